Background: an optimization exercise with open tools, aiming at small area and a short achievable clock period. Do not read the settings as production practice.
Where RTL was checked, it was by simulation tests only, not by an equivalence proof against the original.
The runs stand in the order in which they began. Some may have run side by side, so a run need not build on the results above it, and the first need not be the original design.
Some runs may be left out. An edit can pass the tests and still lose a function that they never use.
The RTL of runs 1 to 4, 7 to 12, 16, 21 and 24 to 29 was laid out without a check of its function.
No activity file was given, so power comes from the tool's default toggle rates.

**design/flow/config.mk**
```make
export PLATFORM = sky130hd
export DESIGN_NAME = MAC
export DESIGN_NICKNAME = MAC
export VERILOG_FILES = /design/flow/design.v
export SDC_FILE = /design/flow/constraint.sdc
export NUM_CORES = 4
export LEC_CHECK = 0
export CAP_MARGIN = 20
export CORE_MARGIN = 2
export CORE_UTILIZATION = 40
export SLEW_MARGIN = 20
```
**design/flow/run.sh**
```bash
#!/bin/bash
# synth_recipe.tcl (not shown) runs the flow's synth.tcl, then flattens the netlist and writes it again
# the make line also repeats each setting of config.mk as NAME=value (left out here)
make -C /OpenROAD-flow-scripts/flow DESIGN_CONFIG=/design/flow/config.mk WORK_HOME=/design/flow/orfs CLKGATE_MAP_FILE= SYNTH_SCRIPT=/design/flow/synth_recipe.tcl finish
```
**design/flow/constraint.sdc**
```tcl
create_clock -name core_clock -period 8.4 [get_ports {clk}]
set_input_delay 1.6800 -clock core_clock [delete_from_list [all_inputs] [get_ports {clk}]]
set_output_delay 1.6800 -clock core_clock [all_outputs]
set_load 0.01 [all_outputs]
```
**design/flow/design.v**
```verilog
module MAC(
	clk,
	rst_n,
	in_valid,
	in_mode,
	in_act,
	in_wgt,
	out_act_idx,
	out_wgt_idx,
	out_idx,
    out_valid,
	out_data,
	out_finish
);
input clk, rst_n, in_valid, in_mode;
input [0:7][3:0] in_act;
input [0:8][3:0] in_wgt;
output logic [3:0] out_act_idx, out_wgt_idx, out_idx;
output logic out_valid, out_finish;
output logic [0:7][11:0] out_data;
logic cs, ns;
logic mode;
logic [3:0] cnt_reg, cnt, cnt_nxt;
logic [0:7][0:7][3:0] in;  
logic [0:9][0:9][3:0] act;  
logic [0:8][3:0] wgt;
logic [0:7][0:8][3:0] a;
logic [0:8][3:0] w;
logic [0:7][11:0] d;
logic [0:7][11:0] data;
logic [2:0] out_cnt;  
logic out_valid_nxt;
always @(*) begin
	case (cs)
	0: ns = (in_valid)? 1 : cs;
	1: ns = (out_finish)? 0 : cs;
	endcase
end
always @(posedge clk or negedge rst_n) begin
	if (~rst_n) begin
		cs <= 0;
	end else begin
		cs <= ns;
	end
end
always @(posedge clk or negedge rst_n) begin
	if (~rst_n) begin
		mode <= 0;
	end else if (in_valid) begin  
		mode <= in_mode;
	end	else begin  
		mode <= mode;
	end
end
assign out_act_idx = cnt;
assign out_wgt_idx = cnt + 1;
always @(*) begin
	if (in_valid) begin
		cnt_nxt = 0;
	end else if (cnt == 15) begin 
		cnt_nxt = 0;
	end else begin
		cnt_nxt = cnt + 1;
	end
end
always @(posedge clk or negedge rst_n) begin
	if (!rst_n) begin
		cnt <= 0;
		cnt_reg <= 0;
	end
	else begin
		cnt <= cnt_nxt;
		cnt_reg <= cnt;
	end
end
genvar i;
genvar j;
generate
	for (i = 0; i < 8; i = i + 1) begin  
		for (j = 0; j < 8; j = j + 1) begin  
			always @(posedge clk or negedge rst_n) begin
				if (~rst_n) begin
					in[i][j] <= 0;
				end else if (i == out_act_idx) begin  
					in[i][j] <= in_act[j];
				end else begin
					in[i][j] <= in[i][j];  
				end
			end
		end
	end
endgenerate
generate
	for(i = 0;i<10; i = i+1)begin
		assign act[0][i] = 0;
		assign act[9][i] = 0;
		assign act[i][0] = 0;
		assign act[i][9] = 0;
	end
	for (i = 1; i < 9; i = i + 1) begin
		for (j = 1; j < 9; j = j + 1) begin
			assign act[i][j] = in[i-1][j-1]; 
		end
	end
endgenerate
generate
	for (i = 0; i < 9; i = i + 1) begin  
		always @(posedge clk or negedge rst_n) begin  
			if (~rst_n) begin
				wgt[i] <= 0;
			end else begin
				wgt[i] <= in_wgt[i];
			end
		end
	end
endgenerate
always @(*) begin
	if (mode) begin  
		case (cnt - 2)  
		0:begin  
			for (integer n = 0; n < 8; n = n + 1) begin
				a[n][0] = act[0][n];
				a[n][1] = act[0][n + 1];
				a[n][2] = act[0][n + 2];
				a[n][3] = act[1][n];
				a[n][4] = act[1][n + 1];
				a[n][5] = act[1][n + 2];
				a[n][6] = act[2][n];
				a[n][7] = act[2][n + 1];
				a[n][8] = act[2][n + 2];
			end
		end
		1:begin  
			for (integer n = 0; n < 8; n = n + 1) begin
				a[n][0] = act[1][n];
				a[n][1] = act[1][n + 1];
				a[n][2] = act[1][n + 2];
				a[n][3] = act[2][n];
				a[n][4] = act[2][n + 1];
				a[n][5] = act[2][n + 2];
				a[n][6] = act[3][n];
				a[n][7] = act[3][n + 1];
				a[n][8] = act[3][n + 2];
			end
		end
		2:begin  
			for (integer n = 0; n < 8; n = n + 1) begin
				a[n][0] = act[2][n];
				a[n][1] = act[2][n + 1];
				a[n][2] = act[2][n + 2];
				a[n][3] = act[3][n];
				a[n][4] = act[3][n + 1];
				a[n][5] = act[3][n + 2];
				a[n][6] = act[4][n];
				a[n][7] = act[4][n + 1];
				a[n][8] = act[4][n + 2];
			end
		end
		3:begin  
			for (integer n = 0; n < 8; n = n + 1) begin
				a[n][0] = act[3][n];
				a[n][1] = act[3][n + 1];
				a[n][2] = act[3][n + 2];
				a[n][3] = act[4][n];
				a[n][4] = act[4][n + 1];
				a[n][5] = act[4][n + 2];
				a[n][6] = act[5][n];
				a[n][7] = act[5][n + 1];
				a[n][8] = act[5][n + 2];
			end
		end
		4:begin  
			for (integer n = 0; n < 8; n = n + 1) begin
				a[n][0] = act[4][n];
				a[n][1] = act[4][n + 1];
				a[n][2] = act[4][n + 2];
				a[n][3] = act[5][n];
				a[n][4] = act[5][n + 1];
				a[n][5] = act[5][n + 2];
				a[n][6] = act[6][n];
				a[n][7] = act[6][n + 1];
				a[n][8] = act[6][n + 2];
			end
		end
		5:begin  
			for (integer n = 0; n < 8; n = n + 1) begin
				a[n][0] = act[5][n];
				a[n][1] = act[5][n + 1];
				a[n][2] = act[5][n + 2];
				a[n][3] = act[6][n];
				a[n][4] = act[6][n + 1];
				a[n][5] = act[6][n + 2];
				a[n][6] = act[7][n];
				a[n][7] = act[7][n + 1];
				a[n][8] = act[7][n + 2];
			end
		end
		6:begin  
			for (integer n = 0; n < 8; n = n + 1) begin
				a[n][0] = act[6][n];
				a[n][1] = act[6][n + 1];
				a[n][2] = act[6][n + 2];
				a[n][3] = act[7][n];
				a[n][4] = act[7][n + 1];
				a[n][5] = act[7][n + 2];
				a[n][6] = act[8][n];
				a[n][7] = act[8][n + 1];
				a[n][8] = act[8][n + 2];
			end
		end
		7:begin  
			for (integer n = 0; n < 8; n = n + 1) begin
				a[n][0] = act[7][n];
				a[n][1] = act[7][n + 1];
				a[n][2] = act[7][n + 2];
				a[n][3] = act[8][n];
				a[n][4] = act[8][n + 1];
				a[n][5] = act[8][n + 2];
				a[n][6] = act[9][n];
				a[n][7] = act[9][n + 1];
				a[n][8] = act[9][n + 2];
			end
		end
		default:begin  
			for (integer n = 0; n < 8; n = n + 1) begin
				for (integer m = 0; m < 9; m = m + 1) begin
					a[n][m] = 0;
				end
			end
		end
		endcase
	end else begin  
		for (integer n = 0; n < 8; n = n + 1) begin
			for (integer m = 0; m < 9; m = m + 1) begin
				a[n][m] = act [n + 1][m + 1];
			end
		end
	end
end
generate
	for (i = 0; i < 9; i = i + 1) begin
		always @(*) begin
			w[i] = wgt[i];  
			if (~mode) begin  
				if (i == 8) begin
					w[i] = 0;
				end
			end
		end
	end
endgenerate
genvar n;
generate
	for (n = 0; n < 8; n = n + 1) begin  
		always @(*) begin
			data[n] =  a[n][0]*w[0] + a[n][1]*w[1] + a[n][2]*w[2] + a[n][3]*w[3] + a[n][4]*w[4] + a[n][5]*w[5] + a[n][6]*w[6] + a[n][7]*w[7] + a[n][8]*w[8];
		end
	end
endgenerate
generate
	for (i = 0; i < 8; i = i + 1) begin
		always @(posedge clk or negedge rst_n) begin
			if (~rst_n) begin  
				out_data[i] <= 0;
			end else begin  
				out_data[i] <= data[i];
			end
		end
	end
endgenerate
assign out_cnt = (mode)? (cnt - 2) : (cnt - 8);  
always @(*) begin
	out_valid_nxt = 0;
	if (in_valid) begin
		out_valid_nxt = 0;
	end else if (mode && cs) begin  
		out_valid_nxt = ((cnt >= 2) && (cnt <= 9));
	end else if (~mode && cs) begin  
		out_valid_nxt = ((cnt >= 8) && (cnt <= 15));
	end
end
always @(posedge clk or negedge rst_n) begin
	if (~rst_n) begin  
		out_valid <= 0;
	end else begin 
		out_valid <= out_valid_nxt;
	end 
end
always @(posedge clk or negedge rst_n) begin
	if (~rst_n) begin
		out_idx[2:0] <= 0;
	end else begin
		out_idx[2:0] <= out_cnt;  
	end
end
always @(posedge clk or negedge rst_n) begin
	if (~rst_n) begin
		out_idx[3] <= 0;
	end else begin
		out_idx[3] <= ~mode;  
	end
end
always @(posedge clk or negedge rst_n) begin
	if (~rst_n) begin
		out_finish <= 0;
	end else begin
		out_finish <= out_valid && (out_cnt == 7);  
	end
end
endmodule
```
==> summary.md, run 1 <==
| Metric | Value |
|---|---|
| Gate count of the mapped netlist | around 6400 |
| R2R cell count | 25 |
| Sequential-to-total area share from yosys stat | 16.1% |
| Post-DRT Antenna Nets | 0 |
| Max-Cap Viols | 0 |
| Vias in the first global route | 53200 |
| CP endpoint kind | flop |
| Reg2reg end | out_data[46] |
| Die Wd | 398 um |
| Vias per std cell | 5.87 |
| Overall Global Routing Usage | a little over a third |
| Largest registers | in x256, out_data x96, wgt x36 |
| Core Util, Final | between 40% and 50% |
| Netlist cell types | 71 |
| Reg clk slew, reported paths | 0.06 ns |
| Worst Max-Slew Pin Slew | ~1.2 ns |
| Setup CP Type | flop to flop |
| Hold Path Origin | cs |
| Overflow after GRT | 0 |
| Largest register FFs | 256 |
| Status | complete, no violations |
| Final GP Congestion | just over 1 |
| Pin count of the biggest net entering global routing | between 100 and 150 |
| Final hold vios | 0 |
| #FFs+latches synth | 400 |
| Row count | 144 |
| Post-route clock period utilization | a little over nine tenths |
| Clock sinks | 400 |
| Period minus WS final | approximately 8.2 ns |
| Post-synth top flop | dfrtp_1 |
| Async SR Flop Fraction | 100% |
| Cell Area, Synth | 0.0620 sq mm |
| Total of warnings raised by yosys | 1 |
| Syn Area/Cell | a little under 10 sq um |
| Commonest non-fill, non-tap cell in the layout | inv_1 |
| Drt pass-1 iters | 9 |
| RSZ-0062 raised after global routing | yes |
| Layout Cells excl Fill | approximately 8800 |
| Worst Hold Depth | 1 |
| DR DRC count | 0 |
| Drt total wl | 278000 um |
| Worst Clk Skew | around 0.087 ns |
| CTS tree | done |
| Most frequent cells in the layout | 1279 x inv_1, 993 x fa_1, 590 x ha_1, 393 x dfrtp_1, 351 x buf_4 |
| Relative slew slack | 19.3% |
| Layout area overhead | 14.9% |
| HPWL reported at the end of detailed placement | about 230000 um |
| Fin Hold WS | between 0.4 and 0.5 ns |
| Crit Reg-Reg Startpoint | cnt[1] |
| TritonCTS Buffers | 54 |
| First-pass GRT wire length | a little under 400000 um |
| # IOs | between 150 and 200 |
| Path category of the worst min-delay check | flop to flop |
| Via count | 51600 |
| Drt wl/cell | between 30 and 40 um |
| Setup TNS | 0 ns |
| Final nets | 8349 |
| Initial antenna violation count | 33 |
| Worst-path fanout max | 23 |
| Layout cells sized above 1 | roughly 16% |
| Post-synth EDFFs | 0 |
| Final setup viols | 0 |
| Initial Util | 40.3% |
| Slowest cell on the critical path | a2111oi_0 |
| Initial drt markers | between 5000 and 6000 |
| Max Freq | between 0.1 and 0.15 GHz |
| CTS Hold Bufs | 0 |
| Max stage delay on crit path | approximately 0.55 ns |
| Die Ht | slightly below 400 um |
| Cell mode on critical path | fa_1 |
| Die ar. | ~0.16 sq mm |
| Port Buffers | between 150 and 200 |
| CTS Root Cell | clkbuf_16 |
| Hold EP | cs |
| Largest Register | in |
| Core box area | approximately 0.15 sq mm |
| Fillers | between 10000 and 15000 |
| H-tree Lvls | 2 |
| Max Slew Vio Count | 0 |
| Clk Latency, worst-skew pair | 0.75 ns |
| CP required | 8.95 ns |
| Crit path DAT | between 8 and 9 ns |
| CTS max path bufs | 3 |
| CP startpoint kind | flop |
| Flop2flop setup slack | between 0.15 and 0.2 ns |
| Dpl cells | 8649 |
worst max path at each step:
stage | depth (start not counted) | slack (ns) | end | startpoint
5_1_grt | 28 | -0.05 | out_data[81] | cnt[1]
3_5_place_dp | 29 | -0.33 | out_data[59] | cnt[1]
3_3_place_gp | 29 | -0.24 | out_data[59] | cnt[1]
6_report | 25 | 0.16 | out_data[46] | cnt[1]
2_1_floorplan | 34 | 0.25 | out_data[59] | cnt[1]
4_1_cts | 29 | 0.003 | out_data[59] | cnt[1]
cell families (layout without fill, tap and decap cells):
logic type | Yosys count | count (layout) | share of synthesized area [%]
and+or+nand+nor | 1781 | 1784 | 16.2
buffers and inverters | 1682 | 1998 | 10.8
adders and majority gates | 1593 | 1593 | 44.2
AOI/OAI and AO/OA | 648 | 649 | 7.27
DFF | 400 | 400 | 16.1
muxes | 256 | 256 | 4.65
xor gates and xnor gates | 48 | 48 | 0.678
other | 0 | 13 | 0
routing by layer:
layer  track usage, %  wire (um)  part of all wire (%)  vias up
met5                0         35                 0.013        -
met3             7.64      25600                   9.2      835
met4             23.3      22700                   8.2        6
met1             43.3     104000                    38    26500
li1                 -          -                     -    21300
met2             54.7     125000                    45     2927
synthesized netlist by cell type (101+ instances only):
master / count / area (sq um)
nor3b_1: 256 / 1920
mux2_2: 256 / 2880
nand3_1: 240 / 1200
and3_1: 310 / 1940
nor2_1: 279 / 1050
nand2_1: 283 / 1060
clkbuf_1: 226 / 848
o21ai_0: 279 / 1400
or2_2: 115 / 719
ha_1: 594 / 7430
buf_2: 101 / 505
dfrtp_1: 400 / 10000
inv_1: 1279 / 4800
fa_1: 999 / 20000
a22oi_1: 116 / 871
layout make-up:
type / instances / area, sq um / area share [%]
antenna: 13 / 32.5 / 0.0457
tap: 2044 / 2560 / 3.59
timing repair buffer: 618 / 6160 / 8.64
multi-input combinational: 4330 / 45700 / 64.2
clock buffer: 70 / 1510 / 2.12
clock inverter: 30 / 452 / 0.634
sequential: 400 / 10000 / 14.1
inverter: 1280 / 4800 / 6.74
what timing repair did:
item,in CTS,in global routing
pin swaps,1,28
buffers inserted,0,16
gates cloned,0,7
gates resized for setup,8,102
setup endpoints to repair,19,43
per-stage QoR:
step / area [sq um] / worst slack [ns]
3_5_place_dp: 68700 / -0.329
6_report: 71300 / 0.165
3_3_place_gp: 68700 / -0.242
2_1_floorplan: 62000 / 0.253
5_1_grt: 71200 / -0.0550
4_1_cts: 70700 / 0.00328
critical path: cells and delay by family (launching register included):
kind / cells / cell delay (ns)
fa+ha+maj: 9 / 4.24
compound gates: 4 / 1.38
buf+inv: 6 / 0.95
simple gates: 5 / 0.91
flops: 1 / 0.38
xor+xnor: 1 / 0.15
Power of run 1 is left out: the tool's default activity adds up to more than one toggle a clock period on the data nets, which glitch-free logic cannot reach.
## Run 2: large edit since run 1, in outline
design/flow/design.v: 310 -> 3497 lines; modules unchanged: 0
  MAC: edited, 310 -> 3497 lines, shown in part
==> module MAC, changes in run 2, first 87 of 3763 lines <==
@@ -10,3 +10,3 @@
 	out_idx,
-    out_valid,
+	out_valid,
 	out_data,
@@ -20,290 +20,3477 @@
 output logic [0:7][11:0] out_data;
-logic cs, ns;
-logic mode;
-logic [3:0] cnt_reg, cnt, cnt_nxt;
-logic [0:7][0:7][3:0] in;  
-logic [0:9][0:9][3:0] act;  
-logic [0:8][3:0] wgt;
-logic [0:7][0:8][3:0] a;
-logic [0:8][3:0] w;
-logic [0:7][11:0] d;
-logic [0:7][11:0] data;
-logic [2:0] out_cnt;  
-logic out_valid_nxt;
-always @(*) begin
-	case (cs)
-	0: ns = (in_valid)? 1 : cs;
-	1: ns = (out_finish)? 0 : cs;
-	endcase
-end
-always @(posedge clk or negedge rst_n) begin
-	if (~rst_n) begin
-		cs <= 0;
-	end else begin
-		cs <= ns;
-	end
-end
-always @(posedge clk or negedge rst_n) begin
-	if (~rst_n) begin
-		mode <= 0;
-	end else if (in_valid) begin  
-		mode <= in_mode;
-	end	else begin  
-		mode <= mode;
-	end
-end
+logic cs, mode;
+logic [3:0] cnt;
+logic [2:0] out_cnt;
 assign out_act_idx = cnt;
-assign out_wgt_idx = cnt + 1;
-always @(*) begin
-	if (in_valid) begin
-		cnt_nxt = 0;
-	end else if (cnt == 15) begin 
-		cnt_nxt = 0;
-	end else begin
-		cnt_nxt = cnt + 1;
-	end
-end
+assign out_wgt_idx = cnt + 4'd1;
+assign out_cnt = mode ? (cnt[2:0] - 3'd2) : cnt[2:0];
 always @(posedge clk or negedge rst_n) begin
 	if (!rst_n) begin
-		cnt <= 0;
-		cnt_reg <= 0;
-	end
-	else begin
-		cnt <= cnt_nxt;
-		cnt_reg <= cnt;
-	end
-end
-genvar i;
-genvar j;
-generate
-	for (i = 0; i < 8; i = i + 1) begin  
-		for (j = 0; j < 8; j = j + 1) begin  
-			always @(posedge clk or negedge rst_n) begin
-				if (~rst_n) begin
-					in[i][j] <= 0;
-				end else if (i == out_act_idx) begin  
-					in[i][j] <= in_act[j];
-				end else begin
-					in[i][j] <= in[i][j];  
-				end
-			end
-		end
-	end
-endgenerate
-generate
-	for(i = 0;i<10; i = i+1)begin
-		assign act[0][i] = 0;
==> summary.md, run 2 <==
| Metric | Value |
|---|---|
| Initial drt markers | 3056 (-46%) |
| Largest Register | S |
| Die ar. | 0.122 sq mm (-23%) |
| Status | complete, no violations |
| Initial Util | 40.4% (+0.18 points) |
| Worst Max-Slew Pin Slew | 1.21 ns (+0.00400 ns) |
| Most frequent cells in the layout | 1057 x inv_1, 962 x fa_1, 397 x nor2b_1, 376 x nand2_1, 315 x and2_1 |
| Port Buffers | 179 (-1.1%) |
| Largest register FFs | 256 (unchanged) |
| Max-Cap Viols | 0 (unchanged) |
| Flop2flop setup slack | 0.67 ns (+0.51 ns) |
| Cell Area, Synth | 0.0478 sq mm (-23%) |
| Worst Hold Depth | 0 (-1) |
| Final nets | 5987 (-28%) |
| CP Launch Point | mode |
| Sequential-to-total area share from yosys stat | 22.1% (+6.0 points) |
| CP endpoint kind | flop |
| Netlist cell types | 56 (-21%) |
| Post-Synth Simple-Gate Area | 15.1% (-1.1 points) |
| Hold Path Origin | S[32] |
| Post-CTS sizing | 0 (-8) |
| RSZ-0062 raised after global routing | no |
| Metal2 WL | 76700 um (-39%) |
| Async SR Flop Fraction | 2.01% (-98 points) |
| CP required | 9.01 ns (+0.06 ns) |
| Fraction of the mapped netlist area in compound gates | 3.84% (-3.4 points) |
| Crit path DAT | 8.33 ns (-0.45 ns) |
| Clk Latency, worst-skew pair | 0.70 ns (-0.05 ns) |
| Path category of the worst min-delay check | flop to flop |
| Layout cells sized above 1 | 5.07% (-11 points) |
| Post-CTS Setup Bufs | 0 (unchanged) |
| Hold EP | S[0] |
| R2R cell count | 19 (-24%) |
| Most frequent cell after synthesis | inv_1 |
| Total of warnings raised by yosys | 1 (unchanged) |
| Dpl cells | 6233 (-28%) |
| Post-DRT Antenna Nets | 0 (unchanged) |
| Setup TNS | 0 ns (unchanged) |
| CTS tree | done |
| Cell mode on critical path | fa_1 |
| Setup CP Type | flop to flop |
| Top cell type by total area after synthesis | fa_1 |
| Layout Cells excl Fill | 6330 (-28%) |
| Adder-cell area share of the yosys netlist | 45.6% (+1.4 points) |
| Reg2reg end | out_data[58] |
| Largest registers | S x256, out_data x94, wreg x36 |
| #FFs+latches synth | 398 (-0.50%) |
| Reg clk slew, reported paths | 0.07 ns (about the same) |
| Vias per std cell | 5.21 (-11%) |
| Gate count of the mapped netlist | 4575 (-29%) |
| Max stage delay on crit path | 0.77 ns (+0.22 ns) |
| CP cell instances | inv_1 > buf_4 > a21boi_0 > nor2b_1 > fa_1 > inv_1 > fa_1 > fa_1 > fa_1 > fa_1 > inv_1 > fa_1 > fa_1 > ha_1 > and3_1 > a2111oi_4 > o21ai_0 > a21oi_1 > xnor2_1 |
| Leak | around 25 nW |
| Relative slew slack | 18.3% (-0.99 points) |
| Drt total wl | 162000 um (-42%) |
| Post-Route M1 WL | 61700 um (-41%) |
| Highest routed layer | met5 |
| Pin count of the biggest net entering global routing | 176 (+52%) |
| Overall Global Routing Usage | 27.2% (-7.7 points) |
| Slowest cell on the critical path | a21boi_0 |
| Core box area | 0.118 sq mm (-23%) |
| HPWL reported at the end of detailed placement | 130000 um (-42%) |
| Met3 wire len | 14700 um (-43%) |
| Drt wl/cell | 25.6 um (-19%) |
| First-pass GRT wire length | 239000 um (-39%) |
| Final setup viols | 0 (unchanged) |
| CP startpoint kind | flop |
| DR DRC count | 0 (unchanged) |
| Fillers | 11300 (-24%) |
| Vias in the first global route | 35600 (-33%) |
| Crit Reg-Reg Startpoint | mode |
| H-tree Lvls | 2 (unchanged) |
| Final hold vios | 0 (unchanged) |
| Period minus WS final | 7.73 ns (-0.508 ns) |
| Max Freq | 0.129 GHz (+6.6%) |
| Largest family of logic cells by synthesized area | adder cells |
| Pwr Density | between 300 and 400 mW/mm^2 |
| Largest cells by area after synthesis | fa_1 40%, edfxtp_1 16%, inv_1 8.3% |
| Post-synth top flop | edfxtp_1 |
| # IOs | 182 (unchanged) |
| TritonCTS Buffers | 51 (-5.6%) |
| Die Wd | 350 um (-12%) |
| Syn Area/Cell | 10.4 sq um (+8.0%) |
| VDD IR max | 0.794 mV |
| Drt pass-1 iters | 5 (-4) |
| Area share of the largest cell type after synthesis | 40.3% (+8.0 points) |
| Die Ht | 350 um (-12%) |
| Row count | 126 (-13%) |
| Post-route clock period utilization | 92.0% (-6.1 points) |
| Overflow after GRT | 0 (unchanged) |
| Mux contribution to synthesized area | 2.36% (-2.3 points) |
| Via count | 33000 (-36%) |
| CTS Hold Bufs | 0 (unchanged) |
| Post-synth EDFFs | 256 (+256) |
| Fin Hold WS | 0.434 ns (-0.0304 ns) |
| Post-synth top cells | 1057 x inv_1, 962 x fa_1, 397 x nor2b_1 |
| Worst-path fanout max | 40 (+74%) |
| CTS Root Cell | clkbuf_16 |
| Worst Clk Skew | 0.0419 ns (-0.0446 ns) |
| Final GP Congestion | 0.950 (-8.5%) |
| Synth Area in XOR/XNOR | 1.32% (+0.64 points) |
| Layout area overhead | 12.0% |
| CTS max path bufs | 3 (unchanged) |
| Initial antenna violation count | 7 (-79%) |
| Max Slew Vio Count | 0 (unchanged) |
| Clock sinks | 398 (-0.50%) |
| Commonest non-fill, non-tap cell in the layout | inv_1 |
## run 2: cell types whose count changed in the layout (fill, tap and decap cells not counted), sizes merged, moves of 253 or more
cell / change
edfxtp: +256
and3: -253
nor2b: +357
ha: -391
dfrtp: -392
buf: -337
nor3b: -254
## run 2: worst max-delay path: cells and delay by family (launching register included)
kind,cells,cell delay [ns]
adder cells (fa/ha/maj),8,3.96
buffers and inverters,4,0.92
flip-flops,1,0.69
AND/OR/NAND/NOR,2,0.39
XOR/XNOR,1,0.14
AO/OA/AOI/OAI,4,1.50
## run 2: stage by stage
step                cell area [sq um]  setup WS [ns]  utilization (%)  total power [mW]
floorplan                       47800           1.69                -              12.7
global placement                51700          0.863             43.8              15.9
detailed placement              51700          0.770             43.8              16.0
CTS                             53500          0.727             45.3              18.4
global route                    53500          0.399             45.3              20.2
finish                          53500          0.673             45.3              18.1
## run 2: cell families (layout without fill, tap and decap cells)
logic type / count (synthesis) / in the layout
AOI/OAI and AO/OA: 290 / 290
xor gates and xnor gates: 72 / 72
adders and majority gates: 1165 / 1165
buffers and inverters: 1213 / 1429
DFF: 398 / 398
muxes: 109 / 109
other: 1 / 4
and+or+nand+nor: 1327 / 1327
## run 2: worst max path at each step
stage,to,slack [ns],cells after the start
after floorplan,S[0],1.69,2
after global placement,out_data[46],0.86,19
after detailed placement,out_data[58],0.77,19
after CTS,out_data[58],0.73,19
after global routing,out_data[58],0.40,19
final,out_data[58],0.67,19
## run 2: per-layer routing
metal / track usage, % / up-vias
met4: 12.5 / 6
met2: 44.6 / 1612
met3: 5.63 / 422
li1: - / 14000
met5: 0 / -
met1: 34.7 / 16900
## run 2: where the power goes
group	total, mW	internal, mW	leakage (nW)	switching (mW)
Sequential	2.77	2.58	4.18	0.197
Clock	2.37	1.32	0.846	1.04
Combinational	13.0	5.78	20.0	7.19
## run 2: area by class of cell
| type | count | area [sq um] | area share, % |
|---|---|---|---|
| multi-input cells | 2965 | 32700 | 61.0 |
| flip-flops and latches | 398 | 10600 | 19.8 |
| inverters | 1057 | 3970 | 7.41 |
| repair buffers | 277 | 2600 | 4.86 |
| well taps | 1536 | 1920 | 3.59 |
| clock buffers | 54 | 1290 | 2.41 |
| clock inverters | 41 | 484 | 0.905 |
| diodes | 2 | 5.00 | 0.00935 |
--- run 3: outline of the changes from run 2 ---
design/flow/design.v: 3497 -> 3443 lines; modules unchanged: 0
  MAC: edited, 3497 -> 3443 lines, shown in part
==> module MAC as of run 3, first 69 of 3443 lines <==
module MAC(
	clk,
	rst_n,
	in_valid,
	in_mode,
	in_act,
	in_wgt,
	out_act_idx,
	out_wgt_idx,
	out_idx,
	out_valid,
	out_data,
	out_finish
);
input clk, rst_n, in_valid, in_mode;
input [0:7][3:0] in_act;
input [0:8][3:0] in_wgt;
output logic [3:0] out_act_idx, out_wgt_idx, out_idx;
output logic out_valid, out_finish;
output logic [0:7][11:0] out_data;
logic cs, mode;
logic [3:0] cnt;
logic [2:0] out_cnt;
assign out_act_idx = cnt;
assign out_wgt_idx = cnt + 4'd1;
assign out_cnt = mode ? (cnt[2:0] - 3'd2) : cnt[2:0];
always @(posedge clk or negedge rst_n) begin
	if (!rst_n) begin
		cs <= 1'b0;
		mode <= 1'b0;
		cnt <= 4'd0;
		out_valid <= 1'b0;
		out_finish <= 1'b0;
	end else begin
		if (in_valid) cs <= 1'b1;
		else if (out_finish) cs <= 1'b0;
		if (in_valid) mode <= in_mode;
		cnt <= in_valid ? 4'd0 : cnt + 4'd1;
		out_valid <= !in_valid && cs && (mode ? (cnt >= 4'd2 && cnt <= 4'd9) : cnt[3]);
		out_finish <= out_valid && (out_cnt == 3'd7);
	end
end
always @(posedge clk) begin
	out_idx <= {~mode, out_cnt};
end
logic [0:8][3:0] wr;
always @(posedge clk) begin
	for (integer x = 0; x < 9; x = x + 1) begin
		wr[x] <= in_wgt[x];
	end
end
logic csel, ld_zero;
logic [0:7][3:0] act_z;
assign csel = mode | in_valid;
assign ld_zero = in_valid | cnt[3];
assign act_z = ld_zero ? 32'd0 : in_act;
logic [0:8][3:0] a0;    
wire ld0 = csel | (cnt == 4'd0);
always @(posedge clk) begin
	if (ld0) a0[0] <= csel ? act_z[1] : in_act[0];
	if (ld0) a0[1] <= csel ? a0[4] : in_act[1];
	if (ld0) a0[2] <= csel ? a0[5] : in_act[2];
	if (cnt == 4'd0) a0[3] <= in_act[3];
	if (ld0) a0[4] <= csel ? a0[7] : in_act[4];
	if (ld0) a0[5] <= csel ? a0[0] : in_act[5];
	if (cnt == 4'd0) a0[6] <= in_act[6];
	if (ld0) a0[7] <= csel ? act_z[0] : in_act[7];
end
wire [3:0] ws8_0 = mode ? wr[8] : wr[0];
==> summary.md, run 3 <==
| Metric | Value |
|---|---|
| R2R cell count | 17 (-2) |
| Drt pass-1 iters | 5 (unchanged) |
| GR Util met1 | 34.6% (-0.077 points) |
| Layout area overhead | 11.0% |
| Status | complete, no violations |
| Post-DRT Antenna Nets | 0 (unchanged) |
| Initial drt markers | 2987 (-2.3%) |
| TritonCTS Buffers | 58 (+14%) |
| Slowest cell on the critical path | dfxtp_1 |
| Cell mode on critical path | fa_1 |
| First-pass GRT wire length | 221000 um (-7.6%) |
| CTS Hold Bufs | 0 (unchanged) |
| Clk Latency, worst-skew pair | 0.70 ns (about the same) |
| Async SR Flop Fraction | 1.75% (-0.26 points) |
| RSZ-0062 raised after global routing | no |
| Reg2reg end | rx0[7] |
| Most frequent cells in the layout | 1025 x inv_1, 990 x fa_1, 799 x and2_1, 466 x nand2_1, 256 x edfxtp_1 |
| Syn Area/Cell | 10.6 sq um (+1.5%) |
| Crit path to | rx0[7] |
| Final nets | 5659 (-5.5%) |
| Pwr Total | 17.7 mW (-2.3%) |
| Post-synth top cells | 1025 x inv_1, 990 x fa_1, 799 x and2_1 |
| Overall Global Routing Usage | 25.2% (-2.0 points) |
| Die Ht | 347 um (-0.76%) |
| Clock sinks | 458 (+15%) |
| Relative slew slack | 13.3% (-5.0 points) |
| #FFs+latches synth | 458 (+15%) |
| Max Slew Vio Count | 0 (unchanged) |
| Layout Cells excl Fill | 6113 (-3.4%) |
| Netlist cell types | 42 (-25%) |
| Core box area | 0.117 sq mm (-1.5%) |
| Design Area, Final | 0.0523 sq mm (-2.3%) |
| CTS Root Cell | clkbuf_16 |
| Period minus WS final | 5.90 ns (-1.83 ns) |
| HPWL reported at the end of detailed placement | 111000 um (-14%) |
| Gate count of the mapped netlist | 4437 (-3.0%) |
| Pin count of the biggest net entering global routing | 99 (-44%) |
| Row count | 125 (-0.79%) |
| VDD IR max | 0.399 mV (-50%) |
| Dpl cells | 5997 (-3.8%) |
| Post-synth EDFFs | 256 (unchanged) |
| CTS max path bufs | 3 (unchanged) |
| Vias per std cell | 5.09 (-2.3%) |
| Max stage delay on crit path | 0.77 ns (about the same) |
| Drt total wl | 148000 um (-8.9%) |
| Setup CP Type | flop to flop |
| Post-CTS Setup Bufs | 0 (unchanged) |
| CP endpoint kind | flop |
| Initial antenna violation count | 5 (-2) |
| Max Freq | 0.170 GHz (+31%) |
| Most frequent cell after synthesis | inv_1 |
| CP Launch Point | wr[35] |
| Total of warnings raised by yosys | 1 (unchanged) |
| Max-Cap Viols | 0 (unchanged) |
| Crit path DAT | 6.47 ns (-1.86 ns) |
| Fin Hold WS | 0.473 ns (+0.0387 ns) |
| Cell Area, Synth | 0.0471 sq mm (-1.5%) |
| Sequential-to-total area share from yosys stat | 25.0% (+2.9 points) |
| DR DRC count | 0 (unchanged) |
| Final hold vios | 0 (unchanged) |
| GR met2 Demand/Resource | 39.3% (-5.3 points) |
| H-tree Lvls | 2 (unchanged) |
| Final setup viols | 0 (unchanged) |
| CP startpoint kind | flop |
| Port Buffers | 173 (-3.4%) |
| Layout cells sized above 1 | 3.40% (-1.7 points) |
| Final GP Congestion | 0.913 (-3.9%) |
| CP cell instances | buf_4 > mux2_2 > nand2_1 > fa_1 > inv_1 > fa_1 > fa_1 > inv_1 > fa_1 > inv_1 > fa_1 > fa_1 > fa_1 > inv_1 > fa_1 > inv_1 > fa_1 |
| Top cell type by total area after synthesis | fa_1 |
| Overflow after GRT | 0 (unchanged) |
| GR peak layer | met2 |
| Die ar. | 0.120 sq mm (-1.5%) |
| Setup TNS | 0 ns (unchanged) |
| Post-CTS sizing | 0 (unchanged) |
| Crit Reg-Reg Startpoint | wr[35] |
| Fillers | 11000 (-2.4%) |
| Leak | 25.4 nW (+1.4%) |
| Worst-path fanout max | 17 (-57%) |
| CP required | 8.97 ns (-0.04 ns) |
| Die Wd | 347 um (-0.76%) |
| # IOs | 182 (unchanged) |
| Vias in the first global route | 33500 (-5.8%) |
| Via count | 31100 (-5.7%) |
| Drt wl/cell | 24.2 um (-5.7%) |
| Worst Max-Slew Pin Slew | 1.30 ns (+0.0862 ns) |
| Largest cells by area after synthesis | fa_1 42%, edfxtp_1 16%, and2_1 11% |
| Cell Area, Placed | 0.0502 sq mm (-3.1%) |
| Area share of the largest cell type after synthesis | 42.1% (+1.8 points) |
| Worst Clk Skew | 0.0365 ns (-0.00539 ns) |
| Initial Util | 40.4% (about the same) |
| Reg clk slew, reported paths | 0.06 ns (about the same) |
| M3 GR Usage | 5.29% (-0.35 points) |
| Post-route clock period utilization | 70.2% (-22 points) |
| Flop2flop setup slack | 2.50 ns (+1.83 ns) |
| Commonest non-fill, non-tap cell in the layout | inv_1 |
| Path category of the worst min-delay check | flop to flop |
| CTS tree | done |
| Pwr Density | 339 mW/mm^2 (about the same) |
| Post-synth top flop | edfxtp_1 |
[run 3: cell count changes after synthesis, moves of 60 or more]
cell and delta:
nor2b_1 -371, and2_1 +484, nand2b_1 -91, a21o_1 +135, ha_1 -139, mux2i_1 -80, nand2_1 +90, o21ai_0 -102
dfxtp_1 +60
[run 3: layout make-up]
| cell class | instances | area [sq um] | area share, % |
|---|---|---|---|
| clock buffer | 69 | 1580 | 3.02 |
| multi-input combinational | 2777 | 30600 | 58.5 |
| antenna | 6 | 15.0 | 0.0287 |
| timing repair buffer | 212 | 2040 | 3.90 |
| sequential | 458 | 11800 | 22.5 |
| clock inverter | 41 | 520 | 0.996 |
| inverter | 1026 | 3850 | 7.37 |
| tap | 1524 | 1910 | 3.65 |
[run 3: metrics by stage]
step | util, % | setup slack (ns)
2_1_floorplan | - | 3.00
3_3_place_gp | 43.0 | 2.65
3_5_place_dp | 43.0 | 2.55
4_1_cts | 44.8 | 2.56
5_1_grt | 44.9 | 2.35
6_report | 44.9 | 2.50
[run 3: how the worst min path moves through the flow]
stage               startpoint  endpoint  slack (ns)  depth (start not counted)
CTS                         cs        cs        0.47                          1
finish                      cs        cs        0.47                          1
floorplan                   cs        cs        0.44                          1
detailed placement          cs        cs        0.46                          1
global route                cs        cs        0.50                          1
global placement            cs        cs        0.46                          1
[run 3: layer usage]
metal / share of wire (%) / up-vias / wire length, um
li1: - / 13100 / -
met1: 41 / 16200 / 60800
met2: 45 / 1490 / 67100
met3: 9.3 / 279 / 13800
met4: 4.1 / 0 / 6110
met5: 0 / - / 0
[run 3: logic make-up (layout without fill, tap and decap cells)]
logic type / count (synthesis) / in the layout / share of synthesized area, %
multiplexers: 4 / 4 / 0.0957
adder cells (fa/ha/maj): 1054 / 1054 / 43.8
AO/OA/AOI/OAI: 228 / 228 / 3.47
flip-flops: 458 / 458 / 25.0
buffers and inverters: 1209 / 1348 / 10.1
AND/OR/NAND/NOR: 1422 / 1422 / 16.4
other: 1 / 14 / 0.00797
XOR/XNOR: 61 / 61 / 1.13
[run 3: worst max-delay path: cells and delay by family, from the launching register on]
family,cells,cell delay (ns)
adder cells (fa/ha/maj),9,3.80
buffers and inverters,6,0.81
flip-flops,1,0.77
multiplexers,1,0.29
AND/OR/NAND/NOR,1,0.08
[run 3: where the power goes]
| group | internal [mW] | total, mW | switching, mW |
|---|---|---|---|
| Clock | 1.63 | 2.79 | 1.16 |
| Sequential | 3.20 | 3.68 | 0.480 |
| Combinational | 5.06 | 11.2 | 6.17 |
==> run 4, diff against run 3 <==
==> design/flow/flow/run.sh (new file) <==
#!/bin/bash
# Standard flow with Yosys's early ABC pass skipped.
export SYNTH_ARGS="-noabc"
bash standard.sh > standard_run.log 2>&1
==> design/flow/standard.sh (new file) <==
#!/bin/bash
# synth_recipe.tcl (not shown) runs the flow's synth.tcl, then flattens the netlist and writes it again
# the make line also repeats each setting of config.mk as NAME=value (left out here)
make -C /OpenROAD-flow-scripts/flow DESIGN_CONFIG=/design/flow/config.mk WORK_HOME=/design/flow/orfs CLKGATE_MAP_FILE= SYNTH_SCRIPT=/design/flow/synth_recipe.tcl "${@:-finish}"
removed: design/flow/run.sh
==> summary.md, run 4 <==
| Metric | Value |
|---|---|
| Status | complete, no violations |
| M3 GR Usage | 5.42% (+0.13 points) |
| GR met2 Demand/Resource | 40.3% (+1.0 points) |
| Netlist cell types | 47 (+12%) |
| CP Launch Point | wr[20] |
| NetSw | 6.87 mW (-12%) |
| Period minus WS final | 5.94 ns (+0.0449 ns) |
| Synth Area in XOR/XNOR | 1.13% (-0.0021 points) |
| Max Slew Vio Count | 0 (unchanged) |
| Setup TNS | 0 ns (unchanged) |
| HPWL reported at the end of detailed placement | 107000 um (-3.8%) |
| Most frequent cells in the layout | 1064 x and2_1, 990 x fa_1, 256 x edfxtp_1, 185 x nand2_1 |
| Net Sw Frac | 41.3% (-2.8 points) |
| Post-synth EDFFs | 256 (unchanged) |
| Register area | 0.0118 sq mm (+0.15%) |
| Flop pwr share | 22.2% (+1.4 points) |
| Area share of the largest cell type after synthesis | 45.0% (+2.9 points) |
| Total of warnings raised by yosys | 1 (unchanged) |
| DR DRC count | 0 (unchanged) |
| Hold Path Origin | cs |
| Multi-input gate area | 0.0315 sq mm (+2.9%) |
| Adder-cell area share of the yosys netlist | 46.8% (+3.0 points) |
| Port Buffers | 173 (unchanged) |
| VDD IR max | 0.412 mV (+3.3%) |
| Reg clk slew, reported paths | 0.07 ns (about the same) |
| Initial antenna violation count | 13 (+8) |
| Top cell type by total area after synthesis | fa_1 |
| Post-synth top flop | edfxtp_1 |
| Layout area overhead | 11.0% (about the same) |
| CTS Root Cell | clkbuf_16 |
| CTS tree | done |
| TritonCTS Buffers | 57 (-1.7%) |
| Cell Area, Synth | 0.0441 sq mm (-6.4%) |
| Overall Global Routing Usage | 25.9% (+0.73 points) |
| Leak | 22.4 nW (-12%) |
| Mux contribution to synthesized area | 0.0908% (-0.0048 points) |
| Row count | 121 (-3.2%) |
| CP endpoint kind | flop |
| Drt wl/cell | 28.3 um (+17%) |
| Fillers | 9935 (-9.6%) |
| # IOs | 182 (unchanged) |
| Syn Area/Cell | 12.8 sq um (+21%) |
| Combinational share of power | 62.6% (-0.9 points) |
| Vias per std cell | 5.44 (+6.9%) |
| Commonest non-fill, non-tap cell in the layout | and2_1 |
| Worst Max-Slew Pin Slew | 1.29 ns (-0.0126 ns) |
| Pwr Density | 340 mW/mm^2 (+0.32%) |
| Relative slew slack | 14.1% (+0.84 points) |
| Die Ht | 336 um (-3.2%) |
| Via count | 27200 (-13%) |
| Setup CP Type | flop to flop |
| CP startpoint kind | flop |
| Max Freq | 0.168 GHz (-0.75%) |
| Max-Cap Viols | 0 (unchanged) |
| Cell Area, Placed | 0.0470 sq mm (-6.2%) |
| Core box area | 0.109 sq mm (-6.4%) |
| Post-DRT Antenna Nets | 0 (unchanged) |
| Fraction of the mapped netlist area in compound gates | 3.94% (+0.47 points) |
| GR Util met1 | 35.7% (+1.1 points) |
| Post-CTS Setup Bufs | 0 (unchanged) |
| Post-Synth Simple-Gate Area | 19.3% (+2.9 points) |
| Clock power share | 15.2% (-0.6 points) |
| Worst Clk Skew | 0.0486 ns (+0.0121 ns) |
| RSZ-0062 raised after global routing | no |
| Largest cells by area after synthesis | fa_1 45%, edfxtp_1 17%, and2_1 15% |
| Int Power | 9.76 mW (-1.3%) |
| Post-synth top cells | 1064 x and2_1, 990 x fa_1, 256 x edfxtp_1 |
| Crit path DAT | 6.51 ns (+0.04 ns) |
| Sequential-to-total area share from yosys stat | 26.7% (+1.7 points) |
| Final setup viols | 0 (unchanged) |
| Post-route clock period utilization | 70.8% (+0.53 points) |
| CTS max path bufs | 3 (unchanged) |
| Clk Latency, worst-skew pair | 0.69 ns (about the same) |
| Overflow after GRT | 0 (unchanged) |
| Post-CTS sizing | 0 (unchanged) |
| Die Wd | 336 um (-3.2%) |
| Drt pass-1 iters | 5 (unchanged) |
| Most frequent cell after synthesis | and2_1 |
| Async SR Flop Fraction | 1.75% (unchanged) |
| Design Area, Final | 0.0489 sq mm (-6.4%) |
| Gate count of the mapped netlist | 3445 (-22%) |
| Pin count of the biggest net entering global routing | 96 (-3.0%) |
| GR peak layer | met2 |
| Initial drt markers | 2827 (-5.4%) |
| Initial Util | 40.4% (about the same) |
| Layout cells sized above 1 | 4.55% (+1.1 points) |
| Path category of the worst min-delay check | flop to flop |
| Crit Reg-Reg Startpoint | wr[20] |
| Largest family of logic cells by synthesized area | adder cells |
| First-pass GRT wire length | 209000 um (-5.2%) |
| Drt total wl | 141000 um (-4.2%) |
| Final GP Congestion | 0.907 (-0.65%) |
| Die ar. | 0.113 sq mm (-6.3%) |
| H-tree Lvls | 2 (unchanged) |
| Worst-path fanout max | 18 (+1) |
| Final nets | 4659 (-18%) |
| Clock sinks | 458 (unchanged) |
| #FFs+latches synth | 458 (unchanged) |
| Dpl ws | 2.50 ns (-0.0526 ns) |
| Vias in the first global route | 30200 (-9.8%) |
| Fin Hold WS | 0.481 ns (+0.00876 ns) |
| CTS Hold Bufs | 0 (unchanged) |
| Final hold vios | 0 (unchanged) |
| CP required | 8.97 ns (about the same) |
| Setup ws final | 2.46 ns (-0.0448 ns) |
==> run 4: per-layer routing <==
metal  part of all wire (%)  routed length, um
met5                  0.066                 93
met4                    4.2               5990
met3                    9.1              12800
met2                     46              65100
met1                     41              57500
==> run 4: path summary, 6_finish.rpt <==
kind	to	slack [ns]	cells after the start
worst max-delay path	rx0[7]	2.46	12
worst min-delay path	cs	0.48	1
worst max register to register	rx0[7]	2.46	12
worst min register to register	cs	0.48	1
max in group asynchronous	mode	6.81	1
min in group asynchronous	mode	1.29	1
==> run 4: power groups by stage <==
stage	registers [mW]	clock network (mW)	logic (mW)
6_report	3.69	2.53	10.4
2_1_floorplan	3.44	0	7.28
4_1_cts	3.68	2.58	10.8
3_3_place_gp	3.72	0	10.5
3_5_place_dp	3.72	0	10.7
5_1_grt	3.73	2.65	12.1
==> run 4: cells by family (layout without fill, tap and decap cells) <==
| group | count (synthesis) | in the layout |
|---|---|---|
| flip-flops | 458 | 458 |
| multiplexers | 4 | 4 |
| buffers and inverters | 189 | 317 |
| XOR/XNOR | 57 | 57 |
| other | 1 | 14 |
| AND/OR/NAND/NOR | 1436 | 1436 |
| AO/OA/AOI/OAI | 244 | 244 |
| adder cells (fa/ha/maj) | 1056 | 1056 |
==> run 4: final cells by class <==
class                      instances  share of cell area, %
timing repair buffer             203                   4.07
clock buffer                      72                   3.18
sequential                       458                   24.1
multi-input combinational       2805                   64.3
inverter                           6                 0.0460
tap                             1414                   3.62
clock inverter                    36                  0.662
antenna                            6                 0.0307
==> run 4: worst max-delay path: stages (launching register included) <==
cell     delay (ns)
dfxtp_1        0.69
buf_4          0.38
nor2b_1        0.41
and2_1         0.22
fa_1           0.42
fa_1           0.57
fa_1           0.44
fa_1           0.48
fa_1           0.42
fa_1           0.46
fa_1           0.45
fa_1           0.42
fa_1           0.45
==> run 4: metrics by stage <==
stage / cells / util [%] / total power [mW]
2_1_floorplan: 3452 / - / 10.7
3_3_place_gp: 4885 / 43.1 / 14.2
3_5_place_dp: 4886 / 43.2 / 14.4
4_1_cts: 4994 / 44.9 / 17.0
5_1_grt: 4994 / 44.9 / 18.5
6_report: 5000 / 44.9 / 16.6
==> run 5, diff against run 4 <==
--- a/design/flow/design.v
+++ b/design/flow/design.v
@@ -314,4 +314,4 @@
 wire fc0_11 = (fs0_7 & fs0_8) | (fs0_7 & fc0_3) | (fs0_8 & fc0_3);
-wire fs0_12 = fs0_9 ^ fs0_10 ^ fs0_11;
-wire fc0_12 = (fs0_9 & fs0_10) | (fs0_9 & fs0_11) | (fs0_10 & fs0_11);
+wire fs0_12 = fs0_9 ^ fs0_10;
+wire fc0_12 = fs0_9 & fs0_10;
 wire fs0_13 = q0_0_02 ^ q0_0_11 ^ q0_0_20;
@@ -344,6 +344,6 @@
 wire fc0_26 = (fs0_21 & fs0_22) | (fs0_21 & fs0_23) | (fs0_22 & fs0_23);
-wire fs0_27 = fs0_24 ^ fc0_11 ^ fs0_25;
-wire fc0_27 = (fs0_24 & fc0_11) | (fs0_24 & fs0_25) | (fc0_11 & fs0_25);
-wire fs0_28 = fs0_26 ^ fc0_12 ^ fs0_27;
-wire fc0_28 = (fs0_26 & fc0_12) | (fs0_26 & fs0_27) | (fc0_12 & fs0_27);
+wire fs0_27 = fs0_24 ^ fc0_12 ^ fc0_11;
+wire fc0_27 = (fs0_24 & fc0_12) | (fs0_24 & fc0_11) | (fc0_12 & fc0_11);
+wire fs0_28 = fs0_25 ^ fs0_26 ^ fs0_27;
+wire fc0_28 = (fs0_25 & fs0_26) | (fs0_25 & fs0_27) | (fs0_26 & fs0_27);
 wire fs0_29 = q0_0_03 ^ q0_0_12 ^ q0_0_21;
@@ -514,4 +514,4 @@
 wire fc0_111 = (fc0_103 & fc0_104) | (fc0_103 & fs0_110) | (fc0_104 & fs0_110);
-wire fs0_112 = fc0_105 ^ fs0_111 ^ fc0_106;
-wire fc0_112 = (fc0_105 & fs0_111) | (fc0_105 & fc0_106) | (fs0_111 & fc0_106);
+wire fs0_112 = fc0_105 ^ fs0_111;
+wire fc0_112 = fc0_105 & fs0_111;
 wire fs0_113 = fc0_107 ^ fc0_108 ^ fc0_109;
@@ -524,3 +524,4 @@
 	ry0[0] <= fs0_3;
-	rx0[1] <= fs0_12;
+	rx0[1] <= fs0_11;
+	ry0[1] <= fs0_12;
 	rx0[2] <= fs0_28;
@@ -531,3 +532,4 @@
 	rx0[6] <= fs0_106;
-	rx0[7] <= fs0_112;
+	rx0[7] <= fc0_106;
+	ry0[7] <= fs0_112;
 	rx0[8] <= fc0_112;
@@ -538,3 +540,3 @@
 wire [10:0] tx0 = {1'b0 , rx0[9] , rx0[8] , rx0[7] , rx0[6] , rx0[5] , rx0[4] , rx0[3] , rx0[2] , rx0[1] , rx0[0]};
-wire [10:0] ty0 = {1'b0 , ry0[9] , ry0[8] , 1'b0 , 1'b0 , 1'b0 , 1'b0 , ry0[3] , 1'b0 , 1'b0 , ry0[0]};
+wire [10:0] ty0 = {1'b0 , ry0[9] , ry0[8] , ry0[7] , 1'b0 , 1'b0 , 1'b0 , ry0[3] , 1'b0 , ry0[1] , ry0[0]};
 assign out_data[0] = {1'b0, tx0 + ty0};
@@ -3216,4 +3218,4 @@
 wire fc7_11 = (fs7_7 & fs7_8) | (fs7_7 & fc7_3) | (fs7_8 & fc7_3);
-wire fs7_12 = fs7_9 ^ fs7_10 ^ fs7_11;
-wire fc7_12 = (fs7_9 & fs7_10) | (fs7_9 & fs7_11) | (fs7_10 & fs7_11);
+wire fs7_12 = fs7_9 ^ fs7_10;
+wire fc7_12 = fs7_9 & fs7_10;
 wire fs7_13 = q7_0_02 ^ q7_0_11 ^ q7_0_20;
@@ -3246,6 +3248,6 @@
 wire fc7_26 = (fs7_21 & fs7_22) | (fs7_21 & fs7_23) | (fs7_22 & fs7_23);
-wire fs7_27 = fs7_24 ^ fc7_11 ^ fs7_25;
-wire fc7_27 = (fs7_24 & fc7_11) | (fs7_24 & fs7_25) | (fc7_11 & fs7_25);
-wire fs7_28 = fs7_26 ^ fc7_12 ^ fs7_27;
-wire fc7_28 = (fs7_26 & fc7_12) | (fs7_26 & fs7_27) | (fc7_12 & fs7_27);
+wire fs7_27 = fs7_24 ^ fc7_12 ^ fc7_11;
+wire fc7_27 = (fs7_24 & fc7_12) | (fs7_24 & fc7_11) | (fc7_12 & fc7_11);
+wire fs7_28 = fs7_25 ^ fs7_26 ^ fs7_27;
+wire fc7_28 = (fs7_25 & fs7_26) | (fs7_25 & fs7_27) | (fs7_26 & fs7_27);
 wire fs7_29 = q7_0_03 ^ q7_0_12 ^ q7_0_21;
@@ -3416,4 +3418,4 @@
 wire fc7_111 = (fc7_103 & fc7_104) | (fc7_103 & fs7_110) | (fc7_104 & fs7_110);
-wire fs7_112 = fc7_105 ^ fs7_111 ^ fc7_106;
-wire fc7_112 = (fc7_105 & fs7_111) | (fc7_105 & fc7_106) | (fs7_111 & fc7_106);
+wire fs7_112 = fc7_105 ^ fs7_111;
+wire fc7_112 = fc7_105 & fs7_111;
 wire fs7_113 = fc7_107 ^ fc7_108 ^ fc7_109;
@@ -3426,3 +3428,4 @@
 	ry7[0] <= fs7_3;
-	rx7[1] <= fs7_12;
+	rx7[1] <= fs7_11;
+	ry7[1] <= fs7_12;
 	rx7[2] <= fs7_28;
@@ -3433,3 +3436,4 @@
 	rx7[6] <= fs7_106;
-	rx7[7] <= fs7_112;
+	rx7[7] <= fc7_106;
+	ry7[7] <= fs7_112;
 	rx7[8] <= fc7_112;
@@ -3440,3 +3444,3 @@
 wire [10:0] tx7 = {1'b0 , rx7[9] , rx7[8] , rx7[7] , rx7[6] , rx7[5] , rx7[4] , rx7[3] , rx7[2] , rx7[1] , rx7[0]};
-wire [10:0] ty7 = {1'b0 , ry7[9] , ry7[8] , 1'b0 , 1'b0 , 1'b0 , 1'b0 , ry7[3] , 1'b0 , 1'b0 , ry7[0]};
+wire [10:0] ty7 = {1'b0 , ry7[9] , ry7[8] , ry7[7] , 1'b0 , 1'b0 , 1'b0 , ry7[3] , 1'b0 , ry7[1] , ry7[0]};
 assign out_data[7] = {1'b0, tx7 + ty7};
==> design/flow/flow/run.sh (replaced) <==
#!/bin/bash
# Layout flow: the standard flow, except that synthesis skips Yosys's early
# "abc -fast" pass (SYNTH_ARGS=-noabc), so the full adders the RTL spells out
# map to full-adder cells without inverters between them. The registers keep
# the standard synthesis's instance names and cell types: the standard
# synthesis is run first for reference, and if the two differ in anything but
# the names, its netlist is used unchanged. Each step logs to a file here.
set -u
RES=$PWD/orfs/results/$FLOW_PLATFORM/MAC/base

bash standard.sh synth > 1_synth_standard.log 2>&1 || exit 1
cp "$RES/1_2_yosys.v" standard_netlist.v

bash standard.sh clean_synth > 1_clean.log 2>&1
if SYNTH_ARGS=-noabc bash standard.sh "$RES/1_2_yosys.v" > 1_synth_noabc.log 2>&1 &&
   python3 flow/match_regs.py standard_netlist.v "$RES/1_2_yosys.v" > 1_match_regs.log 2>&1; then
  echo "using the netlist synthesized without the early ABC pass" >> 1_match_regs.log
else
  echo "falling back to the standard netlist" >> 1_match_regs.log
  bash standard.sh clean_synth >> 1_clean.log 2>&1
  bash standard.sh synth > 1_synth_standard2.log 2>&1 || exit 1
fi

bash standard.sh > 2_layout.log 2>&1
==> design/flow/flow/match_regs.py (new file) <==
#!/usr/bin/env python3
"""Give the registers of a netlist the instance names of a reference netlist.

usage: match_regs.py REF.v NET.v

Both netlists come from the same RTL; register instance names have the form
<register bit>$<Yosys flip-flop type>, and the type part can differ between two
syntheses (an enable or reset absorbed with the other polarity). Each register
of NET.v is renamed to the reference register with the same register bit. NET.v
is rewritten only if both hold the same register bits in the same cell types;
otherwise the script exits with status 1 and leaves NET.v alone.
"""
import re
import sys

INST = re.compile(r'^(\s*)(sky130_fd_sc_hd__\w+)(\s+)(\S+)(\s*\()')
SEQ = re.compile(r'sky130_fd_sc_hd__(df|edf|sdf|dl)')


def regs(lines):
    found = {}
    for k, line in enumerate(lines):
        m = INST.match(line)
        if not m or not SEQ.match(m.group(2)):
            continue
        name = m.group(4)
        plain = name[1:] if name.startswith('\\') else name
        cut = plain.rfind('$_')
        base = plain[:cut] if cut >= 0 else plain
        if base in found:
            raise SystemExit(f"two registers share the bit name {base}")
        found[base] = (m.group(2), name, k)
    return found


def main():
    ref_lines = open(sys.argv[1]).read().split('\n')
    net_lines = open(sys.argv[2]).read().split('\n')
    ref, net = regs(ref_lines), regs(net_lines)
    if set(ref) != set(net):
        print("register bits differ:", sorted(set(ref) ^ set(net))[:20])
        return 1
    bad = [b for b in ref if ref[b][0] != net[b][0]]
    if bad:
        print("cell types differ:", [(b, ref[b][0], net[b][0]) for b in bad[:20]])
        return 1
    renamed = 0
    for b, (cell, name, k) in net.items():
        new = ref[b][1]
        if new != name:
            m = INST.match(net_lines[k])
            net_lines[k] = m.group(1) + cell + m.group(3) + new + \
                (' ' if new.startswith('\\') and not m.group(5).startswith(' ') else '') + \
                m.group(5) + net_lines[k][m.end():]
            renamed += 1
    open(sys.argv[2], 'w').write('\n'.join(net_lines))
    print(f"{len(net)} registers, {renamed} renamed")
    return 0


if __name__ == '__main__':
    sys.exit(main())
--- a/design/flow/config.mk
+++ b/design/flow/config.mk
@@ -10,2 +10,3 @@
 export CORE_UTILIZATION = 40
+export SETUP_SLACK_MARGIN = 2.5
 export SLEW_MARGIN = 20
==> summary.md, run 5 <==
| Metric | Value |
|---|---|
| Pin count of the biggest net entering global routing | 78 (-19%) |
| Worst Clk Skew | 0.0338 ns (-0.0148 ns) |
| Drt wl/cell | 28.3 um (+0.13%) |
| Flop2flop setup slack | 2.69 ns (+0.23 ns) |
| Row count | 121 (unchanged) |
| Crit Reg-Reg Startpoint | wr[25] |
| Cell mode on critical path | fa_1 |
| Port Buffers | 173 (unchanged) |
| Overall Global Routing Usage | 26.2% (+0.28 points) |
| Leak | 22.5 nW (+0.43%) |
| Fraction of the mapped netlist area in compound gates | 4.01% (+0.063 points) |
| Net Sw Frac | 40.9% (-0.44 points) |
| Clk Latency, worst-skew pair | 0.68 ns (about the same) |
| Pwr Density | 339 mW/mm^2 (-0.31%) |
| Clock power share | 15.8% (+0.6 points) |
| Commonest non-fill, non-tap cell in the layout | and2_1 |
| Most frequent cells in the layout | 1065 x and2_1, 988 x fa_1, 256 x edfxtp_1, 177 x dfxtp_1, 176 x nand2_1 |
| First-pass GRT wire length | 212000 um (+1.1%) |
| Final GP Congestion | 0.904 (-0.34%) |
| Async SR Flop Fraction | 1.73% (-0.015 points) |
| Overflow after GRT | 0 (unchanged) |
| Post-CTS Setup Bufs | 0 (unchanged) |
| Syn Area/Cell | 12.8 sq um (+0.27%) |
| Drt total wl | 143000 um (+1.4%) |
| Slowest cell on the critical path | dfxtp_1 |
| Max stage delay on crit path | 0.81 ns (+0.12 ns) |
| Drt pass-1 iters | 5 (unchanged) |
| Synth Area in XOR/XNOR | 1.17% (+0.036 points) |
| Post-synth EDFFs | 256 (unchanged) |
| Post-route clock period utilization | 68.0% (-2.7 points) |
| Core Util, Final | 45.0% (+0.086 points) |
| Core box area | 0.109 sq mm (+0.28%) |
| Max-Cap Viols | 0 (unchanged) |
| HPWL reported at the end of detailed placement | 106000 um (-1.1%) |
| TritonCTS Buffers | 58 (+1.8%) |
| Final nets | 4664 (+0.11%) |
| Clock sinks | 462 (+0.87%) |
| Setup CP Type | flop to flop |
| Crit path DAT | 6.27 ns (-0.24 ns) |
| Worst-path fanout max | 17 (-1) |
| Adder-cell area share of the yosys netlist | 46.8% (-0.075 points) |
| Gate count of the mapped netlist | 3447 (+0.058%) |
| Final setup viols | 0 (unchanged) |
| Post-Synth Simple-Gate Area | 19.0% (-0.24 points) |
| CTS tree | done |
| Highest routed layer | met5 |
| Fillers | 10100 (+1.7%) |
| CP endpoint kind | flop |
| Total of warnings raised by yosys | 1 (unchanged) |
| Sequential-to-total area share from yosys stat | 26.8% (+0.093 points) |
| Combinational share of power | 61.8% (-0.8 points) |
| Area share of the largest cell type after synthesis | 44.7% (-0.24 points) |
| CP required | 8.95 ns (-0.02 ns) |
| Initial Util | 40.5% (about the same) |
| Via count | 27700 (+1.7%) |
| Top cell type by total area after synthesis | fa_1 |
| Layout cells sized above 1 | 4.52% (-0.029 points) |
| Final hold vios | 0 (unchanged) |
| Worst Max-Slew Pin Slew | 1.17 ns (-0.113 ns) |
| RSZ-0062 raised after global routing | no |
| Dpl cells | 4947 (+1.2%) |
| Hold Path Origin | cs |
| Netlist cell types | 43 (-8.5%) |
| Post-DRT Antenna Nets | 0 (unchanged) |
| CTS Root Cell | clkbuf_16 |
| CTS Hold Bufs | 0 (unchanged) |
| #FFs+latches synth | 462 (+0.87%) |
| Status | complete, no violations |
| CP cell instances | buf_4 > nor2b_1 > and2_1 > fa_1 > fa_1 > fa_1 > fa_1 > fa_1 > fa_1 > fa_1 > fa_1 |
| Post-synth top flop | edfxtp_1 |
| H-tree Lvls | 2 (unchanged) |
| Vias in the first global route | 30300 (+0.086%) |
| Die ar. | 0.113 sq mm (+0.32%) |
| Cell Area, Synth | 0.0442 sq mm (+0.33%) |
| Post-Route M1 WL | 57800 um (+0.55%) |
| # IOs | 182 (unchanged) |
| Path category of the worst min-delay check | flop to flop |
| Layout Cells excl Fill | 5063 (+1.3%) |
| Layout area overhead | 11.2% |
| Setup TNS | 0 ns (unchanged) |
| CP startpoint kind | flop |
| Vias per std cell | 5.46 (+0.48%) |
| Post-CTS sizing | 0 (unchanged) |
| Most frequent cell after synthesis | and2_1 |
| CP Launch Point | wr[25] |
| Crit-path leading delay family | adder cells |
| Worst path buffer plus inverter count | 1 (unchanged) |
| Max Freq | 0.175 GHz (+4.0%) |
| Flop pwr share | 22.4% (+0.2 points) |
| DR DRC count | 0 (unchanged) |
| CTS max path bufs | 3 (unchanged) |
| Period minus WS final | 5.71 ns (-0.229 ns) |
| Die Wd | 336 um (+0.16%) |
| Die Ht | 336 um (+0.16%) |
| Largest cells by area after synthesis | fa_1 45%, edfxtp_1 17%, and2_1 15% |
| Mux contribution to synthesized area | 0.0905% (-0.00030 points) |
| Met3 wire len | 14300 um (+12%) |
| Int Power | 9.85 mW (+0.90%) |
| NetSw | 6.80 mW (-0.90%) |
| Largest family of logic cells by synthesized area | adder cells |
| Relative slew slack | 21.7% (+7.6 points) |
| VDD IR max | 0.298 mV (-28%) |
| Reg clk slew, reported paths | 0.06 ns (about the same) |
| Post-synth top cells | 1066 x and2_1, 988 x fa_1, 256 x edfxtp_1 |
| Initial drt markers | 2798 (-1.0%) |
| Max Slew Vio Count | 0 (unchanged) |
| Initial antenna violation count | 14 (+1) |
| Metal2 WL | 65300 um (+0.29%) |
==> run 5: cells by family (layout without fill, tap and decap cells) <==
group,Yosys count,after routing
AOI/OAI and AO/OA,249,249
xor gates and xnor gates,59,59
adders and majority gates,1060,1060
buffers and inverters,191,318
DFF,462,462
muxes,4,4
other,1,14
and+or+nand+nor,1421,1421
==> run 5: per-layer routing <==
layer | vias up | global-route usage [%]
met5 | - | 0
met4 | 14 | 9.99
met3 | 291 | 5.15
met2 | 1506 | 40.5
met1 | 14700 | 36.7
li1 | 11100 | -
==> run 5: area by class of cell <==
class / instances / area, sq um / share of cell area (%)
Timing Repair Buffer: 201 / 1950 / 3.96
Clock buffer: 75 / 1590 / 3.22
Multi-Input combinational cell: 2801 / 31500 / 64.0
Inverter: 8 / 30.0 / 0.0611
Tap cell: 1476 / 1850 / 3.76
Sequential cell: 462 / 11900 / 24.2
Antenna cell: 6 / 15.0 / 0.0305
Clock inverter: 34 / 385 / 0.784
==> run 5: final timing paths <==
kind / end / depth (start not counted)
setup / recovery: rx7[6] / 11
hold / removal: cs / 1
setup reg to reg: rx7[6] / 11
hold reg to reg: cs / 1
max in group asynchronous: mode / 1
min in group asynchronous: cnt[3] / 1
==> run 5: power groups by stage <==
| stage | Clock [mW] | Sequential [mW] | Combinational, mW |
|---|---|---|---|
| floorplan | 0 | 3.46 | 7.23 |
| global placement | 0 | 3.76 | 10.4 |
| detailed placement | 0 | 3.76 | 10.6 |
| CTS | 2.70 | 3.72 | 10.6 |
| global route | 2.77 | 3.78 | 12.1 |
| finish | 2.64 | 3.73 | 10.3 |
==> run 5: stage by stage <==
stage          hold slack (ns)  total power, mW  cell area [sq um]  setup WS, ns
2_1_floorplan            0.441             10.7              44200          3.50
3_3_place_gp             0.470             14.1              47200          2.82
3_5_place_dp             0.480             14.3              47200          2.74
4_1_cts                  0.491             17.0              49100          2.72
5_1_grt                  0.516             18.6              49200          2.54
6_report                 0.496             16.6              49200          2.69
==> run 6, diff against run 5 <==
--- a/design/flow/config.mk
+++ b/design/flow/config.mk
@@ -10,3 +10,3 @@
 export CORE_UTILIZATION = 40
-export SETUP_SLACK_MARGIN = 2.5
+export SETUP_SLACK_MARGIN = 3.5
 export SLEW_MARGIN = 20
==> summary.md, run 6 <==
| Metric | Value |
|---|---|
| Drt total wl | 149000 um (+4.0%) |
| Overflow after GRT | 0 (unchanged) |
| Largest cells by area after synthesis | fa_1 45%, edfxtp_1 17%, and2_1 15% |
| Vias per std cell | 5.48 (+0.36%) |
| Path category of the worst min-delay check | flop to flop |
| Final hold vios | 0 (unchanged) |
| CP required | 8.96 ns (about the same) |
| Sequential-to-total area share from yosys stat | 26.8% (unchanged) |
| Status | complete, no violations |
| Pwr Density | 338 mW/mm^2 (-0.26%) |
| Worst Clk Skew | 0.0359 ns (+0.00203 ns) |
| Worst-path fanout max | 8 (-9) |
| # IOs | 182 (unchanged) |
| H-tree Lvls | 2 (unchanged) |
| Netlist cell types | 43 (unchanged) |
| Top cell type by total area after synthesis | fa_1 |
| Drt wl/cell | 29.3 um (+3.5%) |
| CP startpoint kind | flop |
| Worst Hold Depth | 1 (unchanged) |
| Area share of the largest cell type after synthesis | 44.7% (unchanged) |
| CTS max path bufs | 3 (unchanged) |
| Setup CP Type | flop to flop |
| RSZ-0062 raised after global routing | yes |
| Max stage delay on crit path | 0.60 ns (-0.21 ns) |
| Reg clk slew, reported paths | 0.06 ns (about the same) |
| Port Buffers | 173 (unchanged) |
| Async SR Flop Fraction | 1.73% (unchanged) |
| Layout Cells excl Fill | 5091 (+0.55%) |
| Die Wd | 336 um (unchanged) |
| Most frequent cell after synthesis | and2_1 |
| Pwr Total | 16.8 mW (+1.0%) |
| Clk Latency, worst-skew pair | 0.68 ns (about the same) |
| CP cell instances | buf_12 > nor2b_4 > and2_4 > fa_1 > fa_2 > fa_1 > fa_1 > fa_2 > fa_2 > fa_2 > fa_1 |
| Relative slew slack | 16.6% (-5.1 points) |
| Leak | 22.7 nW (+0.83%) |
| Dpl cells | 4947 (unchanged) |
| Flop2flop setup slack | 3.54 ns (+0.85 ns) |
| Max Slew Vio Count | 0 (unchanged) |
| Core box area | 0.109 sq mm (unchanged) |
| Layout cells sized above 1 | 6.77% (+2.2 points) |
| TritonCTS Buffers | 58 (unchanged) |
| Gate count of the mapped netlist | 3447 (unchanged) |
| Crit path DAT | 5.42 ns (-0.85 ns) |
| Post-synth top cells | 1066 x and2_1, 988 x fa_1, 256 x edfxtp_1 |
| Vias in the first global route | 30600 (+1.0%) |
| Post-route clock period utilization | 57.9% (-10 points) |
| Initial Util | 40.5% (unchanged) |
| HPWL reported at the end of detailed placement | 106000 um (unchanged) |
| DR DRC count | 0 (unchanged) |
| R2R cell count | 11 (unchanged) |
| Max Freq | 0.206 GHz (+17%) |
| Most frequent cells in the layout | 1061 x and2_1, 955 x fa_1, 256 x edfxtp_1, 176 x nand2_1 |
| Overall Global Routing Usage | 27.1% (+0.90 points) |
| Max-Cap Viols | 0 (unchanged) |
| Core Util, Final | 45.6% (+0.59 points) |
| #FFs+latches synth | 462 (unchanged) |
| CTS Root Cell | clkbuf_16 |
| Period minus WS final | 4.86 ns (-0.851 ns) |
| Post-DRT Antenna Nets | 0 (unchanged) |
| CTS tree | done |
| Drt pass-1 iters | 5 (unchanged) |
| Initial drt markers | 3052 (+9.1%) |
| Final setup viols | 0 (unchanged) |
| CP endpoint kind | flop |
| Total of warnings raised by yosys | 1 (unchanged) |
| Pin count of the biggest net entering global routing | 78 (unchanged) |
| Die Ht | 336 um (unchanged) |
| Initial antenna violation count | 20 (+6) |
| VDD IR max | 0.308 mV (+3.3%) |
| Post-synth EDFFs | 256 (unchanged) |
| Final GP Congestion | 0.904 (unchanged) |
| Commonest non-fill, non-tap cell in the layout | and2_1 |
| Syn Area/Cell | 12.8 sq um (unchanged) |
| Post-synth top flop | edfxtp_1 |
| Layout area overhead | 12.6% |
| Clock sinks | 462 (unchanged) |
| Cell Area, Synth | 0.0442 sq mm (unchanged) |
| Worst Max-Slew Pin Slew | 1.25 ns (+0.0769 ns) |
| Row count | 121 (unchanged) |
| Setup TNS | 0 ns (unchanged) |
| Die ar. | 0.113 sq mm (unchanged) |
| First-pass GRT wire length | 217000 um (+2.6%) |
| Via count | 27900 (+0.91%) |
| Slowest cell on the critical path | dfrtp_4 |
| Final nets | 4687 (+0.49%) |
run 6: cell type report:
cell class / count / area [sq um]
diodes: 11 / 27.5
clock buffers: 75 / 1590
clock inverters: 34 / 385
fillers: 10000 / 59500
inverters: 8 / 30.0
multi-input cells: 2801 / 31700
flip-flops and latches: 462 / 11900
well taps: 1476 / 1850
repair buffers: 224 / 2310
run 6: logic make-up (layout without fill, tap and decap cells):
kind of cell,Yosys count,in the layout,synth area share [%]
and+or+nand+nor,1421,1421,19.0
adders and majority gates,1060,1060,46.8
DFF,462,462,26.8
AOI/OAI and AO/OA,249,249,4.01
buffers and inverters,191,341,2.13
xor gates and xnor gates,59,59,1.17
muxes,4,4,0.0906
other,1,19,0.00848
run 6: critical path: cells and delay by family, from the launching register on:
family	cells	cell delay (ns)
adders and majority gates	8	3.56
buffers and inverters	1	0.21
DFF	1	0.60
and+or+nand+nor	2	0.34
run 6: path summary, 6_finish.rpt:
path / start / endpoint
max: mode / rx7[6]
max in group asynchronous: rst_n / mode
min reg2reg: cs / cs
min in group asynchronous: rst_n / cnt[3]
max reg2reg: mode / rx7[6]
min: cs / cs
run 6: repair_timing:
action / in CTS / in global routing
setup buffers: 19 / 4
hold buffers: 0 / 0
gates resized for setup: 57 / 47
endpoints found under the setup margin: 46 / 22
pin swaps: 0 / 19
run 6: routing by layer:
layer / up-vias / wire, um / global-route usage [%]
met5: - / 74 / 0
met2: 1691 / 66600 / 41.2
met4: 12 / 7890 / 12.1
met3: 359 / 16700 / 6.09
met1: 14600 / 58000 / 37.4
li1: 11200 / - / -
run 6: power by group:
| group | switching (mW) | total (mW) | internal (mW) |
|---|---|---|---|
| clock | 1.13 | 2.65 | 1.52 |
| combinational | 5.26 | 10.5 | 5.20 |
| sequential | 0.496 | 3.71 | 3.21 |
| total | 6.88 | 16.8 | 9.94 |
run 6: through the flow:
step                area (sq um)  setup slack (ns)  hold slack (ns)
floorplan                  44200              3.50            0.441
global placement           47200              2.82            0.470
detailed placement         47200              2.74            0.480
CTS                        49600              3.44            0.491
global route               49800              3.43            0.516
finish                     49800              3.54            0.486
--- run 7: outline of the changes from run 6 ---
design/flow/design.v: 3447 -> 3443 lines; modules unchanged: 0
  MAC: edited, 3447 -> 3443 lines, shown in part
==> module MAC, changes in run 7, first 49 of 2455 lines <==
@@ -48,3 +48,3 @@
 	for (integer x = 0; x < 9; x = x + 1) begin
-		wr[x] <= in_wgt[x];
+		wr[x] <= ~in_wgt[x];
 	end
@@ -56,238 +56,234 @@
 assign act_z = ld_zero ? 32'd0 : in_act;
+wire [0:7][3:0] act_zn = ~act_z;
+wire [0:7][3:0] act_n = ~in_act;
 logic [0:8][3:0] a0;    
+logic [0:8][3:0] a1;    
+logic [0:8][3:0] a2;    
+logic [0:8][3:0] a3;    
+logic [0:8][3:0] a4;    
+logic [0:8][3:0] a5;    
+logic [0:8][3:0] a6;    
+logic [0:8][3:0] a7;    
 wire ld0 = csel | (cnt == 4'd0);
 always @(posedge clk) begin
-	if (ld0) a0[0] <= csel ? act_z[1] : in_act[0];
-	if (ld0) a0[1] <= csel ? a0[4] : in_act[1];
-	if (ld0) a0[2] <= csel ? a0[5] : in_act[2];
-	if (cnt == 4'd0) a0[3] <= in_act[3];
-	if (ld0) a0[4] <= csel ? a0[7] : in_act[4];
-	if (ld0) a0[5] <= csel ? a0[0] : in_act[5];
-	if (cnt == 4'd0) a0[6] <= in_act[6];
-	if (ld0) a0[7] <= csel ? act_z[0] : in_act[7];
+	if (ld0) a0[0] <= csel ? act_zn[1] : act_n[0];
+	if (ld0) a0[1] <= csel ? a0[4] : act_n[1];
+	if (ld0) a0[2] <= csel ? a0[5] : act_n[2];
+	if (cnt == 4'd0) a0[3] <= act_n[3];
+	if (ld0) a0[4] <= csel ? a0[7] : act_n[4];
+	if (ld0) a0[5] <= csel ? a0[0] : act_n[5];
+	if (cnt == 4'd0) a0[6] <= act_n[6];
+	if (ld0) a0[7] <= csel ? act_zn[0] : act_n[7];
 end
 wire [3:0] ws8_0 = mode ? wr[8] : wr[0];
-wire [3:0] wm3 = mode ? 4'd0 : wr[3];
-wire [3:0] wm6 = mode ? 4'd0 : wr[6];
-logic [0:8][3:0] a1;    
+wire [3:0] wm3 = mode ? 4'hf : wr[3];
+wire [3:0] wm6 = mode ? 4'hf : wr[6];
 wire ld1 = csel | (cnt == 4'd1);
 always @(posedge clk) begin
-	if (ld1) a1[0] <= csel ? a1[3] : in_act[0];
-	if (ld1) a1[1] <= csel ? a1[4] : in_act[1];
-	if (ld1) a1[2] <= csel ? a1[5] : in_act[2];
-	if (ld1) a1[3] <= csel ? a1[6] : in_act[3];
-	if (ld1) a1[4] <= csel ? a1[7] : in_act[4];
--- a/design/flow/config.mk
+++ b/design/flow/config.mk
@@ -10,3 +10,3 @@
 export CORE_UTILIZATION = 40
-export SETUP_SLACK_MARGIN = 3.5
+export SETUP_SLACK_MARGIN = 4.5
 export SLEW_MARGIN = 20
==> summary.md, run 7 <==
| Metric | Value |
|---|---|
| Status | complete, no violations |
| Drt pass-1 iters | 8 (+3) |
| Sequential-to-total area share from yosys stat | 27.7% (+0.87 points) |
| Total of warnings raised by yosys | 1 (unchanged) |
| Syn Area/Cell | 11.9 sq um (-7.0%) |
| H-tree Lvls | 2 (unchanged) |
| Initial drt markers | 3483 (+14%) |
| Net Sw Frac | 41.7% (+0.76 points) |
| Post-synth top cells | 1073 x nor2_1, 988 x fa_1, 256 x edfxtp_1 |
| Pwr Density | 326 mW/mm^2 (-3.4%) |
| Drt total wl | 149000 um (-0.24%) |
| Port Buffers | 173 (unchanged) |
| Final setup viols | 0 (unchanged) |
| Max Freq | 0.210 GHz (+2.3%) |
| Core box area | 0.102 sq mm (-6.8%) |
| Int Power | 9.43 mW (-5.2%) |
| Dpl cells | 4846 (-2.0%) |
| Die ar. | 0.105 sq mm (-7.0%) |
| Layout cells sized above 1 | 23.9% (+17 points) |
| CTS Root Cell | clkbuf_16 |
| VDD IR max | 0.224 mV (-27%) |
| Layout area overhead | 20.6% |
| Post-DRT Antenna Nets | 0 (unchanged) |
| #FFs+latches synth | 438 (-5.2%) |
| Crit path DAT | 5.28 ns (-0.14 ns) |
| Largest register FFs | 36 |
| Cell Area, Synth | 0.0411 sq mm (-7.1%) |
| Most frequent cells in the layout | 1001 x nor2_1, 635 x fa_1, 353 x fa_2, 256 x edfxtp_1, 142 x dfxtp_1 |
| Pwr Total | 16.2 mW (-3.9%) |
| Via count | 29100 (+4.4%) |
| Clock sinks | 438 (-5.2%) |
| Multi-input gate area | 0.0308 sq mm (-2.7%) |
| NetSw | 6.73 mW (-2.1%) |
| Cell mode on critical path | fa_2 |
| Path category of the worst min-delay check | flop to flop |
| CTS Hold Bufs | 0 (unchanged) |
| Area share of the largest cell type after synthesis | 48.1% (+3.4 points) |
| DR DRC count | 0 (unchanged) |
| Flop pwr share | 22.1% (about the same) |
| Setup TNS | 0 ns (unchanged) |
| HPWL reported at the end of detailed placement | 102000 um (-3.9%) |
| Initial antenna violation count | 6 (-70%) |
| Final hold vios | 0 (unchanged) |
| # IOs | 182 (unchanged) |
| RSZ-0062 raised after global routing | yes |
| Async SR Flop Fraction | 1.83% (+0.095 points) |
| Leak | 20.6 nW (-9.3%) |
| Fillers | 9085 (-9.4%) |
| Post-route clock period utilization | 56.6% (-1.3 points) |
| Overflow after GRT | 0 (unchanged) |
| Max Slew Vio Count | 0 (unchanged) |
| Largest Register | wr |
| Reg clk slew, reported paths | 0.06 ns (about the same) |
| Die Wd | 325 um (-3.6%) |
| Top cell type by total area after synthesis | fa_1 |
| Overall Global Routing Usage | 28.0% (+0.90 points) |
| CP required | 8.92 ns (-0.04 ns) |
| Die Ht | 325 um (-3.6%) |
| Max stage delay on crit path | 0.56 ns (-0.04 ns) |
| Initial Util | 40.3% (-0.12 points) |
| Drt wl/cell | 29.5 um (+0.50%) |
| First-pass GRT wire length | 213000 um (-1.8%) |
| Commonest non-fill, non-tap cell in the layout | nor2_1 |
| Post-synth top flop | edfxtp_1 |
| Register area | 0.0115 sq mm (-4.0%) |
| CP cell instances | buf_12 > mux2_4 > nor2_4 > fa_1 > fa_2 > fa_2 > fa_2 > fa_2 > fa_1 > fa_2 > fa_1 |
| Period minus WS final | 4.75 ns (-0.110 ns) |
| Relative slew slack | 27.0% (+10 points) |
| Vias per std cell | 5.77 (+5.1%) |
| Pin count of the biggest net entering global routing | 113 (+45%) |
| Design Area, Final | 0.0496 sq mm (-0.51%) |
| Most frequent cell after synthesis | nor2_1 |
| Gate count of the mapped netlist | 3443 (-0.12%) |
| Combinational share of power | 63.4% (+1.2 points) |
| Slowest cell on the critical path | fa_2 |
| Setup ws final | 3.65 ns (+0.110 ns) |
| CTS max path bufs | 3 (unchanged) |
| Worst-path fanout max | 4 (-4) |
| Layout Cells excl Fill | 5054 (-0.73%) |
| Vias in the first global route | 31500 (+3.1%) |
| CTS tree | done |
| Netlist cell types | 53 (+23%) |
| Worst Max-Slew Pin Slew | 1.09 ns (-0.158 ns) |
| Max-Cap Viols | 0 (unchanged) |
| Final GP Congestion | 0.928 (+2.7%) |
| TritonCTS Buffers | 52 (-10%) |
| Cell Area, Placed | 0.0450 sq mm (-4.6%) |
| Final nets | 4775 (+1.9%) |
| Setup CP Type | flop to flop |
| CP startpoint kind | flop |
| Row count | 117 (-3.3%) |
| Clock power share | 14.5% (-1.3 points) |
| Post-synth EDFFs | 256 (unchanged) |
| CP endpoint kind | flop |
| Worst Clk Skew | 0.0295 ns (-0.00636 ns) |
| Clk Latency, worst-skew pair | 0.65 ns (-0.03 ns) |
| Dpl ws | 2.89 ns (+0.146 ns) |
| Largest cells by area after synthesis | fa_1 48%, edfxtp_1 19%, nor2_1 9.8% |
run 7: cell types whose count changed in the layout (fill, tap and decap cells not counted), sizes merged, moves of 24 or more:
cell	previous run	this run
nor2	16	1086
and2	1066	5
clkdlybuf4s50	173	115
a21o	163	92
dfxtp	198	174
buf	51	174
nand2	180	124
dlygate4sd2	0	25
and3	101	3
nor2b	41	7
inv	11	62
o21a	8	93
nor3	1	67
run 7: cells by family (layout without fill, tap and decap cells):
logic type | Yosys count | after routing | share of synthesized area, %
AND/OR/NAND/NOR | 1332 | 1334 | 12.9
multiplexers | 4 | 4 | 0.110
other | 1 | 9 | 0.00912
buffers and inverters | 249 | 482 | 2.61
adder cells (fa/ha/maj) | 1060 | 1060 | 50.3
flip-flops | 438 | 438 | 27.7
AO/OA/AOI/OAI | 301 | 301 | 5.19
XOR/XNOR | 58 | 58 | 1.24
run 7: layout make-up:
class	instances	area share, %
Inverter	59	0.447
Tap cell	1368	3.45
Multi-Input combinational cell	2765	62.2
Clock inverter	31	0.654
Timing Repair Buffer	327	7.25
Sequential cell	438	23.1
Clock buffer	65	2.85
Antenna cell	1	0.00505
run 7: stage by stage:
step	utilization [%]	hold WS (ns)
6_report	48.6	0.490
3_5_place_dp	44.2	0.483
2_1_floorplan	-	0.442
3_3_place_gp	44.2	0.459
5_1_grt	48.6	0.520
4_1_cts	47.4	0.497
run 7: worst max-delay path, delay by kind of cell, from the launching register on:
family / cells / cell delay [ns]
muxes: 1 / 0.36
and+or+nand+nor: 1 / 0.10
DFF: 1 / 0.51
buffers and inverters: 1 / 0.16
adders and majority gates: 8 / 3.49
run 7: layer usage:
| layer | global-route usage [%] | part of all wire, % | vias to the layer above | wire length, um |
|---|---|---|---|---|
| met5 | 0 | 0.046 | - | 69 |
| li1 | - | - | 11400 | - |
| met1 | 36.2 | 36 | 15200 | 53300 |
| met4 | 14.1 | 6.0 | 10 | 8940 |
| met2 | 43.1 | 45 | 2089 | 67600 |
| met3 | 8.22 | 13 | 445 | 19000 |
run 7: final timing paths:
| check | to | cells after the start | startpoint | slack (ns) |
|---|---|---|---|---|
| min reg2reg | cs | 1 | cs | 0.49 |
| max reg2reg | rx0[6] | 11 | mode | 3.65 |
| max | rx0[6] | 11 | mode | 3.65 |
| min | cs | 1 | cs | 0.49 |
| min in group asynchronous | out_finish | 1 | rst_n | 1.32 |
| max in group asynchronous | mode | 1 | rst_n | 6.76 |
run 7: power groups by stage:
stage / Sequential [mW] / Combinational [mW] / Clock (mW)
2_1_floorplan: 3.27 / 6.66 / 0
3_3_place_gp: 3.54 / 9.49 / 0
3_5_place_dp: 3.54 / 9.71 / 0
4_1_cts: 3.53 / 10.1 / 2.37
5_1_grt: 3.61 / 11.8 / 2.44
6_report: 3.58 / 10.3 / 2.34
run 7: what timing repair did:
action	CTS	global route
setup endpoints to repair	310	229
cloned	9	4
resized for setup	370	202
buffers inserted	44	54
pin swaps	70	126
## Run 8: large edit since run 7, in outline
design/flow/design.v: 3443 -> 3407 lines; modules unchanged: 0
  MAC: edited, 3443 -> 3407 lines, shown in part
==> module MAC, changes in run 8, first 31 of 3123 lines <==
@@ -288,252 +288,246 @@
 wire q0_7_33 = (~a0[7][3]) & (~wr[7][3]);
-wire fs0_1 = q0_0_00 ^ q0_1_00 ^ q0_2_00;
-wire fc0_1 = (q0_0_00 & q0_1_00) | (q0_0_00 & q0_2_00) | (q0_1_00 & q0_2_00);
-wire fs0_2 = q0_3_00 ^ q0_4_00 ^ q0_5_00;
-wire fc0_2 = (q0_3_00 & q0_4_00) | (q0_3_00 & q0_5_00) | (q0_4_00 & q0_5_00);
-wire fs0_3 = q0_6_00 ^ q0_7_00 ^ fs0_1;
-wire fc0_3 = (q0_6_00 & q0_7_00) | (q0_6_00 & fs0_1) | (q0_7_00 & fs0_1);
-wire fs0_4 = q0_0_01 ^ q0_0_10 ^ q0_1_01;
-wire fc0_4 = (q0_0_01 & q0_0_10) | (q0_0_01 & q0_1_01) | (q0_0_10 & q0_1_01);
-wire fs0_5 = q0_1_10 ^ q0_2_01 ^ q0_2_10;
-wire fc0_5 = (q0_1_10 & q0_2_01) | (q0_1_10 & q0_2_10) | (q0_2_01 & q0_2_10);
-wire fs0_6 = q0_3_01 ^ q0_3_10 ^ q0_4_01;
-wire fc0_6 = (q0_3_01 & q0_3_10) | (q0_3_01 & q0_4_01) | (q0_3_10 & q0_4_01);
-wire fs0_7 = q0_4_10 ^ q0_5_01 ^ q0_5_10;
-wire fc0_7 = (q0_4_10 & q0_5_01) | (q0_4_10 & q0_5_10) | (q0_5_01 & q0_5_10);
-wire fs0_8 = q0_6_01 ^ q0_6_10 ^ q0_7_01;
-wire fc0_8 = (q0_6_01 & q0_6_10) | (q0_6_01 & q0_7_01) | (q0_6_10 & q0_7_01);
-wire fs0_9 = q0_7_10 ^ fc0_1 ^ fc0_2;
-wire fc0_9 = (q0_7_10 & fc0_1) | (q0_7_10 & fc0_2) | (fc0_1 & fc0_2);
-wire fs0_10 = fs0_4 ^ fs0_5 ^ fs0_6;
-wire fc0_10 = (fs0_4 & fs0_5) | (fs0_4 & fs0_6) | (fs0_5 & fs0_6);
+wire fs0_1 = q0_1_00 ^ q0_2_00 ^ q0_4_00;
+wire fc0_1 = (q0_1_00 & q0_2_00) | (q0_1_00 & q0_4_00) | (q0_2_00 & q0_4_00);
+wire fs0_2 = q0_5_00 ^ q0_7_00 ^ q0_3_00;
+wire fc0_2 = (q0_5_00 & q0_7_00) | (q0_5_00 & q0_3_00) | (q0_7_00 & q0_3_00);
+wire fs0_3 = q0_6_00 ^ q0_0_00 ^ fs0_1;
+wire fc0_3 = (q0_6_00 & q0_0_00) | (q0_6_00 & fs0_1) | (q0_0_00 & fs0_1);
+wire fs0_4 = q0_1_01 ^ q0_1_10 ^ q0_2_01;
+wire fc0_4 = (q0_1_01 & q0_1_10) | (q0_1_01 & q0_2_01) | (q0_1_10 & q0_2_01);
+wire fs0_5 = q0_2_10 ^ q0_4_01 ^ q0_4_10;
==> summary.md, run 8 <==
| Metric | Value |
|---|---|
| Status | complete, no violations |
| Commonest non-fill, non-tap cell in the layout | nor2_1 |
| Layout cells sized above 1 | 15.5% (-8.4 points) |
| Die Wd | 328 um (+1.2%) |
| Cell Area, Placed | 0.0452 sq mm (+0.33%) |
| Fraction of the mapped netlist area in compound gates | 5.02% (-0.17 points) |
| Dpl ws | 3.62 ns (+0.735 ns) |
| DR DRC count | 0 (unchanged) |
| Final nets | 4913 (+2.9%) |
| First-pass GRT wire length | 203000 um (-5.0%) |
| Post-synth top cells | 1104 x nor2_1, 982 x fa_1, 256 x edfxtp_1 |
| Post-route clock period utilization | 54.3% (-2.3 points) |
| Drt pass-1 iters | 6 (-2) |
| CTS Root Cell | clkbuf_16 |
| H-tree Lvls | 2 (unchanged) |
| Port Buffers | 173 (unchanged) |
| Relative slew slack | 32.7% (+5.7 points) |
| Path category of the worst min-delay check | flop to flop |
| Clk Latency, worst-skew pair | 0.65 ns (about the same) |
| Syn Area/Cell | 12.0 sq um (+0.28%) |
| Largest cells by area after synthesis | fa_1 47%, edfxtp_1 18%, dfxtp_1 11% |
| Die Ht | 328 um (+1.2%) |
| Initial drt markers | 4046 (+16%) |
| NetSw | 7.40 mW (+9.8%) |
| Vias per std cell | 5.78 (+0.14%) |
| CP endpoint kind | output pin |
| Setup TNS | 0 ns (unchanged) |
| Setup CP Type | flop to output pin |
| Worst Max-Slew Pin Slew | 1.01 ns (-0.0848 ns) |
| Cell mode on critical path | fa_2 |
| Largest register FFs | 36 (unchanged) |
| Net Sw Frac | 41.7% (+0.089 points) |
| CTS max path bufs | 3 (unchanged) |
| Initial antenna violation count | 8 (+2) |
| Overflow after GRT | 0 (unchanged) |
| TritonCTS Buffers | 55 (+5.8%) |
| Combinational share of power | 64.3% (+0.9 points) |
| Pin count of the biggest net entering global routing | 81 (-28%) |
| Layout area overhead | 19.8% |
| Synth Area in XOR/XNOR | 0.937% (-0.30 points) |
| Flop pwr share | 21.2% (-0.9 points) |
| Largest family of logic cells by synthesized area | adder cells |
| # IOs | 182 (unchanged) |
| Post-synth top flop | edfxtp_1 |
| Overall Global Routing Usage | 25.6% (-2.4 points) |
| Clock power share | 14.5% (about the same) |
| Clock sinks | 486 (+11%) |
| RSZ-0062 raised after global routing | yes |
| Mux contribution to synthesized area | 0.131% (+0.021 points) |
| Max Slew Vio Count | 0 (unchanged) |
| Sequential-to-total area share from yosys stat | 29.3% (+1.6 points) |
| Reg clk slew, reported paths | 0.06 ns (about the same) |
| Row count | 118 (+0.85%) |
| Post-Synth Simple-Gate Area | 12.4% (-0.44 points) |
| Area share of the largest cell type after synthesis | 46.7% (-1.4 points) |
| Pwr Density | 352 mW/mm^2 (+7.8%) |
| Max stage delay on crit path | 0.48 ns (-0.08 ns) |
| Largest Register | wr |
| Final hold vios | 0 (unchanged) |
| Leak | 22.1 nW (+7.1%) |
| Int Power | 10.3 mW (+9.4%) |
| Crit path DAT | 2.88 ns (-2.40 ns) |
| Slowest cell on the critical path | fa_2 |
| Design Area, Final | 0.0504 sq mm (+1.7%) |
| Final setup viols | 0 (unchanged) |
| Post-DRT Antenna Nets | 0 (unchanged) |
| Worst path buffer plus inverter count | 1 (unchanged) |
| Drt total wl | 154000 um (+3.6%) |
| Worst Clk Skew | 0.0277 ns (-0.00179 ns) |
| VDD IR max | 0.565 mV (+150%) |
| Max Freq | 0.219 GHz (+4.2%) |
| Vias in the first global route | 31500 (-0.14%) |
| Cell Area, Synth | 0.0421 sq mm (+2.4%) |
| Max-Cap Viols | 0 (unchanged) |
| CTS tree | done |
| Via count | 30000 (+2.8%) |
| Worst-path fanout max | 2 (-2) |
| CTS Hold Bufs | 0 (unchanged) |
| Gate count of the mapped netlist | 3515 (+2.1%) |
| CP startpoint kind | flop |
| Initial Util | 40.5% (+0.14 points) |
| CP required | 6.72 ns (-2.20 ns) |
| HPWL reported at the end of detailed placement | 98700 um (-2.8%) |
| Adder-cell area share of the yosys netlist | 49.6% (-0.68 points) |
| Top cell type by total area after synthesis | fa_1 |
| Total of warnings raised by yosys | 1 (unchanged) |
| Most frequent cell after synthesis | nor2_1 |
| Setup ws final | 3.84 ns (+0.194 ns) |
| #FFs+latches synth | 486 (+11%) |
| Drt wl/cell | 29.7 um (+0.91%) |
| Most frequent cells in the layout | 1093 x nor2_1, 940 x fa_1, 256 x edfxtp_1, 188 x dfxtp_1, 106 x clkdlybuf4s50_1 |
| Die ar. | 0.108 sq mm (+2.3%) |
| CP cell instances | fa_2 > ha_4 > fa_2 > a21o_1 > a22o_1 > nor3_2 > o21bai_1 > xor2_1 > buf_2 |
| Post-synth EDFFs | 256 (unchanged) |
| Crit-path leading delay family | adder cells |
| Async SR Flop Fraction | 1.65% (-0.18 points) |
| Final GP Congestion | 0.911 (-1.9%) |
| Netlist cell types | 55 (+3.8%) |
| Period minus WS final | 4.56 ns (-0.194 ns) |
| Core box area | 0.104 sq mm (+2.0%) |
==> run 8: logic make-up after synthesis <==
group / Yosys count
AND/OR/NAND/NOR: 1323
adder cells (fa/ha/maj): 1080
flip-flops: 486
AO/OA/AOI/OAI: 320
buffers and inverters: 255
XOR/XNOR: 45
multiplexers: 5
other: 1
==> run 8: final timing paths <==
| kind | from | end | slack, ns | cells after the start |
|---|---|---|---|---|
| max | r0_2[1] | out_data[93] | 3.84 | 9 |
| min | cs | cs | 0.47 | 1 |
| max reg2reg | a3[6] | r3_2[7] | 4.54 | 7 |
| min reg2reg | cs | cs | 0.47 | 1 |
| max in group asynchronous | rst_n | mode | 6.79 | 1 |
| min in group asynchronous | rst_n | out_valid | 1.32 | 1 |
==> run 8: area by class of cell <==
class | count | area, sq um
inverters | 64 | 240
diodes | 2 | 5.00
clock buffers | 80 | 1620
multi-input cells | 2784 | 29900
fillers | 9257 | 53500
well taps | 1380 | 1730
clock inverters | 23 | 290
repair buffers | 370 | 4170
flip-flops and latches | 486 | 12400
==> run 8: power groups by stage <==
stage | Clock, mW | Sequential (mW) | Combinational, mW
after floorplan | 0 | 3.56 | 6.31
after global placement | 0 | 3.79 | 10.0
after detailed placement | 0 | 3.80 | 10.2
after CTS | 2.60 | 3.74 | 10.7
after global routing | 2.69 | 3.81 | 12.8
final | 2.56 | 3.76 | 11.4
==> run 8: per-layer routing <==
metal,track usage (%),vias up,part of all wire [%]
li1,-,11700,-
met1,34.7,15400,35
met2,39.9,2358,43
met3,6.36,504,15
met4,10.1,14,6.8
met5,0,-,0.082
==> run 8: stage by stage <==
stage                     total power [mW]  std cells  utilization, %  hold slack [ns]
final                                 17.7       5189            48.5            0.472
after global routing                  19.3       5188            48.5            0.477
after CTS                             17.1       5085            46.4            0.472
after detailed placement              14.0       4932            43.4            0.458
after global placement                13.8       4931            43.4            0.450
after floorplan                       9.87       3522               -            0.442
==> run 8: what timing repair did <==
item,CTS,global route
buffers inserted,49,72
resized for setup,455,207
pin swaps,87,73
cloned,1,30
endpoints found under the setup margin,227,120
==> run 8: worst reg2reg max path, stage by stage, from the launching register on <==
cell and delay (ns):
edfxtp_1 0.78, nor2_1 0.16, fa_1 0.57, fa_1 0.45
fa_2 0.38, fa_1 0.48, fa_1 0.46, fa_1 0.45
==> run 9, diff against run 8 <==
--- a/design/flow/config.mk
+++ b/design/flow/config.mk
@@ -9,3 +9,3 @@
 export CORE_MARGIN = 2
-export CORE_UTILIZATION = 40
+export CORE_UTILIZATION = 60
 export SETUP_SLACK_MARGIN = 4.5
==> summary.md, run 9 <==
| Metric | Value |
|---|---|
| HPWL reported at the end of detailed placement | 97600 um (-1.1%) |
| Commonest non-fill, non-tap cell in the layout | nor2_1 |
| Overall Global Routing Usage | 43.6% (+18 points) |
| Reg clk slew, reported paths | 0.06 ns (about the same) |
| Crit-path leading delay family | adder cells |
| Layout cells sized above 1 | 18.5% (+3.0 points) |
| Drt total wl | 164000 um (+6.2%) |
| Highest routed layer | met5 |
| Core box area | 0.0698 sq mm (-33%) |
| Period minus WS final | 4.56 ns (+0.000310 ns) |
| Cell Area, Synth | 0.0421 sq mm (unchanged) |
| Gate count of the mapped netlist | 3515 (unchanged) |
| Relative slew slack | 34.1% (+1.4 points) |
| Final setup viols | 0 (unchanged) |
| Clk Latency, worst-skew pair | 0.65 ns (about the same) |
| Die Ht | 269 um (-18%) |
| Post-synth top flop | edfxtp_1 |
| Port Buffers | 173 (unchanged) |
| Drt wl/cell | 34.1 um (+15%) |
| Largest cells by area after synthesis | fa_1 47%, edfxtp_1 18%, dfxtp_1 11% |
| CP endpoint kind | output pin |
| # IOs | 182 (unchanged) |
| DR DRC count | 0 (unchanged) |
| Initial drt markers | 4926 (+22%) |
| Overflow after GRT | 0 (unchanged) |
| Worst Clk Skew | 0.0400 ns (+0.0123 ns) |
| Layout area overhead | 20.6% |
| Post-DRT Antenna Nets | 0 (unchanged) |
| Crit path DAT | 2.88 ns (about the same) |
| CTS Hold Bufs | 0 (unchanged) |
| Via count | 31600 (+5.6%) |
| Drt pass-1 iters | 8 (+2) |
| Final hold vios | 0 (unchanged) |
| Vias per std cell | 6.59 (+14%) |
| VDD IR max | 0.529 mV (-6.2%) |
| Setup TNS | 0 ns (unchanged) |
| Fillers | 4707 (-49%) |
| Multi-input gate area | 0.0302 sq mm (+1.1%) |
| Most frequent cells in the layout | 1068 x nor2_1, 890 x fa_1, 256 x edfxtp_1, 180 x dfxtp_1, 106 x clkdlybuf4s50_1 |
| Initial Util | 60.3% (+20 points) |
| Cell count along the critical path | 9 (unchanged) |
| CTS tree | done |
| R2R cell count | 12 (+5) |
| CP cell instances | fa_2 > ha_4 > fa_2 > a21o_1 > a22o_1 > nor3_1 > o21bai_1 > xor2_1 > buf_2 |
| Final nets | 4953 (+0.81%) |
| Post-synth top cells | 1104 x nor2_1, 982 x fa_1, 256 x edfxtp_1 |
| Slowest cell on the critical path | fa_2 |
| Pwr Density | 352 mW/mm^2 (about the same) |
| Pin count of the biggest net entering global routing | 86 (+6.2%) |
| Area share of the largest cell type after synthesis | 46.7% (unchanged) |
| Row count | 97 (-18%) |
| Register area | 0.0124 sq mm (+0.17%) |
| Crit path to | out_data[93] |
| Met3 wire len | 28200 um (+21%) |
| CTS Root Cell | clkbuf_16 |
| Max Slew Vio Count | 0 (unchanged) |
| Flop2flop setup slack | 4.39 ns (-0.15 ns) |
| CP required | 6.72 ns (about the same) |
| Max-Cap Viols | 0 (unchanged) |
| Pwr Total | 17.9 mW (+0.79%) |
| Vias in the first global route | 32900 (+4.7%) |
| Max Freq | 0.219 GHz (about the same) |
| Netlist cell types | 55 (unchanged) |
| Reg2reg end | r6_1[3] |
| Worst Max-Slew Pin Slew | 0.987 ns (-0.0215 ns) |
| TritonCTS Buffers | 52 (-5.5%) |
| Worst path buffer plus inverter count | 1 (unchanged) |
| H-tree Lvls | 2 (unchanged) |
| Die ar. | 0.0723 sq mm (-33%) |
| First-pass GRT wire length | 219000 um (+7.9%) |
| Setup CP Type | flop to output pin |
| #FFs+latches synth | 486 (unchanged) |
| Clock sinks | 486 (unchanged) |
| Post-Route M1 WL | 52000 um (-4.0%) |
| RSZ-0062 raised after global routing | yes |
| Top cell type by total area after synthesis | fa_1 |
| Post-route clock period utilization | 54.3% (about the same) |
| Largest register FFs | 36 (unchanged) |
| Total of warnings raised by yosys | 1 (unchanged) |
| CP startpoint kind | flop |
| Path category of the worst min-delay check | flop to flop |
| Final GP Congestion | 0.970 (+6.5%) |
| Largest Register | wr |
| Syn Area/Cell | 12.0 sq um (unchanged) |
| Most frequent cell after synthesis | nor2_1 |
| Async SR Flop Fraction | 1.65% (unchanged) |
| Metal2 WL | 69500 um (+5.1%) |
| CTS max path bufs | 3 (unchanged) |
| Crit Reg-Reg Startpoint | mode |
| Leak | 22.3 nW (+1.0%) |
| Cell mode on critical path | fa_2 |
| Die Wd | 269 um (-18%) |
| Status | complete, no violations |
| Max stage delay on crit path | 0.48 ns (about the same) |
| Post-synth EDFFs | 256 (unchanged) |
| Sequential-to-total area share from yosys stat | 29.3% (unchanged) |
| Initial antenna violation count | 15 (+7) |
| Worst-path fanout max | 2 (unchanged) |
| CP Launch Point | r0_2[1] |
==> run 9: repair_timing <==
item,in CTS,in global routing
pin swaps,88,116
gates cloned,15,18
resized for setup,461,270
endpoints found under the setup margin,370,350
buffers inserted,91,81
==> run 9: cell type report <==
| class | instances | share of cell area [%] |
|---|---|---|
| tap | 940 | 2.32 |
| sequential | 486 | 24.5 |
| inverter | 64 | 0.473 |
| timing repair buffer | 409 | 9.59 |
| clock inverter | 35 | 0.717 |
| clock buffer | 63 | 2.75 |
| antenna | 13 | 0.0641 |
| multi-input combinational | 2788 | 59.6 |
==> run 9: routing by layer <==
layer	vias up	global-route usage, %
met5	-	0
met4	12	26.8
met3	777	17.0
met2	3067	63.8
met1	16000	55.2
li1	11800	-
==> run 9: kinds of logic after synthesis <==
group / share of synthesized area (%)
other cells: 0.00891
buf+inv: 2.53
flops: 29.3
simple gates: 12.4
compound gates: 5.02
xor+xnor: 0.937
fa+ha+maj: 49.6
mux: 0.131
==> run 9: worst min-delay path by stage <==
stage               from  to  slack (ns)  depth (start not counted)
floorplan             cs  cs        0.44                          1
global placement      cs  cs        0.45                          1
detailed placement    cs  cs        0.48                          1
CTS                   cs  cs        0.49                          1
global route          cs  cs        0.52                          1
finish                cs  cs        0.50                          1
==> run 9: power by group <==
group          switching (mW)  internal [mW]  total [mW]
clock                    1.05           1.38        2.43
sequential              0.527           3.25        3.78
combinational            6.01           5.64        11.6
total                    7.58           10.3        17.9
==> run 9: worst reg2reg max path: cells and delay by family, from the launching register on <==
| kind | cells | cell delay, ns |
|---|---|---|
| adders and majority gates | 5 | 2.49 |
| buffers and inverters | 5 | 0.77 |
| and+or+nand+nor | 2 | 0.17 |
| DFF | 1 | 0.52 |
==> run 9: metrics by stage <==
| step | cell area (sq um) | setup slack (ns) | hold WS (ns) | utilization, % | cells |
|---|---|---|---|---|---|
| 2_1_floorplan | 42100 | 4.49 | 0.442 | - | 3522 |
| 3_3_place_gp | 44500 | 3.53 | 0.452 | 63.8 | 4482 |
| 3_5_place_dp | 44500 | 3.40 | 0.477 | 63.8 | 4482 |
| 4_1_cts | 48500 | 3.77 | 0.494 | 69.5 | 4686 |
| 5_1_grt | 50700 | 3.77 | 0.518 | 72.7 | 4785 |
| 6_report | 50800 | 3.84 | 0.496 | 72.7 | 4798 |
==> run 10: too many edits to list; what changed since run 9 <==
design/flow/design.v: 3407 -> 3497 lines; modules unchanged: 0
  MAC: edited, 3407 -> 3497 lines, shown in part
==> module MAC as of run 10, first 71 of 3497 lines <==
module MAC(
	clk,
	rst_n,
	in_valid,
	in_mode,
	in_act,
	in_wgt,
	out_act_idx,
	out_wgt_idx,
	out_idx,
	out_valid,
	out_data,
	out_finish
);
input clk, rst_n, in_valid, in_mode;
input [0:7][3:0] in_act;
input [0:8][3:0] in_wgt;
output logic [3:0] out_act_idx, out_wgt_idx, out_idx;
output logic out_valid, out_finish;
output logic [0:7][11:0] out_data;
logic cs, mode;
logic [3:0] cnt;
logic [2:0] out_cnt;
assign out_act_idx = cnt;
assign out_wgt_idx = cnt + 4'd1;
assign out_cnt = mode ? (cnt[2:0] - 3'd2) : cnt[2:0];
always @(posedge clk or negedge rst_n) begin
	if (!rst_n) begin
		cs <= 1'b0;
		mode <= 1'b0;
		cnt <= 4'd0;
		out_valid <= 1'b0;
		out_finish <= 1'b0;
	end else begin
		if (in_valid) cs <= 1'b1;
		else if (out_finish) cs <= 1'b0;
		if (in_valid) mode <= in_mode;
		cnt <= in_valid ? 4'd0 : cnt + 4'd1;
		out_valid <= !in_valid && cs && (mode ? (cnt >= 4'd2 && cnt <= 4'd9) : cnt[3]);
		out_finish <= out_valid && (out_cnt == 3'd7);
	end
end
always @(posedge clk) begin
	out_idx <= {~mode, out_cnt};
end
logic [0:8][3:0] wr;
always @(posedge clk) begin
	for (integer x = 0; x < 9; x = x + 1) begin
		wr[x] <= ~in_wgt[x];
	end
end
logic csel, ld_zero;
logic [0:7][3:0] act_z;
assign csel = mode | in_valid;
assign ld_zero = in_valid | cnt[3];
assign act_z = ld_zero ? 32'd0 : in_act;
wire [0:7][3:0] act_zn = ~act_z;
wire [0:7][3:0] act_n = ~in_act;
logic [0:8][3:0] a0;    
logic [0:8][3:0] a1;    
logic [0:8][3:0] a2;    
logic [0:8][3:0] a3;    
logic [0:8][3:0] a4;    
logic [0:8][3:0] a5;    
logic [0:8][3:0] a6;    
logic [0:8][3:0] a7;    
wire ld0 = csel | (cnt == 4'd0);
always @(posedge clk) begin
	if (ld0) a0[0] <= csel ? act_zn[1] : act_n[0];
	if (ld0) a0[1] <= csel ? a0[4] : act_n[1];
	if (ld0) a0[2] <= csel ? a0[5] : act_n[2];
--- a/design/flow/config.mk
+++ b/design/flow/config.mk
@@ -9,3 +9,3 @@
 export CORE_MARGIN = 2
-export CORE_UTILIZATION = 60
+export CORE_UTILIZATION = 40
 export SETUP_SLACK_MARGIN = 4.5
==> summary.md, run 10 <==
| Metric | Value |
|---|---|
| VDD IR max | 0.267 mV (-50%) |
| Core Util, Final | 52.8% (-20 points) |
| Reg clk slew, reported paths | 0.07 ns (about the same) |
| First-pass GRT wire length | 229000 um (+4.5%) |
| NetSw | 6.84 mW (-9.8%) |
| Overall Global Routing Usage | 30.1% (-13 points) |
| Path category of the worst min-delay check | flop to flop |
| Layout area overhead | 30.4% |
| Async SR Flop Fraction | 1.82% (+0.17 points) |
| Max Slew Vio Count | 0 (unchanged) |
| Final nets | 5007 (+1.1%) |
| R2R cell count | 9 (-3) |
| Dpl ws | 3.49 ns (+0.0948 ns) |
| CP cell instances | buf_12 > nor2_1 > fa_2 > fa_2 > fa_2 > fa_2 > fa_2 > fa_2 > fa_2 |
| Max Freq | 0.236 GHz (+7.8%) |
| Clk Latency, worst-skew pair | 0.67 ns (+0.02 ns) |
| Largest Register | wr |
| Period minus WS final | 4.23 ns (-0.330 ns) |
| CTS max path bufs | 3 (unchanged) |
| Int Power | 9.65 mW (-6.1%) |
| Final GP Congestion | 0.920 (-5.1%) |
| Cell Area, Synth | 0.0414 sq mm (-1.7%) |
| Sequential-to-total area share from yosys stat | 27.6% (-1.7 points) |
| Gate count of the mapped netlist | 3473 (-1.2%) |
| CP startpoint kind | flop |
| Worst Max-Slew Pin Slew | 0.933 ns (-0.0539 ns) |
| Most frequent cell after synthesis | nor2_1 |
| CTS tree | done |
| RSZ-0062 raised after global routing | yes |
| Row count | 117 (+21%) |
| Post-DRT Antenna Nets | 0 (unchanged) |
| Drt pass-1 iters | 13 (+5) |
| Max stage delay on crit path | 0.57 ns (+0.09 ns) |
| Via count | 32400 (+2.3%) |
| Overflow after GRT | 0 (unchanged) |
| Final hold vios | 0 (unchanged) |
| Combinational share of power | 63.4% (-1.8 points) |
| Fillers | 8667 (+84%) |
| Flop pwr share | 21.4% (+0.2 points) |
| Initial antenna violation count | 14 (-1) |
| Syn Area/Cell | 11.9 sq um (-0.53%) |
| Total of warnings raised by yosys | 1 (unchanged) |
| Largest cells by area after synthesis | fa_1 48%, edfxtp_1 19%, nor2_1 9.9% |
| Post-route clock period utilization | 50.4% (-3.9 points) |
| Reg2reg end | r4_1[6] |
| Status | complete, no violations |
| Hold Path Origin | cs |
| Cell mode on critical path | fa_2 |
| Pin count of the biggest net entering global routing | 70 (-19%) |
| Largest register FFs | 36 (unchanged) |
| TritonCTS Buffers | 53 (+1.9%) |
| Setup TNS | 0 ns (unchanged) |
| Slowest cell on the critical path | fa_2 |
| Vias per std cell | 6.13 (-7.0%) |
| Top cell type by total area after synthesis | fa_1 |
| Worst Clk Skew | 0.0338 ns (-0.00614 ns) |
| Initial Util | 40.5% (-20 points) |
| DR DRC count | 0 (unchanged) |
| H-tree Lvls | 2 (unchanged) |
| # IOs | 182 (unchanged) |
| Die ar. | 0.106 sq mm (+47%) |
| CP required | 8.91 ns (+2.19 ns) |
| Flop2flop setup slack | 4.17 ns (-0.22 ns) |
| Layout cells sized above 1 | 32.0% (+14 points) |
| Multi-input gate area | 0.0318 sq mm (+5.2%) |
| CP endpoint kind | flop |
| Final setup viols | 0 (unchanged) |
| Post-synth top cells | 1091 x nor2_1, 984 x fa_1, 256 x edfxtp_1 |
| Setup CP Type | flop to flop |
| Drt wl/cell | 34.0 um (-0.54%) |
| Net Sw Frac | 41.5% (-0.97 points) |
| Max-Cap Viols | 0 (unchanged) |
| Crit Reg-Reg Startpoint | wr[23] |
| Die Wd | 326 um (+21%) |
| Clock power share | 15.2% (+1.6 points) |
| Vias in the first global route | 32800 (-0.48%) |
| Setup ws final | 4.17 ns (+0.330 ns) |
| Post-synth EDFFs | 256 (unchanged) |
| #FFs+latches synth | 440 (-9.5%) |
| Port Buffers | 173 (unchanged) |
| Clock sinks | 440 (-9.5%) |
| Core box area | 0.102 sq mm (+46%) |
| Worst-path fanout max | 10 (+8) |
| Pwr Density | 306 mW/mm^2 (-13%) |
| Pwr Total | 16.5 mW (-7.7%) |
| Initial drt markers | 4798 (-2.6%) |
| CTS Root Cell | clkbuf_16 |
| Hold EP | cs |
| Commonest non-fill, non-tap cell in the layout | nor2_1 |
| Netlist cell types | 47 (-15%) |
| Crit path DAT | 4.74 ns (+1.86 ns) |
| Most frequent cells in the layout | 904 x nor2_1, 580 x fa_1, 404 x fa_2, 256 x edfxtp_1, 144 x buf_4 |
| Post-synth top flop | edfxtp_1 |
| Register area | 0.0116 sq mm (-7.2%) |
| Die Ht | 326 um (+21%) |
| Drt total wl | 179000 um (+9.4%) |
| Fin Hold WS | 0.481 ns (-0.0154 ns) |
| Leak | 22.5 nW (+0.90%) |
| Relative slew slack | 37.7% (+3.6 points) |
| Worst Hold Depth | 1 (unchanged) |
| Area share of the largest cell type after synthesis | 47.6% (+0.91 points) |
| HPWL reported at the end of detailed placement | 99800 um (+2.2%) |
==> run 10: how the worst max path moves through the flow <==
stage               to  startpoint  cells after the start  slack [ns]
2_1_floorplan  r0_1[6]        mode                     12        4.30
6_report       r4_1[6]      wr[23]                      9        4.17
3_3_place_gp    a0[24]    in_valid                      4        3.56
3_5_place_dp   r0_1[6]        mode                      9        3.49
4_1_cts        r7_1[6]      wr[16]                      9        4.22
5_1_grt        r0_1[6]        mode                     10        4.12
==> run 10: final cells by class <==
type	count	area share (%)
clock inverters	36	0.889
flip-flops and latches	440	21.4
clock buffers	63	2.53
repair buffers	513	12.5
diodes	10	0.0464
multi-input cells	2793	59.0
well taps	1368	3.17
inverters	57	0.397
==> run 10: logic make-up (layout without fill, tap and decap cells) <==
family / Yosys count / count (layout) / synth area share [%]
other: 1 / 18 / 0.00907
AOI/OAI and AO/OA: 347 / 347 / 5.66
adders and majority gates: 1077 / 1077 / 50.5
muxes: 4 / 4 / 0.109
xor gates and xnor gates: 52 / 52 / 1.10
DFF: 440 / 440 / 27.6
and+or+nand+nor: 1301 / 1305 / 12.5
buffers and inverters: 251 / 669 / 2.53
==> run 10: power groups by stage <==
stage                     combinational, mW  sequential, mW  clock [mW]
final                                  10.5            3.53        2.51
after global routing                   11.9            3.55        2.61
after CTS                              10.1            3.46        2.52
after detailed placement               9.51            3.48           0
after global placement                 9.21            3.48           0
after floorplan                        6.45            3.25           0
==> run 10: repair_timing <==
action | 4_1_cts | 5_1_grt
endpoints found under the setup margin | 264 | 165
resized for setup | 475 | 539
cloned | 27 | 39
setup buffers | 156 | 75
pin swaps | 58 | 218
hold buffers | 0 | 0
==> run 10: worst max-delay path, delay by kind of cell (launching register included) <==
kind / cells / cell delay [ns]
fa+ha+maj: 7 / 3.25
buf+inv: 1 / 0.16
flops: 1 / 0.38
simple gates: 1 / 0.28
==> run 10: metal layers <==
metal  vias up  track usage (%)  share of wire, %
li1      11900                -                 -
met1     16300             38.6                32
met2      3127             43.7                40
met3       927             11.2                18
met4        34             18.1               9.6
met5         -                0              0.41
==> run 10: per-stage QoR <==
step | cells | cell area (sq um)
2_1_floorplan | 3480 | 42500
3_3_place_gp | 4874 | 45000
3_5_place_dp | 4874 | 45000
4_1_cts | 5156 | 50600
5_1_grt | 5273 | 53900
6_report | 5280 | 53900
==> run 11, diff against run 10 <==
--- a/design/flow/config.mk
+++ b/design/flow/config.mk
@@ -10,3 +10,3 @@
 export CORE_UTILIZATION = 40
-export SETUP_SLACK_MARGIN = 4.5
+export SETUP_SLACK_MARGIN = 4.0
 export SLEW_MARGIN = 20
==> summary.md, run 11 <==
| Metric | Value |
|---|---|
| Pwr Density | 320 mW/mm^2 (+4.5%) |
| #FFs+latches synth | 440 (unchanged) |
| Crit path DAT | 4.88 ns (+0.14 ns) |
| CP required | 8.89 ns (-0.02 ns) |
| CP endpoint kind | flop |
| VDD IR max | 0.211 mV (-21%) |
| Initial antenna violation count | 10 (-4) |
| HPWL reported at the end of detailed placement | 100000 um (+0.42%) |
| Post-synth top cells | 1091 x nor2_1, 984 x fa_1, 256 x edfxtp_1 |
| Overall Global Routing Usage | 27.4% (-2.8 points) |
| Post-DRT Antenna Nets | 0 (unchanged) |
| Die Ht | 326 um (unchanged) |
| TritonCTS Buffers | 51 (-3.8%) |
| Core box area | 0.102 sq mm (unchanged) |
| Layout Cells excl Fill | 5043 (-4.5%) |
| Overflow after GRT | 0 (unchanged) |
| Top cell type by total area after synthesis | fa_1 |
| CTS tree | done |
| First-pass GRT wire length | 211000 um (-7.6%) |
| Row count | 117 (unchanged) |
| Drt wl/cell | 29.6 um (-13%) |
| Vias in the first global route | 31400 (-4.2%) |
| Flop2flop setup slack | 4.02 ns (-0.15 ns) |
| Post-synth top flop | edfxtp_1 |
| DR DRC count | 0 (unchanged) |
| Fin Hold WS | 0.488 ns (+0.00700 ns) |
| H-tree Lvls | 2 (unchanged) |
| CTS Root Cell | clkbuf_16 |
| Most frequent cell after synthesis | nor2_1 |
| Drt total wl | 149000 um (-17%) |
| Clock sinks | 440 (unchanged) |
| Initial drt markers | 3947 (-18%) |
| Setup ws final | 4.02 ns (-0.152 ns) |
| Final nets | 4780 (-4.5%) |
| # IOs | 182 (unchanged) |
| RSZ-0062 raised after global routing | yes |
| Total of warnings raised by yosys | 1 (unchanged) |
| Final setup viols | 0 (unchanged) |
| Dpl cells | 4872 (-0.041%) |
| Most frequent cells in the layout | 1086 x nor2_1, 970 x fa_1, 256 x edfxtp_1, 165 x dfxtp_1, 160 x clkdlybuf4s50_1 |
| Clk Latency, worst-skew pair | 0.66 ns (about the same) |
| Largest cells by area after synthesis | fa_1 48%, edfxtp_1 19%, nor2_1 9.9% |
| Commonest non-fill, non-tap cell in the layout | nor2_1 |
| Final hold vios | 0 (unchanged) |
| Worst Clk Skew | 0.0331 ns (-0.000759 ns) |
| Worst Hold Depth | 1 (unchanged) |
| Async SR Flop Fraction | 1.82% (unchanged) |
| Cell Area, Synth | 0.0414 sq mm (unchanged) |
| R2R cell count | 10 (+1) |
| Die Wd | 326 um (unchanged) |
| Path category of the worst min-delay check | flop to flop |
| Relative slew slack | 29.2% (-8.5 points) |
| Core Util, Final | 46.7% (-6.0 points) |
| Max-Cap Viols | 0 (unchanged) |
| CTS Hold Bufs | 0 (unchanged) |
| Reg clk slew, reported paths | 0.07 ns (about the same) |
| Layout cells sized above 1 | 8.79% (-23 points) |
| Die ar. | 0.106 sq mm (unchanged) |
| Period minus WS final | 4.38 ns (+0.152 ns) |
| CP startpoint kind | flop |
| Status | complete, no violations |
| Max Slew Vio Count | 0 (unchanged) |
| Vias per std cell | 5.85 (-4.6%) |
| Sequential-to-total area share from yosys stat | 27.6% (unchanged) |
| Largest Register | wr |
| Netlist cell types | 47 (unchanged) |
| Initial Util | 40.5% (unchanged) |
| Pin count of the biggest net entering global routing | 83 (+19%) |
| Port Buffers | 173 (unchanged) |
| Post-route clock period utilization | 52.2% (+1.8 points) |
| Dpl ws | 3.27 ns (-0.225 ns) |
| CTS max path bufs | 3 (unchanged) |
| Post-synth EDFFs | 256 (unchanged) |
| Via count | 29500 (-8.9%) |
| Setup CP Type | flop to flop |
| Layout area overhead | 15.5% |
| Worst-path fanout max | 12 (+2) |
| Drt pass-1 iters | 6 (-7) |
| Leak | 21.1 nW (-6.4%) |
| Area share of the largest cell type after synthesis | 47.6% (unchanged) |
| Gate count of the mapped netlist | 3473 (unchanged) |
| Final GP Congestion | 0.948 (+3.0%) |
| Worst Max-Slew Pin Slew | 1.06 ns (+0.127 ns) |
| Syn Area/Cell | 11.9 sq um (unchanged) |
| Largest register FFs | 36 (unchanged) |
| Setup TNS | 0 ns (unchanged) |
| Max Freq | 0.228 GHz (-3.5%) |
==> run 11: cell counts after synthesis <==
No cell type changed its count.
==> run 11: layout make-up <==
class	instances	area [sq um]
Antenna cell	1	2.50
Clock inverter	31	364
Multi-Input combinational cell	2792	29300
Timing Repair Buffer	289	3270
Sequential cell	440	11500
Inverter	57	214
Tap cell	1368	1710
Clock buffer	65	1400
Fill cell	9355	54400
==> run 11: through the flow <==
step	area, sq um	power (mW)
6_report	47700	15.3
5_1_grt	47700	16.8
4_1_cts	46800	15.4
3_5_place_dp	44500	12.9
3_3_place_gp	44500	12.7
2_1_floorplan	41500	9.42
==> run 11: path summary, 6_finish.rpt <==
kind | from | end
setup / recovery | mode | r1_1[5]
hold / removal | cs | cs
setup reg to reg | mode | r1_1[5]
hold reg to reg | cs | cs
max in group asynchronous | rst_n | mode
min in group asynchronous | rst_n | cnt[1]
==> run 11: cell families after synthesis <==
family                   synth area share (%)
AND/OR/NAND/NOR                          12.5
adder cells (fa/ha/maj)                  50.5
flip-flops                               27.6
AO/OA/AOI/OAI                            5.66
buffers and inverters                    2.53
XOR/XNOR                                 1.10
multiplexers                            0.109
other                                 0.00907
==> run 11: critical path, cell delays in order, from the launching register on <==
cell and delay [ns]:
dfrtp_4 0.54, buf_6 0.16, buf_4 0.17, nand2b_4 0.36, nor2_1 0.12, fa_1 0.54
fa_1 0.42, fa_1 0.51, fa_1 0.43, fa_1 0.51, fa_1 0.44
==> run 11: where the power goes <==
part / switching, mW / total, mW / internal [mW]
registers: 0.417 / 3.41 / 3.00
logic: 4.93 / 9.48 / 4.55
clock network: 1.03 / 2.38 / 1.35
==> run 11: repair_timing <==
action,CTS,global route
buffers inserted,20,42
pin swaps,3,7
resized for setup,93,92
cloned,1,11
setup endpoints to repair,95,76
==> run 11: routing by layer <==
layer  global-route usage, %  wire length [um]  vias up
li1                        -                 -    11400
met1                    36.6             53900    15300
met2                    41.4             66000     2285
met3                    8.20             21200      417
met4                    12.0              8210       16
met5                       0               110        -
==> run 12: too many edits to list; what changed since run 11 <==
design/flow/design.v: 3497 -> 3508 lines; modules unchanged: 0
  MAC: edited, 3497 -> 3508 lines, shown in part
==> module MAC, changes in run 12, first 50 of 2201 lines <==
@@ -24,5 +24,8 @@
 assign out_act_idx = cnt;
-assign out_wgt_idx = cnt + 4'd1;
 assign out_cnt = mode ? (cnt[2:0] - 3'd2) : cnt[2:0];
 always @(posedge clk or negedge rst_n) begin
+	if (!rst_n) out_wgt_idx <= 4'd1;
+	else out_wgt_idx <= in_valid ? 4'd1 : cnt + 4'd2;
+end
+always @(posedge clk or negedge rst_n) begin
 	if (!rst_n) begin
@@ -51,2 +54,4 @@
 end
+logic mode_nx;
+assign mode_nx = in_valid ? in_mode : mode;
 logic csel, ld_zero;
@@ -77,5 +82,8 @@
 end
-wire [3:0] ws8_0 = mode ? wr[8] : wr[0];
-wire [3:0] wm3 = mode ? 4'hf : wr[3];
-wire [3:0] wm6 = mode ? 4'hf : wr[6];
+logic [3:0] ws8_0;
+always @(posedge clk) ws8_0 <= mode_nx ? ~in_wgt[8] : ~in_wgt[0];
+logic [3:0] wm3;
+always @(posedge clk) wm3 <= mode_nx ? 4'hf : ~in_wgt[3];
+logic [3:0] wm6;
+always @(posedge clk) wm6 <= mode_nx ? 4'hf : ~in_wgt[6];
 wire ld1 = csel | (cnt == 4'd1);
@@ -91,3 +99,4 @@
 end
-wire [3:0] wc8 = mode ? wr[8] : 4'hf;
+logic [3:0] wc8;
+always @(posedge clk) wc8 <= mode_nx ? ~in_wgt[8] : 4'hf;
 wire ld2 = csel | (cnt == 4'd2);
@@ -158,4 +167,6 @@
 end
-wire [3:0] wm2 = mode ? 4'hf : wr[2];
-wire [3:0] wm5 = mode ? 4'hf : wr[5];
+logic [3:0] wm2;
+always @(posedge clk) wm2 <= mode_nx ? 4'hf : ~in_wgt[2];
+logic [3:0] wm5;
+always @(posedge clk) wm5 <= mode_nx ? 4'hf : ~in_wgt[5];
 wire q0_0_00 = (~a0[0][0]) & (~ws8_0[0]);
@@ -288,90 +299,90 @@
 wire q0_7_33 = (~a0[7][3]) & (~wr[7][3]);
-wire fs0_1 = q0_1_00 ^ q0_2_00 ^ q0_4_00;
-wire fc0_1 = (q0_1_00 & q0_2_00) | (q0_1_00 & q0_4_00) | (q0_2_00 & q0_4_00);
-wire fs0_2 = q0_5_00 ^ q0_7_00 ^ 1'b0;
-wire fc0_2 = (q0_5_00 & q0_7_00) | (q0_5_00 & 1'b0) | (q0_7_00 & 1'b0);
-wire fs0_3 = q0_3_00 ^ q0_6_00 ^ q0_0_00;
-wire fc0_3 = (q0_3_00 & q0_6_00) | (q0_3_00 & q0_0_00) | (q0_6_00 & q0_0_00);
--- a/design/flow/flow/run.sh
+++ b/design/flow/flow/run.sh
@@ -6,3 +6,4 @@
 # synthesis is run first for reference, and if the two differ in anything but
-# the names, its netlist is used unchanged. Each step logs to a file here.
+# the names, its netlist is used unchanged. Ports are buffered with buf_2 rather
+# than the delay cell buffer_ports picks by default. Each step logs to a file here.
 set -u
@@ -23,2 +24,3 @@
 
+export BUFFER_PORTS_ARGS="-buffer_cell sky130_fd_sc_hd__buf_2"
 bash standard.sh > 2_layout.log 2>&1
--- a/design/flow/config.mk
+++ b/design/flow/config.mk
@@ -10,3 +10,3 @@
 export CORE_UTILIZATION = 40
-export SETUP_SLACK_MARGIN = 4.0
+export SETUP_SLACK_MARGIN = 4.5
 export SLEW_MARGIN = 20
==> summary.md, run 12 <==
| Metric | Value |
|---|---|
| Cell Area, Synth | 0.0417 sq mm (+0.90%) |
| CTS Root Cell | clkbuf_16 |
| CP Launch Point | wc8[1] |
| Vias per std cell | 6.16 (+5.3%) |
| Core box area | 0.103 sq mm (+1.3%) |
| Path category of the worst min-delay check | flop to flop |
| Die Ht | 327 um (+0.44%) |
| Layout area overhead | 29.6% |
| Pwr Total | 16.7 mW (+9.3%) |
| Vias in the first global route | 33400 (+6.3%) |
| Worst-path fanout max | 7 (-5) |
| Max-Cap Viols | 0 (unchanged) |
| Largest cells by area after synthesis | fa_1 47%, edfxtp_1 18%, nor2_1 10% |
| Final nets | 5032 (+5.3%) |
| Async SR Flop Fraction | 2.59% (+0.77 points) |
| Crit Reg-Reg Startpoint | wc8[1] |
| Final GP Congestion | 0.987 (+4.2%) |
| Dpl ws | 3.46 ns (+0.196 ns) |
| Core Util, Final | 52.2% (+5.5 points) |
| Worst Clk Skew | 0.0306 ns (-0.00242 ns) |
| Sequential-to-total area share from yosys stat | 28.6% (+0.96 points) |
| Gate count of the mapped netlist | 3497 (+0.69%) |
| Commonest non-fill, non-tap cell in the layout | nor2_1 |
| Drt wl/cell | 35.4 um (+19%) |
| CTS max path bufs | 3 (unchanged) |
| TritonCTS Buffers | 54 (+5.9%) |
| Crit path to | r4_1[6] |
| Max Slew Vio Count | 0 (unchanged) |
| Post-synth EDFFs | 256 (unchanged) |
| Reg2reg end | r4_1[6] |
| Clock sinks | 464 (+5.5%) |
| Setup CP Type | flop to flop |
| Pwr Density | 309 mW/mm^2 (-3.5%) |
| Pin count of the biggest net entering global routing | 83 (unchanged) |
| Most frequent cells in the layout | 859 x nor2_1, 529 x fa_2, 455 x fa_1, 256 x edfxtp_1, 198 x nor2_2 |
| HPWL reported at the end of detailed placement | 103000 um (+3.2%) |
| Drt pass-1 iters | 10 (+4) |
| Top cell type by total area after synthesis | fa_1 |
| Reg clk slew, reported paths | 0.06 ns (about the same) |
| Setup TNS | 0 ns (unchanged) |
| First-pass GRT wire length | 250000 um (+18%) |
| VDD IR max | 0.268 mV (+27%) |
| Row count | 118 (+0.85%) |
| H-tree Lvls | 2 (unchanged) |
| Clk Latency, worst-skew pair | 0.71 ns (+0.05 ns) |
| Relative slew slack | 17.4% (-12 points) |
| CTS Hold Bufs | 0 (unchanged) |
| Worst Max-Slew Pin Slew | 1.24 ns (+0.177 ns) |
| Overall Global Routing Usage | 34.0% (+6.7 points) |
| Post-DRT Antenna Nets | 0 (unchanged) |
| Via count | 32700 (+11%) |
| R2R cell count | 9 (-1) |
| Status | complete, no violations |
| Post-synth top flop | edfxtp_1 |
| Leak | 22.5 nW (+6.8%) |
| Syn Area/Cell | 11.9 sq um (+0.21%) |
| GR peak layer | met2 |
| Initial drt markers | 5287 (+34%) |
| Overflow after GRT | 0 (unchanged) |
| Max Freq | 0.236 GHz (+3.4%) |
| Area share of the largest cell type after synthesis | 47.2% (-0.43 points) |
| GR Util met1 | 40.1% (+3.5 points) |
| Setup ws final | 4.16 ns (+0.143 ns) |
| Post-synth top cells | 1134 x nor2_1, 984 x fa_1, 256 x edfxtp_1 |
| Initial antenna violation count | 17 (+7) |
| Netlist cell types | 46 (-2.1%) |
| # IOs | 182 (unchanged) |
| Period minus WS final | 4.24 ns (-0.143 ns) |
| Post-route clock period utilization | 50.5% (-1.7 points) |
| Crit path DAT | 4.81 ns (-0.07 ns) |
| Layout cells sized above 1 | 39.1% (+30 points) |
| RSZ-0062 raised after global routing | yes |
| Fillers | 8672 (-7.3%) |
| Port Buffers | 173 (unchanged) |
| Final setup viols | 0 (unchanged) |
| DR DRC count | 0 (unchanged) |
| Die ar. | 0.107 sq mm (+0.89%) |
| CP startpoint kind | flop |
| Flop2flop setup slack | 4.16 ns (+0.14 ns) |
| GR met2 Demand/Resource | 46.2% (+4.9 points) |
| CTS tree | done |
| Drt total wl | 188000 um (+26%) |
| Die Wd | 327 um (+0.44%) |
| CP required | 8.97 ns (+0.08 ns) |
| CP endpoint kind | flop |
| Most frequent cell after synthesis | nor2_1 |
| M3 GR Usage | 19.9% (+12 points) |
| #FFs+latches synth | 464 (+5.5%) |
| Initial Util | 40.3% (-0.15 points) |
| Final hold vios | 0 (unchanged) |
| Total of warnings raised by yosys | 1 (unchanged) |
[run 12: logic make-up after synthesis]
logic type / after synthesis / share of synthesized area, %
AND/OR/NAND/NOR: 1341 / 12.5
adder cells (fa/ha/maj): 1078 / 50.0
flip-flops: 464 / 28.6
AO/OA/AOI/OAI: 321 / 5.42
buffers and inverters: 237 / 2.36
XOR/XNOR: 55 / 1.15
other: 1 / 0.00899
[run 12: per-stage QoR]
| stage | cells | area [sq um] | hold WS, ns |
|---|---|---|---|
| floorplan | 3504 | 42900 | 0.441 |
| global placement | 4927 | 44600 | 0.457 |
| detailed placement | 4927 | 44600 | 0.475 |
| CTS | 5229 | 51800 | 0.489 |
| global route | 5312 | 54100 | 0.508 |
| finish | 5318 | 54100 | 0.485 |
[run 12: repair_timing]
item,in CTS,in global routing
resized for setup,656,368
pin swaps,163,221
gates cloned,58,14
endpoints found under the hold margin,0,0
setup buffers,143,64
setup endpoints to repair,129,151
[run 12: worst min path at each step]
stage	cells past startpoint	from	endpoint
2_1_floorplan	1	cs	cs
3_3_place_gp	1	cs	cs
3_5_place_dp	1	cs	cs
4_1_cts	1	cs	cs
5_1_grt	1	cs	cs
6_report	1	cs	cs
[run 12: worst max-delay path, stage by stage (launching register included)]
cell and delay, ns:
dfxtp_4 0.56, buf_12 0.22, nor2_2 0.07, fa_1 0.57, fa_2 0.51, fa_2 0.42
fa_2 0.40, fa_2 0.35, fa_2 0.56, fa_2 0.43
[run 12: cell type report]
class	instances	area (sq um)	area share (%)
repair buffers	502	6130	11.3
well taps	1380	1730	3.19
clock buffers	57	1360	2.52
multi-input cells	2803	31900	59.1
clock inverters	44	609	1.13
flip-flops and latches	464	12100	22.3
diodes	11	27.5	0.0509
inverters	57	214	0.396
[run 12: power by group]
part	switching [mW]	total, mW	internal, mW
Combinational	5.32	10.3	4.96
Sequential	0.571	3.71	3.14
Clock	1.14	2.70	1.56
Total	7.03	16.7	9.66
[run 12: routing by layer]
metal | part of all wire, % | up-vias
li1 | - | 11900
met1 | 32 | 16500
met2 | 39 | 3359
met3 | 19 | 967
met4 | 9.6 | 35
met5 | 0.28 | -
==> run 13, diff against run 12 <==
--- a/design/flow/design.v
+++ b/design/flow/design.v
@@ -48,16 +48,15 @@
 end
-logic [0:8][3:0] wr;
-always @(posedge clk) begin
-	for (integer x = 0; x < 9; x = x + 1) begin
-		wr[x] <= ~in_wgt[x];
+logic mode_nx, pad_top, pad_bot;
+assign mode_nx = in_valid ? in_mode : mode;    
+assign pad_top = mode_nx & (cnt == 4'd1);
+assign pad_bot = mode_nx & (cnt == 4'd8);
+logic [0:7][3:0] wr;
+always @(posedge clk) begin
+	for (integer x = 0; x < 8; x = x + 1) begin
+		if ((x < 3 && pad_top) || (x >= 6 && pad_bot)) wr[x] <= 4'hf;
+		else wr[x] <= ~in_wgt[x];
 	end
 end
-logic mode_nx;
-assign mode_nx = in_valid ? in_mode : mode;
-logic csel, ld_zero;
-logic [0:7][3:0] act_z;
-assign csel = mode | in_valid;
-assign ld_zero = in_valid | cnt[3];
-assign act_z = ld_zero ? 32'd0 : in_act;
-wire [0:7][3:0] act_zn = ~act_z;
+logic csel;
+assign csel = mode;
 wire [0:7][3:0] act_n = ~in_act;
@@ -73,3 +72,3 @@
 always @(posedge clk) begin
-	if (ld0) a0[0] <= csel ? act_zn[1] : act_n[0];
+	if (ld0) a0[0] <= csel ? act_n[1] : act_n[0];
 	if (ld0) a0[1] <= csel ? a0[4] : act_n[1];
@@ -80,6 +79,6 @@
 	if (cnt == 4'd0) a0[6] <= act_n[6];
-	if (ld0) a0[7] <= csel ? act_zn[0] : act_n[7];
+	if (ld0) a0[7] <= csel ? act_n[0] : act_n[7];
 end
 logic [3:0] ws8_0;
-always @(posedge clk) ws8_0 <= mode_nx ? ~in_wgt[8] : ~in_wgt[0];
+always @(posedge clk) ws8_0 <= mode_nx ? (pad_bot ? 4'hf : ~in_wgt[8]) : ~in_wgt[0];
 logic [3:0] wm3;
@@ -96,7 +95,7 @@
 	if (ld1) a1[5] <= csel ? a2[7] : act_n[5];
-	if (ld1) a1[6] <= csel ? act_zn[0] : act_n[6];
-	if (ld1) a1[7] <= csel ? act_zn[1] : act_n[7];
+	if (ld1) a1[6] <= csel ? act_n[0] : act_n[6];
+	if (ld1) a1[7] <= csel ? act_n[1] : act_n[7];
 end
 logic [3:0] wc8;
-always @(posedge clk) wc8 <= mode_nx ? ~in_wgt[8] : 4'hf;
+always @(posedge clk) wc8 <= (mode_nx && !pad_bot) ? ~in_wgt[8] : 4'hf;
 wire ld2 = csel | (cnt == 4'd2);
@@ -109,4 +108,4 @@
 	if (ld2) a2[5] <= csel ? a3[7] : act_n[5];
-	if (ld2) a2[6] <= csel ? act_zn[1] : act_n[6];
-	if (ld2) a2[7] <= csel ? act_zn[2] : act_n[7];
+	if (ld2) a2[6] <= csel ? act_n[1] : act_n[6];
+	if (ld2) a2[7] <= csel ? act_n[2] : act_n[7];
 end
@@ -120,4 +119,4 @@
 	if (ld3) a3[5] <= csel ? a4[7] : act_n[5];
-	if (ld3) a3[6] <= csel ? act_zn[2] : act_n[6];
-	if (ld3) a3[7] <= csel ? act_zn[3] : act_n[7];
+	if (ld3) a3[6] <= csel ? act_n[2] : act_n[6];
+	if (ld3) a3[7] <= csel ? act_n[3] : act_n[7];
 end
@@ -131,4 +130,4 @@
 	if (ld4) a4[5] <= csel ? a5[7] : act_n[5];
-	if (ld4) a4[6] <= csel ? act_zn[3] : act_n[6];
-	if (ld4) a4[7] <= csel ? act_zn[4] : act_n[7];
+	if (ld4) a4[6] <= csel ? act_n[3] : act_n[6];
+	if (ld4) a4[7] <= csel ? act_n[4] : act_n[7];
 end
@@ -142,4 +141,4 @@
 	if (ld5) a5[5] <= csel ? a6[7] : act_n[5];
-	if (ld5) a5[6] <= csel ? act_zn[4] : act_n[6];
-	if (ld5) a5[7] <= csel ? act_zn[5] : act_n[7];
+	if (ld5) a5[6] <= csel ? act_n[4] : act_n[6];
+	if (ld5) a5[7] <= csel ? act_n[5] : act_n[7];
 end
@@ -153,4 +152,4 @@
 	if (ld6) a6[5] <= csel ? a7[7] : act_n[5];
-	if (ld6) a6[6] <= csel ? act_zn[5] : act_n[6];
-	if (ld6) a6[7] <= csel ? act_zn[6] : act_n[7];
+	if (ld6) a6[6] <= csel ? act_n[5] : act_n[6];
+	if (ld6) a6[7] <= csel ? act_n[6] : act_n[7];
 end
@@ -164,4 +163,4 @@
 	if (cnt == 4'd7) a7[5] <= act_n[5];
-	if (ld7) a7[6] <= csel ? act_zn[6] : act_n[6];
-	if (ld7) a7[7] <= csel ? act_zn[7] : act_n[7];
+	if (ld7) a7[6] <= csel ? act_n[6] : act_n[6];
+	if (ld7) a7[7] <= csel ? act_n[7] : act_n[7];
 end
--- a/design/flow/config.mk
+++ b/design/flow/config.mk
@@ -10,3 +10,3 @@
 export CORE_UTILIZATION = 40
-export SETUP_SLACK_MARGIN = 4.5
+export SETUP_SLACK_MARGIN = 4.2
 export SLEW_MARGIN = 20
==> summary.md, run 13 <==
| Metric | Value |
|---|---|
| Status | complete, no violations |
| Worst-path fanout max | 16 (+9) |
| Layout Cells excl Fill | 5299 (-0.36%) |
| Cell mode on critical path | fa_1 |
| # IOs | 182 (unchanged) |
| Slowest cell on the critical path | fa_1 |
| Setup CP Type | flop to flop |
| Die Wd | 327 um (about the same) |
| Layout cells sized above 1 | 21.4% (-18 points) |
| Final setup viols | 0 (unchanged) |
| Largest cells by area after synthesis | fa_1 47%, edfxtp_1 18%, nor2_1 11% |
| CP endpoint kind | flop |
| Pwr Density | 344 mW/mm^2 (+11%) |
| Final GP Congestion | 0.939 (-4.8%) |
| Post-synth top cells | 1192 x nor2_1, 984 x fa_1, 256 x edfxtp_1 |
| DR DRC count | 0 (unchanged) |
| Max-Cap Viols | 0 (unchanged) |
| Die Ht | 327 um (about the same) |
| Post-route clock period utilization | 50.4% (about the same) |
| Leak | 21.8 nW (-2.9%) |
| Max stage delay on crit path | 0.62 ns (+0.05 ns) |
| Cell Area, Synth | 0.0416 sq mm (-0.19%) |
| Dpl ws | 3.66 ns (+0.195 ns) |
| Dpl cells | 4996 (+1.4%) |
| TritonCTS Buffers | 53 (-1.9%) |
| Post-DRT Antenna Nets | 0 (unchanged) |
| Overflow after GRT | 0 (unchanged) |
| Max Slew Vio Count | 0 (unchanged) |
| CTS tree | done |
| Pin count of the biggest net entering global routing | 216 (+160%) |
| #FFs+latches synth | 464 (unchanged) |
| Core box area | 0.103 sq mm (-0.14%) |
| Total of warnings raised by yosys | 1 (unchanged) |
| Via count | 31600 (-3.5%) |
| Drt wl/cell | 32.6 um (-7.8%) |
| First-pass GRT wire length | 224000 um (-10%) |
| Worst Clk Skew | 0.0224 ns (-0.00827 ns) |
| Most frequent cells in the layout | 1115 x nor2_1, 759 x fa_1, 256 x edfxtp_1, 225 x fa_2, 192 x a21oi_1 |
| Netlist cell types | 46 (unchanged) |
| Initial drt markers | 5230 (-1.1%) |
| Drt pass-1 iters | 9 (-1) |
| Initial antenna violation count | 28 (+11) |
| Gate count of the mapped netlist | 3581 (+2.4%) |
| Period minus WS final | 4.24 ns (-0.00190 ns) |
| Post-synth EDFFs | 256 (unchanged) |
| Die ar. | 0.107 sq mm (-0.19%) |
| Most frequent cell after synthesis | nor2_1 |
| Setup ws final | 4.16 ns (+0.00190 ns) |
| RSZ-0062 raised after global routing | yes |
| Port Buffers | 173 (unchanged) |
| CTS max path bufs | 3 (unchanged) |
| CP cell instances | bufbuf_16 > nor2_1 > fa_1 > fa_1 > fa_1 > fa_1 > fa_2 > fa_1 |
| Commonest non-fill, non-tap cell in the layout | nor2_1 |
| Async SR Flop Fraction | 2.59% (unchanged) |
| CP startpoint kind | flop |
| Crit path DAT | 4.75 ns (-0.06 ns) |
| CTS Root Cell | clkbuf_16 |
| Row count | 118 (unchanged) |
| Setup TNS | 0 ns (unchanged) |
| Area share of the largest cell type after synthesis | 47.3% (+0.091 points) |
| Final nets | 5007 (-0.50%) |
| Layout area overhead | 19.4% |
| Relative slew slack | 13.3% (-4.2 points) |
| Top cell type by total area after synthesis | fa_1 |
| CP required | 8.91 ns (-0.06 ns) |
| Clk Latency, worst-skew pair | 0.65 ns (-0.06 ns) |
| Max Freq | 0.236 GHz (about the same) |
| Syn Area/Cell | 11.6 sq um (-2.5%) |
| Worst Max-Slew Pin Slew | 1.30 ns (+0.0592 ns) |
| Initial Util | 40.3% (about the same) |
| Post-synth top flop | edfxtp_1 |
| HPWL reported at the end of detailed placement | 100000 um (-3.1%) |
| Vias in the first global route | 32100 (-4.0%) |
| Core Util, Final | 48.1% (-4.2 points) |
| Overall Global Routing Usage | 29.7% (-4.3 points) |
| H-tree Lvls | 2 (unchanged) |
| VDD IR max | 0.260 mV (-3.1%) |
| Clock sinks | 464 (unchanged) |
| Final hold vios | 0 (unchanged) |
| Reg clk slew, reported paths | 0.06 ns (about the same) |
| Vias per std cell | 5.96 (-3.1%) |
| Drt total wl | 173000 um (-8.2%) |
| Path category of the worst min-delay check | flop to flop |
| Sequential-to-total area share from yosys stat | 28.6% (+0.055 points) |
==> run 13: cell types whose count changed in the layout (fill, tap and decap cells not counted), moves of 48 or more <==
cell     delta
a21o_1     -50
inv_1      +95
buf_16     -48
a21oi_1   +167
o21a_1     -97
fa_2      -304
nor2_2    -123
nand2_1    -65
fa_1      +304
nor2_1    +256
nor2_4     -86
==> run 13: power by group <==
group	total [mW]	switching [mW]	internal, mW
registers	3.68	0.455	3.22
logic	11.1	5.98	5.14
clock network	2.29	1.04	1.25
==> run 13: what timing repair did <==
action                                  CTS  global route
endpoints found under the setup margin   78            64
buffers inserted                         85            59
gates resized for setup                 144           299
hold buffers                              0             0
cloned                                   14            28
pin swaps                                 6            54
==> run 13: metal layers <==
| metal | global-route usage (%) | share of wire (%) | wire [um] | up-vias |
|---|---|---|---|---|
| li1 | - | - | - | 11800 |
| met1 | 38.4 | 33 | 57700 | 15900 |
| met2 | 41.6 | 40 | 68600 | 3055 |
| met3 | 13.5 | 18 | 31800 | 800 |
| met4 | 15.8 | 8.3 | 14300 | 32 |
| met5 | 0.754 | 0.23 | 391 | - |
==> run 13: critical path, delay by kind of cell, from the launching register on <==
kind | cells | cell delay (ns)
and+or+nand+nor | 1 | 0.09
adders and majority gates | 6 | 3.18
DFF | 1 | 0.43
buffers and inverters | 1 | 0.38
==> run 13: layout make-up <==
cell class	count	area, sq um
well taps	1380	1730
flip-flops and latches	464	12000
diodes	18	45.0
repair buffers	401	4480
multi-input cells	2785	29200
clock inverters	32	255
fillers	9165	53600
clock buffers	67	1390
inverters	152	571
==> run 13: metrics by stage <==
| stage | total power, mW | area (sq um) | hold slack (ns) |
|---|---|---|---|
| floorplan | 10.8 | 41700 | 0.441 |
| global placement | 13.9 | 43800 | 0.454 |
| detailed placement | 14.1 | 43800 | 0.462 |
| CTS | 16.8 | 47600 | 0.477 |
| global route | 18.8 | 49700 | 0.512 |
| finish | 17.1 | 49700 | 0.471 |
==> run 13: final timing paths <==
| check | startpoint | end | slack [ns] | cells past startpoint |
|---|---|---|---|---|
| max in group asynchronous | rst_n | out_wgt_idx[0] | 7.21 | 1 |
| worst min register to register | cs | cs | 0.47 | 1 |
| worst min-delay path | cs | cs | 0.47 | 1 |
| worst max register to register | wr[3] | r0_1[5] | 4.16 | 8 |
| min in group asynchronous | rst_n | cnt[2] | 0.91 | 1 |
| worst max-delay path | wr[3] | r0_1[5] | 4.16 | 8 |
==> run 13: kinds of logic (layout without fill, tap and decap cells) <==
kind of cell | after synthesis | count (layout) | synth area share, %
other | 1 | 26 | 0.00900
xor gates and xnor gates | 56 | 56 | 1.18
AOI/OAI and AO/OA | 323 | 323 | 4.54
DFF | 464 | 464 | 28.6
and+or+nand+nor | 1318 | 1318 | 12.2
muxes | 2 | 2 | 0.0481
buffers and inverters | 339 | 652 | 3.29
adders and majority gates | 1078 | 1078 | 50.1
==> run 14, diff against run 13 <==
--- a/design/flow/design.v
+++ b/design/flow/design.v
@@ -552,25 +552,62 @@
 wire fc0_127 = (fc0_123 & fs0_126) | (fc0_123 & fc0_124) | (fs0_126 & fc0_124);
-logic [10:0] r0_0, r0_1;    
+wire lo0_0_s = fs0_4;
+wire lo0_1_s = fs0_13 ^ fs0_14;
+wire lo0_1_c = fs0_13 & fs0_14;
+wire lo0_2_s = fs0_32 ^ lo0_1_c;
+wire lo0_2_c = fs0_32 & lo0_1_c;
+wire lo0_3_s = fc0_32 ^ fs0_58 ^ lo0_2_c;
+wire lo0_3_c = (fc0_32 & fs0_58) | (fc0_32 & lo0_2_c) | (fs0_58 & lo0_2_c);
+logic [3:0] rs0;    
+logic rc0;         
+logic [10:0] rx0, ry0;    
 always @(posedge clk) begin
-	r0_0[0] <= fs0_4;
-	r0_0[1] <= fs0_13;
-	r0_1[1] <= fs0_14;
-	r0_0[2] <= fs0_32;
-	r0_0[3] <= fc0_32;
-	r0_1[3] <= fs0_58;
-	r0_0[4] <= fs0_84;
-	r0_0[5] <= fc0_84;
-	r0_1[5] <= fs0_105;
-	r0_0[6] <= fc0_105;
-	r0_1[6] <= fs0_119;
-	r0_0[7] <= fc0_119;
-	r0_1[7] <= fs0_125;
-	r0_0[8] <= fc0_125;
-	r0_1[8] <= fs0_127;
-	r0_0[9] <= fc0_126;
-	r0_1[9] <= fc0_127;
+	rs0[0] <= lo0_0_s;
+	rs0[1] <= lo0_1_s;
+	rs0[2] <= lo0_2_s;
+	rs0[3] <= lo0_3_s;
+	rc0 <= lo0_3_c;
+	rx0[4] <= fs0_84;
+	rx0[5] <= fc0_84;
+	ry0[5] <= fs0_105;
+	rx0[6] <= fc0_105;
+	ry0[6] <= fs0_119;
+	rx0[7] <= fc0_119;
+	ry0[7] <= fs0_125;
+	rx0[8] <= fc0_125;
+	ry0[8] <= fs0_127;
+	rx0[9] <= fc0_126;
+	ry0[9] <= fc0_127;
 end
-wire [10:0] t0_0 = {1'b0 , r0_0[9] , r0_0[8] , r0_0[7] , r0_0[6] , r0_0[5] , r0_0[4] , r0_0[3] , r0_0[2] , r0_0[1] , r0_0[0]};
-wire [10:0] t0_1 = {1'b0 , r0_1[9] , r0_1[8] , r0_1[7] , r0_1[6] , r0_1[5] , 1'b0 , r0_1[3] , 1'b0 , r0_1[1] , 1'b0};
-assign out_data[0] = {1'b0, t0_0 + t0_1};
+wire hp0_5 = rx0[5] ^ ry0[5];
+wire hg0_5 = rx0[5] & ry0[5];
+wire hp0_6 = rx0[6] ^ ry0[6];
+wire hg0_6 = rx0[6] & ry0[6];
+wire hp0_7 = rx0[7] ^ ry0[7];
+wire hg0_7 = rx0[7] & ry0[7];
+wire hp0_8 = rx0[8] ^ ry0[8];
+wire hg0_8 = rx0[8] & ry0[8];
+wire hp0_9 = rx0[9] ^ ry0[9];
+wire hg0_9 = rx0[9] & ry0[9];
+wire ks0_g1_4 = 1'b0 | (rx0[4] & rc0);
+wire ks0_p1_5 = hp0_5 & rx0[4];
+wire ks0_g1_6 = hg0_6 | (hp0_6 & hg0_5);
+wire ks0_p1_6 = hp0_6 & hp0_5;
+wire ks0_g1_7 = hg0_7 | (hp0_7 & hg0_6);
+wire ks0_p1_7 = hp0_7 & hp0_6;
+wire ks0_g1_8 = hg0_8 | (hp0_8 & hg0_7);
+wire ks0_p1_8 = hp0_8 & hp0_7;
+wire ks0_g1_9 = hg0_9 | (hp0_9 & hg0_8);
+wire ks0_p1_9 = hp0_9 & hp0_8;
+wire ks0_g2_5 = hg0_5 | (ks0_p1_5 & rc0);
+wire ks0_g2_6 = ks0_g1_6 | (ks0_p1_6 & ks0_g1_4);
+wire ks0_g2_7 = ks0_g1_7 | (ks0_p1_7 & hg0_5);
+wire ks0_p2_7 = ks0_p1_7 & ks0_p1_5;
+wire ks0_g2_8 = ks0_g1_8 | (ks0_p1_8 & ks0_g1_6);
+wire ks0_p2_8 = ks0_p1_8 & ks0_p1_6;
+wire ks0_g2_9 = ks0_g1_9 | (ks0_p1_9 & ks0_g1_7);
+wire ks0_p2_9 = ks0_p1_9 & ks0_p1_7;
+wire ks0_g3_7 = ks0_g2_7 | (ks0_p2_7 & rc0);
+wire ks0_g3_8 = ks0_g2_8 | (ks0_p2_8 & ks0_g1_4);
+wire ks0_g3_9 = ks0_g2_9 | (ks0_p2_9 & ks0_g2_5);
+assign out_data[0] = {1'b0, (1'b0 ^ ks0_g3_9), (hp0_9 ^ ks0_g3_8), (hp0_8 ^ ks0_g3_7), (hp0_7 ^ ks0_g2_6), (hp0_6 ^ ks0_g2_5), (hp0_5 ^ ks0_g1_4), (rx0[4] ^ rc0), rs0[3], rs0[2], rs0[1], rs0[0]};
 wire q1_0_00 = (~a1[0][0]) & (~wr[0][0]);
@@ -973,25 +1010,62 @@
 wire fc1_127 = (fc1_123 & fs1_126) | (fc1_123 & fc1_124) | (fs1_126 & fc1_124);
-logic [10:0] r1_0, r1_1;    
+wire lo1_0_s = fs1_4;
+wire lo1_1_s = fs1_13 ^ fs1_14;
+wire lo1_1_c = fs1_13 & fs1_14;
+wire lo1_2_s = fs1_32 ^ lo1_1_c;
+wire lo1_2_c = fs1_32 & lo1_1_c;
+wire lo1_3_s = fc1_32 ^ fs1_58 ^ lo1_2_c;
+wire lo1_3_c = (fc1_32 & fs1_58) | (fc1_32 & lo1_2_c) | (fs1_58 & lo1_2_c);
+logic [3:0] rs1;    
+logic rc1;         
+logic [10:0] rx1, ry1;    
 always @(posedge clk) begin
-	r1_0[0] <= fs1_4;
-	r1_0[1] <= fs1_13;
-	r1_1[1] <= fs1_14;
-	r1_0[2] <= fs1_32;
-	r1_0[3] <= fc1_32;
-	r1_1[3] <= fs1_58;
-	r1_0[4] <= fs1_84;
-	r1_0[5] <= fc1_84;
-	r1_1[5] <= fs1_105;
-	r1_0[6] <= fc1_105;
-	r1_1[6] <= fs1_119;
-	r1_0[7] <= fc1_119;
-	r1_1[7] <= fs1_125;
-	r1_0[8] <= fc1_125;
-	r1_1[8] <= fs1_127;
-	r1_0[9] <= fc1_126;
-	r1_1[9] <= fc1_127;
+	rs1[0] <= lo1_0_s;
+	rs1[1] <= lo1_1_s;
+	rs1[2] <= lo1_2_s;
+	rs1[3] <= lo1_3_s;
+	rc1 <= lo1_3_c;
+	rx1[4] <= fs1_84;
+	rx1[5] <= fc1_84;
+	ry1[5] <= fs1_105;
+	rx1[6] <= fc1_105;
+	ry1[6] <= fs1_119;
+	rx1[7] <= fc1_119;
+	ry1[7] <= fs1_125;
+	rx1[8] <= fc1_125;
+	ry1[8] <= fs1_127;
+	rx1[9] <= fc1_126;
+	ry1[9] <= fc1_127;
 end
-wire [10:0] t1_0 = {1'b0 , r1_0[9] , r1_0[8] , r1_0[7] , r1_0[6] , r1_0[5] , r1_0[4] , r1_0[3] , r1_0[2] , r1_0[1] , r1_0[0]};
-wire [10:0] t1_1 = {1'b0 , r1_1[9] , r1_1[8] , r1_1[7] , r1_1[6] , r1_1[5] , 1'b0 , r1_1[3] , 1'b0 , r1_1[1] , 1'b0};
-assign out_data[1] = {1'b0, t1_0 + t1_1};
+wire hp1_5 = rx1[5] ^ ry1[5];
+wire hg1_5 = rx1[5] & ry1[5];
+wire hp1_6 = rx1[6] ^ ry1[6];
+wire hg1_6 = rx1[6] & ry1[6];
+wire hp1_7 = rx1[7] ^ ry1[7];
+wire hg1_7 = rx1[7] & ry1[7];
+wire hp1_8 = rx1[8] ^ ry1[8];
+wire hg1_8 = rx1[8] & ry1[8];
+wire hp1_9 = rx1[9] ^ ry1[9];
+wire hg1_9 = rx1[9] & ry1[9];
+wire ks1_g1_4 = 1'b0 | (rx1[4] & rc1);
+wire ks1_p1_5 = hp1_5 & rx1[4];
+wire ks1_g1_6 = hg1_6 | (hp1_6 & hg1_5);
+wire ks1_p1_6 = hp1_6 & hp1_5;
+wire ks1_g1_7 = hg1_7 | (hp1_7 & hg1_6);
+wire ks1_p1_7 = hp1_7 & hp1_6;
+wire ks1_g1_8 = hg1_8 | (hp1_8 & hg1_7);
+wire ks1_p1_8 = hp1_8 & hp1_7;
+wire ks1_g1_9 = hg1_9 | (hp1_9 & hg1_8);
+wire ks1_p1_9 = hp1_9 & hp1_8;
+wire ks1_g2_5 = hg1_5 | (ks1_p1_5 & rc1);
+wire ks1_g2_6 = ks1_g1_6 | (ks1_p1_6 & ks1_g1_4);
+wire ks1_g2_7 = ks1_g1_7 | (ks1_p1_7 & hg1_5);
+wire ks1_p2_7 = ks1_p1_7 & ks1_p1_5;
+wire ks1_g2_8 = ks1_g1_8 | (ks1_p1_8 & ks1_g1_6);
+wire ks1_p2_8 = ks1_p1_8 & ks1_p1_6;
+wire ks1_g2_9 = ks1_g1_9 | (ks1_p1_9 & ks1_g1_7);
+wire ks1_p2_9 = ks1_p1_9 & ks1_p1_7;
+wire ks1_g3_7 = ks1_g2_7 | (ks1_p2_7 & rc1);
+wire ks1_g3_8 = ks1_g2_8 | (ks1_p2_8 & ks1_g1_4);
+wire ks1_g3_9 = ks1_g2_9 | (ks1_p2_9 & ks1_g2_5);
+assign out_data[1] = {1'b0, (1'b0 ^ ks1_g3_9), (hp1_9 ^ ks1_g3_8), (hp1_8 ^ ks1_g3_7), (hp1_7 ^ ks1_g2_6), (hp1_6 ^ ks1_g2_5), (hp1_5 ^ ks1_g1_4), (rx1[4] ^ rc1), rs1[3], rs1[2], rs1[1], rs1[0]};
 wire q2_0_00 = (~a2[0][0]) & (~wr[0][0]);
@@ -1394,25 +1468,62 @@
 wire fc2_127 = (fc2_123 & fs2_126) | (fc2_123 & fc2_124) | (fs2_126 & fc2_124);
-logic [10:0] r2_0, r2_1;    
+wire lo2_0_s = fs2_4;
+wire lo2_1_s = fs2_13 ^ fs2_14;
+wire lo2_1_c = fs2_13 & fs2_14;
+wire lo2_2_s = fs2_32 ^ lo2_1_c;
+wire lo2_2_c = fs2_32 & lo2_1_c;
+wire lo2_3_s = fc2_32 ^ fs2_58 ^ lo2_2_c;
+wire lo2_3_c = (fc2_32 & fs2_58) | (fc2_32 & lo2_2_c) | (fs2_58 & lo2_2_c);
+logic [3:0] rs2;    
+logic rc2;         
+logic [10:0] rx2, ry2;    
 always @(posedge clk) begin
-	r2_0[0] <= fs2_4;
-	r2_0[1] <= fs2_13;
-	r2_1[1] <= fs2_14;
-	r2_0[2] <= fs2_32;
-	r2_0[3] <= fc2_32;
-	r2_1[3] <= fs2_58;
-	r2_0[4] <= fs2_84;
-	r2_0[5] <= fc2_84;
-	r2_1[5] <= fs2_105;
-	r2_0[6] <= fc2_105;
-	r2_1[6] <= fs2_119;
-	r2_0[7] <= fc2_119;
-	r2_1[7] <= fs2_125;
-	r2_0[8] <= fc2_125;
-	r2_1[8] <= fs2_127;
-	r2_0[9] <= fc2_126;
-	r2_1[9] <= fc2_127;
+	rs2[0] <= lo2_0_s;
+	rs2[1] <= lo2_1_s;
+	rs2[2] <= lo2_2_s;
+	rs2[3] <= lo2_3_s;
+	rc2 <= lo2_3_c;
+	rx2[4] <= fs2_84;
+	rx2[5] <= fc2_84;
+	ry2[5] <= fs2_105;
+	rx2[6] <= fc2_105;
+	ry2[6] <= fs2_119;
+	rx2[7] <= fc2_119;
+	ry2[7] <= fs2_125;
+	rx2[8] <= fc2_125;
+	ry2[8] <= fs2_127;
+	rx2[9] <= fc2_126;
+	ry2[9] <= fc2_127;
 end
-wire [10:0] t2_0 = {1'b0 , r2_0[9] , r2_0[8] , r2_0[7] , r2_0[6] , r2_0[5] , r2_0[4] , r2_0[3] , r2_0[2] , r2_0[1] , r2_0[0]};
-wire [10:0] t2_1 = {1'b0 , r2_1[9] , r2_1[8] , r2_1[7] , r2_1[6] , r2_1[5] , 1'b0 , r2_1[3] , 1'b0 , r2_1[1] , 1'b0};
-assign out_data[2] = {1'b0, t2_0 + t2_1};
+wire hp2_5 = rx2[5] ^ ry2[5];
+wire hg2_5 = rx2[5] & ry2[5];
+wire hp2_6 = rx2[6] ^ ry2[6];
+wire hg2_6 = rx2[6] & ry2[6];
+wire hp2_7 = rx2[7] ^ ry2[7];
+wire hg2_7 = rx2[7] & ry2[7];
+wire hp2_8 = rx2[8] ^ ry2[8];
+wire hg2_8 = rx2[8] & ry2[8];
+wire hp2_9 = rx2[9] ^ ry2[9];
+wire hg2_9 = rx2[9] & ry2[9];
+wire ks2_g1_4 = 1'b0 | (rx2[4] & rc2);
+wire ks2_p1_5 = hp2_5 & rx2[4];
+wire ks2_g1_6 = hg2_6 | (hp2_6 & hg2_5);
+wire ks2_p1_6 = hp2_6 & hp2_5;
+wire ks2_g1_7 = hg2_7 | (hp2_7 & hg2_6);
+wire ks2_p1_7 = hp2_7 & hp2_6;
+wire ks2_g1_8 = hg2_8 | (hp2_8 & hg2_7);
+wire ks2_p1_8 = hp2_8 & hp2_7;
+wire ks2_g1_9 = hg2_9 | (hp2_9 & hg2_8);
+wire ks2_p1_9 = hp2_9 & hp2_8;
+wire ks2_g2_5 = hg2_5 | (ks2_p1_5 & rc2);
+wire ks2_g2_6 = ks2_g1_6 | (ks2_p1_6 & ks2_g1_4);
+wire ks2_g2_7 = ks2_g1_7 | (ks2_p1_7 & hg2_5);
+wire ks2_p2_7 = ks2_p1_7 & ks2_p1_5;
+wire ks2_g2_8 = ks2_g1_8 | (ks2_p1_8 & ks2_g1_6);
+wire ks2_p2_8 = ks2_p1_8 & ks2_p1_6;
+wire ks2_g2_9 = ks2_g1_9 | (ks2_p1_9 & ks2_g1_7);
+wire ks2_p2_9 = ks2_p1_9 & ks2_p1_7;
+wire ks2_g3_7 = ks2_g2_7 | (ks2_p2_7 & rc2);
+wire ks2_g3_8 = ks2_g2_8 | (ks2_p2_8 & ks2_g1_4);
+wire ks2_g3_9 = ks2_g2_9 | (ks2_p2_9 & ks2_g2_5);
+assign out_data[2] = {1'b0, (1'b0 ^ ks2_g3_9), (hp2_9 ^ ks2_g3_8), (hp2_8 ^ ks2_g3_7), (hp2_7 ^ ks2_g2_6), (hp2_6 ^ ks2_g2_5), (hp2_5 ^ ks2_g1_4), (rx2[4] ^ rc2), rs2[3], rs2[2], rs2[1], rs2[0]};
 wire q3_0_00 = (~a3[0][0]) & (~wr[0][0]);
@@ -1815,25 +1926,62 @@
 wire fc3_127 = (fc3_123 & fs3_126) | (fc3_123 & fc3_124) | (fs3_126 & fc3_124);
-logic [10:0] r3_0, r3_1;    
+wire lo3_0_s = fs3_4;
+wire lo3_1_s = fs3_13 ^ fs3_14;
+wire lo3_1_c = fs3_13 & fs3_14;
+wire lo3_2_s = fs3_32 ^ lo3_1_c;
+wire lo3_2_c = fs3_32 & lo3_1_c;
+wire lo3_3_s = fc3_32 ^ fs3_58 ^ lo3_2_c;
+wire lo3_3_c = (fc3_32 & fs3_58) | (fc3_32 & lo3_2_c) | (fs3_58 & lo3_2_c);
+logic [3:0] rs3;    
+logic rc3;         
+logic [10:0] rx3, ry3;    
 always @(posedge clk) begin
-	r3_0[0] <= fs3_4;
-	r3_0[1] <= fs3_13;
-	r3_1[1] <= fs3_14;
-	r3_0[2] <= fs3_32;
-	r3_0[3] <= fc3_32;
-	r3_1[3] <= fs3_58;
-	r3_0[4] <= fs3_84;
-	r3_0[5] <= fc3_84;
-	r3_1[5] <= fs3_105;
-	r3_0[6] <= fc3_105;
-	r3_1[6] <= fs3_119;
-	r3_0[7] <= fc3_119;
-	r3_1[7] <= fs3_125;
-	r3_0[8] <= fc3_125;
-	r3_1[8] <= fs3_127;
-	r3_0[9] <= fc3_126;
-	r3_1[9] <= fc3_127;
+	rs3[0] <= lo3_0_s;
+	rs3[1] <= lo3_1_s;
+	rs3[2] <= lo3_2_s;
+	rs3[3] <= lo3_3_s;
+	rc3 <= lo3_3_c;
+	rx3[4] <= fs3_84;
+	rx3[5] <= fc3_84;
+	ry3[5] <= fs3_105;
+	rx3[6] <= fc3_105;
+	ry3[6] <= fs3_119;
+	rx3[7] <= fc3_119;
+	ry3[7] <= fs3_125;
+	rx3[8] <= fc3_125;
+	ry3[8] <= fs3_127;
+	rx3[9] <= fc3_126;
+	ry3[9] <= fc3_127;
 end
-wire [10:0] t3_0 = {1'b0 , r3_0[9] , r3_0[8] , r3_0[7] , r3_0[6] , r3_0[5] , r3_0[4] , r3_0[3] , r3_0[2] , r3_0[1] , r3_0[0]};
-wire [10:0] t3_1 = {1'b0 , r3_1[9] , r3_1[8] , r3_1[7] , r3_1[6] , r3_1[5] , 1'b0 , r3_1[3] , 1'b0 , r3_1[1] , 1'b0};
-assign out_data[3] = {1'b0, t3_0 + t3_1};
+wire hp3_5 = rx3[5] ^ ry3[5];
+wire hg3_5 = rx3[5] & ry3[5];
+wire hp3_6 = rx3[6] ^ ry3[6];
+wire hg3_6 = rx3[6] & ry3[6];
+wire hp3_7 = rx3[7] ^ ry3[7];
+wire hg3_7 = rx3[7] & ry3[7];
+wire hp3_8 = rx3[8] ^ ry3[8];
+wire hg3_8 = rx3[8] & ry3[8];
+wire hp3_9 = rx3[9] ^ ry3[9];
+wire hg3_9 = rx3[9] & ry3[9];
+wire ks3_g1_4 = 1'b0 | (rx3[4] & rc3);
+wire ks3_p1_5 = hp3_5 & rx3[4];
+wire ks3_g1_6 = hg3_6 | (hp3_6 & hg3_5);
+wire ks3_p1_6 = hp3_6 & hp3_5;
+wire ks3_g1_7 = hg3_7 | (hp3_7 & hg3_6);
+wire ks3_p1_7 = hp3_7 & hp3_6;
+wire ks3_g1_8 = hg3_8 | (hp3_8 & hg3_7);
+wire ks3_p1_8 = hp3_8 & hp3_7;
+wire ks3_g1_9 = hg3_9 | (hp3_9 & hg3_8);
+wire ks3_p1_9 = hp3_9 & hp3_8;
+wire ks3_g2_5 = hg3_5 | (ks3_p1_5 & rc3);
+wire ks3_g2_6 = ks3_g1_6 | (ks3_p1_6 & ks3_g1_4);
+wire ks3_g2_7 = ks3_g1_7 | (ks3_p1_7 & hg3_5);
+wire ks3_p2_7 = ks3_p1_7 & ks3_p1_5;
+wire ks3_g2_8 = ks3_g1_8 | (ks3_p1_8 & ks3_g1_6);
+wire ks3_p2_8 = ks3_p1_8 & ks3_p1_6;
+wire ks3_g2_9 = ks3_g1_9 | (ks3_p1_9 & ks3_g1_7);
+wire ks3_p2_9 = ks3_p1_9 & ks3_p1_7;
+wire ks3_g3_7 = ks3_g2_7 | (ks3_p2_7 & rc3);
+wire ks3_g3_8 = ks3_g2_8 | (ks3_p2_8 & ks3_g1_4);
+wire ks3_g3_9 = ks3_g2_9 | (ks3_p2_9 & ks3_g2_5);
+assign out_data[3] = {1'b0, (1'b0 ^ ks3_g3_9), (hp3_9 ^ ks3_g3_8), (hp3_8 ^ ks3_g3_7), (hp3_7 ^ ks3_g2_6), (hp3_6 ^ ks3_g2_5), (hp3_5 ^ ks3_g1_4), (rx3[4] ^ rc3), rs3[3], rs3[2], rs3[1], rs3[0]};
 wire q4_0_00 = (~a4[0][0]) & (~wr[0][0]);
@@ -2236,25 +2384,62 @@
 wire fc4_127 = (fc4_123 & fs4_126) | (fc4_123 & fc4_124) | (fs4_126 & fc4_124);
-logic [10:0] r4_0, r4_1;    
+wire lo4_0_s = fs4_4;
+wire lo4_1_s = fs4_13 ^ fs4_14;
+wire lo4_1_c = fs4_13 & fs4_14;
+wire lo4_2_s = fs4_32 ^ lo4_1_c;
+wire lo4_2_c = fs4_32 & lo4_1_c;
+wire lo4_3_s = fc4_32 ^ fs4_58 ^ lo4_2_c;
+wire lo4_3_c = (fc4_32 & fs4_58) | (fc4_32 & lo4_2_c) | (fs4_58 & lo4_2_c);
+logic [3:0] rs4;    
+logic rc4;         
+logic [10:0] rx4, ry4;    
 always @(posedge clk) begin
-	r4_0[0] <= fs4_4;
-	r4_0[1] <= fs4_13;
-	r4_1[1] <= fs4_14;
-	r4_0[2] <= fs4_32;
-	r4_0[3] <= fc4_32;
-	r4_1[3] <= fs4_58;
-	r4_0[4] <= fs4_84;
-	r4_0[5] <= fc4_84;
-	r4_1[5] <= fs4_105;
-	r4_0[6] <= fc4_105;
-	r4_1[6] <= fs4_119;
-	r4_0[7] <= fc4_119;
-	r4_1[7] <= fs4_125;
-	r4_0[8] <= fc4_125;
-	r4_1[8] <= fs4_127;
-	r4_0[9] <= fc4_126;
-	r4_1[9] <= fc4_127;
+	rs4[0] <= lo4_0_s;
+	rs4[1] <= lo4_1_s;
+	rs4[2] <= lo4_2_s;
+	rs4[3] <= lo4_3_s;
+	rc4 <= lo4_3_c;
+	rx4[4] <= fs4_84;
+	rx4[5] <= fc4_84;
+	ry4[5] <= fs4_105;
+	rx4[6] <= fc4_105;
+	ry4[6] <= fs4_119;
+	rx4[7] <= fc4_119;
+	ry4[7] <= fs4_125;
+	rx4[8] <= fc4_125;
+	ry4[8] <= fs4_127;
+	rx4[9] <= fc4_126;
+	ry4[9] <= fc4_127;
 end
-wire [10:0] t4_0 = {1'b0 , r4_0[9] , r4_0[8] , r4_0[7] , r4_0[6] , r4_0[5] , r4_0[4] , r4_0[3] , r4_0[2] , r4_0[1] , r4_0[0]};
-wire [10:0] t4_1 = {1'b0 , r4_1[9] , r4_1[8] , r4_1[7] , r4_1[6] , r4_1[5] , 1'b0 , r4_1[3] , 1'b0 , r4_1[1] , 1'b0};
-assign out_data[4] = {1'b0, t4_0 + t4_1};
+wire hp4_5 = rx4[5] ^ ry4[5];
+wire hg4_5 = rx4[5] & ry4[5];
+wire hp4_6 = rx4[6] ^ ry4[6];
+wire hg4_6 = rx4[6] & ry4[6];
+wire hp4_7 = rx4[7] ^ ry4[7];
+wire hg4_7 = rx4[7] & ry4[7];
+wire hp4_8 = rx4[8] ^ ry4[8];
+wire hg4_8 = rx4[8] & ry4[8];
+wire hp4_9 = rx4[9] ^ ry4[9];
+wire hg4_9 = rx4[9] & ry4[9];
+wire ks4_g1_4 = 1'b0 | (rx4[4] & rc4);
+wire ks4_p1_5 = hp4_5 & rx4[4];
+wire ks4_g1_6 = hg4_6 | (hp4_6 & hg4_5);
+wire ks4_p1_6 = hp4_6 & hp4_5;
+wire ks4_g1_7 = hg4_7 | (hp4_7 & hg4_6);
+wire ks4_p1_7 = hp4_7 & hp4_6;
+wire ks4_g1_8 = hg4_8 | (hp4_8 & hg4_7);
+wire ks4_p1_8 = hp4_8 & hp4_7;
+wire ks4_g1_9 = hg4_9 | (hp4_9 & hg4_8);
+wire ks4_p1_9 = hp4_9 & hp4_8;
+wire ks4_g2_5 = hg4_5 | (ks4_p1_5 & rc4);
+wire ks4_g2_6 = ks4_g1_6 | (ks4_p1_6 & ks4_g1_4);
+wire ks4_g2_7 = ks4_g1_7 | (ks4_p1_7 & hg4_5);
+wire ks4_p2_7 = ks4_p1_7 & ks4_p1_5;
+wire ks4_g2_8 = ks4_g1_8 | (ks4_p1_8 & ks4_g1_6);
+wire ks4_p2_8 = ks4_p1_8 & ks4_p1_6;
+wire ks4_g2_9 = ks4_g1_9 | (ks4_p1_9 & ks4_g1_7);
+wire ks4_p2_9 = ks4_p1_9 & ks4_p1_7;
+wire ks4_g3_7 = ks4_g2_7 | (ks4_p2_7 & rc4);
+wire ks4_g3_8 = ks4_g2_8 | (ks4_p2_8 & ks4_g1_4);
+wire ks4_g3_9 = ks4_g2_9 | (ks4_p2_9 & ks4_g2_5);
+assign out_data[4] = {1'b0, (1'b0 ^ ks4_g3_9), (hp4_9 ^ ks4_g3_8), (hp4_8 ^ ks4_g3_7), (hp4_7 ^ ks4_g2_6), (hp4_6 ^ ks4_g2_5), (hp4_5 ^ ks4_g1_4), (rx4[4] ^ rc4), rs4[3], rs4[2], rs4[1], rs4[0]};
 wire q5_0_00 = (~a5[0][0]) & (~wr[0][0]);
@@ -2657,25 +2842,62 @@
 wire fc5_127 = (fc5_123 & fs5_126) | (fc5_123 & fc5_124) | (fs5_126 & fc5_124);
-logic [10:0] r5_0, r5_1;    
+wire lo5_0_s = fs5_4;
+wire lo5_1_s = fs5_13 ^ fs5_14;
+wire lo5_1_c = fs5_13 & fs5_14;
+wire lo5_2_s = fs5_32 ^ lo5_1_c;
+wire lo5_2_c = fs5_32 & lo5_1_c;
+wire lo5_3_s = fc5_32 ^ fs5_58 ^ lo5_2_c;
+wire lo5_3_c = (fc5_32 & fs5_58) | (fc5_32 & lo5_2_c) | (fs5_58 & lo5_2_c);
+logic [3:0] rs5;    
+logic rc5;         
+logic [10:0] rx5, ry5;    
 always @(posedge clk) begin
-	r5_0[0] <= fs5_4;
-	r5_0[1] <= fs5_13;
-	r5_1[1] <= fs5_14;
-	r5_0[2] <= fs5_32;
-	r5_0[3] <= fc5_32;
-	r5_1[3] <= fs5_58;
-	r5_0[4] <= fs5_84;
-	r5_0[5] <= fc5_84;
-	r5_1[5] <= fs5_105;
-	r5_0[6] <= fc5_105;
-	r5_1[6] <= fs5_119;
-	r5_0[7] <= fc5_119;
-	r5_1[7] <= fs5_125;
-	r5_0[8] <= fc5_125;
-	r5_1[8] <= fs5_127;
-	r5_0[9] <= fc5_126;
-	r5_1[9] <= fc5_127;
+	rs5[0] <= lo5_0_s;
+	rs5[1] <= lo5_1_s;
+	rs5[2] <= lo5_2_s;
+	rs5[3] <= lo5_3_s;
+	rc5 <= lo5_3_c;
+	rx5[4] <= fs5_84;
+	rx5[5] <= fc5_84;
+	ry5[5] <= fs5_105;
+	rx5[6] <= fc5_105;
+	ry5[6] <= fs5_119;
+	rx5[7] <= fc5_119;
+	ry5[7] <= fs5_125;
+	rx5[8] <= fc5_125;
+	ry5[8] <= fs5_127;
+	rx5[9] <= fc5_126;
+	ry5[9] <= fc5_127;
 end
-wire [10:0] t5_0 = {1'b0 , r5_0[9] , r5_0[8] , r5_0[7] , r5_0[6] , r5_0[5] , r5_0[4] , r5_0[3] , r5_0[2] , r5_0[1] , r5_0[0]};
-wire [10:0] t5_1 = {1'b0 , r5_1[9] , r5_1[8] , r5_1[7] , r5_1[6] , r5_1[5] , 1'b0 , r5_1[3] , 1'b0 , r5_1[1] , 1'b0};
-assign out_data[5] = {1'b0, t5_0 + t5_1};
+wire hp5_5 = rx5[5] ^ ry5[5];
+wire hg5_5 = rx5[5] & ry5[5];
+wire hp5_6 = rx5[6] ^ ry5[6];
+wire hg5_6 = rx5[6] & ry5[6];
+wire hp5_7 = rx5[7] ^ ry5[7];
+wire hg5_7 = rx5[7] & ry5[7];
+wire hp5_8 = rx5[8] ^ ry5[8];
+wire hg5_8 = rx5[8] & ry5[8];
+wire hp5_9 = rx5[9] ^ ry5[9];
+wire hg5_9 = rx5[9] & ry5[9];
+wire ks5_g1_4 = 1'b0 | (rx5[4] & rc5);
+wire ks5_p1_5 = hp5_5 & rx5[4];
+wire ks5_g1_6 = hg5_6 | (hp5_6 & hg5_5);
+wire ks5_p1_6 = hp5_6 & hp5_5;
+wire ks5_g1_7 = hg5_7 | (hp5_7 & hg5_6);
+wire ks5_p1_7 = hp5_7 & hp5_6;
+wire ks5_g1_8 = hg5_8 | (hp5_8 & hg5_7);
+wire ks5_p1_8 = hp5_8 & hp5_7;
+wire ks5_g1_9 = hg5_9 | (hp5_9 & hg5_8);
+wire ks5_p1_9 = hp5_9 & hp5_8;
+wire ks5_g2_5 = hg5_5 | (ks5_p1_5 & rc5);
+wire ks5_g2_6 = ks5_g1_6 | (ks5_p1_6 & ks5_g1_4);
+wire ks5_g2_7 = ks5_g1_7 | (ks5_p1_7 & hg5_5);
+wire ks5_p2_7 = ks5_p1_7 & ks5_p1_5;
+wire ks5_g2_8 = ks5_g1_8 | (ks5_p1_8 & ks5_g1_6);
+wire ks5_p2_8 = ks5_p1_8 & ks5_p1_6;
+wire ks5_g2_9 = ks5_g1_9 | (ks5_p1_9 & ks5_g1_7);
+wire ks5_p2_9 = ks5_p1_9 & ks5_p1_7;
+wire ks5_g3_7 = ks5_g2_7 | (ks5_p2_7 & rc5);
+wire ks5_g3_8 = ks5_g2_8 | (ks5_p2_8 & ks5_g1_4);
+wire ks5_g3_9 = ks5_g2_9 | (ks5_p2_9 & ks5_g2_5);
+assign out_data[5] = {1'b0, (1'b0 ^ ks5_g3_9), (hp5_9 ^ ks5_g3_8), (hp5_8 ^ ks5_g3_7), (hp5_7 ^ ks5_g2_6), (hp5_6 ^ ks5_g2_5), (hp5_5 ^ ks5_g1_4), (rx5[4] ^ rc5), rs5[3], rs5[2], rs5[1], rs5[0]};
 wire q6_0_00 = (~a6[0][0]) & (~wr[0][0]);
@@ -3078,25 +3300,62 @@
 wire fc6_127 = (fc6_123 & fs6_126) | (fc6_123 & fc6_124) | (fs6_126 & fc6_124);
-logic [10:0] r6_0, r6_1;    
+wire lo6_0_s = fs6_4;
+wire lo6_1_s = fs6_13 ^ fs6_14;
+wire lo6_1_c = fs6_13 & fs6_14;
+wire lo6_2_s = fs6_32 ^ lo6_1_c;
+wire lo6_2_c = fs6_32 & lo6_1_c;
+wire lo6_3_s = fc6_32 ^ fs6_58 ^ lo6_2_c;
+wire lo6_3_c = (fc6_32 & fs6_58) | (fc6_32 & lo6_2_c) | (fs6_58 & lo6_2_c);
+logic [3:0] rs6;    
+logic rc6;         
+logic [10:0] rx6, ry6;    
 always @(posedge clk) begin
-	r6_0[0] <= fs6_4;
-	r6_0[1] <= fs6_13;
-	r6_1[1] <= fs6_14;
-	r6_0[2] <= fs6_32;
-	r6_0[3] <= fc6_32;
-	r6_1[3] <= fs6_58;
-	r6_0[4] <= fs6_84;
-	r6_0[5] <= fc6_84;
-	r6_1[5] <= fs6_105;
-	r6_0[6] <= fc6_105;
-	r6_1[6] <= fs6_119;
-	r6_0[7] <= fc6_119;
-	r6_1[7] <= fs6_125;
-	r6_0[8] <= fc6_125;
-	r6_1[8] <= fs6_127;
-	r6_0[9] <= fc6_126;
-	r6_1[9] <= fc6_127;
+	rs6[0] <= lo6_0_s;
+	rs6[1] <= lo6_1_s;
+	rs6[2] <= lo6_2_s;
+	rs6[3] <= lo6_3_s;
+	rc6 <= lo6_3_c;
+	rx6[4] <= fs6_84;
+	rx6[5] <= fc6_84;
+	ry6[5] <= fs6_105;
+	rx6[6] <= fc6_105;
+	ry6[6] <= fs6_119;
+	rx6[7] <= fc6_119;
+	ry6[7] <= fs6_125;
+	rx6[8] <= fc6_125;
+	ry6[8] <= fs6_127;
+	rx6[9] <= fc6_126;
+	ry6[9] <= fc6_127;
 end
-wire [10:0] t6_0 = {1'b0 , r6_0[9] , r6_0[8] , r6_0[7] , r6_0[6] , r6_0[5] , r6_0[4] , r6_0[3] , r6_0[2] , r6_0[1] , r6_0[0]};
-wire [10:0] t6_1 = {1'b0 , r6_1[9] , r6_1[8] , r6_1[7] , r6_1[6] , r6_1[5] , 1'b0 , r6_1[3] , 1'b0 , r6_1[1] , 1'b0};
-assign out_data[6] = {1'b0, t6_0 + t6_1};
+wire hp6_5 = rx6[5] ^ ry6[5];
+wire hg6_5 = rx6[5] & ry6[5];
+wire hp6_6 = rx6[6] ^ ry6[6];
+wire hg6_6 = rx6[6] & ry6[6];
+wire hp6_7 = rx6[7] ^ ry6[7];
+wire hg6_7 = rx6[7] & ry6[7];
+wire hp6_8 = rx6[8] ^ ry6[8];
+wire hg6_8 = rx6[8] & ry6[8];
+wire hp6_9 = rx6[9] ^ ry6[9];
+wire hg6_9 = rx6[9] & ry6[9];
+wire ks6_g1_4 = 1'b0 | (rx6[4] & rc6);
+wire ks6_p1_5 = hp6_5 & rx6[4];
+wire ks6_g1_6 = hg6_6 | (hp6_6 & hg6_5);
+wire ks6_p1_6 = hp6_6 & hp6_5;
+wire ks6_g1_7 = hg6_7 | (hp6_7 & hg6_6);
+wire ks6_p1_7 = hp6_7 & hp6_6;
+wire ks6_g1_8 = hg6_8 | (hp6_8 & hg6_7);
+wire ks6_p1_8 = hp6_8 & hp6_7;
+wire ks6_g1_9 = hg6_9 | (hp6_9 & hg6_8);
+wire ks6_p1_9 = hp6_9 & hp6_8;
+wire ks6_g2_5 = hg6_5 | (ks6_p1_5 & rc6);
+wire ks6_g2_6 = ks6_g1_6 | (ks6_p1_6 & ks6_g1_4);
+wire ks6_g2_7 = ks6_g1_7 | (ks6_p1_7 & hg6_5);
+wire ks6_p2_7 = ks6_p1_7 & ks6_p1_5;
+wire ks6_g2_8 = ks6_g1_8 | (ks6_p1_8 & ks6_g1_6);
+wire ks6_p2_8 = ks6_p1_8 & ks6_p1_6;
+wire ks6_g2_9 = ks6_g1_9 | (ks6_p1_9 & ks6_g1_7);
+wire ks6_p2_9 = ks6_p1_9 & ks6_p1_7;
+wire ks6_g3_7 = ks6_g2_7 | (ks6_p2_7 & rc6);
+wire ks6_g3_8 = ks6_g2_8 | (ks6_p2_8 & ks6_g1_4);
+wire ks6_g3_9 = ks6_g2_9 | (ks6_p2_9 & ks6_g2_5);
+assign out_data[6] = {1'b0, (1'b0 ^ ks6_g3_9), (hp6_9 ^ ks6_g3_8), (hp6_8 ^ ks6_g3_7), (hp6_7 ^ ks6_g2_6), (hp6_6 ^ ks6_g2_5), (hp6_5 ^ ks6_g1_4), (rx6[4] ^ rc6), rs6[3], rs6[2], rs6[1], rs6[0]};
 wire q7_0_00 = (~a7[0][0]) & (~wr[0][0]);
@@ -3483,25 +3742,62 @@
 wire fc7_127 = (fc7_123 & fs7_126) | (fc7_123 & fc7_124) | (fs7_126 & fc7_124);
-logic [10:0] r7_0, r7_1;    
+wire lo7_0_s = fs7_4;
+wire lo7_1_s = fs7_13 ^ fs7_14;
+wire lo7_1_c = fs7_13 & fs7_14;
+wire lo7_2_s = fs7_32 ^ lo7_1_c;
+wire lo7_2_c = fs7_32 & lo7_1_c;
+wire lo7_3_s = fc7_32 ^ fs7_58 ^ lo7_2_c;
+wire lo7_3_c = (fc7_32 & fs7_58) | (fc7_32 & lo7_2_c) | (fs7_58 & lo7_2_c);
+logic [3:0] rs7;    
+logic rc7;         
+logic [10:0] rx7, ry7;    
 always @(posedge clk) begin
-	r7_0[0] <= fs7_4;
-	r7_0[1] <= fs7_13;
-	r7_1[1] <= fs7_14;
-	r7_0[2] <= fs7_32;
-	r7_0[3] <= fc7_32;
-	r7_1[3] <= fs7_58;
-	r7_0[4] <= fs7_84;
-	r7_0[5] <= fc7_84;
-	r7_1[5] <= fs7_105;
-	r7_0[6] <= fc7_105;
-	r7_1[6] <= fs7_119;
-	r7_0[7] <= fc7_119;
-	r7_1[7] <= fs7_125;
-	r7_0[8] <= fc7_125;
-	r7_1[8] <= fs7_127;
-	r7_0[9] <= fc7_126;
-	r7_1[9] <= fc7_127;
+	rs7[0] <= lo7_0_s;
+	rs7[1] <= lo7_1_s;
+	rs7[2] <= lo7_2_s;
+	rs7[3] <= lo7_3_s;
+	rc7 <= lo7_3_c;
+	rx7[4] <= fs7_84;
+	rx7[5] <= fc7_84;
+	ry7[5] <= fs7_105;
+	rx7[6] <= fc7_105;
+	ry7[6] <= fs7_119;
+	rx7[7] <= fc7_119;
+	ry7[7] <= fs7_125;
+	rx7[8] <= fc7_125;
+	ry7[8] <= fs7_127;
+	rx7[9] <= fc7_126;
+	ry7[9] <= fc7_127;
 end
-wire [10:0] t7_0 = {1'b0 , r7_0[9] , r7_0[8] , r7_0[7] , r7_0[6] , r7_0[5] , r7_0[4] , r7_0[3] , r7_0[2] , r7_0[1] , r7_0[0]};
-wire [10:0] t7_1 = {1'b0 , r7_1[9] , r7_1[8] , r7_1[7] , r7_1[6] , r7_1[5] , 1'b0 , r7_1[3] , 1'b0 , r7_1[1] , 1'b0};
-assign out_data[7] = {1'b0, t7_0 + t7_1};
+wire hp7_5 = rx7[5] ^ ry7[5];
+wire hg7_5 = rx7[5] & ry7[5];
+wire hp7_6 = rx7[6] ^ ry7[6];
+wire hg7_6 = rx7[6] & ry7[6];
+wire hp7_7 = rx7[7] ^ ry7[7];
+wire hg7_7 = rx7[7] & ry7[7];
+wire hp7_8 = rx7[8] ^ ry7[8];
+wire hg7_8 = rx7[8] & ry7[8];
+wire hp7_9 = rx7[9] ^ ry7[9];
+wire hg7_9 = rx7[9] & ry7[9];
+wire ks7_g1_4 = 1'b0 | (rx7[4] & rc7);
+wire ks7_p1_5 = hp7_5 & rx7[4];
+wire ks7_g1_6 = hg7_6 | (hp7_6 & hg7_5);
+wire ks7_p1_6 = hp7_6 & hp7_5;
+wire ks7_g1_7 = hg7_7 | (hp7_7 & hg7_6);
+wire ks7_p1_7 = hp7_7 & hp7_6;
+wire ks7_g1_8 = hg7_8 | (hp7_8 & hg7_7);
+wire ks7_p1_8 = hp7_8 & hp7_7;
+wire ks7_g1_9 = hg7_9 | (hp7_9 & hg7_8);
+wire ks7_p1_9 = hp7_9 & hp7_8;
+wire ks7_g2_5 = hg7_5 | (ks7_p1_5 & rc7);
+wire ks7_g2_6 = ks7_g1_6 | (ks7_p1_6 & ks7_g1_4);
+wire ks7_g2_7 = ks7_g1_7 | (ks7_p1_7 & hg7_5);
+wire ks7_p2_7 = ks7_p1_7 & ks7_p1_5;
+wire ks7_g2_8 = ks7_g1_8 | (ks7_p1_8 & ks7_g1_6);
+wire ks7_p2_8 = ks7_p1_8 & ks7_p1_6;
+wire ks7_g2_9 = ks7_g1_9 | (ks7_p1_9 & ks7_g1_7);
+wire ks7_p2_9 = ks7_p1_9 & ks7_p1_7;
+wire ks7_g3_7 = ks7_g2_7 | (ks7_p2_7 & rc7);
+wire ks7_g3_8 = ks7_g2_8 | (ks7_p2_8 & ks7_g1_4);
+wire ks7_g3_9 = ks7_g2_9 | (ks7_p2_9 & ks7_g2_5);
+assign out_data[7] = {1'b0, (1'b0 ^ ks7_g3_9), (hp7_9 ^ ks7_g3_8), (hp7_8 ^ ks7_g3_7), (hp7_7 ^ ks7_g2_6), (hp7_6 ^ ks7_g2_5), (hp7_5 ^ ks7_g1_4), (rx7[4] ^ rc7), rs7[3], rs7[2], rs7[1], rs7[0]};
 endmodule
--- a/design/flow/config.mk
+++ b/design/flow/config.mk
@@ -10,3 +10,3 @@
 export CORE_UTILIZATION = 40
-export SETUP_SLACK_MARGIN = 4.2
+export SETUP_SLACK_MARGIN = 4.0
 export SLEW_MARGIN = 20
==> summary.md, run 14 <==
| Metric | Value |
|---|---|
| Layout cells sized above 1 | 10.7% (-11 points) |
| Via count | 29100 (-7.9%) |
| CP cell instances | nor2_1 > fa_1 > fa_1 > fa_1 > fa_1 > fa_1 > fa_1 > fa_1 |
| CTS Root Cell | clkbuf_16 |
| Initial Util | 40.2% (-0.12 points) |
| Slowest cell on the critical path | dfxtp_4 |
| Crit-path leading delay family | adder cells |
| First-pass GRT wire length | 207000 um (-7.5%) |
| Clk Latency, worst-skew pair | 0.65 ns (about the same) |
| Leak | 21.0 nW (-4.0%) |
| Area share of the largest cell type after synthesis | 48.0% (+0.67 points) |
| Relative slew slack | 16.9% (+3.6 points) |
| Overall Global Routing Usage | 26.9% (-2.8 points) |
| Gate count of the mapped netlist | 3560 (-0.59%) |
| Drt pass-1 iters | 6 (-3) |
| Drt total wl | 148000 um (-14%) |
| Crit path DAT | 4.84 ns (+0.09 ns) |
| Commonest non-fill, non-tap cell in the layout | nor2_1 |
| Die Wd | 326 um (-0.29%) |
| Async SR Flop Fraction | 2.63% (+0.045 points) |
| CP startpoint kind | flop |
| RSZ-0062 raised after global routing | yes |
| HPWL reported at the end of detailed placement | 101000 um (+0.31%) |
| DR DRC count | 0 (unchanged) |
| Setup CP Type | flop to flop |
| Max stage delay on crit path | 0.68 ns (+0.06 ns) |
| CP endpoint kind | flop |
| # IOs | 182 (unchanged) |
| Core box area | 0.103 sq mm (-0.29%) |
| TritonCTS Buffers | 54 (+1.9%) |
| Post-synth top flop | edfxtp_1 |
| Status | complete, no violations |
| CTS Hold Bufs | 0 (unchanged) |
| Period minus WS final | 4.34 ns (+0.102 ns) |
| Clock sinks | 456 (-1.7%) |
| Post-route clock period utilization | 51.7% (+1.2 points) |
| Post-synth top cells | 1230 x nor2_1, 992 x fa_1, 256 x edfxtp_1 |
| Netlist cell types | 47 (+2.2%) |
| Max-Cap Viols | 0 (unchanged) |
| Post-DRT Antenna Nets | 0 (unchanged) |
| Die Ht | 326 um (-0.29%) |
| Most frequent cells in the layout | 1228 x nor2_1, 992 x fa_1, 256 x edfxtp_1, 194 x a21oi_1, 173 x buf_2 |
| #FFs+latches synth | 456 (-1.7%) |
| CP required | 8.91 ns (about the same) |
| Layout area overhead | 12.8% |
| Final nets | 4869 (-2.8%) |
| Vias per std cell | 5.66 (-5.1%) |
| Total of warnings raised by yosys | 1 (unchanged) |
| Row count | 118 (unchanged) |
| Cell Area, Synth | 0.0414 sq mm (-0.59%) |
| Overflow after GRT | 0 (unchanged) |
| Worst Clk Skew | 0.0225 ns (+0.0000824 ns) |
| Setup ws final | 4.06 ns (-0.102 ns) |
| Drt wl/cell | 28.7 um (-12%) |
| Setup TNS | 0 ns (unchanged) |
| Worst Max-Slew Pin Slew | 1.24 ns (-0.0545 ns) |
| VDD IR max | 0.339 mV (+30%) |
| Initial drt markers | 4160 (-20%) |
| Vias in the first global route | 31000 (-3.2%) |
| Port Buffers | 173 (unchanged) |
| H-tree Lvls | 2 (unchanged) |
| Pwr Density | 378 mW/mm^2 (+10%) |
| Final hold vios | 0 (unchanged) |
| CTS max path bufs | 3 (unchanged) |
| Initial antenna violation count | 16 (-43%) |
| Path category of the worst min-delay check | flop to flop |
| Pin count of the biggest net entering global routing | 176 (-19%) |
| Sequential-to-total area share from yosys stat | 28.4% (-0.22 points) |
| Post-synth EDFFs | 256 (unchanged) |
| Reg clk slew, reported paths | 0.07 ns (about the same) |
| Die ar. | 0.106 sq mm (-0.58%) |
| Cell mode on critical path | fa_1 |
| Largest cells by area after synthesis | fa_1 48%, edfxtp_1 19%, nor2_1 11% |
| CTS tree | done |
| Worst-path fanout max | 24 (+8) |
| Final setup viols | 0 (unchanged) |
| Syn Area/Cell | 11.6 sq um (about the same) |
| Dpl ws | 3.32 ns (-0.341 ns) |
| Top cell type by total area after synthesis | fa_1 |
| Worst path buffer plus inverter count | 0 (-1) |
| Max Freq | 0.230 GHz (-2.3%) |
| Max Slew Vio Count | 0 (unchanged) |
| Most frequent cell after synthesis | nor2_1 |
| Final GP Congestion | 0.948 (+0.88%) |
[run 14: cell families (layout without fill, tap and decap cells)]
group / after synthesis / in the layout / synth area share (%)
xor+xnor: 34 / 34 / 0.719
compound gates: 287 / 287 / 4.00
other cells: 1 / 16 / 0.00906
flops: 456 / 456 / 28.4
mux: 1 / 1 / 0.0544
simple gates: 1338 / 1338 / 12.5
fa+ha+maj: 1086 / 1086 / 50.8
buf+inv: 357 / 546 / 3.51
[run 14: routing by layer]
layer	wire length (um)	track usage (%)
met1	53000	36.6
met2	63700	39.4
met3	23200	8.96
met4	7870	11.3
met5	98	0.932
[run 14: per-stage QoR]
step	hold slack [ns]	cell area (sq um)	total power [mW]	util, %	std cells
2_1_floorplan	0.441	41400	11.5	-	3567
3_3_place_gp	0.456	43600	14.9	42.3	4973
3_5_place_dp	0.474	43600	15.3	42.3	4973
4_1_cts	0.488	45700	17.9	44.3	5085
5_1_grt	0.512	46700	19.7	45.3	5137
6_report	0.482	46700	17.7	45.3	5144
[run 14: worst paths after layout]
path / cells after the start / startpoint / slack (ns) / to
max in group asynchronous: 1 / rst_n / 7.20 / out_wgt_idx[0]
hold / removal: 1 / cs / 0.48 / cs
hold reg to reg: 1 / cs / 0.48 / cs
setup reg to reg: 8 / wc8[3] / 4.06 / ry4[7]
setup / recovery: 8 / wc8[3] / 4.06 / ry4[7]
min in group asynchronous: 1 / rst_n / 0.91 / mode
[run 14: what timing repair did]
| action | in CTS | in global routing |
|---|---|---|
| buffers inserted | 11 | 47 |
| gates resized for setup | 40 | 51 |
| endpoints found under the setup margin | 93 | 57 |
| gates cloned | 0 | 4 |
[run 14: area by class of cell]
type / instances / area [sq um]
clock buffer: 68 / 1510
sequential: 456 / 11800
clock inverter: 33 / 344
inverter: 168 / 631
fill: 9562 / 56400
antenna: 8 / 20.0
multi-input combinational: 2754 / 28200
timing repair buffer: 277 / 2400
tap: 1380 / 1730
[run 14: power by group]
part	leakage [nW]	switching, mW	internal, mW
registers	4.21	0.499	3.25
clock network	0.897	1.02	1.45
logic	15.8	6.22	5.23
total	21.0	7.74	9.93
==> run 15, diff against run 14 <==
==> design/flow/design.v: back to that of run 13 <==
--- a/design/flow/config.mk
+++ b/design/flow/config.mk
@@ -10,2 +10,3 @@
 export CORE_UTILIZATION = 40
+export CTS_BUF_LIST = sky130_fd_sc_hd__clkbuf_8
 export SETUP_SLACK_MARGIN = 4.0
==> summary.md, run 15 <==
| Metric | Value |
|---|---|
| Pwr Density | 345 mW/mm^2 (-8.8%) |
| Post-route clock period utilization | 51.6% (about the same) |
| CTS max path bufs | 3 (unchanged) |
| Leak | 21.5 nW (+2.5%) |
| Setup ws final | 4.06 ns (+0.00299 ns) |
| Max Freq | 0.231 GHz (about the same) |
| Relative slew slack | 15.1% (-1.8 points) |
| Dpl ws | 3.60 ns (+0.284 ns) |
| CTS Root Cell | clkbuf_8 |
| CP endpoint kind | flop |
| # IOs | 182 (unchanged) |
| First-pass GRT wire length | 212000 um (+2.2%) |
| Most frequent cell after synthesis | nor2_1 |
| Via count | 29600 (+1.7%) |
| Vias in the first global route | 31700 (+2.0%) |
| RSZ-0062 raised after global routing | yes |
| Die ar. | 0.107 sq mm (+0.58%) |
| Final nets | 4944 (+1.5%) |
| Final setup viols | 0 (unchanged) |
| Top cell type by total area after synthesis | fa_1 |
| Max-Cap Viols | 0 (unchanged) |
| Drt pass-1 iters | 8 (+2) |
| Initial Util | 40.3% (+0.12 points) |
| Final GP Congestion | 0.943 (-0.53%) |
| HPWL reported at the end of detailed placement | 99800 um (-0.75%) |
| Layout cells sized above 1 | 12.0% (+1.2 points) |
| Pin count of the biggest net entering global routing | 91 (-48%) |
| CTS Hold Bufs | 0 (unchanged) |
| Largest cells by area after synthesis | fa_1 47%, edfxtp_1 18%, nor2_1 11% |
| Worst Clk Skew | 0.0611 ns (+0.0387 ns) |
| TritonCTS Buffers | 84 (+56%) |
| Drt wl/cell | 28.9 um (+0.61%) |
| Layout area overhead | 13.5% |
| Syn Area/Cell | 11.6 sq um (about the same) |
| Worst-path fanout max | 28 (+17%) |
| Worst Max-Slew Pin Slew | 1.27 ns (+0.0273 ns) |
| CP startpoint kind | flop |
| Crit path DAT | 4.91 ns (+0.07 ns) |
| Status | complete, no violations |
| Most frequent cells in the layout | 1186 x nor2_1, 982 x fa_1, 256 x edfxtp_1, 194 x a21oi_1, 178 x inv_1 |
| Max Slew Vio Count | 0 (unchanged) |
| Reg clk slew, reported paths | 0.06 ns (about the same) |
| Row count | 118 (unchanged) |
| Cell Area, Synth | 0.0416 sq mm (+0.59%) |
| Overall Global Routing Usage | 27.6% (+0.73 points) |
| Final hold vios | 0 (unchanged) |
| DR DRC count | 0 (unchanged) |
| H-tree Lvls | 3 (+1) |
| Met3 wire len | 25900 um (+12%) |
| Post-synth EDFFs | 256 (unchanged) |
| Area share of the largest cell type after synthesis | 47.3% (-0.67 points) |
| Netlist cell types | 46 (-2.1%) |
| Die Ht | 327 um (+0.29%) |
| VDD IR max | 0.246 mV (-28%) |
| Async SR Flop Fraction | 2.59% (-0.045 points) |
| Path category of the worst min-delay check | flop to flop |
| Initial antenna violation count | 17 (+1) |
| Setup TNS | 0 ns (unchanged) |
| Core box area | 0.103 sq mm (+0.29%) |
| Fillers | 9467 (-0.99%) |
| Highest routed layer | met5 |
| Period minus WS final | 4.34 ns (-0.00299 ns) |
| Initial drt markers | 4215 (+1.3%) |
| Post-Route M1 WL | 53500 um (+0.87%) |
| Post-synth top cells | 1192 x nor2_1, 984 x fa_1, 256 x edfxtp_1 |
| Clk Latency, worst-skew pair | 0.74 ns (+0.09 ns) |
| #FFs+latches synth | 464 (+1.8%) |
| Metal2 WL | 63800 um (+0.25%) |
| Setup CP Type | flop to flop |
| CP required | 8.98 ns (+0.07 ns) |
| Post-synth top flop | edfxtp_1 |
| Overflow after GRT | 0 (unchanged) |
| Total of warnings raised by yosys | 1 (unchanged) |
| Drt total wl | 152000 um (+2.7%) |
| Die Wd | 327 um (+0.29%) |
| Gate count of the mapped netlist | 3581 (+0.59%) |
| CTS tree | done |
| Clock sinks | 464 (+1.8%) |
| Post-DRT Antenna Nets | 0 (unchanged) |
| Commonest non-fill, non-tap cell in the layout | nor2_1 |
| Vias per std cell | 5.64 (-0.37%) |
| Port Buffers | 173 (unchanged) |
| Sequential-to-total area share from yosys stat | 28.6% (+0.22 points) |
run 15: worst max-delay path, stage by stage (launching register included):
cell and delay, ns:
dfxtp_1 0.35, buf_12 0.28, nor2_1 0.12, fa_1 0.56, fa_1 0.45, fa_1 0.43
fa_1 0.45, fa_1 0.48, fa_1 0.57, fa_1 0.45
run 15: path summary, 6_finish.rpt:
kind	from	endpoint	slack, ns	cells after the start
max in group asynchronous	rst_n	out_wgt_idx[0]	7.29	1
min in group asynchronous	rst_n	mode	0.83	1
worst max-delay path	wr[21]	r0_1[5]	4.06	9
worst min-delay path	cs	cs	0.48	1
worst max register to register	wr[21]	r0_1[5]	4.06	9
worst min register to register	cs	cs	0.48	1
run 15: timing repair:
item                       4_1_cts  5_1_grt
buffers inserted                39       47
cloned                           0        7
setup endpoints to repair       71       55
resized for setup               36       57
pin swaps                        0        2
run 15: cell type report:
| type | count | area [sq um] | share of cell area [%] |
|---|---|---|---|
| flip-flops and latches | 464 | 12000 | 25.4 |
| clock buffers | 86 | 1180 | 2.51 |
| diodes | 5 | 12.5 | 0.0265 |
| clock inverters | 70 | 493 | 1.04 |
| multi-input cells | 2785 | 28400 | 60.1 |
| well taps | 1380 | 1730 | 3.65 |
| inverters | 152 | 571 | 1.21 |
| repair buffers | 307 | 2850 | 6.03 |
run 15: per-stage QoR:
stage / util, % / cells / hold WS (ns) / power, mW / instance area (sq um)
6_report: 45.7 / 5249 / 0.479 / 16.3 / 47300
5_1_grt: 45.7 / 5245 / 0.490 / 18.2 / 47200
4_1_cts: 44.7 / 5190 / 0.480 / 16.4 / 46200
3_5_place_dp: 42.4 / 4995 / 0.467 / 14.1 / 43800
3_3_place_gp: 42.4 / 4994 / 0.464 / 13.9 / 43800
2_1_floorplan: - / 3588 / 0.441 / 10.8 / 41700
run 15: power breakdown:
| part | internal (mW) | switching, mW | total [mW] |
|---|---|---|---|
| clock network | 1.15 | 1.06 | 2.21 |
| logic | 4.77 | 5.67 | 10.4 |
| registers | 3.23 | 0.431 | 3.66 |
| total | 9.15 | 7.17 | 16.3 |
run 15: cells by family after synthesis:
logic type / synth area share, %
adder cells (fa/ha/maj): 50.1
XOR/XNOR: 1.18
AND/OR/NAND/NOR: 12.2
AO/OA/AOI/OAI: 4.54
multiplexers: 0.0481
other: 0.00900
buffers and inverters: 3.29
flip-flops: 28.6
run 15: per-layer routing:
metal | up-vias | global-route usage, %
met5 | - | 0
li1 | 11700 | -
met2 | 2462 | 40.0
met4 | 22 | 13.1
met3 | 416 | 11.1
met1 | 15000 | 36.2
==> run 16: too many edits to list; what changed since run 15 <==
design/flow/design.v: 3507 -> 3539 lines; modules unchanged: 0
  MAC: edited, 3507 -> 3539 lines, shown in part
==> module MAC, changes in run 16, first 31 of 1800 lines <==
@@ -464,113 +464,117 @@
 wire fc0_83 = (fc0_57 & fs0_80) | (fc0_57 & fs0_81) | (fs0_80 & fs0_81);
-wire fs0_84 = fs0_82 ^ fc0_58 ^ fs0_83;
-wire fc0_84 = (fs0_82 & fc0_58) | (fs0_82 & fs0_83) | (fc0_58 & fs0_83);
-wire fs0_85 = q0_0_23 ^ q0_0_32 ^ q0_1_23;
-wire fc0_85 = (q0_0_23 & q0_0_32) | (q0_0_23 & q0_1_23) | (q0_0_32 & q0_1_23);
-wire fs0_86 = q0_1_32 ^ q0_2_23 ^ q0_2_32;
-wire fc0_86 = (q0_1_32 & q0_2_23) | (q0_1_32 & q0_2_32) | (q0_2_23 & q0_2_32);
-wire fs0_87 = q0_3_23 ^ q0_3_32 ^ q0_4_23;
-wire fc0_87 = (q0_3_23 & q0_3_32) | (q0_3_23 & q0_4_23) | (q0_3_32 & q0_4_23);
-wire fs0_88 = q0_4_32 ^ q0_5_23 ^ q0_5_32;
-wire fc0_88 = (q0_4_32 & q0_5_23) | (q0_4_32 & q0_5_32) | (q0_5_23 & q0_5_32);
-wire fs0_89 = q0_6_23 ^ q0_6_32 ^ q0_7_23;
-wire fc0_89 = (q0_6_23 & q0_6_32) | (q0_6_23 & q0_7_23) | (q0_6_32 & q0_7_23);
-wire fs0_90 = q0_7_32 ^ 1'b0 ^ 1'b0;
-wire fc0_90 = (q0_7_32 & 1'b0) | (q0_7_32 & 1'b0) | (1'b0 & 1'b0);
-wire fs0_91 = fc0_59 ^ fc0_60 ^ fc0_61;
-wire fc0_91 = (fc0_59 & fc0_60) | (fc0_59 & fc0_61) | (fc0_60 & fc0_61);
-wire fs0_92 = fc0_62 ^ fc0_63 ^ fc0_64;
-wire fc0_92 = (fc0_62 & fc0_63) | (fc0_62 & fc0_64) | (fc0_63 & fc0_64);
-wire fs0_93 = fc0_65 ^ fc0_66 ^ fc0_67;
-wire fc0_93 = (fc0_65 & fc0_66) | (fc0_65 & fc0_67) | (fc0_66 & fc0_67);
-wire fs0_94 = fs0_85 ^ fs0_86 ^ fs0_87;
-wire fc0_94 = (fs0_85 & fs0_86) | (fs0_85 & fs0_87) | (fs0_86 & fs0_87);
-wire fs0_95 = fs0_88 ^ fs0_89 ^ fs0_90;
-wire fc0_95 = (fs0_88 & fs0_89) | (fs0_88 & fs0_90) | (fs0_89 & fs0_90);
-wire fs0_96 = fc0_68 ^ fc0_69 ^ fc0_70;
-wire fc0_96 = (fc0_68 & fc0_69) | (fc0_68 & fc0_70) | (fc0_69 & fc0_70);
-wire fs0_97 = fc0_71 ^ fc0_72 ^ fc0_73;
-wire fc0_97 = (fc0_71 & fc0_72) | (fc0_71 & fc0_73) | (fc0_72 & fc0_73);
-wire fs0_98 = fc0_74 ^ fs0_91 ^ fs0_92;
==> summary.md, run 16 <==
| Metric | Value |
|---|---|
| Via count | 28900 (-2.5%) |
| Drt wl/cell | 26.8 um (-7.3%) |
| Layout cells sized above 1 | 13.3% (+1.4 points) |
| Period minus WS final | 4.47 ns (+0.137 ns) |
| R2R cell count | 7 (-2) |
| Clock sinks | 504 (+8.6%) |
| Row count | 119 (+0.85%) |
| Crit Reg-Reg Startpoint | wr[29] |
| Worst Clk Skew | 0.0894 ns (+0.0283 ns) |
| Worst-path fanout max | 3 (-89%) |
| Port Buffers | 173 (unchanged) |
| Initial Util | 40.3% (about the same) |
| Final setup viols | 0 (unchanged) |
| Relative slew slack | 22.9% (+7.8 points) |
| Total of warnings raised by yosys | 1 (unchanged) |
| Overflow after GRT | 0 (unchanged) |
| Initial antenna violation count | 9 (-8) |
| Async SR Flop Fraction | 2.38% (-0.21 points) |
| Reg2reg end | r1_2[5] |
| CTS max path bufs | 3 (unchanged) |
| Leak | 21.4 nW (-0.34%) |
| # IOs | 182 (unchanged) |
| HPWL reported at the end of detailed placement | 100000 um (+0.55%) |
| Clk Latency, worst-skew pair | 0.76 ns (+0.02 ns) |
| Setup CP Type | flop to output pin |
| Crit path DAT | 2.79 ns (-2.12 ns) |
| CTS Root Cell | clkbuf_8 |
| CP required | 6.72 ns (-2.26 ns) |
| CP startpoint kind | flop |
| Drt pass-1 iters | 5 (-3) |
| First-pass GRT wire length | 207000 um (-2.1%) |
| Cell Area, Synth | 0.0424 sq mm (+1.9%) |
| H-tree Lvls | 3 (unchanged) |
| Path category of the worst min-delay check | flop to flop |
| Drt total wl | 140000 um (-7.9%) |
| Post-route clock period utilization | 53.2% (+1.6 points) |
| Pin count of the biggest net entering global routing | 213 (+130%) |
| Worst Hold Depth | 1 (unchanged) |
| Setup TNS | 0 ns (unchanged) |
| Max Freq | 0.224 GHz (-3.1%) |
| Syn Area/Cell | 11.9 sq um (+2.0%) |
| Layout area overhead | 11.9% |
| VDD IR max | 0.455 mV (+85%) |
| RSZ-0062 raised after global routing | yes |
| Register area | 0.0128 sq mm (+6.5%) |
| Most frequent cell after synthesis | nor2_1 |
| Multi-input gate area | 0.0290 sq mm (+2.1%) |
| CTS Hold Bufs | 0 (unchanged) |
| #FFs+latches synth | 504 (+8.6%) |
| Gate count of the mapped netlist | 3577 (-0.11%) |
| Core box area | 0.105 sq mm (+1.9%) |
| Final nets | 4912 (-0.65%) |
| CTS tree | done |
| Hold Path Origin | cs |
| Final GP Congestion | 0.942 (about the same) |
| Overall Global Routing Usage | 26.5% (-1.1 points) |
| Max-Cap Viols | 0 (unchanged) |
| Max Slew Vio Count | 0 (unchanged) |
| Vias in the first global route | 31800 (+0.33%) |
| Post-synth EDFFs | 256 (unchanged) |
| DR DRC count | 0 (unchanged) |
| Die ar. | 0.109 sq mm (+1.8%) |
| Commonest non-fill, non-tap cell in the layout | nor2_1 |
| Final hold vios | 0 (unchanged) |
| Area share of the largest cell type after synthesis | 47.2% (-0.10 points) |
| Netlist cell types | 46 (unchanged) |
| Status | complete, no violations |
| Largest cells by area after synthesis | fa_1 47%, edfxtp_1 18%, dfxtp_1 11% |
| Vias per std cell | 5.54 (-1.8%) |
| Fillers | 9627 (+1.7%) |
| TritonCTS Buffers | 89 (+6.0%) |
| Sequential-to-total area share from yosys stat | 30.0% (+1.4 points) |
| Worst Max-Slew Pin Slew | 1.15 ns (-0.117 ns) |
| Initial drt markers | 3222 (-24%) |
| Die Ht | 330 um (+0.91%) |
| Post-synth top cells | 1195 x nor2_1, 1000 x fa_1, 256 x edfxtp_1 |
| CP endpoint kind | output pin |
| Die Wd | 330 um (+0.91%) |
| Post-DRT Antenna Nets | 0 (unchanged) |
| Top cell type by total area after synthesis | fa_1 |
| Reg clk slew, reported paths | 0.05 ns (about the same) |
| Pwr Density | 391 mW/mm^2 (+13%) |
| Post-synth top flop | edfxtp_1 |
| Hold EP | cs |
| Most frequent cells in the layout | 1191 x nor2_1, 984 x fa_1, 256 x edfxtp_1, 194 x dfxtp_1, 185 x inv_1 |
| Flop2flop setup slack | 4.09 ns (+0.03 ns) |
| Fin Hold WS | 0.468 ns (-0.0117 ns) |
run 16: kinds of logic after synthesis:
kind of cell / count (synthesis) / share of synthesized area, %
multiplexers: 2 / 0.0472
buffers and inverters: 336 / 3.16
adder cells (fa/ha/maj): 1094 / 50.0
XOR/XNOR: 26 / 0.537
AND/OR/NAND/NOR: 1299 / 11.9
flip-flops: 504 / 30.0
other: 1 / 0.00884
AO/OA/AOI/OAI: 315 / 4.41
run 16: worst max path at each step:
| stage | start | end | slack, ns |
|---|---|---|---|
| floorplan | wr[22] | r0_2[6] | 4.54 |
| global placement | wr[29] | r4_2[5] | 4.22 |
| detailed placement | wr[31] | r7_2[6] | 4.17 |
| CTS | r1_2[6] | out_data[81] | 3.85 |
| global route | r0_2[4] | out_data[92] | 3.84 |
| finish | t0_1[2] | out_data[92] | 3.93 |
run 16: report_power, final:
part	internal [mW]	switching (mW)
clock	1.23	1.14
combinational	5.79	6.23
sequential	3.48	0.678
total	10.5	8.05
run 16: final cells by class:
type / count / share of cell area (%)
timing repair buffer: 249 / 3.16
clock buffer: 95 / 2.75
sequential: 504 / 26.9
multi-input combinational: 2744 / 61.2
inverter: 158 / 1.25
clock inverter: 71 / 1.08
antenna: 3 / 0.0158
tap: 1391 / 3.67
run 16: timing repair:
item / in CTS / in global routing
buffers inserted: 29 / 8
resized for setup: 102 / 44
setup endpoints to repair: 26 / 31
cloned: 0 / 0
hold endpoints to repair: 0 / 0
pin swaps: 98 / 35
run 16: stage by stage:
stage	power, mW	instance area, sq um	instances	utilization (%)	worst slack [ns]
2_1_floorplan	11.3	42400	3584	-	4.54
3_3_place_gp	14.7	44700	5009	42.4	4.22
3_5_place_dp	14.9	44700	5009	42.4	4.17
4_1_cts	18.5	47200	5204	44.9	3.85
5_1_grt	20.5	47500	5213	45.1	3.84
6_report	18.5	47500	5215	45.1	3.93
run 16: critical path: stages, from the launching register on:
cell     delay (ns)
dfxtp_2        0.32
fa_2           0.51
buf_4          0.16
fa_2           0.42
a21o_1         0.18
a21oi_2        0.14
xnor2_1        0.15
buf_2          0.16
run 16: routing by layer:
metal,GRT usage [%],part of all wire [%]
met4,11.6,4.9
met2,40.2,45
met1,35.3,38
met3,8.00,13
met5,0,0.047
==> run 17, diff against run 16 <==
==> design/flow/design.v: back to that of run 14 <==
==> summary.md, run 17 <==
| Metric | Value |
|---|---|
| Sequential-to-total area share from yosys stat | 28.4% (-1.6 points) |
| Max-Cap Viols | 0 (unchanged) |
| Reg2reg end | ry6[6] |
| Multi-input gate area | 0.0282 sq mm (-2.7%) |
| Setup CP Type | flop to flop |
| TritonCTS Buffers | 83 (-6.7%) |
| Die Wd | 326 um (-1.2%) |
| Max Slew Vio Count | 0 (unchanged) |
| Overflow after GRT | 0 (unchanged) |
| Setup ws final | 4.05 ns (+0.125 ns) |
| Post-synth top flop | edfxtp_1 |
| Final hold vios | 0 (unchanged) |
| Die ar. | 0.106 sq mm (-2.4%) |
| NetSw | 7.83 mW (-2.7%) |
| Synth Area in XOR/XNOR | 0.719% (+0.18 points) |
| CP required | 8.99 ns (+2.27 ns) |
| R2R cell count | 8 (+1) |
| DR DRC count | 0 (unchanged) |
| Port Buffers | 173 (unchanged) |
| Initial drt markers | 4257 (+32%) |
| Post-synth EDFFs | 256 (unchanged) |
| Gate count of the mapped netlist | 3560 (-0.48%) |
| Fillers | 9589 (-0.39%) |
| Most frequent cells in the layout | 1227 x nor2_1, 992 x fa_1, 256 x edfxtp_1, 194 x a21oi_1, 181 x inv_1 |
| Pwr Density | 376 mW/mm^2 (-3.7%) |
| Worst Hold Depth | 1 (unchanged) |
| Crit path DAT | 4.93 ns (+2.14 ns) |
| Largest cells by area after synthesis | fa_1 48%, edfxtp_1 19%, nor2_1 11% |
| Largest family of logic cells by synthesized area | adder cells |
| Clock sinks | 456 (-9.5%) |
| Commonest non-fill, non-tap cell in the layout | nor2_1 |
| Reg clk slew, reported paths | 0.06 ns (about the same) |
| Cell Area, Synth | 0.0414 sq mm (-2.4%) |
| Post-Synth Simple-Gate Area | 12.5% (+0.63 points) |
| Leak | 21.1 nW (-1.5%) |
| Overall Global Routing Usage | 27.1% (+0.58 points) |
| Drt wl/cell | 28.8 um (+7.6%) |
| Initial Util | 40.2% (-0.12 points) |
| Dpl ws | 3.32 ns (-0.851 ns) |
| Adder-cell area share of the yosys netlist | 50.8% (+0.84 points) |
| Status | complete, no violations |
| CTS max path bufs | 3 (unchanged) |
| Post-route clock period utilization | 51.8% (-1.5 points) |
| Final GP Congestion | 0.948 (+0.61%) |
| H-tree Lvls | 3 (unchanged) |
| Total of warnings raised by yosys | 1 (unchanged) |
| Worst Max-Slew Pin Slew | 1.27 ns (+0.121 ns) |
| Fraction of the mapped netlist area in compound gates | 4.00% (-0.42 points) |
| Layout cells sized above 1 | 11.7% (-1.6 points) |
| First-pass GRT wire length | 208000 um (+0.43%) |
| Async SR Flop Fraction | 2.63% (+0.25 points) |
| Cell Area, Placed | 0.0436 sq mm (-2.4%) |
| Row count | 118 (-0.84%) |
| CP endpoint kind | flop |
| CTS Hold Bufs | 0 (unchanged) |
| Worst-path fanout max | 9 (+6) |
| Core box area | 0.103 sq mm (-2.1%) |
| #FFs+latches synth | 456 (-9.5%) |
| Int Power | 9.76 mW (-6.9%) |
| Clk Latency, worst-skew pair | 0.75 ns (about the same) |
| Relative slew slack | 14.8% (-8.0 points) |
| Worst Clk Skew | 0.0519 ns (-0.0375 ns) |
| Via count | 29500 (+2.2%) |
| Area share of the largest cell type after synthesis | 48.0% (+0.77 points) |
| Syn Area/Cell | 11.6 sq um (-1.9%) |
| Post-synth top cells | 1230 x nor2_1, 992 x fa_1, 256 x edfxtp_1 |
| Drt pass-1 iters | 7 (+2) |
| Netlist cell types | 47 (+2.2%) |
| Die Ht | 326 um (-1.2%) |
| Hold EP | cs |
| Path category of the worst min-delay check | flop to flop |
| Most frequent cell after synthesis | nor2_1 |
| Register area | 0.0118 sq mm (-7.5%) |
| RSZ-0062 raised after global routing | yes |
| Crit Reg-Reg Startpoint | a7[5] |
| Hold Path Origin | cs |
| Post-DRT Antenna Nets | 0 (unchanged) |
| Combinational share of power | 65.5% (+0.7 points) |
| Mux contribution to synthesized area | 0.0544% (+0.0072 points) |
| Max Freq | 0.230 GHz (+2.9%) |
| VDD IR max | 0.357 mV (-22%) |
| Layout area overhead | 12.9% |
| CP startpoint kind | flop |
| Period minus WS final | 4.35 ns (-0.125 ns) |
| Vias per std cell | 5.67 (+2.5%) |
| Net Sw Frac | 44.5% (+1.1 points) |
| Initial antenna violation count | 18 (+9) |
| Drt total wl | 150000 um (+7.3%) |
| Vias in the first global route | 31400 (-1.1%) |
| Flop2flop setup slack | 4.05 ns (-0.04 ns) |
| Final nets | 4908 (-0.081%) |
| # IOs | 182 (unchanged) |
| Pin count of the biggest net entering global routing | 176 (-17%) |
| Flop pwr share | 21.2% (-1.2 points) |
| Setup TNS | 0 ns (unchanged) |
| HPWL reported at the end of detailed placement | 101000 um (+0.20%) |
| Top cell type by total area after synthesis | fa_1 |
| Final setup viols | 0 (unchanged) |
| CTS tree | done |
| Clock power share | 13.3% (+0.5 points) |
| Design Area, Final | 0.0468 sq mm (-1.5%) |
| CTS Root Cell | clkbuf_8 |
## run 17: changes by cell type after synthesis, sizes merged, moves of 10 or more
cell,delta
nor2,+35
a31oi,+10
inv,+11
dfxtp,-48
buf,+13
a21o,-49
a211oi,-10
a21oi,+15
## run 17: layer usage
metal | global-route usage (%) | wire length, um | vias up
met5 | 0 | 361 | -
met3 | 9.88 | 24200 | 476
li1 | - | - | 11500
met2 | 39.5 | 63400 | 2399
met4 | 11.5 | 8270 | 24
met1 | 36.4 | 53800 | 15100
## run 17: worst max path at each step
stage	from	endpoint	slack [ns]	cells past startpoint
5_1_grt	wr[22]	ry3[6]	3.98	9
2_1_floorplan	wr[22]	ry2[6]	4.07	10
4_1_cts	wr[29]	ry4[5]	3.95	8
3_5_place_dp	wr[24]	ry6[5]	3.32	9
6_report	a7[5]	ry6[6]	4.05	8
3_3_place_gp	wr[24]	ry5[5]	3.49	9
## run 17: worst max-delay path, stage by stage (launching register included)
cell      delay (ns)
edfxtp_1        0.71
nor2_1          0.16
fa_1            0.62
fa_1            0.44
fa_1            0.41
fa_1            0.46
fa_1            0.43
fa_1            0.53
fa_1            0.40
## run 17: layout make-up
cell class | instances | area share [%]
diodes | 9 | 0.0482
clock buffers | 88 | 2.59
clock inverters | 61 | 1.15
inverters | 168 | 1.35
multi-input cells | 2754 | 60.4
flip-flops and latches | 456 | 25.3
well taps | 1380 | 3.69
repair buffers | 287 | 5.47
## run 17: cell families after synthesis
| group | Yosys count |
|---|---|
| buffers and inverters | 357 |
| muxes | 1 |
| other | 1 |
| DFF | 456 |
| AOI/OAI and AO/OA | 287 |
| and+or+nand+nor | 1338 |
| adders and majority gates | 1086 |
| xor gates and xnor gates | 34 |
## run 17: power by group through the flow
stage | sequential (mW) | clock [mW] | combinational (mW)
after CTS | 3.79 | 2.37 | 11.6
after detailed placement | 3.85 | 0 | 11.4
after global placement | 3.86 | 0 | 11.0
after global routing | 3.77 | 2.46 | 13.4
final | 3.74 | 2.34 | 11.5
after floorplan | 3.56 | 0 | 7.93
## run 17: timing repair
item                                    in CTS  in global routing
pin swaps                                    0                  0
endpoints found under the setup margin      93                 57
gates cloned                                 0                  3
resized for setup                           40                 55
setup buffers                               14                 55
## run 17: through the flow
step,util [%],instances,hold WS (ns),total power [mW]
floorplan,-,3567,0.441,11.5
global placement,42.3,4973,0.456,14.9
detailed placement,42.3,4973,0.474,15.3
CTS,44.3,5136,0.488,17.7
global route,45.4,5198,0.513,19.6
finish,45.4,5203,0.481,17.6
==> run 18, diff against run 17 <==
--- a/design/flow/config.mk
+++ b/design/flow/config.mk
@@ -11,3 +11,3 @@
 export CTS_BUF_LIST = sky130_fd_sc_hd__clkbuf_8
-export SETUP_SLACK_MARGIN = 4.0
+export SETUP_SLACK_MARGIN = 3.8
 export SLEW_MARGIN = 20
==> summary.md, run 18 <==
| Metric | Value |
|---|---|
| Reg2reg end | ry2[6] |
| Metal2 WL | 60100 um (-5.3%) |
| H-tree Lvls | 3 (unchanged) |
| CP Launch Point | wr[7] |
| Worst Max-Slew Pin Slew | 1.26 ns (-0.0137 ns) |
| Setup CP Type | flop to flop |
| Total of warnings raised by yosys | 1 (unchanged) |
| HPWL reported at the end of detailed placement | 101000 um (unchanged) |
| Int Power | 9.67 mW (-0.99%) |
| Setup TNS | 0 ns (unchanged) |
| Cell Area, Placed | 0.0436 sq mm (unchanged) |
| Register area | 0.0118 sq mm (about the same) |
| Clock sinks | 456 (unchanged) |
| Flop2flop setup slack | 3.86 ns (-0.20 ns) |
| Post-route clock period utilization | 54.1% (+2.3 points) |
| Core box area | 0.103 sq mm (unchanged) |
| Overflow after GRT | 0 (unchanged) |
| Crit Reg-Reg Startpoint | wr[7] |
| Worst Hold Depth | 1 (unchanged) |
| Net Sw Frac | 44.4% (-0.12 points) |
| Layout cells sized above 1 | 10.1% (-1.7 points) |
| Status | complete, no violations |
| Crit path DAT | 5.13 ns (+0.20 ns) |
| CP required | 8.98 ns (about the same) |
| Post-Route M1 WL | 52700 um (-2.2%) |
| Met3 wire len | 19900 um (-18%) |
| Period minus WS final | 4.54 ns (+0.197 ns) |
| Area share of the largest cell type after synthesis | 48.0% (unchanged) |
| CP endpoint kind | flop |
| Final nets | 4840 (-1.4%) |
| Hold EP | cs |
| Fillers | 9714 (+1.3%) |
| Drt wl/cell | 27.2 um (-5.7%) |
| Final setup viols | 0 (unchanged) |
| Clk Latency, worst-skew pair | 0.74 ns (about the same) |
| Initial drt markers | 3718 (-13%) |
| Worst-path fanout max | 28 (+19) |
| Pin count of the biggest net entering global routing | 176 (unchanged) |
| Pwr Total | 17.4 mW (-1.2%) |
| Syn Area/Cell | 11.6 sq um (unchanged) |
| CTS Hold Bufs | 0 (unchanged) |
| Leak | 20.5 nW (-2.9%) |
| Max Freq | 0.220 GHz (-4.3%) |
| First-pass GRT wire length | 208000 um (-0.35%) |
| Post-synth top flop | edfxtp_1 |
| Commonest non-fill, non-tap cell in the layout | nor2_1 |
| Row count | 118 (unchanged) |
| CTS tree | done |
| Pwr Density | 382 mW/mm^2 (+1.5%) |
| Layout area overhead | 9.96% |
| Vias in the first global route | 31300 (-0.25%) |
| CTS Root Cell | clkbuf_8 |
| Combinational share of power | 64.6% (-0.9 points) |
| R2R cell count | 9 (+1) |
| Top cell type by total area after synthesis | fa_1 |
| Design Area, Final | 0.0455 sq mm (-2.6%) |
| Reg clk slew, reported paths | 0.06 ns (about the same) |
| Gate count of the mapped netlist | 3560 (unchanged) |
| Final GP Congestion | 0.948 (unchanged) |
| Drt pass-1 iters | 6 (-1) |
| Dpl ws | 3.32 ns (unchanged) |
| Cell Area, Synth | 0.0414 sq mm (unchanged) |
| CP startpoint kind | flop |
| Overall Global Routing Usage | 26.9% (-0.13 points) |
| Clock power share | 13.4% (about the same) |
| Max-Cap Viols | 0 (unchanged) |
| Post-synth EDFFs | 256 (unchanged) |
| Die Wd | 326 um (unchanged) |
| Worst Clk Skew | 0.0393 ns (-0.0126 ns) |
| Post-DRT Antenna Nets | 0 (unchanged) |
| Most frequent cell after synthesis | nor2_1 |
| Initial antenna violation count | 15 (-3) |
| Port Buffers | 173 (unchanged) |
| Relative slew slack | 15.7% (+0.92 points) |
| DR DRC count | 0 (unchanged) |
| Vias per std cell | 5.56 (-2.0%) |
| Async SR Flop Fraction | 2.63% (unchanged) |
| Flop pwr share | 22.0% (+0.8 points) |
| Sequential-to-total area share from yosys stat | 28.4% (unchanged) |
| Initial Util | 40.2% (unchanged) |
| Most frequent cells in the layout | 1228 x nor2_1, 992 x fa_1, 256 x edfxtp_1, 194 x a21oi_1, 181 x inv_1 |
| Setup ws final | 3.86 ns (-0.197 ns) |
| Hold Path Origin | cs |
| TritonCTS Buffers | 83 (unchanged) |
| Die Ht | 326 um (unchanged) |
| Path category of the worst min-delay check | flop to flop |
| CTS max path bufs | 3 (unchanged) |
| Final hold vios | 0 (unchanged) |
| Highest routed layer | met5 |
| Largest cells by area after synthesis | fa_1 48%, edfxtp_1 19%, nor2_1 11% |
| # IOs | 182 (unchanged) |
| Die ar. | 0.106 sq mm (unchanged) |
| #FFs+latches synth | 456 (unchanged) |
| Post-synth top cells | 1230 x nor2_1, 992 x fa_1, 256 x edfxtp_1 |
| NetSw | 7.72 mW (-1.5%) |
| VDD IR max | 0.357 mV (about the same) |
| Drt total wl | 140000 um (-6.9%) |
| Netlist cell types | 47 (unchanged) |
| Via count | 28500 (-3.3%) |
| Multi-input gate area | 0.0282 sq mm (about the same) |
| Max Slew Vio Count | 0 (unchanged) |
| RSZ-0062 raised after global routing | no |
-- run 18: kinds of logic (layout without fill, tap and decap cells) --
| kind of cell | after synthesis | after routing | synth area share [%] |
|---|---|---|---|
| other cells | 1 | 15 | 0.00906 |
| compound gates | 287 | 287 | 4.00 |
| buf+inv | 357 | 536 | 3.51 |
| flops | 456 | 456 | 28.4 |
| mux | 1 | 1 | 0.0544 |
| simple gates | 1338 | 1338 | 12.5 |
| xor+xnor | 34 | 34 | 0.719 |
| fa+ha+maj | 1086 | 1086 | 50.8 |
-- run 18: worst max path at each step --
stage	end	slack [ns]	cells after the start
after floorplan	ry2[6]	4.07	10
after detailed placement	ry6[5]	3.32	9
after CTS	ry2[6]	3.81	8
after global routing	ry0[7]	3.80	9
final	ry2[6]	3.86	9
after global placement	ry5[5]	3.49	9
-- run 18: per-layer routing --
metal  track usage (%)  up-vias
met5             0.932        -
met2              39.2     2072
met1              36.5    14700
met3              9.40      351
met4              11.6       16
li1                  -    11400
-- run 18: what timing repair did --
action	4_1_cts	5_1_grt
gates resized for setup	16	18
endpoints found under the setup margin	65	38
buffers inserted	0	4
-- run 18: final cells by class --
class	instances	area share, %
Clock inverter	61	1.18
Multi-Input combinational cell	2754	62.0
Antenna cell	7	0.0385
Timing Repair Buffer	219	2.94
Tap cell	1380	3.79
Inverter	168	1.39
Sequential cell	456	26.0
Clock buffer	88	2.66
-- run 18: worst max-delay path, stage by stage (launching register included) --
cell	delay (ns)
dfxtp_2	0.31
buf_4	0.55
nor2_1	0.17
fa_1	0.63
fa_1	0.47
fa_1	0.43
fa_1	0.47
fa_1	0.43
fa_1	0.53
fa_1	0.40
-- run 18: per-stage QoR --
stage | utilization [%] | hold slack, ns | instances
detailed placement | 42.3 | 0.474 | 4973
global route | 44.2 | 0.513 | 5129
global placement | 42.3 | 0.456 | 4973
CTS | 44.0 | 0.488 | 5122
floorplan | - | 0.441 | 3567
finish | 44.2 | 0.481 | 5133
-- run 18: power groups by stage --
stage	clock network (mW)	registers [mW]	logic [mW]
finish	2.33	3.83	11.2
global route	2.46	3.86	13.1
CTS	2.37	3.81	11.5
detailed placement	0	3.85	11.4
global placement	0	3.86	11.0
floorplan	0	3.56	7.93
==> run 19, diff against run 18 <==
--- a/design/flow/config.mk
+++ b/design/flow/config.mk
@@ -11,3 +11,4 @@
 export CTS_BUF_LIST = sky130_fd_sc_hd__clkbuf_8
-export SETUP_SLACK_MARGIN = 3.8
+export PLACE_DENSITY = 0.7
+export SETUP_SLACK_MARGIN = 4.0
 export SLEW_MARGIN = 20
==> summary.md, run 19 <==
| Metric | Value |
|---|---|
| Status | complete, no violations |
| Pwr Total | 17.3 mW (-0.42%) |
| Total of warnings raised by yosys | 1 (unchanged) |
| Initial drt markers | 4393 (+18%) |
| Cell mode on critical path | fa_1 |
| Vias in the first global route | 31300 (+0.013%) |
| NetSw | 7.80 mW (+1.1%) |
| Worst-path fanout max | 28 (unchanged) |
| Post-synth top cells | 1230 x nor2_1, 992 x fa_1, 256 x edfxtp_1 |
| Post-DRT Antenna Nets | 0 (unchanged) |
| Initial Util | 40.2% (unchanged) |
| Setup TNS | 0 ns (unchanged) |
| Post-synth top flop | edfxtp_1 |
| First-pass GRT wire length | 202000 um (-2.5%) |
| Syn Area/Cell | 11.6 sq um (unchanged) |
| Net Sw Frac | 45.1% (+0.68 points) |
| DR DRC count | 0 (unchanged) |
| Via count | 29700 (+4.0%) |
| Netlist cell types | 47 (unchanged) |
| Top cell type by total area after synthesis | fa_1 |
| Leak | 20.9 nW (+2.0%) |
| Overall Global Routing Usage | 26.1% (-0.83 points) |
| Slowest cell on the critical path | dfxtp_4 |
| Port Buffers | 173 (unchanged) |
| Crit path DAT | 5.01 ns (-0.12 ns) |
| H-tree Lvls | 3 (unchanged) |
| CTS Hold Bufs | 0 (unchanged) |
| # IOs | 182 (unchanged) |
| Vias per std cell | 5.72 (+2.9%) |
| Gate count of the mapped netlist | 3560 (unchanged) |
| #FFs+latches synth | 456 (unchanged) |
| Worst Max-Slew Pin Slew | 1.29 ns (+0.0335 ns) |
| Clock sinks | 456 (unchanged) |
| Fillers | 9468 (-2.5%) |
| Core box area | 0.103 sq mm (unchanged) |
| CP required | 8.99 ns (about the same) |
| Async SR Flop Fraction | 2.63% (unchanged) |
| Int Power | 9.51 mW (-1.6%) |
| Clk Latency, worst-skew pair | 0.73 ns (about the same) |
| Final nets | 4886 (+0.95%) |
| Flop pwr share | 21.7% (-0.3 points) |
| Final setup viols | 0 (unchanged) |
| CTS Root Cell | clkbuf_8 |
| Pwr Density | 373 mW/mm^2 (-2.3%) |
| HPWL reported at the end of detailed placement | 97700 um (-2.8%) |
| Clock power share | 11.8% (-1.6 points) |
| Initial antenna violation count | 16 (+1) |
| VDD IR max | 0.323 mV (-9.4%) |
| Most frequent cells in the layout | 1226 x nor2_1, 992 x fa_1, 256 x edfxtp_1, 194 x inv_1, 194 x a21oi_1 |
| Die Ht | 326 um (unchanged) |
| Sequential-to-total area share from yosys stat | 28.4% (unchanged) |
| Layout cells sized above 1 | 11.2% (+1.1 points) |
| Drt wl/cell | 28.2 um (+3.6%) |
| Multi-input gate area | 0.0282 sq mm (unchanged) |
| Max Slew Vio Count | 0 (unchanged) |
| Fin Hold WS | 0.471 ns (-0.0108 ns) |
| Overflow after GRT | 0 (unchanged) |
| Combinational share of power | 66.5% (+1.9 points) |
| Largest cells by area after synthesis | fa_1 48%, edfxtp_1 19%, nor2_1 11% |
| Most frequent cell after synthesis | nor2_1 |
| Max stage delay on crit path | 0.75 ns (+0.12 ns) |
| Drt pass-1 iters | 6 (unchanged) |
| Flop2flop setup slack | 3.98 ns (+0.12 ns) |
| Commonest non-fill, non-tap cell in the layout | nor2_1 |
| Cell Area, Synth | 0.0414 sq mm (unchanged) |
| CP startpoint kind | flop |
| CP cell instances | nor2_1 > fa_1 > fa_1 > fa_1 > fa_1 > fa_1 > fa_1 > fa_1 |
| Die Wd | 326 um (unchanged) |
| Die ar. | 0.106 sq mm (unchanged) |
| RSZ-0062 raised after global routing | yes |
| TritonCTS Buffers | 79 (-4.8%) |
| Final hold vios | 0 (unchanged) |
| Relative slew slack | 13.7% (-2.0 points) |
| Post-route clock period utilization | 52.6% (-1.5 points) |
| Reg clk slew, reported paths | 0.06 ns (about the same) |
| Worst Clk Skew | 0.0407 ns (+0.00142 ns) |
| Post-synth EDFFs | 256 (unchanged) |
| Layout area overhead | 12.1% |
| Path category of the worst min-delay check | flop to flop |
| Drt total wl | 146000 um (+4.6%) |
| Row count | 118 (unchanged) |
| Max Freq | 0.226 GHz (+2.8%) |
| Register area | 0.0118 sq mm (+0.23%) |
| Final GP Congestion | 0.957 (+0.98%) |
| Core Util, Final | 45.0% (+0.85 points) |
| CTS tree | done |
| Period minus WS final | 4.42 ns (-0.124 ns) |
| Pin count of the biggest net entering global routing | 206 (+17%) |
| Area share of the largest cell type after synthesis | 48.0% (unchanged) |
| CTS max path bufs | 3 (unchanged) |
| Max-Cap Viols | 0 (unchanged) |
| CP endpoint kind | flop |
| Setup CP Type | flop to flop |
==> run 19: power groups by stage <==
stage	clock, mW	combinational (mW)	sequential (mW)
floorplan	0	7.93	3.56
global placement	0	11.0	3.89
detailed placement	0	11.4	3.88
CTS	2.05	11.6	3.81
global route	2.15	13.4	3.79
finish	2.04	11.5	3.76
==> run 19: through the flow <==
| step | instances | setup slack [ns] | instance area [sq um] |
|---|---|---|---|
| after floorplan | 3567 | 4.07 | 41400 |
| after global placement | 4962 | 3.68 | 43500 |
| after detailed placement | 4962 | 3.63 | 43500 |
| after CTS | 5124 | 4.00 | 45400 |
| after global routing | 5180 | 3.95 | 46400 |
| final | 5186 | 3.98 | 46400 |
==> run 19: path summary, 6_finish.rpt <==
path	startpoint	endpoint	cells after the start
hold reg to reg	cs	cs	1
min in group asynchronous	rst_n	mode	1
max in group asynchronous	rst_n	out_wgt_idx[0]	1
setup / recovery	wr[9]	ry5[5]	8
setup reg to reg	wr[9]	ry5[5]	8
hold / removal	cs	cs	1
==> run 19: timing repair <==
action	4_1_cts	5_1_grt
setup endpoints to repair	77	55
gates cloned	0	1
resized for setup	37	38
buffers inserted	14	50
==> run 19: area by class of cell <==
type	count	area share [%]
flip-flops and latches	456	25.5
clock inverters	68	0.933
clock buffers	80	2.37
well taps	1380	3.72
diodes	11	0.0593
repair buffers	269	5.14
multi-input cells	2754	60.9
inverters	168	1.36
==> run 19: layer usage <==
metal  GRT usage [%]  vias to the layer above  part of all wire (%)
li1                -                    11500                     -
met1            33.6                    15000                    33
met2            37.9                     2639                    42
met3            11.1                      503                    18
met4            12.8                       16                   6.6
met5           0.133                        -                 0.056
==> run 19: worst max-delay path, delay by kind of cell, from the launching register on <==
kind | cells | cell delay, ns
adder cells (fa/ha/maj) | 7 | 3.41
AND/OR/NAND/NOR | 1 | 0.15
flip-flops | 1 | 0.75
==> run 19: cell families after synthesis <==
kind of cell    after synthesis  synth area share (%)
buf+inv                     357                  3.51
flops                       456                  28.4
compound gates              287                  4.00
mux                           1                0.0544
fa+ha+maj                  1086                  50.8
xor+xnor                     34                 0.719
other cells                   1               0.00906
simple gates               1338                  12.5
==> run 20, diff against run 19 <==
--- a/design/flow/config.mk
+++ b/design/flow/config.mk
@@ -7,2 +7,3 @@
 export LEC_CHECK = 0
+export ABC_AREA = 1
 export CAP_MARGIN = 20
@@ -11,3 +12,2 @@
 export CTS_BUF_LIST = sky130_fd_sc_hd__clkbuf_8
-export PLACE_DENSITY = 0.7
 export SETUP_SLACK_MARGIN = 4.0
==> summary.md, run 20 <==
| Metric | Value |
|---|---|
| Clock power share | 12.8% (+1.0 points) |
| M3 GR Usage | 10.1% (-0.95 points) |
| Net Sw Frac | 45.0% (-0.12 points) |
| Die Wd | 326 um (+0.23%) |
| Worst-path fanout max | 28 (unchanged) |
| Vias in the first global route | 31700 (+1.2%) |
| Flop2flop setup slack | 4.02 ns (+0.04 ns) |
| Leak | 21.6 nW (+3.5%) |
| Status | complete, no violations |
| Post-synth top flop | edfxtp_1 |
| Post-DRT Antenna Nets | 0 (unchanged) |
| # IOs | 182 (unchanged) |
| Worst Clk Skew | 0.0492 ns (+0.00844 ns) |
| RSZ-0062 raised after global routing | yes |
| Sequential-to-total area share from yosys stat | 28.3% (-0.13 points) |
| Clock sinks | 456 (unchanged) |
| Setup TNS | 0 ns (unchanged) |
| #FFs+latches synth | 456 (unchanged) |
| Post-synth EDFFs | 256 (unchanged) |
| CTS tree | done |
| Drt total wl | 151000 um (+3.2%) |
| Dpl cells | 5156 (+3.9%) |
| First-pass GRT wire length | 213000 um (+5.0%) |
| Post-synth top cells | 1162 x nor2_1, 992 x fa_1, 516 x nand2_1 |
| CP required | 8.95 ns (-0.04 ns) |
| Layout cells sized above 1 | 11.4% (+0.19 points) |
| Overflow after GRT | 0 (unchanged) |
| Hold Path Origin | out_finish |
| Largest cells by area after synthesis | fa_1 48%, edfxtp_1 18%, nor2_1 10% |
| Vias per std cell | 5.56 (-2.9%) |
| Pwr Total | 17.8 mW (+2.7%) |
| Area share of the largest cell type after synthesis | 47.7% (-0.22 points) |
| Cell Area, Placed | 0.0437 sq mm (+0.39%) |
| Worst Hold Depth | 1 (unchanged) |
| Setup CP Type | flop to flop |
| Core Util, Final | 45.4% (+0.43 points) |
| Slowest cell on the critical path | fa_1 |
| Final setup viols | 0 (unchanged) |
| Core box area | 0.103 sq mm (+0.29%) |
| CP startpoint kind | flop |
| Path category of the worst min-delay check | flop to flop |
| Pwr Density | 379 mW/mm^2 (+1.5%) |
| Initial antenna violation count | 9 (-7) |
| CP endpoint kind | flop |
| Async SR Flop Fraction | 2.63% (unchanged) |
| Initial Util | 40.2% (+0.072 points) |
| Cell Area, Synth | 0.0416 sq mm (+0.47%) |
| CP cell instances | buf_8 > nor2_1 > fa_1 > fa_1 > fa_1 > fa_1 > fa_1 > fa_1 > fa_1 |
| Syn Area/Cell | 11.1 sq um (-4.7%) |
| TritonCTS Buffers | 82 (+3.8%) |
| Overall Global Routing Usage | 27.6% (+1.5 points) |
| Drt wl/cell | 28.0 um (-0.80%) |
| Die Ht | 326 um (+0.23%) |
| Flop pwr share | 21.0% (-0.7 points) |
| Commonest non-fill, non-tap cell in the layout | nor2_1 |
| Max-Cap Viols | 0 (unchanged) |
| Most frequent cells in the layout | 1161 x nor2_1, 992 x fa_1, 516 x nand2_1, 256 x edfxtp_1, 173 x buf_2 |
| Initial drt markers | 3883 (-12%) |
| HPWL reported at the end of detailed placement | 100000 um (+2.7%) |
| Max Freq | 0.228 GHz (+0.90%) |
| Max Slew Vio Count | 0 (unchanged) |
| Crit Reg-Reg Startpoint | wr[7] |
| Combinational share of power | 66.3% (-0.2 points) |
| Cell mode on critical path | fa_1 |
| Reg2reg end | rx4[8] |
| VDD IR max | 0.270 mV (-16%) |
| Fillers | 9654 (+2.0%) |
| Gate count of the mapped netlist | 3754 (+5.4%) |
| Via count | 30000 (+1.0%) |
| GR met2 Demand/Resource | 40.0% (+2.1 points) |
| NetSw | 8.00 mW (+2.5%) |
| Crit path DAT | 4.93 ns (-0.08 ns) |
| Row count | 118 (unchanged) |
| H-tree Lvls | 3 (unchanged) |
| Final hold vios | 0 (unchanged) |
| Final nets | 5102 (+4.4%) |
| Int Power | 9.79 mW (+3.0%) |
| Top cell type by total area after synthesis | fa_1 |
| Die ar. | 0.107 sq mm (+0.46%) |
| CTS Root Cell | clkbuf_8 |
| Port Buffers | 173 (unchanged) |
| Total of warnings raised by yosys | 1 (unchanged) |
| Design Area, Final | 0.0470 sq mm (+1.2%) |
| CTS max path bufs | 3 (unchanged) |
| R2R cell count | 9 (+1) |
| Pin count of the biggest net entering global routing | 113 (-45%) |
| Post-route clock period utilization | 52.2% (-0.47 points) |
| Period minus WS final | 4.38 ns (-0.0396 ns) |
| Layout Cells excl Fill | 5396 (+4.0%) |
| Clk Latency, worst-skew pair | 0.73 ns (about the same) |
| Netlist cell types | 30 (-36%) |
| Worst path buffer plus inverter count | 1 (+1) |
| Worst Max-Slew Pin Slew | 1.15 ns (-0.143 ns) |
| Layout area overhead | 12.9% |
| DR DRC count | 0 (unchanged) |
| Reg clk slew, reported paths | 0.06 ns (about the same) |
| GR Util met1 | 36.7% (+3.1 points) |
| GR peak layer | met2 |
| Max stage delay on crit path | 0.57 ns (-0.18 ns) |
| Most frequent cell after synthesis | nor2_1 |
| Hold EP | cs |
| Final GP Congestion | 0.938 (-1.9%) |
| Drt pass-1 iters | 6 (unchanged) |
| Relative slew slack | 23.0% (+9.3 points) |
| Crit-path leading delay family | adder cells |
[run 20: cell types whose count changed in the layout (fill, tap and decap cells not counted), moves of 26 or more]
| cell | previous run | this run |
|---|---|---|
| a21oi_1 | 194 | 18 |
| inv_1 | 194 | 168 |
| o21ai_0 | 15 | 94 |
| nand2_1 | 62 | 516 |
| nand3_1 | 2 | 35 |
| nor2_1 | 1226 | 1161 |
[run 20: how the worst max path moves through the flow]
| stage | startpoint | end | slack, ns | depth (start not counted) |
|---|---|---|---|---|
| floorplan | wr[22] | ry2[6] | 4.07 | 10 |
| global placement | wr[15] | ry6[6] | 3.49 | 9 |
| detailed placement | wr[15] | ry6[6] | 3.44 | 9 |
| CTS | wr[29] | ry4[6] | 3.98 | 8 |
| global route | wr[27] | ry4[6] | 3.95 | 9 |
| finish | wr[7] | rx4[8] | 4.02 | 9 |
[run 20: final cells by class]
cell class / count / area [sq um] / share of cell area, %
Antenna cell: 4 / 10.0 / 0.0213
Clock buffer: 87 / 1200 / 2.55
Clock inverter: 65 / 524 / 1.12
Inverter: 152 / 572 / 1.22
Multi-Input combinational cell: 2965 / 28500 / 60.7
Sequential cell: 456 / 11800 / 25.2
Tap cell: 1380 / 1730 / 3.68
Timing Repair Buffer: 287 / 2610 / 5.56
[run 20: through the flow]
step | hold WS (ns) | setup WS (ns)
after floorplan | 0.498 | 4.07
after global placement | 0.449 | 3.49
after detailed placement | 0.485 | 3.44
after CTS | 0.497 | 3.98
after global routing | 0.515 | 3.95
final | 0.494 | 4.02
[run 20: cell families (layout without fill, tap and decap cells)]
kind of cell	count (synthesis)	in the layout	synth area share, %
compound gates	121	121	1.50
flops	456	456	28.3
other cells	1	12	0.00902
buf+inv	340	591	3.35
fa+ha+maj	1086	1086	50.6
simple gates	1724	1724	15.8
xor+xnor	26	26	0.566
[run 20: worst register-to-register path, stage by stage, from the launching register on]
cell and delay, ns:
dfxtp_2 0.33, buf_8 0.34, nor2_1 0.16, fa_1 0.53
fa_1 0.50, fa_1 0.46, fa_1 0.44, fa_1 0.57
fa_1 0.44, fa_1 0.44
[run 20: what timing repair did]
action,4_1_cts,5_1_grt
buffers inserted,17,66
gates cloned,0,1
pin swaps,0,0
endpoints found under the setup margin,87,52
hold buffers,0,0
gates resized for setup,39,49
[run 20: power groups by stage]
stage / logic, mW / clock network [mW] / registers [mW]
after floorplan: 8.35 / 0 / 3.56
after global placement: 11.5 / 0 / 3.87
after detailed placement: 11.8 / 0 / 3.86
after CTS: 11.9 / 2.30 / 3.79
after global routing: 13.9 / 2.39 / 3.76
final: 11.8 / 2.27 / 3.73
[run 20: per-layer routing]
metal	wire length, um	part of all wire, %	vias to the layer above
met1	54800	36	15200
met2	63100	42	2360
met4	9780	6.5	16
li1	-	-	11900
met5	111	0.074	-
met3	23100	15	508
==> run 21, diff against run 20 <==
==> design/flow/design.v: back to that of run 16 <==
--- a/design/flow/config.mk
+++ b/design/flow/config.mk
@@ -7,3 +7,2 @@
 export LEC_CHECK = 0
-export ABC_AREA = 1
 export CAP_MARGIN = 20
@@ -11,3 +10,4 @@
 export CORE_UTILIZATION = 40
-export CTS_BUF_LIST = sky130_fd_sc_hd__clkbuf_8
+export CTS_CLUSTER_DIAMETER = 150
+export CTS_CLUSTER_SIZE = 20
 export SETUP_SLACK_MARGIN = 4.0
==> summary.md, run 21 <==
| Metric | Value |
|---|---|
| Final GP Congestion | 0.942 (+0.38%) |
| NetSw | 7.63 mW (-4.5%) |
| Post-route clock period utilization | 52.3% (+0.19 points) |
| Clock power share | 8.9% (-3.9 points) |
| Post-synth top cells | 1195 x nor2_1, 1000 x fa_1, 256 x edfxtp_1 |
| CP startpoint kind | flop |
| Initial antenna violation count | 8 (-1) |
| Die ar. | 0.109 sq mm (+2.0%) |
| Leak | 20.7 nW (-4.5%) |
| Pwr Density | 374 mW/mm^2 (-1.2%) |
| Worst-path fanout max | 3 (-89%) |
| Area share of the largest cell type after synthesis | 47.2% (-0.55 points) |
| Port Buffers | 173 (unchanged) |
| Async SR Flop Fraction | 2.38% (-0.25 points) |
| Flop pwr share | 24.0% (+3.0 points) |
| Gate count of the mapped netlist | 3577 (-4.7%) |
| Sequential-to-total area share from yosys stat | 30.0% (+1.7 points) |
| Worst Max-Slew Pin Slew | 1.17 ns (+0.0192 ns) |
| Die Ht | 330 um (+0.97%) |
| Hold Path Origin | cs |
| Total of warnings raised by yosys | 1 (unchanged) |
| Path category of the worst min-delay check | flop to flop |
| Via count | 28300 (-5.7%) |
| Crit Reg-Reg Startpoint | wr[9] |
| Post-Route M1 WL | 52600 um (-4.1%) |
| Post-DRT Antenna Nets | 0 (unchanged) |
| DR DRC count | 0 (unchanged) |
| CTS Root Cell | clkbuf_16 |
| Max-Cap Viols | 0 (unchanged) |
| Reg2reg end | r4_2[5] |
| Dpl ws | 4.17 ns (+0.730 ns) |
| #FFs+latches synth | 504 (+11%) |
| Status | complete, no violations |
| Netlist cell types | 46 (+53%) |
| CTS tree | done |
| Highest routed layer | met5 |
| Top cell type by total area after synthesis | fa_1 |
| Syn Area/Cell | 11.9 sq um (+7.0%) |
| Int Power | 9.66 mW (-1.3%) |
| Net Sw Frac | 44.1% (-0.81 points) |
| Drt wl/cell | 27.2 um (-2.9%) |
| Clk Latency, worst-skew pair | 0.67 ns (-0.06 ns) |
| HPWL reported at the end of detailed placement | 100000 um (about the same) |
| Setup TNS | 0 ns (unchanged) |
| Crit path to | out_data[34] |
| Flop2flop setup slack | 4.07 ns (+0.05 ns) |
| Overall Global Routing Usage | 26.0% (-1.6 points) |
| Reg clk slew, reported paths | 0.09 ns (+0.03 ns) |
| Period minus WS final | 4.40 ns (+0.0160 ns) |
| Setup CP Type | flop to output pin |
| Worst Clk Skew | 0.0473 ns (-0.00192 ns) |
| Drt total wl | 138000 um (-8.5%) |
| CTS Hold Bufs | 0 (unchanged) |
| Fillers | 9695 (+0.42%) |
| Multi-input gate area | 0.0289 sq mm (+1.4%) |
| Metal2 WL | 62000 um (-1.7%) |
| Setup ws final | 4.00 ns (-0.0160 ns) |
| First-pass GRT wire length | 205000 um (-3.7%) |
| Initial drt markers | 3234 (-17%) |
| Max Freq | 0.227 GHz (-0.36%) |
| R2R cell count | 7 (-2) |
| Commonest non-fill, non-tap cell in the layout | nor2_1 |
| Post-synth EDFFs | 256 (unchanged) |
| Row count | 119 (+0.85%) |
| Overflow after GRT | 0 (unchanged) |
| Vias per std cell | 5.56 (about the same) |
| Crit path DAT | 2.72 ns (-2.21 ns) |
| Combinational share of power | 67.1% (+0.8 points) |
| H-tree Lvls | 1 (-2) |
| Most frequent cells in the layout | 1191 x nor2_1, 986 x fa_1, 256 x edfxtp_1, 200 x dfxtp_1, 172 x a21oi_1 |
| Layout cells sized above 1 | 10.4% (-0.95 points) |
| # IOs | 182 (unchanged) |
| VDD IR max | 0.440 mV (+63%) |
| Max Slew Vio Count | 0 (unchanged) |
| Largest cells by area after synthesis | fa_1 47%, edfxtp_1 18%, dfxtp_1 11% |
| Final nets | 4836 (-5.2%) |
| CP endpoint kind | output pin |
| Cell Area, Synth | 0.0424 sq mm (+2.0%) |
| Register area | 0.0128 sq mm (+7.9%) |
| Initial Util | 40.3% (+0.048 points) |
| Pin count of the biggest net entering global routing | 213 (+88%) |
| CTS max path bufs | 3 (unchanged) |
| CP required | 6.72 ns (-2.23 ns) |
| Final hold vios | 0 (unchanged) |
| Vias in the first global route | 30900 (-2.5%) |
| Die Wd | 330 um (+0.97%) |
| RSZ-0062 raised after global routing | yes |
| Layout area overhead | 8.94% |
| Most frequent cell after synthesis | nor2_1 |
| Final setup viols | 0 (unchanged) |
| CP Launch Point | r5_2[4] |
| Post-synth top flop | edfxtp_1 |
| Core box area | 0.105 sq mm (+1.9%) |
| Drt pass-1 iters | 6 (unchanged) |
| Met3 wire len | 17100 um (-26%) |
| Clock sinks | 504 (+11%) |
| Relative slew slack | 21.7% (-1.3 points) |
| TritonCTS Buffers | 29 (-65%) |
[run 21: changes by cell type after synthesis, sizes merged, moves of 16 or more]
cell and delta:
nor2 +33, nand2 -461, clkbuf +16, o21ai -78, nand3 -35, a21o +68
a211oi +17, dfxtp +48, a21oi +161, buf -26
[run 21: per-stage QoR]
step / util (%) / hold slack (ns) / cells / power, mW / instance area [sq um]
after global routing: 43.9 / 0.500 / 5080 / 19.2 / 46200
after global placement: 42.4 / 0.452 / 5009 / 14.7 / 44700
after CTS: 43.7 / 0.478 / 5073 / 17.2 / 46000
final: 43.9 / 0.475 / 5084 / 17.3 / 46200
after detailed placement: 42.4 / 0.457 / 5009 / 14.9 / 44700
after floorplan: - / 0.441 / 3584 / 11.3 / 42400
[run 21: cells by family (layout without fill, tap and decap cells)]
group                    count (synthesis)  after routing  share of synthesized area (%)
AND/OR/NAND/NOR                       1299           1299                           11.9
multiplexers                             2              2                         0.0472
XOR/XNOR                                26             26                          0.537
adder cells (fa/ha/maj)               1094           1094                           50.0
other                                    1             12                        0.00884
buffers and inverters                  336            441                           3.16
AO/OA/AOI/OAI                          315            315                           4.41
flip-flops                             504            504                           30.0
[run 21: timing repair]
| action | CTS | global route |
|---|---|---|
| gates resized for setup | 70 | 41 |
| setup buffers | 14 | 7 |
| pin swaps | 38 | 44 |
| setup endpoints to repair | 24 | 27 |
[run 21: power by group through the flow]
stage | Clock [mW] | Combinational [mW] | Sequential, mW
finish | 1.54 | 11.6 | 4.14
global route | 1.64 | 13.4 | 4.20
CTS | 1.56 | 11.6 | 4.12
detailed placement | 0 | 10.7 | 4.17
global placement | 0 | 10.6 | 4.17
floorplan | 0 | 7.45 | 3.85
[run 21: cell type report]
type | instances | area share [%]
clock inverter | 2 | 0.0785
inverter | 158 | 1.28
timing repair buffer | 233 | 2.96
sequential | 504 | 27.6
antenna | 4 | 0.0217
tap | 1391 | 3.77
multi-input combinational | 2744 | 62.5
clock buffer | 48 | 1.72
[run 21: critical path, cell delays in order, from the launching register on]
cell and delay (ns):
dfxtp_2 0.33, fa_1 0.51, ha_4 0.19, fa_2 0.41
a211oi_2 0.19, o21ai_1 0.09, a21o_1 0.18, buf_2 0.14
[run 21: metal layers]
| metal | track usage (%) | up-vias |
|---|---|---|
| met5 | 0 | - |
| met4 | 9.31 | 10 |
| met3 | 7.22 | 333 |
| met2 | 40.2 | 1810 |
| met1 | 35.3 | 14700 |
| li1 | - | 11400 |
[run 21: how the worst min path moves through the flow]
stage	end	slack, ns	depth (start not counted)
floorplan	cs	0.44	1
global placement	cs	0.45	1
detailed placement	cs	0.46	1
CTS	cs	0.48	1
global route	cs	0.50	1
finish	cs	0.48	1
==> run 22, diff against run 21 <==
==> design/flow/design.v: back to that of run 14 <==
==> summary.md, run 22 <==
| Metric | Value |
|---|---|
| Worst path buffer plus inverter count | 0 (-1) |
| CP endpoint kind | flop |
| # IOs | 182 (unchanged) |
| Sequential-to-total area share from yosys stat | 28.4% (-1.6 points) |
| Most frequent cell after synthesis | nor2_1 |
| Max stage delay on crit path | 0.82 ns (+0.31 ns) |
| Post-synth top cells | 1230 x nor2_1, 992 x fa_1, 256 x edfxtp_1 |
| CTS max path bufs | 3 (unchanged) |
| Pwr Density | 366 mW/mm^2 (-2.3%) |
| TritonCTS Buffers | 27 (-6.9%) |
| Clk Latency, worst-skew pair | 0.64 ns (-0.03 ns) |
| Area share of the largest cell type after synthesis | 48.0% (+0.77 points) |
| Cell Area, Synth | 0.0414 sq mm (-2.4%) |
| Max Slew Vio Count | 0 (unchanged) |
| Final nets | 4831 (-0.10%) |
| Final hold vios | 0 (unchanged) |
| Initial antenna violation count | 14 (+6) |
| Core box area | 0.103 sq mm (-2.1%) |
| Initial drt markers | 3899 (+21%) |
| Drt total wl | 146000 um (+5.6%) |
| Post-DRT Antenna Nets | 0 (unchanged) |
| Design Area, Final | 0.0455 sq mm (-1.6%) |
| Cell Area, Placed | 0.0436 sq mm (-2.4%) |
| Dpl cells | 4973 (-0.72%) |
| Worst-path fanout max | 9 (+6) |
| Setup TNS | 0 ns (unchanged) |
| Pwr Total | 16.6 mW (-3.8%) |
| Post-synth top flop | edfxtp_1 |
| CTS Hold Bufs | 0 (unchanged) |
| Via count | 28700 (+1.4%) |
| RSZ-0062 raised after global routing | yes |
| Worst Max-Slew Pin Slew | 1.26 ns (+0.0860 ns) |
| Post-synth EDFFs | 256 (unchanged) |
| Drt pass-1 iters | 8 (+2) |
| Layout cells sized above 1 | 9.04% (-1.4 points) |
| DR DRC count | 0 (unchanged) |
| Largest cells by area after synthesis | fa_1 48%, edfxtp_1 19%, nor2_1 11% |
| Status | complete, no violations |
| Commonest non-fill, non-tap cell in the layout | nor2_1 |
| Period minus WS final | 4.34 ns (-0.0550 ns) |
| Setup CP Type | flop to flop |
| Slowest cell on the critical path | edfxtp_1 |
| Max Freq | 0.230 GHz (+1.3%) |
| #FFs+latches synth | 456 (-9.5%) |
| Final setup viols | 0 (unchanged) |
| Total of warnings raised by yosys | 1 (unchanged) |
| Initial Util | 40.2% (-0.12 points) |
| VDD IR max | 0.340 mV (-23%) |
| Gate count of the mapped netlist | 3560 (-0.48%) |
| Post-route clock period utilization | 51.7% (-0.65 points) |
| Port Buffers | 173 (unchanged) |
| Leak | 20.3 nW (-1.6%) |
| Final GP Congestion | 0.948 (+0.61%) |
| Clock sinks | 456 (-9.5%) |
| Cell mode on critical path | fa_1 |
| Layout area overhead | 9.80% |
| Setup ws final | 4.06 ns (+0.0550 ns) |
| CTS Root Cell | clkbuf_16 |
| CP cell instances | nor2_1 > fa_1 > fa_1 > fa_1 > fa_1 > fa_1 > fa_1 > fa_1 |
| Async SR Flop Fraction | 2.63% (+0.25 points) |
| Overflow after GRT | 0 (unchanged) |
| Layout Cells excl Fill | 5077 (-0.14%) |
| Die ar. | 0.106 sq mm (-2.4%) |
| Reg clk slew, reported paths | 0.10 ns (about the same) |
| Overall Global Routing Usage | 26.7% (+0.65 points) |
| Top cell type by total area after synthesis | fa_1 |
| Fin Hold WS | 0.488 ns (+0.0127 ns) |
| Vias in the first global route | 30900 (-0.14%) |
| Dpl ws | 3.32 ns (-0.851 ns) |
| Relative slew slack | 16.1% (-5.6 points) |
| Vias per std cell | 5.65 (+1.5%) |
| Pin count of the biggest net entering global routing | 176 (-17%) |
| Crit path DAT | 4.86 ns (+2.14 ns) |
| Path category of the worst min-delay check | flop to flop |
| Netlist cell types | 47 (+2.2%) |
| HPWL reported at the end of detailed placement | 101000 um (+0.20%) |
| Die Wd | 326 um (-1.2%) |
| Syn Area/Cell | 11.6 sq um (-1.9%) |
| H-tree Lvls | 1 (unchanged) |
| Drt wl/cell | 28.7 um (+5.8%) |
| First-pass GRT wire length | 206000 um (+0.69%) |
| CP required | 8.92 ns (+2.20 ns) |
| Core Util, Final | 44.1% (+0.22 points) |
| Row count | 118 (-0.84%) |
| Die Ht | 326 um (-1.2%) |
| Worst Clk Skew | 0.0425 ns (-0.00476 ns) |
| Most frequent cells in the layout | 1228 x nor2_1, 992 x fa_1, 256 x edfxtp_1, 194 x a21oi_1, 173 x buf_2 |
| CTS tree | done |
| CP startpoint kind | flop |
| Max-Cap Viols | 0 (unchanged) |
| Crit-path leading delay family | adder cells |
==> run 22: final cells by class <==
type                    count  area (sq um)
fillers                  9698         57600
multi-input cells        2754         28200
flip-flops and latches    456         11800
repair buffers            266          2250
well taps                1380          1730
clock buffers              47           751
inverters                 168           631
clock inverters             2          25.0
diodes                      4          10.0
==> run 22: report_power, final <==
part           switching, mW  leakage, nW  internal (mW)  total [mW]
clock network          0.833        0.368          0.614        1.45
registers              0.508         4.21           3.24        3.75
logic                   6.20         15.8           5.23        11.4
==> run 22: path summary, 6_finish.rpt <==
check / start / end / slack [ns] / depth (start not counted)
max: a6[6] / ry6[6] / 4.06 / 8
min: cs / cs / 0.49 / 1
max reg2reg: a6[6] / ry6[6] / 4.06 / 8
min reg2reg: cs / cs / 0.49 / 1
max in group asynchronous: rst_n / out_wgt_idx[0] / 7.21 / 1
min in group asynchronous: rst_n / cnt[2] / 0.92 / 1
==> run 22: cells by family (layout without fill, tap and decap cells) <==
kind of cell | Yosys count | in the layout | synth area share (%)
fa+ha+maj | 1086 | 1086 | 50.8
compound gates | 287 | 287 | 4.00
buf+inv | 357 | 483 | 3.51
other cells | 1 | 12 | 0.00906
mux | 1 | 1 | 0.0544
xor+xnor | 34 | 34 | 0.719
simple gates | 1338 | 1338 | 12.5
flops | 456 | 456 | 28.4
==> run 22: layer usage <==
layer	global-route usage [%]	up-vias	share of wire (%)
met5	0.932	-	0.059
met2	39.3	2213	43
met4	10.5	14	5.5
met3	9.02	361	15
li1	-	11300	-
met1	36.3	14700	36
==> run 22: repair_timing <==
action	4_1_cts	5_1_grt
gates cloned	0	2
resized for setup	39	49
setup buffers	12	37
endpoints found under the setup margin	95	57
pin swaps	0	0
==> run 23, diff against run 22 <==
--- a/design/flow/config.mk
+++ b/design/flow/config.mk
@@ -12,3 +12,3 @@
 export CTS_CLUSTER_SIZE = 20
-export SETUP_SLACK_MARGIN = 4.0
+export SETUP_SLACK_MARGIN = 4.2
 export SLEW_MARGIN = 20
==> summary.md, run 23 <==
| Metric | Value |
|---|---|
| Port Buffers | 173 (unchanged) |
| Core Util, Final | 47.0% (+2.9 points) |
| CP endpoint kind | flop |
| Gate count of the mapped netlist | 3560 (unchanged) |
| Worst Hold Depth | 1 (unchanged) |
| Relative slew slack | 15.9% (-0.28 points) |
| Worst Clk Skew | 0.0216 ns (-0.0209 ns) |
| Flop2flop setup slack | 4.18 ns (+0.13 ns) |
| R2R cell count | 9 (+1) |
| Clk Latency, worst-skew pair | 0.63 ns (about the same) |
| H-tree Lvls | 1 (unchanged) |
| Reg clk slew, reported paths | 0.09 ns (about the same) |
| Drt pass-1 iters | 7 (-1) |
| RSZ-0062 raised after global routing | yes |
| Period minus WS final | 4.22 ns (-0.125 ns) |
| Vias in the first global route | 31400 (+1.6%) |
| DR DRC count | 0 (unchanged) |
| Cell Area, Synth | 0.0414 sq mm (unchanged) |
| Max Slew Vio Count | 0 (unchanged) |
| Reg2reg end | rs0[3] |
| # IOs | 182 (unchanged) |
| Final GP Congestion | 0.935 (-1.4%) |
| CTS Hold Bufs | 0 (unchanged) |
| Initial antenna violation count | 21 (+7) |
| Pwr Density | 354 mW/mm^2 (-3.2%) |
| Post-DRT Antenna Nets | 0 (unchanged) |
| Most frequent cells in the layout | 1154 x nor2_1, 792 x fa_1, 256 x edfxtp_1, 200 x fa_2, 194 x a21oi_1 |
| Pin count of the biggest net entering global routing | 213 (+21%) |
| Crit path DAT | 4.68 ns (-0.18 ns) |
| CTS max path bufs | 3 (unchanged) |
| Leak | 21.1 nW (+4.0%) |
| VDD IR max | 0.329 mV (-3.3%) |
| Overall Global Routing Usage | 29.4% (+2.8 points) |
| Setup ws final | 4.18 ns (+0.125 ns) |
| Syn Area/Cell | 11.6 sq um (unchanged) |
| Clock sinks | 456 (unchanged) |
| Netlist cell types | 47 (unchanged) |
| Row count | 118 (unchanged) |
| Sequential-to-total area share from yosys stat | 28.4% (unchanged) |
| #FFs+latches synth | 456 (unchanged) |
| Overflow after GRT | 0 (unchanged) |
| Die ar. | 0.106 sq mm (unchanged) |
| Drt wl/cell | 32.3 um (+12%) |
| Area share of the largest cell type after synthesis | 48.0% (unchanged) |
| Drt total wl | 168000 um (+15%) |
| Hold Path Origin | cs |
| Total of warnings raised by yosys | 1 (unchanged) |
| CP startpoint kind | flop |
| Top cell type by total area after synthesis | fa_1 |
| First-pass GRT wire length | 222000 um (+7.6%) |
| Max Freq | 0.237 GHz (+3.0%) |
| TritonCTS Buffers | 26 (-3.7%) |
| Initial Util | 40.2% (unchanged) |
| CP required | 8.86 ns (-0.06 ns) |
| Setup CP Type | flop to flop |
| Worst-path fanout max | 7 (-2) |
| Post-synth top flop | edfxtp_1 |
| Hold EP | cs |
| Status | complete, no violations |
| Largest cells by area after synthesis | fa_1 48%, edfxtp_1 19%, nor2_1 11% |
| Dpl ws | 3.50 ns (+0.180 ns) |
| Multi-input gate area | 0.0289 sq mm (+2.4%) |
| CTS tree | done |
| Vias per std cell | 5.87 (+4.0%) |
| Max-Cap Viols | 0 (unchanged) |
| Commonest non-fill, non-tap cell in the layout | nor2_1 |
| Final hold vios | 0 (unchanged) |
| Initial drt markers | 4823 (+24%) |
| Setup TNS | 0 ns (unchanged) |
| Final nets | 4959 (+2.6%) |
| Worst Max-Slew Pin Slew | 1.26 ns (+0.00416 ns) |
| Final setup viols | 0 (unchanged) |
| CTS Root Cell | clkbuf_16 |
| Path category of the worst min-delay check | flop to flop |
| Post-synth top cells | 1230 x nor2_1, 992 x fa_1, 256 x edfxtp_1 |
| Post-route clock period utilization | 50.2% (-1.5 points) |
| Via count | 30600 (+6.8%) |
| Die Ht | 326 um (unchanged) |
| Crit Reg-Reg Startpoint | wr[12] |
| Most frequent cell after synthesis | nor2_1 |
| Layout area overhead | 16.9% |
| Async SR Flop Fraction | 2.63% (unchanged) |
| Die Wd | 326 um (unchanged) |
| Fillers | 9294 (-4.2%) |
| Layout cells sized above 1 | 19.6% (+11 points) |
| Post-synth EDFFs | 256 (unchanged) |
| Core box area | 0.103 sq mm (unchanged) |
| Register area | 0.0119 sq mm (+0.46%) |
| HPWL reported at the end of detailed placement | 98800 um (-1.7%) |
[run 23: cell counts after synthesis]
No cell type changed its count.
[run 23: timing repair]
item	CTS	global route
resized for setup	185	221
pin swaps	24	46
gates cloned	13	22
endpoints found under the setup margin	96	51
buffers inserted	99	44
[run 23: kinds of logic after synthesis]
family	after synthesis	synth area share, %
simple gates	1338	12.5
fa+ha+maj	1086	50.8
flops	456	28.4
buf+inv	357	3.51
compound gates	287	4.00
xor+xnor	34	0.719
other cells	1	0.00906
mux	1	0.0544
[run 23: layout make-up]
| cell class | instances | area share (%) |
|---|---|---|
| inverter | 168 | 1.30 |
| timing repair buffer | 395 | 9.22 |
| tap | 1380 | 3.57 |
| sequential | 456 | 24.5 |
| clock buffer | 48 | 1.58 |
| antenna | 11 | 0.0569 |
| multi-input combinational | 2754 | 59.8 |
[run 23: critical path: stages (launching register included)]
cell       delay, ns
dfxtp_4         0.49
clkbuf_16       0.26
nor2_1          0.08
fa_1            0.51
fa_1            0.46
fa_1            0.49
fa_1            0.57
fa_1            0.42
ha_1            0.23
fa_1            0.53
[run 23: power by group]
part / internal, mW / switching, mW / total, mW
Sequential: 3.24 / 0.473 / 3.71
Combinational: 5.55 / 6.44 / 12.0
Clock: 0.615 / 0.814 / 1.43
[run 23: metrics by stage]
step / total power, mW / std cells / cell area (sq um) / hold WS [ns]
final: 17.1 / 5212 / 48400 / 0.512
after global routing: 19.1 / 5201 / 48400 / 0.542
after CTS: 17.1 / 5135 / 46800 / 0.514
after detailed placement: 15.3 / 4975 / 43600 / 0.492
after global placement: 15.0 / 4975 / 43600 / 0.471
after floorplan: 11.5 / 3567 / 41500 / 0.441
[run 23: per-layer routing]
layer | vias up | GRT usage, % | part of all wire (%)
met5 | - | 0 | 0.22
met4 | 32 | 16.2 | 8.7
met3 | 699 | 12.3 | 19
met2 | 2814 | 42.0 | 40
met1 | 15400 | 38.0 | 33
li1 | 11600 | - | -
[run 23: worst max-delay path by stage]
stage	from	endpoint	slack [ns]	cells past startpoint
2_1_floorplan	wr[23]	ry4[7]	4.20	10
3_3_place_gp	wr[2]	ry6[6]	3.62	9
3_5_place_dp	wr[2]	ry6[6]	3.50	9
4_1_cts	wr[14]	ry4[6]	4.18	9
5_1_grt	wr[7]	ry1[6]	4.14	10
6_report	wr[12]	rs0[3]	4.18	9
==> run 24, diff against run 23 <==
--- a/design/flow/design.v
+++ b/design/flow/design.v
@@ -52,3 +52,5 @@
 assign pad_bot = mode_nx & (cnt == 4'd8);
-logic [0:7][3:0] wr;
+logic [0:7][3:0] wr, wh;
+logic wh_load;
+assign wh_load = !mode_nx || in_valid || cnt == 4'd1 || cnt == 4'd2 || cnt == 4'd8 || cnt == 4'd9;
 always @(posedge clk) begin
@@ -57,2 +59,6 @@
 		else wr[x] <= ~in_wgt[x];
+		if (wh_load) begin
+			if ((x < 3 && pad_top) || (x >= 6 && pad_bot)) wh[x] <= 4'hf;
+			else wh[x] <= ~in_wgt[x];
+		end
 	end
@@ -1986,130 +1992,130 @@
 assign out_data[3] = {1'b0, (1'b0 ^ ks3_g3_9), (hp3_9 ^ ks3_g3_8), (hp3_8 ^ ks3_g3_7), (hp3_7 ^ ks3_g2_6), (hp3_6 ^ ks3_g2_5), (hp3_5 ^ ks3_g1_4), (rx3[4] ^ rc3), rs3[3], rs3[2], rs3[1], rs3[0]};
-wire q4_0_00 = (~a4[0][0]) & (~wr[0][0]);
-wire q4_0_01 = (~a4[0][0]) & (~wr[0][1]);
-wire q4_0_02 = (~a4[0][0]) & (~wr[0][2]);
-wire q4_0_03 = (~a4[0][0]) & (~wr[0][3]);
-wire q4_0_10 = (~a4[0][1]) & (~wr[0][0]);
-wire q4_0_11 = (~a4[0][1]) & (~wr[0][1]);
-wire q4_0_12 = (~a4[0][1]) & (~wr[0][2]);
-wire q4_0_13 = (~a4[0][1]) & (~wr[0][3]);
-wire q4_0_20 = (~a4[0][2]) & (~wr[0][0]);
-wire q4_0_21 = (~a4[0][2]) & (~wr[0][1]);
-wire q4_0_22 = (~a4[0][2]) & (~wr[0][2]);
-wire q4_0_23 = (~a4[0][2]) & (~wr[0][3]);
-wire q4_0_30 = (~a4[0][3]) & (~wr[0][0]);
-wire q4_0_31 = (~a4[0][3]) & (~wr[0][1]);
-wire q4_0_32 = (~a4[0][3]) & (~wr[0][2]);
-wire q4_0_33 = (~a4[0][3]) & (~wr[0][3]);
-wire q4_1_00 = (~a4[1][0]) & (~wr[1][0]);
-wire q4_1_01 = (~a4[1][0]) & (~wr[1][1]);
-wire q4_1_02 = (~a4[1][0]) & (~wr[1][2]);
-wire q4_1_03 = (~a4[1][0]) & (~wr[1][3]);
-wire q4_1_10 = (~a4[1][1]) & (~wr[1][0]);
-wire q4_1_11 = (~a4[1][1]) & (~wr[1][1]);
-wire q4_1_12 = (~a4[1][1]) & (~wr[1][2]);
-wire q4_1_13 = (~a4[1][1]) & (~wr[1][3]);
-wire q4_1_20 = (~a4[1][2]) & (~wr[1][0]);
-wire q4_1_21 = (~a4[1][2]) & (~wr[1][1]);
-wire q4_1_22 = (~a4[1][2]) & (~wr[1][2]);
-wire q4_1_23 = (~a4[1][2]) & (~wr[1][3]);
-wire q4_1_30 = (~a4[1][3]) & (~wr[1][0]);
-wire q4_1_31 = (~a4[1][3]) & (~wr[1][1]);
-wire q4_1_32 = (~a4[1][3]) & (~wr[1][2]);
-wire q4_1_33 = (~a4[1][3]) & (~wr[1][3]);
-wire q4_2_00 = (~a4[2][0]) & (~wr[2][0]);
-wire q4_2_01 = (~a4[2][0]) & (~wr[2][1]);
-wire q4_2_02 = (~a4[2][0]) & (~wr[2][2]);
-wire q4_2_03 = (~a4[2][0]) & (~wr[2][3]);
-wire q4_2_10 = (~a4[2][1]) & (~wr[2][0]);
-wire q4_2_11 = (~a4[2][1]) & (~wr[2][1]);
-wire q4_2_12 = (~a4[2][1]) & (~wr[2][2]);
-wire q4_2_13 = (~a4[2][1]) & (~wr[2][3]);
-wire q4_2_20 = (~a4[2][2]) & (~wr[2][0]);
-wire q4_2_21 = (~a4[2][2]) & (~wr[2][1]);
-wire q4_2_22 = (~a4[2][2]) & (~wr[2][2]);
-wire q4_2_23 = (~a4[2][2]) & (~wr[2][3]);
-wire q4_2_30 = (~a4[2][3]) & (~wr[2][0]);
-wire q4_2_31 = (~a4[2][3]) & (~wr[2][1]);
-wire q4_2_32 = (~a4[2][3]) & (~wr[2][2]);
-wire q4_2_33 = (~a4[2][3]) & (~wr[2][3]);
-wire q4_3_00 = (~a4[3][0]) & (~wr[3][0]);
-wire q4_3_01 = (~a4[3][0]) & (~wr[3][1]);
-wire q4_3_02 = (~a4[3][0]) & (~wr[3][2]);
-wire q4_3_03 = (~a4[3][0]) & (~wr[3][3]);
-wire q4_3_10 = (~a4[3][1]) & (~wr[3][0]);
-wire q4_3_11 = (~a4[3][1]) & (~wr[3][1]);
-wire q4_3_12 = (~a4[3][1]) & (~wr[3][2]);
-wire q4_3_13 = (~a4[3][1]) & (~wr[3][3]);
-wire q4_3_20 = (~a4[3][2]) & (~wr[3][0]);
-wire q4_3_21 = (~a4[3][2]) & (~wr[3][1]);
-wire q4_3_22 = (~a4[3][2]) & (~wr[3][2]);
-wire q4_3_23 = (~a4[3][2]) & (~wr[3][3]);
-wire q4_3_30 = (~a4[3][3]) & (~wr[3][0]);
-wire q4_3_31 = (~a4[3][3]) & (~wr[3][1]);
-wire q4_3_32 = (~a4[3][3]) & (~wr[3][2]);
-wire q4_3_33 = (~a4[3][3]) & (~wr[3][3]);
-wire q4_4_00 = (~a4[4][0]) & (~wr[4][0]);
-wire q4_4_01 = (~a4[4][0]) & (~wr[4][1]);
-wire q4_4_02 = (~a4[4][0]) & (~wr[4][2]);
-wire q4_4_03 = (~a4[4][0]) & (~wr[4][3]);
-wire q4_4_10 = (~a4[4][1]) & (~wr[4][0]);
-wire q4_4_11 = (~a4[4][1]) & (~wr[4][1]);
-wire q4_4_12 = (~a4[4][1]) & (~wr[4][2]);
-wire q4_4_13 = (~a4[4][1]) & (~wr[4][3]);
-wire q4_4_20 = (~a4[4][2]) & (~wr[4][0]);
-wire q4_4_21 = (~a4[4][2]) & (~wr[4][1]);
-wire q4_4_22 = (~a4[4][2]) & (~wr[4][2]);
-wire q4_4_23 = (~a4[4][2]) & (~wr[4][3]);
-wire q4_4_30 = (~a4[4][3]) & (~wr[4][0]);
-wire q4_4_31 = (~a4[4][3]) & (~wr[4][1]);
-wire q4_4_32 = (~a4[4][3]) & (~wr[4][2]);
-wire q4_4_33 = (~a4[4][3]) & (~wr[4][3]);
-wire q4_5_00 = (~a4[5][0]) & (~wr[5][0]);
-wire q4_5_01 = (~a4[5][0]) & (~wr[5][1]);
-wire q4_5_02 = (~a4[5][0]) & (~wr[5][2]);
-wire q4_5_03 = (~a4[5][0]) & (~wr[5][3]);
-wire q4_5_10 = (~a4[5][1]) & (~wr[5][0]);
-wire q4_5_11 = (~a4[5][1]) & (~wr[5][1]);
-wire q4_5_12 = (~a4[5][1]) & (~wr[5][2]);
-wire q4_5_13 = (~a4[5][1]) & (~wr[5][3]);
-wire q4_5_20 = (~a4[5][2]) & (~wr[5][0]);
-wire q4_5_21 = (~a4[5][2]) & (~wr[5][1]);
-wire q4_5_22 = (~a4[5][2]) & (~wr[5][2]);
-wire q4_5_23 = (~a4[5][2]) & (~wr[5][3]);
-wire q4_5_30 = (~a4[5][3]) & (~wr[5][0]);
-wire q4_5_31 = (~a4[5][3]) & (~wr[5][1]);
-wire q4_5_32 = (~a4[5][3]) & (~wr[5][2]);
-wire q4_5_33 = (~a4[5][3]) & (~wr[5][3]);
-wire q4_6_00 = (~a4[6][0]) & (~wr[6][0]);
-wire q4_6_01 = (~a4[6][0]) & (~wr[6][1]);
-wire q4_6_02 = (~a4[6][0]) & (~wr[6][2]);
-wire q4_6_03 = (~a4[6][0]) & (~wr[6][3]);
-wire q4_6_10 = (~a4[6][1]) & (~wr[6][0]);
-wire q4_6_11 = (~a4[6][1]) & (~wr[6][1]);
-wire q4_6_12 = (~a4[6][1]) & (~wr[6][2]);
-wire q4_6_13 = (~a4[6][1]) & (~wr[6][3]);
-wire q4_6_20 = (~a4[6][2]) & (~wr[6][0]);
-wire q4_6_21 = (~a4[6][2]) & (~wr[6][1]);
-wire q4_6_22 = (~a4[6][2]) & (~wr[6][2]);
-wire q4_6_23 = (~a4[6][2]) & (~wr[6][3]);
-wire q4_6_30 = (~a4[6][3]) & (~wr[6][0]);
-wire q4_6_31 = (~a4[6][3]) & (~wr[6][1]);
-wire q4_6_32 = (~a4[6][3]) & (~wr[6][2]);
-wire q4_6_33 = (~a4[6][3]) & (~wr[6][3]);
-wire q4_7_00 = (~a4[7][0]) & (~wr[7][0]);
-wire q4_7_01 = (~a4[7][0]) & (~wr[7][1]);
-wire q4_7_02 = (~a4[7][0]) & (~wr[7][2]);
-wire q4_7_03 = (~a4[7][0]) & (~wr[7][3]);
-wire q4_7_10 = (~a4[7][1]) & (~wr[7][0]);
-wire q4_7_11 = (~a4[7][1]) & (~wr[7][1]);
-wire q4_7_12 = (~a4[7][1]) & (~wr[7][2]);
-wire q4_7_13 = (~a4[7][1]) & (~wr[7][3]);
-wire q4_7_20 = (~a4[7][2]) & (~wr[7][0]);
-wire q4_7_21 = (~a4[7][2]) & (~wr[7][1]);
-wire q4_7_22 = (~a4[7][2]) & (~wr[7][2]);
-wire q4_7_23 = (~a4[7][2]) & (~wr[7][3]);
-wire q4_7_30 = (~a4[7][3]) & (~wr[7][0]);
-wire q4_7_31 = (~a4[7][3]) & (~wr[7][1]);
-wire q4_7_32 = (~a4[7][3]) & (~wr[7][2]);
-wire q4_7_33 = (~a4[7][3]) & (~wr[7][3]);
+wire q4_0_00 = (~a4[0][0]) & (~wh[0][0]);
+wire q4_0_01 = (~a4[0][0]) & (~wh[0][1]);
+wire q4_0_02 = (~a4[0][0]) & (~wh[0][2]);
+wire q4_0_03 = (~a4[0][0]) & (~wh[0][3]);
+wire q4_0_10 = (~a4[0][1]) & (~wh[0][0]);
+wire q4_0_11 = (~a4[0][1]) & (~wh[0][1]);
+wire q4_0_12 = (~a4[0][1]) & (~wh[0][2]);
+wire q4_0_13 = (~a4[0][1]) & (~wh[0][3]);
+wire q4_0_20 = (~a4[0][2]) & (~wh[0][0]);
+wire q4_0_21 = (~a4[0][2]) & (~wh[0][1]);
+wire q4_0_22 = (~a4[0][2]) & (~wh[0][2]);
+wire q4_0_23 = (~a4[0][2]) & (~wh[0][3]);
+wire q4_0_30 = (~a4[0][3]) & (~wh[0][0]);
+wire q4_0_31 = (~a4[0][3]) & (~wh[0][1]);
+wire q4_0_32 = (~a4[0][3]) & (~wh[0][2]);
+wire q4_0_33 = (~a4[0][3]) & (~wh[0][3]);
+wire q4_1_00 = (~a4[1][0]) & (~wh[1][0]);
+wire q4_1_01 = (~a4[1][0]) & (~wh[1][1]);
+wire q4_1_02 = (~a4[1][0]) & (~wh[1][2]);
+wire q4_1_03 = (~a4[1][0]) & (~wh[1][3]);
+wire q4_1_10 = (~a4[1][1]) & (~wh[1][0]);
+wire q4_1_11 = (~a4[1][1]) & (~wh[1][1]);
+wire q4_1_12 = (~a4[1][1]) & (~wh[1][2]);
+wire q4_1_13 = (~a4[1][1]) & (~wh[1][3]);
+wire q4_1_20 = (~a4[1][2]) & (~wh[1][0]);
+wire q4_1_21 = (~a4[1][2]) & (~wh[1][1]);
+wire q4_1_22 = (~a4[1][2]) & (~wh[1][2]);
+wire q4_1_23 = (~a4[1][2]) & (~wh[1][3]);
+wire q4_1_30 = (~a4[1][3]) & (~wh[1][0]);
+wire q4_1_31 = (~a4[1][3]) & (~wh[1][1]);
+wire q4_1_32 = (~a4[1][3]) & (~wh[1][2]);
+wire q4_1_33 = (~a4[1][3]) & (~wh[1][3]);
+wire q4_2_00 = (~a4[2][0]) & (~wh[2][0]);
+wire q4_2_01 = (~a4[2][0]) & (~wh[2][1]);
+wire q4_2_02 = (~a4[2][0]) & (~wh[2][2]);
+wire q4_2_03 = (~a4[2][0]) & (~wh[2][3]);
+wire q4_2_10 = (~a4[2][1]) & (~wh[2][0]);
+wire q4_2_11 = (~a4[2][1]) & (~wh[2][1]);
+wire q4_2_12 = (~a4[2][1]) & (~wh[2][2]);
+wire q4_2_13 = (~a4[2][1]) & (~wh[2][3]);
+wire q4_2_20 = (~a4[2][2]) & (~wh[2][0]);
+wire q4_2_21 = (~a4[2][2]) & (~wh[2][1]);
+wire q4_2_22 = (~a4[2][2]) & (~wh[2][2]);
+wire q4_2_23 = (~a4[2][2]) & (~wh[2][3]);
+wire q4_2_30 = (~a4[2][3]) & (~wh[2][0]);
+wire q4_2_31 = (~a4[2][3]) & (~wh[2][1]);
+wire q4_2_32 = (~a4[2][3]) & (~wh[2][2]);
+wire q4_2_33 = (~a4[2][3]) & (~wh[2][3]);
+wire q4_3_00 = (~a4[3][0]) & (~wh[3][0]);
+wire q4_3_01 = (~a4[3][0]) & (~wh[3][1]);
+wire q4_3_02 = (~a4[3][0]) & (~wh[3][2]);
+wire q4_3_03 = (~a4[3][0]) & (~wh[3][3]);
+wire q4_3_10 = (~a4[3][1]) & (~wh[3][0]);
+wire q4_3_11 = (~a4[3][1]) & (~wh[3][1]);
+wire q4_3_12 = (~a4[3][1]) & (~wh[3][2]);
+wire q4_3_13 = (~a4[3][1]) & (~wh[3][3]);
+wire q4_3_20 = (~a4[3][2]) & (~wh[3][0]);
+wire q4_3_21 = (~a4[3][2]) & (~wh[3][1]);
+wire q4_3_22 = (~a4[3][2]) & (~wh[3][2]);
+wire q4_3_23 = (~a4[3][2]) & (~wh[3][3]);
+wire q4_3_30 = (~a4[3][3]) & (~wh[3][0]);
+wire q4_3_31 = (~a4[3][3]) & (~wh[3][1]);
+wire q4_3_32 = (~a4[3][3]) & (~wh[3][2]);
+wire q4_3_33 = (~a4[3][3]) & (~wh[3][3]);
+wire q4_4_00 = (~a4[4][0]) & (~wh[4][0]);
+wire q4_4_01 = (~a4[4][0]) & (~wh[4][1]);
+wire q4_4_02 = (~a4[4][0]) & (~wh[4][2]);
+wire q4_4_03 = (~a4[4][0]) & (~wh[4][3]);
+wire q4_4_10 = (~a4[4][1]) & (~wh[4][0]);
+wire q4_4_11 = (~a4[4][1]) & (~wh[4][1]);
+wire q4_4_12 = (~a4[4][1]) & (~wh[4][2]);
+wire q4_4_13 = (~a4[4][1]) & (~wh[4][3]);
+wire q4_4_20 = (~a4[4][2]) & (~wh[4][0]);
+wire q4_4_21 = (~a4[4][2]) & (~wh[4][1]);
+wire q4_4_22 = (~a4[4][2]) & (~wh[4][2]);
+wire q4_4_23 = (~a4[4][2]) & (~wh[4][3]);
+wire q4_4_30 = (~a4[4][3]) & (~wh[4][0]);
+wire q4_4_31 = (~a4[4][3]) & (~wh[4][1]);
+wire q4_4_32 = (~a4[4][3]) & (~wh[4][2]);
+wire q4_4_33 = (~a4[4][3]) & (~wh[4][3]);
+wire q4_5_00 = (~a4[5][0]) & (~wh[5][0]);
+wire q4_5_01 = (~a4[5][0]) & (~wh[5][1]);
+wire q4_5_02 = (~a4[5][0]) & (~wh[5][2]);
+wire q4_5_03 = (~a4[5][0]) & (~wh[5][3]);
+wire q4_5_10 = (~a4[5][1]) & (~wh[5][0]);
+wire q4_5_11 = (~a4[5][1]) & (~wh[5][1]);
+wire q4_5_12 = (~a4[5][1]) & (~wh[5][2]);
+wire q4_5_13 = (~a4[5][1]) & (~wh[5][3]);
+wire q4_5_20 = (~a4[5][2]) & (~wh[5][0]);
+wire q4_5_21 = (~a4[5][2]) & (~wh[5][1]);
+wire q4_5_22 = (~a4[5][2]) & (~wh[5][2]);
+wire q4_5_23 = (~a4[5][2]) & (~wh[5][3]);
+wire q4_5_30 = (~a4[5][3]) & (~wh[5][0]);
+wire q4_5_31 = (~a4[5][3]) & (~wh[5][1]);
+wire q4_5_32 = (~a4[5][3]) & (~wh[5][2]);
+wire q4_5_33 = (~a4[5][3]) & (~wh[5][3]);
+wire q4_6_00 = (~a4[6][0]) & (~wh[6][0]);
+wire q4_6_01 = (~a4[6][0]) & (~wh[6][1]);
+wire q4_6_02 = (~a4[6][0]) & (~wh[6][2]);
+wire q4_6_03 = (~a4[6][0]) & (~wh[6][3]);
+wire q4_6_10 = (~a4[6][1]) & (~wh[6][0]);
+wire q4_6_11 = (~a4[6][1]) & (~wh[6][1]);
+wire q4_6_12 = (~a4[6][1]) & (~wh[6][2]);
+wire q4_6_13 = (~a4[6][1]) & (~wh[6][3]);
+wire q4_6_20 = (~a4[6][2]) & (~wh[6][0]);
+wire q4_6_21 = (~a4[6][2]) & (~wh[6][1]);
+wire q4_6_22 = (~a4[6][2]) & (~wh[6][2]);
+wire q4_6_23 = (~a4[6][2]) & (~wh[6][3]);
+wire q4_6_30 = (~a4[6][3]) & (~wh[6][0]);
+wire q4_6_31 = (~a4[6][3]) & (~wh[6][1]);
+wire q4_6_32 = (~a4[6][3]) & (~wh[6][2]);
+wire q4_6_33 = (~a4[6][3]) & (~wh[6][3]);
+wire q4_7_00 = (~a4[7][0]) & (~wh[7][0]);
+wire q4_7_01 = (~a4[7][0]) & (~wh[7][1]);
+wire q4_7_02 = (~a4[7][0]) & (~wh[7][2]);
+wire q4_7_03 = (~a4[7][0]) & (~wh[7][3]);
+wire q4_7_10 = (~a4[7][1]) & (~wh[7][0]);
+wire q4_7_11 = (~a4[7][1]) & (~wh[7][1]);
+wire q4_7_12 = (~a4[7][1]) & (~wh[7][2]);
+wire q4_7_13 = (~a4[7][1]) & (~wh[7][3]);
+wire q4_7_20 = (~a4[7][2]) & (~wh[7][0]);
+wire q4_7_21 = (~a4[7][2]) & (~wh[7][1]);
+wire q4_7_22 = (~a4[7][2]) & (~wh[7][2]);
+wire q4_7_23 = (~a4[7][2]) & (~wh[7][3]);
+wire q4_7_30 = (~a4[7][3]) & (~wh[7][0]);
+wire q4_7_31 = (~a4[7][3]) & (~wh[7][1]);
+wire q4_7_32 = (~a4[7][3]) & (~wh[7][2]);
+wire q4_7_33 = (~a4[7][3]) & (~wh[7][3]);
 wire q4_8_00 = (~a5[7][0]) & (~wc8[0]);
@@ -2444,130 +2450,130 @@
 assign out_data[4] = {1'b0, (1'b0 ^ ks4_g3_9), (hp4_9 ^ ks4_g3_8), (hp4_8 ^ ks4_g3_7), (hp4_7 ^ ks4_g2_6), (hp4_6 ^ ks4_g2_5), (hp4_5 ^ ks4_g1_4), (rx4[4] ^ rc4), rs4[3], rs4[2], rs4[1], rs4[0]};
-wire q5_0_00 = (~a5[0][0]) & (~wr[0][0]);
-wire q5_0_01 = (~a5[0][0]) & (~wr[0][1]);
-wire q5_0_02 = (~a5[0][0]) & (~wr[0][2]);
-wire q5_0_03 = (~a5[0][0]) & (~wr[0][3]);
-wire q5_0_10 = (~a5[0][1]) & (~wr[0][0]);
-wire q5_0_11 = (~a5[0][1]) & (~wr[0][1]);
-wire q5_0_12 = (~a5[0][1]) & (~wr[0][2]);
-wire q5_0_13 = (~a5[0][1]) & (~wr[0][3]);
-wire q5_0_20 = (~a5[0][2]) & (~wr[0][0]);
-wire q5_0_21 = (~a5[0][2]) & (~wr[0][1]);
-wire q5_0_22 = (~a5[0][2]) & (~wr[0][2]);
-wire q5_0_23 = (~a5[0][2]) & (~wr[0][3]);
-wire q5_0_30 = (~a5[0][3]) & (~wr[0][0]);
-wire q5_0_31 = (~a5[0][3]) & (~wr[0][1]);
-wire q5_0_32 = (~a5[0][3]) & (~wr[0][2]);
-wire q5_0_33 = (~a5[0][3]) & (~wr[0][3]);
-wire q5_1_00 = (~a5[1][0]) & (~wr[1][0]);
-wire q5_1_01 = (~a5[1][0]) & (~wr[1][1]);
-wire q5_1_02 = (~a5[1][0]) & (~wr[1][2]);
-wire q5_1_03 = (~a5[1][0]) & (~wr[1][3]);
-wire q5_1_10 = (~a5[1][1]) & (~wr[1][0]);
-wire q5_1_11 = (~a5[1][1]) & (~wr[1][1]);
-wire q5_1_12 = (~a5[1][1]) & (~wr[1][2]);
-wire q5_1_13 = (~a5[1][1]) & (~wr[1][3]);
-wire q5_1_20 = (~a5[1][2]) & (~wr[1][0]);
-wire q5_1_21 = (~a5[1][2]) & (~wr[1][1]);
-wire q5_1_22 = (~a5[1][2]) & (~wr[1][2]);
-wire q5_1_23 = (~a5[1][2]) & (~wr[1][3]);
-wire q5_1_30 = (~a5[1][3]) & (~wr[1][0]);
-wire q5_1_31 = (~a5[1][3]) & (~wr[1][1]);
-wire q5_1_32 = (~a5[1][3]) & (~wr[1][2]);
-wire q5_1_33 = (~a5[1][3]) & (~wr[1][3]);
-wire q5_2_00 = (~a5[2][0]) & (~wr[2][0]);
-wire q5_2_01 = (~a5[2][0]) & (~wr[2][1]);
-wire q5_2_02 = (~a5[2][0]) & (~wr[2][2]);
-wire q5_2_03 = (~a5[2][0]) & (~wr[2][3]);
-wire q5_2_10 = (~a5[2][1]) & (~wr[2][0]);
-wire q5_2_11 = (~a5[2][1]) & (~wr[2][1]);
-wire q5_2_12 = (~a5[2][1]) & (~wr[2][2]);
-wire q5_2_13 = (~a5[2][1]) & (~wr[2][3]);
-wire q5_2_20 = (~a5[2][2]) & (~wr[2][0]);
-wire q5_2_21 = (~a5[2][2]) & (~wr[2][1]);
-wire q5_2_22 = (~a5[2][2]) & (~wr[2][2]);
-wire q5_2_23 = (~a5[2][2]) & (~wr[2][3]);
-wire q5_2_30 = (~a5[2][3]) & (~wr[2][0]);
-wire q5_2_31 = (~a5[2][3]) & (~wr[2][1]);
-wire q5_2_32 = (~a5[2][3]) & (~wr[2][2]);
-wire q5_2_33 = (~a5[2][3]) & (~wr[2][3]);
-wire q5_3_00 = (~a5[3][0]) & (~wr[3][0]);
-wire q5_3_01 = (~a5[3][0]) & (~wr[3][1]);
-wire q5_3_02 = (~a5[3][0]) & (~wr[3][2]);
-wire q5_3_03 = (~a5[3][0]) & (~wr[3][3]);
-wire q5_3_10 = (~a5[3][1]) & (~wr[3][0]);
-wire q5_3_11 = (~a5[3][1]) & (~wr[3][1]);
-wire q5_3_12 = (~a5[3][1]) & (~wr[3][2]);
-wire q5_3_13 = (~a5[3][1]) & (~wr[3][3]);
-wire q5_3_20 = (~a5[3][2]) & (~wr[3][0]);
-wire q5_3_21 = (~a5[3][2]) & (~wr[3][1]);
-wire q5_3_22 = (~a5[3][2]) & (~wr[3][2]);
-wire q5_3_23 = (~a5[3][2]) & (~wr[3][3]);
-wire q5_3_30 = (~a5[3][3]) & (~wr[3][0]);
-wire q5_3_31 = (~a5[3][3]) & (~wr[3][1]);
-wire q5_3_32 = (~a5[3][3]) & (~wr[3][2]);
-wire q5_3_33 = (~a5[3][3]) & (~wr[3][3]);
-wire q5_4_00 = (~a5[4][0]) & (~wr[4][0]);
-wire q5_4_01 = (~a5[4][0]) & (~wr[4][1]);
-wire q5_4_02 = (~a5[4][0]) & (~wr[4][2]);
-wire q5_4_03 = (~a5[4][0]) & (~wr[4][3]);
-wire q5_4_10 = (~a5[4][1]) & (~wr[4][0]);
-wire q5_4_11 = (~a5[4][1]) & (~wr[4][1]);
-wire q5_4_12 = (~a5[4][1]) & (~wr[4][2]);
-wire q5_4_13 = (~a5[4][1]) & (~wr[4][3]);
-wire q5_4_20 = (~a5[4][2]) & (~wr[4][0]);
-wire q5_4_21 = (~a5[4][2]) & (~wr[4][1]);
-wire q5_4_22 = (~a5[4][2]) & (~wr[4][2]);
-wire q5_4_23 = (~a5[4][2]) & (~wr[4][3]);
-wire q5_4_30 = (~a5[4][3]) & (~wr[4][0]);
-wire q5_4_31 = (~a5[4][3]) & (~wr[4][1]);
-wire q5_4_32 = (~a5[4][3]) & (~wr[4][2]);
-wire q5_4_33 = (~a5[4][3]) & (~wr[4][3]);
-wire q5_5_00 = (~a5[5][0]) & (~wr[5][0]);
-wire q5_5_01 = (~a5[5][0]) & (~wr[5][1]);
-wire q5_5_02 = (~a5[5][0]) & (~wr[5][2]);
-wire q5_5_03 = (~a5[5][0]) & (~wr[5][3]);
-wire q5_5_10 = (~a5[5][1]) & (~wr[5][0]);
-wire q5_5_11 = (~a5[5][1]) & (~wr[5][1]);
-wire q5_5_12 = (~a5[5][1]) & (~wr[5][2]);
-wire q5_5_13 = (~a5[5][1]) & (~wr[5][3]);
-wire q5_5_20 = (~a5[5][2]) & (~wr[5][0]);
-wire q5_5_21 = (~a5[5][2]) & (~wr[5][1]);
-wire q5_5_22 = (~a5[5][2]) & (~wr[5][2]);
-wire q5_5_23 = (~a5[5][2]) & (~wr[5][3]);
-wire q5_5_30 = (~a5[5][3]) & (~wr[5][0]);
-wire q5_5_31 = (~a5[5][3]) & (~wr[5][1]);
-wire q5_5_32 = (~a5[5][3]) & (~wr[5][2]);
-wire q5_5_33 = (~a5[5][3]) & (~wr[5][3]);
-wire q5_6_00 = (~a5[6][0]) & (~wr[6][0]);
-wire q5_6_01 = (~a5[6][0]) & (~wr[6][1]);
-wire q5_6_02 = (~a5[6][0]) & (~wr[6][2]);
-wire q5_6_03 = (~a5[6][0]) & (~wr[6][3]);
-wire q5_6_10 = (~a5[6][1]) & (~wr[6][0]);
-wire q5_6_11 = (~a5[6][1]) & (~wr[6][1]);
-wire q5_6_12 = (~a5[6][1]) & (~wr[6][2]);
-wire q5_6_13 = (~a5[6][1]) & (~wr[6][3]);
-wire q5_6_20 = (~a5[6][2]) & (~wr[6][0]);
-wire q5_6_21 = (~a5[6][2]) & (~wr[6][1]);
-wire q5_6_22 = (~a5[6][2]) & (~wr[6][2]);
-wire q5_6_23 = (~a5[6][2]) & (~wr[6][3]);
-wire q5_6_30 = (~a5[6][3]) & (~wr[6][0]);
-wire q5_6_31 = (~a5[6][3]) & (~wr[6][1]);
-wire q5_6_32 = (~a5[6][3]) & (~wr[6][2]);
-wire q5_6_33 = (~a5[6][3]) & (~wr[6][3]);
-wire q5_7_00 = (~a5[7][0]) & (~wr[7][0]);
-wire q5_7_01 = (~a5[7][0]) & (~wr[7][1]);
-wire q5_7_02 = (~a5[7][0]) & (~wr[7][2]);
-wire q5_7_03 = (~a5[7][0]) & (~wr[7][3]);
-wire q5_7_10 = (~a5[7][1]) & (~wr[7][0]);
-wire q5_7_11 = (~a5[7][1]) & (~wr[7][1]);
-wire q5_7_12 = (~a5[7][1]) & (~wr[7][2]);
-wire q5_7_13 = (~a5[7][1]) & (~wr[7][3]);
-wire q5_7_20 = (~a5[7][2]) & (~wr[7][0]);
-wire q5_7_21 = (~a5[7][2]) & (~wr[7][1]);
-wire q5_7_22 = (~a5[7][2]) & (~wr[7][2]);
-wire q5_7_23 = (~a5[7][2]) & (~wr[7][3]);
-wire q5_7_30 = (~a5[7][3]) & (~wr[7][0]);
-wire q5_7_31 = (~a5[7][3]) & (~wr[7][1]);
-wire q5_7_32 = (~a5[7][3]) & (~wr[7][2]);
-wire q5_7_33 = (~a5[7][3]) & (~wr[7][3]);
+wire q5_0_00 = (~a5[0][0]) & (~wh[0][0]);
+wire q5_0_01 = (~a5[0][0]) & (~wh[0][1]);
+wire q5_0_02 = (~a5[0][0]) & (~wh[0][2]);
+wire q5_0_03 = (~a5[0][0]) & (~wh[0][3]);
+wire q5_0_10 = (~a5[0][1]) & (~wh[0][0]);
+wire q5_0_11 = (~a5[0][1]) & (~wh[0][1]);
+wire q5_0_12 = (~a5[0][1]) & (~wh[0][2]);
+wire q5_0_13 = (~a5[0][1]) & (~wh[0][3]);
+wire q5_0_20 = (~a5[0][2]) & (~wh[0][0]);
+wire q5_0_21 = (~a5[0][2]) & (~wh[0][1]);
+wire q5_0_22 = (~a5[0][2]) & (~wh[0][2]);
+wire q5_0_23 = (~a5[0][2]) & (~wh[0][3]);
+wire q5_0_30 = (~a5[0][3]) & (~wh[0][0]);
+wire q5_0_31 = (~a5[0][3]) & (~wh[0][1]);
+wire q5_0_32 = (~a5[0][3]) & (~wh[0][2]);
+wire q5_0_33 = (~a5[0][3]) & (~wh[0][3]);
+wire q5_1_00 = (~a5[1][0]) & (~wh[1][0]);
+wire q5_1_01 = (~a5[1][0]) & (~wh[1][1]);
+wire q5_1_02 = (~a5[1][0]) & (~wh[1][2]);
+wire q5_1_03 = (~a5[1][0]) & (~wh[1][3]);
+wire q5_1_10 = (~a5[1][1]) & (~wh[1][0]);
+wire q5_1_11 = (~a5[1][1]) & (~wh[1][1]);
+wire q5_1_12 = (~a5[1][1]) & (~wh[1][2]);
+wire q5_1_13 = (~a5[1][1]) & (~wh[1][3]);
+wire q5_1_20 = (~a5[1][2]) & (~wh[1][0]);
+wire q5_1_21 = (~a5[1][2]) & (~wh[1][1]);
+wire q5_1_22 = (~a5[1][2]) & (~wh[1][2]);
+wire q5_1_23 = (~a5[1][2]) & (~wh[1][3]);
+wire q5_1_30 = (~a5[1][3]) & (~wh[1][0]);
+wire q5_1_31 = (~a5[1][3]) & (~wh[1][1]);
+wire q5_1_32 = (~a5[1][3]) & (~wh[1][2]);
+wire q5_1_33 = (~a5[1][3]) & (~wh[1][3]);
+wire q5_2_00 = (~a5[2][0]) & (~wh[2][0]);
+wire q5_2_01 = (~a5[2][0]) & (~wh[2][1]);
+wire q5_2_02 = (~a5[2][0]) & (~wh[2][2]);
+wire q5_2_03 = (~a5[2][0]) & (~wh[2][3]);
+wire q5_2_10 = (~a5[2][1]) & (~wh[2][0]);
+wire q5_2_11 = (~a5[2][1]) & (~wh[2][1]);
+wire q5_2_12 = (~a5[2][1]) & (~wh[2][2]);
+wire q5_2_13 = (~a5[2][1]) & (~wh[2][3]);
+wire q5_2_20 = (~a5[2][2]) & (~wh[2][0]);
+wire q5_2_21 = (~a5[2][2]) & (~wh[2][1]);
+wire q5_2_22 = (~a5[2][2]) & (~wh[2][2]);
+wire q5_2_23 = (~a5[2][2]) & (~wh[2][3]);
+wire q5_2_30 = (~a5[2][3]) & (~wh[2][0]);
+wire q5_2_31 = (~a5[2][3]) & (~wh[2][1]);
+wire q5_2_32 = (~a5[2][3]) & (~wh[2][2]);
+wire q5_2_33 = (~a5[2][3]) & (~wh[2][3]);
+wire q5_3_00 = (~a5[3][0]) & (~wh[3][0]);
+wire q5_3_01 = (~a5[3][0]) & (~wh[3][1]);
+wire q5_3_02 = (~a5[3][0]) & (~wh[3][2]);
+wire q5_3_03 = (~a5[3][0]) & (~wh[3][3]);
+wire q5_3_10 = (~a5[3][1]) & (~wh[3][0]);
+wire q5_3_11 = (~a5[3][1]) & (~wh[3][1]);
+wire q5_3_12 = (~a5[3][1]) & (~wh[3][2]);
+wire q5_3_13 = (~a5[3][1]) & (~wh[3][3]);
+wire q5_3_20 = (~a5[3][2]) & (~wh[3][0]);
+wire q5_3_21 = (~a5[3][2]) & (~wh[3][1]);
+wire q5_3_22 = (~a5[3][2]) & (~wh[3][2]);
+wire q5_3_23 = (~a5[3][2]) & (~wh[3][3]);
+wire q5_3_30 = (~a5[3][3]) & (~wh[3][0]);
+wire q5_3_31 = (~a5[3][3]) & (~wh[3][1]);
+wire q5_3_32 = (~a5[3][3]) & (~wh[3][2]);
+wire q5_3_33 = (~a5[3][3]) & (~wh[3][3]);
+wire q5_4_00 = (~a5[4][0]) & (~wh[4][0]);
+wire q5_4_01 = (~a5[4][0]) & (~wh[4][1]);
+wire q5_4_02 = (~a5[4][0]) & (~wh[4][2]);
+wire q5_4_03 = (~a5[4][0]) & (~wh[4][3]);
+wire q5_4_10 = (~a5[4][1]) & (~wh[4][0]);
+wire q5_4_11 = (~a5[4][1]) & (~wh[4][1]);
+wire q5_4_12 = (~a5[4][1]) & (~wh[4][2]);
+wire q5_4_13 = (~a5[4][1]) & (~wh[4][3]);
+wire q5_4_20 = (~a5[4][2]) & (~wh[4][0]);
+wire q5_4_21 = (~a5[4][2]) & (~wh[4][1]);
+wire q5_4_22 = (~a5[4][2]) & (~wh[4][2]);
+wire q5_4_23 = (~a5[4][2]) & (~wh[4][3]);
+wire q5_4_30 = (~a5[4][3]) & (~wh[4][0]);
+wire q5_4_31 = (~a5[4][3]) & (~wh[4][1]);
+wire q5_4_32 = (~a5[4][3]) & (~wh[4][2]);
+wire q5_4_33 = (~a5[4][3]) & (~wh[4][3]);
+wire q5_5_00 = (~a5[5][0]) & (~wh[5][0]);
+wire q5_5_01 = (~a5[5][0]) & (~wh[5][1]);
+wire q5_5_02 = (~a5[5][0]) & (~wh[5][2]);
+wire q5_5_03 = (~a5[5][0]) & (~wh[5][3]);
+wire q5_5_10 = (~a5[5][1]) & (~wh[5][0]);
+wire q5_5_11 = (~a5[5][1]) & (~wh[5][1]);
+wire q5_5_12 = (~a5[5][1]) & (~wh[5][2]);
+wire q5_5_13 = (~a5[5][1]) & (~wh[5][3]);
+wire q5_5_20 = (~a5[5][2]) & (~wh[5][0]);
+wire q5_5_21 = (~a5[5][2]) & (~wh[5][1]);
+wire q5_5_22 = (~a5[5][2]) & (~wh[5][2]);
+wire q5_5_23 = (~a5[5][2]) & (~wh[5][3]);
+wire q5_5_30 = (~a5[5][3]) & (~wh[5][0]);
+wire q5_5_31 = (~a5[5][3]) & (~wh[5][1]);
+wire q5_5_32 = (~a5[5][3]) & (~wh[5][2]);
+wire q5_5_33 = (~a5[5][3]) & (~wh[5][3]);
+wire q5_6_00 = (~a5[6][0]) & (~wh[6][0]);
+wire q5_6_01 = (~a5[6][0]) & (~wh[6][1]);
+wire q5_6_02 = (~a5[6][0]) & (~wh[6][2]);
+wire q5_6_03 = (~a5[6][0]) & (~wh[6][3]);
+wire q5_6_10 = (~a5[6][1]) & (~wh[6][0]);
+wire q5_6_11 = (~a5[6][1]) & (~wh[6][1]);
+wire q5_6_12 = (~a5[6][1]) & (~wh[6][2]);
+wire q5_6_13 = (~a5[6][1]) & (~wh[6][3]);
+wire q5_6_20 = (~a5[6][2]) & (~wh[6][0]);
+wire q5_6_21 = (~a5[6][2]) & (~wh[6][1]);
+wire q5_6_22 = (~a5[6][2]) & (~wh[6][2]);
+wire q5_6_23 = (~a5[6][2]) & (~wh[6][3]);
+wire q5_6_30 = (~a5[6][3]) & (~wh[6][0]);
+wire q5_6_31 = (~a5[6][3]) & (~wh[6][1]);
+wire q5_6_32 = (~a5[6][3]) & (~wh[6][2]);
+wire q5_6_33 = (~a5[6][3]) & (~wh[6][3]);
+wire q5_7_00 = (~a5[7][0]) & (~wh[7][0]);
+wire q5_7_01 = (~a5[7][0]) & (~wh[7][1]);
+wire q5_7_02 = (~a5[7][0]) & (~wh[7][2]);
+wire q5_7_03 = (~a5[7][0]) & (~wh[7][3]);
+wire q5_7_10 = (~a5[7][1]) & (~wh[7][0]);
+wire q5_7_11 = (~a5[7][1]) & (~wh[7][1]);
+wire q5_7_12 = (~a5[7][1]) & (~wh[7][2]);
+wire q5_7_13 = (~a5[7][1]) & (~wh[7][3]);
+wire q5_7_20 = (~a5[7][2]) & (~wh[7][0]);
+wire q5_7_21 = (~a5[7][2]) & (~wh[7][1]);
+wire q5_7_22 = (~a5[7][2]) & (~wh[7][2]);
+wire q5_7_23 = (~a5[7][2]) & (~wh[7][3]);
+wire q5_7_30 = (~a5[7][3]) & (~wh[7][0]);
+wire q5_7_31 = (~a5[7][3]) & (~wh[7][1]);
+wire q5_7_32 = (~a5[7][3]) & (~wh[7][2]);
+wire q5_7_33 = (~a5[7][3]) & (~wh[7][3]);
 wire q5_8_00 = (~a6[7][0]) & (~wc8[0]);
@@ -2902,130 +2908,130 @@
 assign out_data[5] = {1'b0, (1'b0 ^ ks5_g3_9), (hp5_9 ^ ks5_g3_8), (hp5_8 ^ ks5_g3_7), (hp5_7 ^ ks5_g2_6), (hp5_6 ^ ks5_g2_5), (hp5_5 ^ ks5_g1_4), (rx5[4] ^ rc5), rs5[3], rs5[2], rs5[1], rs5[0]};
-wire q6_0_00 = (~a6[0][0]) & (~wr[0][0]);
-wire q6_0_01 = (~a6[0][0]) & (~wr[0][1]);
-wire q6_0_02 = (~a6[0][0]) & (~wr[0][2]);
-wire q6_0_03 = (~a6[0][0]) & (~wr[0][3]);
-wire q6_0_10 = (~a6[0][1]) & (~wr[0][0]);
-wire q6_0_11 = (~a6[0][1]) & (~wr[0][1]);
-wire q6_0_12 = (~a6[0][1]) & (~wr[0][2]);
-wire q6_0_13 = (~a6[0][1]) & (~wr[0][3]);
-wire q6_0_20 = (~a6[0][2]) & (~wr[0][0]);
-wire q6_0_21 = (~a6[0][2]) & (~wr[0][1]);
-wire q6_0_22 = (~a6[0][2]) & (~wr[0][2]);
-wire q6_0_23 = (~a6[0][2]) & (~wr[0][3]);
-wire q6_0_30 = (~a6[0][3]) & (~wr[0][0]);
-wire q6_0_31 = (~a6[0][3]) & (~wr[0][1]);
-wire q6_0_32 = (~a6[0][3]) & (~wr[0][2]);
-wire q6_0_33 = (~a6[0][3]) & (~wr[0][3]);
-wire q6_1_00 = (~a6[1][0]) & (~wr[1][0]);
-wire q6_1_01 = (~a6[1][0]) & (~wr[1][1]);
-wire q6_1_02 = (~a6[1][0]) & (~wr[1][2]);
-wire q6_1_03 = (~a6[1][0]) & (~wr[1][3]);
-wire q6_1_10 = (~a6[1][1]) & (~wr[1][0]);
-wire q6_1_11 = (~a6[1][1]) & (~wr[1][1]);
-wire q6_1_12 = (~a6[1][1]) & (~wr[1][2]);
-wire q6_1_13 = (~a6[1][1]) & (~wr[1][3]);
-wire q6_1_20 = (~a6[1][2]) & (~wr[1][0]);
-wire q6_1_21 = (~a6[1][2]) & (~wr[1][1]);
-wire q6_1_22 = (~a6[1][2]) & (~wr[1][2]);
-wire q6_1_23 = (~a6[1][2]) & (~wr[1][3]);
-wire q6_1_30 = (~a6[1][3]) & (~wr[1][0]);
-wire q6_1_31 = (~a6[1][3]) & (~wr[1][1]);
-wire q6_1_32 = (~a6[1][3]) & (~wr[1][2]);
-wire q6_1_33 = (~a6[1][3]) & (~wr[1][3]);
-wire q6_2_00 = (~a6[2][0]) & (~wr[2][0]);
-wire q6_2_01 = (~a6[2][0]) & (~wr[2][1]);
-wire q6_2_02 = (~a6[2][0]) & (~wr[2][2]);
-wire q6_2_03 = (~a6[2][0]) & (~wr[2][3]);
-wire q6_2_10 = (~a6[2][1]) & (~wr[2][0]);
-wire q6_2_11 = (~a6[2][1]) & (~wr[2][1]);
-wire q6_2_12 = (~a6[2][1]) & (~wr[2][2]);
-wire q6_2_13 = (~a6[2][1]) & (~wr[2][3]);
-wire q6_2_20 = (~a6[2][2]) & (~wr[2][0]);
-wire q6_2_21 = (~a6[2][2]) & (~wr[2][1]);
-wire q6_2_22 = (~a6[2][2]) & (~wr[2][2]);
-wire q6_2_23 = (~a6[2][2]) & (~wr[2][3]);
-wire q6_2_30 = (~a6[2][3]) & (~wr[2][0]);
-wire q6_2_31 = (~a6[2][3]) & (~wr[2][1]);
-wire q6_2_32 = (~a6[2][3]) & (~wr[2][2]);
-wire q6_2_33 = (~a6[2][3]) & (~wr[2][3]);
-wire q6_3_00 = (~a6[3][0]) & (~wr[3][0]);
-wire q6_3_01 = (~a6[3][0]) & (~wr[3][1]);
-wire q6_3_02 = (~a6[3][0]) & (~wr[3][2]);
-wire q6_3_03 = (~a6[3][0]) & (~wr[3][3]);
-wire q6_3_10 = (~a6[3][1]) & (~wr[3][0]);
-wire q6_3_11 = (~a6[3][1]) & (~wr[3][1]);
-wire q6_3_12 = (~a6[3][1]) & (~wr[3][2]);
-wire q6_3_13 = (~a6[3][1]) & (~wr[3][3]);
-wire q6_3_20 = (~a6[3][2]) & (~wr[3][0]);
-wire q6_3_21 = (~a6[3][2]) & (~wr[3][1]);
-wire q6_3_22 = (~a6[3][2]) & (~wr[3][2]);
-wire q6_3_23 = (~a6[3][2]) & (~wr[3][3]);
-wire q6_3_30 = (~a6[3][3]) & (~wr[3][0]);
-wire q6_3_31 = (~a6[3][3]) & (~wr[3][1]);
-wire q6_3_32 = (~a6[3][3]) & (~wr[3][2]);
-wire q6_3_33 = (~a6[3][3]) & (~wr[3][3]);
-wire q6_4_00 = (~a6[4][0]) & (~wr[4][0]);
-wire q6_4_01 = (~a6[4][0]) & (~wr[4][1]);
-wire q6_4_02 = (~a6[4][0]) & (~wr[4][2]);
-wire q6_4_03 = (~a6[4][0]) & (~wr[4][3]);
-wire q6_4_10 = (~a6[4][1]) & (~wr[4][0]);
-wire q6_4_11 = (~a6[4][1]) & (~wr[4][1]);
-wire q6_4_12 = (~a6[4][1]) & (~wr[4][2]);
-wire q6_4_13 = (~a6[4][1]) & (~wr[4][3]);
-wire q6_4_20 = (~a6[4][2]) & (~wr[4][0]);
-wire q6_4_21 = (~a6[4][2]) & (~wr[4][1]);
-wire q6_4_22 = (~a6[4][2]) & (~wr[4][2]);
-wire q6_4_23 = (~a6[4][2]) & (~wr[4][3]);
-wire q6_4_30 = (~a6[4][3]) & (~wr[4][0]);
-wire q6_4_31 = (~a6[4][3]) & (~wr[4][1]);
-wire q6_4_32 = (~a6[4][3]) & (~wr[4][2]);
-wire q6_4_33 = (~a6[4][3]) & (~wr[4][3]);
-wire q6_5_00 = (~a6[5][0]) & (~wr[5][0]);
-wire q6_5_01 = (~a6[5][0]) & (~wr[5][1]);
-wire q6_5_02 = (~a6[5][0]) & (~wr[5][2]);
-wire q6_5_03 = (~a6[5][0]) & (~wr[5][3]);
-wire q6_5_10 = (~a6[5][1]) & (~wr[5][0]);
-wire q6_5_11 = (~a6[5][1]) & (~wr[5][1]);
-wire q6_5_12 = (~a6[5][1]) & (~wr[5][2]);
-wire q6_5_13 = (~a6[5][1]) & (~wr[5][3]);
-wire q6_5_20 = (~a6[5][2]) & (~wr[5][0]);
-wire q6_5_21 = (~a6[5][2]) & (~wr[5][1]);
-wire q6_5_22 = (~a6[5][2]) & (~wr[5][2]);
-wire q6_5_23 = (~a6[5][2]) & (~wr[5][3]);
-wire q6_5_30 = (~a6[5][3]) & (~wr[5][0]);
-wire q6_5_31 = (~a6[5][3]) & (~wr[5][1]);
-wire q6_5_32 = (~a6[5][3]) & (~wr[5][2]);
-wire q6_5_33 = (~a6[5][3]) & (~wr[5][3]);
-wire q6_6_00 = (~a6[6][0]) & (~wr[6][0]);
-wire q6_6_01 = (~a6[6][0]) & (~wr[6][1]);
-wire q6_6_02 = (~a6[6][0]) & (~wr[6][2]);
-wire q6_6_03 = (~a6[6][0]) & (~wr[6][3]);
-wire q6_6_10 = (~a6[6][1]) & (~wr[6][0]);
-wire q6_6_11 = (~a6[6][1]) & (~wr[6][1]);
-wire q6_6_12 = (~a6[6][1]) & (~wr[6][2]);
-wire q6_6_13 = (~a6[6][1]) & (~wr[6][3]);
-wire q6_6_20 = (~a6[6][2]) & (~wr[6][0]);
-wire q6_6_21 = (~a6[6][2]) & (~wr[6][1]);
-wire q6_6_22 = (~a6[6][2]) & (~wr[6][2]);
-wire q6_6_23 = (~a6[6][2]) & (~wr[6][3]);
-wire q6_6_30 = (~a6[6][3]) & (~wr[6][0]);
-wire q6_6_31 = (~a6[6][3]) & (~wr[6][1]);
-wire q6_6_32 = (~a6[6][3]) & (~wr[6][2]);
-wire q6_6_33 = (~a6[6][3]) & (~wr[6][3]);
-wire q6_7_00 = (~a6[7][0]) & (~wr[7][0]);
-wire q6_7_01 = (~a6[7][0]) & (~wr[7][1]);
-wire q6_7_02 = (~a6[7][0]) & (~wr[7][2]);
-wire q6_7_03 = (~a6[7][0]) & (~wr[7][3]);
-wire q6_7_10 = (~a6[7][1]) & (~wr[7][0]);
-wire q6_7_11 = (~a6[7][1]) & (~wr[7][1]);
-wire q6_7_12 = (~a6[7][1]) & (~wr[7][2]);
-wire q6_7_13 = (~a6[7][1]) & (~wr[7][3]);
-wire q6_7_20 = (~a6[7][2]) & (~wr[7][0]);
-wire q6_7_21 = (~a6[7][2]) & (~wr[7][1]);
-wire q6_7_22 = (~a6[7][2]) & (~wr[7][2]);
-wire q6_7_23 = (~a6[7][2]) & (~wr[7][3]);
-wire q6_7_30 = (~a6[7][3]) & (~wr[7][0]);
-wire q6_7_31 = (~a6[7][3]) & (~wr[7][1]);
-wire q6_7_32 = (~a6[7][3]) & (~wr[7][2]);
-wire q6_7_33 = (~a6[7][3]) & (~wr[7][3]);
+wire q6_0_00 = (~a6[0][0]) & (~wh[0][0]);
+wire q6_0_01 = (~a6[0][0]) & (~wh[0][1]);
+wire q6_0_02 = (~a6[0][0]) & (~wh[0][2]);
+wire q6_0_03 = (~a6[0][0]) & (~wh[0][3]);
+wire q6_0_10 = (~a6[0][1]) & (~wh[0][0]);
+wire q6_0_11 = (~a6[0][1]) & (~wh[0][1]);
+wire q6_0_12 = (~a6[0][1]) & (~wh[0][2]);
+wire q6_0_13 = (~a6[0][1]) & (~wh[0][3]);
+wire q6_0_20 = (~a6[0][2]) & (~wh[0][0]);
+wire q6_0_21 = (~a6[0][2]) & (~wh[0][1]);
+wire q6_0_22 = (~a6[0][2]) & (~wh[0][2]);
+wire q6_0_23 = (~a6[0][2]) & (~wh[0][3]);
+wire q6_0_30 = (~a6[0][3]) & (~wh[0][0]);
+wire q6_0_31 = (~a6[0][3]) & (~wh[0][1]);
+wire q6_0_32 = (~a6[0][3]) & (~wh[0][2]);
+wire q6_0_33 = (~a6[0][3]) & (~wh[0][3]);
+wire q6_1_00 = (~a6[1][0]) & (~wh[1][0]);
+wire q6_1_01 = (~a6[1][0]) & (~wh[1][1]);
+wire q6_1_02 = (~a6[1][0]) & (~wh[1][2]);
+wire q6_1_03 = (~a6[1][0]) & (~wh[1][3]);
+wire q6_1_10 = (~a6[1][1]) & (~wh[1][0]);
+wire q6_1_11 = (~a6[1][1]) & (~wh[1][1]);
+wire q6_1_12 = (~a6[1][1]) & (~wh[1][2]);
+wire q6_1_13 = (~a6[1][1]) & (~wh[1][3]);
+wire q6_1_20 = (~a6[1][2]) & (~wh[1][0]);
+wire q6_1_21 = (~a6[1][2]) & (~wh[1][1]);
+wire q6_1_22 = (~a6[1][2]) & (~wh[1][2]);
+wire q6_1_23 = (~a6[1][2]) & (~wh[1][3]);
+wire q6_1_30 = (~a6[1][3]) & (~wh[1][0]);
+wire q6_1_31 = (~a6[1][3]) & (~wh[1][1]);
+wire q6_1_32 = (~a6[1][3]) & (~wh[1][2]);
+wire q6_1_33 = (~a6[1][3]) & (~wh[1][3]);
+wire q6_2_00 = (~a6[2][0]) & (~wh[2][0]);
+wire q6_2_01 = (~a6[2][0]) & (~wh[2][1]);
+wire q6_2_02 = (~a6[2][0]) & (~wh[2][2]);
+wire q6_2_03 = (~a6[2][0]) & (~wh[2][3]);
+wire q6_2_10 = (~a6[2][1]) & (~wh[2][0]);
+wire q6_2_11 = (~a6[2][1]) & (~wh[2][1]);
+wire q6_2_12 = (~a6[2][1]) & (~wh[2][2]);
+wire q6_2_13 = (~a6[2][1]) & (~wh[2][3]);
+wire q6_2_20 = (~a6[2][2]) & (~wh[2][0]);
+wire q6_2_21 = (~a6[2][2]) & (~wh[2][1]);
+wire q6_2_22 = (~a6[2][2]) & (~wh[2][2]);
+wire q6_2_23 = (~a6[2][2]) & (~wh[2][3]);
+wire q6_2_30 = (~a6[2][3]) & (~wh[2][0]);
+wire q6_2_31 = (~a6[2][3]) & (~wh[2][1]);
+wire q6_2_32 = (~a6[2][3]) & (~wh[2][2]);
+wire q6_2_33 = (~a6[2][3]) & (~wh[2][3]);
+wire q6_3_00 = (~a6[3][0]) & (~wh[3][0]);
+wire q6_3_01 = (~a6[3][0]) & (~wh[3][1]);
+wire q6_3_02 = (~a6[3][0]) & (~wh[3][2]);
+wire q6_3_03 = (~a6[3][0]) & (~wh[3][3]);
+wire q6_3_10 = (~a6[3][1]) & (~wh[3][0]);
+wire q6_3_11 = (~a6[3][1]) & (~wh[3][1]);
+wire q6_3_12 = (~a6[3][1]) & (~wh[3][2]);
+wire q6_3_13 = (~a6[3][1]) & (~wh[3][3]);
+wire q6_3_20 = (~a6[3][2]) & (~wh[3][0]);
+wire q6_3_21 = (~a6[3][2]) & (~wh[3][1]);
+wire q6_3_22 = (~a6[3][2]) & (~wh[3][2]);
+wire q6_3_23 = (~a6[3][2]) & (~wh[3][3]);
+wire q6_3_30 = (~a6[3][3]) & (~wh[3][0]);
+wire q6_3_31 = (~a6[3][3]) & (~wh[3][1]);
+wire q6_3_32 = (~a6[3][3]) & (~wh[3][2]);
+wire q6_3_33 = (~a6[3][3]) & (~wh[3][3]);
+wire q6_4_00 = (~a6[4][0]) & (~wh[4][0]);
+wire q6_4_01 = (~a6[4][0]) & (~wh[4][1]);
+wire q6_4_02 = (~a6[4][0]) & (~wh[4][2]);
+wire q6_4_03 = (~a6[4][0]) & (~wh[4][3]);
+wire q6_4_10 = (~a6[4][1]) & (~wh[4][0]);
+wire q6_4_11 = (~a6[4][1]) & (~wh[4][1]);
+wire q6_4_12 = (~a6[4][1]) & (~wh[4][2]);
+wire q6_4_13 = (~a6[4][1]) & (~wh[4][3]);
+wire q6_4_20 = (~a6[4][2]) & (~wh[4][0]);
+wire q6_4_21 = (~a6[4][2]) & (~wh[4][1]);
+wire q6_4_22 = (~a6[4][2]) & (~wh[4][2]);
+wire q6_4_23 = (~a6[4][2]) & (~wh[4][3]);
+wire q6_4_30 = (~a6[4][3]) & (~wh[4][0]);
+wire q6_4_31 = (~a6[4][3]) & (~wh[4][1]);
+wire q6_4_32 = (~a6[4][3]) & (~wh[4][2]);
+wire q6_4_33 = (~a6[4][3]) & (~wh[4][3]);
+wire q6_5_00 = (~a6[5][0]) & (~wh[5][0]);
+wire q6_5_01 = (~a6[5][0]) & (~wh[5][1]);
+wire q6_5_02 = (~a6[5][0]) & (~wh[5][2]);
+wire q6_5_03 = (~a6[5][0]) & (~wh[5][3]);
+wire q6_5_10 = (~a6[5][1]) & (~wh[5][0]);
+wire q6_5_11 = (~a6[5][1]) & (~wh[5][1]);
+wire q6_5_12 = (~a6[5][1]) & (~wh[5][2]);
+wire q6_5_13 = (~a6[5][1]) & (~wh[5][3]);
+wire q6_5_20 = (~a6[5][2]) & (~wh[5][0]);
+wire q6_5_21 = (~a6[5][2]) & (~wh[5][1]);
+wire q6_5_22 = (~a6[5][2]) & (~wh[5][2]);
+wire q6_5_23 = (~a6[5][2]) & (~wh[5][3]);
+wire q6_5_30 = (~a6[5][3]) & (~wh[5][0]);
+wire q6_5_31 = (~a6[5][3]) & (~wh[5][1]);
+wire q6_5_32 = (~a6[5][3]) & (~wh[5][2]);
+wire q6_5_33 = (~a6[5][3]) & (~wh[5][3]);
+wire q6_6_00 = (~a6[6][0]) & (~wh[6][0]);
+wire q6_6_01 = (~a6[6][0]) & (~wh[6][1]);
+wire q6_6_02 = (~a6[6][0]) & (~wh[6][2]);
+wire q6_6_03 = (~a6[6][0]) & (~wh[6][3]);
+wire q6_6_10 = (~a6[6][1]) & (~wh[6][0]);
+wire q6_6_11 = (~a6[6][1]) & (~wh[6][1]);
+wire q6_6_12 = (~a6[6][1]) & (~wh[6][2]);
+wire q6_6_13 = (~a6[6][1]) & (~wh[6][3]);
+wire q6_6_20 = (~a6[6][2]) & (~wh[6][0]);
+wire q6_6_21 = (~a6[6][2]) & (~wh[6][1]);
+wire q6_6_22 = (~a6[6][2]) & (~wh[6][2]);
+wire q6_6_23 = (~a6[6][2]) & (~wh[6][3]);
+wire q6_6_30 = (~a6[6][3]) & (~wh[6][0]);
+wire q6_6_31 = (~a6[6][3]) & (~wh[6][1]);
+wire q6_6_32 = (~a6[6][3]) & (~wh[6][2]);
+wire q6_6_33 = (~a6[6][3]) & (~wh[6][3]);
+wire q6_7_00 = (~a6[7][0]) & (~wh[7][0]);
+wire q6_7_01 = (~a6[7][0]) & (~wh[7][1]);
+wire q6_7_02 = (~a6[7][0]) & (~wh[7][2]);
+wire q6_7_03 = (~a6[7][0]) & (~wh[7][3]);
+wire q6_7_10 = (~a6[7][1]) & (~wh[7][0]);
+wire q6_7_11 = (~a6[7][1]) & (~wh[7][1]);
+wire q6_7_12 = (~a6[7][1]) & (~wh[7][2]);
+wire q6_7_13 = (~a6[7][1]) & (~wh[7][3]);
+wire q6_7_20 = (~a6[7][2]) & (~wh[7][0]);
+wire q6_7_21 = (~a6[7][2]) & (~wh[7][1]);
+wire q6_7_22 = (~a6[7][2]) & (~wh[7][2]);
+wire q6_7_23 = (~a6[7][2]) & (~wh[7][3]);
+wire q6_7_30 = (~a6[7][3]) & (~wh[7][0]);
+wire q6_7_31 = (~a6[7][3]) & (~wh[7][1]);
+wire q6_7_32 = (~a6[7][3]) & (~wh[7][2]);
+wire q6_7_33 = (~a6[7][3]) & (~wh[7][3]);
 wire q6_8_00 = (~a7[7][0]) & (~wc8[0]);
@@ -3360,34 +3366,34 @@
 assign out_data[6] = {1'b0, (1'b0 ^ ks6_g3_9), (hp6_9 ^ ks6_g3_8), (hp6_8 ^ ks6_g3_7), (hp6_7 ^ ks6_g2_6), (hp6_6 ^ ks6_g2_5), (hp6_5 ^ ks6_g1_4), (rx6[4] ^ rc6), rs6[3], rs6[2], rs6[1], rs6[0]};
-wire q7_0_00 = (~a7[0][0]) & (~wr[0][0]);
-wire q7_0_01 = (~a7[0][0]) & (~wr[0][1]);
-wire q7_0_02 = (~a7[0][0]) & (~wr[0][2]);
-wire q7_0_03 = (~a7[0][0]) & (~wr[0][3]);
-wire q7_0_10 = (~a7[0][1]) & (~wr[0][0]);
-wire q7_0_11 = (~a7[0][1]) & (~wr[0][1]);
-wire q7_0_12 = (~a7[0][1]) & (~wr[0][2]);
-wire q7_0_13 = (~a7[0][1]) & (~wr[0][3]);
-wire q7_0_20 = (~a7[0][2]) & (~wr[0][0]);
-wire q7_0_21 = (~a7[0][2]) & (~wr[0][1]);
-wire q7_0_22 = (~a7[0][2]) & (~wr[0][2]);
-wire q7_0_23 = (~a7[0][2]) & (~wr[0][3]);
-wire q7_0_30 = (~a7[0][3]) & (~wr[0][0]);
-wire q7_0_31 = (~a7[0][3]) & (~wr[0][1]);
-wire q7_0_32 = (~a7[0][3]) & (~wr[0][2]);
-wire q7_0_33 = (~a7[0][3]) & (~wr[0][3]);
-wire q7_1_00 = (~a7[1][0]) & (~wr[1][0]);
-wire q7_1_01 = (~a7[1][0]) & (~wr[1][1]);
-wire q7_1_02 = (~a7[1][0]) & (~wr[1][2]);
-wire q7_1_03 = (~a7[1][0]) & (~wr[1][3]);
-wire q7_1_10 = (~a7[1][1]) & (~wr[1][0]);
-wire q7_1_11 = (~a7[1][1]) & (~wr[1][1]);
-wire q7_1_12 = (~a7[1][1]) & (~wr[1][2]);
-wire q7_1_13 = (~a7[1][1]) & (~wr[1][3]);
-wire q7_1_20 = (~a7[1][2]) & (~wr[1][0]);
-wire q7_1_21 = (~a7[1][2]) & (~wr[1][1]);
-wire q7_1_22 = (~a7[1][2]) & (~wr[1][2]);
-wire q7_1_23 = (~a7[1][2]) & (~wr[1][3]);
-wire q7_1_30 = (~a7[1][3]) & (~wr[1][0]);
-wire q7_1_31 = (~a7[1][3]) & (~wr[1][1]);
-wire q7_1_32 = (~a7[1][3]) & (~wr[1][2]);
-wire q7_1_33 = (~a7[1][3]) & (~wr[1][3]);
+wire q7_0_00 = (~a7[0][0]) & (~wh[0][0]);
+wire q7_0_01 = (~a7[0][0]) & (~wh[0][1]);
+wire q7_0_02 = (~a7[0][0]) & (~wh[0][2]);
+wire q7_0_03 = (~a7[0][0]) & (~wh[0][3]);
+wire q7_0_10 = (~a7[0][1]) & (~wh[0][0]);
+wire q7_0_11 = (~a7[0][1]) & (~wh[0][1]);
+wire q7_0_12 = (~a7[0][1]) & (~wh[0][2]);
+wire q7_0_13 = (~a7[0][1]) & (~wh[0][3]);
+wire q7_0_20 = (~a7[0][2]) & (~wh[0][0]);
+wire q7_0_21 = (~a7[0][2]) & (~wh[0][1]);
+wire q7_0_22 = (~a7[0][2]) & (~wh[0][2]);
+wire q7_0_23 = (~a7[0][2]) & (~wh[0][3]);
+wire q7_0_30 = (~a7[0][3]) & (~wh[0][0]);
+wire q7_0_31 = (~a7[0][3]) & (~wh[0][1]);
+wire q7_0_32 = (~a7[0][3]) & (~wh[0][2]);
+wire q7_0_33 = (~a7[0][3]) & (~wh[0][3]);
+wire q7_1_00 = (~a7[1][0]) & (~wh[1][0]);
+wire q7_1_01 = (~a7[1][0]) & (~wh[1][1]);
+wire q7_1_02 = (~a7[1][0]) & (~wh[1][2]);
+wire q7_1_03 = (~a7[1][0]) & (~wh[1][3]);
+wire q7_1_10 = (~a7[1][1]) & (~wh[1][0]);
+wire q7_1_11 = (~a7[1][1]) & (~wh[1][1]);
+wire q7_1_12 = (~a7[1][1]) & (~wh[1][2]);
+wire q7_1_13 = (~a7[1][1]) & (~wh[1][3]);
+wire q7_1_20 = (~a7[1][2]) & (~wh[1][0]);
+wire q7_1_21 = (~a7[1][2]) & (~wh[1][1]);
+wire q7_1_22 = (~a7[1][2]) & (~wh[1][2]);
+wire q7_1_23 = (~a7[1][2]) & (~wh[1][3]);
+wire q7_1_30 = (~a7[1][3]) & (~wh[1][0]);
+wire q7_1_31 = (~a7[1][3]) & (~wh[1][1]);
+wire q7_1_32 = (~a7[1][3]) & (~wh[1][2]);
+wire q7_1_33 = (~a7[1][3]) & (~wh[1][3]);
 wire q7_2_00 = (~a7[2][0]) & (~wm2[0]);
@@ -3408,34 +3414,34 @@
 wire q7_2_33 = (~a7[2][3]) & (~wm2[3]);
-wire q7_3_00 = (~a7[3][0]) & (~wr[3][0]);
-wire q7_3_01 = (~a7[3][0]) & (~wr[3][1]);
-wire q7_3_02 = (~a7[3][0]) & (~wr[3][2]);
-wire q7_3_03 = (~a7[3][0]) & (~wr[3][3]);
-wire q7_3_10 = (~a7[3][1]) & (~wr[3][0]);
-wire q7_3_11 = (~a7[3][1]) & (~wr[3][1]);
-wire q7_3_12 = (~a7[3][1]) & (~wr[3][2]);
-wire q7_3_13 = (~a7[3][1]) & (~wr[3][3]);
-wire q7_3_20 = (~a7[3][2]) & (~wr[3][0]);
-wire q7_3_21 = (~a7[3][2]) & (~wr[3][1]);
-wire q7_3_22 = (~a7[3][2]) & (~wr[3][2]);
-wire q7_3_23 = (~a7[3][2]) & (~wr[3][3]);
-wire q7_3_30 = (~a7[3][3]) & (~wr[3][0]);
-wire q7_3_31 = (~a7[3][3]) & (~wr[3][1]);
-wire q7_3_32 = (~a7[3][3]) & (~wr[3][2]);
-wire q7_3_33 = (~a7[3][3]) & (~wr[3][3]);
-wire q7_4_00 = (~a7[4][0]) & (~wr[4][0]);
-wire q7_4_01 = (~a7[4][0]) & (~wr[4][1]);
-wire q7_4_02 = (~a7[4][0]) & (~wr[4][2]);
-wire q7_4_03 = (~a7[4][0]) & (~wr[4][3]);
-wire q7_4_10 = (~a7[4][1]) & (~wr[4][0]);
-wire q7_4_11 = (~a7[4][1]) & (~wr[4][1]);
-wire q7_4_12 = (~a7[4][1]) & (~wr[4][2]);
-wire q7_4_13 = (~a7[4][1]) & (~wr[4][3]);
-wire q7_4_20 = (~a7[4][2]) & (~wr[4][0]);
-wire q7_4_21 = (~a7[4][2]) & (~wr[4][1]);
-wire q7_4_22 = (~a7[4][2]) & (~wr[4][2]);
-wire q7_4_23 = (~a7[4][2]) & (~wr[4][3]);
-wire q7_4_30 = (~a7[4][3]) & (~wr[4][0]);
-wire q7_4_31 = (~a7[4][3]) & (~wr[4][1]);
-wire q7_4_32 = (~a7[4][3]) & (~wr[4][2]);
-wire q7_4_33 = (~a7[4][3]) & (~wr[4][3]);
+wire q7_3_00 = (~a7[3][0]) & (~wh[3][0]);
+wire q7_3_01 = (~a7[3][0]) & (~wh[3][1]);
+wire q7_3_02 = (~a7[3][0]) & (~wh[3][2]);
+wire q7_3_03 = (~a7[3][0]) & (~wh[3][3]);
+wire q7_3_10 = (~a7[3][1]) & (~wh[3][0]);
+wire q7_3_11 = (~a7[3][1]) & (~wh[3][1]);
+wire q7_3_12 = (~a7[3][1]) & (~wh[3][2]);
+wire q7_3_13 = (~a7[3][1]) & (~wh[3][3]);
+wire q7_3_20 = (~a7[3][2]) & (~wh[3][0]);
+wire q7_3_21 = (~a7[3][2]) & (~wh[3][1]);
+wire q7_3_22 = (~a7[3][2]) & (~wh[3][2]);
+wire q7_3_23 = (~a7[3][2]) & (~wh[3][3]);
+wire q7_3_30 = (~a7[3][3]) & (~wh[3][0]);
+wire q7_3_31 = (~a7[3][3]) & (~wh[3][1]);
+wire q7_3_32 = (~a7[3][3]) & (~wh[3][2]);
+wire q7_3_33 = (~a7[3][3]) & (~wh[3][3]);
+wire q7_4_00 = (~a7[4][0]) & (~wh[4][0]);
+wire q7_4_01 = (~a7[4][0]) & (~wh[4][1]);
+wire q7_4_02 = (~a7[4][0]) & (~wh[4][2]);
+wire q7_4_03 = (~a7[4][0]) & (~wh[4][3]);
+wire q7_4_10 = (~a7[4][1]) & (~wh[4][0]);
+wire q7_4_11 = (~a7[4][1]) & (~wh[4][1]);
+wire q7_4_12 = (~a7[4][1]) & (~wh[4][2]);
+wire q7_4_13 = (~a7[4][1]) & (~wh[4][3]);
+wire q7_4_20 = (~a7[4][2]) & (~wh[4][0]);
+wire q7_4_21 = (~a7[4][2]) & (~wh[4][1]);
+wire q7_4_22 = (~a7[4][2]) & (~wh[4][2]);
+wire q7_4_23 = (~a7[4][2]) & (~wh[4][3]);
+wire q7_4_30 = (~a7[4][3]) & (~wh[4][0]);
+wire q7_4_31 = (~a7[4][3]) & (~wh[4][1]);
+wire q7_4_32 = (~a7[4][3]) & (~wh[4][2]);
+wire q7_4_33 = (~a7[4][3]) & (~wh[4][3]);
 wire q7_5_00 = (~a7[5][0]) & (~wm5[0]);
@@ -3456,34 +3462,34 @@
 wire q7_5_33 = (~a7[5][3]) & (~wm5[3]);
-wire q7_6_00 = (~a7[6][0]) & (~wr[6][0]);
-wire q7_6_01 = (~a7[6][0]) & (~wr[6][1]);
-wire q7_6_02 = (~a7[6][0]) & (~wr[6][2]);
-wire q7_6_03 = (~a7[6][0]) & (~wr[6][3]);
-wire q7_6_10 = (~a7[6][1]) & (~wr[6][0]);
-wire q7_6_11 = (~a7[6][1]) & (~wr[6][1]);
-wire q7_6_12 = (~a7[6][1]) & (~wr[6][2]);
-wire q7_6_13 = (~a7[6][1]) & (~wr[6][3]);
-wire q7_6_20 = (~a7[6][2]) & (~wr[6][0]);
-wire q7_6_21 = (~a7[6][2]) & (~wr[6][1]);
-wire q7_6_22 = (~a7[6][2]) & (~wr[6][2]);
-wire q7_6_23 = (~a7[6][2]) & (~wr[6][3]);
-wire q7_6_30 = (~a7[6][3]) & (~wr[6][0]);
-wire q7_6_31 = (~a7[6][3]) & (~wr[6][1]);
-wire q7_6_32 = (~a7[6][3]) & (~wr[6][2]);
-wire q7_6_33 = (~a7[6][3]) & (~wr[6][3]);
-wire q7_7_00 = (~a7[7][0]) & (~wr[7][0]);
-wire q7_7_01 = (~a7[7][0]) & (~wr[7][1]);
-wire q7_7_02 = (~a7[7][0]) & (~wr[7][2]);
-wire q7_7_03 = (~a7[7][0]) & (~wr[7][3]);
-wire q7_7_10 = (~a7[7][1]) & (~wr[7][0]);
-wire q7_7_11 = (~a7[7][1]) & (~wr[7][1]);
-wire q7_7_12 = (~a7[7][1]) & (~wr[7][2]);
-wire q7_7_13 = (~a7[7][1]) & (~wr[7][3]);
-wire q7_7_20 = (~a7[7][2]) & (~wr[7][0]);
-wire q7_7_21 = (~a7[7][2]) & (~wr[7][1]);
-wire q7_7_22 = (~a7[7][2]) & (~wr[7][2]);
-wire q7_7_23 = (~a7[7][2]) & (~wr[7][3]);
-wire q7_7_30 = (~a7[7][3]) & (~wr[7][0]);
-wire q7_7_31 = (~a7[7][3]) & (~wr[7][1]);
-wire q7_7_32 = (~a7[7][3]) & (~wr[7][2]);
-wire q7_7_33 = (~a7[7][3]) & (~wr[7][3]);
+wire q7_6_00 = (~a7[6][0]) & (~wh[6][0]);
+wire q7_6_01 = (~a7[6][0]) & (~wh[6][1]);
+wire q7_6_02 = (~a7[6][0]) & (~wh[6][2]);
+wire q7_6_03 = (~a7[6][0]) & (~wh[6][3]);
+wire q7_6_10 = (~a7[6][1]) & (~wh[6][0]);
+wire q7_6_11 = (~a7[6][1]) & (~wh[6][1]);
+wire q7_6_12 = (~a7[6][1]) & (~wh[6][2]);
+wire q7_6_13 = (~a7[6][1]) & (~wh[6][3]);
+wire q7_6_20 = (~a7[6][2]) & (~wh[6][0]);
+wire q7_6_21 = (~a7[6][2]) & (~wh[6][1]);
+wire q7_6_22 = (~a7[6][2]) & (~wh[6][2]);
+wire q7_6_23 = (~a7[6][2]) & (~wh[6][3]);
+wire q7_6_30 = (~a7[6][3]) & (~wh[6][0]);
+wire q7_6_31 = (~a7[6][3]) & (~wh[6][1]);
+wire q7_6_32 = (~a7[6][3]) & (~wh[6][2]);
+wire q7_6_33 = (~a7[6][3]) & (~wh[6][3]);
+wire q7_7_00 = (~a7[7][0]) & (~wh[7][0]);
+wire q7_7_01 = (~a7[7][0]) & (~wh[7][1]);
+wire q7_7_02 = (~a7[7][0]) & (~wh[7][2]);
+wire q7_7_03 = (~a7[7][0]) & (~wh[7][3]);
+wire q7_7_10 = (~a7[7][1]) & (~wh[7][0]);
+wire q7_7_11 = (~a7[7][1]) & (~wh[7][1]);
+wire q7_7_12 = (~a7[7][1]) & (~wh[7][2]);
+wire q7_7_13 = (~a7[7][1]) & (~wh[7][3]);
+wire q7_7_20 = (~a7[7][2]) & (~wh[7][0]);
+wire q7_7_21 = (~a7[7][2]) & (~wh[7][1]);
+wire q7_7_22 = (~a7[7][2]) & (~wh[7][2]);
+wire q7_7_23 = (~a7[7][2]) & (~wh[7][3]);
+wire q7_7_30 = (~a7[7][3]) & (~wh[7][0]);
+wire q7_7_31 = (~a7[7][3]) & (~wh[7][1]);
+wire q7_7_32 = (~a7[7][3]) & (~wh[7][2]);
+wire q7_7_33 = (~a7[7][3]) & (~wh[7][3]);
 wire fs7_1 = q7_0_00 ^ q7_1_00 ^ q7_2_00;
==> summary.md, run 24 <==
| Metric | Value |
|---|---|
| Setup CP Type | flop to flop |
| Netlist cell types | 49 (+4.3%) |
| Adder-cell area share of the yosys netlist | 49.5% (-1.3 points) |
| CP startpoint kind | flop |
| Largest cells by area after synthesis | fa_1 47%, edfxtp_1 20%, nor2_1 11% |
| Die ar. | 0.109 sq mm (+2.6%) |
| R2R cell count | 10 (+1) |
| Design Area, Final | 0.0483 sq mm (-0.13%) |
| Post-synth top flop | edfxtp_1 |
| Initial Util | 40.4% (+0.19 points) |
| Overflow after GRT | 0 (unchanged) |
| Cell Area, Placed | 0.0446 sq mm (+2.3%) |
| Overall Global Routing Usage | 27.6% (-1.9 points) |
| CTS Hold Bufs | 0 (unchanged) |
| Drt pass-1 iters | 6 (-1) |
| Drt wl/cell | 28.5 um (-12%) |
| Sequential-to-total area share from yosys stat | 29.9% (+1.5 points) |
| Post-synth EDFFs | 288 (+13%) |
| Initial drt markers | 3537 (-27%) |
| Final hold vios | 0 (unchanged) |
| Fillers | 9532 (+2.6%) |
| Worst-path fanout max | 7 (unchanged) |
| Setup ws final | 4.23 ns (+0.0487 ns) |
| Pwr Density | 371 mW/mm^2 (+4.8%) |
| Synth Area in XOR/XNOR | 0.722% (+0.0022 points) |
| Commonest non-fill, non-tap cell in the layout | nor2_1 |
| HPWL reported at the end of detailed placement | 109000 um (+10%) |
| Initial antenna violation count | 7 (-67%) |
| Cell Area, Synth | 0.0425 sq mm (+2.6%) |
| Reg clk slew, reported paths | 0.09 ns (about the same) |
| TritonCTS Buffers | 28 (+7.7%) |
| Path category of the worst min-delay check | flop to flop |
| Vias per std cell | 5.64 (-4.0%) |
| CP endpoint kind | flop |
| Max Freq | 0.240 GHz (+1.2%) |
| Largest family of logic cells by synthesized area | adder cells |
| First-pass GRT wire length | 213000 um (-3.9%) |
| RSZ-0062 raised after global routing | yes |
| Die Ht | 330 um (+1.3%) |
| Leak | 21.3 nW (+0.63%) |
| Setup TNS | 0 ns (unchanged) |
| Final setup viols | 0 (unchanged) |
| Layout cells sized above 1 | 18.6% (-0.99 points) |
| # IOs | 182 (unchanged) |
| Final GP Congestion | 0.946 (+1.2%) |
| CTS Root Cell | clkbuf_16 |
| H-tree Lvls | 1 (unchanged) |
| Worst Clk Skew | 0.0191 ns (-0.00252 ns) |
| Dpl ws | 3.63 ns (+0.135 ns) |
| CP required | 8.91 ns (+0.05 ns) |
| Fraction of the mapped netlist area in compound gates | 4.40% (+0.41 points) |
| Pwr Total | 17.9 mW (+4.7%) |
| Worst Hold Depth | 1 (unchanged) |
| Gate count of the mapped netlist | 3585 (+0.70%) |
| Core box area | 0.105 sq mm (+2.1%) |
| Crit path DAT | 4.68 ns (about the same) |
| Async SR Flop Fraction | 2.46% (-0.17 points) |
| Syn Area/Cell | 11.9 sq um (+1.9%) |
| Clock sinks | 488 (+7.0%) |
| Most frequent cell after synthesis | nor2_1 |
| Max-Cap Viols | 0 (unchanged) |
| Port Buffers | 173 (unchanged) |
| Area share of the largest cell type after synthesis | 46.7% (-1.2 points) |
| Die Wd | 330 um (+1.3%) |
| Final nets | 4966 (+0.14%) |
| Clk Latency, worst-skew pair | 0.64 ns (about the same) |
| Mux contribution to synthesized area | 0.0560% (+0.0016 points) |
| CTS tree | done |
| Pin count of the biggest net entering global routing | 82 (-62%) |
| Status | complete, no violations |
| Post-DRT Antenna Nets | 0 (unchanged) |
| Most frequent cells in the layout | 1064 x nor2_1, 880 x fa_1, 288 x edfxtp_1, 185 x a21oi_1, 173 x buf_2 |
| VDD IR max | 0.369 mV (+12%) |
| Layout area overhead | 13.8% |
| Max Slew Vio Count | 0 (unchanged) |
| Period minus WS final | 4.17 ns (-0.0487 ns) |
| Total of warnings raised by yosys | 1 (unchanged) |
| Post-route clock period utilization | 49.6% (-0.58 points) |
| CTS max path bufs | 3 (unchanged) |
| Row count | 119 (+0.85%) |
| Top cell type by total area after synthesis | fa_1 |
| Vias in the first global route | 31300 (-0.25%) |
| Post-Synth Simple-Gate Area | 11.8% (-0.67 points) |
| Drt total wl | 149000 um (-11%) |
| Relative slew slack | 10.8% (-5.1 points) |
| Post-synth top cells | 1199 x nor2_1, 992 x fa_1, 288 x edfxtp_1 |
| Via count | 29500 (-3.8%) |
| DR DRC count | 0 (unchanged) |
| #FFs+latches synth | 488 (+7.0%) |
| Worst Max-Slew Pin Slew | 1.34 ns (+0.0770 ns) |
run 24: cell types whose count changed after synthesis, sizes merged, moves of 7 or more:
cell / previous run / this run
a21o: 19 / 52
a21oi: 194 / 185
buf: 66 / 59
clkbuf: 123 / 141
edfxtp: 256 / 288
inv: 168 / 159
nor2: 1230 / 1199
run 24: through the flow:
| stage | instances | util, % | hold WS, ns |
|---|---|---|---|
| 2_1_floorplan | 3592 | - | 0.442 |
| 3_3_place_gp | 4996 | 42.3 | 0.463 |
| 3_5_place_dp | 4997 | 42.3 | 0.467 |
| 4_1_cts | 5155 | 44.6 | 0.489 |
| 5_1_grt | 5221 | 45.9 | 0.507 |
| 6_report | 5226 | 45.9 | 0.482 |
run 24: final timing paths:
| kind | endpoint | slack (ns) | startpoint |
|---|---|---|---|
| min in group asynchronous | cnt[0] | 0.90 | rst_n |
| max | ry5[6] | 4.23 | wh[5] |
| min reg2reg | cs | 0.48 | cs |
| min | cs | 0.48 | cs |
| max in group asynchronous | out_wgt_idx[0] | 7.22 | rst_n |
| max reg2reg | ry5[6] | 4.23 | wh[5] |
run 24: power breakdown:
group / leakage, nW / switching (mW) / internal, mW
Clock: 0.390 / 0.857 / 0.652
Combinational: 16.3 / 6.64 / 5.83
Sequential: 4.55 / 0.485 / 3.48
Total: 21.3 / 7.98 / 9.96
run 24: area by class of cell:
| cell class | count | area (sq um) | share of cell area, % |
|---|---|---|---|
| clock inverters | 2 | 17.5 | 0.0362 |
| inverters | 159 | 597 | 1.23 |
| multi-input cells | 2745 | 29000 | 59.9 |
| well taps | 1391 | 1740 | 3.60 |
| repair buffers | 386 | 3390 | 7.02 |
| flip-flops and latches | 488 | 12800 | 26.5 |
| diodes | 5 | 12.5 | 0.0259 |
| clock buffers | 50 | 805 | 1.66 |
run 24: timing repair:
action | 4_1_cts | 5_1_grt
resized for setup | 75 | 263
setup buffers | 106 | 64
cloned | 0 | 2
pin swaps | 3 | 52
setup endpoints to repair | 97 | 54
run 24: logic make-up after synthesis:
family,after synthesis
other,1
and+or+nand+nor,1302
AOI/OAI and AO/OA,312
adders and majority gates,1086
buffers and inverters,359
DFF,488
xor gates and xnor gates,35
muxes,2
run 24: routing by layer:
metal	track usage, %	share of wire (%)	vias to the layer above	routed length, um
met1	36.5	36	15300	53500
met2	41.5	45	2090	66300
met5	0	0.031	-	46
met4	12.2	5.4	8	7970
met3	9.14	14	396	21000
li1	-	-	11700	-
run 24: critical path, cell delays in order (launching register included):
cell,delay [ns]
edfxtp_1,0.43
buf_4,0.18
clkbuf_16,0.19
nor2_4,0.12
fa_1,0.46
fa_2,0.52
fa_2,0.37
fa_1,0.44
fa_2,0.37
fa_2,0.55
fa_1,0.40
==> run 25, diff against run 24 <==
--- a/design/flow/config.mk
+++ b/design/flow/config.mk
@@ -12,3 +12,3 @@
 export CTS_CLUSTER_SIZE = 20
-export SETUP_SLACK_MARGIN = 4.2
+export SETUP_SLACK_MARGIN = 4.0
 export SLEW_MARGIN = 20
==> summary.md, run 25 <==
| Metric | Value |
|---|---|
| Status | complete, no violations |
| Largest cells by area after synthesis | fa_1 47%, edfxtp_1 20%, nor2_1 11% |
| DR DRC count | 0 (unchanged) |
| Port Buffers | 173 (unchanged) |
| Flop2flop setup slack | 4.05 ns (-0.19 ns) |
| Layout area overhead | 9.21% |
| Crit path DAT | 4.86 ns (+0.18 ns) |
| RSZ-0062 raised after global routing | yes |
| Path category of the worst min-delay check | flop to flop |
| Via count | 28800 (-2.1%) |
| Clock sinks | 488 (unchanged) |
| CTS Root Cell | clkbuf_16 |
| Final nets | 4866 (-2.0%) |
| Core box area | 0.105 sq mm (unchanged) |
| Final setup viols | 0 (unchanged) |
| TritonCTS Buffers | 28 (unchanged) |
| Post-DRT Antenna Nets | 0 (unchanged) |
| Drt pass-1 iters | 6 (unchanged) |
| Async SR Flop Fraction | 2.46% (unchanged) |
| Max Freq | 0.230 GHz (-4.3%) |
| Top cell type by total area after synthesis | fa_1 |
| Mux contribution to synthesized area | 0.0560% (unchanged) |
| Final hold vios | 0 (unchanged) |
| Initial drt markers | 3699 (+4.6%) |
| Post-Synth Simple-Gate Area | 11.8% (unchanged) |
| Overflow after GRT | 0 (unchanged) |
| Cell mode on critical path | fa_1 |
| Largest family of logic cells by synthesized area | adder cells |
| Max Slew Vio Count | 0 (unchanged) |
| Synth Area in XOR/XNOR | 0.722% (unchanged) |
| VDD IR max | 0.282 mV (-23%) |
| Syn Area/Cell | 11.9 sq um (unchanged) |
| #FFs+latches synth | 488 (unchanged) |
| CP required | 8.91 ns (about the same) |
| H-tree Lvls | 1 (unchanged) |
| CP startpoint kind | flop |
| Slowest cell on the critical path | dfxtp_2 |
| Post-synth top flop | edfxtp_1 |
| R2R cell count | 8 (-2) |
| Fraction of the mapped netlist area in compound gates | 4.40% (unchanged) |
| Total of warnings raised by yosys | 1 (unchanged) |
| Worst Max-Slew Pin Slew | 1.25 ns (-0.0906 ns) |
| Reg clk slew, reported paths | 0.09 ns (about the same) |
| Worst path buffer plus inverter count | 0 (-2) |
| Most frequent cells in the layout | 1191 x nor2_1, 992 x fa_1, 288 x edfxtp_1, 185 x a21oi_1, 173 x buf_2 |
| CTS Hold Bufs | 0 (unchanged) |
| Crit-path leading delay family | adder cells |
| Cell Area, Synth | 0.0425 sq mm (unchanged) |
| Fillers | 9717 (+1.9%) |
| Final GP Congestion | 0.976 (+3.2%) |
| Setup CP Type | flop to flop |
| Relative slew slack | 16.6% (+5.8 points) |
| Leak | 20.8 nW (-2.5%) |
| CTS tree | done |
| # IOs | 182 (unchanged) |
| Cell count along the critical path | 8 (-2) |
| Die ar. | 0.109 sq mm (unchanged) |
| Die Ht | 330 um (unchanged) |
| Max stage delay on crit path | 0.66 ns (+0.11 ns) |
| CP cell instances | nor2_1 > fa_1 > fa_1 > fa_1 > fa_1 > fa_1 > fa_1 > fa_1 |
| Vias in the first global route | 31300 (-0.061%) |
| Area share of the largest cell type after synthesis | 46.7% (unchanged) |
| Gate count of the mapped netlist | 3585 (unchanged) |
| Die Wd | 330 um (unchanged) |
| Commonest non-fill, non-tap cell in the layout | nor2_1 |
| Post-synth top cells | 1199 x nor2_1, 992 x fa_1, 288 x edfxtp_1 |
| Pin count of the biggest net entering global routing | 201 (+150%) |
| Pwr Density | 381 mW/mm^2 (+2.6%) |
| HPWL reported at the end of detailed placement | 109000 um (-0.13%) |
| Layout cells sized above 1 | 10.0% (-8.6 points) |
| Initial Util | 40.4% (unchanged) |
| Adder-cell area share of the yosys netlist | 49.5% (unchanged) |
| Netlist cell types | 49 (unchanged) |
| First-pass GRT wire length | 212000 um (-0.46%) |
| Post-route clock period utilization | 51.8% (+2.2 points) |
| Crit path to | ry3[6] |
| Vias per std cell | 5.62 (-0.20%) |
| Drt total wl | 145000 um (-2.7%) |
| Initial antenna violation count | 10 (+3) |
| Period minus WS final | 4.35 ns (+0.186 ns) |
| Post-synth EDFFs | 288 (unchanged) |
| Sequential-to-total area share from yosys stat | 29.9% (unchanged) |
| Drt wl/cell | 28.2 um (-0.83%) |
| Worst Clk Skew | 0.0493 ns (+0.0302 ns) |
| Reg2reg end | ry3[6] |
| CTS max path bufs | 3 (unchanged) |
| Worst-path fanout max | 12 (+5) |
| Overall Global Routing Usage | 27.4% (-0.17 points) |
| Layout Cells excl Fill | 5126 (-1.9%) |
| Max-Cap Viols | 0 (unchanged) |
| Most frequent cell after synthesis | nor2_1 |
| Clk Latency, worst-skew pair | 0.67 ns (+0.03 ns) |
| Dpl cells | 4996 (-0.020%) |
| Setup TNS | 0 ns (unchanged) |
| CP endpoint kind | flop |
| CP Launch Point | wr[19] |
| Row count | 119 (unchanged) |
| Crit Reg-Reg Startpoint | wr[19] |
run 25: cell counts after synthesis:
Identical to the previous run, type by type.
run 25: area by class of cell:
cell class / count / area, sq um / share of cell area, %
antenna: 5 / 12.5 / 0.0270
clock buffer: 49 / 779 / 1.68
clock inverter: 3 / 32.5 / 0.0701
inverter: 159 / 597 / 1.29
multi-input combinational: 2745 / 28300 / 61.1
sequential: 488 / 12800 / 27.6
tap: 1391 / 1740 / 3.75
timing repair buffer: 286 / 2100 / 4.54
run 25: how the worst min path moves through the flow:
stage / from / to / slack, ns / cells past startpoint
2_1_floorplan: cs / cs / 0.44 / 1
3_3_place_gp: cs / cs / 0.46 / 1
3_5_place_dp: cs / cs / 0.47 / 1
4_1_cts: cs / cs / 0.49 / 1
5_1_grt: cs / cs / 0.52 / 1
6_report: cs / cs / 0.48 / 1
run 25: cell families (layout without fill, tap and decap cells):
group | Yosys count | count (layout)
simple gates | 1302 | 1302
fa+ha+maj | 1086 | 1086
flops | 488 | 488
buf+inv | 359 | 497
compound gates | 312 | 312
xor+xnor | 35 | 35
mux | 2 | 2
other cells | 1 | 13
run 25: worst reg2reg max path, stage by stage (launching register included):
cell	delay [ns]
dfxtp_2	0.66
nor2_1	0.15
fa_1	0.59
fa_1	0.49
fa_1	0.48
fa_1	0.46
fa_1	0.44
fa_1	0.53
fa_1	0.41
run 25: power breakdown:
| part | switching (mW) | internal [mW] |
|---|---|---|
| clock network | 0.877 | 0.637 |
| logic | 6.51 | 5.61 |
| registers | 0.536 | 3.49 |
run 25: metrics by stage:
step / area, sq um / worst slack [ns] / hold WS [ns] / total power, mW / util [%]
finish: 46400 / 4.05 / 0.480 / 17.7 / 44.1
global route: 46400 / 3.97 / 0.516 / 19.9 / 44.1
CTS: 46100 / 3.99 / 0.485 / 18.1 / 43.8
detailed placement: 44600 / 3.60 / 0.465 / 16.4 / 42.3
global placement: 44600 / 3.61 / 0.460 / 16.1 / 42.3
floorplan: 42500 / 4.13 / 0.442 / 12.5 / -
run 25: timing repair:
item	CTS	global route
gates resized for setup	32	13
setup buffers	57	16
endpoints found under the setup margin	81	41
pin swaps	0	0
run 25: routing by layer:
| layer | up-vias | track usage, % | share of wire [%] | wire (um) |
|---|---|---|---|---|
| met4 | 12 | 10.9 | 4.8 | 6980 |
| met2 | 1958 | 41.8 | 45 | 65100 |
| li1 | 11500 | - | - | - |
| met3 | 351 | 9.96 | 14 | 20300 |
| met1 | 15000 | 35.7 | 36 | 52300 |
| met5 | - | 0 | 0.057 | 82 |
==> run 26, diff against run 25 <==
--- a/design/flow/design.v
+++ b/design/flow/design.v
@@ -52,12 +52,11 @@
 assign pad_bot = mode_nx & (cnt == 4'd8);
-logic [0:7][3:0] wr, wh;
-logic wh_load;
-assign wh_load = !mode_nx || in_valid || cnt == 4'd1 || cnt == 4'd2 || cnt == 4'd8 || cnt == 4'd9;
+logic [0:7][3:0] wr, wt;
 always @(posedge clk) begin
 	for (integer x = 0; x < 8; x = x + 1) begin
-		if ((x < 3 && pad_top) || (x >= 6 && pad_bot)) wr[x] <= 4'hf;
-		else wr[x] <= ~in_wgt[x];
-		if (wh_load) begin
-			if ((x < 3 && pad_top) || (x >= 6 && pad_bot)) wh[x] <= 4'hf;
-			else wh[x] <= ~in_wgt[x];
+		if ((x < 3 && pad_top) || (x >= 6 && pad_bot)) begin
+			wr[x] <= 4'hf;
+			wt[x] <= 4'h0;
+		end else begin
+			wr[x] <= ~in_wgt[x];
+			wt[x] <= in_wgt[x];
 		end
@@ -1992,130 +1991,130 @@
 assign out_data[3] = {1'b0, (1'b0 ^ ks3_g3_9), (hp3_9 ^ ks3_g3_8), (hp3_8 ^ ks3_g3_7), (hp3_7 ^ ks3_g2_6), (hp3_6 ^ ks3_g2_5), (hp3_5 ^ ks3_g1_4), (rx3[4] ^ rc3), rs3[3], rs3[2], rs3[1], rs3[0]};
-wire q4_0_00 = (~a4[0][0]) & (~wh[0][0]);
-wire q4_0_01 = (~a4[0][0]) & (~wh[0][1]);
-wire q4_0_02 = (~a4[0][0]) & (~wh[0][2]);
-wire q4_0_03 = (~a4[0][0]) & (~wh[0][3]);
-wire q4_0_10 = (~a4[0][1]) & (~wh[0][0]);
-wire q4_0_11 = (~a4[0][1]) & (~wh[0][1]);
-wire q4_0_12 = (~a4[0][1]) & (~wh[0][2]);
-wire q4_0_13 = (~a4[0][1]) & (~wh[0][3]);
-wire q4_0_20 = (~a4[0][2]) & (~wh[0][0]);
-wire q4_0_21 = (~a4[0][2]) & (~wh[0][1]);
-wire q4_0_22 = (~a4[0][2]) & (~wh[0][2]);
-wire q4_0_23 = (~a4[0][2]) & (~wh[0][3]);
-wire q4_0_30 = (~a4[0][3]) & (~wh[0][0]);
-wire q4_0_31 = (~a4[0][3]) & (~wh[0][1]);
-wire q4_0_32 = (~a4[0][3]) & (~wh[0][2]);
-wire q4_0_33 = (~a4[0][3]) & (~wh[0][3]);
-wire q4_1_00 = (~a4[1][0]) & (~wh[1][0]);
-wire q4_1_01 = (~a4[1][0]) & (~wh[1][1]);
-wire q4_1_02 = (~a4[1][0]) & (~wh[1][2]);
-wire q4_1_03 = (~a4[1][0]) & (~wh[1][3]);
-wire q4_1_10 = (~a4[1][1]) & (~wh[1][0]);
-wire q4_1_11 = (~a4[1][1]) & (~wh[1][1]);
-wire q4_1_12 = (~a4[1][1]) & (~wh[1][2]);
-wire q4_1_13 = (~a4[1][1]) & (~wh[1][3]);
-wire q4_1_20 = (~a4[1][2]) & (~wh[1][0]);
-wire q4_1_21 = (~a4[1][2]) & (~wh[1][1]);
-wire q4_1_22 = (~a4[1][2]) & (~wh[1][2]);
-wire q4_1_23 = (~a4[1][2]) & (~wh[1][3]);
-wire q4_1_30 = (~a4[1][3]) & (~wh[1][0]);
-wire q4_1_31 = (~a4[1][3]) & (~wh[1][1]);
-wire q4_1_32 = (~a4[1][3]) & (~wh[1][2]);
-wire q4_1_33 = (~a4[1][3]) & (~wh[1][3]);
-wire q4_2_00 = (~a4[2][0]) & (~wh[2][0]);
-wire q4_2_01 = (~a4[2][0]) & (~wh[2][1]);
-wire q4_2_02 = (~a4[2][0]) & (~wh[2][2]);
-wire q4_2_03 = (~a4[2][0]) & (~wh[2][3]);
-wire q4_2_10 = (~a4[2][1]) & (~wh[2][0]);
-wire q4_2_11 = (~a4[2][1]) & (~wh[2][1]);
-wire q4_2_12 = (~a4[2][1]) & (~wh[2][2]);
-wire q4_2_13 = (~a4[2][1]) & (~wh[2][3]);
-wire q4_2_20 = (~a4[2][2]) & (~wh[2][0]);
-wire q4_2_21 = (~a4[2][2]) & (~wh[2][1]);
-wire q4_2_22 = (~a4[2][2]) & (~wh[2][2]);
-wire q4_2_23 = (~a4[2][2]) & (~wh[2][3]);
-wire q4_2_30 = (~a4[2][3]) & (~wh[2][0]);
-wire q4_2_31 = (~a4[2][3]) & (~wh[2][1]);
-wire q4_2_32 = (~a4[2][3]) & (~wh[2][2]);
-wire q4_2_33 = (~a4[2][3]) & (~wh[2][3]);
-wire q4_3_00 = (~a4[3][0]) & (~wh[3][0]);
-wire q4_3_01 = (~a4[3][0]) & (~wh[3][1]);
-wire q4_3_02 = (~a4[3][0]) & (~wh[3][2]);
-wire q4_3_03 = (~a4[3][0]) & (~wh[3][3]);
-wire q4_3_10 = (~a4[3][1]) & (~wh[3][0]);
-wire q4_3_11 = (~a4[3][1]) & (~wh[3][1]);
-wire q4_3_12 = (~a4[3][1]) & (~wh[3][2]);
-wire q4_3_13 = (~a4[3][1]) & (~wh[3][3]);
-wire q4_3_20 = (~a4[3][2]) & (~wh[3][0]);
-wire q4_3_21 = (~a4[3][2]) & (~wh[3][1]);
-wire q4_3_22 = (~a4[3][2]) & (~wh[3][2]);
-wire q4_3_23 = (~a4[3][2]) & (~wh[3][3]);
-wire q4_3_30 = (~a4[3][3]) & (~wh[3][0]);
-wire q4_3_31 = (~a4[3][3]) & (~wh[3][1]);
-wire q4_3_32 = (~a4[3][3]) & (~wh[3][2]);
-wire q4_3_33 = (~a4[3][3]) & (~wh[3][3]);
-wire q4_4_00 = (~a4[4][0]) & (~wh[4][0]);
-wire q4_4_01 = (~a4[4][0]) & (~wh[4][1]);
-wire q4_4_02 = (~a4[4][0]) & (~wh[4][2]);
-wire q4_4_03 = (~a4[4][0]) & (~wh[4][3]);
-wire q4_4_10 = (~a4[4][1]) & (~wh[4][0]);
-wire q4_4_11 = (~a4[4][1]) & (~wh[4][1]);
-wire q4_4_12 = (~a4[4][1]) & (~wh[4][2]);
-wire q4_4_13 = (~a4[4][1]) & (~wh[4][3]);
-wire q4_4_20 = (~a4[4][2]) & (~wh[4][0]);
-wire q4_4_21 = (~a4[4][2]) & (~wh[4][1]);
-wire q4_4_22 = (~a4[4][2]) & (~wh[4][2]);
-wire q4_4_23 = (~a4[4][2]) & (~wh[4][3]);
-wire q4_4_30 = (~a4[4][3]) & (~wh[4][0]);
-wire q4_4_31 = (~a4[4][3]) & (~wh[4][1]);
-wire q4_4_32 = (~a4[4][3]) & (~wh[4][2]);
-wire q4_4_33 = (~a4[4][3]) & (~wh[4][3]);
-wire q4_5_00 = (~a4[5][0]) & (~wh[5][0]);
-wire q4_5_01 = (~a4[5][0]) & (~wh[5][1]);
-wire q4_5_02 = (~a4[5][0]) & (~wh[5][2]);
-wire q4_5_03 = (~a4[5][0]) & (~wh[5][3]);
-wire q4_5_10 = (~a4[5][1]) & (~wh[5][0]);
-wire q4_5_11 = (~a4[5][1]) & (~wh[5][1]);
-wire q4_5_12 = (~a4[5][1]) & (~wh[5][2]);
-wire q4_5_13 = (~a4[5][1]) & (~wh[5][3]);
-wire q4_5_20 = (~a4[5][2]) & (~wh[5][0]);
-wire q4_5_21 = (~a4[5][2]) & (~wh[5][1]);
-wire q4_5_22 = (~a4[5][2]) & (~wh[5][2]);
-wire q4_5_23 = (~a4[5][2]) & (~wh[5][3]);
-wire q4_5_30 = (~a4[5][3]) & (~wh[5][0]);
-wire q4_5_31 = (~a4[5][3]) & (~wh[5][1]);
-wire q4_5_32 = (~a4[5][3]) & (~wh[5][2]);
-wire q4_5_33 = (~a4[5][3]) & (~wh[5][3]);
-wire q4_6_00 = (~a4[6][0]) & (~wh[6][0]);
-wire q4_6_01 = (~a4[6][0]) & (~wh[6][1]);
-wire q4_6_02 = (~a4[6][0]) & (~wh[6][2]);
-wire q4_6_03 = (~a4[6][0]) & (~wh[6][3]);
-wire q4_6_10 = (~a4[6][1]) & (~wh[6][0]);
-wire q4_6_11 = (~a4[6][1]) & (~wh[6][1]);
-wire q4_6_12 = (~a4[6][1]) & (~wh[6][2]);
-wire q4_6_13 = (~a4[6][1]) & (~wh[6][3]);
-wire q4_6_20 = (~a4[6][2]) & (~wh[6][0]);
-wire q4_6_21 = (~a4[6][2]) & (~wh[6][1]);
-wire q4_6_22 = (~a4[6][2]) & (~wh[6][2]);
-wire q4_6_23 = (~a4[6][2]) & (~wh[6][3]);
-wire q4_6_30 = (~a4[6][3]) & (~wh[6][0]);
-wire q4_6_31 = (~a4[6][3]) & (~wh[6][1]);
-wire q4_6_32 = (~a4[6][3]) & (~wh[6][2]);
-wire q4_6_33 = (~a4[6][3]) & (~wh[6][3]);
-wire q4_7_00 = (~a4[7][0]) & (~wh[7][0]);
-wire q4_7_01 = (~a4[7][0]) & (~wh[7][1]);
-wire q4_7_02 = (~a4[7][0]) & (~wh[7][2]);
-wire q4_7_03 = (~a4[7][0]) & (~wh[7][3]);
-wire q4_7_10 = (~a4[7][1]) & (~wh[7][0]);
-wire q4_7_11 = (~a4[7][1]) & (~wh[7][1]);
-wire q4_7_12 = (~a4[7][1]) & (~wh[7][2]);
-wire q4_7_13 = (~a4[7][1]) & (~wh[7][3]);
-wire q4_7_20 = (~a4[7][2]) & (~wh[7][0]);
-wire q4_7_21 = (~a4[7][2]) & (~wh[7][1]);
-wire q4_7_22 = (~a4[7][2]) & (~wh[7][2]);
-wire q4_7_23 = (~a4[7][2]) & (~wh[7][3]);
-wire q4_7_30 = (~a4[7][3]) & (~wh[7][0]);
-wire q4_7_31 = (~a4[7][3]) & (~wh[7][1]);
-wire q4_7_32 = (~a4[7][3]) & (~wh[7][2]);
-wire q4_7_33 = (~a4[7][3]) & (~wh[7][3]);
+wire q4_0_00 = (~a4[0][0]) & wt[0][0];
+wire q4_0_01 = (~a4[0][0]) & wt[0][1];
+wire q4_0_02 = (~a4[0][0]) & wt[0][2];
+wire q4_0_03 = (~a4[0][0]) & wt[0][3];
+wire q4_0_10 = (~a4[0][1]) & wt[0][0];
+wire q4_0_11 = (~a4[0][1]) & wt[0][1];
+wire q4_0_12 = (~a4[0][1]) & wt[0][2];
+wire q4_0_13 = (~a4[0][1]) & wt[0][3];
+wire q4_0_20 = (~a4[0][2]) & wt[0][0];
+wire q4_0_21 = (~a4[0][2]) & wt[0][1];
+wire q4_0_22 = (~a4[0][2]) & wt[0][2];
+wire q4_0_23 = (~a4[0][2]) & wt[0][3];
+wire q4_0_30 = (~a4[0][3]) & wt[0][0];
+wire q4_0_31 = (~a4[0][3]) & wt[0][1];
+wire q4_0_32 = (~a4[0][3]) & wt[0][2];
+wire q4_0_33 = (~a4[0][3]) & wt[0][3];
+wire q4_1_00 = (~a4[1][0]) & wt[1][0];
+wire q4_1_01 = (~a4[1][0]) & wt[1][1];
+wire q4_1_02 = (~a4[1][0]) & wt[1][2];
+wire q4_1_03 = (~a4[1][0]) & wt[1][3];
+wire q4_1_10 = (~a4[1][1]) & wt[1][0];
+wire q4_1_11 = (~a4[1][1]) & wt[1][1];
+wire q4_1_12 = (~a4[1][1]) & wt[1][2];
+wire q4_1_13 = (~a4[1][1]) & wt[1][3];
+wire q4_1_20 = (~a4[1][2]) & wt[1][0];
+wire q4_1_21 = (~a4[1][2]) & wt[1][1];
+wire q4_1_22 = (~a4[1][2]) & wt[1][2];
+wire q4_1_23 = (~a4[1][2]) & wt[1][3];
+wire q4_1_30 = (~a4[1][3]) & wt[1][0];
+wire q4_1_31 = (~a4[1][3]) & wt[1][1];
+wire q4_1_32 = (~a4[1][3]) & wt[1][2];
+wire q4_1_33 = (~a4[1][3]) & wt[1][3];
+wire q4_2_00 = (~a4[2][0]) & wt[2][0];
+wire q4_2_01 = (~a4[2][0]) & wt[2][1];
+wire q4_2_02 = (~a4[2][0]) & wt[2][2];
+wire q4_2_03 = (~a4[2][0]) & wt[2][3];
+wire q4_2_10 = (~a4[2][1]) & wt[2][0];
+wire q4_2_11 = (~a4[2][1]) & wt[2][1];
+wire q4_2_12 = (~a4[2][1]) & wt[2][2];
+wire q4_2_13 = (~a4[2][1]) & wt[2][3];
+wire q4_2_20 = (~a4[2][2]) & wt[2][0];
+wire q4_2_21 = (~a4[2][2]) & wt[2][1];
+wire q4_2_22 = (~a4[2][2]) & wt[2][2];
+wire q4_2_23 = (~a4[2][2]) & wt[2][3];
+wire q4_2_30 = (~a4[2][3]) & wt[2][0];
+wire q4_2_31 = (~a4[2][3]) & wt[2][1];
+wire q4_2_32 = (~a4[2][3]) & wt[2][2];
+wire q4_2_33 = (~a4[2][3]) & wt[2][3];
+wire q4_3_00 = (~a4[3][0]) & wt[3][0];
+wire q4_3_01 = (~a4[3][0]) & wt[3][1];
+wire q4_3_02 = (~a4[3][0]) & wt[3][2];
+wire q4_3_03 = (~a4[3][0]) & wt[3][3];
+wire q4_3_10 = (~a4[3][1]) & wt[3][0];
+wire q4_3_11 = (~a4[3][1]) & wt[3][1];
+wire q4_3_12 = (~a4[3][1]) & wt[3][2];
+wire q4_3_13 = (~a4[3][1]) & wt[3][3];
+wire q4_3_20 = (~a4[3][2]) & wt[3][0];
+wire q4_3_21 = (~a4[3][2]) & wt[3][1];
+wire q4_3_22 = (~a4[3][2]) & wt[3][2];
+wire q4_3_23 = (~a4[3][2]) & wt[3][3];
+wire q4_3_30 = (~a4[3][3]) & wt[3][0];
+wire q4_3_31 = (~a4[3][3]) & wt[3][1];
+wire q4_3_32 = (~a4[3][3]) & wt[3][2];
+wire q4_3_33 = (~a4[3][3]) & wt[3][3];
+wire q4_4_00 = (~a4[4][0]) & wt[4][0];
+wire q4_4_01 = (~a4[4][0]) & wt[4][1];
+wire q4_4_02 = (~a4[4][0]) & wt[4][2];
+wire q4_4_03 = (~a4[4][0]) & wt[4][3];
+wire q4_4_10 = (~a4[4][1]) & wt[4][0];
+wire q4_4_11 = (~a4[4][1]) & wt[4][1];
+wire q4_4_12 = (~a4[4][1]) & wt[4][2];
+wire q4_4_13 = (~a4[4][1]) & wt[4][3];
+wire q4_4_20 = (~a4[4][2]) & wt[4][0];
+wire q4_4_21 = (~a4[4][2]) & wt[4][1];
+wire q4_4_22 = (~a4[4][2]) & wt[4][2];
+wire q4_4_23 = (~a4[4][2]) & wt[4][3];
+wire q4_4_30 = (~a4[4][3]) & wt[4][0];
+wire q4_4_31 = (~a4[4][3]) & wt[4][1];
+wire q4_4_32 = (~a4[4][3]) & wt[4][2];
+wire q4_4_33 = (~a4[4][3]) & wt[4][3];
+wire q4_5_00 = (~a4[5][0]) & wt[5][0];
+wire q4_5_01 = (~a4[5][0]) & wt[5][1];
+wire q4_5_02 = (~a4[5][0]) & wt[5][2];
+wire q4_5_03 = (~a4[5][0]) & wt[5][3];
+wire q4_5_10 = (~a4[5][1]) & wt[5][0];
+wire q4_5_11 = (~a4[5][1]) & wt[5][1];
+wire q4_5_12 = (~a4[5][1]) & wt[5][2];
+wire q4_5_13 = (~a4[5][1]) & wt[5][3];
+wire q4_5_20 = (~a4[5][2]) & wt[5][0];
+wire q4_5_21 = (~a4[5][2]) & wt[5][1];
+wire q4_5_22 = (~a4[5][2]) & wt[5][2];
+wire q4_5_23 = (~a4[5][2]) & wt[5][3];
+wire q4_5_30 = (~a4[5][3]) & wt[5][0];
+wire q4_5_31 = (~a4[5][3]) & wt[5][1];
+wire q4_5_32 = (~a4[5][3]) & wt[5][2];
+wire q4_5_33 = (~a4[5][3]) & wt[5][3];
+wire q4_6_00 = (~a4[6][0]) & wt[6][0];
+wire q4_6_01 = (~a4[6][0]) & wt[6][1];
+wire q4_6_02 = (~a4[6][0]) & wt[6][2];
+wire q4_6_03 = (~a4[6][0]) & wt[6][3];
+wire q4_6_10 = (~a4[6][1]) & wt[6][0];
+wire q4_6_11 = (~a4[6][1]) & wt[6][1];
+wire q4_6_12 = (~a4[6][1]) & wt[6][2];
+wire q4_6_13 = (~a4[6][1]) & wt[6][3];
+wire q4_6_20 = (~a4[6][2]) & wt[6][0];
+wire q4_6_21 = (~a4[6][2]) & wt[6][1];
+wire q4_6_22 = (~a4[6][2]) & wt[6][2];
+wire q4_6_23 = (~a4[6][2]) & wt[6][3];
+wire q4_6_30 = (~a4[6][3]) & wt[6][0];
+wire q4_6_31 = (~a4[6][3]) & wt[6][1];
+wire q4_6_32 = (~a4[6][3]) & wt[6][2];
+wire q4_6_33 = (~a4[6][3]) & wt[6][3];
+wire q4_7_00 = (~a4[7][0]) & wt[7][0];
+wire q4_7_01 = (~a4[7][0]) & wt[7][1];
+wire q4_7_02 = (~a4[7][0]) & wt[7][2];
+wire q4_7_03 = (~a4[7][0]) & wt[7][3];
+wire q4_7_10 = (~a4[7][1]) & wt[7][0];
+wire q4_7_11 = (~a4[7][1]) & wt[7][1];
+wire q4_7_12 = (~a4[7][1]) & wt[7][2];
+wire q4_7_13 = (~a4[7][1]) & wt[7][3];
+wire q4_7_20 = (~a4[7][2]) & wt[7][0];
+wire q4_7_21 = (~a4[7][2]) & wt[7][1];
+wire q4_7_22 = (~a4[7][2]) & wt[7][2];
+wire q4_7_23 = (~a4[7][2]) & wt[7][3];
+wire q4_7_30 = (~a4[7][3]) & wt[7][0];
+wire q4_7_31 = (~a4[7][3]) & wt[7][1];
+wire q4_7_32 = (~a4[7][3]) & wt[7][2];
+wire q4_7_33 = (~a4[7][3]) & wt[7][3];
 wire q4_8_00 = (~a5[7][0]) & (~wc8[0]);
@@ -2450,130 +2449,130 @@
 assign out_data[4] = {1'b0, (1'b0 ^ ks4_g3_9), (hp4_9 ^ ks4_g3_8), (hp4_8 ^ ks4_g3_7), (hp4_7 ^ ks4_g2_6), (hp4_6 ^ ks4_g2_5), (hp4_5 ^ ks4_g1_4), (rx4[4] ^ rc4), rs4[3], rs4[2], rs4[1], rs4[0]};
-wire q5_0_00 = (~a5[0][0]) & (~wh[0][0]);
-wire q5_0_01 = (~a5[0][0]) & (~wh[0][1]);
-wire q5_0_02 = (~a5[0][0]) & (~wh[0][2]);
-wire q5_0_03 = (~a5[0][0]) & (~wh[0][3]);
-wire q5_0_10 = (~a5[0][1]) & (~wh[0][0]);
-wire q5_0_11 = (~a5[0][1]) & (~wh[0][1]);
-wire q5_0_12 = (~a5[0][1]) & (~wh[0][2]);
-wire q5_0_13 = (~a5[0][1]) & (~wh[0][3]);
-wire q5_0_20 = (~a5[0][2]) & (~wh[0][0]);
-wire q5_0_21 = (~a5[0][2]) & (~wh[0][1]);
-wire q5_0_22 = (~a5[0][2]) & (~wh[0][2]);
-wire q5_0_23 = (~a5[0][2]) & (~wh[0][3]);
-wire q5_0_30 = (~a5[0][3]) & (~wh[0][0]);
-wire q5_0_31 = (~a5[0][3]) & (~wh[0][1]);
-wire q5_0_32 = (~a5[0][3]) & (~wh[0][2]);
-wire q5_0_33 = (~a5[0][3]) & (~wh[0][3]);
-wire q5_1_00 = (~a5[1][0]) & (~wh[1][0]);
-wire q5_1_01 = (~a5[1][0]) & (~wh[1][1]);
-wire q5_1_02 = (~a5[1][0]) & (~wh[1][2]);
-wire q5_1_03 = (~a5[1][0]) & (~wh[1][3]);
-wire q5_1_10 = (~a5[1][1]) & (~wh[1][0]);
-wire q5_1_11 = (~a5[1][1]) & (~wh[1][1]);
-wire q5_1_12 = (~a5[1][1]) & (~wh[1][2]);
-wire q5_1_13 = (~a5[1][1]) & (~wh[1][3]);
-wire q5_1_20 = (~a5[1][2]) & (~wh[1][0]);
-wire q5_1_21 = (~a5[1][2]) & (~wh[1][1]);
-wire q5_1_22 = (~a5[1][2]) & (~wh[1][2]);
-wire q5_1_23 = (~a5[1][2]) & (~wh[1][3]);
-wire q5_1_30 = (~a5[1][3]) & (~wh[1][0]);
-wire q5_1_31 = (~a5[1][3]) & (~wh[1][1]);
-wire q5_1_32 = (~a5[1][3]) & (~wh[1][2]);
-wire q5_1_33 = (~a5[1][3]) & (~wh[1][3]);
-wire q5_2_00 = (~a5[2][0]) & (~wh[2][0]);
-wire q5_2_01 = (~a5[2][0]) & (~wh[2][1]);
-wire q5_2_02 = (~a5[2][0]) & (~wh[2][2]);
-wire q5_2_03 = (~a5[2][0]) & (~wh[2][3]);
-wire q5_2_10 = (~a5[2][1]) & (~wh[2][0]);
-wire q5_2_11 = (~a5[2][1]) & (~wh[2][1]);
-wire q5_2_12 = (~a5[2][1]) & (~wh[2][2]);
-wire q5_2_13 = (~a5[2][1]) & (~wh[2][3]);
-wire q5_2_20 = (~a5[2][2]) & (~wh[2][0]);
-wire q5_2_21 = (~a5[2][2]) & (~wh[2][1]);
-wire q5_2_22 = (~a5[2][2]) & (~wh[2][2]);
-wire q5_2_23 = (~a5[2][2]) & (~wh[2][3]);
-wire q5_2_30 = (~a5[2][3]) & (~wh[2][0]);
-wire q5_2_31 = (~a5[2][3]) & (~wh[2][1]);
-wire q5_2_32 = (~a5[2][3]) & (~wh[2][2]);
-wire q5_2_33 = (~a5[2][3]) & (~wh[2][3]);
-wire q5_3_00 = (~a5[3][0]) & (~wh[3][0]);
-wire q5_3_01 = (~a5[3][0]) & (~wh[3][1]);
-wire q5_3_02 = (~a5[3][0]) & (~wh[3][2]);
-wire q5_3_03 = (~a5[3][0]) & (~wh[3][3]);
-wire q5_3_10 = (~a5[3][1]) & (~wh[3][0]);
-wire q5_3_11 = (~a5[3][1]) & (~wh[3][1]);
-wire q5_3_12 = (~a5[3][1]) & (~wh[3][2]);
-wire q5_3_13 = (~a5[3][1]) & (~wh[3][3]);
-wire q5_3_20 = (~a5[3][2]) & (~wh[3][0]);
-wire q5_3_21 = (~a5[3][2]) & (~wh[3][1]);
-wire q5_3_22 = (~a5[3][2]) & (~wh[3][2]);
-wire q5_3_23 = (~a5[3][2]) & (~wh[3][3]);
-wire q5_3_30 = (~a5[3][3]) & (~wh[3][0]);
-wire q5_3_31 = (~a5[3][3]) & (~wh[3][1]);
-wire q5_3_32 = (~a5[3][3]) & (~wh[3][2]);
-wire q5_3_33 = (~a5[3][3]) & (~wh[3][3]);
-wire q5_4_00 = (~a5[4][0]) & (~wh[4][0]);
-wire q5_4_01 = (~a5[4][0]) & (~wh[4][1]);
-wire q5_4_02 = (~a5[4][0]) & (~wh[4][2]);
-wire q5_4_03 = (~a5[4][0]) & (~wh[4][3]);
-wire q5_4_10 = (~a5[4][1]) & (~wh[4][0]);
-wire q5_4_11 = (~a5[4][1]) & (~wh[4][1]);
-wire q5_4_12 = (~a5[4][1]) & (~wh[4][2]);
-wire q5_4_13 = (~a5[4][1]) & (~wh[4][3]);
-wire q5_4_20 = (~a5[4][2]) & (~wh[4][0]);
-wire q5_4_21 = (~a5[4][2]) & (~wh[4][1]);
-wire q5_4_22 = (~a5[4][2]) & (~wh[4][2]);
-wire q5_4_23 = (~a5[4][2]) & (~wh[4][3]);
-wire q5_4_30 = (~a5[4][3]) & (~wh[4][0]);
-wire q5_4_31 = (~a5[4][3]) & (~wh[4][1]);
-wire q5_4_32 = (~a5[4][3]) & (~wh[4][2]);
-wire q5_4_33 = (~a5[4][3]) & (~wh[4][3]);
-wire q5_5_00 = (~a5[5][0]) & (~wh[5][0]);
-wire q5_5_01 = (~a5[5][0]) & (~wh[5][1]);
-wire q5_5_02 = (~a5[5][0]) & (~wh[5][2]);
-wire q5_5_03 = (~a5[5][0]) & (~wh[5][3]);
-wire q5_5_10 = (~a5[5][1]) & (~wh[5][0]);
-wire q5_5_11 = (~a5[5][1]) & (~wh[5][1]);
-wire q5_5_12 = (~a5[5][1]) & (~wh[5][2]);
-wire q5_5_13 = (~a5[5][1]) & (~wh[5][3]);
-wire q5_5_20 = (~a5[5][2]) & (~wh[5][0]);
-wire q5_5_21 = (~a5[5][2]) & (~wh[5][1]);
-wire q5_5_22 = (~a5[5][2]) & (~wh[5][2]);
-wire q5_5_23 = (~a5[5][2]) & (~wh[5][3]);
-wire q5_5_30 = (~a5[5][3]) & (~wh[5][0]);
-wire q5_5_31 = (~a5[5][3]) & (~wh[5][1]);
-wire q5_5_32 = (~a5[5][3]) & (~wh[5][2]);
-wire q5_5_33 = (~a5[5][3]) & (~wh[5][3]);
-wire q5_6_00 = (~a5[6][0]) & (~wh[6][0]);
-wire q5_6_01 = (~a5[6][0]) & (~wh[6][1]);
-wire q5_6_02 = (~a5[6][0]) & (~wh[6][2]);
-wire q5_6_03 = (~a5[6][0]) & (~wh[6][3]);
-wire q5_6_10 = (~a5[6][1]) & (~wh[6][0]);
-wire q5_6_11 = (~a5[6][1]) & (~wh[6][1]);
-wire q5_6_12 = (~a5[6][1]) & (~wh[6][2]);
-wire q5_6_13 = (~a5[6][1]) & (~wh[6][3]);
-wire q5_6_20 = (~a5[6][2]) & (~wh[6][0]);
-wire q5_6_21 = (~a5[6][2]) & (~wh[6][1]);
-wire q5_6_22 = (~a5[6][2]) & (~wh[6][2]);
-wire q5_6_23 = (~a5[6][2]) & (~wh[6][3]);
-wire q5_6_30 = (~a5[6][3]) & (~wh[6][0]);
-wire q5_6_31 = (~a5[6][3]) & (~wh[6][1]);
-wire q5_6_32 = (~a5[6][3]) & (~wh[6][2]);
-wire q5_6_33 = (~a5[6][3]) & (~wh[6][3]);
-wire q5_7_00 = (~a5[7][0]) & (~wh[7][0]);
-wire q5_7_01 = (~a5[7][0]) & (~wh[7][1]);
-wire q5_7_02 = (~a5[7][0]) & (~wh[7][2]);
-wire q5_7_03 = (~a5[7][0]) & (~wh[7][3]);
-wire q5_7_10 = (~a5[7][1]) & (~wh[7][0]);
-wire q5_7_11 = (~a5[7][1]) & (~wh[7][1]);
-wire q5_7_12 = (~a5[7][1]) & (~wh[7][2]);
-wire q5_7_13 = (~a5[7][1]) & (~wh[7][3]);
-wire q5_7_20 = (~a5[7][2]) & (~wh[7][0]);
-wire q5_7_21 = (~a5[7][2]) & (~wh[7][1]);
-wire q5_7_22 = (~a5[7][2]) & (~wh[7][2]);
-wire q5_7_23 = (~a5[7][2]) & (~wh[7][3]);
-wire q5_7_30 = (~a5[7][3]) & (~wh[7][0]);
-wire q5_7_31 = (~a5[7][3]) & (~wh[7][1]);
-wire q5_7_32 = (~a5[7][3]) & (~wh[7][2]);
-wire q5_7_33 = (~a5[7][3]) & (~wh[7][3]);
+wire q5_0_00 = (~a5[0][0]) & wt[0][0];
+wire q5_0_01 = (~a5[0][0]) & wt[0][1];
+wire q5_0_02 = (~a5[0][0]) & wt[0][2];
+wire q5_0_03 = (~a5[0][0]) & wt[0][3];
+wire q5_0_10 = (~a5[0][1]) & wt[0][0];
+wire q5_0_11 = (~a5[0][1]) & wt[0][1];
+wire q5_0_12 = (~a5[0][1]) & wt[0][2];
+wire q5_0_13 = (~a5[0][1]) & wt[0][3];
+wire q5_0_20 = (~a5[0][2]) & wt[0][0];
+wire q5_0_21 = (~a5[0][2]) & wt[0][1];
+wire q5_0_22 = (~a5[0][2]) & wt[0][2];
+wire q5_0_23 = (~a5[0][2]) & wt[0][3];
+wire q5_0_30 = (~a5[0][3]) & wt[0][0];
+wire q5_0_31 = (~a5[0][3]) & wt[0][1];
+wire q5_0_32 = (~a5[0][3]) & wt[0][2];
+wire q5_0_33 = (~a5[0][3]) & wt[0][3];
+wire q5_1_00 = (~a5[1][0]) & wt[1][0];
+wire q5_1_01 = (~a5[1][0]) & wt[1][1];
+wire q5_1_02 = (~a5[1][0]) & wt[1][2];
+wire q5_1_03 = (~a5[1][0]) & wt[1][3];
+wire q5_1_10 = (~a5[1][1]) & wt[1][0];
+wire q5_1_11 = (~a5[1][1]) & wt[1][1];
+wire q5_1_12 = (~a5[1][1]) & wt[1][2];
+wire q5_1_13 = (~a5[1][1]) & wt[1][3];
+wire q5_1_20 = (~a5[1][2]) & wt[1][0];
+wire q5_1_21 = (~a5[1][2]) & wt[1][1];
+wire q5_1_22 = (~a5[1][2]) & wt[1][2];
+wire q5_1_23 = (~a5[1][2]) & wt[1][3];
+wire q5_1_30 = (~a5[1][3]) & wt[1][0];
+wire q5_1_31 = (~a5[1][3]) & wt[1][1];
+wire q5_1_32 = (~a5[1][3]) & wt[1][2];
+wire q5_1_33 = (~a5[1][3]) & wt[1][3];
+wire q5_2_00 = (~a5[2][0]) & wt[2][0];
+wire q5_2_01 = (~a5[2][0]) & wt[2][1];
+wire q5_2_02 = (~a5[2][0]) & wt[2][2];
+wire q5_2_03 = (~a5[2][0]) & wt[2][3];
+wire q5_2_10 = (~a5[2][1]) & wt[2][0];
+wire q5_2_11 = (~a5[2][1]) & wt[2][1];
+wire q5_2_12 = (~a5[2][1]) & wt[2][2];
+wire q5_2_13 = (~a5[2][1]) & wt[2][3];
+wire q5_2_20 = (~a5[2][2]) & wt[2][0];
+wire q5_2_21 = (~a5[2][2]) & wt[2][1];
+wire q5_2_22 = (~a5[2][2]) & wt[2][2];
+wire q5_2_23 = (~a5[2][2]) & wt[2][3];
+wire q5_2_30 = (~a5[2][3]) & wt[2][0];
+wire q5_2_31 = (~a5[2][3]) & wt[2][1];
+wire q5_2_32 = (~a5[2][3]) & wt[2][2];
+wire q5_2_33 = (~a5[2][3]) & wt[2][3];
+wire q5_3_00 = (~a5[3][0]) & wt[3][0];
+wire q5_3_01 = (~a5[3][0]) & wt[3][1];
+wire q5_3_02 = (~a5[3][0]) & wt[3][2];
+wire q5_3_03 = (~a5[3][0]) & wt[3][3];
+wire q5_3_10 = (~a5[3][1]) & wt[3][0];
+wire q5_3_11 = (~a5[3][1]) & wt[3][1];
+wire q5_3_12 = (~a5[3][1]) & wt[3][2];
+wire q5_3_13 = (~a5[3][1]) & wt[3][3];
+wire q5_3_20 = (~a5[3][2]) & wt[3][0];
+wire q5_3_21 = (~a5[3][2]) & wt[3][1];
+wire q5_3_22 = (~a5[3][2]) & wt[3][2];
+wire q5_3_23 = (~a5[3][2]) & wt[3][3];
+wire q5_3_30 = (~a5[3][3]) & wt[3][0];
+wire q5_3_31 = (~a5[3][3]) & wt[3][1];
+wire q5_3_32 = (~a5[3][3]) & wt[3][2];
+wire q5_3_33 = (~a5[3][3]) & wt[3][3];
+wire q5_4_00 = (~a5[4][0]) & wt[4][0];
+wire q5_4_01 = (~a5[4][0]) & wt[4][1];
+wire q5_4_02 = (~a5[4][0]) & wt[4][2];
+wire q5_4_03 = (~a5[4][0]) & wt[4][3];
+wire q5_4_10 = (~a5[4][1]) & wt[4][0];
+wire q5_4_11 = (~a5[4][1]) & wt[4][1];
+wire q5_4_12 = (~a5[4][1]) & wt[4][2];
+wire q5_4_13 = (~a5[4][1]) & wt[4][3];
+wire q5_4_20 = (~a5[4][2]) & wt[4][0];
+wire q5_4_21 = (~a5[4][2]) & wt[4][1];
+wire q5_4_22 = (~a5[4][2]) & wt[4][2];
+wire q5_4_23 = (~a5[4][2]) & wt[4][3];
+wire q5_4_30 = (~a5[4][3]) & wt[4][0];
+wire q5_4_31 = (~a5[4][3]) & wt[4][1];
+wire q5_4_32 = (~a5[4][3]) & wt[4][2];
+wire q5_4_33 = (~a5[4][3]) & wt[4][3];
+wire q5_5_00 = (~a5[5][0]) & wt[5][0];
+wire q5_5_01 = (~a5[5][0]) & wt[5][1];
+wire q5_5_02 = (~a5[5][0]) & wt[5][2];
+wire q5_5_03 = (~a5[5][0]) & wt[5][3];
+wire q5_5_10 = (~a5[5][1]) & wt[5][0];
+wire q5_5_11 = (~a5[5][1]) & wt[5][1];
+wire q5_5_12 = (~a5[5][1]) & wt[5][2];
+wire q5_5_13 = (~a5[5][1]) & wt[5][3];
+wire q5_5_20 = (~a5[5][2]) & wt[5][0];
+wire q5_5_21 = (~a5[5][2]) & wt[5][1];
+wire q5_5_22 = (~a5[5][2]) & wt[5][2];
+wire q5_5_23 = (~a5[5][2]) & wt[5][3];
+wire q5_5_30 = (~a5[5][3]) & wt[5][0];
+wire q5_5_31 = (~a5[5][3]) & wt[5][1];
+wire q5_5_32 = (~a5[5][3]) & wt[5][2];
+wire q5_5_33 = (~a5[5][3]) & wt[5][3];
+wire q5_6_00 = (~a5[6][0]) & wt[6][0];
+wire q5_6_01 = (~a5[6][0]) & wt[6][1];
+wire q5_6_02 = (~a5[6][0]) & wt[6][2];
+wire q5_6_03 = (~a5[6][0]) & wt[6][3];
+wire q5_6_10 = (~a5[6][1]) & wt[6][0];
+wire q5_6_11 = (~a5[6][1]) & wt[6][1];
+wire q5_6_12 = (~a5[6][1]) & wt[6][2];
+wire q5_6_13 = (~a5[6][1]) & wt[6][3];
+wire q5_6_20 = (~a5[6][2]) & wt[6][0];
+wire q5_6_21 = (~a5[6][2]) & wt[6][1];
+wire q5_6_22 = (~a5[6][2]) & wt[6][2];
+wire q5_6_23 = (~a5[6][2]) & wt[6][3];
+wire q5_6_30 = (~a5[6][3]) & wt[6][0];
+wire q5_6_31 = (~a5[6][3]) & wt[6][1];
+wire q5_6_32 = (~a5[6][3]) & wt[6][2];
+wire q5_6_33 = (~a5[6][3]) & wt[6][3];
+wire q5_7_00 = (~a5[7][0]) & wt[7][0];
+wire q5_7_01 = (~a5[7][0]) & wt[7][1];
+wire q5_7_02 = (~a5[7][0]) & wt[7][2];
+wire q5_7_03 = (~a5[7][0]) & wt[7][3];
+wire q5_7_10 = (~a5[7][1]) & wt[7][0];
+wire q5_7_11 = (~a5[7][1]) & wt[7][1];
+wire q5_7_12 = (~a5[7][1]) & wt[7][2];
+wire q5_7_13 = (~a5[7][1]) & wt[7][3];
+wire q5_7_20 = (~a5[7][2]) & wt[7][0];
+wire q5_7_21 = (~a5[7][2]) & wt[7][1];
+wire q5_7_22 = (~a5[7][2]) & wt[7][2];
+wire q5_7_23 = (~a5[7][2]) & wt[7][3];
+wire q5_7_30 = (~a5[7][3]) & wt[7][0];
+wire q5_7_31 = (~a5[7][3]) & wt[7][1];
+wire q5_7_32 = (~a5[7][3]) & wt[7][2];
+wire q5_7_33 = (~a5[7][3]) & wt[7][3];
 wire q5_8_00 = (~a6[7][0]) & (~wc8[0]);
@@ -2908,130 +2907,130 @@
 assign out_data[5] = {1'b0, (1'b0 ^ ks5_g3_9), (hp5_9 ^ ks5_g3_8), (hp5_8 ^ ks5_g3_7), (hp5_7 ^ ks5_g2_6), (hp5_6 ^ ks5_g2_5), (hp5_5 ^ ks5_g1_4), (rx5[4] ^ rc5), rs5[3], rs5[2], rs5[1], rs5[0]};
-wire q6_0_00 = (~a6[0][0]) & (~wh[0][0]);
-wire q6_0_01 = (~a6[0][0]) & (~wh[0][1]);
-wire q6_0_02 = (~a6[0][0]) & (~wh[0][2]);
-wire q6_0_03 = (~a6[0][0]) & (~wh[0][3]);
-wire q6_0_10 = (~a6[0][1]) & (~wh[0][0]);
-wire q6_0_11 = (~a6[0][1]) & (~wh[0][1]);
-wire q6_0_12 = (~a6[0][1]) & (~wh[0][2]);
-wire q6_0_13 = (~a6[0][1]) & (~wh[0][3]);
-wire q6_0_20 = (~a6[0][2]) & (~wh[0][0]);
-wire q6_0_21 = (~a6[0][2]) & (~wh[0][1]);
-wire q6_0_22 = (~a6[0][2]) & (~wh[0][2]);
-wire q6_0_23 = (~a6[0][2]) & (~wh[0][3]);
-wire q6_0_30 = (~a6[0][3]) & (~wh[0][0]);
-wire q6_0_31 = (~a6[0][3]) & (~wh[0][1]);
-wire q6_0_32 = (~a6[0][3]) & (~wh[0][2]);
-wire q6_0_33 = (~a6[0][3]) & (~wh[0][3]);
-wire q6_1_00 = (~a6[1][0]) & (~wh[1][0]);
-wire q6_1_01 = (~a6[1][0]) & (~wh[1][1]);
-wire q6_1_02 = (~a6[1][0]) & (~wh[1][2]);
-wire q6_1_03 = (~a6[1][0]) & (~wh[1][3]);
-wire q6_1_10 = (~a6[1][1]) & (~wh[1][0]);
-wire q6_1_11 = (~a6[1][1]) & (~wh[1][1]);
-wire q6_1_12 = (~a6[1][1]) & (~wh[1][2]);
-wire q6_1_13 = (~a6[1][1]) & (~wh[1][3]);
-wire q6_1_20 = (~a6[1][2]) & (~wh[1][0]);
-wire q6_1_21 = (~a6[1][2]) & (~wh[1][1]);
-wire q6_1_22 = (~a6[1][2]) & (~wh[1][2]);
-wire q6_1_23 = (~a6[1][2]) & (~wh[1][3]);
-wire q6_1_30 = (~a6[1][3]) & (~wh[1][0]);
-wire q6_1_31 = (~a6[1][3]) & (~wh[1][1]);
-wire q6_1_32 = (~a6[1][3]) & (~wh[1][2]);
-wire q6_1_33 = (~a6[1][3]) & (~wh[1][3]);
-wire q6_2_00 = (~a6[2][0]) & (~wh[2][0]);
-wire q6_2_01 = (~a6[2][0]) & (~wh[2][1]);
-wire q6_2_02 = (~a6[2][0]) & (~wh[2][2]);
-wire q6_2_03 = (~a6[2][0]) & (~wh[2][3]);
-wire q6_2_10 = (~a6[2][1]) & (~wh[2][0]);
-wire q6_2_11 = (~a6[2][1]) & (~wh[2][1]);
-wire q6_2_12 = (~a6[2][1]) & (~wh[2][2]);
-wire q6_2_13 = (~a6[2][1]) & (~wh[2][3]);
-wire q6_2_20 = (~a6[2][2]) & (~wh[2][0]);
-wire q6_2_21 = (~a6[2][2]) & (~wh[2][1]);
-wire q6_2_22 = (~a6[2][2]) & (~wh[2][2]);
-wire q6_2_23 = (~a6[2][2]) & (~wh[2][3]);
-wire q6_2_30 = (~a6[2][3]) & (~wh[2][0]);
-wire q6_2_31 = (~a6[2][3]) & (~wh[2][1]);
-wire q6_2_32 = (~a6[2][3]) & (~wh[2][2]);
-wire q6_2_33 = (~a6[2][3]) & (~wh[2][3]);
-wire q6_3_00 = (~a6[3][0]) & (~wh[3][0]);
-wire q6_3_01 = (~a6[3][0]) & (~wh[3][1]);
-wire q6_3_02 = (~a6[3][0]) & (~wh[3][2]);
-wire q6_3_03 = (~a6[3][0]) & (~wh[3][3]);
-wire q6_3_10 = (~a6[3][1]) & (~wh[3][0]);
-wire q6_3_11 = (~a6[3][1]) & (~wh[3][1]);
-wire q6_3_12 = (~a6[3][1]) & (~wh[3][2]);
-wire q6_3_13 = (~a6[3][1]) & (~wh[3][3]);
-wire q6_3_20 = (~a6[3][2]) & (~wh[3][0]);
-wire q6_3_21 = (~a6[3][2]) & (~wh[3][1]);
-wire q6_3_22 = (~a6[3][2]) & (~wh[3][2]);
-wire q6_3_23 = (~a6[3][2]) & (~wh[3][3]);
-wire q6_3_30 = (~a6[3][3]) & (~wh[3][0]);
-wire q6_3_31 = (~a6[3][3]) & (~wh[3][1]);
-wire q6_3_32 = (~a6[3][3]) & (~wh[3][2]);
-wire q6_3_33 = (~a6[3][3]) & (~wh[3][3]);
-wire q6_4_00 = (~a6[4][0]) & (~wh[4][0]);
-wire q6_4_01 = (~a6[4][0]) & (~wh[4][1]);
-wire q6_4_02 = (~a6[4][0]) & (~wh[4][2]);
-wire q6_4_03 = (~a6[4][0]) & (~wh[4][3]);
-wire q6_4_10 = (~a6[4][1]) & (~wh[4][0]);
-wire q6_4_11 = (~a6[4][1]) & (~wh[4][1]);
-wire q6_4_12 = (~a6[4][1]) & (~wh[4][2]);
-wire q6_4_13 = (~a6[4][1]) & (~wh[4][3]);
-wire q6_4_20 = (~a6[4][2]) & (~wh[4][0]);
-wire q6_4_21 = (~a6[4][2]) & (~wh[4][1]);
-wire q6_4_22 = (~a6[4][2]) & (~wh[4][2]);
-wire q6_4_23 = (~a6[4][2]) & (~wh[4][3]);
-wire q6_4_30 = (~a6[4][3]) & (~wh[4][0]);
-wire q6_4_31 = (~a6[4][3]) & (~wh[4][1]);
-wire q6_4_32 = (~a6[4][3]) & (~wh[4][2]);
-wire q6_4_33 = (~a6[4][3]) & (~wh[4][3]);
-wire q6_5_00 = (~a6[5][0]) & (~wh[5][0]);
-wire q6_5_01 = (~a6[5][0]) & (~wh[5][1]);
-wire q6_5_02 = (~a6[5][0]) & (~wh[5][2]);
-wire q6_5_03 = (~a6[5][0]) & (~wh[5][3]);
-wire q6_5_10 = (~a6[5][1]) & (~wh[5][0]);
-wire q6_5_11 = (~a6[5][1]) & (~wh[5][1]);
-wire q6_5_12 = (~a6[5][1]) & (~wh[5][2]);
-wire q6_5_13 = (~a6[5][1]) & (~wh[5][3]);
-wire q6_5_20 = (~a6[5][2]) & (~wh[5][0]);
-wire q6_5_21 = (~a6[5][2]) & (~wh[5][1]);
-wire q6_5_22 = (~a6[5][2]) & (~wh[5][2]);
-wire q6_5_23 = (~a6[5][2]) & (~wh[5][3]);
-wire q6_5_30 = (~a6[5][3]) & (~wh[5][0]);
-wire q6_5_31 = (~a6[5][3]) & (~wh[5][1]);
-wire q6_5_32 = (~a6[5][3]) & (~wh[5][2]);
-wire q6_5_33 = (~a6[5][3]) & (~wh[5][3]);
-wire q6_6_00 = (~a6[6][0]) & (~wh[6][0]);
-wire q6_6_01 = (~a6[6][0]) & (~wh[6][1]);
-wire q6_6_02 = (~a6[6][0]) & (~wh[6][2]);
-wire q6_6_03 = (~a6[6][0]) & (~wh[6][3]);
-wire q6_6_10 = (~a6[6][1]) & (~wh[6][0]);
-wire q6_6_11 = (~a6[6][1]) & (~wh[6][1]);
-wire q6_6_12 = (~a6[6][1]) & (~wh[6][2]);
-wire q6_6_13 = (~a6[6][1]) & (~wh[6][3]);
-wire q6_6_20 = (~a6[6][2]) & (~wh[6][0]);
-wire q6_6_21 = (~a6[6][2]) & (~wh[6][1]);
-wire q6_6_22 = (~a6[6][2]) & (~wh[6][2]);
-wire q6_6_23 = (~a6[6][2]) & (~wh[6][3]);
-wire q6_6_30 = (~a6[6][3]) & (~wh[6][0]);
-wire q6_6_31 = (~a6[6][3]) & (~wh[6][1]);
-wire q6_6_32 = (~a6[6][3]) & (~wh[6][2]);
-wire q6_6_33 = (~a6[6][3]) & (~wh[6][3]);
-wire q6_7_00 = (~a6[7][0]) & (~wh[7][0]);
-wire q6_7_01 = (~a6[7][0]) & (~wh[7][1]);
-wire q6_7_02 = (~a6[7][0]) & (~wh[7][2]);
-wire q6_7_03 = (~a6[7][0]) & (~wh[7][3]);
-wire q6_7_10 = (~a6[7][1]) & (~wh[7][0]);
-wire q6_7_11 = (~a6[7][1]) & (~wh[7][1]);
-wire q6_7_12 = (~a6[7][1]) & (~wh[7][2]);
-wire q6_7_13 = (~a6[7][1]) & (~wh[7][3]);
-wire q6_7_20 = (~a6[7][2]) & (~wh[7][0]);
-wire q6_7_21 = (~a6[7][2]) & (~wh[7][1]);
-wire q6_7_22 = (~a6[7][2]) & (~wh[7][2]);
-wire q6_7_23 = (~a6[7][2]) & (~wh[7][3]);
-wire q6_7_30 = (~a6[7][3]) & (~wh[7][0]);
-wire q6_7_31 = (~a6[7][3]) & (~wh[7][1]);
-wire q6_7_32 = (~a6[7][3]) & (~wh[7][2]);
-wire q6_7_33 = (~a6[7][3]) & (~wh[7][3]);
+wire q6_0_00 = (~a6[0][0]) & wt[0][0];
+wire q6_0_01 = (~a6[0][0]) & wt[0][1];
+wire q6_0_02 = (~a6[0][0]) & wt[0][2];
+wire q6_0_03 = (~a6[0][0]) & wt[0][3];
+wire q6_0_10 = (~a6[0][1]) & wt[0][0];
+wire q6_0_11 = (~a6[0][1]) & wt[0][1];
+wire q6_0_12 = (~a6[0][1]) & wt[0][2];
+wire q6_0_13 = (~a6[0][1]) & wt[0][3];
+wire q6_0_20 = (~a6[0][2]) & wt[0][0];
+wire q6_0_21 = (~a6[0][2]) & wt[0][1];
+wire q6_0_22 = (~a6[0][2]) & wt[0][2];
+wire q6_0_23 = (~a6[0][2]) & wt[0][3];
+wire q6_0_30 = (~a6[0][3]) & wt[0][0];
+wire q6_0_31 = (~a6[0][3]) & wt[0][1];
+wire q6_0_32 = (~a6[0][3]) & wt[0][2];
+wire q6_0_33 = (~a6[0][3]) & wt[0][3];
+wire q6_1_00 = (~a6[1][0]) & wt[1][0];
+wire q6_1_01 = (~a6[1][0]) & wt[1][1];
+wire q6_1_02 = (~a6[1][0]) & wt[1][2];
+wire q6_1_03 = (~a6[1][0]) & wt[1][3];
+wire q6_1_10 = (~a6[1][1]) & wt[1][0];
+wire q6_1_11 = (~a6[1][1]) & wt[1][1];
+wire q6_1_12 = (~a6[1][1]) & wt[1][2];
+wire q6_1_13 = (~a6[1][1]) & wt[1][3];
+wire q6_1_20 = (~a6[1][2]) & wt[1][0];
+wire q6_1_21 = (~a6[1][2]) & wt[1][1];
+wire q6_1_22 = (~a6[1][2]) & wt[1][2];
+wire q6_1_23 = (~a6[1][2]) & wt[1][3];
+wire q6_1_30 = (~a6[1][3]) & wt[1][0];
+wire q6_1_31 = (~a6[1][3]) & wt[1][1];
+wire q6_1_32 = (~a6[1][3]) & wt[1][2];
+wire q6_1_33 = (~a6[1][3]) & wt[1][3];
+wire q6_2_00 = (~a6[2][0]) & wt[2][0];
+wire q6_2_01 = (~a6[2][0]) & wt[2][1];
+wire q6_2_02 = (~a6[2][0]) & wt[2][2];
+wire q6_2_03 = (~a6[2][0]) & wt[2][3];
+wire q6_2_10 = (~a6[2][1]) & wt[2][0];
+wire q6_2_11 = (~a6[2][1]) & wt[2][1];
+wire q6_2_12 = (~a6[2][1]) & wt[2][2];
+wire q6_2_13 = (~a6[2][1]) & wt[2][3];
+wire q6_2_20 = (~a6[2][2]) & wt[2][0];
+wire q6_2_21 = (~a6[2][2]) & wt[2][1];
+wire q6_2_22 = (~a6[2][2]) & wt[2][2];
+wire q6_2_23 = (~a6[2][2]) & wt[2][3];
+wire q6_2_30 = (~a6[2][3]) & wt[2][0];
+wire q6_2_31 = (~a6[2][3]) & wt[2][1];
+wire q6_2_32 = (~a6[2][3]) & wt[2][2];
+wire q6_2_33 = (~a6[2][3]) & wt[2][3];
+wire q6_3_00 = (~a6[3][0]) & wt[3][0];
+wire q6_3_01 = (~a6[3][0]) & wt[3][1];
+wire q6_3_02 = (~a6[3][0]) & wt[3][2];
+wire q6_3_03 = (~a6[3][0]) & wt[3][3];
+wire q6_3_10 = (~a6[3][1]) & wt[3][0];
+wire q6_3_11 = (~a6[3][1]) & wt[3][1];
+wire q6_3_12 = (~a6[3][1]) & wt[3][2];
+wire q6_3_13 = (~a6[3][1]) & wt[3][3];
+wire q6_3_20 = (~a6[3][2]) & wt[3][0];
+wire q6_3_21 = (~a6[3][2]) & wt[3][1];
+wire q6_3_22 = (~a6[3][2]) & wt[3][2];
+wire q6_3_23 = (~a6[3][2]) & wt[3][3];
+wire q6_3_30 = (~a6[3][3]) & wt[3][0];
+wire q6_3_31 = (~a6[3][3]) & wt[3][1];
+wire q6_3_32 = (~a6[3][3]) & wt[3][2];
+wire q6_3_33 = (~a6[3][3]) & wt[3][3];
+wire q6_4_00 = (~a6[4][0]) & wt[4][0];
+wire q6_4_01 = (~a6[4][0]) & wt[4][1];
+wire q6_4_02 = (~a6[4][0]) & wt[4][2];
+wire q6_4_03 = (~a6[4][0]) & wt[4][3];
+wire q6_4_10 = (~a6[4][1]) & wt[4][0];
+wire q6_4_11 = (~a6[4][1]) & wt[4][1];
+wire q6_4_12 = (~a6[4][1]) & wt[4][2];
+wire q6_4_13 = (~a6[4][1]) & wt[4][3];
+wire q6_4_20 = (~a6[4][2]) & wt[4][0];
+wire q6_4_21 = (~a6[4][2]) & wt[4][1];
+wire q6_4_22 = (~a6[4][2]) & wt[4][2];
+wire q6_4_23 = (~a6[4][2]) & wt[4][3];
+wire q6_4_30 = (~a6[4][3]) & wt[4][0];
+wire q6_4_31 = (~a6[4][3]) & wt[4][1];
+wire q6_4_32 = (~a6[4][3]) & wt[4][2];
+wire q6_4_33 = (~a6[4][3]) & wt[4][3];
+wire q6_5_00 = (~a6[5][0]) & wt[5][0];
+wire q6_5_01 = (~a6[5][0]) & wt[5][1];
+wire q6_5_02 = (~a6[5][0]) & wt[5][2];
+wire q6_5_03 = (~a6[5][0]) & wt[5][3];
+wire q6_5_10 = (~a6[5][1]) & wt[5][0];
+wire q6_5_11 = (~a6[5][1]) & wt[5][1];
+wire q6_5_12 = (~a6[5][1]) & wt[5][2];
+wire q6_5_13 = (~a6[5][1]) & wt[5][3];
+wire q6_5_20 = (~a6[5][2]) & wt[5][0];
+wire q6_5_21 = (~a6[5][2]) & wt[5][1];
+wire q6_5_22 = (~a6[5][2]) & wt[5][2];
+wire q6_5_23 = (~a6[5][2]) & wt[5][3];
+wire q6_5_30 = (~a6[5][3]) & wt[5][0];
+wire q6_5_31 = (~a6[5][3]) & wt[5][1];
+wire q6_5_32 = (~a6[5][3]) & wt[5][2];
+wire q6_5_33 = (~a6[5][3]) & wt[5][3];
+wire q6_6_00 = (~a6[6][0]) & wt[6][0];
+wire q6_6_01 = (~a6[6][0]) & wt[6][1];
+wire q6_6_02 = (~a6[6][0]) & wt[6][2];
+wire q6_6_03 = (~a6[6][0]) & wt[6][3];
+wire q6_6_10 = (~a6[6][1]) & wt[6][0];
+wire q6_6_11 = (~a6[6][1]) & wt[6][1];
+wire q6_6_12 = (~a6[6][1]) & wt[6][2];
+wire q6_6_13 = (~a6[6][1]) & wt[6][3];
+wire q6_6_20 = (~a6[6][2]) & wt[6][0];
+wire q6_6_21 = (~a6[6][2]) & wt[6][1];
+wire q6_6_22 = (~a6[6][2]) & wt[6][2];
+wire q6_6_23 = (~a6[6][2]) & wt[6][3];
+wire q6_6_30 = (~a6[6][3]) & wt[6][0];
+wire q6_6_31 = (~a6[6][3]) & wt[6][1];
+wire q6_6_32 = (~a6[6][3]) & wt[6][2];
+wire q6_6_33 = (~a6[6][3]) & wt[6][3];
+wire q6_7_00 = (~a6[7][0]) & wt[7][0];
+wire q6_7_01 = (~a6[7][0]) & wt[7][1];
+wire q6_7_02 = (~a6[7][0]) & wt[7][2];
+wire q6_7_03 = (~a6[7][0]) & wt[7][3];
+wire q6_7_10 = (~a6[7][1]) & wt[7][0];
+wire q6_7_11 = (~a6[7][1]) & wt[7][1];
+wire q6_7_12 = (~a6[7][1]) & wt[7][2];
+wire q6_7_13 = (~a6[7][1]) & wt[7][3];
+wire q6_7_20 = (~a6[7][2]) & wt[7][0];
+wire q6_7_21 = (~a6[7][2]) & wt[7][1];
+wire q6_7_22 = (~a6[7][2]) & wt[7][2];
+wire q6_7_23 = (~a6[7][2]) & wt[7][3];
+wire q6_7_30 = (~a6[7][3]) & wt[7][0];
+wire q6_7_31 = (~a6[7][3]) & wt[7][1];
+wire q6_7_32 = (~a6[7][3]) & wt[7][2];
+wire q6_7_33 = (~a6[7][3]) & wt[7][3];
 wire q6_8_00 = (~a7[7][0]) & (~wc8[0]);
@@ -3366,34 +3365,34 @@
 assign out_data[6] = {1'b0, (1'b0 ^ ks6_g3_9), (hp6_9 ^ ks6_g3_8), (hp6_8 ^ ks6_g3_7), (hp6_7 ^ ks6_g2_6), (hp6_6 ^ ks6_g2_5), (hp6_5 ^ ks6_g1_4), (rx6[4] ^ rc6), rs6[3], rs6[2], rs6[1], rs6[0]};
-wire q7_0_00 = (~a7[0][0]) & (~wh[0][0]);
-wire q7_0_01 = (~a7[0][0]) & (~wh[0][1]);
-wire q7_0_02 = (~a7[0][0]) & (~wh[0][2]);
-wire q7_0_03 = (~a7[0][0]) & (~wh[0][3]);
-wire q7_0_10 = (~a7[0][1]) & (~wh[0][0]);
-wire q7_0_11 = (~a7[0][1]) & (~wh[0][1]);
-wire q7_0_12 = (~a7[0][1]) & (~wh[0][2]);
-wire q7_0_13 = (~a7[0][1]) & (~wh[0][3]);
-wire q7_0_20 = (~a7[0][2]) & (~wh[0][0]);
-wire q7_0_21 = (~a7[0][2]) & (~wh[0][1]);
-wire q7_0_22 = (~a7[0][2]) & (~wh[0][2]);
-wire q7_0_23 = (~a7[0][2]) & (~wh[0][3]);
-wire q7_0_30 = (~a7[0][3]) & (~wh[0][0]);
-wire q7_0_31 = (~a7[0][3]) & (~wh[0][1]);
-wire q7_0_32 = (~a7[0][3]) & (~wh[0][2]);
-wire q7_0_33 = (~a7[0][3]) & (~wh[0][3]);
-wire q7_1_00 = (~a7[1][0]) & (~wh[1][0]);
-wire q7_1_01 = (~a7[1][0]) & (~wh[1][1]);
-wire q7_1_02 = (~a7[1][0]) & (~wh[1][2]);
-wire q7_1_03 = (~a7[1][0]) & (~wh[1][3]);
-wire q7_1_10 = (~a7[1][1]) & (~wh[1][0]);
-wire q7_1_11 = (~a7[1][1]) & (~wh[1][1]);
-wire q7_1_12 = (~a7[1][1]) & (~wh[1][2]);
-wire q7_1_13 = (~a7[1][1]) & (~wh[1][3]);
-wire q7_1_20 = (~a7[1][2]) & (~wh[1][0]);
-wire q7_1_21 = (~a7[1][2]) & (~wh[1][1]);
-wire q7_1_22 = (~a7[1][2]) & (~wh[1][2]);
-wire q7_1_23 = (~a7[1][2]) & (~wh[1][3]);
-wire q7_1_30 = (~a7[1][3]) & (~wh[1][0]);
-wire q7_1_31 = (~a7[1][3]) & (~wh[1][1]);
-wire q7_1_32 = (~a7[1][3]) & (~wh[1][2]);
-wire q7_1_33 = (~a7[1][3]) & (~wh[1][3]);
+wire q7_0_00 = (~a7[0][0]) & wt[0][0];
+wire q7_0_01 = (~a7[0][0]) & wt[0][1];
+wire q7_0_02 = (~a7[0][0]) & wt[0][2];
+wire q7_0_03 = (~a7[0][0]) & wt[0][3];
+wire q7_0_10 = (~a7[0][1]) & wt[0][0];
+wire q7_0_11 = (~a7[0][1]) & wt[0][1];
+wire q7_0_12 = (~a7[0][1]) & wt[0][2];
+wire q7_0_13 = (~a7[0][1]) & wt[0][3];
+wire q7_0_20 = (~a7[0][2]) & wt[0][0];
+wire q7_0_21 = (~a7[0][2]) & wt[0][1];
+wire q7_0_22 = (~a7[0][2]) & wt[0][2];
+wire q7_0_23 = (~a7[0][2]) & wt[0][3];
+wire q7_0_30 = (~a7[0][3]) & wt[0][0];
+wire q7_0_31 = (~a7[0][3]) & wt[0][1];
+wire q7_0_32 = (~a7[0][3]) & wt[0][2];
+wire q7_0_33 = (~a7[0][3]) & wt[0][3];
+wire q7_1_00 = (~a7[1][0]) & wt[1][0];
+wire q7_1_01 = (~a7[1][0]) & wt[1][1];
+wire q7_1_02 = (~a7[1][0]) & wt[1][2];
+wire q7_1_03 = (~a7[1][0]) & wt[1][3];
+wire q7_1_10 = (~a7[1][1]) & wt[1][0];
+wire q7_1_11 = (~a7[1][1]) & wt[1][1];
+wire q7_1_12 = (~a7[1][1]) & wt[1][2];
+wire q7_1_13 = (~a7[1][1]) & wt[1][3];
+wire q7_1_20 = (~a7[1][2]) & wt[1][0];
+wire q7_1_21 = (~a7[1][2]) & wt[1][1];
+wire q7_1_22 = (~a7[1][2]) & wt[1][2];
+wire q7_1_23 = (~a7[1][2]) & wt[1][3];
+wire q7_1_30 = (~a7[1][3]) & wt[1][0];
+wire q7_1_31 = (~a7[1][3]) & wt[1][1];
+wire q7_1_32 = (~a7[1][3]) & wt[1][2];
+wire q7_1_33 = (~a7[1][3]) & wt[1][3];
 wire q7_2_00 = (~a7[2][0]) & (~wm2[0]);
@@ -3414,34 +3413,34 @@
 wire q7_2_33 = (~a7[2][3]) & (~wm2[3]);
-wire q7_3_00 = (~a7[3][0]) & (~wh[3][0]);
-wire q7_3_01 = (~a7[3][0]) & (~wh[3][1]);
-wire q7_3_02 = (~a7[3][0]) & (~wh[3][2]);
-wire q7_3_03 = (~a7[3][0]) & (~wh[3][3]);
-wire q7_3_10 = (~a7[3][1]) & (~wh[3][0]);
-wire q7_3_11 = (~a7[3][1]) & (~wh[3][1]);
-wire q7_3_12 = (~a7[3][1]) & (~wh[3][2]);
-wire q7_3_13 = (~a7[3][1]) & (~wh[3][3]);
-wire q7_3_20 = (~a7[3][2]) & (~wh[3][0]);
-wire q7_3_21 = (~a7[3][2]) & (~wh[3][1]);
-wire q7_3_22 = (~a7[3][2]) & (~wh[3][2]);
-wire q7_3_23 = (~a7[3][2]) & (~wh[3][3]);
-wire q7_3_30 = (~a7[3][3]) & (~wh[3][0]);
-wire q7_3_31 = (~a7[3][3]) & (~wh[3][1]);
-wire q7_3_32 = (~a7[3][3]) & (~wh[3][2]);
-wire q7_3_33 = (~a7[3][3]) & (~wh[3][3]);
-wire q7_4_00 = (~a7[4][0]) & (~wh[4][0]);
-wire q7_4_01 = (~a7[4][0]) & (~wh[4][1]);
-wire q7_4_02 = (~a7[4][0]) & (~wh[4][2]);
-wire q7_4_03 = (~a7[4][0]) & (~wh[4][3]);
-wire q7_4_10 = (~a7[4][1]) & (~wh[4][0]);
-wire q7_4_11 = (~a7[4][1]) & (~wh[4][1]);
-wire q7_4_12 = (~a7[4][1]) & (~wh[4][2]);
-wire q7_4_13 = (~a7[4][1]) & (~wh[4][3]);
-wire q7_4_20 = (~a7[4][2]) & (~wh[4][0]);
-wire q7_4_21 = (~a7[4][2]) & (~wh[4][1]);
-wire q7_4_22 = (~a7[4][2]) & (~wh[4][2]);
-wire q7_4_23 = (~a7[4][2]) & (~wh[4][3]);
-wire q7_4_30 = (~a7[4][3]) & (~wh[4][0]);
-wire q7_4_31 = (~a7[4][3]) & (~wh[4][1]);
-wire q7_4_32 = (~a7[4][3]) & (~wh[4][2]);
-wire q7_4_33 = (~a7[4][3]) & (~wh[4][3]);
+wire q7_3_00 = (~a7[3][0]) & wt[3][0];
+wire q7_3_01 = (~a7[3][0]) & wt[3][1];
+wire q7_3_02 = (~a7[3][0]) & wt[3][2];
+wire q7_3_03 = (~a7[3][0]) & wt[3][3];
+wire q7_3_10 = (~a7[3][1]) & wt[3][0];
+wire q7_3_11 = (~a7[3][1]) & wt[3][1];
+wire q7_3_12 = (~a7[3][1]) & wt[3][2];
+wire q7_3_13 = (~a7[3][1]) & wt[3][3];
+wire q7_3_20 = (~a7[3][2]) & wt[3][0];
+wire q7_3_21 = (~a7[3][2]) & wt[3][1];
+wire q7_3_22 = (~a7[3][2]) & wt[3][2];
+wire q7_3_23 = (~a7[3][2]) & wt[3][3];
+wire q7_3_30 = (~a7[3][3]) & wt[3][0];
+wire q7_3_31 = (~a7[3][3]) & wt[3][1];
+wire q7_3_32 = (~a7[3][3]) & wt[3][2];
+wire q7_3_33 = (~a7[3][3]) & wt[3][3];
+wire q7_4_00 = (~a7[4][0]) & wt[4][0];
+wire q7_4_01 = (~a7[4][0]) & wt[4][1];
+wire q7_4_02 = (~a7[4][0]) & wt[4][2];
+wire q7_4_03 = (~a7[4][0]) & wt[4][3];
+wire q7_4_10 = (~a7[4][1]) & wt[4][0];
+wire q7_4_11 = (~a7[4][1]) & wt[4][1];
+wire q7_4_12 = (~a7[4][1]) & wt[4][2];
+wire q7_4_13 = (~a7[4][1]) & wt[4][3];
+wire q7_4_20 = (~a7[4][2]) & wt[4][0];
+wire q7_4_21 = (~a7[4][2]) & wt[4][1];
+wire q7_4_22 = (~a7[4][2]) & wt[4][2];
+wire q7_4_23 = (~a7[4][2]) & wt[4][3];
+wire q7_4_30 = (~a7[4][3]) & wt[4][0];
+wire q7_4_31 = (~a7[4][3]) & wt[4][1];
+wire q7_4_32 = (~a7[4][3]) & wt[4][2];
+wire q7_4_33 = (~a7[4][3]) & wt[4][3];
 wire q7_5_00 = (~a7[5][0]) & (~wm5[0]);
@@ -3462,34 +3461,34 @@
 wire q7_5_33 = (~a7[5][3]) & (~wm5[3]);
-wire q7_6_00 = (~a7[6][0]) & (~wh[6][0]);
-wire q7_6_01 = (~a7[6][0]) & (~wh[6][1]);
-wire q7_6_02 = (~a7[6][0]) & (~wh[6][2]);
-wire q7_6_03 = (~a7[6][0]) & (~wh[6][3]);
-wire q7_6_10 = (~a7[6][1]) & (~wh[6][0]);
-wire q7_6_11 = (~a7[6][1]) & (~wh[6][1]);
-wire q7_6_12 = (~a7[6][1]) & (~wh[6][2]);
-wire q7_6_13 = (~a7[6][1]) & (~wh[6][3]);
-wire q7_6_20 = (~a7[6][2]) & (~wh[6][0]);
-wire q7_6_21 = (~a7[6][2]) & (~wh[6][1]);
-wire q7_6_22 = (~a7[6][2]) & (~wh[6][2]);
-wire q7_6_23 = (~a7[6][2]) & (~wh[6][3]);
-wire q7_6_30 = (~a7[6][3]) & (~wh[6][0]);
-wire q7_6_31 = (~a7[6][3]) & (~wh[6][1]);
-wire q7_6_32 = (~a7[6][3]) & (~wh[6][2]);
-wire q7_6_33 = (~a7[6][3]) & (~wh[6][3]);
-wire q7_7_00 = (~a7[7][0]) & (~wh[7][0]);
-wire q7_7_01 = (~a7[7][0]) & (~wh[7][1]);
-wire q7_7_02 = (~a7[7][0]) & (~wh[7][2]);
-wire q7_7_03 = (~a7[7][0]) & (~wh[7][3]);
-wire q7_7_10 = (~a7[7][1]) & (~wh[7][0]);
-wire q7_7_11 = (~a7[7][1]) & (~wh[7][1]);
-wire q7_7_12 = (~a7[7][1]) & (~wh[7][2]);
-wire q7_7_13 = (~a7[7][1]) & (~wh[7][3]);
-wire q7_7_20 = (~a7[7][2]) & (~wh[7][0]);
-wire q7_7_21 = (~a7[7][2]) & (~wh[7][1]);
-wire q7_7_22 = (~a7[7][2]) & (~wh[7][2]);
-wire q7_7_23 = (~a7[7][2]) & (~wh[7][3]);
-wire q7_7_30 = (~a7[7][3]) & (~wh[7][0]);
-wire q7_7_31 = (~a7[7][3]) & (~wh[7][1]);
-wire q7_7_32 = (~a7[7][3]) & (~wh[7][2]);
-wire q7_7_33 = (~a7[7][3]) & (~wh[7][3]);
+wire q7_6_00 = (~a7[6][0]) & wt[6][0];
+wire q7_6_01 = (~a7[6][0]) & wt[6][1];
+wire q7_6_02 = (~a7[6][0]) & wt[6][2];
+wire q7_6_03 = (~a7[6][0]) & wt[6][3];
+wire q7_6_10 = (~a7[6][1]) & wt[6][0];
+wire q7_6_11 = (~a7[6][1]) & wt[6][1];
+wire q7_6_12 = (~a7[6][1]) & wt[6][2];
+wire q7_6_13 = (~a7[6][1]) & wt[6][3];
+wire q7_6_20 = (~a7[6][2]) & wt[6][0];
+wire q7_6_21 = (~a7[6][2]) & wt[6][1];
+wire q7_6_22 = (~a7[6][2]) & wt[6][2];
+wire q7_6_23 = (~a7[6][2]) & wt[6][3];
+wire q7_6_30 = (~a7[6][3]) & wt[6][0];
+wire q7_6_31 = (~a7[6][3]) & wt[6][1];
+wire q7_6_32 = (~a7[6][3]) & wt[6][2];
+wire q7_6_33 = (~a7[6][3]) & wt[6][3];
+wire q7_7_00 = (~a7[7][0]) & wt[7][0];
+wire q7_7_01 = (~a7[7][0]) & wt[7][1];
+wire q7_7_02 = (~a7[7][0]) & wt[7][2];
+wire q7_7_03 = (~a7[7][0]) & wt[7][3];
+wire q7_7_10 = (~a7[7][1]) & wt[7][0];
+wire q7_7_11 = (~a7[7][1]) & wt[7][1];
+wire q7_7_12 = (~a7[7][1]) & wt[7][2];
+wire q7_7_13 = (~a7[7][1]) & wt[7][3];
+wire q7_7_20 = (~a7[7][2]) & wt[7][0];
+wire q7_7_21 = (~a7[7][2]) & wt[7][1];
+wire q7_7_22 = (~a7[7][2]) & wt[7][2];
+wire q7_7_23 = (~a7[7][2]) & wt[7][3];
+wire q7_7_30 = (~a7[7][3]) & wt[7][0];
+wire q7_7_31 = (~a7[7][3]) & wt[7][1];
+wire q7_7_32 = (~a7[7][3]) & wt[7][2];
+wire q7_7_33 = (~a7[7][3]) & wt[7][3];
 wire fs7_1 = q7_0_00 ^ q7_1_00 ^ q7_2_00;
--- a/design/flow/config.mk
+++ b/design/flow/config.mk
@@ -12,3 +12,3 @@
 export CTS_CLUSTER_SIZE = 20
-export SETUP_SLACK_MARGIN = 4.0
+export SETUP_SLACK_MARGIN = 4.2
 export SLEW_MARGIN = 20
==> summary.md, run 26 <==
| Metric | Value |
|---|---|
| Register area | 0.0126 sq mm (-1.4%) |
| Syn Area/Cell | 12.1 sq um (+1.7%) |
| Cell Area, Synth | 0.0433 sq mm (+1.9%) |
| Drt pass-1 iters | 5 (-1) |
| Post-synth top flop | edfxtp_1 |
| Sequential-to-total area share from yosys stat | 28.6% (-1.3 points) |
| Period minus WS final | 4.15 ns (-0.204 ns) |
| Max Slew Vio Count | 0 (unchanged) |
| Worst-path fanout max | 5 (-7) |
| Drt wl/cell | 28.8 um (+2.1%) |
| Slowest cell on the critical path | edfxtp_1 |
| Commonest non-fill, non-tap cell in the layout | fa_1 |
| Flop2flop setup slack | 4.25 ns (+0.20 ns) |
| Post-synth top cells | 992 x fa_1, 745 x nor2_1, 494 x nor2b_1 |
| Final hold vios | 0 (unchanged) |
| Relative slew slack | 15.8% (-0.74 points) |
| Multi-input gate area | 0.0302 sq mm (+6.7%) |
| Layout cells sized above 1 | 19.4% (+9.4 points) |
| Max stage delay on crit path | 0.58 ns (-0.08 ns) |
| CP cell instances | nor2b_1 > fa_1 > fa_1 > fa_2 > fa_1 > fa_1 > fa_1 > fa_1 |
| Post-route clock period utilization | 49.4% (-2.4 points) |
| Cell count along the critical path | 8 (unchanged) |
| Max Freq | 0.241 GHz (+4.9%) |
| Max-Cap Viols | 0 (unchanged) |
| Leak | 21.5 nW (+3.5%) |
| Reg2reg end | ry5[6] |
| TritonCTS Buffers | 28 (unchanged) |
| CP Launch Point | a5[9] |
| Path category of the worst min-delay check | flop to flop |
| Most frequent cells in the layout | 917 x fa_1, 688 x nor2_1, 378 x nor2b_1, 256 x edfxtp_1, 185 x a21oi_1 |
| Final GP Congestion | 0.960 (-1.6%) |
| HPWL reported at the end of detailed placement | 110000 um (+1.3%) |
| Final setup viols | 0 (unchanged) |
| Clk Latency, worst-skew pair | 0.67 ns (about the same) |
| Initial Util | 40.4% (about the same) |
| H-tree Lvls | 1 (unchanged) |
| Total of warnings raised by yosys | 1 (unchanged) |
| Area share of the largest cell type after synthesis | 45.9% (-0.88 points) |
| Cell mode on critical path | fa_1 |
| #FFs+latches synth | 488 (unchanged) |
| Post-synth EDFFs | 256 (-11%) |
| Worst Clk Skew | 0.0260 ns (-0.0232 ns) |
| Row count | 120 (+0.84%) |
| DR DRC count | 0 (unchanged) |
| Async SR Flop Fraction | 2.46% (unchanged) |
| Worst path buffer plus inverter count | 0 (unchanged) |
| Crit Reg-Reg Startpoint | a5[9] |
| R2R cell count | 8 (unchanged) |
| Dpl ws | 3.63 ns (+0.0249 ns) |
| CP required | 8.93 ns (+0.02 ns) |
| Setup ws final | 4.25 ns (+0.204 ns) |
| Most frequent cell after synthesis | fa_1 |
| Drt total wl | 152000 um (+4.9%) |
| Port Buffers | 173 (unchanged) |
| RSZ-0062 raised after global routing | yes |
| Pin count of the biggest net entering global routing | 77 (-62%) |
| Setup CP Type | flop to flop |
| Layout area overhead | 14.2% |
| Vias per std cell | 5.62 (-0.16%) |
| Top cell type by total area after synthesis | fa_1 |
| Vias in the first global route | 31500 (+0.67%) |
| Pwr Density | 343 mW/mm^2 (-9.8%) |
| Largest cells by area after synthesis | fa_1 46%, edfxtp_1 18%, dfxtp_1 10% |
| Die Wd | 333 um (+0.94%) |
| CP endpoint kind | flop |
| Initial antenna violation count | 14 (+4) |
| Die ar. | 0.111 sq mm (+1.9%) |
| Via count | 29600 (+2.7%) |
| First-pass GRT wire length | 216000 um (+1.6%) |
| Reg clk slew, reported paths | 0.09 ns (about the same) |
| CTS Root Cell | clkbuf_16 |
| Worst Max-Slew Pin Slew | 1.26 ns (+0.0121 ns) |
| Overflow after GRT | 0 (unchanged) |
| Netlist cell types | 46 (-6.1%) |
| Crit path DAT | 4.68 ns (-0.18 ns) |
| Core box area | 0.107 sq mm (+1.8%) |
| CP startpoint kind | flop |
| Crit-path leading delay family | adder cells |
| CTS max path bufs | 3 (unchanged) |
| Die Ht | 333 um (+0.94%) |
| Post-DRT Antenna Nets | 0 (unchanged) |
| Setup TNS | 0 ns (unchanged) |
| Fillers | 9774 (+0.59%) |
| Final nets | 4998 (+2.7%) |
| # IOs | 182 (unchanged) |
| Clock sinks | 488 (unchanged) |
| Gate count of the mapped netlist | 3591 (+0.17%) |
| Initial drt markers | 3661 (-1.0%) |
| CTS Hold Bufs | 0 (unchanged) |
| CTS tree | done |
| VDD IR max | 0.338 mV (+20%) |
| Crit path to | ry5[6] |
| Overall Global Routing Usage | 27.0% (-0.41 points) |
| Status | complete, no violations |
[run 26: worst min-delay path by stage]
stage / startpoint / to / slack [ns] / cells after the start
6_report: cs / cs / 0.48 / 1
5_1_grt: cs / cs / 0.50 / 1
4_1_cts: cs / cs / 0.48 / 1
3_5_place_dp: cs / cs / 0.47 / 1
3_3_place_gp: cs / cs / 0.46 / 1
2_1_floorplan: cs / cs / 0.44 / 1
[run 26: per-stage QoR]
step | std cells | cell area, sq um | power [mW] | hold WS (ns) | util [%]
global placement | 5029 | 45500 | 15.2 | 0.463 | 42.4
CTS | 5152 | 47500 | 17.1 | 0.482 | 44.3
floorplan | 3598 | 43300 | 11.7 | 0.441 | -
finish | 5271 | 49500 | 17.0 | 0.479 | 46.1
detailed placement | 5029 | 45500 | 15.5 | 0.466 | 42.4
global route | 5265 | 49400 | 19.2 | 0.504 | 46.1
[run 26: routing by layer]
metal,track usage (%),wire length (um)
met1,35.9,55600
met2,41.9,69100
met3,8.46,20400
met4,9.46,6750
met5,0,118
[run 26: area by class of cell]
cell class                 instances  area share, %
inverter                         159           1.21
clock buffer                      48           1.57
sequential                       488           25.5
multi-input combinational       2774           61.1
timing repair buffer             389           6.87
clock inverter                     4          0.119
tap                             1403           3.55
antenna                            6         0.0304
[run 26: report_power, final]
group          switching (mW)  leakage [nW]  internal [mW]
Sequential              0.498          4.50           3.40
Clock                   0.873         0.394          0.665
Combinational            6.13          16.6           5.41
Total                    7.50          21.5           9.48
[run 26: logic make-up after synthesis]
kind of cell    synth area share (%)
mux                           0.0549
fa+ha+maj                       48.6
buf+inv                         3.15
flops                           28.6
other cells                  0.00866
xor+xnor                       0.688
compound gates                  3.88
simple gates                    15.0
[run 26: what timing repair did]
action / CTS / global route
endpoints found under the setup margin: 97 / 57
pin swaps: 0 / 18
hold endpoints to repair: 0 / 0
setup buffers: 71 / 112
cloned: 0 / 1
gates resized for setup: 116 / 270
==> run 27, diff against run 26 <==
--- a/design/flow/config.mk
+++ b/design/flow/config.mk
@@ -12,3 +12,3 @@
 export CTS_CLUSTER_SIZE = 20
-export SETUP_SLACK_MARGIN = 4.2
+export SETUP_SLACK_MARGIN = 4.0
 export SLEW_MARGIN = 20
==> summary.md, run 27 <==
| Metric | Value |
|---|---|
| Final nets | 4834 (-3.3%) |
| Setup CP Type | flop to flop |
| Final setup viols | 0 (unchanged) |
| Die ar. | 0.111 sq mm (unchanged) |
| Layout cells sized above 1 | 9.30% (-10 points) |
| Most frequent cells in the layout | 992 x fa_1, 742 x nor2_1, 486 x nor2b_1, 256 x edfxtp_1, 185 x a21oi_1 |
| #FFs+latches synth | 488 (unchanged) |
| Via count | 28400 (-4.2%) |
| DR DRC count | 0 (unchanged) |
| Crit path DAT | 4.82 ns (+0.14 ns) |
| TritonCTS Buffers | 28 (unchanged) |
| Max stage delay on crit path | 0.65 ns (+0.07 ns) |
| Syn Area/Cell | 12.1 sq um (unchanged) |
| Max Slew Vio Count | 0 (unchanged) |
| CTS max path bufs | 3 (unchanged) |
| Overflow after GRT | 0 (unchanged) |
| CTS Root Cell | clkbuf_16 |
| Final hold vios | 0 (unchanged) |
| Reg clk slew, reported paths | 0.09 ns (about the same) |
| Worst-path fanout max | 9 (+4) |
| Design Area, Final | 0.0468 sq mm (-5.4%) |
| Worst Clk Skew | 0.0527 ns (+0.0266 ns) |
| Clock sinks | 488 (unchanged) |
| Initial drt markers | 3233 (-12%) |
| CP startpoint kind | flop |
| Mux contribution to synthesized area | 0.0549% (unchanged) |
| Vias per std cell | 5.55 (-1.1%) |
| Cell Area, Placed | 0.0455 sq mm (about the same) |
| Total of warnings raised by yosys | 1 (unchanged) |
| Period minus WS final | 4.32 ns (+0.167 ns) |
| VDD IR max | 0.342 mV (+1.2%) |
| Largest family of logic cells by synthesized area | adder cells |
| Netlist cell types | 46 (unchanged) |
| Slowest cell on the critical path | edfxtp_1 |
| Drt total wl | 141000 um (-7.3%) |
| Reg2reg end | ry4[6] |
| CP endpoint kind | flop |
| Layout area overhead | 8.04% |
| Cell Area, Synth | 0.0433 sq mm (unchanged) |
| Async SR Flop Fraction | 2.46% (unchanged) |
| Leak | 20.4 nW (-5.1%) |
| Post-synth top cells | 992 x fa_1, 745 x nor2_1, 494 x nor2b_1 |
| Drt wl/cell | 27.6 um (-4.3%) |
| Setup TNS | 0 ns (unchanged) |
| Commonest non-fill, non-tap cell in the layout | fa_1 |
| Post-Synth Simple-Gate Area | 15.0% (unchanged) |
| Worst Hold Depth | 1 (unchanged) |
| Post-synth top flop | edfxtp_1 |
| Post-synth EDFFs | 256 (unchanged) |
| R2R cell count | 8 (unchanged) |
| Initial Util | 40.4% (unchanged) |
| Final GP Congestion | 0.961 (about the same) |
| Drt pass-1 iters | 6 (+1) |
| Post-route clock period utilization | 51.4% (+2.0 points) |
| Path category of the worst min-delay check | flop to flop |
| Max-Cap Viols | 0 (unchanged) |
| CTS tree | done |
| Hold Path Origin | cs |
| Overall Global Routing Usage | 25.9% (-1.1 points) |
| Port Buffers | 173 (unchanged) |
| Area share of the largest cell type after synthesis | 45.9% (unchanged) |
| Setup ws final | 4.08 ns (-0.167 ns) |
| Flop2flop setup slack | 4.08 ns (-0.17 ns) |
| Fraction of the mapped netlist area in compound gates | 3.88% (unchanged) |
| Clk Latency, worst-skew pair | 0.67 ns (about the same) |
| # IOs | 182 (unchanged) |
| Sequential-to-total area share from yosys stat | 28.6% (unchanged) |
| Post-DRT Antenna Nets | 0 (unchanged) |
| Die Ht | 333 um (unchanged) |
| Hold EP | cs |
| Relative slew slack | 17.7% (+1.8 points) |
| Worst Max-Slew Pin Slew | 1.23 ns (-0.0275 ns) |
| Pin count of the biggest net entering global routing | 199 (+160%) |
| Status | complete, no violations |
| RSZ-0062 raised after global routing | yes |
| Pwr Density | 352 mW/mm^2 (+2.6%) |
| Synth Area in XOR/XNOR | 0.688% (unchanged) |
| H-tree Lvls | 1 (unchanged) |
| First-pass GRT wire length | 208000 um (-3.6%) |
| Dpl ws | 3.66 ns (+0.0397 ns) |
| HPWL reported at the end of detailed placement | 108000 um (-1.4%) |
| CP required | 8.90 ns (-0.03 ns) |
| Most frequent cell after synthesis | fa_1 |
| Largest cells by area after synthesis | fa_1 46%, edfxtp_1 18%, dfxtp_1 10% |
| Initial antenna violation count | 9 (-5) |
| Crit Reg-Reg Startpoint | a4[6] |
| Vias in the first global route | 30700 (-2.5%) |
| Cell mode on critical path | fa_1 |
| Row count | 120 (unchanged) |
| Top cell type by total area after synthesis | fa_1 |
| Max Freq | 0.232 GHz (-3.9%) |
| Core box area | 0.107 sq mm (unchanged) |
| CP cell instances | nor2b_1 > fa_1 > fa_1 > fa_1 > fa_1 > fa_1 > fa_1 > fa_1 |
| Gate count of the mapped netlist | 3591 (unchanged) |
| Adder-cell area share of the yosys netlist | 48.6% (unchanged) |
| Die Wd | 333 um (unchanged) |
## run 27: cell counts after synthesis
No cell type changed its count.
## run 27: layer usage
| metal | vias up | GRT usage [%] | wire [um] |
|---|---|---|---|
| met1 | 14900 | 35.3 | 53500 |
| met5 | - | 0 | 33 |
| met4 | 6 | 7.17 | 4830 |
| met3 | 275 | 7.98 | 18700 |
| met2 | 1806 | 40.0 | 63800 |
| li1 | 11400 | - | - |
## run 27: what timing repair did
item | CTS | global route
resized for setup | 57 | 37
pin swaps | 0 | 0
endpoints found under the setup margin | 78 | 46
setup buffers | 1 | 18
hold buffers | 0 | 0
## run 27: stage by stage
stage                     cells  utilization [%]  total power, mW  hold WS, ns
after floorplan            3598                -             11.7        0.441
after global placement     5030             42.4             15.2        0.460
after detailed placement   5030             42.4             15.3        0.468
after CTS                  5083             43.3             16.9        0.482
after global routing       5102             43.6             18.7        0.500
final                      5106             43.6             16.5        0.481
## run 27: worst max-delay path by stage
| stage | start | to | slack, ns | cells after the start |
|---|---|---|---|---|
| 2_1_floorplan | wr[22] | ry2[6] | 4.13 | 10 |
| 3_3_place_gp | wt[0] | ry4[6] | 3.64 | 8 |
| 3_5_place_dp | wr[26] | ry2[5] | 3.66 | 8 |
| 4_1_cts | wr[13] | ry3[6] | 4.00 | 9 |
| 5_1_grt | a4[6] | ry4[6] | 3.95 | 8 |
| 6_report | a4[6] | ry4[6] | 4.08 | 8 |
## run 27: cells by family after synthesis
logic type,Yosys count
compound gates,289
buf+inv,336
flops,488
xor+xnor,34
fa+ha+maj,1086
simple gates,1355
other cells,1
mux,2
## run 27: layout make-up
class	count	area, sq um
Clock buffer	50	793
Fill cell	9987	60400
Inverter	159	597
Tap cell	1403	1760
Clock inverter	2	41.3
Sequential cell	488	12600
Timing Repair Buffer	225	1420
Antenna cell	5	12.5
Multi-Input combinational cell	2774	29600
## run 27: power by group
| part | internal, mW | switching (mW) | leakage [nW] |
|---|---|---|---|
| Combinational | 5.14 | 5.83 | 15.5 |
| Clock | 0.648 | 0.858 | 0.395 |
| Sequential | 3.41 | 0.605 | 4.49 |
## run 27: critical path, delay by kind of cell (launching register included)
| kind | cells | cell delay (ns) |
|---|---|---|
| adders and majority gates | 7 | 3.20 |
| DFF | 1 | 0.65 |
| and+or+nand+nor | 1 | 0.30 |
==> run 28: too many edits to list; what changed since run 27 <==
design/flow/design.v: 3808 -> 3891 lines; modules unchanged: 0
  MAC: edited, 3808 -> 3891 lines, shown in part
==> module MAC as of run 28, first 71 of 3891 lines <==
module MAC(
	clk,
	rst_n,
	in_valid,
	in_mode,
	in_act,
	in_wgt,
	out_act_idx,
	out_wgt_idx,
	out_idx,
	out_valid,
	out_data,
	out_finish
);
input clk, rst_n, in_valid, in_mode;
input [0:7][3:0] in_act;
input [0:8][3:0] in_wgt;
output logic [3:0] out_act_idx, out_wgt_idx, out_idx;
output logic out_valid, out_finish;
output logic [0:7][11:0] out_data;
logic cs, mode;
logic [3:0] cnt;
logic [2:0] out_cnt;
assign out_act_idx = cnt;
assign out_cnt = mode ? (cnt[2:0] - 3'd2) : cnt[2:0];
always @(posedge clk or negedge rst_n) begin
	if (!rst_n) out_wgt_idx <= 4'd1;
	else out_wgt_idx <= in_valid ? 4'd1 : cnt + 4'd2;
end
always @(posedge clk or negedge rst_n) begin
	if (!rst_n) begin
		cs <= 1'b0;
		mode <= 1'b0;
		cnt <= 4'd0;
		out_valid <= 1'b0;
		out_finish <= 1'b0;
	end else begin
		if (in_valid) cs <= 1'b1;
		else if (out_finish) cs <= 1'b0;
		if (in_valid) mode <= in_mode;
		cnt <= in_valid ? 4'd0 : cnt + 4'd1;
		out_valid <= !in_valid && cs && (mode ? (cnt >= 4'd2 && cnt <= 4'd9) : cnt[3]);
		out_finish <= out_valid && (out_cnt == 3'd7);
	end
end
always @(posedge clk) begin
	out_idx <= {~mode, out_cnt};
end
logic mode_nx, pad_top, pad_bot;
assign mode_nx = in_valid ? in_mode : mode;    
assign pad_top = mode_nx & (cnt == 4'd1);
assign pad_bot = mode_nx & (cnt == 4'd8);
logic [0:7][3:0] wr;
always @(posedge clk) begin
	for (integer x = 0; x < 8; x = x + 1) begin
		if ((x < 3 && pad_top) || (x >= 6 && pad_bot)) wr[x] <= 4'hf;
		else wr[x] <= ~in_wgt[x];
	end
end
logic csel;
assign csel = mode;
wire [0:7][3:0] act_n = ~in_act;
logic [0:8][3:0] a0;    
logic [0:8][3:0] a1;    
logic [0:8][3:0] a2;    
logic [0:8][3:0] a3;    
logic [0:8][3:0] a4;    
logic [0:8][3:0] a5;    
logic [0:8][3:0] a6;    
logic [0:8][3:0] a7;    
wire ld0 = csel | (cnt == 4'd0);
--- a/design/flow/config.mk
+++ b/design/flow/config.mk
@@ -12,3 +12,3 @@
 export CTS_CLUSTER_SIZE = 20
-export SETUP_SLACK_MARGIN = 4.0
+export SETUP_SLACK_MARGIN = 4.3
 export SLEW_MARGIN = 20
==> summary.md, run 28 <==
| Metric | Value |
|---|---|
| Status | complete, no violations |
| CTS Hold Bufs | 0 (unchanged) |
| TritonCTS Buffers | 29 (+3.6%) |
| Setup ws final | 3.69 ns (-0.392 ns) |
| Period minus WS final | 4.71 ns (+0.392 ns) |
| Top cell type by total area after synthesis | fa_1 |
| Post-synth top flop | edfxtp_1 |
| CP cell instances | fa_1 > ha_4 > and3_4 > a221o_1 > and4_4 > or4_4 > buf_6 |
| Pin count of the biggest net entering global routing | 97 (-51%) |
| Gate count of the mapped netlist | 3593 (+0.056%) |
| #FFs+latches synth | 504 (+3.3%) |
| Drt wl/cell | 27.0 um (-2.0%) |
| Initial Util | 40.2% (-0.15 points) |
| Post-synth top cells | 1194 x nor2_1, 992 x fa_1, 256 x edfxtp_1 |
| Final nets | 4844 (+0.21%) |
| CTS tree | done |
| Vias in the first global route | 31200 (+1.8%) |
| Pwr Total | 17.2 mW (+4.2%) |
| Cell Area, Synth | 0.0423 sq mm (-2.3%) |
| Drt pass-1 iters | 6 (unchanged) |
| Relative slew slack | 15.5% (-2.2 points) |
| CTS Root Cell | clkbuf_16 |
| Syn Area/Cell | 11.8 sq um (-2.4%) |
| Total of warnings raised by yosys | 1 (unchanged) |
| Most frequent cells in the layout | 1191 x nor2_1, 992 x fa_1, 256 x edfxtp_1, 202 x dfxtp_1, 188 x a21oi_1 |
| Crit path DAT | 3.03 ns (-1.79 ns) |
| Reg clk slew, reported paths | 0.08 ns (about the same) |
| HPWL reported at the end of detailed placement | 101000 um (-6.9%) |
| Setup TNS | 0 ns (unchanged) |
| H-tree Lvls | 1 (unchanged) |
| Largest cells by area after synthesis | fa_1 47%, edfxtp_1 18%, dfxtp_1 11% |
| Max stage delay on crit path | 0.59 ns (-0.06 ns) |
| Max Freq | 0.212 GHz (-8.3%) |
| Final hold vios | 0 (unchanged) |
| Fin Hold WS | 0.484 ns (+0.00370 ns) |
| Port Buffers | 173 (unchanged) |
| Layout Cells excl Fill | 5100 (-0.12%) |
| Worst Max-Slew Pin Slew | 1.26 ns (+0.0328 ns) |
| Commonest non-fill, non-tap cell in the layout | nor2_1 |
| Sequential-to-total area share from yosys stat | 30.1% (+1.4 points) |
| Layout cells sized above 1 | 10.5% (+1.2 points) |
| Clock sinks | 504 (+3.3%) |
| CP endpoint kind | output pin |
| Core box area | 0.105 sq mm (-1.9%) |
| Post-route clock period utilization | 56.1% (+4.7 points) |
| Final setup viols | 0 (unchanged) |
| Setup CP Type | flop to output pin |
| First-pass GRT wire length | 206000 um (-0.83%) |
| Die Wd | 329 um (-1.2%) |
| Most frequent cell after synthesis | nor2_1 |
| Post-synth EDFFs | 256 (unchanged) |
| CTS max path bufs | 3 (unchanged) |
| Die ar. | 0.108 sq mm (-2.3%) |
| RSZ-0062 raised after global routing | yes |
| Max Slew Vio Count | 0 (unchanged) |
| # IOs | 182 (unchanged) |
| Slowest cell on the critical path | fa_1 |
| Drt total wl | 138000 um (-2.1%) |
| Layout area overhead | 9.53% |
| Overflow after GRT | 0 (unchanged) |
| CP required | 6.72 ns (-2.18 ns) |
| Pwr Density | 371 mW/mm^2 (+5.2%) |
| Initial drt markers | 3378 (+4.5%) |
| Async SR Flop Fraction | 2.38% (-0.078 points) |
| Leak | 20.6 nW (+1.1%) |
| CP startpoint kind | flop |
| Via count | 28500 (+0.46%) |
| Netlist cell types | 47 (+2.2%) |
| Design Area, Final | 0.0463 sq mm (-0.97%) |
| Core Util, Final | 44.1% (+0.43 points) |
| Cell Area, Placed | 0.0445 sq mm (-2.2%) |
| Area share of the largest cell type after synthesis | 47.0% (+1.1 points) |
| Dpl ws | 4.11 ns (+0.447 ns) |
| Die Ht | 329 um (-1.2%) |
| DR DRC count | 0 (unchanged) |
| Crit-path leading delay family | adder cells |
| Initial antenna violation count | 20 (+11) |
| Vias per std cell | 5.58 (+0.58%) |
| Overall Global Routing Usage | 26.2% (+0.33 points) |
| VDD IR max | 0.388 mV (+13%) |
| Dpl cells | 5013 (-0.34%) |
| Worst Clk Skew | 0.0301 ns (-0.0226 ns) |
| Clk Latency, worst-skew pair | 0.67 ns (about the same) |
| Worst path buffer plus inverter count | 1 (+1) |
| Post-DRT Antenna Nets | 0 (unchanged) |
| Path category of the worst min-delay check | flop to flop |
| Row count | 119 (-0.83%) |
| Final GP Congestion | 0.915 (-4.7%) |
| Worst-path fanout max | 3 (-6) |
| Max-Cap Viols | 0 (unchanged) |
==> run 28: cell types whose count changed after synthesis, sizes merged, moves of 16 or more <==
cell / change
nor2: +449
a21o: +19
dfxtp: +16
clkbuf: +16
xor2: +16
and2: -20
nor2b: -478
==> run 28: logic make-up (layout without fill, tap and decap cells) <==
kind of cell / Yosys count / in the layout / share of synthesized area (%)
AOI/OAI and AO/OA: 296 / 296 / 3.97
xor gates and xnor gates: 48 / 48 / 0.994
adders and majority gates: 1086 / 1086 / 49.7
buffers and inverters: 340 / 445 / 3.20
DFF: 504 / 504 / 30.1
muxes: 1 / 1 / 0.0237
other: 1 / 12 / 0.00887
and+or+nand+nor: 1317 / 1317 / 12.0
==> run 28: where the power goes <==
group | switching (mW) | internal (mW) | total (mW)
registers | 0.657 | 3.41 | 4.07
clock network | 0.885 | 0.656 | 1.54
logic | 6.00 | 5.57 | 11.6
total | 7.55 | 9.63 | 17.2
==> run 28: path summary, 6_finish.rpt <==
kind                          from              to  slack, ns  cells after the start
max                        r1_2[5]    out_data[81]       3.69                      7
max reg2reg                  a6[5]         r5_2[6]       4.37                      7
min reg2reg                     cs              cs       0.48                      1
min in group asynchronous    rst_n  out_wgt_idx[3]       0.88                      1
min                             cs              cs       0.48                      1
max in group asynchronous    rst_n  out_wgt_idx[0]       7.22                      1
==> run 28: cell type report <==
type / instances / area [sq um]
clock inverters: 2 / 36.3
inverters: 153 / 574
fillers: 9856 / 58800
well taps: 1391 / 1740
diodes: 4 / 10.0
clock buffers: 48 / 797
flip-flops and latches: 504 / 12800
multi-input cells: 2756 / 28800
repair buffers: 242 / 1510
==> run 28: what timing repair did <==
| item | 4_1_cts | 5_1_grt |
|---|---|---|
| resized for setup | 113 | 51 |
| setup buffers | 19 | 14 |
| endpoints found under the setup margin | 83 | 57 |
| pin swaps | 60 | 27 |
==> run 28: per-layer routing <==
layer / GRT usage (%) / part of all wire, % / vias up
li1: - / - / 11400
met1: 35.1 / 38 / 14800
met2: 40.7 / 45 / 1880
met3: 7.86 / 13 / 374
met4: 9.11 / 4.2 / 28
met5: 0 / 0.16 / -
==> run 29, diff against run 28 <==
--- a/design/flow/config.mk
+++ b/design/flow/config.mk
@@ -12,3 +12,3 @@
 export CTS_CLUSTER_SIZE = 20
-export SETUP_SLACK_MARGIN = 4.3
+export SETUP_SLACK_MARGIN = 4.0
 export SLEW_MARGIN = 20
==> summary.md, run 29 <==
| Metric | Value |
|---|---|
| Status | complete, no violations |
| Crit Reg-Reg Startpoint | wc8[1] |
| Layout Cells excl Fill | 5080 (-0.39%) |
| Net Sw Frac | 44.3% (+0.38 points) |
| Cell count along the critical path | 7 (unchanged) |
| H-tree Lvls | 1 (unchanged) |
| Core box area | 0.105 sq mm (unchanged) |
| Die Wd | 329 um (unchanged) |
| Vias per std cell | 5.60 (+0.30%) |
| Vias in the first global route | 31100 (-0.52%) |
| Reg clk slew, reported paths | 0.08 ns (about the same) |
| Sequential-to-total area share from yosys stat | 30.1% (unchanged) |
| CP startpoint kind | flop |
| Final hold vios | 0 (unchanged) |
| Post-synth top cells | 1194 x nor2_1, 992 x fa_1, 256 x edfxtp_1 |
| Initial drt markers | 3470 (+2.7%) |
| Overall Global Routing Usage | 26.1% (-0.087 points) |
| Die Ht | 329 um (unchanged) |
| Pin count of the biggest net entering global routing | 97 (unchanged) |
| Row count | 119 (unchanged) |
| Leak | 20.4 nW (-1.0%) |
| CP required | 6.72 ns (about the same) |
| CTS max path bufs | 3 (unchanged) |
| Combinational share of power | 65.4% (-2.0 points) |
| Dpl ws | 4.11 ns (unchanged) |
| Flop2flop setup slack | 4.05 ns (-0.32 ns) |
| Gate count of the mapped netlist | 3593 (unchanged) |
| Fillers | 9912 (+0.57%) |
| Dpl cells | 5013 (unchanged) |
| Commonest non-fill, non-tap cell in the layout | nor2_1 |
| Syn Area/Cell | 11.8 sq um (unchanged) |
| Period minus WS final | 4.71 ns (+0.00515 ns) |
| Setup CP Type | flop to output pin |
| Drt wl/cell | 27.0 um (-0.16%) |
| Netlist cell types | 47 (unchanged) |
| Worst path buffer plus inverter count | 1 (unchanged) |
| Initial Util | 40.2% (unchanged) |
| DR DRC count | 0 (unchanged) |
| Max-Cap Viols | 0 (unchanged) |
| Async SR Flop Fraction | 2.38% (unchanged) |
| Cell Area, Placed | 0.0445 sq mm (unchanged) |
| Largest cells by area after synthesis | fa_1 47%, edfxtp_1 18%, dfxtp_1 11% |
| Top cell type by total area after synthesis | fa_1 |
| Overflow after GRT | 0 (unchanged) |
| Layout area overhead | 8.08% |
| Path category of the worst min-delay check | flop to flop |
| First-pass GRT wire length | 205000 um (-0.35%) |
| Post-synth EDFFs | 256 (unchanged) |
| Final setup viols | 0 (unchanged) |
| Hold Path Origin | cs |
| Clk Latency, worst-skew pair | 0.67 ns (about the same) |
| Total of warnings raised by yosys | 1 (unchanged) |
| Slowest cell on the critical path | fa_1 |
| R2R cell count | 7 (unchanged) |
| Hold EP | cs |
| CP endpoint kind | output pin |
| Crit path DAT | 3.03 ns (about the same) |
| Crit-path leading delay family | adder cells |
| #FFs+latches synth | 504 (unchanged) |
| Most frequent cells in the layout | 1191 x nor2_1, 992 x fa_1, 256 x edfxtp_1, 209 x dfxtp_1, 192 x a21oi_1 |
| Post-synth top flop | edfxtp_1 |
| Design Area, Final | 0.0457 sq mm (-1.3%) |
| Die ar. | 0.108 sq mm (unchanged) |
| Int Power | 9.03 mW (-6.2%) |
| Reg2reg end | r5_2[6] |
| Worst-path fanout max | 3 (unchanged) |
| Final GP Congestion | 0.915 (unchanged) |
| Worst Max-Slew Pin Slew | 1.23 ns (-0.0307 ns) |
| Flop pwr share | 25.1% (+1.4 points) |
| CTS tree | done |
| Setup TNS | 0 ns (unchanged) |
| Cell Area, Synth | 0.0423 sq mm (unchanged) |
| Via count | 28500 (-0.098%) |
| Worst Clk Skew | 0.0284 ns (-0.00170 ns) |
| NetSw | 7.19 mW (-4.8%) |
| Initial antenna violation count | 19 (-5.0%) |
| HPWL reported at the end of detailed placement | 101000 um (unchanged) |
| Layout cells sized above 1 | 8.77% (-1.8 points) |
| CTS Hold Bufs | 0 (unchanged) |
| Post-route clock period utilization | 56.1% (+0.061 points) |
| Max Slew Vio Count | 0 (unchanged) |
| Drt pass-1 iters | 6 (unchanged) |
| Setup ws final | 3.69 ns (-0.00515 ns) |
| CTS Root Cell | clkbuf_16 |
| Max stage delay on crit path | 0.58 ns (about the same) |
| Max Freq | 0.212 GHz (-0.11%) |
| Port Buffers | 173 (unchanged) |
| Most frequent cell after synthesis | nor2_1 |
| Worst Hold Depth | 1 (unchanged) |
| Pwr Density | 355 mW/mm^2 (-4.3%) |
| Post-DRT Antenna Nets | 0 (unchanged) |
| TritonCTS Buffers | 29 (unchanged) |
| CP cell instances | fa_1 > ha_4 > and3_4 > a221o_1 > and4_4 > or4_4 > buf_6 |
| # IOs | 182 (unchanged) |
| Clock sinks | 504 (unchanged) |
| Area share of the largest cell type after synthesis | 47.0% (unchanged) |
| Drt total wl | 137000 um (-0.56%) |
| Clock power share | 9.5% (+0.5 points) |
| VDD IR max | 0.412 mV (+6.1%) |
| Final nets | 4821 (-0.47%) |
| RSZ-0062 raised after global routing | yes |
| Relative slew slack | 17.5% (+2.1 points) |
run 29: layer usage:
layer | vias up | global-route usage [%] | wire [um]
met2 | 1933 | 40.4 | 61600
met5 | - | 0 | 138
met4 | 22 | 9.16 | 6000
li1 | 11300 | - | -
met1 | 14800 | 35.0 | 51700
met3 | 388 | 7.94 | 17700
run 29: power groups by stage:
stage          Sequential [mW]  Combinational (mW)  Clock [mW]
2_1_floorplan             3.78                6.83           0
3_3_place_gp              4.10                9.97           0
3_5_place_dp              4.11                10.1           0
4_1_cts                   4.06                10.5        1.58
5_1_grt                   4.13                12.2        1.65
6_report                  4.07                10.6        1.54
run 29: worst max-delay path by stage:
stage | slack, ns | end | start
after detailed placement | 4.11 | r3_2[6] | wr[21]
after CTS | 3.68 | out_data[81] | r1_2[5]
final | 3.69 | out_data[81] | r1_0[6]
after global routing | 3.58 | out_data[81] | r1_0[6]
after global placement | 4.15 | r5_2[6] | wr[21]
after floorplan | 4.37 | out_data[81] | r1_0[5]
run 29: worst register-to-register path, stage by stage (launching register included):
cell and delay (ns):
dfxtp_2 1.14, nor2_1 0.19, fa_1 0.67, fa_1 0.47, fa_1 0.41, fa_1 0.45
fa_1 0.45, fa_1 0.47
run 29: per-stage QoR:
step	util [%]	power [mW]	hold WS, ns
after global placement	42.3	14.1	0.462
after floorplan	-	10.6	0.442
after detailed placement	42.3	14.2	0.466
final	43.5	16.2	0.486
after global routing	43.5	18.0	0.506
after CTS	43.3	16.2	0.488
run 29: repair_timing:
item | in CTS | in global routing
hold endpoints to repair | 0 | 0
setup endpoints to repair | 12 | 27
buffers inserted | 6 | 4
pin swaps | 16 | 13
resized for setup | 25 | 34
run 29: cell type report:
type                       instances  area, sq um  share of cell area (%)
multi-input combinational       2756        28600                    62.5
sequential                       504        12800                    27.9
inverter                         153          574                    1.26
clock buffer                      48          797                    1.74
timing repair buffer             219         1230                    2.69
tap                             1391         1740                    3.81
antenna                            7         17.5                  0.0383
clock inverter                     2         36.3                  0.0794
run 29: kinds of logic (layout without fill, tap and decap cells):
family                   count (synthesis)  count (layout)  share of synthesized area, %
AND/OR/NAND/NOR                       1317            1317                          12.0
adder cells (fa/ha/maj)               1086            1086                          49.7
multiplexers                             1               1                        0.0237
other                                    1              15                       0.00887
XOR/XNOR                                48              48                         0.994
buffers and inverters                  340             422                          3.20
AO/OA/AOI/OAI                          296             296                          3.97
flip-flops                             504             504                          30.1

==> static timing again, ports no longer ideal <==
The flow's constraints put no driver on any port. The routed layouts listed below were extracted and timed again, unchanged, in two steps. Step 1 assumes that a clkbuf_16 drives the clock port and a buf_2 every other input. Step 2 also shifts input and output timing later by t, the mid clock arrival at the registers, as if the neighbouring blocks saw the same clock. Slacks: ideal ports / drivers / drivers and shift; pairs: ideal ports / drivers.
| run | t, ns | slack for setup (ns) | latest minus earliest clock arrival (ns) | worst data-port slew with drivers (ns) |
|---|---|---|---|---|
| run 1 | 0.787 | 0.165 / 0.165 / 0.165 | 0.086 / 0.087 | 0.08 |
| run 2 | 0.756 | 0.673 / 0.673 / 0.673 | 0.043 / 0.043 | 0.06 |
| run 3 | 0.759 | 2.500 / 2.500 / 2.500 | 0.038 / 0.038 | 0.06 |
| run 4 | 0.731 | 2.456 / 2.456 / 2.456 | 0.050 / 0.050 | 0.11 |
| run 5 | 0.731 | 2.685 / 2.685 / 2.685 | 0.033 / 0.034 | 0.10 |
| run 6 | 0.735 | 3.536 / 3.536 / 3.536 | 0.036 / 0.036 | 0.10 |
| run 7 | 0.710 | 3.646 / 3.646 / 3.646 | 0.031 / 0.031 | 0.18 |
| run 8 | 0.704 | 3.840 / 3.771 / 3.821 | 0.033 / 0.033 | 0.19 |
| run 9 | 0.696 | 3.840 / 3.771 / 3.833 | 0.042 / 0.042 | 0.11 |
| run 10 | 0.722 | 4.170 / 4.170 / 4.093 | 0.035 / 0.035 | 0.15 |
| run 11 | 0.710 | 4.018 / 3.998 / 3.548 | 0.035 / 0.035 | 0.18 |
| run 12 | 0.764 | 4.161 / 4.161 / 3.869 | 0.030 / 0.031 | 0.15 |
| run 13 | 0.712 | 4.163 / 4.163 / 4.163 | 0.025 / 0.024 | 0.22 |
| run 14 | 0.710 | 4.061 / 4.061 / 4.061 | 0.024 / 0.024 | 0.18 |
| run 15 | 0.778 | 4.064 / 4.064 / 4.064 | 0.061 / 0.061 | 0.20 |
| run 16 | 0.786 | 3.928 / 3.860 / 4.088 | 0.090 / 0.089 | 0.21 |
| run 17 | 0.790 | 4.053 / 4.053 / 4.053 | 0.053 / 0.053 | 0.19 |
| run 18 | 0.780 | 3.856 / 3.856 / 3.856 | 0.043 / 0.044 | 0.18 |
| run 19 | 0.772 | 3.980 / 3.980 / 3.980 | 0.041 / 0.041 | 0.21 |
| run 20 | 0.776 | 4.019 / 4.019 / 4.019 | 0.052 / 0.051 | 0.20 |
| run 21 | 0.718 | 4.003 / 3.931 / 4.070 | 0.048 / 0.047 | 0.19 |
| run 22 | 0.691 | 4.058 / 4.058 / 4.058 | 0.047 / 0.047 | 0.18 |
| run 23 | 0.694 | 4.183 / 4.183 / 4.183 | 0.023 / 0.023 | 0.22 |
| run 24 | 0.710 | 4.232 / 4.232 / 4.232 | 0.026 / 0.025 | 0.14 |
| run 25 | 0.720 | 4.046 / 4.046 / 4.046 | 0.050 / 0.050 | 0.14 |
| run 26 | 0.729 | 4.251 / 4.251 / 4.251 | 0.026 / 0.026 | 0.18 |
| run 27 | 0.720 | 4.084 / 4.084 / 4.084 | 0.054 / 0.055 | 0.20 |
| run 28 | 0.728 | 3.692 / 3.619 / 4.347 | 0.034 / 0.034 | 0.17 |
| run 29 | 0.729 | 3.687 / 3.615 / 4.051 | 0.032 / 0.032 | 0.17 |
After both steps setup and hold are still met in every run listed. The setup slack of run 11, which loses most, moves by -0.020 ns with the drivers and by -0.470 ns with both steps.
